From an optimization exercise on the open Yosys and OpenROAD flow, aimed at small area, a short achievable clock period and few clock cycles per item; shortcuts taken in it are not production practice.
At most, simulation tests tie the RTL to the original design; equivalence was not proved.
Runs are listed by start time; runs that overlapped did not see each other's results, and the first one shown may already differ from the original design.
Not every run is shown, and edits may drop behaviour that the tests do not exercise.
Only the layout flow was run in runs 2 to 4, 6, 8, 14, 16, 23 and 27; the RTL was not checked for function there.

<file path="flow/config.mk">
export PLATFORM = sky130hd
export DESIGN_NAME = part4_mac
export DESIGN_NICKNAME = part4_mac
export VERILOG_FILES = /design/flow/design.v
export SDC_FILE = /design/flow/constraint.sdc
export NUM_CORES = 4
export LEC_CHECK = 0
export CAP_MARGIN = 20
export CORE_MARGIN = 2
export CORE_UTILIZATION = 40
export SLEW_MARGIN = 20
</file>
<file path="flow/constraint.sdc">
create_clock -name core_clock -period 6.0 [get_ports {clk}]
set_input_delay 1.2000 -clock core_clock [delete_from_list [all_inputs] [get_ports {clk}]]
set_output_delay 1.2000 -clock core_clock [all_outputs]
set_load 0.01 [all_outputs]
</file>
<file path="flow/design.v">
module D_FF_13b(d, q, clk, enable_ab, reset);
    input [13:0] d;
    input clk, reset, enable_ab;
    output logic [13:0] q;
    always_ff @(posedge clk) begin
        if (reset == 1)
            q <= 0;
        else if(enable_ab == 1)
            q <= d;
    end
endmodule
module D_FF_PipelineReg_28b(regProdIn, regProdOut, clk, reset);  
    input [27:0] regProdIn;
    input clk, reset;
    output logic [27:0] regProdOut;
    always_ff @(posedge clk) begin
        if (reset == 1)
            regProdOut <= 0;
        else
            regProdOut <= regProdIn;
    end
endmodule 
module D_FF_28b(sum, f, clk, enable_f, reset);
    input clk, enable_f, reset;
    input signed [27:0] sum;
    output logic signed [27:0] f;
    always_ff @(posedge clk) begin
        if(reset == 1)
            f <= 0;
        else if(enable_f == 1)
            f <= sum;
    end
endmodule
module Controller(clk, valid_in, enable_ab, enable_f, valid_out, reset);
    input clk, valid_in, reset;
    output logic enable_ab, enable_f, valid_out;
    logic vin_temp_out1, vin_temp_out2;
    logic f_temp_out1;
    always_comb begin 
        enable_ab = valid_in;
    end
    always_ff @(posedge clk) begin
        f_temp_out1 <= valid_in;
        enable_f <= f_temp_out1;
        vin_temp_out1 <= valid_in;
        vin_temp_out2 <= vin_temp_out1;
        valid_out <= vin_temp_out2; 
        if(reset == 1) begin
            vin_temp_out1 <= 0;
            vin_temp_out2 <= 0;
            valid_out <= 0;
            f_temp_out1 <= 0;
            enable_f <= 0;
        end
    end
endmodule
module part4_mac(clk, reset, a, b, f, valid_in, valid_out);
    input clk, reset, valid_in;
    input signed [13:0] a, b;
    output logic signed [27:0] f;
    output logic valid_out;
    logic enable_ab, enable_f;
    logic signed [27:0] prod, sum;
    logic signed [27:0] pipelinedRegOut;
    logic signed [13:0] q1,q2;
    Controller controller(.clk(clk), .valid_in(valid_in), .enable_ab(enable_ab), .enable_f(enable_f), .valid_out(valid_out), .reset(reset));
    D_FF_13b D1(a,q1,clk,enable_ab, reset);
    D_FF_13b D2(b,q2,clk,enable_ab, reset); 
    logic [27:0] MIN_VALUE, MAX_VALUE;
    assign MAX_VALUE = 28'h7ffffff;
    assign MIN_VALUE = 28'h8000000;   
    always_comb begin
        prod = q1 * q2;
        sum = pipelinedRegOut + f;        
        if(pipelinedRegOut[27] && f[27] && ~sum[27]) begin
            sum = MIN_VALUE;  
        end
        else if(~pipelinedRegOut[27] && ~f[27] && sum[27]) begin
            sum = MAX_VALUE;
        end
    end
    D_FF_PipelineReg_28b pipelineReg(prod, pipelinedRegOut, clk, reset);
    D_FF_28b D_FF_28b(sum, f, clk, enable_f, reset);
endmodule
</file>
<file path="flow/run.sh">
#!/bin/bash
# synth_recipe.tcl (not shown) runs the flow's synth.tcl, then flattens the netlist and writes it again
# the make line also repeats each setting of config.mk as NAME=value (left out here)
make -C /OpenROAD-flow-scripts/flow DESIGN_CONFIG=/design/flow/config.mk WORK_HOME=/design/flow/orfs CLKGATE_MAP_FILE= SYNTH_SCRIPT=/design/flow/synth_recipe.tcl finish
</file>
==> qor.csv, run 1 <==
stage,metric,value,unit
clock_tree,cts bufs inserted,9,
floorplanning,Starting Density,0.405,
clock_tree,Root Driver,clkbuf_16,
timing,FMAX,172,MHz
detailed_routing,vias,9289,
worst_setup_path,top cell family by delay on the critical path,adder cells,
timing,max-slew violations,0,
detailed_routing,router iterations before antenna repair,5,
timing,Min Hold Slack,0.438,ns
placement,buffers added on ports,59,
worst_setup_path,CP Launch Type,register,
detailed_routing,final wirelength,28300,um
clock_tree,Sink Count,87,
synth,syn avg cell area,8.91,um2
timing,fin crit period,5.83,ns
synth,Post-synth top flop,dfxtp_1,
timing,Final Setup Violations,0,
floorplanning,total I/O pin count,60,
worst_setup_path,Worst EP arrival,6.08,ns
synth,synth cell count leaders,"inv_1 (230), fa_1 (196), nand2_1 (118)",
global_routing,Total GRT Usage,0.196,
clock_tree,clock latency on the worst-skew pair,0.37,ns
worst_setup_path,worst r2r src,D2.q[2]$_SDFFE_PP0P_,
timing,Worst-Margin Slew,1.05,ns
worst_setup_path,"Cell Chain, Critical Path",and2_1 -> fa_1 -> inv_1 -> fa_1 -> inv_1 -> fa_1 -> inv_1 -> fa_1 -> inv_1 -> fa_1 -> inv_1 -> fa_1 -> inv_1 -> ha_1 -> or4_1 -> a21oi_2 -> nor3_2 -> nor3_2 -> o31ai_1 -> a31oi_1 -> mux2_2,
worst_setup_path,crit-path max FO,4,
placement,placed wire-length estimate,23100,um
min_path,Hold Crit Class,register to register,
timing,RSZ-0062 raised after global routing,no,
floorplanning,DIE AREA,31300,um2
timing,Final Hold Viols,0,
synth,"EDFF count, synth",0,
synth,leading post-synthesis cells by cell area,"fa_1 (33%), dfxtp_1 (15%), ha_1 (10%)",
run_status,status,"complete, no violations",
detailed_routing,DRT iter0 DRCs,551,
global_routing,GRT Residual Overflow,0,
synth,top-count cell post-synth,inv_1,
detailed_routing,DR DRC count,0,
worst_setup_path,CP max-delay cell,fa_1,
placement,gpl congestion,0.875,
worst_setup_path,CP Capture Type,register,
floorplanning,core area,29600,um2
worst_setup_path,crit path launch,D2.q[2]$_SDFFE_PP0P_,
global_routing,vias in the first global route,9937,
floorplanning,Row Count,63,
floorplanning,die width,177,um
worst_setup_path,largest stage delay on the critical path,0.55,ns
cells_and_area,# diodes,0,
clock_tree,CTS tree,yes,
worst_setup_path,WP buf/inv,6,
detailed_routing,vias per inst,5.11,
worst_setup_path,worst endpoint required time,6.25,ns
synth,synth warn,5,
min_path,cell depth of the worst hold path,1,
detailed_routing,post-route ant nets,0,
timing,period utilization,0.972,
synth,syn nets,1666,
synth,Yosys top cell area share,0.328,
cells_and_area,Area Overhead vs Synth,14.7,%
synth,Gate Count Post-Synth,1343,
synth,post-synth top area cell,fa_1,
min_path,hold_sp,controller.vin_temp_out1$_SDFF_PP0_,
detailed_routing,drt wl/cell,15.6,um
timing,skew final,0.0183,ns
global_routing,largest net degree at the start of global routing,57,
global_routing,first-pass GRT wire length,48900,um
synth,Post-Syn Area,12000,um2
global_routing,initial antenna violation count,0,
clock_tree,Max clock buf depth,2,
synth,"FF+latch count, synth",87,
synth,Synth async-reset ratio,0,
floorplanning,die height,177,um
clock_tree,H-tree depth,3,
worst_setup_path,R2R setup slack,0.17,ns
clock_tree,Hold Buf Count CTS,0,
clock_tree,Worst-path clk slew,0.07,ns
worst_setup_path,worst r2r dst,pipelineReg.regProdOut[20]$_SDFF_PP0_,
worst_setup_path,CP Class,register to register,
timing,relative slew slack,0.297,
cells_and_area,Layout Nets,1747,
synth,Yosys cell types,68,
cells_and_area,Filler cells,2872,
cells_and_area,fraction of layout cells with a size suffix above 1,0.0812,
min_path,Hold EP,controller.enable_f$_SDFF_PP0_,
synth,register area share after synthesis,0.146,
job,max-cap violations,0,
worst_setup_path,R2R cell count,21,
[registers in the layout, indices dropped and copies added, names as in the netlist]
name / flops
controller.valid_out: 1
D2.q: 14
D1.q: 14
controller.vin_temp_out1: 1
pipelineReg.regProdOut: 28
controller.enable_f: 1
D_FF_28b.f: 28
[area by class of cell]
type | count | area, um2 | area share
Timing Repair Buffer | 122 | 1100 | 0.0802
Clock inverter | 6 | 56.3 | 0.00410
Sequential cell | 87 | 1750 | 0.127
Tap cell | 390 | 488 | 0.0356
Multi-Input combinational cell | 973 | 9220 | 0.672
Clock buffer | 10 | 239 | 0.0174
Inverter | 231 | 867 | 0.0632
[layer usage]
metal	GRT usage	vias to the layer above	wire, um
li1	-	4441	-
met1	0.249	4658	12500
met2	0.354	153	14500
met3	0.0193	37	765
met4	0.0510	0	547
met5	0	-	0
[through the flow]
stage,setup WS (ns),setup TNS [ns],instance area (um2),utilization,std cells
after floorplan,0.148,0,12000,-,1343
after global placement,0.0736,0,13300,0.451,1802
after detailed placement,-0.0475,-0.0570,13300,0.451,1802
after CTS,0.0372,0,13600,0.461,1818
after global routing,0.000540,0,13700,0.464,1819
final,0.169,0,13700,0.464,1819
[layout by cell type (no fill, tap or decap), drive strengths merged, types with 57 or more instances in the layout]
master and n:
a21oi 64, and2 106, dfxtp 87, nand2 118, clkdlybuf4s50 57, fa 196, buf 65, nor2 84
ha 96, inv 235
[logic make-up (layout without fill, tap and decap cells)]
family | Yosys count | after routing | share of synthesized area
AND/OR/NAND/NOR | 412 | 412 | 0.174
adder cells (fa/ha/maj) | 292 | 292 | 0.428
buffers and inverters | 283 | 369 | 0.0907
AO/OA/AOI/OAI | 197 | 197 | 0.105
flip-flops | 87 | 87 | 0.146
XOR/XNOR | 41 | 41 | 0.0300
multiplexers | 31 | 31 | 0.0271
[what timing repair did]
item	CTS	global route
gates resized for setup	2	24
endpoints found under the hold margin	0	0
buffers inserted	0	0
pin swaps	0	1
cloned	0	0
setup endpoints to repair	3	9
[worst max-delay path by stage]
stage,cells past startpoint,endpoint
3_3_place_gp,22,pipelineReg.regProdOut[27]$_SDFF_PP0_
3_5_place_dp,22,pipelineReg.regProdOut[27]$_SDFF_PP0_
4_1_cts,21,pipelineReg.regProdOut[20]$_SDFF_PP0_
2_1_floorplan,19,pipelineReg.regProdOut[27]$_SDFF_PP0_
6_report,21,pipelineReg.regProdOut[20]$_SDFF_PP0_
5_1_grt,20,pipelineReg.regProdOut[20]$_SDFF_PP0_
Testbench counts, summed over its fixed seeds: cycles 4,824, items 4,800.
Power of run 1 is not shown: the default activity estimate is doubtful for this run.
==> run 2, diff against run 1 <==
==> flow/design.v (replaced) <==
module part4_mac(clk, reset, a, b, f, valid_in, valid_out);
    input clk, reset, valid_in;
    input signed [13:0] a, b;
    output logic signed [27:0] f;
    output logic valid_out;
  logic [13:0] a_r;
  logic [13:0] b_r;
  logic one1;
  logic two2;
  logic pp0_3;
  logic pp0_4;
  logic pp0_5;
  logic pp0_6;
  logic pp0_7;
  logic pp0_8;
  logic pp0_9;
  logic pp0_10;
  logic pp0_11;
  logic pp0_12;
  logic pp0_13;
  logic pp0_14;
  logic pp0_15;
  logic pp0_16;
  logic pp0_17;
  logic ps0_18;
  logic one19;
  logic two20;
  logic pp1_21;
  logic pp1_22;
  logic pp1_23;
  logic pp1_24;
  logic pp1_25;
  logic pp1_26;
  logic pp1_27;
  logic pp1_28;
  logic pp1_29;
  logic pp1_30;
  logic pp1_31;
  logic pp1_32;
  logic pp1_33;
  logic pp1_34;
  logic pp1_35;
  logic ps1_36;
  logic one37;
  logic two38;
  logic pp2_39;
  logic pp2_40;
  logic pp2_41;
  logic pp2_42;
  logic pp2_43;
  logic pp2_44;
  logic pp2_45;
  logic pp2_46;
  logic pp2_47;
  logic pp2_48;
  logic pp2_49;
  logic pp2_50;
  logic pp2_51;
  logic pp2_52;
  logic pp2_53;
  logic ps2_54;
  logic one55;
  logic two56;
  logic pp3_57;
  logic pp3_58;
  logic pp3_59;
  logic pp3_60;
  logic pp3_61;
  logic pp3_62;
  logic pp3_63;
  logic pp3_64;
  logic pp3_65;
  logic pp3_66;
  logic pp3_67;
  logic pp3_68;
  logic pp3_69;
  logic pp3_70;
  logic pp3_71;
  logic ps3_72;
  logic one73;
  logic two74;
  logic pp4_75;
  logic pp4_76;
  logic pp4_77;
  logic pp4_78;
  logic pp4_79;
  logic pp4_80;
  logic pp4_81;
  logic pp4_82;
  logic pp4_83;
  logic pp4_84;
  logic pp4_85;
  logic pp4_86;
  logic pp4_87;
  logic pp4_88;
  logic pp4_89;
  logic ps4_90;
  logic one91;
  logic two92;
  logic pp5_93;
  logic pp5_94;
  logic pp5_95;
  logic pp5_96;
  logic pp5_97;
  logic pp5_98;
  logic pp5_99;
  logic pp5_100;
  logic pp5_101;
  logic pp5_102;
  logic pp5_103;
  logic pp5_104;
  logic pp5_105;
  logic pp5_106;
  logic pp5_107;
  logic ps5_108;
  logic one109;
  logic two110;
  logic pp6_111;
  logic pp6_112;
  logic pp6_113;
  logic pp6_114;
  logic pp6_115;
  logic pp6_116;
  logic pp6_117;
  logic pp6_118;
  logic pp6_119;
  logic pp6_120;
  logic pp6_121;
  logic pp6_122;
  logic pp6_123;
  logic pp6_124;
  logic pp6_125;
  logic ps6_126;
  logic s127;
  logic c128;
  logic s129;
  logic c130;
  logic s131;
  logic c132;
  logic s133;
  logic c134;
  logic s135;
  logic c136;
  logic s137;
  logic c138;
  logic s139;
  logic c140;
  logic s141;
  logic c142;
  logic s143;
  logic c144;
  logic s145;
  logic c146;
  logic s147;
  logic c148;
  logic s149;
  logic c150;
  logic s151;
  logic c152;
  logic s153;
  logic c154;
  logic s155;
  logic c156;
  logic s157;
  logic c158;
  logic s159;
  logic c160;
  logic s161;
  logic c162;
  logic s163;
  logic c164;
  logic s165;
  logic c166;
  logic s167;
  logic c168;
  logic s169;
  logic c170;
  logic s171;
  logic c172;
  logic s173;
  logic c174;
  logic s175;
  logic c176;
  logic s177;
  logic c178;
  logic s179;
  logic c180;
  logic s181;
  logic c182;
  logic s183;
  logic c184;
  logic s185;
  logic c186;
  logic s187;
  logic c188;
  logic s189;
  logic c190;
  logic s191;
  logic c192;
  logic s193;
  logic c194;
  logic s195;
  logic c196;
  logic s197;
  logic c198;
  logic s199;
  logic c200;
  logic s201;
  logic c202;
  logic s203;
  logic c204;
  logic s205;
  logic c206;
  logic s207;
  logic c208;
  logic s209;
  logic c210;
  logic s211;
  logic c212;
  logic s213;
  logic c214;
  logic s215;
  logic c216;
  logic s217;
  logic c218;
  logic s219;
  logic c220;
  logic s221;
  logic c222;
  logic s223;
  logic c224;
  logic s225;
  logic c226;
  logic s227;
  logic c228;
  logic s229;
  logic c230;
  logic s231;
  logic c232;
  logic s233;
  logic c234;
  logic s235;
  logic c236;
  logic s237;
  logic c238;
  logic s239;
  logic c240;
  logic s241;
  logic c242;
  logic s243;
  logic c244;
  logic s245;
  logic c246;
  logic s247;
  logic c248;
  logic s249;
  logic c250;
  logic s251;
  logic c252;
  logic s253;
  logic c254;
  logic s255;
  logic c256;
  logic s257;
  logic c258;
  logic s259;
  logic c260;
  logic s261;
  logic c262;
  logic s263;
  logic c264;
  logic s265;
  logic c266;
  logic s267;
  logic c268;
  logic s269;
  logic c270;
  logic s271;
  logic c272;
  logic s273;
  logic c274;
  logic s275;
  logic c276;
  logic s277;
  logic c278;
  logic s279;
  logic c280;
  logic s281;
  logic c282;
  logic s283;
  logic c284;
  logic s285;
  logic c286;
  logic s287;
  logic c288;
  logic s289;
  logic c290;
  logic s291;
  logic c292;
  logic s293;
  logic c294;
  logic [27:0] sS, sC, prod;
  logic [27:0] p_r;
  logic r1_c0_0;
  logic r1_c0_1;
  logic r1_c1_0;
  logic r1_c2_0;
  logic r1_c2_1;
  logic r1_c2_2;
  logic r1_c3_0;
  logic r1_c3_1;
  logic r1_c4_0;
  logic r1_c4_1;
  logic r1_c4_2;
  logic r1_c4_3;
  logic r1_c5_0;
  logic r1_c5_1;
  logic r1_c5_2;
  logic r1_c6_0;
  logic r1_c6_1;
  logic r1_c6_2;
  logic r1_c6_3;
  logic r1_c7_0;
  logic r1_c7_1;
  logic r1_c7_2;
  logic r1_c7_3;
  logic r1_c8_0;
  logic r1_c8_1;
  logic r1_c8_2;
  logic r1_c8_3;
  logic r1_c9_0;
  logic r1_c9_1;
  logic r1_c9_2;
  logic r1_c9_3;
  logic r1_c10_0;
  logic r1_c10_1;
  logic r1_c10_2;
  logic r1_c10_3;
  logic r1_c11_0;
  logic r1_c11_1;
  logic r1_c11_2;
  logic r1_c11_3;
  logic r1_c12_0;
  logic r1_c12_1;
  logic r1_c12_2;
  logic r1_c12_3;
  logic r1_c13_0;
  logic r1_c13_1;
  logic r1_c13_2;
  logic r1_c13_3;
  logic r1_c14_0;
  logic r1_c14_1;
  logic r1_c14_2;
  logic r1_c14_3;
  logic r1_c15_0;
  logic r1_c15_1;
  logic r1_c15_2;
  logic r1_c15_3;
  logic r1_c16_0;
  logic r1_c16_1;
  logic r1_c16_2;
  logic r1_c16_3;
  logic r1_c17_0;
  logic r1_c17_1;
  logic r1_c17_2;
  logic r1_c17_3;
  logic r1_c18_0;
  logic r1_c18_1;
  logic r1_c18_2;
  logic r1_c18_3;
  logic r1_c19_0;
  logic r1_c19_1;
  logic r1_c19_2;
  logic r1_c19_3;
  logic r1_c20_0;
  logic r1_c20_1;
  logic r1_c20_2;
  logic r1_c20_3;
  logic r1_c21_0;
  logic r1_c21_1;
  logic r1_c21_2;
  logic r1_c21_3;
  logic r1_c22_0;
  logic r1_c22_1;
  logic r1_c22_2;
  logic r1_c22_3;
  logic r1_c23_0;
  logic r1_c23_1;
  logic r1_c24_0;
  logic r1_c24_1;
  logic r1_c25_0;
  logic r1_c26_0;
  assign one1 = b_r[0] ^ 1'b0;
  assign two2 = (b_r[1] ^ b_r[0]) & ~(b_r[0] ^ 1'b0);
  assign pp0_3 = (one1 & a_r[0]) ^ b_r[1];
  assign pp0_4 = ((one1 & a_r[1]) | (two2 & a_r[0])) ^ b_r[1];
  assign pp0_5 = ((one1 & a_r[2]) | (two2 & a_r[1])) ^ b_r[1];
  assign pp0_6 = ((one1 & a_r[3]) | (two2 & a_r[2])) ^ b_r[1];
  assign pp0_7 = ((one1 & a_r[4]) | (two2 & a_r[3])) ^ b_r[1];
  assign pp0_8 = ((one1 & a_r[5]) | (two2 & a_r[4])) ^ b_r[1];
  assign pp0_9 = ((one1 & a_r[6]) | (two2 & a_r[5])) ^ b_r[1];
  assign pp0_10 = ((one1 & a_r[7]) | (two2 & a_r[6])) ^ b_r[1];
  assign pp0_11 = ((one1 & a_r[8]) | (two2 & a_r[7])) ^ b_r[1];
  assign pp0_12 = ((one1 & a_r[9]) | (two2 & a_r[8])) ^ b_r[1];
  assign pp0_13 = ((one1 & a_r[10]) | (two2 & a_r[9])) ^ b_r[1];
  assign pp0_14 = ((one1 & a_r[11]) | (two2 & a_r[10])) ^ b_r[1];
  assign pp0_15 = ((one1 & a_r[12]) | (two2 & a_r[11])) ^ b_r[1];
  assign pp0_16 = ((one1 & a_r[13]) | (two2 & a_r[12])) ^ b_r[1];
  assign pp0_17 = ((one1 & a_r[13]) | (two2 & a_r[13])) ^ b_r[1];
  assign ps0_18 = ~pp0_17;
  assign one19 = b_r[2] ^ b_r[1];
  assign two20 = (b_r[3] ^ b_r[2]) & ~(b_r[2] ^ b_r[1]);
  assign pp1_21 = (one19 & a_r[0]) ^ b_r[3];
  assign pp1_22 = ((one19 & a_r[1]) | (two20 & a_r[0])) ^ b_r[3];
  assign pp1_23 = ((one19 & a_r[2]) | (two20 & a_r[1])) ^ b_r[3];
  assign pp1_24 = ((one19 & a_r[3]) | (two20 & a_r[2])) ^ b_r[3];
  assign pp1_25 = ((one19 & a_r[4]) | (two20 & a_r[3])) ^ b_r[3];
  assign pp1_26 = ((one19 & a_r[5]) | (two20 & a_r[4])) ^ b_r[3];
  assign pp1_27 = ((one19 & a_r[6]) | (two20 & a_r[5])) ^ b_r[3];
  assign pp1_28 = ((one19 & a_r[7]) | (two20 & a_r[6])) ^ b_r[3];
  assign pp1_29 = ((one19 & a_r[8]) | (two20 & a_r[7])) ^ b_r[3];
  assign pp1_30 = ((one19 & a_r[9]) | (two20 & a_r[8])) ^ b_r[3];
  assign pp1_31 = ((one19 & a_r[10]) | (two20 & a_r[9])) ^ b_r[3];
  assign pp1_32 = ((one19 & a_r[11]) | (two20 & a_r[10])) ^ b_r[3];
  assign pp1_33 = ((one19 & a_r[12]) | (two20 & a_r[11])) ^ b_r[3];
  assign pp1_34 = ((one19 & a_r[13]) | (two20 & a_r[12])) ^ b_r[3];
  assign pp1_35 = ((one19 & a_r[13]) | (two20 & a_r[13])) ^ b_r[3];
  assign ps1_36 = ~pp1_35;
  assign one37 = b_r[4] ^ b_r[3];
  assign two38 = (b_r[5] ^ b_r[4]) & ~(b_r[4] ^ b_r[3]);
  assign pp2_39 = (one37 & a_r[0]) ^ b_r[5];
  assign pp2_40 = ((one37 & a_r[1]) | (two38 & a_r[0])) ^ b_r[5];
  assign pp2_41 = ((one37 & a_r[2]) | (two38 & a_r[1])) ^ b_r[5];
  assign pp2_42 = ((one37 & a_r[3]) | (two38 & a_r[2])) ^ b_r[5];
  assign pp2_43 = ((one37 & a_r[4]) | (two38 & a_r[3])) ^ b_r[5];
  assign pp2_44 = ((one37 & a_r[5]) | (two38 & a_r[4])) ^ b_r[5];
  assign pp2_45 = ((one37 & a_r[6]) | (two38 & a_r[5])) ^ b_r[5];
  assign pp2_46 = ((one37 & a_r[7]) | (two38 & a_r[6])) ^ b_r[5];
  assign pp2_47 = ((one37 & a_r[8]) | (two38 & a_r[7])) ^ b_r[5];
  assign pp2_48 = ((one37 & a_r[9]) | (two38 & a_r[8])) ^ b_r[5];
  assign pp2_49 = ((one37 & a_r[10]) | (two38 & a_r[9])) ^ b_r[5];
  assign pp2_50 = ((one37 & a_r[11]) | (two38 & a_r[10])) ^ b_r[5];
  assign pp2_51 = ((one37 & a_r[12]) | (two38 & a_r[11])) ^ b_r[5];
  assign pp2_52 = ((one37 & a_r[13]) | (two38 & a_r[12])) ^ b_r[5];
  assign pp2_53 = ((one37 & a_r[13]) | (two38 & a_r[13])) ^ b_r[5];
  assign ps2_54 = ~pp2_53;
  assign one55 = b_r[6] ^ b_r[5];
  assign two56 = (b_r[7] ^ b_r[6]) & ~(b_r[6] ^ b_r[5]);
  assign pp3_57 = (one55 & a_r[0]) ^ b_r[7];
  assign pp3_58 = ((one55 & a_r[1]) | (two56 & a_r[0])) ^ b_r[7];
  assign pp3_59 = ((one55 & a_r[2]) | (two56 & a_r[1])) ^ b_r[7];
  assign pp3_60 = ((one55 & a_r[3]) | (two56 & a_r[2])) ^ b_r[7];
  assign pp3_61 = ((one55 & a_r[4]) | (two56 & a_r[3])) ^ b_r[7];
  assign pp3_62 = ((one55 & a_r[5]) | (two56 & a_r[4])) ^ b_r[7];
  assign pp3_63 = ((one55 & a_r[6]) | (two56 & a_r[5])) ^ b_r[7];
  assign pp3_64 = ((one55 & a_r[7]) | (two56 & a_r[6])) ^ b_r[7];
  assign pp3_65 = ((one55 & a_r[8]) | (two56 & a_r[7])) ^ b_r[7];
  assign pp3_66 = ((one55 & a_r[9]) | (two56 & a_r[8])) ^ b_r[7];
  assign pp3_67 = ((one55 & a_r[10]) | (two56 & a_r[9])) ^ b_r[7];
  assign pp3_68 = ((one55 & a_r[11]) | (two56 & a_r[10])) ^ b_r[7];
  assign pp3_69 = ((one55 & a_r[12]) | (two56 & a_r[11])) ^ b_r[7];
  assign pp3_70 = ((one55 & a_r[13]) | (two56 & a_r[12])) ^ b_r[7];
  assign pp3_71 = ((one55 & a_r[13]) | (two56 & a_r[13])) ^ b_r[7];
  assign ps3_72 = ~pp3_71;
  assign one73 = b_r[8] ^ b_r[7];
  assign two74 = (b_r[9] ^ b_r[8]) & ~(b_r[8] ^ b_r[7]);
  assign pp4_75 = (one73 & a_r[0]) ^ b_r[9];
  assign pp4_76 = ((one73 & a_r[1]) | (two74 & a_r[0])) ^ b_r[9];
  assign pp4_77 = ((one73 & a_r[2]) | (two74 & a_r[1])) ^ b_r[9];
  assign pp4_78 = ((one73 & a_r[3]) | (two74 & a_r[2])) ^ b_r[9];
  assign pp4_79 = ((one73 & a_r[4]) | (two74 & a_r[3])) ^ b_r[9];
  assign pp4_80 = ((one73 & a_r[5]) | (two74 & a_r[4])) ^ b_r[9];
  assign pp4_81 = ((one73 & a_r[6]) | (two74 & a_r[5])) ^ b_r[9];
  assign pp4_82 = ((one73 & a_r[7]) | (two74 & a_r[6])) ^ b_r[9];
  assign pp4_83 = ((one73 & a_r[8]) | (two74 & a_r[7])) ^ b_r[9];
  assign pp4_84 = ((one73 & a_r[9]) | (two74 & a_r[8])) ^ b_r[9];
  assign pp4_85 = ((one73 & a_r[10]) | (two74 & a_r[9])) ^ b_r[9];
  assign pp4_86 = ((one73 & a_r[11]) | (two74 & a_r[10])) ^ b_r[9];
  assign pp4_87 = ((one73 & a_r[12]) | (two74 & a_r[11])) ^ b_r[9];
  assign pp4_88 = ((one73 & a_r[13]) | (two74 & a_r[12])) ^ b_r[9];
  assign pp4_89 = ((one73 & a_r[13]) | (two74 & a_r[13])) ^ b_r[9];
  assign ps4_90 = ~pp4_89;
  assign one91 = b_r[10] ^ b_r[9];
  assign two92 = (b_r[11] ^ b_r[10]) & ~(b_r[10] ^ b_r[9]);
  assign pp5_93 = (one91 & a_r[0]) ^ b_r[11];
  assign pp5_94 = ((one91 & a_r[1]) | (two92 & a_r[0])) ^ b_r[11];
  assign pp5_95 = ((one91 & a_r[2]) | (two92 & a_r[1])) ^ b_r[11];
  assign pp5_96 = ((one91 & a_r[3]) | (two92 & a_r[2])) ^ b_r[11];
  assign pp5_97 = ((one91 & a_r[4]) | (two92 & a_r[3])) ^ b_r[11];
  assign pp5_98 = ((one91 & a_r[5]) | (two92 & a_r[4])) ^ b_r[11];
  assign pp5_99 = ((one91 & a_r[6]) | (two92 & a_r[5])) ^ b_r[11];
  assign pp5_100 = ((one91 & a_r[7]) | (two92 & a_r[6])) ^ b_r[11];
  assign pp5_101 = ((one91 & a_r[8]) | (two92 & a_r[7])) ^ b_r[11];
  assign pp5_102 = ((one91 & a_r[9]) | (two92 & a_r[8])) ^ b_r[11];
  assign pp5_103 = ((one91 & a_r[10]) | (two92 & a_r[9])) ^ b_r[11];
  assign pp5_104 = ((one91 & a_r[11]) | (two92 & a_r[10])) ^ b_r[11];
  assign pp5_105 = ((one91 & a_r[12]) | (two92 & a_r[11])) ^ b_r[11];
  assign pp5_106 = ((one91 & a_r[13]) | (two92 & a_r[12])) ^ b_r[11];
  assign pp5_107 = ((one91 & a_r[13]) | (two92 & a_r[13])) ^ b_r[11];
  assign ps5_108 = ~pp5_107;
  assign one109 = b_r[12] ^ b_r[11];
  assign two110 = (b_r[13] ^ b_r[12]) & ~(b_r[12] ^ b_r[11]);
  assign pp6_111 = (one109 & a_r[0]) ^ b_r[13];
  assign pp6_112 = ((one109 & a_r[1]) | (two110 & a_r[0])) ^ b_r[13];
  assign pp6_113 = ((one109 & a_r[2]) | (two110 & a_r[1])) ^ b_r[13];
  assign pp6_114 = ((one109 & a_r[3]) | (two110 & a_r[2])) ^ b_r[13];
  assign pp6_115 = ((one109 & a_r[4]) | (two110 & a_r[3])) ^ b_r[13];
  assign pp6_116 = ((one109 & a_r[5]) | (two110 & a_r[4])) ^ b_r[13];
  assign pp6_117 = ((one109 & a_r[6]) | (two110 & a_r[5])) ^ b_r[13];
  assign pp6_118 = ((one109 & a_r[7]) | (two110 & a_r[6])) ^ b_r[13];
  assign pp6_119 = ((one109 & a_r[8]) | (two110 & a_r[7])) ^ b_r[13];
  assign pp6_120 = ((one109 & a_r[9]) | (two110 & a_r[8])) ^ b_r[13];
  assign pp6_121 = ((one109 & a_r[10]) | (two110 & a_r[9])) ^ b_r[13];
  assign pp6_122 = ((one109 & a_r[11]) | (two110 & a_r[10])) ^ b_r[13];
  assign pp6_123 = ((one109 & a_r[12]) | (two110 & a_r[11])) ^ b_r[13];
  assign pp6_124 = ((one109 & a_r[13]) | (two110 & a_r[12])) ^ b_r[13];
  assign pp6_125 = ((one109 & a_r[13]) | (two110 & a_r[13])) ^ b_r[13];
  assign ps6_126 = ~pp6_125;
  assign s127 = b_r[11] ^ pp5_93;
  assign c128 = b_r[11] & pp5_93;
  assign s129 = pp5_94 ^ pp4_78;
  assign c130 = pp5_94 & pp4_78;
  assign s131 = b_r[13] ^ pp6_111 ^ pp5_95;
  assign c132 = (b_r[13] & pp6_111) | (b_r[13] & pp5_95) | (pp6_111 & pp5_95);
  assign s133 = pp4_79 ^ pp3_63;
  assign c134 = pp4_79 & pp3_63;
  assign s135 = pp6_112 ^ pp5_96 ^ pp4_80;
  assign c136 = (pp6_112 & pp5_96) | (pp6_112 & pp4_80) | (pp5_96 & pp4_80);
  assign s137 = pp3_64 ^ pp2_48;
  assign c138 = pp3_64 & pp2_48;
  assign s139 = 1'b1 ^ pp6_113 ^ pp5_97;
  assign c140 = (1'b1 & pp6_113) | (1'b1 & pp5_97) | (pp6_113 & pp5_97);
  assign s141 = pp4_81 ^ pp3_65 ^ pp2_49;
  assign c142 = (pp4_81 & pp3_65) | (pp4_81 & pp2_49) | (pp3_65 & pp2_49);
  assign s143 = 1'b1 ^ pp6_114 ^ pp5_98;
  assign c144 = (1'b1 & pp6_114) | (1'b1 & pp5_98) | (pp6_114 & pp5_98);
  assign s145 = pp4_82 ^ pp3_66;
  assign c146 = pp4_82 & pp3_66;
  assign s147 = pp6_115 ^ pp5_99 ^ pp4_83;
  assign c148 = (pp6_115 & pp5_99) | (pp6_115 & pp4_83) | (pp5_99 & pp4_83);
  assign s149 = 1'b1 ^ pp6_116;
  assign c150 = 1'b1 & pp6_116;
  assign s151 = b_r[7] ^ pp3_57;
  assign c152 = b_r[7] & pp3_57;
  assign s153 = pp3_58 ^ pp2_42;
  assign c154 = pp3_58 & pp2_42;
  assign s155 = b_r[9] ^ pp4_75 ^ pp3_59;
  assign c156 = (b_r[9] & pp4_75) | (b_r[9] & pp3_59) | (pp4_75 & pp3_59);
  assign s157 = pp2_43 ^ pp1_27;
  assign c158 = pp2_43 & pp1_27;
  assign s159 = pp4_76 ^ pp3_60 ^ pp2_44;
  assign c160 = (pp4_76 & pp3_60) | (pp4_76 & pp2_44) | (pp3_60 & pp2_44);
  assign s161 = pp1_28 ^ pp0_12;
  assign c162 = pp1_28 & pp0_12;
  assign s163 = pp4_77 ^ pp3_61 ^ pp2_45;
  assign c164 = (pp4_77 & pp3_61) | (pp4_77 & pp2_45) | (pp3_61 & pp2_45);
  assign s165 = pp1_29 ^ pp0_13 ^ s127;
  assign c166 = (pp1_29 & pp0_13) | (pp1_29 & s127) | (pp0_13 & s127);
  assign s167 = pp3_62 ^ pp2_46 ^ pp1_30;
  assign c168 = (pp3_62 & pp2_46) | (pp3_62 & pp1_30) | (pp2_46 & pp1_30);
  assign s169 = pp0_14 ^ s129 ^ c128;
  assign c170 = (pp0_14 & s129) | (pp0_14 & c128) | (s129 & c128);
  assign s171 = pp2_47 ^ pp1_31 ^ pp0_15;
  assign c172 = (pp2_47 & pp1_31) | (pp2_47 & pp0_15) | (pp1_31 & pp0_15);
  assign s173 = s133 ^ s131 ^ c130;
  assign c174 = (s133 & s131) | (s133 & c130) | (s131 & c130);
  assign s175 = pp1_32 ^ pp0_16 ^ s137;
  assign c176 = (pp1_32 & pp0_16) | (pp1_32 & s137) | (pp0_16 & s137);
  assign s177 = s135 ^ c134 ^ c132;
  assign c178 = (s135 & c134) | (s135 & c132) | (c134 & c132);
  assign s179 = pp1_33 ^ ps0_18 ^ s141;
  assign c180 = (pp1_33 & ps0_18) | (pp1_33 & s141) | (ps0_18 & s141);
  assign s181 = s139 ^ c138 ^ c136;
  assign c182 = (s139 & c138) | (s139 & c136) | (c138 & c136);
  assign s183 = pp2_50 ^ pp1_34 ^ s145;
  assign c184 = (pp2_50 & pp1_34) | (pp2_50 & s145) | (pp1_34 & s145);
  assign s185 = s143 ^ c142 ^ c140;
  assign c186 = (s143 & c142) | (s143 & c140) | (c142 & c140);
  assign s187 = pp3_67 ^ pp2_51 ^ ps1_36;
  assign c188 = (pp3_67 & pp2_51) | (pp3_67 & ps1_36) | (pp2_51 & ps1_36);
  assign s189 = s147 ^ c146 ^ c144;
  assign c190 = (s147 & c146) | (s147 & c144) | (c146 & c144);
  assign s191 = pp5_100 ^ pp4_84 ^ pp3_68;
  assign c192 = (pp5_100 & pp4_84) | (pp5_100 & pp3_68) | (pp4_84 & pp3_68);
  assign s193 = pp2_52 ^ s149 ^ c148;
  assign c194 = (pp2_52 & s149) | (pp2_52 & c148) | (s149 & c148);
  assign s195 = pp6_117 ^ pp5_101 ^ pp4_85;
  assign c196 = (pp6_117 & pp5_101) | (pp6_117 & pp4_85) | (pp5_101 & pp4_85);
  assign s197 = pp3_69 ^ ps2_54 ^ c150;
  assign c198 = (pp3_69 & ps2_54) | (pp3_69 & c150) | (ps2_54 & c150);
  assign s199 = 1'b1 ^ pp6_118 ^ pp5_102;
  assign c200 = (1'b1 & pp6_118) | (1'b1 & pp5_102) | (pp6_118 & pp5_102);
  assign s201 = pp4_86 ^ pp3_70;
  assign c202 = pp4_86 & pp3_70;
  assign s203 = pp6_119 ^ pp5_103 ^ pp4_87;
  assign c204 = (pp6_119 & pp5_103) | (pp6_119 & pp4_87) | (pp5_103 & pp4_87);
  assign s205 = 1'b1 ^ pp6_120;
  assign c206 = 1'b1 & pp6_120;
  assign s207 = r1_c4_3 ^ r1_c4_2;
  assign c208 = r1_c4_3 & r1_c4_2;
  assign s209 = r1_c5_2 ^ r1_c5_1;
  assign c210 = r1_c5_2 & r1_c5_1;
  assign s211 = r1_c6_3 ^ r1_c6_2 ^ r1_c6_1;
  assign c212 = (r1_c6_3 & r1_c6_2) | (r1_c6_3 & r1_c6_1) | (r1_c6_2 & r1_c6_1);
  assign s213 = r1_c7_3 ^ r1_c7_2 ^ r1_c7_1;
  assign c214 = (r1_c7_3 & r1_c7_2) | (r1_c7_3 & r1_c7_1) | (r1_c7_2 & r1_c7_1);
  assign s215 = r1_c8_3 ^ r1_c8_2 ^ r1_c8_1;
  assign c216 = (r1_c8_3 & r1_c8_2) | (r1_c8_3 & r1_c8_1) | (r1_c8_2 & r1_c8_1);
  assign s217 = r1_c9_3 ^ r1_c9_2 ^ r1_c9_1;
  assign c218 = (r1_c9_3 & r1_c9_2) | (r1_c9_3 & r1_c9_1) | (r1_c9_2 & r1_c9_1);
  assign s219 = r1_c10_3 ^ r1_c10_2 ^ r1_c10_1;
  assign c220 = (r1_c10_3 & r1_c10_2) | (r1_c10_3 & r1_c10_1) | (r1_c10_2 & r1_c10_1);
  assign s221 = r1_c11_3 ^ r1_c11_2 ^ r1_c11_1;
  assign c222 = (r1_c11_3 & r1_c11_2) | (r1_c11_3 & r1_c11_1) | (r1_c11_2 & r1_c11_1);
  assign s223 = r1_c12_3 ^ r1_c12_2 ^ r1_c12_1;
  assign c224 = (r1_c12_3 & r1_c12_2) | (r1_c12_3 & r1_c12_1) | (r1_c12_2 & r1_c12_1);
  assign s225 = r1_c13_3 ^ r1_c13_2 ^ r1_c13_1;
  assign c226 = (r1_c13_3 & r1_c13_2) | (r1_c13_3 & r1_c13_1) | (r1_c13_2 & r1_c13_1);
  assign s227 = r1_c14_3 ^ r1_c14_2 ^ r1_c14_1;
  assign c228 = (r1_c14_3 & r1_c14_2) | (r1_c14_3 & r1_c14_1) | (r1_c14_2 & r1_c14_1);
  assign s229 = r1_c15_3 ^ r1_c15_2 ^ r1_c15_1;
  assign c230 = (r1_c15_3 & r1_c15_2) | (r1_c15_3 & r1_c15_1) | (r1_c15_2 & r1_c15_1);
  assign s231 = r1_c16_3 ^ r1_c16_2 ^ r1_c16_1;
  assign c232 = (r1_c16_3 & r1_c16_2) | (r1_c16_3 & r1_c16_1) | (r1_c16_2 & r1_c16_1);
  assign s233 = r1_c17_3 ^ r1_c17_2 ^ r1_c17_1;
  assign c234 = (r1_c17_3 & r1_c17_2) | (r1_c17_3 & r1_c17_1) | (r1_c17_2 & r1_c17_1);
  assign s235 = r1_c18_3 ^ r1_c18_2 ^ r1_c18_1;
  assign c236 = (r1_c18_3 & r1_c18_2) | (r1_c18_3 & r1_c18_1) | (r1_c18_2 & r1_c18_1);
  assign s237 = r1_c19_3 ^ r1_c19_2 ^ r1_c19_1;
  assign c238 = (r1_c19_3 & r1_c19_2) | (r1_c19_3 & r1_c19_1) | (r1_c19_2 & r1_c19_1);
  assign s239 = r1_c20_3 ^ r1_c20_2 ^ r1_c20_1;
  assign c240 = (r1_c20_3 & r1_c20_2) | (r1_c20_3 & r1_c20_1) | (r1_c20_2 & r1_c20_1);
  assign s241 = r1_c21_3 ^ r1_c21_2 ^ r1_c21_1;
  assign c242 = (r1_c21_3 & r1_c21_2) | (r1_c21_3 & r1_c21_1) | (r1_c21_2 & r1_c21_1);
  assign s243 = r1_c22_3 ^ r1_c22_2 ^ r1_c22_1;
  assign c244 = (r1_c22_3 & r1_c22_2) | (r1_c22_3 & r1_c22_1) | (r1_c22_2 & r1_c22_1);
  assign s245 = 1'b1 ^ r1_c23_1;
  assign c246 = 1'b1 & r1_c23_1;
  assign s247 = r1_c2_2 ^ r1_c2_1;
  assign c248 = r1_c2_2 & r1_c2_1;
  assign s249 = r1_c3_1 ^ r1_c3_0;
  assign c250 = r1_c3_1 & r1_c3_0;
  assign s251 = r1_c4_1 ^ r1_c4_0 ^ s207;
  assign c252 = (r1_c4_1 & r1_c4_0) | (r1_c4_1 & s207) | (r1_c4_0 & s207);
  assign s253 = r1_c5_0 ^ s209 ^ c208;
  assign c254 = (r1_c5_0 & s209) | (r1_c5_0 & c208) | (s209 & c208);
  assign s255 = r1_c6_0 ^ s211 ^ c210;
  assign c256 = (r1_c6_0 & s211) | (r1_c6_0 & c210) | (s211 & c210);
  assign s257 = r1_c7_0 ^ s213 ^ c212;
  assign c258 = (r1_c7_0 & s213) | (r1_c7_0 & c212) | (s213 & c212);
  assign s259 = r1_c8_0 ^ s215 ^ c214;
  assign c260 = (r1_c8_0 & s215) | (r1_c8_0 & c214) | (s215 & c214);
  assign s261 = r1_c9_0 ^ s217 ^ c216;
  assign c262 = (r1_c9_0 & s217) | (r1_c9_0 & c216) | (s217 & c216);
  assign s263 = r1_c10_0 ^ s219 ^ c218;
  assign c264 = (r1_c10_0 & s219) | (r1_c10_0 & c218) | (s219 & c218);
  assign s265 = r1_c11_0 ^ s221 ^ c220;
  assign c266 = (r1_c11_0 & s221) | (r1_c11_0 & c220) | (s221 & c220);
  assign s267 = r1_c12_0 ^ s223 ^ c222;
  assign c268 = (r1_c12_0 & s223) | (r1_c12_0 & c222) | (s223 & c222);
  assign s269 = r1_c13_0 ^ s225 ^ c224;
  assign c270 = (r1_c13_0 & s225) | (r1_c13_0 & c224) | (s225 & c224);
  assign s271 = r1_c14_0 ^ s227 ^ c226;
  assign c272 = (r1_c14_0 & s227) | (r1_c14_0 & c226) | (s227 & c226);
  assign s273 = r1_c15_0 ^ s229 ^ c228;
  assign c274 = (r1_c15_0 & s229) | (r1_c15_0 & c228) | (s229 & c228);
  assign s275 = r1_c16_0 ^ s231 ^ c230;
  assign c276 = (r1_c16_0 & s231) | (r1_c16_0 & c230) | (s231 & c230);
  assign s277 = r1_c17_0 ^ s233 ^ c232;
  assign c278 = (r1_c17_0 & s233) | (r1_c17_0 & c232) | (s233 & c232);
  assign s279 = r1_c18_0 ^ s235 ^ c234;
  assign c280 = (r1_c18_0 & s235) | (r1_c18_0 & c234) | (s235 & c234);
  assign s281 = r1_c19_0 ^ s237 ^ c236;
  assign c282 = (r1_c19_0 & s237) | (r1_c19_0 & c236) | (s237 & c236);
  assign s283 = r1_c20_0 ^ s239 ^ c238;
  assign c284 = (r1_c20_0 & s239) | (r1_c20_0 & c238) | (s239 & c238);
  assign s285 = r1_c21_0 ^ s241 ^ c240;
  assign c286 = (r1_c21_0 & s241) | (r1_c21_0 & c240) | (s241 & c240);
  assign s287 = r1_c22_0 ^ s243 ^ c242;
  assign c288 = (r1_c22_0 & s243) | (r1_c22_0 & c242) | (s243 & c242);
  assign s289 = r1_c23_0 ^ s245 ^ c244;
  assign c290 = (r1_c23_0 & s245) | (r1_c23_0 & c244) | (s245 & c244);
  assign s291 = r1_c24_1 ^ r1_c24_0 ^ c246;
  assign c292 = (r1_c24_1 & r1_c24_0) | (r1_c24_1 & c246) | (r1_c24_0 & c246);
  assign s293 = 1'b1 ^ r1_c25_0;
  assign c294 = 1'b1 & r1_c25_0;
  assign sS = {1'b1, c294, c292, c290, c288, c286, c284, c282, c280, c278, c276, c274, c272, c270, c268, c266, c264, c262, c260, c258, c256, c254, c252, c250, c248, s247, r1_c1_0, r1_c0_0};
  assign sC = {1'b0, r1_c26_0, s293, s291, s289, s287, s285, s283, s281, s279, s277, s275, s273, s271, s269, s267, s265, s263, s261, s259, s257, s255, s253, s251, s249, r1_c2_0, 1'b0, r1_c0_1};
  assign prod = sS + sC;
  logic [2:0] v;
  logic [1:0] rd;    
  logic take;
  assign take = valid_in & ~reset;
  always_ff @(posedge clk) begin
    a_r <= take ? a : 14'd0;
    b_r <= b;
    r1_c0_0 <= pp0_3;
    r1_c0_1 <= b_r[1];
    r1_c1_0 <= pp0_4;
    r1_c2_0 <= pp0_5;
    r1_c2_1 <= pp1_21;
    r1_c2_2 <= b_r[3];
    r1_c3_0 <= pp0_6;
    r1_c3_1 <= pp1_22;
    r1_c4_0 <= pp0_7;
    r1_c4_1 <= pp1_23;
    r1_c4_2 <= pp2_39;
    r1_c4_3 <= b_r[5];
    r1_c5_0 <= pp0_8;
    r1_c5_1 <= pp1_24;
    r1_c5_2 <= pp2_40;
    r1_c6_0 <= s151;
    r1_c6_1 <= pp0_9;
    r1_c6_2 <= pp1_25;
    r1_c6_3 <= pp2_41;
    r1_c7_0 <= c152;
    r1_c7_1 <= s153;
    r1_c7_2 <= pp0_10;
    r1_c7_3 <= pp1_26;
    r1_c8_0 <= c154;
    r1_c8_1 <= s155;
    r1_c8_2 <= s157;
    r1_c8_3 <= pp0_11;
    r1_c9_0 <= c156;
    r1_c9_1 <= c158;
    r1_c9_2 <= s159;
    r1_c9_3 <= s161;
    r1_c10_0 <= c160;
    r1_c10_1 <= c162;
    r1_c10_2 <= s163;
    r1_c10_3 <= s165;
    r1_c11_0 <= c164;
    r1_c11_1 <= c166;
    r1_c11_2 <= s167;
    r1_c11_3 <= s169;
    r1_c12_0 <= c168;
    r1_c12_1 <= c170;
    r1_c12_2 <= s171;
    r1_c12_3 <= s173;
    r1_c13_0 <= c172;
    r1_c13_1 <= c174;
    r1_c13_2 <= s175;
    r1_c13_3 <= s177;
    r1_c14_0 <= c176;
    r1_c14_1 <= c178;
    r1_c14_2 <= s179;
    r1_c14_3 <= s181;
    r1_c15_0 <= c180;
    r1_c15_1 <= c182;
    r1_c15_2 <= s183;
    r1_c15_3 <= s185;
    r1_c16_0 <= c184;
    r1_c16_1 <= c186;
    r1_c16_2 <= s187;
    r1_c16_3 <= s189;
    r1_c17_0 <= c188;
    r1_c17_1 <= c190;
    r1_c17_2 <= s191;
    r1_c17_3 <= s193;
    r1_c18_0 <= c192;
    r1_c18_1 <= c194;
    r1_c18_2 <= s195;
    r1_c18_3 <= s197;
    r1_c19_0 <= c196;
    r1_c19_1 <= c198;
    r1_c19_2 <= s199;
    r1_c19_3 <= s201;
    r1_c20_0 <= c200;
    r1_c20_1 <= c202;
    r1_c20_2 <= s203;
    r1_c20_3 <= ps3_72;
    r1_c21_0 <= c204;
    r1_c21_1 <= s205;
    r1_c21_2 <= pp4_88;
    r1_c21_3 <= pp5_104;
    r1_c22_0 <= c206;
    r1_c22_1 <= ps4_90;
    r1_c22_2 <= pp5_105;
    r1_c22_3 <= pp6_121;
    r1_c23_0 <= pp5_106;
    r1_c23_1 <= pp6_122;
    r1_c24_0 <= ps5_108;
    r1_c24_1 <= pp6_123;
    r1_c25_0 <= pp6_124;
    r1_c26_0 <= ps6_126;
    p_r <= prod;
  end
  always_ff @(posedge clk) begin
    if (reset) begin
      v <= '0;
      valid_out <= 1'b0;
    end else begin
      v <= {v, valid_in};
      valid_out <= v[2];
    end
    rd <= {rd, reset};
  end
  logic [27:0] sum;
  logic ovp, ovn, clr;
  assign sum = f + p_r;
  assign ovp = ~f[27] & ~p_r[27] & sum[27];
  assign ovn = f[27] & p_r[27] & ~sum[27];
  assign clr = reset | (|rd);
  always_ff @(posedge clk) begin
    if (clr)
      f <= 28'd0;
    else if (ovp)
      f <= 28'h7ffffff;
    else if (ovn)
      f <= 28'h8000000;
    else
      f <= sum;
  end
endmodule
--- a/flow/config.mk
+++ b/flow/config.mk
@@ -8,4 +8,5 @@
 export CAP_MARGIN = 20
 export CORE_MARGIN = 2
 export CORE_UTILIZATION = 40
+export SETUP_SLACK_MARGIN = 3.9
 export SLEW_MARGIN = 20
==> qor.csv, run 2 <==
stage,metric,value,unit
run_status,status,"complete, no violations",
detailed_routing,drt wl/cell,16.6,um
detailed_routing,router iterations before antenna repair,5,
floorplanning,core area,30300,um2
placement,Inst Count DP,1875,
floorplanning,Starting Density,0.404,
synth,register area share after synthesis,0.293,
global_routing,GRT Residual Overflow,0,
synth,syn nets,1693,
synth,"EDFF count, synth",0,
detailed_routing,final wirelength,33700,um
synth,post-synth top area cell,dfxtp_1,
worst_setup_path,R2R cell count,13,
synth,synth warn,1,
timing,setup TNS,0,ns
min_path,Hold EP,rd[1]$_DFF_P_,
global_routing,Total GRT Usage,0.205,
worst_setup_path,crit-path max FO,3,
cells_and_area,Area Overhead vs Synth,35.6,%
synth,syn avg cell area,8.02,um2
clock_tree,Hold Buf Count CTS,0,
worst_setup_path,worst endpoint required time,6.32,ns
worst_setup_path,"most used cell, CP",inv_2,
clock_tree,CTS tree,yes,
global_routing,initial antenna violation count,0,
clock_tree,Sink Count,179,
detailed_routing,post-route ant nets,0,
cells_and_area,"most common cell after layout, fill and taps aside",nand2_1,
timing,RSZ-0062 raised after global routing,yes,
timing,FMAX,315,MHz
floorplanning,die height,179,um
floorplanning,DIE AREA,32000,um2
timing,Final Setup Violations,0,
job,max-cap violations,0,
detailed_routing,vias per inst,5.42,
synth,Yosys cell types,65,
synth,Synth async-reset ratio,0,
synth,Post-synth top flop,dfxtp_1,
clock_tree,clock latency on the worst-skew pair,0.44,ns
cells_and_area,most frequent cells in the layout,"nand2_1 (147), inv_1 (126), dfxtp_1 (119)",
clock_tree,Root Driver,clkbuf_16,
synth,Gate Count Post-Synth,1527,
global_routing,first-pass GRT wire length,52200,um
detailed_routing,vias,11000,
clock_tree,H-tree depth,4,
worst_setup_path,worst r2r dst,p_r[20]$_DFF_P_,
worst_setup_path,CP max-delay cell,fa_1,
cells_and_area,leading registers by flop count,"f (28), p_r (28)",
worst_setup_path,CP Launch Type,register,
synth,Yosys top cell area share,0.293,
timing,fin crit period,3.17,ns
timing,period utilization,0.529,
worst_setup_path,R2R setup slack,2.83,ns
timing,Worst-Margin Slew,0.581,ns
worst_setup_path,Worst EP arrival,3.50,ns
global_routing,vias in the first global route,9948,
placement,Place WS,2.60,ns
clock_tree,Worst-path clk slew,0.07,ns
placement,gpl congestion,0.855,
worst_setup_path,CP Class,register to register,
synth,leading post-synthesis cells by cell area,"dfxtp_1 (29%), fa_1 (10%), ha_1 (7.5%)",
worst_setup_path,crit path launch,r1_c6_3$_DFF_P_,
worst_setup_path,"Cell Chain, Critical Path",inv_2 -> fa_2 -> fa_1 -> inv_2 -> ha_4 -> inv_2 -> o32a_1 -> a21bo_2 -> buf_6 -> o211ai_1 -> a21o_1 -> a21oi_2 -> xnor2_1,
timing,max-slew violations,0,
clock_tree,cts bufs inserted,17,
floorplanning,Row Count,64,
cells_and_area,# diodes,0,
floorplanning,total I/O pin count,60,
cells_and_area,Final Non-Filler Cells,2030,
placement,buffers added on ports,59,
floorplanning,die width,179,um
synth,top-count cell post-synth,dfxtp_1,
min_path,Hold Crit Class,register to register,
timing,relative slew slack,0.612,
synth,synth cell count leaders,"dfxtp_1 (179), nand2_1 (156), inv_1 (149)",
synth,Post-Syn Area,12200,um2
clock_tree,Max clock buf depth,2,
timing,skew final,0.0151,ns
cells_and_area,fraction of layout cells with a size suffix above 1,0.296,
worst_setup_path,largest stage delay on the critical path,0.51,ns
worst_setup_path,CP Capture Type,register,
cells_and_area,Layout Nets,1787,
timing,Final Hold Viols,0,
detailed_routing,DR DRC count,0,
min_path,hold_sp,rd[0]$_DFF_P_,
synth,"FF+latch count, synth",179,
detailed_routing,DRT iter0 DRCs,773,
placement,placed wire-length estimate,20600,um
timing,Final Worst Setup Slack,2.83,ns
global_routing,largest net degree at the start of global routing,45,
min_path,cell depth of the worst hold path,0,
worst_setup_path,worst r2r src,r1_c6_3$_DFF_P_,
[run 2: cell count changes after synthesis, moves of 23 or more]
cell,change
fa_1,-134
dfxtp_1,+92
a21oi_1,+83
inv_1,-81
and2_1,-77
o21ai_0,+61
clkbuf_1,+55
o22ai_1,+42
nand2_1,+38
a221oi_1,+36
maj3_1,+29
ha_1,-23
[run 2: kinds of logic (layout without fill, tap and decap cells)]
logic type | count (synthesis) | in the layout | synth area share
muxes | 11 | 11 | 0.00909
xor gates and xnor gates | 55 | 55 | 0.0393
and+or+nand+nor | 389 | 392 | 0.144
AOI/OAI and AO/OA | 455 | 458 | 0.230
DFF | 179 | 179 | 0.293
adders and majority gates | 164 | 164 | 0.200
buffers and inverters | 274 | 375 | 0.0852
[run 2: repair_timing]
item	4_1_cts	5_1_grt
pin swaps	94	93
hold endpoints to repair	0	0
setup buffers	64	43
setup endpoints to repair	140	103
cloned	13	3
gates resized for setup	367	144
[run 2: per-stage QoR]
stage,utilization,instance area (um2),hold WS [ns]
after floorplan,-,12700,0.329
after global placement,0.438,13300,0.353
after detailed placement,0.438,13300,0.358
after CTS,0.512,15500,0.390
after global routing,0.547,16600,0.397
final,0.547,16600,0.390
[run 2: how the worst max path moves through the flow]
stage	endpoint	slack, ns	cells after the start
after CTS	p_r[26]$_DFF_P_	2.85	13
after detailed placement	f[25]$_SDFF_PP0_	2.60	5
after global routing	p_r[22]$_DFF_P_	2.69	12
after floorplan	p_r[26]$_DFF_P_	3.01	13
after global placement	f[16]$_SDFF_PP0_	2.66	5
final	p_r[20]$_DFF_P_	2.83	13
[run 2: per-layer routing]
layer | GRT usage | vias up | share of wire
met5 | 0 | - | 0
met4 | 0.0684 | 0 | 0.019
met3 | 0.0237 | 52 | 0.042
met2 | 0.340 | 287 | 0.48
met1 | 0.279 | 5226 | 0.46
li1 | - | 5428 | -
[run 2: final cells by class]
cell class	instances	area, um2
Clock buffer	17	425
Clock inverter	15	244
Fill cell	2660	13700
Inverter	149	564
Multi-Input combinational cell	1080	9050
Sequential cell	179	3720
Tap cell	396	495
Timing Repair Buffer	194	2110
[run 2: critical path: cells and delay by family, from the launching register on]
kind            cells  cell delay (ns)
fa+ha+maj           3             1.23
compound gates      5             1.09
flops               1             0.32
buf+inv             4             0.31
xor+xnor            1             0.12
Power of run 2 is not shown: the default activity estimate is doubtful for this run.
==> run 3, diff against run 2 <==
--- a/flow/config.mk
+++ b/flow/config.mk
@@ -8,5 +8,4 @@
 export CAP_MARGIN = 20
 export CORE_MARGIN = 2
 export CORE_UTILIZATION = 40
-export SETUP_SLACK_MARGIN = 3.9
 export SLEW_MARGIN = 20
==> qor.csv, run 3 <==
stage,metric,value,unit
run_status,status,"complete, no violations",
timing,RSZ-0062 raised after global routing,no,
timing,Worst-Margin Slew,1.10,ns
timing,skew final,0.0116,ns
clock_tree,setup bufs post-CTS,0,
synth,top-count cell post-synth,dfxtp_1,
placement,buffers added on ports,59,
worst_setup_path,Worst EP arrival,3.89,ns
detailed_routing,vias per inst,5.30,
worst_setup_path,CP Launch Type,register,
worst_setup_path,CP max-delay cell,fa_1,
detailed_routing,router iterations before antenna repair,5,
synth,syn nets,1693,
global_routing,first-pass GRT wire length,47300,um
clock_tree,Resized cells post-CTS,0,
detailed_routing,post-route ant nets,0,
timing,Final Hold Viols,0,
worst_setup_path,CP Class,register to register,
synth,"EDFF count, synth",0,
global_routing,initial antenna violation count,0,
worst_setup_path,top cell family by delay on the critical path,adder cells,
floorplanning,DIE AREA,32000,um2
synth,"FF+latch count, synth",179,
synth,leading post-synthesis cells by cell area,"dfxtp_1 (29%), fa_1 (10%), ha_1 (7.5%)",
clock_tree,CTS tree,yes,
clock_tree,Sink Count,179,
timing,setup TNS,0,ns
cells_and_area,Layout Nets,1667,
clock_tree,Hold Buf Count CTS,0,
clock_tree,clock latency on the worst-skew pair,0.44,ns
detailed_routing,DRT iter0 DRCs,757,
timing,max-slew violations,0,
synth,Post-Syn Area,12200,um2
clock_tree,Max clock buf depth,2,
floorplanning,die width,179,um
cells_and_area,most frequent cells in the layout,"dfxtp_1 (175), nand2_1 (156), inv_1 (149)",
placement,placed wire-length estimate,20400,um
placement,gpl congestion,0.841,
floorplanning,Starting Density,0.404,
worst_setup_path,worst endpoint required time,6.37,ns
job,max-cap violations,0,
synth,register area share after synthesis,0.293,
floorplanning,die height,179,um
detailed_routing,vias,10100,
global_routing,vias in the first global route,9438,
worst_setup_path,crit-path max FO,5,
synth,Post-synth top flop,dfxtp_1,
floorplanning,core area,30300,um2
detailed_routing,final wirelength,27900,um
timing,FMAX,285,MHz
global_routing,Total GRT Usage,0.184,
synth,Synth async-reset ratio,0,
global_routing,GRT Residual Overflow,0,
detailed_routing,DR DRC count,0,
clock_tree,Root Driver,clkbuf_16,
cells_and_area,"most common cell after layout, fill and taps aside",dfxtp_1,
floorplanning,total I/O pin count,60,
timing,period utilization,0.586,
worst_setup_path,WP buf/inv,2,
worst_setup_path,CP Capture Type,register,
synth,Yosys top cell area share,0.293,
worst_setup_path,"Cell Chain, Critical Path",inv_1 -> fa_1 -> fa_1 -> inv_1 -> ha_1 -> a21o_1 -> a21oi_1 -> nor4b_1 -> a21bo_2 -> o2111ai_1 -> and2_1 -> a311oi_1 -> xnor2_1,
global_routing,largest net degree at the start of global routing,58,
detailed_routing,drt wl/cell,14.6,um
clock_tree,Worst-path clk slew,0.08,ns
timing,Final Setup Violations,0,
timing,fin crit period,3.51,ns
clock_tree,H-tree depth,4,
floorplanning,Row Count,64,
min_path,Hold Crit Class,register to register,
synth,synth cell count leaders,"dfxtp_1 (179), nand2_1 (156), inv_1 (149)",
synth,syn avg cell area,8.02,um2
synth,post-synth top area cell,dfxtp_1,
cells_and_area,fraction of layout cells with a size suffix above 1,0.0482,
worst_setup_path,largest stage delay on the critical path,0.51,ns
synth,synth warn,1,
cells_and_area,Area Overhead vs Synth,11.3,%
timing,relative slew slack,0.265,
cells_and_area,leading registers by flop count,"f (28), p_r (28)",
clock_tree,cts bufs inserted,17,
synth,Yosys cell types,65,
cells_and_area,Filler cells,3000,
synth,Gate Count Post-Synth,1527,
cells_and_area,# diodes,0,
run 3: layout make-up:
class,instances,area (um2),share of cell area
Timing Repair Buffer,80,748,0.0549
Clock buffer,18,439,0.0322
Multi-Input combinational cell,1074,7620,0.559
Tap cell,396,495,0.0363
Sequential cell,179,3590,0.263
Inverter,149,559,0.0410
Clock inverter,14,179,0.0131
run 3: worst reg2reg max path: cells and delay by family, from the launching register on:
family / cells / cell delay [ns]
AOI/OAI and AO/OA: 5 / 1.14
DFF: 1 / 0.32
adders and majority gates: 3 / 1.28
xor gates and xnor gates: 1 / 0.15
and+or+nand+nor: 2 / 0.47
buffers and inverters: 2 / 0.10
run 3: per-layer routing:
layer | global-route usage | part of all wire | vias up
met4 | 0.0491 | 0.013 | 0
li1 | - | - | 5162
met1 | 0.262 | 0.50 | 4683
met5 | 0 | 0 | -
met2 | 0.289 | 0.44 | 240
met3 | 0.0291 | 0.043 | 30
run 3: kinds of logic (layout without fill, tap and decap cells):
logic type      Yosys count  count (layout)  share of synthesized area
xor+xnor                 55              55                     0.0393
simple gates            389             389                      0.144
buf+inv                 274             261                     0.0852
fa+ha+maj               164             164                      0.200
mux                      11              11                    0.00909
compound gates          455             455                      0.230
flops                   179             179                      0.293
run 3: final timing paths:
kind / startpoint / endpoint / slack [ns] / cells past startpoint
worst max-delay path: r1_c8_1$_DFF_P_ / p_r[26]$_DFF_P_ / 2.49 / 13
worst min-delay path: rd[0]$_DFF_P_ / rd[1]$_DFF_P_ / 0.37 / 0
worst min register to register: rd[0]$_DFF_P_ / rd[1]$_DFF_P_ / 0.37 / 0
worst max register to register: r1_c8_1$_DFF_P_ / p_r[26]$_DFF_P_ / 2.49 / 13
run 3: through the flow:
step                instance area [um2]  setup WS, ns  hold slack (ns)  std cells  utilization
global placement                  13000          2.56            0.337       1878        0.429
detailed placement                13000          2.53            0.350       1878        0.429
finish                            13600          2.49            0.369       1910        0.449
global route                      13600          2.22            0.387       1910        0.449
floorplan                         12200          2.80            0.329       1527            -
CTS                               13600          2.49            0.371       1910        0.449
Power of run 3 is not shown: the default activity estimate is doubtful for this run.
## Run 4: large edit since run 3, in outline
flow/design.v: 814 -> 1766 lines; modules unchanged: 0
  part4_mac: edited, 814 -> 1766 lines, shown in part
==> module part4_mac, changes in run 4, first 102 of 2339 lines <==
@@ -4,9 +4,9 @@
     output logic signed [27:0] f;
     output logic valid_out;
   logic [13:0] a_r;
-  logic [13:0] b_r;
-  logic one1;
-  logic two2;
+  logic [6:0] neg_r, one_r, two_r;
+  logic pp0_1;
+  logic pp0_2;
   logic pp0_3;
   logic pp0_4;
   logic pp0_5;
@@ -20,11 +20,11 @@
   logic pp0_13;
   logic pp0_14;
   logic pp0_15;
-  logic pp0_16;
-  logic pp0_17;
-  logic ps0_18;
-  logic one19;
-  logic two20;
+  logic pp1_16;
+  logic pp1_17;
+  logic pp1_18;
+  logic pp1_19;
+  logic pp1_20;
   logic pp1_21;
   logic pp1_22;
   logic pp1_23;
@@ -35,14 +35,14 @@
   logic pp1_28;
   logic pp1_29;
   logic pp1_30;
-  logic pp1_31;
-  logic pp1_32;
-  logic pp1_33;
-  logic pp1_34;
-  logic pp1_35;
-  logic ps1_36;
-  logic one37;
-  logic two38;
+  logic pp2_31;
+  logic pp2_32;
+  logic pp2_33;
+  logic pp2_34;
+  logic pp2_35;
+  logic pp2_36;
+  logic pp2_37;
+  logic pp2_38;
   logic pp2_39;
   logic pp2_40;
   logic pp2_41;
@@ -50,257 +50,658 @@
   logic pp2_43;
   logic pp2_44;
   logic pp2_45;
-  logic pp2_46;
-  logic pp2_47;
-  logic pp2_48;
-  logic pp2_49;
-  logic pp2_50;
-  logic pp2_51;
-  logic pp2_52;
-  logic pp2_53;
-  logic ps2_54;
-  logic one55;
-  logic two56;
+  logic pp3_46;
+  logic pp3_47;
+  logic pp3_48;
+  logic pp3_49;
+  logic pp3_50;
+  logic pp3_51;
+  logic pp3_52;
+  logic pp3_53;
+  logic pp3_54;
+  logic pp3_55;
+  logic pp3_56;
   logic pp3_57;
   logic pp3_58;
   logic pp3_59;
   logic pp3_60;
-  logic pp3_61;
-  logic pp3_62;
-  logic pp3_63;
-  logic pp3_64;
-  logic pp3_65;
-  logic pp3_66;
-  logic pp3_67;
-  logic pp3_68;
-  logic pp3_69;
-  logic pp3_70;
-  logic pp3_71;
-  logic ps3_72;
-  logic one73;
-  logic two74;
+  logic pp4_61;
+  logic pp4_62;
+  logic pp4_63;
+  logic pp4_64;
+  logic pp4_65;
--- a/flow/config.mk
+++ b/flow/config.mk
@@ -8,4 +8,5 @@
 export CAP_MARGIN = 20
 export CORE_MARGIN = 2
 export CORE_UTILIZATION = 40
+export SETUP_SLACK_MARGIN = 3.4
 export SLEW_MARGIN = 20
==> qor.csv, run 4 <==
stage,metric,value,unit
floorplanning,die width,169,um
worst_setup_path,R2R cell count,12,
worst_setup_path,worst r2r dst,raw[27]$_DFF_P_,
timing,Worst-Margin Slew,0.977,ns
cells_and_area,Area Overhead vs Synth,22.0,%
synth,synth warn,1,
timing,RSZ-0062 raised after global routing,yes,
synth,Yosys top cell area share,0.449,
clock_tree,CTS tree,yes,
floorplanning,Row Count,60,
synth,top-count cell post-synth,dfxtp_1,
worst_setup_path,worst r2r src,keep$_DFF_P_,
floorplanning,core area,26900,um2
synth,Post-synth top flop,dfxtp_1,
detailed_routing,DR DRC count,0,
synth,"FF+latch count, synth",245,
synth,syn nets,1122,
detailed_routing,Routed met1 length,10600,um
detailed_routing,final wirelength,21400,um
timing,Final Setup Violations,0,
timing,Min Hold Slack,0.323,ns
global_routing,GRT Residual Overflow,0,
timing,period utilization,0.486,
synth,Post-Syn Area,10900,um2
global_routing,initial antenna violation count,0,
job,max-cap violations,0,
placement,gpl congestion,0.819,
floorplanning,die height,169,um
timing,fin crit period,2.91,ns
timing,FMAX,343,MHz
placement,placed wire-length estimate,14400,um
min_path,Hold Crit Class,register to register,
timing,max-slew violations,0,
worst_setup_path,CP Capture Type,register,
detailed_routing,WL met2,9530,um
worst_setup_path,crit path launch,keep$_DFF_P_,
clock_tree,Sink Count,245,
detailed_routing,router iterations before antenna repair,4,
detailed_routing,vias per inst,4.80,
clock_tree,clock latency on the worst-skew pair,0.51,ns
detailed_routing,met3 routed WL,905,um
worst_setup_path,crit-path max FO,7,
detailed_routing,drt wl/cell,15.4,um
floorplanning,total I/O pin count,60,
synth,post-synth top area cell,dfxtp_1,
detailed_routing,vias,6662,
synth,Gate Count Post-Synth,953,
global_routing,largest net degree at the start of global routing,17,
worst_setup_path,Worst EP arrival,3.37,ns
cells_and_area,"most common cell after layout, fill and taps aside",dfxtp_1,
cells_and_area,post-route cell area,13300,um2
worst_setup_path,CP Launch Type,register,
cells_and_area,Layout Nets,1201,
global_routing,Total GRT Usage,0.152,
timing,Final Hold Viols,0,
worst_setup_path,Worst Setup EP,raw[27]$_DFF_P_,
clock_tree,Worst-path clk slew,0.06,ns
placement,cell area after placement,11800,um2
timing,setup TNS,0,ns
cells_and_area,most frequent cells in the layout,"dfxtp_1 (243), xnor2_1 (102), a22oi_1 (91)",
clock_tree,cts bufs inserted,25,
synth,synth cell count leaders,"dfxtp_1 (245), xnor2_1 (103), a22oi_1 (91)",
synth,register area share after synthesis,0.449,
detailed_routing,DRT iter0 DRCs,303,
synth,leading post-synthesis cells by cell area,"dfxtp_1 (45%), fa_1 (13%), xnor2_1 (8.2%)",
floorplanning,DIE AREA,28700,um2
run_status,status,"complete, no violations",
synth,Synth async-reset ratio,0,
timing,relative slew slack,0.348,
global_routing,vias in the first global route,6819,
floorplanning,Starting Density,0.407,
synth,"EDFF count, synth",0,
worst_setup_path,worst endpoint required time,6.45,ns
global_routing,first-pass GRT wire length,35400,um
detailed_routing,DR top layer,met4,
synth,Yosys cell types,50,
cells_and_area,fraction of layout cells with a size suffix above 1,0.148,
worst_setup_path,R2R setup slack,3.09,ns
worst_setup_path,CP Class,register to register,
clock_tree,Root Driver,clkbuf_16,
synth,syn avg cell area,11.5,um2
placement,buffers added on ports,59,
detailed_routing,post-route ant nets,0,
cells_and_area,# diodes,0,
clock_tree,H-tree depth,1,
timing,skew final,0.0111,ns
clock_tree,Max clock buf depth,3,
cells_and_area,leading registers by flop count,"p_r (28), raw (28), a_r (14)",
==> run 4: layout make-up <==
class / instances / area, um2
flip-flops and latches: 245 / 4910
clock inverters: 12 / 221
well taps: 341 / 427
multi-input cells: 613 / 5900
repair buffers: 101 / 1000
fillers: 2407 / 13500
inverters: 46 / 173
clock buffers: 31 / 698
==> run 4: worst min path at each step <==
stage / startpoint / end / slack [ns] / depth (start not counted)
finish: r1_c0_1$_DFF_P_ / r2_c0_1$_DFF_P_ / 0.32 / 0
global route: r1_c0_0$_DFF_P_ / r2_c0_0$_DFF_P_ / 0.33 / 0
CTS: r1_c0_1$_DFF_P_ / r2_c0_1$_DFF_P_ / 0.32 / 0
detailed placement: r1_c0_1$_DFF_P_ / r2_c0_1$_DFF_P_ / 0.32 / 0
global placement: r1_c0_1$_DFF_P_ / r2_c0_1$_DFF_P_ / 0.31 / 0
floorplan: r1_c0_0$_DFF_P_ / r2_c0_0$_DFF_P_ / 0.31 / 0
==> run 4: cell families after synthesis <==
logic type | share of synthesized area
AO/OA/AOI/OAI | 0.136
XOR/XNOR | 0.117
adder cells (fa/ha/maj) | 0.206
multiplexers | 0.00206
flip-flops | 0.449
buffers and inverters | 0.0326
AND/OR/NAND/NOR | 0.0580
==> run 4: per-stage QoR <==
stage               utilization  cells  setup WS [ns]
detailed placement        0.440   1307           2.37
floorplan                     -    953           3.00
global route              0.496   1389           2.94
CTS                       0.487   1376           3.07
finish                    0.496   1389           3.09
global placement          0.440   1307           2.45
==> run 4: per-layer routing <==
metal  GRT usage  up-vias
li1            -     3401
met1       0.214     3095
met2       0.242      134
met3      0.0236       32
met4      0.0438        0
met5           0        -
==> run 4: repair_timing <==
item | CTS | global route
setup endpoints to repair | 52 | 49
endpoints found under the hold margin | 0 | 0
buffers inserted | 24 | 12
gates resized for setup | 124 | 64
hold buffers | 0 | 0
cloned | 2 | 1
pin swaps | 17 | 18
==> run 4: worst max-delay path, stage by stage (launching register included) <==
cell	delay (ns)
dfxtp_4	0.38
buf_12	0.13
buf_16	0.13
a21o_1	0.18
ha_1	0.34
and4_1	0.23
nand4_1	0.11
a21oi_2	0.04
nand3b_4	0.18
o21ba_4	0.23
a221o_1	0.34
or4b_1	0.50
nand3_1	0.09
Power of run 4 is not shown: the default activity estimate is doubtful for this run.
==> run 5: too many edits to list; what changed since run 4 <==
flow/design.v: 1766 -> 1253 lines; modules unchanged: 0
  part4_mac: edited, 1766 -> 1253 lines, shown in part
==> module part4_mac as of run 5, first 105 of 1253 lines <==
module part4_mac(clk, reset, a, b, f, valid_in, valid_out);
    input clk, reset, valid_in;
    input signed [13:0] a, b;
    output logic signed [27:0] f;
    output logic valid_out;
  logic [13:0] a_r;
  logic [6:0] neg_r, one_r, two_r;
  logic pp0_1;
  logic pp0_2;
  logic pp0_3;
  logic pp0_4;
  logic pp0_5;
  logic pp0_6;
  logic pp0_7;
  logic pp0_8;
  logic pp0_9;
  logic pp0_10;
  logic pp0_11;
  logic pp0_12;
  logic pp0_13;
  logic pp0_14;
  logic pp0_15;
  logic pp1_16;
  logic pp1_17;
  logic pp1_18;
  logic pp1_19;
  logic pp1_20;
  logic pp1_21;
  logic pp1_22;
  logic pp1_23;
  logic pp1_24;
  logic pp1_25;
  logic pp1_26;
  logic pp1_27;
  logic pp1_28;
  logic pp1_29;
  logic pp1_30;
  logic pp2_31;
  logic pp2_32;
  logic pp2_33;
  logic pp2_34;
  logic pp2_35;
  logic pp2_36;
  logic pp2_37;
  logic pp2_38;
  logic pp2_39;
  logic pp2_40;
  logic pp2_41;
  logic pp2_42;
  logic pp2_43;
  logic pp2_44;
  logic pp2_45;
  logic pp3_46;
  logic pp3_47;
  logic pp3_48;
  logic pp3_49;
  logic pp3_50;
  logic pp3_51;
  logic pp3_52;
  logic pp3_53;
  logic pp3_54;
  logic pp3_55;
  logic pp3_56;
  logic pp3_57;
  logic pp3_58;
  logic pp3_59;
  logic pp3_60;
  logic pp4_61;
  logic pp4_62;
  logic pp4_63;
  logic pp4_64;
  logic pp4_65;
  logic pp4_66;
  logic pp4_67;
  logic pp4_68;
  logic pp4_69;
  logic pp4_70;
  logic pp4_71;
  logic pp4_72;
  logic pp4_73;
  logic pp4_74;
  logic pp4_75;
  logic pp5_76;
  logic pp5_77;
  logic pp5_78;
  logic pp5_79;
  logic pp5_80;
  logic pp5_81;
  logic pp5_82;
  logic pp5_83;
  logic pp5_84;
  logic pp5_85;
  logic pp5_86;
  logic pp5_87;
  logic pp5_88;
  logic pp5_89;
  logic pp5_90;
  logic pp6_91;
  logic pp6_92;
  logic pp6_93;
  logic pp6_94;
  logic pp6_95;
  logic pp6_96;
  logic pp6_97;
  logic pp6_98;
--- a/flow/config.mk
+++ b/flow/config.mk
@@ -8,5 +8,5 @@
 export CAP_MARGIN = 20
 export CORE_MARGIN = 2
 export CORE_UTILIZATION = 40
-export SETUP_SLACK_MARGIN = 3.4
+export SETUP_SLACK_MARGIN = 2.8
 export SLEW_MARGIN = 20
==> qor.csv, run 5 <==
stage,metric,value,unit
run_status,status,"complete, no violations",
floorplanning,die width,150,um
global_routing,initial antenna violation count,0,
timing,FMAX,300,MHz
cells_and_area,"most common cell after layout, fill and taps aside",inv_1,
placement,placed wire-length estimate,13500,um
cells_and_area,# diodes,0,
detailed_routing,drt wl/cell,16.3,um
detailed_routing,router iterations before antenna repair,5,
cells_and_area,Layout Nets,1105,
global_routing,vias in the first global route,5996,
global_routing,Total GRT Usage,0.185,
placement,Place WS,2.06,ns
synth,syn nets,1042,
cells_and_area,max FFs per register,28,
timing,Worst-Margin Slew,0.875,ns
floorplanning,DIE AREA,22600,um2
cells_and_area,fraction of layout cells with a size suffix above 1,0.151,
timing,RSZ-0062 raised after global routing,yes,
timing,skew final,0.00839,ns
worst_setup_path,Worst EP arrival,3.64,ns
synth,synth warn,1,
synth,syn avg cell area,9.75,um2
clock_tree,Hold Buf Count CTS,0,
synth,top-count cell post-synth,inv_1,
worst_setup_path,CP Class,register to register,
cells_and_area,Area Overhead vs Synth,24.1,%
cells_and_area,post-layout util,0.506,
cells_and_area,Filler cells,1876,
clock_tree,cts bufs inserted,17,
floorplanning,Row Count,53,
synth,Post-Syn Area,8580,um2
synth,Gate Count Post-Synth,880,
cells_and_area,leading registers by flop count,"raw (28), a_r (14)",
detailed_routing,DR DRC count,0,
synth,Synth async-reset ratio,0,
synth,Yosys cell types,45,
worst_setup_path,CP Launch Type,register,
synth,"FF+latch count, synth",126,
detailed_routing,DRT iter0 DRCs,378,
global_routing,largest net degree at the start of global routing,17,
timing,max-slew violations,0,
timing,Final Hold Viols,0,
timing,period utilization,0.556,
global_routing,GRT Residual Overflow,0,
synth,"EDFF count, synth",0,
synth,leading post-synthesis cells by cell area,"dfxtp_1 (29%), fa_1 (21%), xnor2_1 (8.3%)",
timing,setup TNS,0,ns
worst_setup_path,crit-path max FO,5,
min_path,Hold Crit Class,register to register,
detailed_routing,vias,5914,
clock_tree,Worst-path clk slew,0.06,ns
synth,register area share after synthesis,0.294,
floorplanning,Starting Density,0.408,
clock_tree,clock latency on the worst-skew pair,0.42,ns
synth,synth cell count leaders,"inv_1 (186), dfxtp_1 (126), a22oi_1 (91), fa_1 (91), xnor2_1 (81)",
worst_setup_path,worst endpoint required time,6.31,ns
clock_tree,CTS tree,yes,
placement,gpl congestion,0.836,
floorplanning,core area,21000,um2
detailed_routing,post-route ant nets,0,
timing,fin crit period,3.34,ns
detailed_routing,final wirelength,20000,um
timing,Final Worst Setup Slack,2.66,ns
detailed_routing,vias per inst,4.81,
cells_and_area,Top reg by flops,raw,
cells_and_area,most frequent cells in the layout,"inv_1 (183), dfxtp_1 (98), a22oi_1 (89)",
job,max-cap violations,0,
synth,Post-synth top flop,dfxtp_1,
floorplanning,die height,150,um
clock_tree,Root Driver,clkbuf_16,
clock_tree,Max clock buf depth,2,
timing,Final Setup Violations,0,
clock_tree,H-tree depth,4,
clock_tree,Sink Count,126,
timing,relative slew slack,0.416,
synth,post-synth top area cell,dfxtp_1,
worst_setup_path,CP Capture Type,register,
placement,buffers added on ports,59,
synth,Yosys top cell area share,0.294,
floorplanning,total I/O pin count,60,
global_routing,first-pass GRT wire length,32100,um
## run 5: changes by cell type in the layout (fill, tap and decap cells not counted), sizes merged, moves of 21 or more
| cell | change |
|---|---|
| inv | +139 |
| dfxtp | -119 |
| buf | -32 |
| ha | -28 |
| clkdlybuf4s50 | +27 |
| xnor2 | -22 |
| fa | +21 |
## run 5: kinds of logic after synthesis
group | after synthesis | synth area share
buf+inv | 237 | 0.104
compound gates | 174 | 0.146
mux | 2 | 0.00263
xor+xnor | 129 | 0.133
flops | 126 | 0.294
simple gates | 81 | 0.0487
fa+ha+maj | 131 | 0.271
## run 5: final timing paths
check                                    start              end  slack [ns]  cells after the start
worst min register to register  sgn[0]$_DFF_P_   sgn[1]$_DFF_P_        0.34                      0
worst max register to register    keep$_DFF_P_  raw[22]$_DFF_P_        2.66                     13
worst min-delay path            sgn[0]$_DFF_P_   sgn[1]$_DFF_P_        0.34                      0
worst max-delay path              keep$_DFF_P_  raw[22]$_DFF_P_        2.66                     13
## run 5: layout make-up
class | instances | area [um2] | area share
Inverter | 186 | 698 | 0.0656
Timing Repair Buffer | 95 | 956 | 0.0898
Tap cell | 275 | 344 | 0.0323
Clock inverter | 12 | 123 | 0.0115
Clock buffer | 18 | 439 | 0.0413
Sequential cell | 126 | 2610 | 0.245
Multi-Input combinational cell | 517 | 5470 | 0.514
## run 5: through the flow
| step | instances | hold WS [ns] | area, um2 |
|---|---|---|---|
| after detailed placement | 1163 | 0.332 | 9350 |
| after CTS | 1222 | 0.345 | 10400 |
| after floorplan | 880 | 0.310 | 8670 |
| final | 1229 | 0.336 | 10600 |
| after global placement | 1163 | 0.331 | 9350 |
| after global routing | 1229 | 0.349 | 10600 |
## run 5: metal layers
| metal | up-vias | part of all wire | track usage |
|---|---|---|---|
| met5 | - | 0 | 0 |
| met4 | 0 | 0.021 | 0.0670 |
| met3 | 27 | 0.053 | 0.0467 |
| met2 | 151 | 0.45 | 0.277 |
| met1 | 2839 | 0.48 | 0.259 |
| li1 | 2897 | - | - |
## run 5: critical path, stage by stage (launching register included)
cell       delay [ns]
dfxtp_4          0.36
buf_4            0.16
buf_4            0.14
a21o_1           0.20
fa_1             0.51
ha_4             0.32
inv_1            0.04
a2111o_1         0.42
o2bb2ai_4        0.19
buf_4            0.17
a41oi_4          0.15
o31ai_4          0.30
a21oi_1          0.13
xnor2_1          0.13
## run 5: what timing repair did
item | CTS | global route
gates resized for setup | 54 | 51
setup buffers | 29 | 7
setup endpoints to repair | 60 | 30
endpoints found under the hold margin | 0 | 0
pin swaps | 16 | 28
Testbench counts for the RTL of run 5, summed over its fixed seeds: cycles 4,824, items 4,800.
Power of run 5 is not shown: the default activity estimate is doubtful for this run.
--- run 6: outline of the changes from run 5 ---
flow/design.v: 1253 -> 1871 lines; modules unchanged: 0
  part4_mac: edited, 1253 -> 1871 lines, shown in part
==> module part4_mac as of run 6, first 105 of 1871 lines <==
module part4_mac(clk, reset, a, b, f, valid_in, valid_out);
    input clk, reset, valid_in;
    input signed [13:0] a, b;
    output logic signed [27:0] f;
    output logic valid_out;
  logic [13:0] a_r;
  logic [6:0] neg_r, one_r, two_r;
  logic pp0_1;
  logic pp0_2;
  logic pp0_3;
  logic pp0_4;
  logic pp0_5;
  logic pp0_6;
  logic pp0_7;
  logic pp0_8;
  logic pp0_9;
  logic pp0_10;
  logic pp0_11;
  logic pp0_12;
  logic pp0_13;
  logic pp0_14;
  logic pp0_15;
  logic pp1_16;
  logic pp1_17;
  logic pp1_18;
  logic pp1_19;
  logic pp1_20;
  logic pp1_21;
  logic pp1_22;
  logic pp1_23;
  logic pp1_24;
  logic pp1_25;
  logic pp1_26;
  logic pp1_27;
  logic pp1_28;
  logic pp1_29;
  logic pp1_30;
  logic pp2_31;
  logic pp2_32;
  logic pp2_33;
  logic pp2_34;
  logic pp2_35;
  logic pp2_36;
  logic pp2_37;
  logic pp2_38;
  logic pp2_39;
  logic pp2_40;
  logic pp2_41;
  logic pp2_42;
  logic pp2_43;
  logic pp2_44;
  logic pp2_45;
  logic pp3_46;
  logic pp3_47;
  logic pp3_48;
  logic pp3_49;
  logic pp3_50;
  logic pp3_51;
  logic pp3_52;
  logic pp3_53;
  logic pp3_54;
  logic pp3_55;
  logic pp3_56;
  logic pp3_57;
  logic pp3_58;
  logic pp3_59;
  logic pp3_60;
  logic pp4_61;
  logic pp4_62;
  logic pp4_63;
  logic pp4_64;
  logic pp4_65;
  logic pp4_66;
  logic pp4_67;
  logic pp4_68;
  logic pp4_69;
  logic pp4_70;
  logic pp4_71;
  logic pp4_72;
  logic pp4_73;
  logic pp4_74;
  logic pp4_75;
  logic pp5_76;
  logic pp5_77;
  logic pp5_78;
  logic pp5_79;
  logic pp5_80;
  logic pp5_81;
  logic pp5_82;
  logic pp5_83;
  logic pp5_84;
  logic pp5_85;
  logic pp5_86;
  logic pp5_87;
  logic pp5_88;
  logic pp5_89;
  logic pp5_90;
  logic pp6_91;
  logic pp6_92;
  logic pp6_93;
  logic pp6_94;
  logic pp6_95;
  logic pp6_96;
  logic pp6_97;
  logic pp6_98;
--- a/flow/config.mk
+++ b/flow/config.mk
@@ -8,5 +8,4 @@
 export CAP_MARGIN = 20
 export CORE_MARGIN = 2
 export CORE_UTILIZATION = 40
-export SETUP_SLACK_MARGIN = 2.8
 export SLEW_MARGIN = 20
==> qor.csv, run 6 <==
stage,metric,value,unit
run_status,status,"complete, no violations",
cells_and_area,# diodes,0,
clock_tree,clock latency on the worst-skew pair,0.43,ns
synth,"EDFF count, synth",0,
timing,fin crit period,3.30,ns
timing,max-slew violations,0,
synth,Post-Syn Area,10400,um2
global_routing,initial antenna violation count,0,
timing,Final Setup Violations,0,
synth,register area share after synthesis,0.332,
clock_tree,cts bufs inserted,17,
synth,Synth async-reset ratio,0,
detailed_routing,vias,7218,
synth,"FF+latch count, synth",173,
clock_tree,setup bufs post-CTS,0,
detailed_routing,vias per inst,4.99,
global_routing,largest net degree at the start of global routing,51,
timing,skew final,0.0133,ns
floorplanning,core area,25800,um2
detailed_routing,drt wl/cell,14.5,um
cells_and_area,leading registers by flop count,"p_r (28), raw (28), a_r (14)",
detailed_routing,DRT iter0 DRCs,341,
synth,post-synth top area cell,dfxtp_1,
detailed_routing,DR DRC count,0,
placement,cell area after placement,11200,um2
worst_setup_path,CP Launch Type,register,
cells_and_area,Layout Nets,1278,
placement,buffers added on ports,59,
clock_tree,Max clock buf depth,2,
cells_and_area,most frequent cells in the layout,"dfxtp_1 (172), a22oi_1 (92), xnor2_1 (87)",
timing,relative slew slack,0.354,
timing,Final Hold Viols,0,
worst_setup_path,CP Capture Type,register,
clock_tree,Worst-path clk slew,0.06,ns
placement,placed wire-length estimate,15700,um
global_routing,vias in the first global route,7154,
synth,Post-synth top flop,dfxtp_1,
detailed_routing,final wirelength,21100,um
synth,synth cell count leaders,"dfxtp_1 (173), a22oi_1 (92), xnor2_1 (87)",
synth,syn nets,1257,
synth,Yosys top cell area share,0.332,
floorplanning,Row Count,59,
floorplanning,Starting Density,0.404,
cells_and_area,fraction of layout cells with a size suffix above 1,0.0414,
clock_tree,Hold Buf Count CTS,0,
cells_and_area,"most common cell after layout, fill and taps aside",dfxtp_1,
worst_setup_path,Worst EP arrival,3.61,ns
floorplanning,total I/O pin count,60,
job,max-cap violations,0,
timing,period utilization,0.550,
detailed_routing,post-route ant nets,0,
clock_tree,H-tree depth,4,
synth,syn avg cell area,9.68,um2
timing,setup TNS,0,ns
synth,synth warn,1,
worst_setup_path,crit-path max FO,4,
worst_setup_path,CP max-delay cell,fa_1,
global_routing,Total GRT Usage,0.165,
global_routing,first-pass GRT wire length,35600,um
timing,RSZ-0062 raised after global routing,no,
cells_and_area,Filler cells,2503,
min_path,Hold Crit Class,register to register,
floorplanning,DIE AREA,27400,um2
global_routing,GRT Residual Overflow,0,
clock_tree,Resized cells post-CTS,0,
cells_and_area,post-route cell area,11900,um2
worst_setup_path,largest stage delay on the critical path,0.59,ns
synth,Yosys cell types,53,
worst_setup_path,"Cell Chain, Critical Path",fa_1 -> ha_1 -> a21oi_1 -> nor2b_1 -> o31ai_1 -> a211oi_1 -> a31oi_1 -> a211oi_1 -> o31ai_1 -> nand2b_1 -> xor2_1,
detailed_routing,router iterations before antenna repair,5,
worst_setup_path,CP Class,register to register,
synth,Gate Count Post-Synth,1078,
synth,top-count cell post-synth,dfxtp_1,
cells_and_area,Area Overhead vs Synth,13.8,%
synth,leading post-synthesis cells by cell area,"dfxtp_1 (33%), fa_1 (13%), ha_1 (9.4%)",
clock_tree,Root Driver,clkbuf_16,
timing,Min Hold Slack,0.359,ns
timing,FMAX,303,MHz
clock_tree,CTS tree,yes,
floorplanning,die width,165,um
timing,Worst-Margin Slew,0.967,ns
worst_setup_path,worst endpoint required time,6.31,ns
clock_tree,Sink Count,173,
floorplanning,die height,165,um
placement,gpl congestion,0.844,
## run 6: final timing paths
| kind | startpoint | to | slack [ns] | cells after the start |
|---|---|---|---|---|
| setup / recovery | r1_c4_0$_DFF_P_ | p_r[26]$_DFF_P_ | 2.70 | 11 |
| hold / removal | rd[0]$_DFF_P_ | rd[1]$_DFF_P_ | 0.36 | 0 |
| setup reg to reg | r1_c4_0$_DFF_P_ | p_r[26]$_DFF_P_ | 2.70 | 11 |
| hold reg to reg | rd[0]$_DFF_P_ | rd[1]$_DFF_P_ | 0.36 | 0 |
## run 6: critical path: cells and delay by family (launching register included)
kind / cells / cell delay (ns)
AOI/OAI and AO/OA: 6 / 1.68
DFF: 1 / 0.31
xor gates and xnor gates: 1 / 0.15
and+or+nand+nor: 2 / 0.20
adders and majority gates: 2 / 0.85
## run 6: layer usage
layer  vias to the layer above  share of wire  GRT usage
met5                         -              0          0
met4                         0          0.014     0.0525
met3                        20          0.049     0.0385
met2                       161           0.44      0.259
met1                      3369           0.50      0.226
li1                       3668              -          -
## run 6: kinds of logic (layout without fill, tap and decap cells)
kind of cell / Yosys count / count (layout) / synth area share
compound gates: 247 / 247 / 0.154
xor+xnor: 169 / 169 / 0.142
fa+ha+maj: 148 / 148 / 0.228
buf+inv: 147 / 181 / 0.0529
flops: 173 / 173 / 0.332
mux: 3 / 3 / 0.00300
simple gates: 191 / 191 / 0.0882
## run 6: layout make-up
class | count | area (um2) | share of cell area
Inverter | 87 | 327 | 0.0275
Timing Repair Buffer | 62 | 613 | 0.0517
Clock inverter | 10 | 136 | 0.0115
Clock buffer | 22 | 484 | 0.0408
Multi-Input combinational cell | 758 | 6420 | 0.541
Tap cell | 335 | 419 | 0.0353
Sequential cell | 173 | 3460 | 0.292
## run 6: stage by stage
step                cells  setup WS, ns  utilization
floorplan            1078          3.16            -
global placement     1415          2.75        0.435
detailed placement   1415          2.68        0.435
CTS                  1447          2.51        0.459
global route         1447          2.35        0.459
finish               1447          2.70        0.459
Power of run 6 is not shown: the default activity estimate is doubtful for this run.
==> run 7, diff against run 6 <==
==> flow/design.v: back to that of run 5 <==
--- a/flow/config.mk
+++ b/flow/config.mk
@@ -8,4 +8,5 @@
 export CAP_MARGIN = 20
 export CORE_MARGIN = 2
 export CORE_UTILIZATION = 40
+export SETUP_SLACK_MARGIN = 3.1
 export SLEW_MARGIN = 20
==> qor.csv, run 7 <==
stage,metric,value,unit
floorplanning,Starting Density,0.408,
cells_and_area,# diodes,0,
cells_and_area,Filler cells,1852,
placement,placed wire-length estimate,13800,um
detailed_routing,post-route ant nets,0,
placement,gpl congestion,0.846,
global_routing,initial antenna violation count,0,
synth,"EDFF count, synth",0,
synth,leading post-synthesis cells by cell area,"dfxtp_1 (29%), fa_1 (21%), xnor2_1 (8.3%)",
worst_setup_path,top cell family by delay on the critical path,compound AO/OA/AOI/OAI gates,
cells_and_area,leading registers by flop count,"raw (28), a_r (14)",
detailed_routing,drt wl/cell,15.9,um
run_status,status,"complete, no violations",
global_routing,largest net degree at the start of global routing,17,
cells_and_area,max FFs per register,28,
timing,RSZ-0062 raised after global routing,yes,
clock_tree,cts bufs inserted,17,
synth,Post-Syn Area,8580,um2
timing,relative slew slack,0.538,
synth,synth warn,1,
timing,Final Hold Viols,0,
placement,buffers added on ports,59,
worst_setup_path,Worst EP arrival,3.58,ns
synth,Post-synth top flop,dfxtp_1,
synth,synth cell count leaders,"inv_1 (186), dfxtp_1 (126), a22oi_1 (91), fa_1 (91), xnor2_1 (81)",
cells_and_area,"most common cell after layout, fill and taps aside",inv_1,
worst_setup_path,CP Launch Type,register,
floorplanning,Row Count,53,
worst_setup_path,crit-path max FO,14,
timing,max-slew violations,0,
timing,fin crit period,3.28,ns
synth,syn nets,1042,
synth,Gate Count Post-Synth,880,
cells_and_area,most frequent cells in the layout,"inv_1 (181), dfxtp_1 (93), fa_1 (88)",
cells_and_area,Area Overhead vs Synth,26.5,%
timing,FMAX,305,MHz
synth,top-count cell post-synth,inv_1,
worst_setup_path,WP buf/inv,3,
detailed_routing,DRT iter0 DRCs,431,
clock_tree,Root Driver,clkbuf_16,
clock_tree,Sink Count,126,
global_routing,GRT Residual Overflow,0,
worst_setup_path,CP Capture Type,register,
detailed_routing,final wirelength,19900,um
synth,Yosys top cell area share,0.294,
floorplanning,total I/O pin count,60,
timing,Final Setup Violations,0,
timing,period utilization,0.546,
timing,Worst-Margin Slew,0.692,ns
worst_setup_path,CP Class,register to register,
detailed_routing,vias,5985,
cells_and_area,Top reg by flops,raw,
detailed_routing,vias per inst,4.79,
job,max-cap violations,0,
floorplanning,core area,21000,um2
synth,Yosys cell types,45,
clock_tree,CTS tree,yes,
cells_and_area,Layout Nets,1124,
floorplanning,die width,150,um
worst_setup_path,"Cell Chain, Critical Path",buf_12 -> a21o_1 -> inv_1 -> fa_1 -> inv_2 -> ha_4 -> a2111o_1 -> a21oi_4 -> o2bb2ai_4 -> and3b_4 -> o2111a_2 -> o21a_1 -> o31a_1,
floorplanning,die height,150,um
worst_setup_path,CP max-delay cell,fa_1,
floorplanning,DIE AREA,22600,um2
cells_and_area,fraction of layout cells with a size suffix above 1,0.196,
clock_tree,Hold Buf Count CTS,0,
detailed_routing,router iterations before antenna repair,5,
clock_tree,Worst-path clk slew,0.06,ns
clock_tree,H-tree depth,4,
synth,Synth async-reset ratio,0,
clock_tree,clock latency on the worst-skew pair,0.42,ns
global_routing,first-pass GRT wire length,32100,um
global_routing,vias in the first global route,6005,
timing,skew final,0.0106,ns
cells_and_area,post-layout util,0.516,
worst_setup_path,largest stage delay on the critical path,0.50,ns
clock_tree,Max clock buf depth,2,
detailed_routing,DR DRC count,0,
synth,"FF+latch count, synth",126,
timing,setup TNS,0,ns
global_routing,Total GRT Usage,0.184,
synth,register area share after synthesis,0.294,
worst_setup_path,worst endpoint required time,6.30,ns
synth,post-synth top area cell,dfxtp_1,
synth,syn avg cell area,9.75,um2
min_path,Hold Crit Class,register to register,
run 7: cell types whose count changed after synthesis, moves of 38 or more:
cell / before / now
a21oi_1: 53 / 15
dfxtp_1: 173 / 126
ha_1: 78 / 40
inv_1: 86 / 186
nand2_1: 64 / 26
nor2_1: 56 / 15
run 7: final timing paths:
| path | startpoint | cells after the start | endpoint | slack [ns] |
|---|---|---|---|---|
| worst max-delay path | keep$_DFF_P_ | 13 | keep$_DFF_P_ | 2.72 |
| worst min-delay path | sgn[0]$_DFF_P_ | 0 | sgn[1]$_DFF_P_ | 0.34 |
| worst max register to register | keep$_DFF_P_ | 13 | keep$_DFF_P_ | 2.72 |
| worst min register to register | sgn[0]$_DFF_P_ | 0 | sgn[1]$_DFF_P_ | 0.34 |
run 7: layout make-up:
class                      count  area, um2  share of cell area
multi-input combinational    517       5530               0.509
sequential                   126       2630               0.243
timing repair buffer         114       1040              0.0961
inverter                     186        698              0.0644
clock buffer                  23        498              0.0459
tap                          275        344              0.0317
clock inverter                 9        106             0.00980
run 7: cells by family (layout without fill, tap and decap cells):
group,Yosys count,count (layout),synth area share
flops,126,126,0.294
buf+inv,237,332,0.104
mux,2,2,0.00263
simple gates,81,81,0.0487
fa+ha+maj,131,131,0.271
compound gates,174,174,0.146
xor+xnor,129,129,0.133
run 7: timing repair:
action,4_1_cts,5_1_grt
pin swaps,3,15
resized for setup,65,50
gates cloned,0,0
setup endpoints to repair,71,38
setup buffers,40,15
run 7: routing by layer:
layer | wire [um] | vias up | track usage
li1 | - | 2932 | -
met4 | 179 | 0 | 0.0491
met3 | 1040 | 15 | 0.0336
met1 | 9790 | 2875 | 0.275
met5 | 0 | - | 0
met2 | 8890 | 163 | 0.273
run 7: per-stage QoR:
| stage | area, um2 | worst slack (ns) | instances | hold WS, ns |
|---|---|---|---|---|
| 6_report | 10800 | 2.72 | 1250 | 0.342 |
| 5_1_grt | 10800 | 2.62 | 1250 | 0.356 |
| 4_1_cts | 10500 | 2.76 | 1235 | 0.348 |
| 3_5_place_dp | 9440 | 2.14 | 1163 | 0.334 |
| 3_3_place_gp | 9440 | 2.20 | 1163 | 0.326 |
| 2_1_floorplan | 8950 | 2.81 | 880 | 0.310 |
Testbench counts for the RTL of run 7, summed over its fixed seeds: cycles 4,824, items 4,800.
Power of run 7 is not shown: the default activity estimate is doubtful for this run.
==> run 8, diff against run 7 <==
==> flow/design.v: back to that of run 6 <==
--- a/flow/config.mk
+++ b/flow/config.mk
@@ -8,5 +8,5 @@
 export CAP_MARGIN = 20
 export CORE_MARGIN = 2
 export CORE_UTILIZATION = 40
-export SETUP_SLACK_MARGIN = 3.1
+export SETUP_SLACK_MARGIN = 3.3
 export SLEW_MARGIN = 20
==> qor.csv, run 8 <==
stage,metric,value,unit
synth,"FF+latch count, synth",173,
clock_tree,cts bufs inserted,17,
clock_tree,Sink Count,173,
min_path,Hold Crit Class,register to register,
global_routing,GRT Residual Overflow,0,
placement,gpl congestion,0.824,
synth,syn avg cell area,9.68,um2
synth,register area share after synthesis,0.332,
floorplanning,Starting Density,0.404,
clock_tree,Root Driver,clkbuf_16,
timing,period utilization,0.480,
placement,Inst Count DP,1414,
synth,post-synth top area cell,dfxtp_1,
cells_and_area,"most common cell after layout, fill and taps aside",dfxtp_1,
synth,Yosys cell types,53,
clock_tree,Hold Buf Count CTS,0,
global_routing,vias in the first global route,7394,
detailed_routing,vias per inst,5.05,
detailed_routing,router iterations before antenna repair,5,
cells_and_area,leading registers by flop count,"p_r (28), raw (28), a_r (14)",
run_status,status,"complete, no violations",
synth,top-count cell post-synth,dfxtp_1,
synth,"EDFF count, synth",0,
global_routing,first-pass GRT wire length,37800,um
synth,Post-Syn Area,10400,um2
cells_and_area,post-route cell area,12400,um2
timing,Final Hold Viols,0,
synth,synth cell count leaders,"dfxtp_1 (173), a22oi_1 (92), xnor2_1 (87)",
placement,buffers added on ports,59,
timing,Final Setup Violations,0,
cells_and_area,most frequent cells in the layout,"dfxtp_1 (141), a22oi_1 (92), xnor2_1 (86)",
synth,Synth async-reset ratio,0,
global_routing,Total GRT Usage,0.176,
synth,Post-synth top flop,dfxtp_1,
global_routing,initial antenna violation count,0,
clock_tree,Worst-path clk slew,0.06,ns
global_routing,largest net degree at the start of global routing,31,
worst_setup_path,CP Capture Type,register,
placement,placed wire-length estimate,15700,um
timing,Worst-Margin Slew,0.899,ns
synth,syn nets,1257,
synth,Gate Count Post-Synth,1078,
worst_setup_path,Worst EP arrival,3.19,ns
timing,skew final,0.0106,ns
cells_and_area,Layout Nets,1295,
job,max-cap violations,0,
cells_and_area,Area Overhead vs Synth,19.0,%
worst_setup_path,R2R cell count,11,
floorplanning,die width,165,um
clock_tree,Max clock buf depth,2,
floorplanning,total I/O pin count,60,
global_routing,GR peak layer,met2,
detailed_routing,DRT iter0 DRCs,394,
global_routing,met1 usage,0.241,
global_routing,GR Util met2,0.280,
timing,setup TNS,0,ns
timing,max-slew violations,0,
timing,RSZ-0062 raised after global routing,yes,
worst_setup_path,CP Launch Type,register,
clock_tree,H-tree depth,4,
floorplanning,DIE AREA,27400,um2
worst_setup_path,worst endpoint required time,6.31,ns
clock_tree,clock latency on the worst-skew pair,0.42,ns
floorplanning,die height,165,um
timing,FMAX,347,MHz
floorplanning,core area,25800,um2
cells_and_area,Final Non-Filler Cells,1461,
clock_tree,CTS tree,yes,
detailed_routing,post-route ant nets,0,
cells_and_area,# diodes,0,
cells_and_area,fraction of layout cells with a size suffix above 1,0.139,
synth,leading post-synthesis cells by cell area,"dfxtp_1 (33%), fa_1 (13%), ha_1 (9.4%)",
min_path,cell depth of the worst hold path,0,
detailed_routing,DR DRC count,0,
global_routing,GRT met3 Usage,0.0357,
detailed_routing,drt wl/cell,15.5,um
placement,cell area after placement,11300,um2
worst_setup_path,CP Class,register to register,
synth,synth warn,1,
timing,fin crit period,2.88,ns
timing,relative slew slack,0.400,
detailed_routing,vias,7378,
detailed_routing,final wirelength,22700,um
floorplanning,Row Count,59,
synth,Yosys top cell area share,0.332,
worst_setup_path,crit-path max FO,4,
run 8: final cells by class:
class	count	area (um2)
Timing Repair inverter	1	8.76
Clock inverter	8	144
Tap cell	335	419
Sequential cell	173	3530
Multi-Input combinational cell	758	6760
Clock buffer	21	440
Timing Repair Buffer	78	778
Fill cell	2416	13400
Inverter	87	334
run 8: path summary, 6_finish.rpt:
path              startpoint         endpoint  slack, ns
max reg2reg  r1_c4_1$_DFF_P_  p_r[26]$_DFF_P_       3.12
max          r1_c4_1$_DFF_P_  p_r[26]$_DFF_P_       3.12
min reg2reg    rd[0]$_DFF_P_    rd[1]$_DFF_P_       0.37
min            rd[0]$_DFF_P_    rd[1]$_DFF_P_       0.37
run 8: kinds of logic (layout without fill, tap and decap cells):
logic type	after synthesis	count (layout)	synth area share
compound gates	247	247	0.154
xor+xnor	169	169	0.142
fa+ha+maj	148	148	0.228
buf+inv	147	195	0.0529
flops	173	173	0.332
mux	3	3	0.00300
simple gates	191	191	0.0882
run 8: critical path, stage by stage (launching register included):
cell,delay (ns)
dfxtp_1,0.32
fa_2,0.61
ha_4,0.21
a21oi_2,0.15
nor2b_2,0.07
o31ai_4,0.30
a211oi_4,0.13
a31oi_4,0.27
a211oi_2,0.12
o31ai_2,0.29
nand2b_1,0.12
xor2_1,0.17
run 8: through the flow:
step,setup slack [ns],hold WS (ns),utilization
2_1_floorplan,3.28,0.329,-
3_3_place_gp,3.00,0.335,0.436
3_5_place_dp,2.89,0.344,0.436
4_1_cts,3.09,0.354,0.474
5_1_grt,2.99,0.387,0.481
6_report,3.12,0.371,0.481
run 8: timing repair:
item                                    CTS  global route
setup buffers                            13             2
gates cloned                              3             0
endpoints found under the setup margin   65            48
pin swaps                                29            22
resized for setup                       131            46
run 8: metal layers:
layer,wire length [um],vias up,share of wire
met5,0,-,0
met4,314,0,0.014
met3,1080,28,0.047
met2,10400,183,0.46
met1,10900,3472,0.48
li1,-,3695,-
Power of run 8 is not shown: the default activity estimate is doubtful for this run.
==> run 9, diff against run 8 <==
==> flow/design.v: back to that of run 5 <==
==> flow/flow/run.sh (new file) <==
#!/bin/bash
# The standard layout, with the I/O ports buffered by buf_2 cells.
set -uo pipefail
bash standard.sh BUFFER_PORTS_ARGS="-buffer_cell sky130_fd_sc_hd__buf_2" finish > standard.log 2>&1
==> flow/standard.sh (new file) <==
#!/bin/bash
# synth_recipe.tcl (not shown) runs the flow's synth.tcl, then flattens the netlist and writes it again
# the make line also repeats each setting of config.mk as NAME=value (left out here)
make -C /OpenROAD-flow-scripts/flow DESIGN_CONFIG=/design/flow/config.mk WORK_HOME=/design/flow/orfs CLKGATE_MAP_FILE= SYNTH_SCRIPT=/design/flow/synth_recipe.tcl "${@:-finish}"
--- a/flow/config.mk
+++ b/flow/config.mk
@@ -8,5 +8,5 @@
 export CAP_MARGIN = 20
 export CORE_MARGIN = 2
 export CORE_UTILIZATION = 40
-export SETUP_SLACK_MARGIN = 3.3
+export SETUP_SLACK_MARGIN = 3.1
 export SLEW_MARGIN = 20
removed: flow/run.sh
==> qor.csv, run 9 <==
stage,metric,value,unit
worst_setup_path,CP Class,register to register,
synth,post-synth top area cell,dfxtp_1,
global_routing,initial antenna violation count,0,
timing,max-slew violations,0,
worst_setup_path,"Cell Chain, Critical Path",buf_12 -> clkbuf_16 -> a21o_1 -> fa_2 -> ha_4 -> a2111o_1 -> a21oi_4 -> o2bb2ai_4 -> and3b_4 -> o2111a_2 -> o21a_1 -> o31a_1,
cells_and_area,Area Overhead vs Synth,25.3,%
detailed_routing,DR DRC count,0,
run_status,status,"complete, no violations",
cells_and_area,leading registers by flop count,"raw (28), a_r (14)",
detailed_routing,router iterations before antenna repair,5,
global_routing,first-pass GRT wire length,32400,um
placement,Inst Count DP,1163,
detailed_routing,DRT iter0 DRCs,359,
cells_and_area,"most common cell after layout, fill and taps aside",inv_1,
global_routing,vias in the first global route,6059,
synth,Post-Syn Area,8580,um2
worst_setup_path,CP max-delay cell,a2111o_1,
job,max-cap violations,0,
detailed_routing,vias,6132,
synth,top-count cell post-synth,inv_1,
synth,Yosys cell types,45,
synth,Gate Count Post-Synth,880,
clock_tree,Worst-path clk slew,0.06,ns
synth,syn nets,1042,
worst_setup_path,CP Launch Type,register,
detailed_routing,final wirelength,20400,um
timing,FMAX,304,MHz
synth,Synth Area in Adders,0.271,
timing,fin crit period,3.29,ns
timing,RSZ-0062 raised after global routing,yes,
timing,Final Setup Violations,0,
worst_setup_path,WP buf/inv,2,
clock_tree,Root Driver,clkbuf_16,
synth,synth cell count leaders,"inv_1 (186), dfxtp_1 (126), a22oi_1 (91), fa_1 (91), xnor2_1 (81)",
synth,XOR/XNOR Fraction of Synth Area,0.133,
clock_tree,Max clock buf depth,2,
cells_and_area,max FFs per register,28,
cells_and_area,Filler cells,1832,
synth,"FF+latch count, synth",126,
cells_and_area,most frequent cells in the layout,"inv_1 (174), dfxtp_1 (93), fa_1 (83)",
worst_setup_path,crit-path max FO,7,
floorplanning,die width,150,um
floorplanning,Row Count,53,
synth,Yosys top cell area share,0.294,
timing,Worst-Margin Slew,0.922,ns
clock_tree,Hold Buf Count CTS,0,
clock_tree,cts bufs inserted,17,
floorplanning,DIE AREA,22600,um2
synth,"EDFF count, synth",0,
timing,Min Hold Slack,0.336,ns
global_routing,GRT Residual Overflow,0,
cells_and_area,# diodes,0,
timing,setup TNS,0,ns
clock_tree,CTS tree,yes,
synth,Synth async-reset ratio,0,
floorplanning,core area,21000,um2
placement,gpl congestion,0.854,
detailed_routing,post-route ant nets,0,
synth,main combinational cell family by area after synthesis,adder cells,
clock_tree,Sink Count,126,
clock_tree,H-tree depth,4,
placement,buffers added on ports,59,
synth,mux contribution to synthesized area,0.00263,
synth,syn avg cell area,9.75,um2
cells_and_area,Layout Nets,1139,
synth,Compound-Gate Fraction of Synth Area,0.146,
synth,Post-synth top flop,dfxtp_1,
worst_setup_path,worst endpoint required time,6.31,ns
timing,period utilization,0.549,
timing,Final Hold Viols,0,
detailed_routing,vias per inst,4.85,
timing,relative slew slack,0.384,
synth,Post-Synth Simple-Gate Area,0.0487,
min_path,Hold Crit Class,register to register,
global_routing,largest net degree at the start of global routing,17,
cells_and_area,fraction of layout cells with a size suffix above 1,0.282,
worst_setup_path,largest stage delay on the critical path,0.44,ns
synth,synth warn,1,
synth,leading post-synthesis cells by cell area,"dfxtp_1 (29%), fa_1 (21%), xnor2_1 (8.3%)",
floorplanning,Starting Density,0.408,
cells_and_area,post-layout util,0.511,
worst_setup_path,CP Capture Type,register,
timing,skew final,0.0167,ns
cells_and_area,Final Non-Filler Cells,1265,
placement,placed wire-length estimate,13800,um
floorplanning,die height,150,um
cells_and_area,Top reg by flops,raw,
synth,register area share after synthesis,0.294,
worst_setup_path,top cell family by delay on the critical path,compound AO/OA/AOI/OAI gates,
global_routing,Total GRT Usage,0.187,
detailed_routing,drt wl/cell,16.1,um
worst_setup_path,Worst EP arrival,3.60,ns
clock_tree,clock latency on the worst-skew pair,0.43,ns
floorplanning,total I/O pin count,60,
-- run 9: cell count changes after synthesis, sizes merged, moves of 6 or more --
cell	previous run	this run
a21oi	53	16
xnor2	87	81
a21o	16	30
nor3	10	3
inv	87	186
nor2	56	15
dfxtp	173	126
ha	78	40
nand2	64	26
clkbuf	54	43
xor2	82	47
o21ai	54	20
fa	70	91
-- run 9: path summary, 6_finish.rpt --
| path | from | to | slack [ns] | cells past startpoint |
|---|---|---|---|---|
| setup reg to reg | keep$_DFF_P_ | keep$_DFF_P_ | 2.71 | 12 |
| hold reg to reg | sgn[0]$_DFF_P_ | sgn[1]$_DFF_P_ | 0.34 | 0 |
| hold / removal | sgn[0]$_DFF_P_ | sgn[1]$_DFF_P_ | 0.34 | 0 |
| setup / recovery | keep$_DFF_P_ | keep$_DFF_P_ | 2.71 | 12 |
-- run 9: kinds of logic (layout without fill, tap and decap cells) --
| kind of cell | after synthesis | count (layout) |
|---|---|---|
| DFF | 126 | 126 |
| muxes | 2 | 2 |
| xor gates and xnor gates | 129 | 129 |
| and+or+nand+nor | 81 | 81 |
| buffers and inverters | 237 | 347 |
| AOI/OAI and AO/OA | 174 | 174 |
| adders and majority gates | 131 | 131 |
-- run 9: per-layer routing --
layer	GRT usage	vias to the layer above	wire length, um
met5	0	-	0
met4	0.0675	0	310
met3	0.0403	23	1200
met2	0.278	180	9170
met1	0.267	2952	9730
li1	-	2977	-
-- run 9: final cells by class --
cell class | instances | area (um2) | share of cell area
Tap cell | 275 | 344 | 0.0320
Multi-Input combinational cell | 517 | 5590 | 0.520
Clock inverter | 12 | 136 | 0.0127
Clock buffer | 20 | 457 | 0.0425
Sequential cell | 126 | 2630 | 0.245
Inverter | 186 | 698 | 0.0650
Timing Repair Buffer | 129 | 891 | 0.0829
-- run 9: metrics by stage --
stage	cell area, um2	setup WS (ns)
global route	10700	2.63
global placement	9140	2.22
finish	10700	2.71
detailed placement	9140	2.16
floorplan	8950	2.81
CTS	10200	2.76
-- run 9: worst register-to-register path: stages (launching register included) --
cell,delay [ns]
dfxtp_4,0.37
buf_12,0.13
clkbuf_16,0.15
a21o_1,0.22
fa_2,0.40
ha_4,0.23
a2111o_1,0.44
a21oi_4,0.17
o2bb2ai_4,0.11
and3b_4,0.21
o2111a_2,0.28
o21a_1,0.22
o31a_1,0.25
-- run 9: repair_timing --
action | CTS | global route
pin swaps | 3 | 38
hold endpoints to repair | 0 | 0
setup endpoints to repair | 71 | 35
setup buffers | 34 | 35
resized for setup | 63 | 56
gates cloned | 0 | 1
Testbench counts for the RTL of run 9, summed over its fixed seeds: cycles 4,824, items 4,800.
Power of run 9 is not shown: the default activity estimate is doubtful for this run.
==> run 10, diff against run 9 <==
==> flow/flow/run.sh (replaced) <==
#!/bin/bash
# The standard layout, without Yosys's full-adder extraction (the adder
# logic is left to ABC), and with the I/O ports buffered by buf_2 cells.
set -uo pipefail
bash standard.sh ADDER_MAP_FILE= BUFFER_PORTS_ARGS="-buffer_cell sky130_fd_sc_hd__buf_2" finish > standard.log 2>&1
--- a/flow/config.mk
+++ b/flow/config.mk
@@ -8,5 +8,5 @@
 export CAP_MARGIN = 20
 export CORE_MARGIN = 2
 export CORE_UTILIZATION = 40
-export SETUP_SLACK_MARGIN = 3.1
+export SETUP_SLACK_MARGIN = 3.4
 export SLEW_MARGIN = 20
==> qor.csv, run 10 <==
stage,metric,value,unit
placement,gpl congestion,0.864,
timing,skew final,0.0108,ns
timing,Final Hold Viols,0,
synth,Synth async-reset ratio,0,
run_status,status,"complete, no violations",
global_routing,largest net degree at the start of global routing,20,
placement,placed wire-length estimate,18300,um
worst_setup_path,worst r2r src,keep$_DFF_P_,
cells_and_area,# diodes,0,
cells_and_area,Layout Nets,1414,
worst_setup_path,R2R setup slack,2.35,ns
worst_setup_path,CP Launch Type,register,
timing,period utilization,0.608,
synth,Yosys top cell area share,0.242,
floorplanning,die height,165,um
clock_tree,CTS tree,yes,
worst_setup_path,CP Depth,17,
floorplanning,total I/O pin count,60,
synth,syn nets,1305,
cells_and_area,"most common cell after layout, fill and taps aside",xnor2_1,
global_routing,vias in the first global route,8732,
synth,Post-Syn Area,10400,um2
floorplanning,Starting Density,0.403,
detailed_routing,vias per inst,5.47,
worst_setup_path,Worst EP arrival,3.95,ns
detailed_routing,DRT iter0 DRCs,768,
timing,setup TNS,0,ns
detailed_routing,drt wl/cell,16.7,um
floorplanning,core area,25800,um2
synth,syn avg cell area,8.18,um2
detailed_routing,router iterations before antenna repair,5,
timing,FMAX,274,MHz
detailed_routing,DR DRC count,0,
cells_and_area,Top reg by flops,raw,
worst_setup_path,"Cell Chain, Critical Path",buf_8 -> buf_4 -> a21oi_4 -> buf_12 -> nor3_4 -> a21oi_1 -> o211ai_1 -> o2bb2ai_2 -> or2_1 -> o21a_4 -> buf_4 -> buf_6 -> nor3b_4 -> o22a_1 -> a221o_2 -> buf_6 -> xnor2_2,
synth,"EDFF count, synth",0,
cells_and_area,leading registers by flop count,"raw (28), a_r (14)",
synth,synth warn,1,
timing,max-slew violations,0,
worst_setup_path,R2R cell count,17,
synth,"FF+latch count, synth",126,
worst_setup_path,CP Class,register to register,
worst_setup_path,largest stage delay on the critical path,0.43,ns
global_routing,GRT Residual Overflow,0,
synth,Post-synth top flop,dfxtp_1,
placement,buffers added on ports,59,
global_routing,Total GRT Usage,0.203,
detailed_routing,final wirelength,28900,um
floorplanning,DIE AREA,27400,um2
floorplanning,die width,165,um
cells_and_area,fraction of layout cells with a size suffix above 1,0.270,
timing,Worst-Margin Slew,0.676,ns
timing,RSZ-0062 raised after global routing,yes,
timing,fin crit period,3.65,ns
worst_setup_path,top cell family by delay on the critical path,compound AO/OA/AOI/OAI gates,
worst_setup_path,crit-path max FO,7,
synth,register area share after synthesis,0.242,
worst_setup_path,WP buf/inv,6,
timing,relative slew slack,0.549,
min_path,Hold Crit Class,register to register,
worst_setup_path,worst endpoint required time,6.30,ns
synth,Yosys cell types,82,
clock_tree,Root Driver,clkbuf_16,
worst_setup_path,crit path launch,keep$_DFF_P_,
clock_tree,H-tree depth,4,
cells_and_area,most frequent cells in the layout,"xnor2_1 (257), a22oi_1 (94), dfxtp_1 (88)",
cells_and_area,max FFs per register,28,
timing,Final Setup Violations,0,
clock_tree,Max clock buf depth,2,
clock_tree,cts bufs inserted,17,
global_routing,initial antenna violation count,0,
worst_setup_path,Worst Setup EP,raw[18]$_DFF_P_,
clock_tree,clock latency on the worst-skew pair,0.42,ns
cells_and_area,Area Overhead vs Synth,26.7,%
detailed_routing,post-route ant nets,0,
clock_tree,Sink Count,126,
floorplanning,Row Count,59,
synth,post-synth top area cell,dfxtp_1,
job,max-cap violations,0,
synth,top-count cell post-synth,xnor2_1,
worst_setup_path,worst r2r dst,raw[18]$_DFF_P_,
detailed_routing,vias,9476,
worst_setup_path,CP max-delay cell,dfxtp_4,
worst_setup_path,CP Capture Type,register,
synth,synth cell count leaders,"xnor2_1 (267), dfxtp_1 (126), a22oi_1 (96)",
timing,Min Hold Slack,0.398,ns
global_routing,first-pass GRT wire length,44500,um
synth,leading post-synthesis cells by cell area,"dfxtp_1 (24%), xnor2_1 (22%), a22oi_1 (6.9%)",
synth,Gate Count Post-Synth,1274,
clock_tree,Worst-path clk slew,0.06,ns
[run 10: how the worst min path moves through the flow]
stage / startpoint / endpoint / slack [ns] / cells past startpoint
finish: sgn[0]$_DFF_P_ / sgn[1]$_DFF_P_ / 0.40 / 0
global route: sgn[0]$_DFF_P_ / sgn[1]$_DFF_P_ / 0.41 / 0
CTS: sgn[0]$_DFF_P_ / sgn[1]$_DFF_P_ / 0.39 / 0
detailed placement: sgn[0]$_DFF_P_ / sgn[1]$_DFF_P_ / 0.39 / 0
global placement: sgn[0]$_DFF_P_ / sgn[1]$_DFF_P_ / 0.39 / 0
floorplan: sgn[0]$_DFF_P_ / sgn[1]$_DFF_P_ / 0.31 / 0
[run 10: what timing repair did]
action / in CTS / in global routing
hold buffers: 0 / 0
pin swaps: 32 / 55
buffers inserted: 50 / 46
endpoints found under the setup margin: 65 / 62
cloned: 2 / 1
resized for setup: 129 / 101
[run 10: worst register-to-register path, stage by stage, from the launching register on]
cell and delay (ns):
dfxtp_4 0.43, buf_8 0.16, buf_4 0.13, a21oi_4 0.08, buf_12 0.14, nor3_4 0.22, a21oi_1 0.08, o211ai_1 0.41
o2bb2ai_2 0.11, or2_1 0.27, o21a_4 0.24, buf_4 0.15, buf_6 0.11, nor3b_4 0.16, o22a_1 0.19, a221o_2 0.37
buf_6 0.14, xnor2_2 0.13
[run 10: final cells by class]
| type | instances | area (um2) |
|---|---|---|
| fill | 2393 | 12600 |
| multi-input combinational | 1037 | 8150 |
| sequential | 126 | 2610 |
| timing repair buffer | 159 | 1240 |
| clock buffer | 19 | 453 |
| tap | 335 | 419 |
| inverter | 42 | 166 |
| clock inverter | 13 | 165 |
[run 10: kinds of logic after synthesis]
logic type      synth area share
mux                      0.00492
buf+inv                   0.0446
flops                      0.242
fa+ha+maj                 0.0548
compound gates             0.237
xor+xnor                   0.283
simple gates               0.134
[run 10: metrics by stage]
stage	std cells	setup slack (ns)	area [um2]	util
2_1_floorplan	1274	2.71	10500	-
3_3_place_gp	1600	2.09	10900	0.422
3_5_place_dp	1600	1.97	10900	0.422
4_1_cts	1684	2.52	12400	0.481
5_1_grt	1731	2.25	13200	0.511
6_report	1731	2.35	13200	0.511
[run 10: metal layers]
| layer | share of wire | vias to the layer above | wire length [um] | GRT usage |
|---|---|---|---|---|
| met5 | 0 | - | 0 | 0 |
| met4 | 0.016 | 0 | 462 | 0.0717 |
| met3 | 0.054 | 39 | 1560 | 0.0312 |
| met2 | 0.46 | 322 | 13300 | 0.314 |
| met1 | 0.47 | 4436 | 13600 | 0.288 |
| li1 | - | 4679 | - | - |
Power of run 10 is not shown: the default activity estimate is doubtful for this run.
==> run 11, diff against run 10 <==
==> flow/flow/run.sh (replaced) <==
#!/bin/bash
# The standard layout, with one extra step between synthesis and
# floorplan: flow/bubble.py removes the inverters that Yosys's full-adder
# extraction leaves around full adders (a full adder is self-dual, so it can
# work on complemented inputs and give complemented outputs instead).
# Registers and the logic function are unchanged.
set -uo pipefail
R=$PWD/orfs/results/sky130hd/part4_mac/base
bash standard.sh synth > synth.log 2>&1 || exit 1
cp "$R/1_2_yosys.v" 1_2_yosys_standard.v
python3 flow/bubble.py 1_2_yosys_standard.v "$R/1_2_yosys.v" > bubble.log 2>&1 || exit 1
touch "$R/1_2_yosys.v"
bash standard.sh finish > standard.log 2>&1
==> flow/flow/bubble.py (new file) <==
#!/usr/bin/env python3
"""Remove inverters around full-adder cells in a flat Yosys netlist.

A full adder is self-dual: FA(~a, ~b, ~c) = (~sum, ~cout). Yosys's full-adder
extraction often builds adders whose inputs and outputs all go through
inverters. This pass removes every inverter that does not drive a port,
chooses for each full adder whether it works on true or complemented
signals so that as few signals as possible are needed in both polarities,
and puts back one inverter per signal that is still needed inverted.
The logic function of every register input and output port is unchanged.

usage: bubble.py netlist.v [out.v]
"""
import re
import sys
from collections import defaultdict

OUT_PINS = {'X', 'Y', 'Q', 'Q_N', 'SUM', 'COUT', 'HI', 'LO'}
src = open(sys.argv[1]).read()
dst = sys.argv[2] if len(sys.argv) > 2 else sys.argv[1]

m = re.search(r'^\s*module\s+(\S+)\s*\((.*?)\);', src, re.S | re.M)
top = m.group(1)
# port bit names
ports = set()
for d, rng, names in re.findall(r'^\s*(input|output|inout)\s*(\[\d+:\d+\])?\s*([^;]+);', src, re.M):
    for n in names.split(','):
        n = n.strip()
        if rng:
            hi, lo = map(int, rng[1:-1].split(':'))
            for i in range(min(hi, lo), max(hi, lo) + 1):
                ports.add(f'{n}[{i}]')
        else:
            ports.add(n)

inst_re = re.compile(r'^\s*(sky130_fd_sc_hd__\w+)\s+(\S+)\s*\((.*?)\);\s*$', re.S | re.M)
pin_re = re.compile(r'\.(\w+)\((.*?)\)\s*(?:,|$)', re.S)


raw = {}


def norm(net):
    r = net.strip()
    net = r
    if net.startswith('\\'):
        net = net[1:].strip()
    raw.setdefault(net, r + (' ' if r.startswith('\\') else ''))
    return net


def vname(net):
    """net name as written in Verilog"""
    if net in raw:
        return raw[net]
    if re.fullmatch(r'[A-Za-z_][A-Za-z0-9_$]*(\[\d+\])?', net):
        return net
    if re.fullmatch(r'.*\[\d+\]', net):
        b, i = re.fullmatch(r'(.*)(\[\d+\])', net).groups()
        if re.fullmatch(r'[A-Za-z_][A-Za-z0-9_$]*', b):
            return net
        return '\\' + b + ' ' + i
    return '\\' + net + ' '


insts = []
for mm in inst_re.finditer(src):
    typ, name, body = mm.groups()
    pins = [(p, norm(n)) for p, n in pin_re.findall(body)]
    insts.append({'type': typ, 'name': name, 'pins': pins, 'span': mm.span()})

driver = {}
for k, it in enumerate(insts):
    for p, n in it['pins']:
        if p in OUT_PINS:
            driver[n] = (k, p)


def is_inv(it):
    return re.match(r'sky130_fd_sc_hd__(clk)?inv_\d+$', it['type']) is not None


def is_fa(it):
    return re.match(r'sky130_fd_sc_hd__fa_\d+$', it['type']) is not None


def pin(it, p):
    for q, n in it['pins']:
        if q == p:
            return n
    return None


removable = set()
for k, it in enumerate(insts):
    if is_inv(it) and pin(it, 'Y') not in ports and pin(it, 'A') is not None:
        removable.add(k)

memo = {}


def base(net):
    """(base net, polarity) of a net, looking through removable inverters"""
    if net in memo:
        return memo[net]
    d = driver.get(net)
    if d is not None and d[0] in removable:
        b, p = base(pin(insts[d[0]], 'A'))
        r = (b, p ^ 1)
    else:
        r = (net, 0)
    memo[net] = r
    return r


fas = [k for k, it in enumerate(insts) if is_fa(it)]
flippable = set()
for k in fas:
    outs = [pin(insts[k], 'SUM'), pin(insts[k], 'COUT')]
    if not any(o in ports for o in outs if o):
        flippable.add(k)

flip = defaultdict(int)
phys = defaultdict(int)
cnt = defaultdict(lambda: [0, 0])
demands = []          # (inst, pin, base, pol)
by_inst = defaultdict(list)
for k, it in enumerate(insts):
    if k in removable:
        continue
    for p, n in it['pins']:
        if p in OUT_PINS or n == '' or "'" in n:
            continue
        b, pol = base(n)
        demands.append([k, p, b, pol])
        by_inst[k].append(len(demands) - 1)
        cnt[b][pol] += 1


def needs(b):
    return 1 if cnt[b][phys[b] ^ 1] > 0 else 0


before = sum(needs(b) for b in list(cnt))
changed = True
passes = 0
while changed and passes < 50:
    changed = False
    passes += 1
    for k in fas:
        if k not in flippable:
            continue
        it = insts[k]
        outs = [o for o in (pin(it, 'SUM'), pin(it, 'COUT')) if o]
        aff = set(demands[i][2] for i in by_inst[k]) | set(outs)
        old = sum(needs(b) for b in aff)
        for i in by_inst[k]:
            d = demands[i]
            cnt[d[2]][d[3]] -= 1
            d[3] ^= 1
            cnt[d[2]][d[3]] += 1
        for o in outs:
            phys[o] ^= 1
        new = sum(needs(b) for b in aff)
        if new < old:
            flip[k] ^= 1
            changed = True
        else:   # undo
            for i in by_inst[k]:
                d = demands[i]
                cnt[d[2]][d[3]] -= 1
                d[3] ^= 1
                cnt[d[2]][d[3]] += 1
            for o in outs:
                phys[o] ^= 1
after = sum(needs(b) for b in list(cnt))

# rebuild
invnet = {}
newinst = []
newwires = []
conn = {}
for k, p, b, pol in demands:
    if pol == phys[b]:
        conn[(k, p)] = b
    else:
        if b not in invnet:
            j = len(invnet)
            invnet[b] = f'bbl_n{j}'
            newwires.append(f'bbl_n{j}')
            newinst.append(f'  sky130_fd_sc_hd__inv_1 bbl_i{j} (\n    .A({vname(b)}),\n    .Y(bbl_n{j})\n  );\n')
        conn[(k, p)] = invnet[b]

out = []
pos = 0
for k, it in enumerate(insts):
    s, e = it['span']
    out.append(src[pos:s])
    pos = e
    if k in removable:
        continue
    lines = [f'  {it["type"]} {it["name"]} (']
    pl = []
    for p, n in it['pins']:
        n2 = conn.get((k, p), n)
        pl.append(f'    .{p}({vname(n2) if n2 else ""})')
    lines.append(',\n'.join(pl))
    lines.append('  );')
    out.append('\n'.join(lines))
rest = src[pos:]
i = rest.rfind('endmodule')
out.append(rest[:i] + ''.join(newinst) + rest[i:])
text = ''.join(out)
# declare the new wires after the module header
hdr_end = m.end()
decl = ''.join(f'  wire {w};\n' for w in newwires)
text = text[:hdr_end] + '\n' + decl + text[hdr_end:]
open(dst, 'w').write(text)
print(f'bubble: {len(removable)} inverters removed, {len(invnet)} added '
      f'({before} -> {after} by count), {sum(flip.values())} of {len(fas)} full adders flipped',
      file=sys.stderr)
--- a/flow/config.mk
+++ b/flow/config.mk
@@ -8,5 +8,5 @@
 export CAP_MARGIN = 20
 export CORE_MARGIN = 2
 export CORE_UTILIZATION = 40
-export SETUP_SLACK_MARGIN = 3.4
+export SETUP_SLACK_MARGIN = 3.1
 export SLEW_MARGIN = 20
==> qor.csv, run 11 <==
stage,metric,value,unit
min_path,cell depth of the worst hold path,0,
placement,Inst Count DP,1004,
timing,setup TNS,0,ns
timing,skew final,0.0106,ns
cells_and_area,Seq. cell area,2630,um2
worst_setup_path,top cell family by delay on the critical path,compound AO/OA/AOI/OAI gates,
cells_and_area,max FFs per register,28,
detailed_routing,router iterations before antenna repair,5,
synth,syn avg cell area,11.0,um2
worst_setup_path,R2R cell count,12,
worst_setup_path,worst r2r src,ovp$_DFF_P_,
timing,RSZ-0062 raised after global routing,yes,
floorplanning,Row Count,51,
timing,period utilization,0.539,
clock_tree,cts bufs inserted,17,
job,max-cap violations,0,
run_status,status,"complete, no violations",
global_routing,largest net degree at the start of global routing,17,
clock_tree,Sink Count,126,
detailed_routing,post-route ant nets,0,
timing,FMAX,309,MHz
cells_and_area,fraction of layout cells with a size suffix above 1,0.234,
placement,gpl congestion,0.835,
placement,placed wire-length estimate,13500,um
floorplanning,core area,19600,um2
cells_and_area,Multi-input gate area,5520,um2
worst_setup_path,"Cell Chain, Critical Path",buf_12 -> buf_6 -> a21o_1 -> fa_1 -> ha_1 -> a21oi_1 -> o21bai_1 -> a21oi_2 -> o21ai_2 -> o2111a_2 -> o21a_1 -> o31a_1,
cells_and_area,"most common cell after layout, fill and taps aside",dfxtp_1,
clock_tree,Max clock buf depth,2,
clock_tree,Hold Buf Count CTS,0,
global_routing,initial antenna violation count,0,
worst_setup_path,crit path launch,ovp$_DFF_P_,
worst_setup_path,CP Launch Type,register,
clock_tree,clock latency on the worst-skew pair,0.42,ns
clock_tree,CTS tree,yes,
global_routing,Total GRT Usage,0.200,
floorplanning,die height,146,um
synth,synth warn,1,
detailed_routing,final wirelength,20600,um
floorplanning,die width,146,um
detailed_routing,drt wl/cell,18.6,um
worst_setup_path,CP Capture Type,register,
floorplanning,Starting Density,0.409,
floorplanning,total I/O pin count,60,
clock_tree,Worst-path clk slew,0.06,ns
min_path,hold_sp,sgn[0]$_DFF_P_,
worst_setup_path,WP buf/inv,2,
worst_setup_path,worst endpoint required time,6.30,ns
detailed_routing,DRT iter0 DRCs,393,
timing,max-slew violations,0,
timing,relative slew slack,0.437,
cells_and_area,most frequent cells in the layout,"dfxtp_1 (97), fa_1 (85), xnor2_1 (80)",
clock_tree,Root Driver,clkbuf_16,
detailed_routing,vias,5785,
timing,Worst-Margin Slew,0.844,ns
timing,fin crit period,3.23,ns
worst_setup_path,largest stage delay on the critical path,0.44,ns
placement,buffers added on ports,59,
synth,Gate Count Post-Synth,731,
cells_and_area,Layout Nets,994,
synth,Post-Syn Area,8020,um2
worst_setup_path,crit-path max FO,7,
worst_setup_path,CP Class,register to register,
floorplanning,DIE AREA,21200,um2
cells_and_area,Filler cells,1677,
global_routing,GRT Residual Overflow,0,
global_routing,vias in the first global route,6100,
timing,Final Hold Viols,0,
min_path,Hold Crit Class,register to register,
synth,syn nets,893,
cells_and_area,leading registers by flop count,"raw (28), a_r (14)",
cells_and_area,Area Overhead vs Synth,29.6,%
worst_setup_path,Worst EP arrival,3.53,ns
worst_setup_path,CP Depth,12,
worst_setup_path,CP max-delay cell,fa_1,
cells_and_area,# diodes,0,
clock_tree,H-tree depth,4,
global_routing,first-pass GRT wire length,33100,um
cells_and_area,Top reg by flops,raw,
detailed_routing,DR DRC count,0,
timing,Final Setup Violations,0,
detailed_routing,vias per inst,5.22,
cells_and_area,Final Non-Filler Cells,1108,
-- run 11: repair_timing --
item / CTS / global route
gates cloned: 0 / 0
setup buffers: 56 / 18
resized for setup: 124 / 28
pin swaps: 23 / 24
endpoints found under the setup margin: 71 / 37
-- run 11: area by class of cell --
class,instances,area share
timing repair buffer,133,0.116
inverter,37,0.0134
tap,265,0.0319
sequential,126,0.253
multi-input combinational,517,0.531
clock inverter,7,0.00843
clock buffer,23,0.0460
-- run 11: per-layer routing --
metal,track usage,part of all wire,vias to the layer above
met5,0,0,-
met4,0.0755,0.029,0
li1,-,-,2676
met3,0.0470,0.063,40
met2,0.325,0.47,187
met1,0.259,0.44,2882
-- run 11: path summary, 6_finish.rpt --
check	endpoint	slack [ns]
setup / recovery	keep$_DFF_P_	2.77
hold / removal	sgn[1]$_DFF_P_	0.35
setup reg to reg	keep$_DFF_P_	2.77
hold reg to reg	sgn[1]$_DFF_P_	0.35
-- run 11: per-stage QoR --
| stage | hold WS (ns) | cell area [um2] | util | worst slack [ns] |
|---|---|---|---|---|
| 2_1_floorplan | 0.310 | 8260 | - | 2.89 |
| 3_3_place_gp | 0.347 | 8820 | 0.450 | 2.25 |
| 3_5_place_dp | 0.338 | 8820 | 0.450 | 2.19 |
| 4_1_cts | 0.357 | 10100 | 0.517 | 2.78 |
| 5_1_grt | 0.362 | 10400 | 0.530 | 2.64 |
| 6_report | 0.354 | 10400 | 0.530 | 2.77 |
Power of run 11 is not shown: the default activity estimate is doubtful for this run.
==> run 12, diff against run 11 <==
--- a/flow/config.mk
+++ b/flow/config.mk
@@ -7,6 +7,7 @@
 export LEC_CHECK = 0
 export CAP_MARGIN = 20
 export CORE_MARGIN = 2
-export CORE_UTILIZATION = 40
+export CORE_UTILIZATION = 65
+export PLACE_DENSITY = 0.75
 export SETUP_SLACK_MARGIN = 3.1
 export SLEW_MARGIN = 20
==> qor.csv, run 12 <==
stage,metric,value,unit
worst_setup_path,largest stage delay on the critical path,0.49,ns
clock_tree,Sink Count,126,
timing,Worst-Margin Slew,0.913,ns
min_path,Hold EP,sgn[1]$_DFF_P_,
worst_setup_path,top cell family by delay on the critical path,compound AO/OA/AOI/OAI gates,
global_routing,largest net degree at the start of global routing,17,
clock_tree,cts bufs inserted,17,
floorplanning,Starting Density,0.668,
cells_and_area,Filler cells,583,
min_path,Hold Crit Class,register to register,
detailed_routing,router iterations before antenna repair,6,
worst_setup_path,CP Capture Type,register,
clock_tree,Max clock buf depth,2,
floorplanning,DIE AREA,13200,um2
cells_and_area,"most common cell after layout, fill and taps aside",dfxtp_1,
clock_tree,CTS tree,yes,
placement,placed wire-length estimate,13000,um
detailed_routing,vias,6162,
global_routing,GRT Residual Overflow,0,
worst_setup_path,R2R setup slack,2.83,ns
timing,max-slew violations,0,
cells_and_area,max FFs per register,28,
global_routing,vias in the first global route,6150,
detailed_routing,drt wl/cell,22.2,um
global_routing,initial antenna violation count,0,
synth,syn nets,893,
job,max-cap violations,0,
run_status,status,"complete, no violations",
synth,Post-Syn Area,8020,um2
worst_setup_path,CP Launch Type,register,
min_path,cell depth of the worst hold path,0,
worst_setup_path,R2R cell count,11,
floorplanning,die height,115,um
floorplanning,die width,115,um
worst_setup_path,crit path launch,ovp$_DFF_P_,
clock_tree,Root Driver,clkbuf_16,
clock_tree,H-tree depth,4,
floorplanning,total I/O pin count,60,
cells_and_area,most frequent cells in the layout,"dfxtp_1 (97), fa_1 (86), xnor2_1 (81)",
worst_setup_path,"Cell Chain, Critical Path",buf_6 -> a21o_1 -> fa_1 -> ha_4 -> inv_1 -> a2111o_1 -> o2bb2ai_4 -> a41oi_1 -> o21ba_2 -> o21bai_1 -> xor2_1,
floorplanning,Row Count,40,
detailed_routing,DR DRC count,0,
detailed_routing,vias per inst,6.24,
global_routing,first-pass GRT wire length,32800,um
synth,synth warn,1,
timing,RSZ-0062 raised after global routing,yes,
cells_and_area,# diodes,0,
clock_tree,clock latency on the worst-skew pair,0.42,ns
cells_and_area,Top reg by flops,raw,
worst_setup_path,CP Class,register to register,
worst_setup_path,worst endpoint required time,6.34,ns
cells_and_area,Layout Nets,990,
timing,fin crit period,3.17,ns
clock_tree,Hold Buf Count CTS,0,
synth,syn avg cell area,11.0,um2
worst_setup_path,Worst EP arrival,3.51,ns
timing,relative slew slack,0.390,
floorplanning,core area,12000,um2
detailed_routing,post-route ant nets,0,
cells_and_area,leading registers by flop count,"raw (28), a_r (14)",
placement,buffers added on ports,59,
placement,gpl congestion,0.872,
cells_and_area,fraction of layout cells with a size suffix above 1,0.233,
timing,setup TNS,0,ns
worst_setup_path,worst r2r src,ovp$_DFF_P_,
cells_and_area,Area Overhead vs Synth,27.9,%
timing,FMAX,315,MHz
timing,Final Hold Viols,0,
clock_tree,Worst-path clk slew,0.06,ns
timing,Final Setup Violations,0,
worst_setup_path,CP max-delay cell,fa_1,
synth,Gate Count Post-Synth,731,
min_path,hold_sp,sgn[0]$_DFF_P_,
detailed_routing,DRT iter0 DRCs,904,
detailed_routing,final wirelength,21900,um
timing,skew final,0.00781,ns
worst_setup_path,WP buf/inv,2,
global_routing,Total GRT Usage,0.329,
timing,period utilization,0.529,
worst_setup_path,crit-path max FO,8,
worst_setup_path,worst r2r dst,raw[23]$_DFF_P_,
run 12: layout make-up:
type / instances / area [um2] / area share
clock inverter: 11 / 165 / 0.0161
multi-input combinational: 517 / 5570 / 0.543
tap: 147 / 184 / 0.0179
clock buffer: 21 / 450 / 0.0439
inverter: 37 / 139 / 0.0135
timing repair buffer: 129 / 1120 / 0.109
sequential: 126 / 2630 / 0.256
run 12: layer usage:
metal  global-route usage  wire (um)
met2                0.531      10500
met3               0.0548       1850
met5                    0          0
met4                0.105        498
met1                0.458       9080
run 12: repair_timing:
| item | in CTS | in global routing |
|---|---|---|
| resized for setup | 113 | 27 |
| buffers inserted | 45 | 25 |
| pin swaps | 21 | 21 |
| endpoints found under the setup margin | 71 | 33 |
run 12: worst max path at each step:
stage               depth (start not counted)               to  slack, ns
floorplan                                  12     keep$_DFF_P_       2.89
global placement                           10  raw[22]$_DFF_P_       2.35
detailed placement                         10  raw[22]$_DFF_P_       2.25
CTS                                        10     keep$_DFF_P_       2.91
global route                               11     keep$_DFF_P_       2.74
finish                                     11  raw[23]$_DFF_P_       2.83
run 12: through the flow:
step	hold slack (ns)	util	instances	area [um2]	setup slack, ns
6_report	0.345	0.854	988	10300	2.83
2_1_floorplan	0.310	-	731	8260	2.89
4_1_cts	0.337	0.827	963	9940	2.91
3_5_place_dp	0.325	0.722	886	8670	2.25
5_1_grt	0.336	0.854	988	10300	2.74
3_3_place_gp	0.317	0.722	886	8670	2.35
Power of run 12 is not shown: the default activity estimate is doubtful for this run.
==> run 13, diff against run 12 <==
--- a/flow/config.mk
+++ b/flow/config.mk
@@ -7,7 +7,7 @@
 export LEC_CHECK = 0
 export CAP_MARGIN = 20
 export CORE_MARGIN = 2
-export CORE_UTILIZATION = 65
-export PLACE_DENSITY = 0.75
+export CORE_UTILIZATION = 40
+export CTS_BUF_LIST = sky130_fd_sc_hd__clkbuf_4 sky130_fd_sc_hd__clkbuf_8
 export SETUP_SLACK_MARGIN = 3.1
 export SLEW_MARGIN = 20
==> qor.csv, run 13 <==
stage,metric,value,unit
clock_tree,Worst-path clk slew,0.08,ns
clock_tree,H-tree depth,4,
min_path,cell depth of the worst hold path,0,
run_status,status,"complete, no violations",
cells_and_area,Filler cells,1717,
cells_and_area,most frequent cells in the layout,"dfxtp_1 (97), fa_1 (85), xnor2_1 (80)",
detailed_routing,router iterations before antenna repair,5,
timing,setup TNS,0,ns
cells_and_area,max FFs per register,28,
worst_setup_path,worst r2r src,keep$_DFF_P_,
floorplanning,Starting Density,0.409,
cells_and_area,Top reg by flops,raw,
detailed_routing,drt wl/cell,18.0,um
floorplanning,core area,19600,um2
cells_and_area,# diodes,0,
job,max-cap violations,0,
clock_tree,cts bufs inserted,17,
worst_setup_path,CP max-delay cell,fa_1,
cells_and_area,"most common cell after layout, fill and taps aside",dfxtp_1,
worst_setup_path,top cell family by delay on the critical path,compound AO/OA/AOI/OAI gates,
floorplanning,DIE AREA,21200,um2
placement,buffers added on ports,59,
timing,RSZ-0062 raised after global routing,yes,
timing,FMAX,311,MHz
min_path,Hold EP,sgn[1]$_DFF_P_,
synth,Gate Count Post-Synth,731,
worst_setup_path,R2R cell count,11,
clock_tree,Hold Buf Count CTS,0,
global_routing,first-pass GRT wire length,32300,um
timing,Final Setup Violations,0,
worst_setup_path,CP Capture Type,register,
detailed_routing,vias,5754,
placement,gpl congestion,0.835,
worst_setup_path,largest stage delay on the critical path,0.53,ns
worst_setup_path,WP buf/inv,1,
global_routing,largest net degree at the start of global routing,17,
global_routing,initial antenna violation count,0,
detailed_routing,DR DRC count,0,
cells_and_area,Multi-input gate area,5530,um2
min_path,Hold Crit Class,register to register,
floorplanning,total I/O pin count,60,
worst_setup_path,R2R setup slack,2.78,ns
worst_setup_path,Worst EP arrival,3.56,ns
synth,syn nets,893,
worst_setup_path,CP Class,register to register,
worst_setup_path,"Cell Chain, Critical Path",buf_6 -> a21o_1 -> fa_1 -> ha_4 -> a2111o_1 -> a21oi_4 -> o2bb2ai_4 -> and3b_4 -> o2111a_2 -> o21a_1 -> o31a_1,
detailed_routing,final wirelength,20000,um
clock_tree,clock latency on the worst-skew pair,0.46,ns
timing,Final Hold Viols,0,
timing,relative slew slack,0.415,
timing,fin crit period,3.22,ns
floorplanning,Row Count,51,
worst_setup_path,worst endpoint required time,6.34,ns
timing,period utilization,0.537,
worst_setup_path,crit-path max FO,4,
cells_and_area,Layout Nets,997,
cells_and_area,post-layout util,0.521,
detailed_routing,DRT iter0 DRCs,287,
placement,placed wire-length estimate,13500,um
synth,synth warn,1,
cells_and_area,Area Overhead vs Synth,27.4,%
timing,skew final,0.0139,ns
global_routing,Total GRT Usage,0.193,
cells_and_area,leading registers by flop count,"raw (28), a_r (14)",
worst_setup_path,worst r2r dst,keep$_DFF_P_,
global_routing,vias in the first global route,6074,
clock_tree,CTS tree,yes,
cells_and_area,Seq. cell area,2630,um2
cells_and_area,fraction of layout cells with a size suffix above 1,0.238,
floorplanning,die width,146,um
synth,syn avg cell area,11.0,um2
clock_tree,Root Driver,clkbuf_8,
timing,max-slew violations,0,
clock_tree,Max clock buf depth,2,
worst_setup_path,CP Launch Type,register,
detailed_routing,post-route ant nets,0,
min_path,hold_sp,sgn[0]$_DFF_P_,
global_routing,GRT Residual Overflow,0,
detailed_routing,vias per inst,5.18,
synth,Post-Syn Area,8020,um2
clock_tree,Sink Count,126,
floorplanning,die height,146,um
timing,Worst-Margin Slew,0.876,ns
==> run 13: how the worst max path moves through the flow <==
stage	start	depth (start not counted)	endpoint
3_5_place_dp	keep$_DFF_P_	10	raw[22]$_DFF_P_
2_1_floorplan	keep$_DFF_P_	12	keep$_DFF_P_
5_1_grt	ovp$_DFF_P_	11	raw[23]$_DFF_P_
6_report	keep$_DFF_P_	11	keep$_DFF_P_
4_1_cts	keep$_DFF_P_	11	keep$_DFF_P_
3_3_place_gp	keep$_DFF_P_	9	keep$_DFF_P_
==> run 13: final cells by class <==
| type | count | area share |
|---|---|---|
| multi-input cells | 517 | 0.542 |
| flip-flops and latches | 126 | 0.257 |
| repair buffers | 136 | 0.117 |
| well taps | 265 | 0.0325 |
| clock buffers | 23 | 0.0292 |
| inverters | 37 | 0.0136 |
| clock inverters | 7 | 0.00858 |
==> run 13: metrics by stage <==
stage	instances	cell area, um2	worst slack (ns)	hold slack, ns
after floorplan	731	8260	2.89	0.310
after global placement	1004	8820	2.25	0.347
after detailed placement	1004	8820	2.19	0.338
after CTS	1085	9880	2.79	0.363
after global routing	1111	10200	2.73	0.367
final	1111	10200	2.78	0.357
==> run 13: repair_timing <==
| action | CTS | global route |
|---|---|---|
| endpoints found under the hold margin | 0 | 0 |
| setup buffers | 51 | 26 |
| pin swaps | 24 | 21 |
| setup endpoints to repair | 71 | 34 |
| resized for setup | 109 | 30 |
==> run 13: routing by layer <==
layer | routed length, um | vias up | part of all wire | GRT usage
met5 | 0 | - | 0 | 0
met4 | 459 | 0 | 0.023 | 0.0775
met3 | 1270 | 31 | 0.063 | 0.0382
met2 | 9620 | 184 | 0.48 | 0.316
met1 | 8620 | 2862 | 0.43 | 0.253
li1 | - | 2677 | - | -
Power of run 13 is not shown: the default activity estimate is doubtful for this run.
==> run 14, diff against run 13 <==
--- a/flow/design.v
+++ b/flow/design.v
@@ -278,170 +278,170 @@
   logic c271;
   logic s272;
   logic c273;
-  logic s274;
-  logic c275;
-  logic s276;
-  logic c277;
-  logic s278;
-  logic c279;
-  logic s280;
-  logic c281;
-  logic s282;
-  logic c283;
-  logic s284;
-  logic c285;
-  logic s286;
-  logic c287;
-  logic s288;
-  logic c289;
-  logic s290;
-  logic c291;
-  logic s292;
-  logic c293;
-  logic s294;
-  logic c295;
-  logic s296;
-  logic c297;
-  logic s298;
-  logic c299;
-  logic s300;
-  logic c301;
-  logic s302;
-  logic c303;
-  logic s304;
-  logic c305;
-  logic s306;
-  logic c307;
-  logic s308;
-  logic c309;
-  logic s310;
-  logic c311;
-  logic s312;
-  logic c313;
-  logic s314;
-  logic c315;
-  logic s316;
-  logic c317;
-  logic s318;
-  logic c319;
-  logic s320;
-  logic c321;
-  logic s322;
-  logic c323;
-  logic s324;
-  logic c325;
-  logic s326;
-  logic c327;
-  logic s328;
-  logic c329;
-  logic sag330;
-  logic sag331;
-  logic sag332;
-  logic sag333;
-  logic sag334;
-  logic sag335;
-  logic sag336;
-  logic sag337;
-  logic sag338;
-  logic sag339;
-  logic sag340;
-  logic sag341;
-  logic sag342;
-  logic sag343;
-  logic sag344;
-  logic sag345;
-  logic sag346;
-  logic sag347;
-  logic sag348;
-  logic sag349;
-  logic sag350;
-  logic sag351;
-  logic sag352;
-  logic sag353;
-  logic sag354;
-  logic sag355;
-  logic sag356;
-  logic sag357;
-  logic sap358;
-  logic sap359;
-  logic sap360;
-  logic sap361;
-  logic sap362;
-  logic sap363;
-  logic sap364;
-  logic sap365;
-  logic sap366;
-  logic sap367;
-  logic sap368;
-  logic sap369;
-  logic sap370;
-  logic sap371;
-  logic sap372;
-  logic sap373;
-  logic sap374;
-  logic sap375;
-  logic sap376;
-  logic sap377;
-  logic sap378;
-  logic sap379;
-  logic sap380;
-  logic sap381;
-  logic sap382;
-  logic sap383;
-  logic sap384;
-  logic sap385;
-  logic saG386;
-  logic saP387;
-  logic saG388;
-  logic saP389;
-  logic saG390;
-  logic saP391;
-  logic saG392;
-  logic saP393;
-  logic saG394;
-  logic saP395;
-  logic saG396;
-  logic saP397;
-  logic saG398;
-  logic saP399;
-  logic saG400;
-  logic saP401;
-  logic saG402;
-  logic saP403;
-  logic saG404;
-  logic saP405;
-  logic saG406;
-  logic saP407;
-  logic saG408;
-  logic saP409;
-  logic saG410;
-  logic saP411;
-  logic saG412;
-  logic saP413;
-  logic saG414;
-  logic saP415;
-  logic saG416;
-  logic saP417;
-  logic saG418;
-  logic saP419;
-  logic saG420;
-  logic saP421;
-  logic saG422;
-  logic saP423;
-  logic saG424;
-  logic saP425;
-  logic saG426;
-  logic saP427;
-  logic saG428;
-  logic saP429;
-  logic saG430;
-  logic saP431;
-  logic saG432;
-  logic saP433;
-  logic saG434;
-  logic saP435;
-  logic saG436;
-  logic saP437;
+  logic h274;
+  logic g275;
+  logic h276;
+  logic g277;
+  logic h278;
+  logic g279;
+  logic h280;
+  logic g281;
+  logic h282;
+  logic g283;
+  logic h284;
+  logic g285;
+  logic h286;
+  logic g287;
+  logic h288;
+  logic g289;
+  logic h290;
+  logic g291;
+  logic h292;
+  logic g293;
+  logic h294;
+  logic g295;
+  logic h296;
+  logic g297;
+  logic h298;
+  logic g299;
+  logic h300;
+  logic g301;
+  logic h302;
+  logic g303;
+  logic h304;
+  logic g305;
+  logic h306;
+  logic g307;
+  logic h308;
+  logic g309;
+  logic h310;
+  logic g311;
+  logic h312;
+  logic g313;
+  logic h314;
+  logic g315;
+  logic h316;
+  logic g317;
+  logic h318;
+  logic g319;
+  logic h320;
+  logic g321;
+  logic h322;
+  logic g323;
+  logic h324;
+  logic g325;
+  logic x326;
+  logic y327;
+  logic x328;
+  logic y329;
+  logic x330;
+  logic y331;
+  logic x332;
+  logic y333;
+  logic x334;
+  logic y335;
+  logic x336;
+  logic y337;
+  logic x338;
+  logic y339;
+  logic x340;
+  logic y341;
+  logic x342;
+  logic y343;
+  logic x344;
+  logic y345;
+  logic x346;
+  logic y347;
+  logic x348;
+  logic y349;
+  logic x350;
+  logic y351;
+  logic x352;
+  logic y353;
+  logic x354;
+  logic y355;
+  logic x356;
+  logic y357;
+  logic x358;
+  logic y359;
+  logic x360;
+  logic y361;
+  logic x362;
+  logic y363;
+  logic x364;
+  logic y365;
+  logic x366;
+  logic y367;
+  logic x368;
+  logic y369;
+  logic x370;
+  logic y371;
+  logic x372;
+  logic y373;
+  logic x374;
+  logic y375;
+  logic x376;
+  logic y377;
+  logic x378;
+  logic y379;
+  logic x380;
+  logic y381;
+  logic sag382;
+  logic sag383;
+  logic sag384;
+  logic sag385;
+  logic sag386;
+  logic sag387;
+  logic sag388;
+  logic sag389;
+  logic sag390;
+  logic sag391;
+  logic sag392;
+  logic sag393;
+  logic sag394;
+  logic sag395;
+  logic sag396;
+  logic sag397;
+  logic sag398;
+  logic sag399;
+  logic sag400;
+  logic sag401;
+  logic sag402;
+  logic sag403;
+  logic sag404;
+  logic sag405;
+  logic sag406;
+  logic sag407;
+  logic sag408;
+  logic sag409;
+  logic sap410;
+  logic sap411;
+  logic sap412;
+  logic sap413;
+  logic sap414;
+  logic sap415;
+  logic sap416;
+  logic sap417;
+  logic sap418;
+  logic sap419;
+  logic sap420;
+  logic sap421;
+  logic sap422;
+  logic sap423;
+  logic sap424;
+  logic sap425;
+  logic sap426;
+  logic sap427;
+  logic sap428;
+  logic sap429;
+  logic sap430;
+  logic sap431;
+  logic sap432;
+  logic sap433;
+  logic sap434;
+  logic sap435;
+  logic sap436;
+  logic sap437;
   logic saG438;
   logic saP439;
   logic saG440;
@@ -518,33 +518,85 @@
   logic saP511;
   logic saG512;
   logic saP513;
-  logic sas514;
-  logic sas515;
-  logic sas516;
-  logic sas517;
-  logic sas518;
-  logic sas519;
-  logic sas520;
-  logic sas521;
-  logic sas522;
-  logic sas523;
-  logic sas524;
-  logic sas525;
-  logic sas526;
-  logic sas527;
-  logic sas528;
-  logic sas529;
-  logic sas530;
-  logic sas531;
-  logic sas532;
-  logic sas533;
-  logic sas534;
-  logic sas535;
-  logic sas536;
-  logic sas537;
-  logic sas538;
-  logic sas539;
-  logic sas540;
+  logic saG514;
+  logic saP515;
+  logic saG516;
+  logic saP517;
+  logic saG518;
+  logic saP519;
+  logic saG520;
+  logic saP521;
+  logic saG522;
+  logic saP523;
+  logic saG524;
+  logic saP525;
+  logic saG526;
+  logic saP527;
+  logic saG528;
+  logic saP529;
+  logic saG530;
+  logic saP531;
+  logic saG532;
+  logic saP533;
+  logic saG534;
+  logic saP535;
+  logic saG536;
+  logic saP537;
+  logic saG538;
+  logic saP539;
+  logic saG540;
+  logic saP541;
+  logic saG542;
+  logic saP543;
+  logic saG544;
+  logic saP545;
+  logic saG546;
+  logic saP547;
+  logic saG548;
+  logic saP549;
+  logic saG550;
+  logic saP551;
+  logic saG552;
+  logic saP553;
+  logic saG554;
+  logic saP555;
+  logic saG556;
+  logic saP557;
+  logic saG558;
+  logic saP559;
+  logic saG560;
+  logic saP561;
+  logic saG562;
+  logic saP563;
+  logic saG564;
+  logic saP565;
+  logic sas566;
+  logic sas567;
+  logic sas568;
+  logic sas569;
+  logic sas570;
+  logic sas571;
+  logic sas572;
+  logic sas573;
+  logic sas574;
+  logic sas575;
+  logic sas576;
+  logic sas577;
+  logic sas578;
+  logic sas579;
+  logic sas580;
+  logic sas581;
+  logic sas582;
+  logic sas583;
+  logic sas584;
+  logic sas585;
+  logic sas586;
+  logic sas587;
+  logic sas588;
+  logic sas589;
+  logic sas590;
+  logic sas591;
+  logic sas592;
   logic [27:0] accx;
   logic r1_c0_0;
   logic r1_c0_1;
@@ -875,273 +927,325 @@
   assign c271 = (pp6_103 & pp5_90) | (pp6_103 & c225) | (pp5_90 & c225);
   assign s272 = 1'b1 ^ pp6_104;
   assign c273 = 1'b1 & pp6_104;
-  assign s274 = accx[0] ^ r1_c0_0 ^ r1_c0_1;
-  assign c275 = (accx[0] & r1_c0_0) | (accx[0] & r1_c0_1) | (r1_c0_0 & r1_c0_1);
-  assign s276 = accx[1] ^ r1_c1_0;
-  assign c277 = accx[1] & r1_c1_0;
-  assign s278 = accx[2] ^ r1_c2_0 ^ r1_c2_1;
-  assign c279 = (accx[2] & r1_c2_0) | (accx[2] & r1_c2_1) | (r1_c2_0 & r1_c2_1);
-  assign s280 = accx[3] ^ r1_c3_0 ^ r1_c3_1;
-  assign c281 = (accx[3] & r1_c3_0) | (accx[3] & r1_c3_1) | (r1_c3_0 & r1_c3_1);
-  assign s282 = accx[4] ^ r1_c4_0 ^ r1_c4_1;
-  assign c283 = (accx[4] & r1_c4_0) | (accx[4] & r1_c4_1) | (r1_c4_0 & r1_c4_1);
-  assign s284 = accx[5] ^ r1_c5_0 ^ r1_c5_1;
-  assign c285 = (accx[5] & r1_c5_0) | (accx[5] & r1_c5_1) | (r1_c5_0 & r1_c5_1);
-  assign s286 = accx[6] ^ r1_c6_0 ^ r1_c6_1;
-  assign c287 = (accx[6] & r1_c6_0) | (accx[6] & r1_c6_1) | (r1_c6_0 & r1_c6_1);
-  assign s288 = accx[7] ^ r1_c7_0 ^ r1_c7_1;
-  assign c289 = (accx[7] & r1_c7_0) | (accx[7] & r1_c7_1) | (r1_c7_0 & r1_c7_1);
-  assign s290 = accx[8] ^ r1_c8_0 ^ r1_c8_1;
-  assign c291 = (accx[8] & r1_c8_0) | (accx[8] & r1_c8_1) | (r1_c8_0 & r1_c8_1);
-  assign s292 = accx[9] ^ r1_c9_0 ^ r1_c9_1;
-  assign c293 = (accx[9] & r1_c9_0) | (accx[9] & r1_c9_1) | (r1_c9_0 & r1_c9_1);
-  assign s294 = accx[10] ^ r1_c10_0 ^ r1_c10_1;
-  assign c295 = (accx[10] & r1_c10_0) | (accx[10] & r1_c10_1) | (r1_c10_0 & r1_c10_1);
-  assign s296 = accx[11] ^ r1_c11_0 ^ r1_c11_1;
-  assign c297 = (accx[11] & r1_c11_0) | (accx[11] & r1_c11_1) | (r1_c11_0 & r1_c11_1);
-  assign s298 = accx[12] ^ r1_c12_0 ^ r1_c12_1;
-  assign c299 = (accx[12] & r1_c12_0) | (accx[12] & r1_c12_1) | (r1_c12_0 & r1_c12_1);
-  assign s300 = accx[13] ^ r1_c13_0 ^ r1_c13_1;
-  assign c301 = (accx[13] & r1_c13_0) | (accx[13] & r1_c13_1) | (r1_c13_0 & r1_c13_1);
-  assign s302 = accx[14] ^ r1_c14_0 ^ r1_c14_1;
-  assign c303 = (accx[14] & r1_c14_0) | (accx[14] & r1_c14_1) | (r1_c14_0 & r1_c14_1);
-  assign s304 = accx[15] ^ r1_c15_0 ^ r1_c15_1;
-  assign c305 = (accx[15] & r1_c15_0) | (accx[15] & r1_c15_1) | (r1_c15_0 & r1_c15_1);
-  assign s306 = accx[16] ^ r1_c16_0 ^ r1_c16_1;
-  assign c307 = (accx[16] & r1_c16_0) | (accx[16] & r1_c16_1) | (r1_c16_0 & r1_c16_1);
-  assign s308 = accx[17] ^ r1_c17_0 ^ r1_c17_1;
-  assign c309 = (accx[17] & r1_c17_0) | (accx[17] & r1_c17_1) | (r1_c17_0 & r1_c17_1);
-  assign s310 = accx[18] ^ r1_c18_0 ^ r1_c18_1;
-  assign c311 = (accx[18] & r1_c18_0) | (accx[18] & r1_c18_1) | (r1_c18_0 & r1_c18_1);
-  assign s312 = accx[19] ^ r1_c19_0 ^ r1_c19_1;
-  assign c313 = (accx[19] & r1_c19_0) | (accx[19] & r1_c19_1) | (r1_c19_0 & r1_c19_1);
-  assign s314 = accx[20] ^ r1_c20_0 ^ r1_c20_1;
-  assign c315 = (accx[20] & r1_c20_0) | (accx[20] & r1_c20_1) | (r1_c20_0 & r1_c20_1);
-  assign s316 = accx[21] ^ r1_c21_0 ^ r1_c21_1;
-  assign c317 = (accx[21] & r1_c21_0) | (accx[21] & r1_c21_1) | (r1_c21_0 & r1_c21_1);
-  assign s318 = accx[22] ^ r1_c22_0 ^ r1_c22_1;
-  assign c319 = (accx[22] & r1_c22_0) | (accx[22] & r1_c22_1) | (r1_c22_0 & r1_c22_1);
-  assign s320 = accx[23] ^ r1_c23_0 ^ r1_c23_1;
-  assign c321 = (accx[23] & r1_c23_0) | (accx[23] & r1_c23_1) | (r1_c23_0 & r1_c23_1);
-  assign s322 = accx[24] ^ r1_c24_0 ^ r1_c24_1;
-  assign c323 = (accx[24] & r1_c24_0) | (accx[24] & r1_c24_1) | (r1_c24_0 & r1_c24_1);
-  assign s324 = accx[25] ^ r1_c25_0 ^ r1_c25_1;
-  assign c325 = (accx[25] & r1_c25_0) | (accx[25] & r1_c25_1) | (r1_c25_0 & r1_c25_1);
-  assign s326 = accx[26] ^ r1_c26_0 ^ r1_c26_1;
-  assign c327 = (accx[26] & r1_c26_0) | (accx[26] & r1_c26_1) | (r1_c26_0 & r1_c26_1);
-  assign s328 = accx[27] ^ 1'b1;
-  assign c329 = accx[27] & 1'b1;
-  assign sag330 = s274 & 1'b0;
-  assign sag331 = s276 & c275;
-  assign sag332 = s278 & c277;
-  assign sag333 = s280 & c279;
-  assign sag334 = s282 & c281;
-  assign sag335 = s284 & c283;
-  assign sag336 = s286 & c285;
-  assign sag337 = s288 & c287;
-  assign sag338 = s290 & c289;
-  assign sag339 = s292 & c291;
-  assign sag340 = s294 & c293;
-  assign sag341 = s296 & c295;
-  assign sag342 = s298 & c297;
-  assign sag343 = s300 & c299;
-  assign sag344 = s302 & c301;
-  assign sag345 = s304 & c303;
-  assign sag346 = s306 & c305;
-  assign sag347 = s308 & c307;
-  assign sag348 = s310 & c309;
-  assign sag349 = s312 & c311;
-  assign sag350 = s314 & c313;
-  assign sag351 = s316 & c315;
-  assign sag352 = s318 & c317;
-  assign sag353 = s320 & c319;
-  assign sag354 = s322 & c321;
-  assign sag355 = s324 & c323;
-  assign sag356 = s326 & c325;
-  assign sag357 = s328 & c327;
-  assign sap358 = s274 ^ 1'b0;
-  assign sap359 = s276 ^ c275;
-  assign sap360 = s278 ^ c277;
-  assign sap361 = s280 ^ c279;
-  assign sap362 = s282 ^ c281;
-  assign sap363 = s284 ^ c283;
-  assign sap364 = s286 ^ c285;
-  assign sap365 = s288 ^ c287;
-  assign sap366 = s290 ^ c289;
-  assign sap367 = s292 ^ c291;
-  assign sap368 = s294 ^ c293;
-  assign sap369 = s296 ^ c295;
-  assign sap370 = s298 ^ c297;
-  assign sap371 = s300 ^ c299;
-  assign sap372 = s302 ^ c301;
-  assign sap373 = s304 ^ c303;
-  assign sap374 = s306 ^ c305;
-  assign sap375 = s308 ^ c307;
-  assign sap376 = s310 ^ c309;
-  assign sap377 = s312 ^ c311;
-  assign sap378 = s314 ^ c313;
-  assign sap379 = s316 ^ c315;
-  assign sap380 = s318 ^ c317;
-  assign sap381 = s320 ^ c319;
-  assign sap382 = s322 ^ c321;
-  assign sap383 = s324 ^ c323;
-  assign sap384 = s326 ^ c325;
-  assign sap385 = s328 ^ c327;
-  assign saG386 = sag331 | (sap359 & sag330);
-  assign saP387 = sap359 & sap358;
-  assign saG388 = sag333 | (sap361 & sag332);
-  assign saP389 = sap361 & sap360;
-  assign saG390 = sag335 | (sap363 & sag334);
-  assign saP391 = sap363 & sap362;
-  assign saG392 = sag337 | (sap365 & sag336);
-  assign saP393 = sap365 & sap364;
-  assign saG394 = sag339 | (sap367 & sag338);
-  assign saP395 = sap367 & sap366;
-  assign saG396 = sag341 | (sap369 & sag340);
-  assign saP397 = sap369 & sap368;
-  assign saG398 = sag343 | (sap371 & sag342);
-  assign saP399 = sap371 & sap370;
-  assign saG400 = sag345 | (sap373 & sag344);
-  assign saP401 = sap373 & sap372;
-  assign saG402 = sag347 | (sap375 & sag346);
-  assign saP403 = sap375 & sap374;
-  assign saG404 = sag349 | (sap377 & sag348);
-  assign saP405 = sap377 & sap376;
-  assign saG406 = sag351 | (sap379 & sag350);
-  assign saP407 = sap379 & sap378;
-  assign saG408 = sag353 | (sap381 & sag352);
-  assign saP409 = sap381 & sap380;
-  assign saG410 = sag355 | (sap383 & sag354);
-  assign saP411 = sap383 & sap382;
-  assign saG412 = sag357 | (sap385 & sag356);
-  assign saP413 = sap385 & sap384;
-  assign saG414 = sag332 | (sap360 & saG386);
-  assign saP415 = sap360 & saP387;
-  assign saG416 = saG388 | (saP389 & saG386);
-  assign saP417 = saP389 & saP387;
-  assign saG418 = sag336 | (sap364 & saG390);
-  assign saP419 = sap364 & saP391;
-  assign saG420 = saG392 | (saP393 & saG390);
-  assign saP421 = saP393 & saP391;
-  assign saG422 = sag340 | (sap368 & saG394);
-  assign saP423 = sap368 & saP395;
-  assign saG424 = saG396 | (saP397 & saG394);
-  assign saP425 = saP397 & saP395;
-  assign saG426 = sag344 | (sap372 & saG398);
-  assign saP427 = sap372 & saP399;
-  assign saG428 = saG400 | (saP401 & saG398);
-  assign saP429 = saP401 & saP399;
-  assign saG430 = sag348 | (sap376 & saG402);
-  assign saP431 = sap376 & saP403;
-  assign saG432 = saG404 | (saP405 & saG402);
-  assign saP433 = saP405 & saP403;
-  assign saG434 = sag352 | (sap380 & saG406);
-  assign saP435 = sap380 & saP407;
-  assign saG436 = saG408 | (saP409 & saG406);
-  assign saP437 = saP409 & saP407;
-  assign saG438 = sag356 | (sap384 & saG410);
-  assign saP439 = sap384 & saP411;
-  assign saG440 = saG412 | (saP413 & saG410);
-  assign saP441 = saP413 & saP411;
-  assign saG442 = sag334 | (sap362 & saG416);
-  assign saP443 = sap362 & saP417;
-  assign saG444 = saG390 | (saP391 & saG416);
-  assign saP445 = saP391 & saP417;
-  assign saG446 = saG418 | (saP419 & saG416);
-  assign saP447 = saP419 & saP417;
-  assign saG448 = saG420 | (saP421 & saG416);
-  assign saP449 = saP421 & saP417;
-  assign saG450 = sag342 | (sap370 & saG424);
-  assign saP451 = sap370 & saP425;
-  assign saG452 = saG398 | (saP399 & saG424);
-  assign saP453 = saP399 & saP425;
-  assign saG454 = saG426 | (saP427 & saG424);
-  assign saP455 = saP427 & saP425;
-  assign saG456 = saG428 | (saP429 & saG424);
-  assign saP457 = saP429 & saP425;
-  assign saG458 = sag350 | (sap378 & saG432);
-  assign saP459 = sap378 & saP433;
-  assign saG460 = saG406 | (saP407 & saG432);
-  assign saP461 = saP407 & saP433;
-  assign saG462 = saG434 | (saP435 & saG432);
-  assign saP463 = saP435 & saP433;
-  assign saG464 = saG436 | (saP437 & saG432);
-  assign saP465 = saP437 & saP433;
-  assign saG466 = sag338 | (sap366 & saG448);
-  assign saP467 = sap366 & saP449;
-  assign saG468 = saG394 | (saP395 & saG448);
-  assign saP469 = saP395 & saP449;
-  assign saG470 = saG422 | (saP423 & saG448);
-  assign saP471 = saP423 & saP449;
-  assign saG472 = saG424 | (saP425 & saG448);
-  assign saP473 = saP425 & saP449;
-  assign saG474 = saG450 | (saP451 & saG448);
-  assign saP475 = saP451 & saP449;
-  assign saG476 = saG452 | (saP453 & saG448);
-  assign saP477 = saP453 & saP449;
-  assign saG478 = saG454 | (saP455 & saG448);
-  assign saP479 = saP455 & saP449;
-  assign saG480 = saG456 | (saP457 & saG448);
-  assign saP481 = saP457 & saP449;
-  assign saG482 = sag354 | (sap382 & saG464);
-  assign saP483 = sap382 & saP465;
-  assign saG484 = saG410 | (saP411 & saG464);
-  assign saP485 = saP411 & saP465;
-  assign saG486 = saG438 | (saP439 & saG464);
-  assign saP487 = saP439 & saP465;
-  assign saG488 = saG440 | (saP441 & saG464);
-  assign saP489 = saP441 & saP465;
-  assign saG490 = sag346 | (sap374 & saG480);
-  assign saP491 = sap374 & saP481;
-  assign saG492 = saG402 | (saP403 & saG480);
-  assign saP493 = saP403 & saP481;
-  assign saG494 = saG430 | (saP431 & saG480);
-  assign saP495 = saP431 & saP481;
-  assign saG496 = saG432 | (saP433 & saG480);
-  assign saP497 = saP433 & saP481;
-  assign saG498 = saG458 | (saP459 & saG480);
-  assign saP499 = saP459 & saP481;
-  assign saG500 = saG460 | (saP461 & saG480);
-  assign saP501 = saP461 & saP481;
-  assign saG502 = saG462 | (saP463 & saG480);
-  assign saP503 = saP463 & saP481;
-  assign saG504 = saG464 | (saP465 & saG480);
-  assign saP505 = saP465 & saP481;
-  assign saG506 = saG482 | (saP483 & saG480);
-  assign saP507 = saP483 & saP481;
-  assign saG508 = saG484 | (saP485 & saG480);
-  assign saP509 = saP485 & saP481;
-  assign saG510 = saG486 | (saP487 & saG480);
-  assign saP511 = saP487 & saP481;
-  assign saG512 = saG488 | (saP489 & saG480);
-  assign saP513 = saP489 & saP481;
-  assign sas514 = sap359 ^ sag330;
-  assign sas515 = sap360 ^ saG386;
-  assign sas516 = sap361 ^ saG414;
-  assign sas517 = sap362 ^ saG416;
-  assign sas518 = sap363 ^ saG442;
-  assign sas519 = sap364 ^ saG444;
-  assign sas520 = sap365 ^ saG446;
-  assign sas521 = sap366 ^ saG448;
-  assign sas522 = sap367 ^ saG466;
-  assign sas523 = sap368 ^ saG468;
-  assign sas524 = sap369 ^ saG470;
-  assign sas525 = sap370 ^ saG472;
-  assign sas526 = sap371 ^ saG474;
-  assign sas527 = sap372 ^ saG476;
-  assign sas528 = sap373 ^ saG478;
-  assign sas529 = sap374 ^ saG480;
-  assign sas530 = sap375 ^ saG490;
-  assign sas531 = sap376 ^ saG492;
-  assign sas532 = sap377 ^ saG494;
-  assign sas533 = sap378 ^ saG496;
-  assign sas534 = sap379 ^ saG498;
-  assign sas535 = sap380 ^ saG500;
-  assign sas536 = sap381 ^ saG502;
-  assign sas537 = sap382 ^ saG504;
-  assign sas538 = sap383 ^ saG506;
-  assign sas539 = sap384 ^ saG508;
-  assign sas540 = sap385 ^ saG510;
+  assign h274 = pp0_1 ^ neg_r[0];
+  assign g275 = pp0_1 & neg_r[0];
+  assign h276 = s226 ^ pp0_3;
+  assign g277 = s226 & pp0_3;
+  assign h278 = c227 ^ s228;
+  assign g279 = c227 & s228;
+  assign h280 = c229 ^ s230;
+  assign g281 = c229 & s230;
+  assign h282 = c231 ^ s232;
+  assign g283 = c231 & s232;
+  assign h284 = c233 ^ s234;
+  assign g285 = c233 & s234;
+  assign h286 = c235 ^ s236;
+  assign g287 = c235 & s236;
+  assign h288 = c237 ^ s238;
+  assign g289 = c237 & s238;
+  assign h290 = c239 ^ s240;
+  assign g291 = c239 & s240;
+  assign h292 = c241 ^ s242;
+  assign g293 = c241 & s242;
+  assign h294 = c243 ^ s244;
+  assign g295 = c243 & s244;
+  assign h296 = c245 ^ s246;
+  assign g297 = c245 & s246;
+  assign h298 = c247 ^ s248;
+  assign g299 = c247 & s248;
+  assign h300 = c249 ^ s250;
+  assign g301 = c249 & s250;
+  assign h302 = c251 ^ s252;
+  assign g303 = c251 & s252;
+  assign h304 = c253 ^ s254;
+  assign g305 = c253 & s254;
+  assign h306 = c255 ^ s256;
+  assign g307 = c255 & s256;
+  assign h308 = c257 ^ s258;
+  assign g309 = c257 & s258;
+  assign h310 = c259 ^ s260;
+  assign g311 = c259 & s260;
+  assign h312 = c261 ^ s262;
+  assign g313 = c261 & s262;
+  assign h314 = c263 ^ s264;
+  assign g315 = c263 & s264;
+  assign h316 = c265 ^ s266;
+  assign g317 = c265 & s266;
+  assign h318 = c267 ^ s268;
+  assign g319 = c267 & s268;
+  assign h320 = c269 ^ s270;
+  assign g321 = c269 & s270;
+  assign h322 = c271 ^ s272;
+  assign g323 = c271 & s272;
+  assign h324 = c273 ^ pp6_105;
+  assign g325 = c273 & pp6_105;
+  assign x326 = accx[0] ^ r1_c0_0;
+  assign y327 = r1_c0_1 | (accx[0] & r1_c0_0);
+  assign x328 = accx[1] ^ r1_c1_0;
+  assign y329 = accx[1] & r1_c1_0;
+  assign x330 = accx[2] ^ r1_c2_0;
+  assign y331 = r1_c2_1 | (accx[2] & r1_c2_0);
+  assign x332 = accx[3] ^ r1_c3_0;
+  assign y333 = r1_c3_1 | (accx[3] & r1_c3_0);
+  assign x334 = accx[4] ^ r1_c4_0;
+  assign y335 = r1_c4_1 | (accx[4] & r1_c4_0);
+  assign x336 = accx[5] ^ r1_c5_0;
+  assign y337 = r1_c5_1 | (accx[5] & r1_c5_0);
+  assign x338 = accx[6] ^ r1_c6_0;
+  assign y339 = r1_c6_1 | (accx[6] & r1_c6_0);
+  assign x340 = accx[7] ^ r1_c7_0;
+  assign y341 = r1_c7_1 | (accx[7] & r1_c7_0);
+  assign x342 = accx[8] ^ r1_c8_0;
+  assign y343 = r1_c8_1 | (accx[8] & r1_c8_0);
+  assign x344 = accx[9] ^ r1_c9_0;
+  assign y345 = r1_c9_1 | (accx[9] & r1_c9_0);
+  assign x346 = accx[10] ^ r1_c10_0;
+  assign y347 = r1_c10_1 | (accx[10] & r1_c10_0);
+  assign x348 = accx[11] ^ r1_c11_0;
+  assign y349 = r1_c11_1 | (accx[11] & r1_c11_0);
+  assign x350 = accx[12] ^ r1_c12_0;
+  assign y351 = r1_c12_1 | (accx[12] & r1_c12_0);
+  assign x352 = accx[13] ^ r1_c13_0;
+  assign y353 = r1_c13_1 | (accx[13] & r1_c13_0);
+  assign x354 = accx[14] ^ r1_c14_0;
+  assign y355 = r1_c14_1 | (accx[14] & r1_c14_0);
+  assign x356 = accx[15] ^ r1_c15_0;
+  assign y357 = r1_c15_1 | (accx[15] & r1_c15_0);
+  assign x358 = accx[16] ^ r1_c16_0;
+  assign y359 = r1_c16_1 | (accx[16] & r1_c16_0);
+  assign x360 = accx[17] ^ r1_c17_0;
+  assign y361 = r1_c17_1 | (accx[17] & r1_c17_0);
+  assign x362 = accx[18] ^ r1_c18_0;
+  assign y363 = r1_c18_1 | (accx[18] & r1_c18_0);
+  assign x364 = accx[19] ^ r1_c19_0;
+  assign y365 = r1_c19_1 | (accx[19] & r1_c19_0);
+  assign x366 = accx[20] ^ r1_c20_0;
+  assign y367 = r1_c20_1 | (accx[20] & r1_c20_0);
+  assign x368 = accx[21] ^ r1_c21_0;
+  assign y369 = r1_c21_1 | (accx[21] & r1_c21_0);
+  assign x370 = accx[22] ^ r1_c22_0;
+  assign y371 = r1_c22_1 | (accx[22] & r1_c22_0);
+  assign x372 = accx[23] ^ r1_c23_0;
+  assign y373 = r1_c23_1 | (accx[23] & r1_c23_0);
+  assign x374 = accx[24] ^ r1_c24_0;
+  assign y375 = r1_c24_1 | (accx[24] & r1_c24_0);
+  assign x376 = accx[25] ^ r1_c25_0;
+  assign y377 = r1_c25_1 | (accx[25] & r1_c25_0);
+  assign x378 = accx[26] ^ r1_c26_0;
+  assign y379 = r1_c26_1 | (accx[26] & r1_c26_0);
+  assign x380 = accx[27] ^ 1'b1;
+  assign y381 = accx[27] & 1'b1;
+  assign sag382 = x326 & 1'b0;
+  assign sag383 = x328 & y327;
+  assign sag384 = x330 & y329;
+  assign sag385 = x332 & y331;
+  assign sag386 = x334 & y333;
+  assign sag387 = x336 & y335;
+  assign sag388 = x338 & y337;
+  assign sag389 = x340 & y339;
+  assign sag390 = x342 & y341;
+  assign sag391 = x344 & y343;
+  assign sag392 = x346 & y345;
+  assign sag393 = x348 & y347;
+  assign sag394 = x350 & y349;
+  assign sag395 = x352 & y351;
+  assign sag396 = x354 & y353;
+  assign sag397 = x356 & y355;
+  assign sag398 = x358 & y357;
+  assign sag399 = x360 & y359;
+  assign sag400 = x362 & y361;
+  assign sag401 = x364 & y363;
+  assign sag402 = x366 & y365;
+  assign sag403 = x368 & y367;
+  assign sag404 = x370 & y369;
+  assign sag405 = x372 & y371;
+  assign sag406 = x374 & y373;
+  assign sag407 = x376 & y375;
+  assign sag408 = x378 & y377;
+  assign sag409 = x380 & y379;
+  assign sap410 = x326 ^ 1'b0;
+  assign sap411 = x328 ^ y327;
+  assign sap412 = x330 ^ y329;
+  assign sap413 = x332 ^ y331;
+  assign sap414 = x334 ^ y333;
+  assign sap415 = x336 ^ y335;
+  assign sap416 = x338 ^ y337;
+  assign sap417 = x340 ^ y339;
+  assign sap418 = x342 ^ y341;
+  assign sap419 = x344 ^ y343;
+  assign sap420 = x346 ^ y345;
+  assign sap421 = x348 ^ y347;
+  assign sap422 = x350 ^ y349;
+  assign sap423 = x352 ^ y351;
+  assign sap424 = x354 ^ y353;
+  assign sap425 = x356 ^ y355;
+  assign sap426 = x358 ^ y357;
+  assign sap427 = x360 ^ y359;
+  assign sap428 = x362 ^ y361;
+  assign sap429 = x364 ^ y363;
+  assign sap430 = x366 ^ y365;
+  assign sap431 = x368 ^ y367;
+  assign sap432 = x370 ^ y369;
+  assign sap433 = x372 ^ y371;
+  assign sap434 = x374 ^ y373;
+  assign sap435 = x376 ^ y375;
+  assign sap436 = x378 ^ y377;
+  assign sap437 = x380 ^ y379;
+  assign saG438 = sag383 | (sap411 & sag382);
+  assign saP439 = sap411 & sap410;
+  assign saG440 = sag385 | (sap413 & sag384);
+  assign saP441 = sap413 & sap412;
+  assign saG442 = sag387 | (sap415 & sag386);
+  assign saP443 = sap415 & sap414;
+  assign saG444 = sag389 | (sap417 & sag388);
+  assign saP445 = sap417 & sap416;
+  assign saG446 = sag391 | (sap419 & sag390);
+  assign saP447 = sap419 & sap418;
+  assign saG448 = sag393 | (sap421 & sag392);
+  assign saP449 = sap421 & sap420;
+  assign saG450 = sag395 | (sap423 & sag394);
+  assign saP451 = sap423 & sap422;
+  assign saG452 = sag397 | (sap425 & sag396);
+  assign saP453 = sap425 & sap424;
+  assign saG454 = sag399 | (sap427 & sag398);
+  assign saP455 = sap427 & sap426;
+  assign saG456 = sag401 | (sap429 & sag400);
+  assign saP457 = sap429 & sap428;
+  assign saG458 = sag403 | (sap431 & sag402);
+  assign saP459 = sap431 & sap430;
+  assign saG460 = sag405 | (sap433 & sag404);
+  assign saP461 = sap433 & sap432;
+  assign saG462 = sag407 | (sap435 & sag406);
+  assign saP463 = sap435 & sap434;
+  assign saG464 = sag409 | (sap437 & sag408);
+  assign saP465 = sap437 & sap436;
+  assign saG466 = sag384 | (sap412 & saG438);
+  assign saP467 = sap412 & saP439;
+  assign saG468 = saG440 | (saP441 & saG438);
+  assign saP469 = saP441 & saP439;
+  assign saG470 = sag388 | (sap416 & saG442);
+  assign saP471 = sap416 & saP443;
+  assign saG472 = saG444 | (saP445 & saG442);
+  assign saP473 = saP445 & saP443;
+  assign saG474 = sag392 | (sap420 & saG446);
+  assign saP475 = sap420 & saP447;
+  assign saG476 = saG448 | (saP449 & saG446);
+  assign saP477 = saP449 & saP447;
+  assign saG478 = sag396 | (sap424 & saG450);
+  assign saP479 = sap424 & saP451;
+  assign saG480 = saG452 | (saP453 & saG450);
+  assign saP481 = saP453 & saP451;
+  assign saG482 = sag400 | (sap428 & saG454);
+  assign saP483 = sap428 & saP455;
+  assign saG484 = saG456 | (saP457 & saG454);
+  assign saP485 = saP457 & saP455;
+  assign saG486 = sag404 | (sap432 & saG458);
+  assign saP487 = sap432 & saP459;
+  assign saG488 = saG460 | (saP461 & saG458);
+  assign saP489 = saP461 & saP459;
+  assign saG490 = sag408 | (sap436 & saG462);
+  assign saP491 = sap436 & saP463;
+  assign saG492 = saG464 | (saP465 & saG462);
+  assign saP493 = saP465 & saP463;
+  assign saG494 = sag386 | (sap414 & saG468);
+  assign saP495 = sap414 & saP469;
+  assign saG496 = saG442 | (saP443 & saG468);
+  assign saP497 = saP443 & saP469;
+  assign saG498 = saG470 | (saP471 & saG468);
+  assign saP499 = saP471 & saP469;
+  assign saG500 = saG472 | (saP473 & saG468);
+  assign saP501 = saP473 & saP469;
+  assign saG502 = sag394 | (sap422 & saG476);
+  assign saP503 = sap422 & saP477;
+  assign saG504 = saG450 | (saP451 & saG476);
+  assign saP505 = saP451 & saP477;
+  assign saG506 = saG478 | (saP479 & saG476);
+  assign saP507 = saP479 & saP477;
+  assign saG508 = saG480 | (saP481 & saG476);
+  assign saP509 = saP481 & saP477;
+  assign saG510 = sag402 | (sap430 & saG484);
+  assign saP511 = sap430 & saP485;
+  assign saG512 = saG458 | (saP459 & saG484);
+  assign saP513 = saP459 & saP485;
+  assign saG514 = saG486 | (saP487 & saG484);
+  assign saP515 = saP487 & saP485;
+  assign saG516 = saG488 | (saP489 & saG484);
+  assign saP517 = saP489 & saP485;
+  assign saG518 = sag390 | (sap418 & saG500);
+  assign saP519 = sap418 & saP501;
+  assign saG520 = saG446 | (saP447 & saG500);
+  assign saP521 = saP447 & saP501;
+  assign saG522 = saG474 | (saP475 & saG500);
+  assign saP523 = saP475 & saP501;
+  assign saG524 = saG476 | (saP477 & saG500);
+  assign saP525 = saP477 & saP501;
+  assign saG526 = saG502 | (saP503 & saG500);
+  assign saP527 = saP503 & saP501;
+  assign saG528 = saG504 | (saP505 & saG500);
+  assign saP529 = saP505 & saP501;
+  assign saG530 = saG506 | (saP507 & saG500);
+  assign saP531 = saP507 & saP501;
+  assign saG532 = saG508 | (saP509 & saG500);
+  assign saP533 = saP509 & saP501;
+  assign saG534 = sag406 | (sap434 & saG516);
+  assign saP535 = sap434 & saP517;
+  assign saG536 = saG462 | (saP463 & saG516);
+  assign saP537 = saP463 & saP517;
+  assign saG538 = saG490 | (saP491 & saG516);
+  assign saP539 = saP491 & saP517;
+  assign saG540 = saG492 | (saP493 & saG516);
+  assign saP541 = saP493 & saP517;
+  assign saG542 = sag398 | (sap426 & saG532);
+  assign saP543 = sap426 & saP533;
+  assign saG544 = saG454 | (saP455 & saG532);
+  assign saP545 = saP455 & saP533;
+  assign saG546 = saG482 | (saP483 & saG532);
+  assign saP547 = saP483 & saP533;
+  assign saG548 = saG484 | (saP485 & saG532);
+  assign saP549 = saP485 & saP533;
+  assign saG550 = saG510 | (saP511 & saG532);
+  assign saP551 = saP511 & saP533;
+  assign saG552 = saG512 | (saP513 & saG532);
+  assign saP553 = saP513 & saP533;
+  assign saG554 = saG514 | (saP515 & saG532);
+  assign saP555 = saP515 & saP533;
+  assign saG556 = saG516 | (saP517 & saG532);
+  assign saP557 = saP517 & saP533;
+  assign saG558 = saG534 | (saP535 & saG532);
+  assign saP559 = saP535 & saP533;
+  assign saG560 = saG536 | (saP537 & saG532);
+  assign saP561 = saP537 & saP533;
+  assign saG562 = saG538 | (saP539 & saG532);
+  assign saP563 = saP539 & saP533;
+  assign saG564 = saG540 | (saP541 & saG532);
+  assign saP565 = saP541 & saP533;
+  assign sas566 = sap411 ^ sag382;
+  assign sas567 = sap412 ^ saG438;
+  assign sas568 = sap413 ^ saG466;
+  assign sas569 = sap414 ^ saG468;
+  assign sas570 = sap415 ^ saG494;
+  assign sas571 = sap416 ^ saG496;
+  assign sas572 = sap417 ^ saG498;
+  assign sas573 = sap418 ^ saG500;
+  assign sas574 = sap419 ^ saG518;
+  assign sas575 = sap420 ^ saG520;
+  assign sas576 = sap421 ^ saG522;
+  assign sas577 = sap422 ^ saG524;
+  assign sas578 = sap423 ^ saG526;
+  assign sas579 = sap424 ^ saG528;
+  assign sas580 = sap425 ^ saG530;
+  assign sas581 = sap426 ^ saG532;
+  assign sas582 = sap427 ^ saG542;
+  assign sas583 = sap428 ^ saG544;
+  assign sas584 = sap429 ^ saG546;
+  assign sas585 = sap430 ^ saG548;
+  assign sas586 = sap431 ^ saG550;
+  assign sas587 = sap432 ^ saG552;
+  assign sas588 = sap433 ^ saG554;
+  assign sas589 = sap434 ^ saG556;
+  assign sas590 = sap435 ^ saG558;
+  assign sas591 = sap436 ^ saG560;
+  assign sas592 = sap437 ^ saG562;
   logic [1:0] v;       
   logic [0:0] rd;      
   logic take;
@@ -1170,59 +1274,59 @@
     one_r[6] <= b[12] ^ b[11];
     two_r[6] <= (b[13] ^ b[12]) & ~(b[12] ^ b[11]);
     sgn <= {sgn, a[13] ^ b[13]};
-    r1_c0_0 <= pp0_1;
-    r1_c0_1 <= neg_r[0];
+    r1_c0_0 <= h274;
+    r1_c0_1 <= g275;
     r1_c1_0 <= pp0_2;
-    r1_c2_0 <= s226;
-    r1_c2_1 <= pp0_3;
-    r1_c3_0 <= c227;
-    r1_c3_1 <= s228;
-    r1_c4_0 <= c229;
-    r1_c4_1 <= s230;
-    r1_c5_0 <= c231;
-    r1_c5_1 <= s232;
-    r1_c6_0 <= c233;
-    r1_c6_1 <= s234;
-    r1_c7_0 <= c235;
-    r1_c7_1 <= s236;
-    r1_c8_0 <= c237;
-    r1_c8_1 <= s238;
-    r1_c9_0 <= c239;
-    r1_c9_1 <= s240;
-    r1_c10_0 <= c241;
-    r1_c10_1 <= s242;
-    r1_c11_0 <= c243;
-    r1_c11_1 <= s244;
-    r1_c12_0 <= c245;
-    r1_c12_1 <= s246;
-    r1_c13_0 <= c247;
-    r1_c13_1 <= s248;
-    r1_c14_0 <= c249;
-    r1_c14_1 <= s250;
-    r1_c15_0 <= c251;
-    r1_c15_1 <= s252;
-    r1_c16_0 <= c253;
-    r1_c16_1 <= s254;
-    r1_c17_0 <= c255;
-    r1_c17_1 <= s256;
-    r1_c18_0 <= c257;
-    r1_c18_1 <= s258;
-    r1_c19_0 <= c259;
-    r1_c19_1 <= s260;
-    r1_c20_0 <= c261;
-    r1_c20_1 <= s262;
-    r1_c21_0 <= c263;
-    r1_c21_1 <= s264;
-    r1_c22_0 <= c265;
-    r1_c22_1 <= s266;
-    r1_c23_0 <= c267;
-    r1_c23_1 <= s268;
-    r1_c24_0 <= c269;
-    r1_c24_1 <= s270;
-    r1_c25_0 <= c271;
-    r1_c25_1 <= s272;
-    r1_c26_0 <= c273;
-    r1_c26_1 <= pp6_105;
+    r1_c2_0 <= h276;
+    r1_c2_1 <= g277;
+    r1_c3_0 <= h278;
+    r1_c3_1 <= g279;
+    r1_c4_0 <= h280;
+    r1_c4_1 <= g281;
+    r1_c5_0 <= h282;
+    r1_c5_1 <= g283;
+    r1_c6_0 <= h284;
+    r1_c6_1 <= g285;
+    r1_c7_0 <= h286;
+    r1_c7_1 <= g287;
+    r1_c8_0 <= h288;
+    r1_c8_1 <= g289;
+    r1_c9_0 <= h290;
+    r1_c9_1 <= g291;
+    r1_c10_0 <= h292;
+    r1_c10_1 <= g293;
+    r1_c11_0 <= h294;
+    r1_c11_1 <= g295;
+    r1_c12_0 <= h296;
+    r1_c12_1 <= g297;
+    r1_c13_0 <= h298;
+    r1_c13_1 <= g299;
+    r1_c14_0 <= h300;
+    r1_c14_1 <= g301;
+    r1_c15_0 <= h302;
+    r1_c15_1 <= g303;
+    r1_c16_0 <= h304;
+    r1_c16_1 <= g305;
+    r1_c17_0 <= h306;
+    r1_c17_1 <= g307;
+    r1_c18_0 <= h308;
+    r1_c18_1 <= g309;
+    r1_c19_0 <= h310;
+    r1_c19_1 <= g311;
+    r1_c20_0 <= h312;
+    r1_c20_1 <= g313;
+    r1_c21_0 <= h314;
+    r1_c21_1 <= g315;
+    r1_c22_0 <= h316;
+    r1_c22_1 <= g317;
+    r1_c23_0 <= h318;
+    r1_c23_1 <= g319;
+    r1_c24_0 <= h320;
+    r1_c24_1 <= g321;
+    r1_c25_0 <= h322;
+    r1_c25_1 <= g323;
+    r1_c26_0 <= h324;
+    r1_c26_1 <= g325;
   end
   always_ff @(posedge clk) begin
     if (reset) begin
@@ -1240,7 +1344,7 @@
   assign accx[26:0] = {27{ovp}} | (raw[26:0] & {27{keep}});
   assign accx[27] = ovn | (raw[27] & ~ovp & ~zr);
   assign f = accx;
-  assign sum = {sas540, sas539, sas538, sas537, sas536, sas535, sas534, sas533, sas532, sas531, sas530, sas529, sas528, sas527, sas526, sas525, sas524, sas523, sas522, sas521, sas520, sas519, sas518, sas517, sas516, sas515, sas514, sap358};
+  assign sum = {sas592, sas591, sas590, sas589, sas588, sas587, sas586, sas585, sas584, sas583, sas582, sas581, sas580, sas579, sas578, sas577, sas576, sas575, sas574, sas573, sas572, sas571, sas570, sas569, sas568, sas567, sas566, sap410};
   assign ovp_n = ~clr & ~accx[27] & ~sp_r & sum[27];
   assign ovn_n = ~clr & accx[27] & sp_r & ~sum[27];
   always_ff @(posedge clk) begin
--- a/flow/config.mk
+++ b/flow/config.mk
@@ -7,7 +7,8 @@
 export LEC_CHECK = 0
 export CAP_MARGIN = 20
 export CORE_MARGIN = 2
-export CORE_UTILIZATION = 40
+export CORE_UTILIZATION = 65
 export CTS_BUF_LIST = sky130_fd_sc_hd__clkbuf_4 sky130_fd_sc_hd__clkbuf_8
+export PLACE_DENSITY = 0.75
 export SETUP_SLACK_MARGIN = 3.1
 export SLEW_MARGIN = 20
==> qor.csv, run 14 <==
stage,metric,value,unit
cells_and_area,Layout Nets,1151,
worst_setup_path,"Cell Chain, Critical Path",buf_16 -> a21o_1 -> ha_1 -> or2_2 -> ha_4 -> buf_4 -> a21oi_1 -> o21ai_2 -> a22oi_2 -> a31oi_4 -> buf_6 -> o21a_4 -> buf_12 -> nor2_4 -> xnor2_1,
cells_and_area,Top reg by flops,raw,
timing,Final Hold Viols,0,
floorplanning,DIE AREA,14000,um2
cells_and_area,fraction of layout cells with a size suffix above 1,0.363,
detailed_routing,post-route ant nets,0,
min_path,Hold Crit Class,register to register,
floorplanning,total I/O pin count,60,
placement,gpl congestion,0.927,
clock_tree,H-tree depth,4,
worst_setup_path,CP max-delay cell,dfxtp_4,
detailed_routing,DRT iter0 DRCs,1088,
cells_and_area,max FFs per register,28,
global_routing,vias in the first global route,6606,
job,max-cap violations,0,
synth,synth warn,1,
worst_setup_path,crit path launch,ovp$_DFF_P_,
detailed_routing,DR DRC count,0,
synth,syn avg cell area,10.3,um2
global_routing,GRT Residual Overflow,0,
cells_and_area,# diodes,0,
cells_and_area,leading registers by flop count,"raw (28), a_r (14)",
clock_tree,Sink Count,126,
placement,buffers added on ports,59,
clock_tree,CTS tree,yes,
placement,Inst Count DP,1006,
detailed_routing,router iterations before antenna repair,8,
floorplanning,die height,118,um
worst_setup_path,CP Launch Type,register,
floorplanning,Starting Density,0.668,
clock_tree,Worst-path clk slew,0.07,ns
synth,Post-Syn Area,8470,um2
clock_tree,cts bufs inserted,17,
floorplanning,Row Count,41,
worst_setup_path,CP Class,register to register,
cells_and_area,most frequent cells in the layout,"dfxtp_1 (91), buf_4 (86), xor2_1 (60)",
cells_and_area,Final Non-Filler Cells,1149,
worst_setup_path,CP Capture Type,register,
timing,skew final,0.0130,ns
synth,syn nets,1011,
global_routing,Total GRT Usage,0.317,
worst_setup_path,largest stage delay on the critical path,0.41,ns
cells_and_area,"most common cell after layout, fill and taps aside",dfxtp_1,
synth,Gate Count Post-Synth,824,
worst_setup_path,crit-path max FO,7,
global_routing,initial antenna violation count,0,
timing,FMAX,303,MHz
timing,Final Setup Violations,0,
min_path,hold_sp,sgn[0]$_DFF_P_,
timing,Worst-Margin Slew,0.691,ns
timing,RSZ-0062 raised after global routing,yes,
worst_setup_path,worst r2r src,ovp$_DFF_P_,
timing,relative slew slack,0.539,
cells_and_area,Area Overhead vs Synth,35.7,%
detailed_routing,drt wl/cell,24.6,um
placement,cell area after placement,9320,um2
worst_setup_path,Worst EP arrival,3.66,ns
floorplanning,die width,118,um
detailed_routing,final wirelength,28300,um
clock_tree,Root Driver,clkbuf_8,
worst_setup_path,worst endpoint required time,6.36,ns
timing,fin crit period,3.30,ns
detailed_routing,vias per inst,6.39,
placement,placed wire-length estimate,14100,um
run_status,status,"complete, no violations",
cells_and_area,post-route cell area,11500,um2
detailed_routing,vias,7338,
timing,period utilization,0.550,
timing,setup TNS,0,ns
clock_tree,clock latency on the worst-skew pair,0.45,ns
global_routing,largest net degree at the start of global routing,28,
clock_tree,Max clock buf depth,2,
floorplanning,core area,12700,um2
timing,max-slew violations,0,
worst_setup_path,R2R setup slack,2.70,ns
global_routing,first-pass GRT wire length,34300,um
## run 14: worst max-delay path: cells and delay by family, from the launching register on
| family | cells | cell delay, ns |
|---|---|---|
| compound gates | 6 | 1.25 |
| xor+xnor | 1 | 0.13 |
| buf+inv | 4 | 0.61 |
| simple gates | 2 | 0.38 |
| fa+ha+maj | 2 | 0.42 |
| flops | 1 | 0.41 |
## run 14: metal layers
metal / global-route usage / share of wire / vias to the layer above
met4: 0.141 / 0.064 / 0
li1: - / - / 3063
met2: 0.497 / 0.47 / 557
met5: 0 / 0 / -
met3: 0.0707 / 0.097 / 182
met1: 0.420 / 0.37 / 3536
## run 14: worst paths after layout
path,cells past startpoint,to
setup / recovery,15,raw[25]$_DFF_P_
hold / removal,0,sgn[1]$_DFF_P_
setup reg to reg,15,raw[25]$_DFF_P_
hold reg to reg,0,sgn[1]$_DFF_P_
## run 14: metrics by stage
step	hold slack (ns)	utilization	setup slack, ns
2_1_floorplan	0.310	-	2.86
3_3_place_gp	0.316	0.735	2.52
3_5_place_dp	0.318	0.735	2.44
4_1_cts	0.335	0.836	2.81
5_1_grt	0.346	0.907	2.65
6_report	0.331	0.907	2.70
## run 14: layout make-up
cell class                 count  area, um2
multi-input combinational    580       6380
sequential                   126       2630
timing repair buffer         172       1630
fill                         480       1180
clock buffer                  19        262
inverter                      67        251
tap                          172        215
clock inverter                13        116
## run 14: repair_timing
item                                    4_1_cts  5_1_grt
buffers inserted                             52       56
hold buffers                                  0        0
gates resized for setup                     150      102
gates cloned                                  2        1
pin swaps                                    47       60
endpoints found under the setup margin       75       55
Power of run 14 is not shown: the default activity estimate is doubtful for this run.
==> run 15, diff against run 14 <==
==> flow/design.v: back to that of run 5 <==
==> qor.csv, run 15 <==
stage,metric,value,unit
placement,gpl congestion,0.872,
clock_tree,Max clock buf depth,2,
worst_setup_path,"Cell Chain, Critical Path",buf_4 -> a21o_1 -> fa_1 -> ha_4 -> a2111o_1 -> a21oi_4 -> o2bb2ai_4 -> and3b_4 -> o2111a_2 -> o21a_1 -> o31a_1,
synth,synth warn,1,
detailed_routing,DRT iter0 DRCs,690,
timing,max-slew violations,0,
floorplanning,Row Count,40,
cells_and_area,most frequent cells in the layout,"dfxtp_1 (97), fa_1 (85), a22oi_1 (82)",
cells_and_area,max FFs per register,28,
global_routing,vias in the first global route,6107,
detailed_routing,post-route ant nets,0,
placement,buffers added on ports,59,
synth,syn nets,893,
cells_and_area,leading registers by flop count,"raw (28), a_r (14)",
cells_and_area,Layout Nets,985,
floorplanning,die width,115,um
global_routing,first-pass GRT wire length,31700,um
timing,period utilization,0.533,
worst_setup_path,worst endpoint required time,6.33,ns
timing,setup TNS,0,ns
synth,syn avg cell area,11.0,um2
floorplanning,total I/O pin count,60,
detailed_routing,drt wl/cell,20.6,um
placement,placed wire-length estimate,13000,um
cells_and_area,Area Overhead vs Synth,23.7,%
detailed_routing,DR DRC count,0,
worst_setup_path,crit-path max FO,4,
detailed_routing,vias,5871,
floorplanning,DIE AREA,13200,um2
clock_tree,cts bufs inserted,17,
timing,Min Hold Slack,0.348,ns
floorplanning,core area,12000,um2
worst_setup_path,Worst EP arrival,3.53,ns
run_status,status,"complete, no violations",
global_routing,largest net degree at the start of global routing,17,
synth,Post-Syn Area,8020,um2
timing,relative slew slack,0.369,
min_path,Hold Crit Class,register to register,
timing,fin crit period,3.20,ns
worst_setup_path,CP Class,register to register,
clock_tree,CTS tree,yes,
detailed_routing,final wirelength,20300,um
detailed_routing,router iterations before antenna repair,6,
global_routing,Total GRT Usage,0.318,
worst_setup_path,CP Capture Type,register,
worst_setup_path,CP max-delay cell,fa_1,
detailed_routing,DR top layer,met4,
clock_tree,Hold Buf Count CTS,0,
detailed_routing,WL met2,9580,um
clock_tree,H-tree depth,4,
worst_setup_path,largest stage delay on the critical path,0.50,ns
cells_and_area,"most common cell after layout, fill and taps aside",dfxtp_1,
cells_and_area,Final Non-Filler Cells,983,
floorplanning,die height,115,um
timing,skew final,0.0127,ns
cells_and_area,fraction of layout cells with a size suffix above 1,0.212,
global_routing,initial antenna violation count,0,
placement,Inst Count DP,886,
clock_tree,Root Driver,clkbuf_8,
timing,RSZ-0062 raised after global routing,yes,
timing,Final Setup Violations,0,
synth,Gate Count Post-Synth,731,
detailed_routing,met3 routed WL,1530,um
job,max-cap violations,0,
global_routing,GRT Residual Overflow,0,
cells_and_area,Top reg by flops,raw,
cells_and_area,post-layout util,0.825,
timing,FMAX,312,MHz
clock_tree,Worst-path clk slew,0.07,ns
detailed_routing,vias per inst,5.97,
timing,Worst-Margin Slew,0.945,ns
clock_tree,Sink Count,126,
timing,Final Hold Viols,0,
clock_tree,clock latency on the worst-skew pair,0.45,ns
cells_and_area,# diodes,0,
detailed_routing,Routed met1 length,8800,um
worst_setup_path,CP Launch Type,register,
floorplanning,Starting Density,0.668,
## run 15: worst paths after layout
path	start	end	slack [ns]	cells after the start
worst max-delay path	keep$_DFF_P_	keep$_DFF_P_	2.80	11
worst max register to register	keep$_DFF_P_	keep$_DFF_P_	2.80	11
worst min register to register	sgn[0]$_DFF_P_	sgn[1]$_DFF_P_	0.35	0
worst min-delay path	sgn[0]$_DFF_P_	sgn[1]$_DFF_P_	0.35	0
## run 15: layer usage
| metal | up-vias | global-route usage |
|---|---|---|
| li1 | 2654 | - |
| met1 | 2881 | 0.435 |
| met2 | 304 | 0.525 |
| met3 | 32 | 0.0580 |
| met4 | 0 | 0.0900 |
| met5 | - | 0 |
## run 15: final cells by class
type / instances / area, um2
flip-flops and latches: 126 / 2630
fillers: 665 / 2100
well taps: 147 / 184
repair buffers: 124 / 1090
multi-input cells: 517 / 5440
inverters: 37 / 139
clock buffers: 21 / 270
clock inverters: 11 / 165
## run 15: what timing repair did
| item | 4_1_cts | 5_1_grt |
|---|---|---|
| resized for setup | 96 | 24 |
| setup buffers | 49 | 16 |
| setup endpoints to repair | 71 | 33 |
| pin swaps | 24 | 20 |
## run 15: per-stage QoR
step	worst slack (ns)	instance area [um2]
floorplan	2.89	8260
global placement	2.35	8670
detailed placement	2.25	8670
CTS	2.81	9690
global route	2.73	9910
finish	2.80	9910
## run 15: worst max-delay path, delay by kind of cell (launching register included)
family / cells / cell delay, ns
AOI/OAI and AO/OA: 7 / 1.64
and+or+nand+nor: 1 / 0.21
DFF: 1 / 0.36
buffers and inverters: 1 / 0.16
adders and majority gates: 2 / 0.70
Testbench counts for the RTL of run 15, summed over its fixed seeds: cycles 4,824, items 4,800.
Power of run 15 is not shown: the default activity estimate is doubtful for this run.
==> run 16, diff against run 15 <==
--- a/flow/design.v
+++ b/flow/design.v
@@ -390,161 +390,189 @@
   logic sap383;
   logic sap384;
   logic sap385;
-  logic saG386;
-  logic saP387;
-  logic saG388;
-  logic saP389;
-  logic saG390;
-  logic saP391;
-  logic saG392;
-  logic saP393;
-  logic saG394;
-  logic saP395;
-  logic saG396;
-  logic saP397;
-  logic saG398;
-  logic saP399;
-  logic saG400;
-  logic saP401;
-  logic saG402;
-  logic saP403;
-  logic saG404;
-  logic saP405;
-  logic saG406;
-  logic saP407;
-  logic saG408;
-  logic saP409;
-  logic saG410;
-  logic saP411;
-  logic saG412;
-  logic saP413;
+  logic sat386;
+  logic sat387;
+  logic sat388;
+  logic sat389;
+  logic sat390;
+  logic sat391;
+  logic sat392;
+  logic sat393;
+  logic sat394;
+  logic sat395;
+  logic sat396;
+  logic sat397;
+  logic sat398;
+  logic sat399;
+  logic sat400;
+  logic sat401;
+  logic sat402;
+  logic sat403;
+  logic sat404;
+  logic sat405;
+  logic sat406;
+  logic sat407;
+  logic sat408;
+  logic sat409;
+  logic sat410;
+  logic sat411;
+  logic sat412;
+  logic sat413;
   logic saG414;
-  logic saP415;
-  logic saG416;
-  logic saP417;
-  logic saG418;
-  logic saP419;
-  logic saG420;
-  logic saP421;
-  logic saG422;
-  logic saP423;
-  logic saG424;
-  logic saP425;
-  logic saG426;
-  logic saP427;
-  logic saG428;
-  logic saP429;
-  logic saG430;
-  logic saP431;
-  logic saG432;
-  logic saP433;
-  logic saG434;
-  logic saP435;
-  logic saG436;
-  logic saP437;
-  logic saG438;
-  logic saP439;
-  logic saG440;
-  logic saP441;
+  logic saG415;
+  logic saP416;
+  logic saG417;
+  logic saP418;
+  logic saG419;
+  logic saP420;
+  logic saG421;
+  logic saP422;
+  logic saG423;
+  logic saP424;
+  logic saG425;
+  logic saP426;
+  logic saG427;
+  logic saP428;
+  logic saG429;
+  logic saP430;
+  logic saG431;
+  logic saP432;
+  logic saG433;
+  logic saP434;
+  logic saG435;
+  logic saP436;
+  logic saG437;
+  logic saP438;
+  logic saG439;
+  logic saP440;
+  logic saG441;
   logic saG442;
-  logic saP443;
-  logic saG444;
-  logic saP445;
-  logic saG446;
-  logic saP447;
-  logic saG448;
-  logic saP449;
-  logic saG450;
-  logic saP451;
-  logic saG452;
-  logic saP453;
-  logic saG454;
-  logic saP455;
-  logic saG456;
-  logic saP457;
-  logic saG458;
-  logic saP459;
-  logic saG460;
-  logic saP461;
-  logic saG462;
-  logic saP463;
-  logic saG464;
-  logic saP465;
-  logic saG466;
-  logic saP467;
+  logic saG443;
+  logic saP444;
+  logic saG445;
+  logic saP446;
+  logic saG447;
+  logic saP448;
+  logic saG449;
+  logic saP450;
+  logic saG451;
+  logic saP452;
+  logic saG453;
+  logic saP454;
+  logic saG455;
+  logic saP456;
+  logic saG457;
+  logic saP458;
+  logic saG459;
+  logic saP460;
+  logic saG461;
+  logic saP462;
+  logic saG463;
+  logic saP464;
+  logic saG465;
+  logic saP466;
+  logic saG467;
   logic saG468;
-  logic saP469;
+  logic saG469;
   logic saG470;
-  logic saP471;
-  logic saG472;
-  logic saP473;
-  logic saG474;
-  logic saP475;
-  logic saG476;
-  logic saP477;
-  logic saG478;
-  logic saP479;
-  logic saG480;
-  logic saP481;
-  logic saG482;
-  logic saP483;
-  logic saG484;
-  logic saP485;
-  logic saG486;
-  logic saP487;
+  logic saG471;
+  logic saP472;
+  logic saG473;
+  logic saP474;
+  logic saG475;
+  logic saP476;
+  logic saG477;
+  logic saP478;
+  logic saG479;
+  logic saP480;
+  logic saG481;
+  logic saP482;
+  logic saG483;
+  logic saP484;
+  logic saG485;
+  logic saP486;
+  logic saG487;
   logic saG488;
-  logic saP489;
+  logic saG489;
   logic saG490;
-  logic saP491;
+  logic saG491;
   logic saG492;
-  logic saP493;
+  logic saG493;
   logic saG494;
-  logic saP495;
-  logic saG496;
-  logic saP497;
-  logic saG498;
-  logic saP499;
-  logic saG500;
-  logic saP501;
-  logic saG502;
-  logic saP503;
+  logic saG495;
+  logic saP496;
+  logic saG497;
+  logic saP498;
+  logic saG499;
+  logic saP500;
+  logic saG501;
+  logic saP502;
+  logic saG503;
   logic saG504;
-  logic saP505;
+  logic saG505;
   logic saG506;
-  logic saP507;
+  logic saG507;
   logic saG508;
-  logic saP509;
+  logic saG509;
   logic saG510;
-  logic saP511;
+  logic saG511;
   logic saG512;
-  logic saP513;
-  logic sas514;
-  logic sas515;
+  logic saG513;
+  logic saG514;
+  logic sau515;
   logic sas516;
-  logic sas517;
+  logic sau517;
   logic sas518;
-  logic sas519;
+  logic sau519;
   logic sas520;
-  logic sas521;
+  logic sau521;
   logic sas522;
-  logic sas523;
+  logic sau523;
   logic sas524;
-  logic sas525;
+  logic sau525;
   logic sas526;
-  logic sas527;
+  logic sau527;
   logic sas528;
-  logic sas529;
+  logic sau529;
   logic sas530;
-  logic sas531;
+  logic sau531;
   logic sas532;
-  logic sas533;
+  logic sau533;
   logic sas534;
-  logic sas535;
+  logic sau535;
   logic sas536;
-  logic sas537;
+  logic sau537;
   logic sas538;
-  logic sas539;
+  logic sau539;
   logic sas540;
+  logic sau541;
+  logic sas542;
+  logic sau543;
+  logic sas544;
+  logic sau545;
+  logic sas546;
+  logic sau547;
+  logic sas548;
+  logic sau549;
+  logic sas550;
+  logic sau551;
+  logic sas552;
+  logic sau553;
+  logic sas554;
+  logic sau555;
+  logic sas556;
+  logic sau557;
+  logic sas558;
+  logic sau559;
+  logic sas560;
+  logic sau561;
+  logic sas562;
+  logic sau563;
+  logic sas564;
+  logic sau565;
+  logic sas566;
+  logic sau567;
+  logic sas568;
   logic [27:0] accx;
   logic r1_c0_0;
   logic r1_c0_1;
@@ -987,161 +1015,189 @@
   assign sap383 = s324 ^ c323;
   assign sap384 = s326 ^ c325;
   assign sap385 = s328 ^ c327;
-  assign saG386 = sag331 | (sap359 & sag330);
-  assign saP387 = sap359 & sap358;
-  assign saG388 = sag333 | (sap361 & sag332);
-  assign saP389 = sap361 & sap360;
-  assign saG390 = sag335 | (sap363 & sag334);
-  assign saP391 = sap363 & sap362;
-  assign saG392 = sag337 | (sap365 & sag336);
-  assign saP393 = sap365 & sap364;
-  assign saG394 = sag339 | (sap367 & sag338);
-  assign saP395 = sap367 & sap366;
-  assign saG396 = sag341 | (sap369 & sag340);
-  assign saP397 = sap369 & sap368;
-  assign saG398 = sag343 | (sap371 & sag342);
-  assign saP399 = sap371 & sap370;
-  assign saG400 = sag345 | (sap373 & sag344);
-  assign saP401 = sap373 & sap372;
-  assign saG402 = sag347 | (sap375 & sag346);
-  assign saP403 = sap375 & sap374;
-  assign saG404 = sag349 | (sap377 & sag348);
-  assign saP405 = sap377 & sap376;
-  assign saG406 = sag351 | (sap379 & sag350);
-  assign saP407 = sap379 & sap378;
-  assign saG408 = sag353 | (sap381 & sag352);
-  assign saP409 = sap381 & sap380;
-  assign saG410 = sag355 | (sap383 & sag354);
-  assign saP411 = sap383 & sap382;
-  assign saG412 = sag357 | (sap385 & sag356);
-  assign saP413 = sap385 & sap384;
-  assign saG414 = sag332 | (sap360 & saG386);
-  assign saP415 = sap360 & saP387;
-  assign saG416 = saG388 | (saP389 & saG386);
-  assign saP417 = saP389 & saP387;
-  assign saG418 = sag336 | (sap364 & saG390);
-  assign saP419 = sap364 & saP391;
-  assign saG420 = saG392 | (saP393 & saG390);
-  assign saP421 = saP393 & saP391;
-  assign saG422 = sag340 | (sap368 & saG394);
-  assign saP423 = sap368 & saP395;
-  assign saG424 = saG396 | (saP397 & saG394);
-  assign saP425 = saP397 & saP395;
-  assign saG426 = sag344 | (sap372 & saG398);
-  assign saP427 = sap372 & saP399;
-  assign saG428 = saG400 | (saP401 & saG398);
-  assign saP429 = saP401 & saP399;
-  assign saG430 = sag348 | (sap376 & saG402);
-  assign saP431 = sap376 & saP403;
-  assign saG432 = saG404 | (saP405 & saG402);
-  assign saP433 = saP405 & saP403;
-  assign saG434 = sag352 | (sap380 & saG406);
-  assign saP435 = sap380 & saP407;
-  assign saG436 = saG408 | (saP409 & saG406);
-  assign saP437 = saP409 & saP407;
-  assign saG438 = sag356 | (sap384 & saG410);
-  assign saP439 = sap384 & saP411;
-  assign saG440 = saG412 | (saP413 & saG410);
-  assign saP441 = saP413 & saP411;
-  assign saG442 = sag334 | (sap362 & saG416);
-  assign saP443 = sap362 & saP417;
-  assign saG444 = saG390 | (saP391 & saG416);
-  assign saP445 = saP391 & saP417;
-  assign saG446 = saG418 | (saP419 & saG416);
-  assign saP447 = saP419 & saP417;
-  assign saG448 = saG420 | (saP421 & saG416);
-  assign saP449 = saP421 & saP417;
-  assign saG450 = sag342 | (sap370 & saG424);
-  assign saP451 = sap370 & saP425;
-  assign saG452 = saG398 | (saP399 & saG424);
-  assign saP453 = saP399 & saP425;
-  assign saG454 = saG426 | (saP427 & saG424);
-  assign saP455 = saP427 & saP425;
-  assign saG456 = saG428 | (saP429 & saG424);
-  assign saP457 = saP429 & saP425;
-  assign saG458 = sag350 | (sap378 & saG432);
-  assign saP459 = sap378 & saP433;
-  assign saG460 = saG406 | (saP407 & saG432);
-  assign saP461 = saP407 & saP433;
-  assign saG462 = saG434 | (saP435 & saG432);
-  assign saP463 = saP435 & saP433;
-  assign saG464 = saG436 | (saP437 & saG432);
-  assign saP465 = saP437 & saP433;
-  assign saG466 = sag338 | (sap366 & saG448);
-  assign saP467 = sap366 & saP449;
-  assign saG468 = saG394 | (saP395 & saG448);
-  assign saP469 = saP395 & saP449;
-  assign saG470 = saG422 | (saP423 & saG448);
-  assign saP471 = saP423 & saP449;
-  assign saG472 = saG424 | (saP425 & saG448);
-  assign saP473 = saP425 & saP449;
-  assign saG474 = saG450 | (saP451 & saG448);
-  assign saP475 = saP451 & saP449;
-  assign saG476 = saG452 | (saP453 & saG448);
-  assign saP477 = saP453 & saP449;
-  assign saG478 = saG454 | (saP455 & saG448);
-  assign saP479 = saP455 & saP449;
-  assign saG480 = saG456 | (saP457 & saG448);
-  assign saP481 = saP457 & saP449;
-  assign saG482 = sag354 | (sap382 & saG464);
-  assign saP483 = sap382 & saP465;
-  assign saG484 = saG410 | (saP411 & saG464);
-  assign saP485 = saP411 & saP465;
-  assign saG486 = saG438 | (saP439 & saG464);
-  assign saP487 = saP439 & saP465;
-  assign saG488 = saG440 | (saP441 & saG464);
-  assign saP489 = saP441 & saP465;
-  assign saG490 = sag346 | (sap374 & saG480);
-  assign saP491 = sap374 & saP481;
-  assign saG492 = saG402 | (saP403 & saG480);
-  assign saP493 = saP403 & saP481;
-  assign saG494 = saG430 | (saP431 & saG480);
-  assign saP495 = saP431 & saP481;
-  assign saG496 = saG432 | (saP433 & saG480);
-  assign saP497 = saP433 & saP481;
-  assign saG498 = saG458 | (saP459 & saG480);
-  assign saP499 = saP459 & saP481;
-  assign saG500 = saG460 | (saP461 & saG480);
-  assign saP501 = saP461 & saP481;
-  assign saG502 = saG462 | (saP463 & saG480);
-  assign saP503 = saP463 & saP481;
-  assign saG504 = saG464 | (saP465 & saG480);
-  assign saP505 = saP465 & saP481;
-  assign saG506 = saG482 | (saP483 & saG480);
-  assign saP507 = saP483 & saP481;
-  assign saG508 = saG484 | (saP485 & saG480);
-  assign saP509 = saP485 & saP481;
-  assign saG510 = saG486 | (saP487 & saG480);
-  assign saP511 = saP487 & saP481;
-  assign saG512 = saG488 | (saP489 & saG480);
-  assign saP513 = saP489 & saP481;
-  assign sas514 = sap359 ^ sag330;
-  assign sas515 = sap360 ^ saG386;
-  assign sas516 = sap361 ^ saG414;
-  assign sas517 = sap362 ^ saG416;
-  assign sas518 = sap363 ^ saG442;
-  assign sas519 = sap364 ^ saG444;
-  assign sas520 = sap365 ^ saG446;
-  assign sas521 = sap366 ^ saG448;
-  assign sas522 = sap367 ^ saG466;
-  assign sas523 = sap368 ^ saG468;
-  assign sas524 = sap369 ^ saG470;
-  assign sas525 = sap370 ^ saG472;
-  assign sas526 = sap371 ^ saG474;
-  assign sas527 = sap372 ^ saG476;
-  assign sas528 = sap373 ^ saG478;
-  assign sas529 = sap374 ^ saG480;
-  assign sas530 = sap375 ^ saG490;
-  assign sas531 = sap376 ^ saG492;
-  assign sas532 = sap377 ^ saG494;
-  assign sas533 = sap378 ^ saG496;
-  assign sas534 = sap379 ^ saG498;
-  assign sas535 = sap380 ^ saG500;
-  assign sas536 = sap381 ^ saG502;
-  assign sas537 = sap382 ^ saG504;
-  assign sas538 = sap383 ^ saG506;
-  assign sas539 = sap384 ^ saG508;
-  assign sas540 = sap385 ^ saG510;
+  assign sat386 = s274 | 1'b0;
+  assign sat387 = s276 | c275;
+  assign sat388 = s278 | c277;
+  assign sat389 = s280 | c279;
+  assign sat390 = s282 | c281;
+  assign sat391 = s284 | c283;
+  assign sat392 = s286 | c285;
+  assign sat393 = s288 | c287;
+  assign sat394 = s290 | c289;
+  assign sat395 = s292 | c291;
+  assign sat396 = s294 | c293;
+  assign sat397 = s296 | c295;
+  assign sat398 = s298 | c297;
+  assign sat399 = s300 | c299;
+  assign sat400 = s302 | c301;
+  assign sat401 = s304 | c303;
+  assign sat402 = s306 | c305;
+  assign sat403 = s308 | c307;
+  assign sat404 = s310 | c309;
+  assign sat405 = s312 | c311;
+  assign sat406 = s314 | c313;
+  assign sat407 = s316 | c315;
+  assign sat408 = s318 | c317;
+  assign sat409 = s320 | c319;
+  assign sat410 = s322 | c321;
+  assign sat411 = s324 | c323;
+  assign sat412 = s326 | c325;
+  assign sat413 = s328 | c327;
+  assign saG414 = sag331 | (sat386 & sag330);
+  assign saG415 = sag333 | (sat388 & sag332);
+  assign saP416 = sat388 & sat387;
+  assign saG417 = sag335 | (sat390 & sag334);
+  assign saP418 = sat390 & sat389;
+  assign saG419 = sag337 | (sat392 & sag336);
+  assign saP420 = sat392 & sat391;
+  assign saG421 = sag339 | (sat394 & sag338);
+  assign saP422 = sat394 & sat393;
+  assign saG423 = sag341 | (sat396 & sag340);
+  assign saP424 = sat396 & sat395;
+  assign saG425 = sag343 | (sat398 & sag342);
+  assign saP426 = sat398 & sat397;
+  assign saG427 = sag345 | (sat400 & sag344);
+  assign saP428 = sat400 & sat399;
+  assign saG429 = sag347 | (sat402 & sag346);
+  assign saP430 = sat402 & sat401;
+  assign saG431 = sag349 | (sat404 & sag348);
+  assign saP432 = sat404 & sat403;
+  assign saG433 = sag351 | (sat406 & sag350);
+  assign saP434 = sat406 & sat405;
+  assign saG435 = sag353 | (sat408 & sag352);
+  assign saP436 = sat408 & sat407;
+  assign saG437 = sag355 | (sat410 & sag354);
+  assign saP438 = sat410 & sat409;
+  assign saG439 = sag357 | (sat412 & sag356);
+  assign saP440 = sat412 & sat411;
+  assign saG441 = sag332 | (sat387 & saG414);
+  assign saG442 = saG415 | (saP416 & saG414);
+  assign saG443 = sag336 | (sat391 & saG417);
+  assign saP444 = sat391 & saP418;
+  assign saG445 = saG419 | (saP420 & saG417);
+  assign saP446 = saP420 & saP418;
+  assign saG447 = sag340 | (sat395 & saG421);
+  assign saP448 = sat395 & saP422;
+  assign saG449 = saG423 | (saP424 & saG421);
+  assign saP450 = saP424 & saP422;
+  assign saG451 = sag344 | (sat399 & saG425);
+  assign saP452 = sat399 & saP426;
+  assign saG453 = saG427 | (saP428 & saG425);
+  assign saP454 = saP428 & saP426;
+  assign saG455 = sag348 | (sat403 & saG429);
+  assign saP456 = sat403 & saP430;
+  assign saG457 = saG431 | (saP432 & saG429);
+  assign saP458 = saP432 & saP430;
+  assign saG459 = sag352 | (sat407 & saG433);
+  assign saP460 = sat407 & saP434;
+  assign saG461 = saG435 | (saP436 & saG433);
+  assign saP462 = saP436 & saP434;
+  assign saG463 = sag356 | (sat411 & saG437);
+  assign saP464 = sat411 & saP438;
+  assign saG465 = saG439 | (saP440 & saG437);
+  assign saP466 = saP440 & saP438;
+  assign saG467 = sag334 | (sat389 & saG442);
+  assign saG468 = saG417 | (saP418 & saG442);
+  assign saG469 = saG443 | (saP444 & saG442);
+  assign saG470 = saG445 | (saP446 & saG442);
+  assign saG471 = sag342 | (sat397 & saG449);
+  assign saP472 = sat397 & saP450;
+  assign saG473 = saG425 | (saP426 & saG449);
+  assign saP474 = saP426 & saP450;
+  assign saG475 = saG451 | (saP452 & saG449);
+  assign saP476 = saP452 & saP450;
+  assign saG477 = saG453 | (saP454 & saG449);
+  assign saP478 = saP454 & saP450;
+  assign saG479 = sag350 | (sat405 & saG457);
+  assign saP480 = sat405 & saP458;
+  assign saG481 = saG433 | (saP434 & saG457);
+  assign saP482 = saP434 & saP458;
+  assign saG483 = saG459 | (saP460 & saG457);
+  assign saP484 = saP460 & saP458;
+  assign saG485 = saG461 | (saP462 & saG457);
+  assign saP486 = saP462 & saP458;
+  assign saG487 = sag338 | (sat393 & saG470);
+  assign saG488 = saG421 | (saP422 & saG470);
+  assign saG489 = saG447 | (saP448 & saG470);
+  assign saG490 = saG449 | (saP450 & saG470);
+  assign saG491 = saG471 | (saP472 & saG470);
+  assign saG492 = saG473 | (saP474 & saG470);
+  assign saG493 = saG475 | (saP476 & saG470);
+  assign saG494 = saG477 | (saP478 & saG470);
+  assign saG495 = sag354 | (sat409 & saG485);
+  assign saP496 = sat409 & saP486;
+  assign saG497 = saG437 | (saP438 & saG485);
+  assign saP498 = saP438 & saP486;
+  assign saG499 = saG463 | (saP464 & saG485);
+  assign saP500 = saP464 & saP486;
+  assign saG501 = saG465 | (saP466 & saG485);
+  assign saP502 = saP466 & saP486;
+  assign saG503 = sag346 | (sat401 & saG494);
+  assign saG504 = saG429 | (saP430 & saG494);
+  assign saG505 = saG455 | (saP456 & saG494);
+  assign saG506 = saG457 | (saP458 & saG494);
+  assign saG507 = saG479 | (saP480 & saG494);
+  assign saG508 = saG481 | (saP482 & saG494);
+  assign saG509 = saG483 | (saP484 & saG494);
+  assign saG510 = saG485 | (saP486 & saG494);
+  assign saG511 = saG495 | (saP496 & saG494);
+  assign saG512 = saG497 | (saP498 & saG494);
+  assign saG513 = saG499 | (saP500 & saG494);
+  assign saG514 = saG501 | (saP502 & saG494);
+  assign sau515 = sap359 ^ sat386;
+  assign sas516 = sag330 ? sau515 : sap359;
+  assign sau517 = sap360 ^ sat387;
+  assign sas518 = saG414 ? sau517 : sap360;
+  assign sau519 = sap361 ^ sat388;
+  assign sas520 = saG441 ? sau519 : sap361;
+  assign sau521 = sap362 ^ sat389;
+  assign sas522 = saG442 ? sau521 : sap362;
+  assign sau523 = sap363 ^ sat390;
+  assign sas524 = saG467 ? sau523 : sap363;
+  assign sau525 = sap364 ^ sat391;
+  assign sas526 = saG468 ? sau525 : sap364;
+  assign sau527 = sap365 ^ sat392;
+  assign sas528 = saG469 ? sau527 : sap365;
+  assign sau529 = sap366 ^ sat393;
+  assign sas530 = saG470 ? sau529 : sap366;
+  assign sau531 = sap367 ^ sat394;
+  assign sas532 = saG487 ? sau531 : sap367;
+  assign sau533 = sap368 ^ sat395;
+  assign sas534 = saG488 ? sau533 : sap368;
+  assign sau535 = sap369 ^ sat396;
+  assign sas536 = saG489 ? sau535 : sap369;
+  assign sau537 = sap370 ^ sat397;
+  assign sas538 = saG490 ? sau537 : sap370;
+  assign sau539 = sap371 ^ sat398;
+  assign sas540 = saG491 ? sau539 : sap371;
+  assign sau541 = sap372 ^ sat399;
+  assign sas542 = saG492 ? sau541 : sap372;
+  assign sau543 = sap373 ^ sat400;
+  assign sas544 = saG493 ? sau543 : sap373;
+  assign sau545 = sap374 ^ sat401;
+  assign sas546 = saG494 ? sau545 : sap374;
+  assign sau547 = sap375 ^ sat402;
+  assign sas548 = saG503 ? sau547 : sap375;
+  assign sau549 = sap376 ^ sat403;
+  assign sas550 = saG504 ? sau549 : sap376;
+  assign sau551 = sap377 ^ sat404;
+  assign sas552 = saG505 ? sau551 : sap377;
+  assign sau553 = sap378 ^ sat405;
+  assign sas554 = saG506 ? sau553 : sap378;
+  assign sau555 = sap379 ^ sat406;
+  assign sas556 = saG507 ? sau555 : sap379;
+  assign sau557 = sap380 ^ sat407;
+  assign sas558 = saG508 ? sau557 : sap380;
+  assign sau559 = sap381 ^ sat408;
+  assign sas560 = saG509 ? sau559 : sap381;
+  assign sau561 = sap382 ^ sat409;
+  assign sas562 = saG510 ? sau561 : sap382;
+  assign sau563 = sap383 ^ sat410;
+  assign sas564 = saG511 ? sau563 : sap383;
+  assign sau565 = sap384 ^ sat411;
+  assign sas566 = saG512 ? sau565 : sap384;
+  assign sau567 = sap385 ^ sat412;
+  assign sas568 = saG513 ? sau567 : sap385;
   logic [1:0] v;       
   logic [0:0] rd;      
   logic take;
@@ -1240,7 +1296,7 @@
   assign accx[26:0] = {27{ovp}} | (raw[26:0] & {27{keep}});
   assign accx[27] = ovn | (raw[27] & ~ovp & ~zr);
   assign f = accx;
-  assign sum = {sas540, sas539, sas538, sas537, sas536, sas535, sas534, sas533, sas532, sas531, sas530, sas529, sas528, sas527, sas526, sas525, sas524, sas523, sas522, sas521, sas520, sas519, sas518, sas517, sas516, sas515, sas514, sap358};
+  assign sum = {sas568, sas566, sas564, sas562, sas560, sas558, sas556, sas554, sas552, sas550, sas548, sas546, sas544, sas542, sas540, sas538, sas536, sas534, sas532, sas530, sas528, sas526, sas524, sas522, sas520, sas518, sas516, sap358};
   assign ovp_n = ~clr & ~accx[27] & ~sp_r & sum[27];
   assign ovn_n = ~clr & accx[27] & sp_r & ~sum[27];
   always_ff @(posedge clk) begin
==> qor.csv, run 16 <==
stage,metric,value,unit
timing,setup TNS,0,ns
placement,gpl congestion,0.902,
detailed_routing,vias,6738,
timing,Final Hold Viols,0,
cells_and_area,Filler cells,772,
detailed_routing,drt wl/cell,20.7,um
worst_setup_path,"most used cell, CP",buf_4,
detailed_routing,DR top layer,met4,
worst_setup_path,CP Class,register to register,
placement,cell area after placement,9490,um2
timing,RSZ-0062 raised after global routing,yes,
detailed_routing,router iterations before antenna repair,6,
cells_and_area,# diodes,0,
floorplanning,Starting Density,0.663,
worst_setup_path,crit-path max FO,7,
clock_tree,Sink Count,126,
floorplanning,die height,120,um
job,max-cap violations,0,
worst_setup_path,"Cell Chain, Critical Path",buf_12 -> a21o_1 -> fa_1 -> inv_2 -> ha_4 -> nor4_4 -> o31ai_4 -> a211oi_4 -> buf_4 -> a31oi_4 -> buf_4 -> nor2_4 -> o21bai_1 -> xnor2_1,
worst_setup_path,Worst EP arrival,3.69,ns
cells_and_area,most frequent cells in the layout,"dfxtp_1 (96), fa_1 (84), a22oi_1 (80), inv_1 (80), xnor2_1 (78)",
timing,relative slew slack,0.440,
synth,Post-Syn Area,8780,um2
detailed_routing,DR DRC count,0,
worst_setup_path,top cell family by delay on the critical path,compound AO/OA/AOI/OAI gates,
detailed_routing,DRT iter0 DRCs,771,
detailed_routing,vias per inst,5.95,
cells_and_area,post-layout util,0.821,
clock_tree,H-tree depth,4,
timing,max-slew violations,0,
synth,synth warn,1,
global_routing,Total GRT Usage,0.322,
floorplanning,die width,120,um
worst_setup_path,worst endpoint required time,6.33,ns
cells_and_area,"most common cell after layout, fill and taps aside",dfxtp_1,
global_routing,GRT Residual Overflow,0,
worst_setup_path,largest stage delay on the critical path,0.57,ns
timing,Worst-Margin Slew,0.839,ns
floorplanning,total I/O pin count,60,
placement,placed wire-length estimate,14800,um
clock_tree,CTS tree,yes,
cells_and_area,fraction of layout cells with a size suffix above 1,0.217,
worst_setup_path,CP Capture Type,register,
worst_setup_path,WP buf/inv,4,
global_routing,largest net degree at the start of global routing,17,
cells_and_area,Top reg by flops,raw,
global_routing,first-pass GRT wire length,35700,um
clock_tree,Worst-path clk slew,0.08,ns
clock_tree,cts bufs inserted,17,
timing,skew final,0.0131,ns
run_status,status,"complete, no violations",
synth,syn nets,1036,
placement,Inst Count DP,1032,
detailed_routing,met3 routed WL,1960,um
cells_and_area,leading registers by flop count,"raw (28), a_r (14)",
detailed_routing,post-route ant nets,0,
worst_setup_path,CP Launch Type,register,
timing,Final Setup Violations,0,
timing,FMAX,298,MHz
synth,Gate Count Post-Synth,847,
cells_and_area,Layout Nets,1132,
clock_tree,Hold Buf Count CTS,0,
cells_and_area,post-route cell area,10900,um2
min_path,Hold Crit Class,register to register,
floorplanning,core area,13200,um2
synth,syn avg cell area,10.4,um2
cells_and_area,max FFs per register,28,
clock_tree,Max clock buf depth,2,
timing,fin crit period,3.36,ns
floorplanning,DIE AREA,14500,um2
clock_tree,clock latency on the worst-skew pair,0.46,ns
detailed_routing,WL met2,11100,um
timing,period utilization,0.560,
worst_setup_path,CP max-delay cell,fa_1,
floorplanning,Row Count,42,
cells_and_area,Area Overhead vs Synth,23.9,%
clock_tree,Root Driver,clkbuf_8,
global_routing,initial antenna violation count,1,
cells_and_area,Final Non-Filler Cells,1132,
detailed_routing,final wirelength,23400,um
global_routing,vias in the first global route,6851,
detailed_routing,Routed met1 length,9660,um
placement,buffers added on ports,59,
-- run 16: final cells by class --
type | count | area (um2) | share of cell area
clock buffers | 19 | 255 | 0.0235
multi-input cells | 585 | 6130 | 0.564
flip-flops and latches | 126 | 2630 | 0.242
repair buffers | 127 | 1180 | 0.108
inverters | 86 | 323 | 0.0297
well taps | 176 | 220 | 0.0202
clock inverters | 13 | 140 | 0.0129
-- run 16: final timing paths --
check	start	endpoint	slack [ns]	cells after the start
max	ovp$_DFF_P_	raw[17]$_DFF_P_	2.64	14
min	sgn[0]$_DFF_P_	sgn[1]$_DFF_P_	0.33	0
max reg2reg	ovp$_DFF_P_	raw[17]$_DFF_P_	2.64	14
min reg2reg	sgn[0]$_DFF_P_	sgn[1]$_DFF_P_	0.33	0
-- run 16: what timing repair did --
| action | 4_1_cts | 5_1_grt |
|---|---|---|
| pin swaps | 24 | 29 |
| gates resized for setup | 114 | 46 |
| setup endpoints to repair | 68 | 34 |
| cloned | 2 | 0 |
| buffers inserted | 40 | 26 |
-- run 16: per-layer routing --
metal	vias to the layer above	GRT usage
met1	3303	0.424
met3	69	0.0849
met2	369	0.518
met5	-	0
li1	2997	-
met4	0	0.110
-- run 16: per-stage QoR --
stage | hold slack (ns) | setup slack [ns]
3_3_place_gp | 0.314 | 2.53
2_1_floorplan | 0.310 | 3.07
4_1_cts | 0.332 | 2.91
6_report | 0.330 | 2.64
5_1_grt | 0.338 | 2.57
3_5_place_dp | 0.314 | 2.42
Power of run 16 is not shown: the default activity estimate is doubtful for this run.
==> run 17, diff against run 16 <==
==> flow/design.v: back to that of run 5 <==
--- a/flow/config.mk
+++ b/flow/config.mk
@@ -12,3 +12,4 @@
 export PLACE_DENSITY = 0.75
 export SETUP_SLACK_MARGIN = 3.1
 export SLEW_MARGIN = 20
+export TNS_END_PERCENT = 10
==> qor.csv, run 17 <==
stage,metric,value,unit
run_status,status,"complete, no violations",
floorplanning,core area,12000,um2
timing,setup TNS,0,ns
min_path,Hold Crit Class,register to register,
global_routing,GR Util met2,0.496,
cells_and_area,max FFs per register,28,
worst_setup_path,Worst EP arrival,3.55,ns
clock_tree,CTS tree,yes,
global_routing,initial antenna violation count,0,
clock_tree,clock latency on the worst-skew pair,0.45,ns
worst_setup_path,CP Launch Type,register,
detailed_routing,post-route ant nets,0,
floorplanning,die height,115,um
detailed_routing,DR DRC count,0,
clock_tree,Sink Count,126,
timing,skew final,0.0131,ns
placement,placed wire-length estimate,13100,um
cells_and_area,"most common cell after layout, fill and taps aside",dfxtp_1,
global_routing,largest net degree at the start of global routing,17,
clock_tree,Root Driver,clkbuf_8,
global_routing,Total GRT Usage,0.317,
timing,fin crit period,3.21,ns
clock_tree,Worst-path clk slew,0.07,ns
timing,period utilization,0.536,
worst_setup_path,crit-path max FO,7,
detailed_routing,final wirelength,19600,um
worst_setup_path,CP Capture Type,register,
global_routing,vias in the first global route,6012,
clock_tree,Hold Buf Count CTS,0,
synth,syn nets,893,
floorplanning,Starting Density,0.668,
floorplanning,Row Count,40,
detailed_routing,DRT iter0 DRCs,743,
worst_setup_path,CP Class,register to register,
placement,gpl congestion,0.921,
detailed_routing,vias per inst,6.07,
clock_tree,cts bufs inserted,17,
timing,Worst-Margin Slew,0.938,ns
global_routing,first-pass GRT wire length,31900,um
cells_and_area,Top reg by flops,raw,
cells_and_area,Area Overhead vs Synth,20.0,%
clock_tree,H-tree depth,4,
job,max-cap violations,0,
global_routing,met1 usage,0.447,
synth,synth warn,1,
placement,buffers added on ports,59,
timing,relative slew slack,0.374,
detailed_routing,drt wl/cell,20.6,um
cells_and_area,# diodes,0,
timing,max-slew violations,0,
synth,syn avg cell area,11.0,um2
worst_setup_path,worst endpoint required time,6.34,ns
floorplanning,die width,115,um
global_routing,GRT met3 Usage,0.0801,
timing,FMAX,311,MHz
detailed_routing,vias,5770,
timing,RSZ-0062 raised after global routing,yes,
global_routing,GR peak layer,met2,
cells_and_area,fraction of layout cells with a size suffix above 1,0.165,
floorplanning,total I/O pin count,60,
synth,Gate Count Post-Synth,731,
cells_and_area,leading registers by flop count,"raw (28), a_r (14)",
timing,Final Setup Violations,0,
detailed_routing,router iterations before antenna repair,5,
cells_and_area,Layout Nets,954,
clock_tree,Max clock buf depth,2,
timing,Final Hold Viols,0,
cells_and_area,most frequent cells in the layout,"dfxtp_1 (98), a22oi_1 (88), fa_1 (86)",
global_routing,GRT Residual Overflow,0,
synth,Post-Syn Area,8020,um2
floorplanning,DIE AREA,13200,um2
[run 17: layout make-up]
class | count | area [um2]
Multi-Input combinational cell | 517 | 5360
Timing Repair Buffer | 93 | 897
Sequential cell | 126 | 2620
Clock buffer | 19 | 255
Fill cell | 766 | 2390
Clock inverter | 12 | 169
Inverter | 37 | 139
Tap cell | 147 | 184
[run 17: metrics by stage]
stage	util	setup WS, ns	std cells	hold slack, ns	area, um2
6_report	0.801	2.79	951	0.330	9620
5_1_grt	0.801	2.70	951	0.336	9620
4_1_cts	0.782	2.82	939	0.329	9390
3_5_place_dp	0.719	2.16	886	0.312	8630
3_3_place_gp	0.719	2.34	886	0.310	8630
2_1_floorplan	-	2.89	731	0.310	8110
[run 17: per-layer routing]
layer  wire length (um)  vias to the layer above
li1                   -                     2591
met1               8600                     2887
met2               9140                      261
met3               1500                       31
met4                329                        0
met5                  0                        -
[run 17: path summary, 6_finish.rpt]
path,cells after the start,endpoint,start,slack [ns]
max,11,keep$_DFF_P_,keep$_DFF_P_,2.79
min,0,sgn[1]$_DFF_P_,sgn[0]$_DFF_P_,0.33
max reg2reg,11,keep$_DFF_P_,keep$_DFF_P_,2.79
min reg2reg,0,sgn[1]$_DFF_P_,sgn[0]$_DFF_P_,0.33
[run 17: timing repair]
action,CTS,global route
endpoints found under the setup margin,71,61
setup buffers,22,12
resized for setup,46,40
pin swaps,9,4
[run 17: critical path, cell delays in order, from the launching register on]
cell and delay (ns):
dfxtp_4 0.40, buf_4 0.15, a21o_1 0.20, fa_1 0.49
ha_1 0.34, a211o_1 0.32, a21oi_4 0.18, o2bb2ai_4 0.10
and3b_4 0.20, o2111a_2 0.28, o21a_1 0.20, o31a_1 0.23
Testbench counts for the RTL of run 17, summed over its fixed seeds: cycles 4,824, items 4,800.
Power of run 17 is not shown: the default activity estimate is doubtful for this run.
==> run 18, diff against run 17 <==
--- a/flow/config.mk
+++ b/flow/config.mk
@@ -10,6 +10,6 @@
 export CORE_UTILIZATION = 65
 export CTS_BUF_LIST = sky130_fd_sc_hd__clkbuf_4 sky130_fd_sc_hd__clkbuf_8
 export PLACE_DENSITY = 0.75
-export SETUP_SLACK_MARGIN = 3.1
+export SETUP_SLACK_MARGIN = 3.3
 export SLEW_MARGIN = 20
 export TNS_END_PERCENT = 10
==> qor.csv, run 18 <==
stage,metric,value,unit
floorplanning,Row Count,40,
worst_setup_path,"Cell Chain, Critical Path",buf_6 -> a21o_1 -> fa_1 -> ha_1 -> a2111o_1 -> a21oi_4 -> o2bb2ai_4 -> and3b_4 -> o2111a_2 -> buf_4 -> nor2_2 -> xnor3_1,
synth,Gate Count Post-Synth,731,
global_routing,Total GRT Usage,0.315,
cells_and_area,Area Overhead vs Synth,22.4,%
global_routing,largest net degree at the start of global routing,17,
detailed_routing,vias,5877,
cells_and_area,fraction of layout cells with a size suffix above 1,0.203,
timing,setup TNS,0,ns
cells_and_area,most frequent cells in the layout,"dfxtp_1 (97), fa_1 (85), a22oi_1 (83)",
floorplanning,core area,12000,um2
clock_tree,Hold Buf Count CTS,0,
clock_tree,Worst-path clk slew,0.08,ns
placement,gpl congestion,0.892,
timing,period utilization,0.540,
floorplanning,Starting Density,0.668,
global_routing,first-pass GRT wire length,31500,um
global_routing,vias in the first global route,5986,
job,max-cap violations,0,
synth,synth warn,1,
worst_setup_path,worst endpoint required time,6.34,ns
timing,FMAX,309,MHz
worst_setup_path,crit-path max FO,7,
worst_setup_path,largest stage delay on the critical path,0.48,ns
clock_tree,cts bufs inserted,17,
placement,placed wire-length estimate,13200,um
min_path,hold_sp,sgn[0]$_DFF_P_,
timing,Worst-Margin Slew,0.894,ns
worst_setup_path,CP max-delay cell,fa_1,
clock_tree,Max clock buf depth,2,
worst_setup_path,crit path launch,keep$_DFF_P_,
worst_setup_path,Worst EP arrival,3.58,ns
clock_tree,clock latency on the worst-skew pair,0.46,ns
synth,syn avg cell area,11.0,um2
cells_and_area,Top reg by flops,raw,
min_path,Hold Crit Class,register to register,
worst_setup_path,top cell family by delay on the critical path,compound AO/OA/AOI/OAI gates,
timing,max-slew violations,0,
timing,Final Hold Viols,0,
detailed_routing,DRT iter0 DRCs,667,
worst_setup_path,CP Launch Type,register,
cells_and_area,# diodes,0,
worst_setup_path,WP buf/inv,2,
floorplanning,die width,115,um
floorplanning,die height,115,um
timing,Final Setup Violations,0,
timing,RSZ-0062 raised after global routing,yes,
floorplanning,total I/O pin count,60,
placement,buffers added on ports,59,
detailed_routing,vias per inst,6.01,
worst_setup_path,worst r2r src,keep$_DFF_P_,
floorplanning,DIE AREA,13200,um2
synth,Post-Syn Area,8020,um2
detailed_routing,drt wl/cell,20.7,um
worst_setup_path,CP Class,register to register,
global_routing,GRT Residual Overflow,0,
clock_tree,H-tree depth,4,
cells_and_area,max FFs per register,28,
worst_setup_path,R2R setup slack,2.76,ns
cells_and_area,"most common cell after layout, fill and taps aside",dfxtp_1,
cells_and_area,Layout Nets,980,
run_status,status,"complete, no violations",
detailed_routing,post-route ant nets,0,
clock_tree,CTS tree,yes,
detailed_routing,DR DRC count,0,
clock_tree,Root Driver,clkbuf_8,
synth,syn nets,893,
worst_setup_path,CP Capture Type,register,
timing,skew final,0.0113,ns
cells_and_area,post-layout util,0.817,
timing,fin crit period,3.24,ns
global_routing,initial antenna violation count,0,
detailed_routing,router iterations before antenna repair,5,
cells_and_area,leading registers by flop count,"raw (28), a_r (14)",
timing,relative slew slack,0.403,
clock_tree,Sink Count,126,
detailed_routing,final wirelength,20300,um
[run 18: cell count changes in the layout (fill, tap and decap cells not counted), sizes merged]
cell,previous run,this run
buf,34,61
dlygate4sd2,1,0
bufinv,4,1
inv,37,42
clkbuf,19,18
[run 18: final timing paths]
check | cells past startpoint | endpoint
max | 12 | raw[27]$_DFF_P_
min | 0 | sgn[1]$_DFF_P_
max reg2reg | 12 | raw[27]$_DFF_P_
min reg2reg | 0 | sgn[1]$_DFF_P_
[run 18: final cells by class]
class / count / area (um2)
fillers: 729 / 2190
clock buffers: 18 / 248
flip-flops and latches: 126 / 2630
inverters: 37 / 139
clock inverters: 14 / 133
well taps: 147 / 184
multi-input cells: 517 / 5430
repair buffers: 119 / 1060
[run 18: worst reg2reg max path: cells and delay by family (launching register included)]
kind                     cells  cell delay, ns
AO/OA/AOI/OAI                5            1.20
XOR/XNOR                     1            0.22
adder cells (fa/ha/maj)      2            0.70
buffers and inverters        2            0.30
flip-flops                   1            0.40
AND/OR/NAND/NOR              2            0.30
[run 18: through the flow]
| step | hold slack (ns) | worst slack [ns] | std cells | instance area [um2] |
|---|---|---|---|---|
| 6_report | 0.359 | 2.76 | 978 | 9820 |
| 3_5_place_dp | 0.343 | 2.23 | 886 | 8630 |
| 5_1_grt | 0.370 | 2.68 | 978 | 9820 |
| 3_3_place_gp | 0.312 | 2.35 | 886 | 8630 |
| 4_1_cts | 0.365 | 2.79 | 940 | 9350 |
| 2_1_floorplan | 0.310 | 2.89 | 731 | 8110 |
[run 18: metal layers]
layer / vias up / wire (um) / track usage
li1: 2653 / - / -
met1: 2908 / 8940 / 0.438
met2: 279 / 9430 / 0.495
met3: 37 / 1540 / 0.0838
met4: 0 / 342 / 0.0803
met5: - / 0 / 0
[run 18: what timing repair did]
item	CTS	global route
hold endpoints to repair	0	0
setup endpoints to repair	78	74
resized for setup	56	51
buffers inserted	22	38
pin swaps	16	17
Power of run 18 is not shown: the default activity estimate is doubtful for this run.
==> run 19, diff against run 18 <==
--- a/flow/design.v
+++ b/flow/design.v
@@ -518,33 +518,123 @@
   logic saP511;
   logic saG512;
   logic saP513;
-  logic sas514;
-  logic sas515;
-  logic sas516;
-  logic sas517;
-  logic sas518;
-  logic sas519;
-  logic sas520;
-  logic sas521;
-  logic sas522;
-  logic sas523;
-  logic sas524;
-  logic sas525;
-  logic sas526;
-  logic sas527;
-  logic sas528;
-  logic sas529;
-  logic sas530;
-  logic sas531;
-  logic sas532;
-  logic sas533;
-  logic sas534;
-  logic sas535;
-  logic sas536;
-  logic sas537;
-  logic sas538;
-  logic sas539;
-  logic sas540;
+  logic saG514;
+  logic saP515;
+  logic saG516;
+  logic saP517;
+  logic saG518;
+  logic saP519;
+  logic saG520;
+  logic saP521;
+  logic saG522;
+  logic saP523;
+  logic saG524;
+  logic saP525;
+  logic saG526;
+  logic saP527;
+  logic saG528;
+  logic saP529;
+  logic saG530;
+  logic saP531;
+  logic saG532;
+  logic saP533;
+  logic saG534;
+  logic saP535;
+  logic saG536;
+  logic saP537;
+  logic saG538;
+  logic saP539;
+  logic saG540;
+  logic saP541;
+  logic saG542;
+  logic saP543;
+  logic saG544;
+  logic saP545;
+  logic saG546;
+  logic saP547;
+  logic saG548;
+  logic saP549;
+  logic saG550;
+  logic saP551;
+  logic saG552;
+  logic saP553;
+  logic saG554;
+  logic saP555;
+  logic saG556;
+  logic saP557;
+  logic saG558;
+  logic saP559;
+  logic saG560;
+  logic saP561;
+  logic saG562;
+  logic saP563;
+  logic saG564;
+  logic saP565;
+  logic saG566;
+  logic saP567;
+  logic saG568;
+  logic saP569;
+  logic saG570;
+  logic saP571;
+  logic saG572;
+  logic saP573;
+  logic saG574;
+  logic saP575;
+  logic saG576;
+  logic saP577;
+  logic saG578;
+  logic saP579;
+  logic saG580;
+  logic saP581;
+  logic saG582;
+  logic saP583;
+  logic saG584;
+  logic saP585;
+  logic saG586;
+  logic saP587;
+  logic saG588;
+  logic saP589;
+  logic saG590;
+  logic saP591;
+  logic saG592;
+  logic saP593;
+  logic saG594;
+  logic saP595;
+  logic saG596;
+  logic saP597;
+  logic saG598;
+  logic saP599;
+  logic saG600;
+  logic saP601;
+  logic saG602;
+  logic saP603;
+  logic sas604;
+  logic sas605;
+  logic sas606;
+  logic sas607;
+  logic sas608;
+  logic sas609;
+  logic sas610;
+  logic sas611;
+  logic sas612;
+  logic sas613;
+  logic sas614;
+  logic sas615;
+  logic sas616;
+  logic sas617;
+  logic sas618;
+  logic sas619;
+  logic sas620;
+  logic sas621;
+  logic sas622;
+  logic sas623;
+  logic sas624;
+  logic sas625;
+  logic sas626;
+  logic sas627;
+  logic sas628;
+  logic sas629;
+  logic sas630;
   logic [27:0] accx;
   logic r1_c0_0;
   logic r1_c0_1;
@@ -989,159 +1079,249 @@
   assign sap385 = s328 ^ c327;
   assign saG386 = sag331 | (sap359 & sag330);
   assign saP387 = sap359 & sap358;
-  assign saG388 = sag333 | (sap361 & sag332);
-  assign saP389 = sap361 & sap360;
-  assign saG390 = sag335 | (sap363 & sag334);
-  assign saP391 = sap363 & sap362;
-  assign saG392 = sag337 | (sap365 & sag336);
-  assign saP393 = sap365 & sap364;
-  assign saG394 = sag339 | (sap367 & sag338);
-  assign saP395 = sap367 & sap366;
-  assign saG396 = sag341 | (sap369 & sag340);
-  assign saP397 = sap369 & sap368;
-  assign saG398 = sag343 | (sap371 & sag342);
-  assign saP399 = sap371 & sap370;
-  assign saG400 = sag345 | (sap373 & sag344);
-  assign saP401 = sap373 & sap372;
-  assign saG402 = sag347 | (sap375 & sag346);
-  assign saP403 = sap375 & sap374;
-  assign saG404 = sag349 | (sap377 & sag348);
-  assign saP405 = sap377 & sap376;
-  assign saG406 = sag351 | (sap379 & sag350);
-  assign saP407 = sap379 & sap378;
-  assign saG408 = sag353 | (sap381 & sag352);
-  assign saP409 = sap381 & sap380;
-  assign saG410 = sag355 | (sap383 & sag354);
-  assign saP411 = sap383 & sap382;
-  assign saG412 = sag357 | (sap385 & sag356);
-  assign saP413 = sap385 & sap384;
-  assign saG414 = sag332 | (sap360 & saG386);
-  assign saP415 = sap360 & saP387;
-  assign saG416 = saG388 | (saP389 & saG386);
-  assign saP417 = saP389 & saP387;
-  assign saG418 = sag336 | (sap364 & saG390);
-  assign saP419 = sap364 & saP391;
-  assign saG420 = saG392 | (saP393 & saG390);
-  assign saP421 = saP393 & saP391;
-  assign saG422 = sag340 | (sap368 & saG394);
-  assign saP423 = sap368 & saP395;
-  assign saG424 = saG396 | (saP397 & saG394);
-  assign saP425 = saP397 & saP395;
-  assign saG426 = sag344 | (sap372 & saG398);
-  assign saP427 = sap372 & saP399;
-  assign saG428 = saG400 | (saP401 & saG398);
-  assign saP429 = saP401 & saP399;
-  assign saG430 = sag348 | (sap376 & saG402);
-  assign saP431 = sap376 & saP403;
-  assign saG432 = saG404 | (saP405 & saG402);
-  assign saP433 = saP405 & saP403;
-  assign saG434 = sag352 | (sap380 & saG406);
-  assign saP435 = sap380 & saP407;
-  assign saG436 = saG408 | (saP409 & saG406);
-  assign saP437 = saP409 & saP407;
-  assign saG438 = sag356 | (sap384 & saG410);
-  assign saP439 = sap384 & saP411;
-  assign saG440 = saG412 | (saP413 & saG410);
-  assign saP441 = saP413 & saP411;
-  assign saG442 = sag334 | (sap362 & saG416);
-  assign saP443 = sap362 & saP417;
-  assign saG444 = saG390 | (saP391 & saG416);
-  assign saP445 = saP391 & saP417;
-  assign saG446 = saG418 | (saP419 & saG416);
-  assign saP447 = saP419 & saP417;
-  assign saG448 = saG420 | (saP421 & saG416);
-  assign saP449 = saP421 & saP417;
-  assign saG450 = sag342 | (sap370 & saG424);
-  assign saP451 = sap370 & saP425;
-  assign saG452 = saG398 | (saP399 & saG424);
-  assign saP453 = saP399 & saP425;
-  assign saG454 = saG426 | (saP427 & saG424);
-  assign saP455 = saP427 & saP425;
-  assign saG456 = saG428 | (saP429 & saG424);
-  assign saP457 = saP429 & saP425;
-  assign saG458 = sag350 | (sap378 & saG432);
-  assign saP459 = sap378 & saP433;
-  assign saG460 = saG406 | (saP407 & saG432);
-  assign saP461 = saP407 & saP433;
-  assign saG462 = saG434 | (saP435 & saG432);
-  assign saP463 = saP435 & saP433;
-  assign saG464 = saG436 | (saP437 & saG432);
-  assign saP465 = saP437 & saP433;
-  assign saG466 = sag338 | (sap366 & saG448);
-  assign saP467 = sap366 & saP449;
-  assign saG468 = saG394 | (saP395 & saG448);
-  assign saP469 = saP395 & saP449;
-  assign saG470 = saG422 | (saP423 & saG448);
-  assign saP471 = saP423 & saP449;
-  assign saG472 = saG424 | (saP425 & saG448);
-  assign saP473 = saP425 & saP449;
-  assign saG474 = saG450 | (saP451 & saG448);
-  assign saP475 = saP451 & saP449;
-  assign saG476 = saG452 | (saP453 & saG448);
-  assign saP477 = saP453 & saP449;
-  assign saG478 = saG454 | (saP455 & saG448);
-  assign saP479 = saP455 & saP449;
-  assign saG480 = saG456 | (saP457 & saG448);
-  assign saP481 = saP457 & saP449;
-  assign saG482 = sag354 | (sap382 & saG464);
-  assign saP483 = sap382 & saP465;
-  assign saG484 = saG410 | (saP411 & saG464);
-  assign saP485 = saP411 & saP465;
-  assign saG486 = saG438 | (saP439 & saG464);
-  assign saP487 = saP439 & saP465;
-  assign saG488 = saG440 | (saP441 & saG464);
-  assign saP489 = saP441 & saP465;
-  assign saG490 = sag346 | (sap374 & saG480);
-  assign saP491 = sap374 & saP481;
-  assign saG492 = saG402 | (saP403 & saG480);
-  assign saP493 = saP403 & saP481;
-  assign saG494 = saG430 | (saP431 & saG480);
-  assign saP495 = saP431 & saP481;
-  assign saG496 = saG432 | (saP433 & saG480);
-  assign saP497 = saP433 & saP481;
-  assign saG498 = saG458 | (saP459 & saG480);
-  assign saP499 = saP459 & saP481;
-  assign saG500 = saG460 | (saP461 & saG480);
-  assign saP501 = saP461 & saP481;
-  assign saG502 = saG462 | (saP463 & saG480);
-  assign saP503 = saP463 & saP481;
-  assign saG504 = saG464 | (saP465 & saG480);
-  assign saP505 = saP465 & saP481;
-  assign saG506 = saG482 | (saP483 & saG480);
-  assign saP507 = saP483 & saP481;
-  assign saG508 = saG484 | (saP485 & saG480);
-  assign saP509 = saP485 & saP481;
-  assign saG510 = saG486 | (saP487 & saG480);
-  assign saP511 = saP487 & saP481;
-  assign saG512 = saG488 | (saP489 & saG480);
-  assign saP513 = saP489 & saP481;
-  assign sas514 = sap359 ^ sag330;
-  assign sas515 = sap360 ^ saG386;
-  assign sas516 = sap361 ^ saG414;
-  assign sas517 = sap362 ^ saG416;
-  assign sas518 = sap363 ^ saG442;
-  assign sas519 = sap364 ^ saG444;
-  assign sas520 = sap365 ^ saG446;
-  assign sas521 = sap366 ^ saG448;
-  assign sas522 = sap367 ^ saG466;
-  assign sas523 = sap368 ^ saG468;
-  assign sas524 = sap369 ^ saG470;
-  assign sas525 = sap370 ^ saG472;
-  assign sas526 = sap371 ^ saG474;
-  assign sas527 = sap372 ^ saG476;
-  assign sas528 = sap373 ^ saG478;
-  assign sas529 = sap374 ^ saG480;
-  assign sas530 = sap375 ^ saG490;
-  assign sas531 = sap376 ^ saG492;
-  assign sas532 = sap377 ^ saG494;
-  assign sas533 = sap378 ^ saG496;
-  assign sas534 = sap379 ^ saG498;
-  assign sas535 = sap380 ^ saG500;
-  assign sas536 = sap381 ^ saG502;
-  assign sas537 = sap382 ^ saG504;
-  assign sas538 = sap383 ^ saG506;
-  assign sas539 = sap384 ^ saG508;
-  assign sas540 = sap385 ^ saG510;
+  assign saG388 = sag332 | (sap360 & sag331);
+  assign saP389 = sap360 & sap359;
+  assign saG390 = sag333 | (sap361 & sag332);
+  assign saP391 = sap361 & sap360;
+  assign saG392 = sag334 | (sap362 & sag333);
+  assign saP393 = sap362 & sap361;
+  assign saG394 = sag335 | (sap363 & sag334);
+  assign saP395 = sap363 & sap362;
+  assign saG396 = sag336 | (sap364 & sag335);
+  assign saP397 = sap364 & sap363;
+  assign saG398 = sag337 | (sap365 & sag336);
+  assign saP399 = sap365 & sap364;
+  assign saG400 = sag338 | (sap366 & sag337);
+  assign saP401 = sap366 & sap365;
+  assign saG402 = sag339 | (sap367 & sag338);
+  assign saP403 = sap367 & sap366;
+  assign saG404 = sag340 | (sap368 & sag339);
+  assign saP405 = sap368 & sap367;
+  assign saG406 = sag341 | (sap369 & sag340);
+  assign saP407 = sap369 & sap368;
+  assign saG408 = sag342 | (sap370 & sag341);
+  assign saP409 = sap370 & sap369;
+  assign saG410 = sag343 | (sap371 & sag342);
+  assign saP411 = sap371 & sap370;
+  assign saG412 = sag344 | (sap372 & sag343);
+  assign saP413 = sap372 & sap371;
+  assign saG414 = sag345 | (sap373 & sag344);
+  assign saP415 = sap373 & sap372;
+  assign saG416 = sag346 | (sap374 & sag345);
+  assign saP417 = sap374 & sap373;
+  assign saG418 = sag347 | (sap375 & sag346);
+  assign saP419 = sap375 & sap374;
+  assign saG420 = sag348 | (sap376 & sag347);
+  assign saP421 = sap376 & sap375;
+  assign saG422 = sag349 | (sap377 & sag348);
+  assign saP423 = sap377 & sap376;
+  assign saG424 = sag350 | (sap378 & sag349);
+  assign saP425 = sap378 & sap377;
+  assign saG426 = sag351 | (sap379 & sag350);
+  assign saP427 = sap379 & sap378;
+  assign saG428 = sag352 | (sap380 & sag351);
+  assign saP429 = sap380 & sap379;
+  assign saG430 = sag353 | (sap381 & sag352);
+  assign saP431 = sap381 & sap380;
+  assign saG432 = sag354 | (sap382 & sag353);
+  assign saP433 = sap382 & sap381;
+  assign saG434 = sag355 | (sap383 & sag354);
+  assign saP435 = sap383 & sap382;
+  assign saG436 = sag356 | (sap384 & sag355);
+  assign saP437 = sap384 & sap383;
+  assign saG438 = sag357 | (sap385 & sag356);
+  assign saP439 = sap385 & sap384;
+  assign saG440 = saG388 | (saP389 & sag330);
+  assign saP441 = saP389 & sap358;
+  assign saG442 = saG390 | (saP391 & saG386);
+  assign saP443 = saP391 & saP387;
+  assign saG444 = saG392 | (saP393 & saG388);
+  assign saP445 = saP393 & saP389;
+  assign saG446 = saG394 | (saP395 & saG390);
+  assign saP447 = saP395 & saP391;
+  assign saG448 = saG396 | (saP397 & saG392);
+  assign saP449 = saP397 & saP393;
+  assign saG450 = saG398 | (saP399 & saG394);
+  assign saP451 = saP399 & saP395;
+  assign saG452 = saG400 | (saP401 & saG396);
+  assign saP453 = saP401 & saP397;
+  assign saG454 = saG402 | (saP403 & saG398);
+  assign saP455 = saP403 & saP399;
+  assign saG456 = saG404 | (saP405 & saG400);
+  assign saP457 = saP405 & saP401;
+  assign saG458 = saG406 | (saP407 & saG402);
+  assign saP459 = saP407 & saP403;
+  assign saG460 = saG408 | (saP409 & saG404);
+  assign saP461 = saP409 & saP405;
+  assign saG462 = saG410 | (saP411 & saG406);
+  assign saP463 = saP411 & saP407;
+  assign saG464 = saG412 | (saP413 & saG408);
+  assign saP465 = saP413 & saP409;
+  assign saG466 = saG414 | (saP415 & saG410);
+  assign saP467 = saP415 & saP411;
+  assign saG468 = saG416 | (saP417 & saG412);
+  assign saP469 = saP417 & saP413;
+  assign saG470 = saG418 | (saP419 & saG414);
+  assign saP471 = saP419 & saP415;
+  assign saG472 = saG420 | (saP421 & saG416);
+  assign saP473 = saP421 & saP417;
+  assign saG474 = saG422 | (saP423 & saG418);
+  assign saP475 = saP423 & saP419;
+  assign saG476 = saG424 | (saP425 & saG420);
+  assign saP477 = saP425 & saP421;
+  assign saG478 = saG426 | (saP427 & saG422);
+  assign saP479 = saP427 & saP423;
+  assign saG480 = saG428 | (saP429 & saG424);
+  assign saP481 = saP429 & saP425;
+  assign saG482 = saG430 | (saP431 & saG426);
+  assign saP483 = saP431 & saP427;
+  assign saG484 = saG432 | (saP433 & saG428);
+  assign saP485 = saP433 & saP429;
+  assign saG486 = saG434 | (saP435 & saG430);
+  assign saP487 = saP435 & saP431;
+  assign saG488 = saG436 | (saP437 & saG432);
+  assign saP489 = saP437 & saP433;
+  assign saG490 = saG438 | (saP439 & saG434);
+  assign saP491 = saP439 & saP435;
+  assign saG492 = saG444 | (saP445 & sag330);
+  assign saP493 = saP445 & sap358;
+  assign saG494 = saG446 | (saP447 & saG386);
+  assign saP495 = saP447 & saP387;
+  assign saG496 = saG448 | (saP449 & saG440);
+  assign saP497 = saP449 & saP441;
+  assign saG498 = saG450 | (saP451 & saG442);
+  assign saP499 = saP451 & saP443;
+  assign saG500 = saG452 | (saP453 & saG444);
+  assign saP501 = saP453 & saP445;
+  assign saG502 = saG454 | (saP455 & saG446);
+  assign saP503 = saP455 & saP447;
+  assign saG504 = saG456 | (saP457 & saG448);
+  assign saP505 = saP457 & saP449;
+  assign saG506 = saG458 | (saP459 & saG450);
+  assign saP507 = saP459 & saP451;
+  assign saG508 = saG460 | (saP461 & saG452);
+  assign saP509 = saP461 & saP453;
+  assign saG510 = saG462 | (saP463 & saG454);
+  assign saP511 = saP463 & saP455;
+  assign saG512 = saG464 | (saP465 & saG456);
+  assign saP513 = saP465 & saP457;
+  assign saG514 = saG466 | (saP467 & saG458);
+  assign saP515 = saP467 & saP459;
+  assign saG516 = saG468 | (saP469 & saG460);
+  assign saP517 = saP469 & saP461;
+  assign saG518 = saG470 | (saP471 & saG462);
+  assign saP519 = saP471 & saP463;
+  assign saG520 = saG472 | (saP473 & saG464);
+  assign saP521 = saP473 & saP465;
+  assign saG522 = saG474 | (saP475 & saG466);
+  assign saP523 = saP475 & saP467;
+  assign saG524 = saG476 | (saP477 & saG468);
+  assign saP525 = saP477 & saP469;
+  assign saG526 = saG478 | (saP479 & saG470);
+  assign saP527 = saP479 & saP471;
+  assign saG528 = saG480 | (saP481 & saG472);
+  assign saP529 = saP481 & saP473;
+  assign saG530 = saG482 | (saP483 & saG474);
+  assign saP531 = saP483 & saP475;
+  assign saG532 = saG484 | (saP485 & saG476);
+  assign saP533 = saP485 & saP477;
+  assign saG534 = saG486 | (saP487 & saG478);
+  assign saP535 = saP487 & saP479;
+  assign saG536 = saG488 | (saP489 & saG480);
+  assign saP537 = saP489 & saP481;
+  assign saG538 = saG490 | (saP491 & saG482);
+  assign saP539 = saP491 & saP483;
+  assign saG540 = saG500 | (saP501 & sag330);
+  assign saP541 = saP501 & sap358;
+  assign saG542 = saG502 | (saP503 & saG386);
+  assign saP543 = saP503 & saP387;
+  assign saG544 = saG504 | (saP505 & saG440);
+  assign saP545 = saP505 & saP441;
+  assign saG546 = saG506 | (saP507 & saG442);
+  assign saP547 = saP507 & saP443;
+  assign saG548 = saG508 | (saP509 & saG492);
+  assign saP549 = saP509 & saP493;
+  assign saG550 = saG510 | (saP511 & saG494);
+  assign saP551 = saP511 & saP495;
+  assign saG552 = saG512 | (saP513 & saG496);
+  assign saP553 = saP513 & saP497;
+  assign saG554 = saG514 | (saP515 & saG498);
+  assign saP555 = saP515 & saP499;
+  assign saG556 = saG516 | (saP517 & saG500);
+  assign saP557 = saP517 & saP501;
+  assign saG558 = saG518 | (saP519 & saG502);
+  assign saP559 = saP519 & saP503;
+  assign saG560 = saG520 | (saP521 & saG504);
+  assign saP561 = saP521 & saP505;
+  assign saG562 = saG522 | (saP523 & saG506);
+  assign saP563 = saP523 & saP507;
+  assign saG564 = saG524 | (saP525 & saG508);
+  assign saP565 = saP525 & saP509;
+  assign saG566 = saG526 | (saP527 & saG510);
+  assign saP567 = saP527 & saP511;
+  assign saG568 = saG528 | (saP529 & saG512);
+  assign saP569 = saP529 & saP513;
+  assign saG570 = saG530 | (saP531 & saG514);
+  assign saP571 = saP531 & saP515;
+  assign saG572 = saG532 | (saP533 & saG516);
+  assign saP573 = saP533 & saP517;
+  assign saG574 = saG534 | (saP535 & saG518);
+  assign saP575 = saP535 & saP519;
+  assign saG576 = saG536 | (saP537 & saG520);
+  assign saP577 = saP537 & saP521;
+  assign saG578 = saG538 | (saP539 & saG522);
+  assign saP579 = saP539 & saP523;
+  assign saG580 = saG556 | (saP557 & sag330);
+  assign saP581 = saP557 & sap358;
+  assign saG582 = saG558 | (saP559 & saG386);
+  assign saP583 = saP559 & saP387;
+  assign saG584 = saG560 | (saP561 & saG440);
+  assign saP585 = saP561 & saP441;
+  assign saG586 = saG562 | (saP563 & saG442);
+  assign saP587 = saP563 & saP443;
+  assign saG588 = saG564 | (saP565 & saG492);
+  assign saP589 = saP565 & saP493;
+  assign saG590 = saG566 | (saP567 & saG494);
+  assign saP591 = saP567 & saP495;
+  assign saG592 = saG568 | (saP569 & saG496);
+  assign saP593 = saP569 & saP497;
+  assign saG594 = saG570 | (saP571 & saG498);
+  assign saP595 = saP571 & saP499;
+  assign saG596 = saG572 | (saP573 & saG540);
+  assign saP597 = saP573 & saP541;
+  assign saG598 = saG574 | (saP575 & saG542);
+  assign saP599 = saP575 & saP543;
+  assign saG600 = saG576 | (saP577 & saG544);
+  assign saP601 = saP577 & saP545;
+  assign saG602 = saG578 | (saP579 & saG546);
+  assign saP603 = saP579 & saP547;
+  assign sas604 = sap359 ^ sag330;
+  assign sas605 = sap360 ^ saG386;
+  assign sas606 = sap361 ^ saG440;
+  assign sas607 = sap362 ^ saG442;
+  assign sas608 = sap363 ^ saG492;
+  assign sas609 = sap364 ^ saG494;
+  assign sas610 = sap365 ^ saG496;
+  assign sas611 = sap366 ^ saG498;
+  assign sas612 = sap367 ^ saG540;
+  assign sas613 = sap368 ^ saG542;
+  assign sas614 = sap369 ^ saG544;
+  assign sas615 = sap370 ^ saG546;
+  assign sas616 = sap371 ^ saG548;
+  assign sas617 = sap372 ^ saG550;
+  assign sas618 = sap373 ^ saG552;
+  assign sas619 = sap374 ^ saG554;
+  assign sas620 = sap375 ^ saG580;
+  assign sas621 = sap376 ^ saG582;
+  assign sas622 = sap377 ^ saG584;
+  assign sas623 = sap378 ^ saG586;
+  assign sas624 = sap379 ^ saG588;
+  assign sas625 = sap380 ^ saG590;
+  assign sas626 = sap381 ^ saG592;
+  assign sas627 = sap382 ^ saG594;
+  assign sas628 = sap383 ^ saG596;
+  assign sas629 = sap384 ^ saG598;
+  assign sas630 = sap385 ^ saG600;
   logic [1:0] v;       
   logic [0:0] rd;      
   logic take;
@@ -1240,7 +1420,7 @@
   assign accx[26:0] = {27{ovp}} | (raw[26:0] & {27{keep}});
   assign accx[27] = ovn | (raw[27] & ~ovp & ~zr);
   assign f = accx;
-  assign sum = {sas540, sas539, sas538, sas537, sas536, sas535, sas534, sas533, sas532, sas531, sas530, sas529, sas528, sas527, sas526, sas525, sas524, sas523, sas522, sas521, sas520, sas519, sas518, sas517, sas516, sas515, sas514, sap358};
+  assign sum = {sas630, sas629, sas628, sas627, sas626, sas625, sas624, sas623, sas622, sas621, sas620, sas619, sas618, sas617, sas616, sas615, sas614, sas613, sas612, sas611, sas610, sas609, sas608, sas607, sas606, sas605, sas604, sap358};
   assign ovp_n = ~clr & ~accx[27] & ~sp_r & sum[27];
   assign ovn_n = ~clr & accx[27] & sp_r & ~sum[27];
   always_ff @(posedge clk) begin
--- a/flow/config.mk
+++ b/flow/config.mk
@@ -10,6 +10,6 @@
 export CORE_UTILIZATION = 65
 export CTS_BUF_LIST = sky130_fd_sc_hd__clkbuf_4 sky130_fd_sc_hd__clkbuf_8
 export PLACE_DENSITY = 0.75
-export SETUP_SLACK_MARGIN = 3.3
+export SETUP_SLACK_MARGIN = 3.1
 export SLEW_MARGIN = 20
 export TNS_END_PERCENT = 10
==> qor.csv, run 19 <==
stage,metric,value,unit
cells_and_area,post-route cell area,9690,um2
timing,Worst-Margin Slew,0.911,ns
min_path,hold_sp,sgn[0]$_DFF_P_,
cells_and_area,max FFs per register,28,
detailed_routing,vias,6001,
min_path,Hold EP,sgn[1]$_DFF_P_,
detailed_routing,DRT iter0 DRCs,645,
timing,setup TNS,0,ns
job,max-cap violations,0,
synth,syn avg cell area,10.4,um2
worst_setup_path,R2R setup slack,2.84,ns
cells_and_area,# diodes,0,
worst_setup_path,CP Launch Type,register,
detailed_routing,post-route ant nets,0,
cells_and_area,Filler cells,841,
clock_tree,CTS tree,yes,
detailed_routing,final wirelength,19500,um
worst_setup_path,crit-path max FO,10,
clock_tree,Hold Buf Count CTS,0,
worst_setup_path,CP Class,register to register,
global_routing,first-pass GRT wire length,31300,um
floorplanning,DIE AREA,13700,um2
timing,skew final,0.0107,ns
placement,gpl congestion,0.956,
cells_and_area,leading registers by flop count,"raw (28), a_r (14)",
timing,relative slew slack,0.392,
synth,syn nets,960,
floorplanning,die width,117,um
global_routing,GR Util met2,0.495,
worst_setup_path,R2R cell count,11,
global_routing,GRT Residual Overflow,0,
detailed_routing,router iterations before antenna repair,7,
cells_and_area,Multi-input gate area,5610,um2
global_routing,initial antenna violation count,0,
clock_tree,Worst-path clk slew,0.08,ns
synth,Post-Syn Area,8300,um2
timing,FMAX,317,MHz
synth,synth warn,1,
placement,Place WS,2.43,ns
min_path,cell depth of the worst hold path,0,
clock_tree,Root Driver,clkbuf_8,
global_routing,Total GRT Usage,0.306,
floorplanning,total I/O pin count,60,
min_path,Hold Crit Class,register to register,
clock_tree,Sink Count,126,
floorplanning,core area,12600,um2
global_routing,met1 usage,0.418,
cells_and_area,Layout Nets,994,
worst_setup_path,worst endpoint required time,6.33,ns
detailed_routing,drt wl/cell,19.1,um
timing,max-slew violations,0,
cells_and_area,most frequent cells in the layout,"dfxtp_1 (98), a22oi_1 (89), fa_1 (86)",
timing,fin crit period,3.16,ns
worst_setup_path,worst r2r src,keep$_DFF_P_,
global_routing,GRT met3 Usage,0.0767,
global_routing,largest net degree at the start of global routing,18,
global_routing,vias in the first global route,5990,
cells_and_area,Seq. cell area,2560,um2
cells_and_area,fraction of layout cells with a size suffix above 1,0.127,
clock_tree,H-tree depth,4,
placement,placed wire-length estimate,14200,um
cells_and_area,Top reg by flops,raw,
clock_tree,clock latency on the worst-skew pair,0.45,ns
placement,cell area after placement,9000,um2
clock_tree,cts bufs inserted,17,
cells_and_area,Area Overhead vs Synth,16.7,%
timing,Final Worst Setup Slack,2.84,ns
timing,period utilization,0.526,
floorplanning,Row Count,41,
timing,RSZ-0062 raised after global routing,yes,
clock_tree,Max clock buf depth,2,
global_routing,GR peak layer,met2,
worst_setup_path,CP Capture Type,register,
cells_and_area,"most common cell after layout, fill and taps aside",dfxtp_1,
timing,Final Hold Viols,0,
floorplanning,die height,117,um
run_status,status,"complete, no violations",
timing,Final Setup Violations,0,
worst_setup_path,Worst EP arrival,3.49,ns
synth,Gate Count Post-Synth,801,
floorplanning,Starting Density,0.661,
detailed_routing,DR DRC count,0,
worst_setup_path,worst r2r dst,raw[24]$_DFF_P_,
detailed_routing,vias per inst,5.88,
placement,buffers added on ports,59,
==> run 19: through the flow <==
step,hold slack (ns),cells,utilization
2_1_floorplan,0.310,801,-
3_3_place_gp,0.351,981,0.716
3_5_place_dp,0.339,981,0.716
4_1_cts,0.357,1017,0.764
5_1_grt,0.361,1020,0.771
6_report,0.360,1020,0.771
==> run 19: what timing repair did <==
action	CTS	global route
gates cloned	1	0
pin swaps	11	2
endpoints found under the setup margin	62	62
setup buffers	3	3
gates resized for setup	49	12
hold endpoints to repair	0	0
==> run 19: area by class of cell <==
| cell class | instances | share of cell area |
|---|---|---|
| inverters | 38 | 0.0147 |
| multi-input cells | 584 | 0.579 |
| well taps | 172 | 0.0222 |
| clock buffers | 20 | 0.0271 |
| flip-flops and latches | 126 | 0.265 |
| clock inverters | 12 | 0.0190 |
| repair buffers | 68 | 0.0736 |
==> run 19: worst max-delay path, stage by stage (launching register included) <==
cell	delay [ns]
dfxtp_4	0.37
buf_12	0.14
a21o_1	0.19
fa_1	0.42
ha_1	0.41
nand2_1	0.09
o211a_1	0.25
or3b_1	0.40
a311o_1	0.33
a21oi_2	0.22
a221oi_2	0.09
xnor2_1	0.13
==> run 19: worst max path at each step <==
| stage | startpoint | endpoint | slack (ns) | cells past startpoint |
|---|---|---|---|---|
| 3_3_place_gp | ovp$_DFF_P_ | keep$_DFF_P_ | 2.44 | 11 |
| 3_5_place_dp | ovp$_DFF_P_ | keep$_DFF_P_ | 2.43 | 11 |
| 2_1_floorplan | keep$_DFF_P_ | raw[24]$_DFF_P_ | 2.94 | 12 |
| 5_1_grt | keep$_DFF_P_ | raw[21]$_DFF_P_ | 2.74 | 11 |
| 4_1_cts | keep$_DFF_P_ | raw[24]$_DFF_P_ | 2.86 | 11 |
| 6_report | keep$_DFF_P_ | raw[24]$_DFF_P_ | 2.84 | 11 |
==> run 19: layer usage <==
layer / wire length [um] / vias up
met3: 1370 / 42
met2: 9170 / 279
met5: 0 / -
met4: 297 / 0
li1: - / 2790
met1: 8660 / 2890
Testbench counts for the RTL of run 19, summed over its fixed seeds: cycles 4,824, items 4,800.
Power of run 19 is not shown: the default activity estimate is doubtful for this run.
==> run 20, diff against run 19 <==
==> flow/design.v: back to that of run 5 <==
--- a/flow/config.mk
+++ b/flow/config.mk
@@ -10,6 +10,6 @@
 export CORE_UTILIZATION = 65
 export CTS_BUF_LIST = sky130_fd_sc_hd__clkbuf_4 sky130_fd_sc_hd__clkbuf_8
 export PLACE_DENSITY = 0.75
-export SETUP_SLACK_MARGIN = 3.1
+export SETUP_SLACK_MARGIN = 2.9
 export SLEW_MARGIN = 20
 export TNS_END_PERCENT = 10
==> qor.csv, run 20 <==
stage,metric,value,unit
clock_tree,Max clock buf depth,2,
clock_tree,H-tree depth,4,
min_path,Hold Crit Class,register to register,
timing,RSZ-0062 raised after global routing,yes,
floorplanning,DIE AREA,13200,um2
floorplanning,die height,115,um
timing,skew final,0.00882,ns
global_routing,vias in the first global route,5848,
detailed_routing,DRT iter0 DRCs,565,
timing,max-slew violations,0,
clock_tree,Hold Buf Count CTS,0,
job,max-cap violations,0,
detailed_routing,drt wl/cell,20.1,um
timing,period utilization,0.539,
global_routing,GRT Residual Overflow,0,
detailed_routing,post-route ant nets,0,
floorplanning,Starting Density,0.668,
timing,relative slew slack,0.369,
floorplanning,total I/O pin count,60,
clock_tree,clock latency on the worst-skew pair,0.45,ns
worst_setup_path,worst endpoint required time,6.34,ns
clock_tree,Worst-path clk slew,0.07,ns
cells_and_area,fraction of layout cells with a size suffix above 1,0.132,
cells_and_area,most frequent cells in the layout,"dfxtp_1 (98), a22oi_1 (91), fa_1 (88)",
worst_setup_path,CP Launch Type,register,
global_routing,first-pass GRT wire length,30200,um
cells_and_area,# diodes,0,
worst_setup_path,crit-path max FO,8,
cells_and_area,leading registers by flop count,"raw (28), a_r (14)",
floorplanning,die width,115,um
detailed_routing,router iterations before antenna repair,6,
global_routing,largest net degree at the start of global routing,17,
cells_and_area,Top reg by flops,raw,
worst_setup_path,Worst EP arrival,3.58,ns
cells_and_area,Area Overhead vs Synth,16.9,%
cells_and_area,Multi-input gate area,5330,um2
timing,Final Hold Viols,0,
floorplanning,core area,12000,um2
detailed_routing,DR DRC count,0,
placement,buffers added on ports,59,
synth,syn avg cell area,11.0,um2
worst_setup_path,CP Capture Type,register,
synth,syn nets,893,
synth,Post-Syn Area,8020,um2
timing,setup TNS,0,ns
floorplanning,Row Count,40,
cells_and_area,max FFs per register,28,
clock_tree,Root Driver,clkbuf_8,
clock_tree,cts bufs inserted,17,
placement,gpl congestion,0.902,
placement,placed wire-length estimate,13000,um
cells_and_area,Layout Nets,935,
cells_and_area,Seq. cell area,2580,um2
clock_tree,CTS tree,yes,
detailed_routing,vias,5637,
timing,Worst-Margin Slew,0.945,ns
cells_and_area,Filler cells,810,
detailed_routing,vias per inst,6.05,
worst_setup_path,CP Class,register to register,
timing,fin crit period,3.24,ns
run_status,status,"complete, no violations",
global_routing,Total GRT Usage,0.301,
clock_tree,Sink Count,126,
synth,Gate Count Post-Synth,731,
synth,synth warn,1,
timing,FMAX,309,MHz
timing,Final Setup Violations,0,
detailed_routing,final wirelength,18700,um
global_routing,initial antenna violation count,0,
cells_and_area,"most common cell after layout, fill and taps aside",dfxtp_1,
==> run 20: per-stage QoR <==
stage               hold WS [ns]  instances  setup slack (ns)  cell area (um2)   util
CTS                        0.334        930              2.81             9290  0.773
global route               0.333        932              2.70             9370  0.780
global placement           0.310        886              2.36             8630  0.719
detailed placement         0.312        886              2.15             8630  0.719
floorplan                  0.310        731              2.88             8110      -
finish                     0.331        932              2.76             9370  0.780
==> run 20: per-layer routing <==
metal / GRT usage / vias to the layer above / wire (um)
met3: 0.0717 / 26 / 1490
met1: 0.427 / 2764 / 8330
li1: - / 2560 / -
met2: 0.465 / 287 / 8600
met4: 0.0876 / 0 / 277
met5: 0 / - / 0
==> run 20: timing repair <==
action / in CTS / in global routing
pin swaps: 6 / 6
gates cloned: 0 / 0
endpoints found under the setup margin: 66 / 22
gates resized for setup: 40 / 17
setup buffers: 13 / 2
==> run 20: final cells by class <==
type / count / share of cell area
Clock inverter: 10 / 0.0148
Clock buffer: 21 / 0.0295
Sequential cell: 126 / 0.275
Multi-Input combinational cell: 517 / 0.568
Tap cell: 147 / 0.0196
Timing Repair Buffer: 74 / 0.0776
Inverter: 37 / 0.0148
==> run 20: path summary, 6_finish.rpt <==
check / slack [ns] / from / cells past startpoint / endpoint
setup / recovery: 2.76 / ovp$_DFF_P_ / 11 / keep$_DFF_P_
hold / removal: 0.33 / sgn[0]$_DFF_P_ / 0 / sgn[1]$_DFF_P_
setup reg to reg: 2.76 / ovp$_DFF_P_ / 11 / keep$_DFF_P_
hold reg to reg: 0.33 / sgn[0]$_DFF_P_ / 0 / sgn[1]$_DFF_P_
==> run 20: worst max-delay path: stages, from the launching register on <==
cell and delay, ns:
dfxtp_4 0.40, buf_4 0.15, a21o_1 0.18, fa_2 0.57
ha_4 0.21, a211o_1 0.34, a21oi_4 0.22, o2bb2ai_4 0.12
and3b_4 0.20, o2111a_2 0.29, o21a_4 0.22, o31a_1 0.23
Testbench counts for the RTL of run 20, summed over its fixed seeds: cycles 4,824, items 4,800.
Power of run 20 is not shown: the default activity estimate is doubtful for this run.
==> run 21, diff against run 20 <==
==> flow/design.v: back to that of run 19 <==
--- a/flow/config.mk
+++ b/flow/config.mk
@@ -7,9 +7,9 @@
 export LEC_CHECK = 0
 export CAP_MARGIN = 20
 export CORE_MARGIN = 2
-export CORE_UTILIZATION = 65
+export CORE_UTILIZATION = 75
 export CTS_BUF_LIST = sky130_fd_sc_hd__clkbuf_4 sky130_fd_sc_hd__clkbuf_8
-export PLACE_DENSITY = 0.75
-export SETUP_SLACK_MARGIN = 2.9
+export PLACE_DENSITY = 0.85
+export SETUP_SLACK_MARGIN = 3.1
 export SLEW_MARGIN = 20
 export TNS_END_PERCENT = 10
==> qor.csv, run 21 <==
stage,metric,value,unit
worst_setup_path,CP Class,register to register,
detailed_routing,DR top layer,met4,
timing,period utilization,0.578,
worst_setup_path,CP Launch Type,register,
cells_and_area,most frequent cells in the layout,"dfxtp_1 (98), a22oi_1 (89), fa_1 (86)",
timing,Final Setup Violations,0,
detailed_routing,final wirelength,26000,um
run_status,status,"complete, no violations",
floorplanning,die height,109,um
worst_setup_path,CP Capture Type,register,
cells_and_area,fraction of layout cells with a size suffix above 1,0.129,
global_routing,GRT Residual Overflow,0,
detailed_routing,DR DRC count,0,
timing,fin crit period,3.47,ns
clock_tree,Sink Count,126,
min_path,cell depth of the worst hold path,0,
global_routing,first-pass GRT wire length,36400,um
cells_and_area,# diodes,0,
timing,skew final,0.0107,ns
detailed_routing,DRT iter0 DRCs,1112,
clock_tree,CTS tree,yes,
synth,synth warn,1,
detailed_routing,vias,7034,
clock_tree,Max clock buf depth,2,
worst_setup_path,crit-path max FO,7,
job,max-cap violations,0,
placement,placed wire-length estimate,14600,um
clock_tree,H-tree depth,4,
cells_and_area,"most common cell after layout, fill and taps aside",dfxtp_1,
placement,gpl congestion,0.936,
floorplanning,Starting Density,0.766,
min_path,Hold Crit Class,register to register,
placement,Inst Count DP,949,
cells_and_area,Final Non-Filler Cells,994,
floorplanning,total I/O pin count,60,
cells_and_area,Filler cells,449,
placement,cell area after placement,8960,um2
timing,RSZ-0062 raised after global routing,yes,
worst_setup_path,Worst EP arrival,3.84,ns
synth,Gate Count Post-Synth,801,
timing,setup TNS,0,ns
timing,Worst-Margin Slew,0.899,ns
detailed_routing,met3 routed WL,3300,um
clock_tree,clock latency on the worst-skew pair,0.47,ns
clock_tree,Worst-path clk slew,0.08,ns
cells_and_area,Layout Nets,1000,
clock_tree,Hold Buf Count CTS,0,
synth,syn nets,960,
detailed_routing,post-route ant nets,0,
worst_setup_path,worst endpoint required time,6.38,ns
floorplanning,Row Count,38,
cells_and_area,Top reg by flops,raw,
timing,relative slew slack,0.400,
cells_and_area,max FFs per register,28,
clock_tree,Root Driver,clkbuf_8,
floorplanning,die width,109,um
placement,buffers added on ports,59,
timing,FMAX,289,MHz
worst_setup_path,R2R cell count,12,
timing,Final Hold Viols,0,
detailed_routing,WL met2,11700,um
global_routing,largest net degree at the start of global routing,28,
global_routing,initial antenna violation count,0,
cells_and_area,post-route cell area,9680,um2
timing,max-slew violations,0,
floorplanning,core area,10800,um2
detailed_routing,router iterations before antenna repair,10,
clock_tree,cts bufs inserted,17,
floorplanning,DIE AREA,11900,um2
cells_and_area,leading registers by flop count,"raw (28), a_r (14)",
synth,Post-Syn Area,8300,um2
detailed_routing,drt wl/cell,26.2,um
detailed_routing,vias per inst,7.08,
cells_and_area,Area Overhead vs Synth,16.6,%
detailed_routing,Routed met1 length,8860,um
global_routing,vias in the first global route,6791,
synth,syn avg cell area,10.4,um2
global_routing,Total GRT Usage,0.412,
[run 21: critical path: stages (launching register included)]
cell and delay [ns]:
dfxtp_4 0.38, clkbuf_16 0.17, a21o_1 0.21, fa_1 0.52, ha_2 0.44, nand4_1 0.19, nor3_2 0.37, nand2_1 0.11
o211ai_1 0.32, nor3_2 0.10, xor2_1 0.18, buf_4 0.16, xnor2_1 0.21
[run 21: layout make-up]
cell class	count	area, um2	share of cell area
Timing Repair Buffer	74	763	0.0789
Inverter	38	143	0.0147
Sequential cell	126	2560	0.265
Tap cell	140	175	0.0181
Clock buffer	18	241	0.0250
Multi-Input combinational cell	584	5620	0.581
Clock inverter	14	169	0.0175
[run 21: final timing paths]
| kind | end | slack (ns) | from |
|---|---|---|---|
| max reg2reg | raw[27]$_DFF_P_ | 2.53 | keep$_DFF_P_ |
| min reg2reg | sgn[1]$_DFF_P_ | 0.35 | sgn[0]$_DFF_P_ |
| min | sgn[1]$_DFF_P_ | 0.35 | sgn[0]$_DFF_P_ |
| max | raw[27]$_DFF_P_ | 2.53 | keep$_DFF_P_ |
[run 21: per-stage QoR]
stage | utilization | hold WS (ns) | setup slack [ns]
after detailed placement | 0.827 | 0.324 | 2.43
final | 0.893 | 0.345 | 2.53
after floorplan | - | 0.310 | 2.94
after global placement | 0.827 | 0.312 | 2.65
after global routing | 0.893 | 0.363 | 2.54
after CTS | 0.877 | 0.346 | 2.82
[run 21: metal layers]
metal	track usage	vias to the layer above
met1	0.509	3261
met3	0.112	252
met4	0.202	0
met2	0.671	712
li1	-	2809
met5	0	-
[run 21: timing repair]
action,in CTS,in global routing
buffers inserted,5,6
gates resized for setup,41,16
pin swaps,10,5
endpoints found under the setup margin,66,66
gates cloned,0,2
Testbench counts for the RTL of run 21, summed over its fixed seeds: cycles 4,824, items 4,800.
Power of run 21 is not shown: the default activity estimate is doubtful for this run.
==> run 22, diff against run 21 <==
--- a/flow/config.mk
+++ b/flow/config.mk
@@ -7,9 +7,9 @@
 export LEC_CHECK = 0
 export CAP_MARGIN = 20
 export CORE_MARGIN = 2
-export CORE_UTILIZATION = 75
+export CORE_UTILIZATION = 65
 export CTS_BUF_LIST = sky130_fd_sc_hd__clkbuf_4 sky130_fd_sc_hd__clkbuf_8
-export PLACE_DENSITY = 0.85
-export SETUP_SLACK_MARGIN = 3.1
+export PLACE_DENSITY = 0.75
+export SETUP_SLACK_MARGIN = 2.9
 export SLEW_MARGIN = 20
 export TNS_END_PERCENT = 10
==> qor.csv, run 22 <==
stage,metric,value,unit
run_status,status,"complete, no violations",
worst_setup_path,crit-path max FO,5,
timing,period utilization,0.545,
floorplanning,Row Count,41,
timing,Worst-Margin Slew,0.900,ns
worst_setup_path,CP max-delay cell,fa_1,
clock_tree,cts bufs inserted,17,
detailed_routing,final wirelength,19500,um
worst_setup_path,worst r2r src,keep$_DFF_P_,
worst_setup_path,CP Class,register to register,
worst_setup_path,Worst EP arrival,3.62,ns
min_path,Hold Crit Class,register to register,
worst_setup_path,"Cell Chain, Critical Path",buf_12 -> a21o_1 -> fa_1 -> ha_4 -> and2_4 -> a221o_1 -> o211ai_1 -> buf_4 -> o211ai_1 -> nor3_2 -> xor2_1 -> buf_4 -> nor3_1,
floorplanning,DIE AREA,13700,um2
floorplanning,core area,12600,um2
global_routing,first-pass GRT wire length,30500,um
clock_tree,CTS tree,yes,
cells_and_area,max FFs per register,28,
synth,syn avg cell area,10.4,um2
timing,skew final,0.00938,ns
timing,max-slew violations,0,
detailed_routing,DR DRC count,0,
cells_and_area,Area Overhead vs Synth,16.8,%
clock_tree,Root Driver,clkbuf_8,
cells_and_area,"most common cell after layout, fill and taps aside",dfxtp_1,
floorplanning,Starting Density,0.661,
min_path,hold_sp,sgn[0]$_DFF_P_,
cells_and_area,most frequent cells in the layout,"dfxtp_1 (98), a22oi_1 (89), fa_1 (86)",
timing,fin crit period,3.27,ns
worst_setup_path,worst r2r dst,ovn$_DFF_P_,
worst_setup_path,R2R cell count,13,
floorplanning,total I/O pin count,60,
global_routing,Total GRT Usage,0.295,
min_path,cell depth of the worst hold path,0,
detailed_routing,drt wl/cell,19.1,um
synth,Post-Syn Area,8300,um2
clock_tree,H-tree depth,4,
worst_setup_path,R2R setup slack,2.73,ns
floorplanning,die height,117,um
placement,placed wire-length estimate,13800,um
synth,synth warn,1,
cells_and_area,# diodes,0,
timing,setup TNS,0,ns
worst_setup_path,CP Capture Type,register,
cells_and_area,Layout Nets,996,
synth,syn nets,960,
global_routing,vias in the first global route,6049,
worst_setup_path,CP Launch Type,register,
timing,FMAX,306,MHz
timing,Final Setup Violations,0,
job,max-cap violations,0,
worst_setup_path,worst endpoint required time,6.35,ns
clock_tree,Max clock buf depth,2,
cells_and_area,fraction of layout cells with a size suffix above 1,0.118,
worst_setup_path,largest stage delay on the critical path,0.57,ns
placement,gpl congestion,0.969,
detailed_routing,vias per inst,6.01,
cells_and_area,leading registers by flop count,"raw (28), a_r (14)",
floorplanning,die width,117,um
clock_tree,Sink Count,126,
timing,Final Hold Viols,0,
placement,buffers added on ports,59,
timing,RSZ-0062 raised after global routing,yes,
global_routing,initial antenna violation count,0,
synth,Gate Count Post-Synth,801,
detailed_routing,DRT iter0 DRCs,634,
global_routing,GRT Residual Overflow,0,
detailed_routing,router iterations before antenna repair,6,
cells_and_area,post-layout util,0.772,
clock_tree,clock latency on the worst-skew pair,0.44,ns
min_path,Hold EP,sgn[1]$_DFF_P_,
cells_and_area,Top reg by flops,raw,
timing,relative slew slack,0.399,
detailed_routing,vias,6139,
detailed_routing,post-route ant nets,0,
clock_tree,Worst-path clk slew,0.07,ns
global_routing,largest net degree at the start of global routing,22,
## run 22: worst max-delay path by stage
stage	start	to	slack, ns	depth (start not counted)
2_1_floorplan	neg_r[5]$_DFF_P_	r1_c13_1$_DFF_P_	2.88	8
3_3_place_gp	keep$_DFF_P_	raw[23]$_DFF_P_	2.44	10
3_5_place_dp	keep$_DFF_P_	raw[27]$_DFF_P_	2.33	10
4_1_cts	keep$_DFF_P_	raw[24]$_DFF_P_	2.80	11
5_1_grt	keep$_DFF_P_	ovn$_DFF_P_	2.60	14
6_report	keep$_DFF_P_	ovn$_DFF_P_	2.73	13
## run 22: layout make-up
cell class,count,area (um2)
Clock buffer,20,263
Clock inverter,11,190
Fill cell,843,2870
Inverter,38,143
Multi-Input combinational cell,584,5580
Sequential cell,126,2590
Tap cell,172,215
Timing Repair Buffer,70,716
## run 22: repair_timing
item / in CTS / in global routing
pin swaps: 3 / 16
gates cloned: 0 / 1
buffers inserted: 4 / 4
gates resized for setup: 36 / 30
endpoints found under the setup margin: 59 / 30
hold buffers: 0 / 0
## run 22: critical path, delay by kind of cell, from the launching register on
family	cells	cell delay, ns
AO/OA/AOI/OAI	4	0.84
adder cells (fa/ha/maj)	2	0.79
AND/OR/NAND/NOR	3	0.59
buffers and inverters	3	0.48
flip-flops	1	0.38
XOR/XNOR	1	0.10
## run 22: layer usage
layer,vias to the layer above,share of wire,track usage
met3,36,0.090,0.0649
met2,346,0.46,0.459
met5,-,0,0
li1,2801,-,-
met1,2956,0.43,0.406
met4,0,0.021,0.115
## run 22: metrics by stage
| step | instances | hold WS, ns | setup slack [ns] | cell area [um2] |
|---|---|---|---|---|
| final | 1021 | 0.352 | 2.73 | 9700 |
| after global routing | 1021 | 0.363 | 2.60 | 9700 |
| after CTS | 1016 | 0.340 | 2.80 | 9510 |
| after detailed placement | 981 | 0.318 | 2.33 | 8950 |
| after global placement | 981 | 0.317 | 2.44 | 8950 |
| after floorplan | 801 | 0.310 | 2.88 | 8350 |
Power of run 22 is not shown: the default activity estimate is doubtful for this run.
--- run 23: outline of the changes from run 22 ---
flow/design.v: 1433 -> 2231 lines; modules unchanged: 0
  part4_mac: edited, 1433 -> 2231 lines, shown in part
==> module part4_mac as of run 23, first 105 of 2231 lines <==
module part4_mac(clk, reset, a, b, f, valid_in, valid_out);
    input clk, reset, valid_in;
    input signed [13:0] a, b;
    output logic signed [27:0] f;
    output logic valid_out;
  logic [13:0] a_r;
  logic [6:0] neg_r, one_r, two_r;
  logic pp0_1;
  logic pp0_2;
  logic pp0_3;
  logic pp0_4;
  logic pp0_5;
  logic pp0_6;
  logic pp0_7;
  logic pp0_8;
  logic pp0_9;
  logic pp0_10;
  logic pp0_11;
  logic pp0_12;
  logic pp0_13;
  logic pp0_14;
  logic pp0_15;
  logic pp1_16;
  logic pp1_17;
  logic pp1_18;
  logic pp1_19;
  logic pp1_20;
  logic pp1_21;
  logic pp1_22;
  logic pp1_23;
  logic pp1_24;
  logic pp1_25;
  logic pp1_26;
  logic pp1_27;
  logic pp1_28;
  logic pp1_29;
  logic pp1_30;
  logic pp2_31;
  logic pp2_32;
  logic pp2_33;
  logic pp2_34;
  logic pp2_35;
  logic pp2_36;
  logic pp2_37;
  logic pp2_38;
  logic pp2_39;
  logic pp2_40;
  logic pp2_41;
  logic pp2_42;
  logic pp2_43;
  logic pp2_44;
  logic pp2_45;
  logic pp3_46;
  logic pp3_47;
  logic pp3_48;
  logic pp3_49;
  logic pp3_50;
  logic pp3_51;
  logic pp3_52;
  logic pp3_53;
  logic pp3_54;
  logic pp3_55;
  logic pp3_56;
  logic pp3_57;
  logic pp3_58;
  logic pp3_59;
  logic pp3_60;
  logic pp4_61;
  logic pp4_62;
  logic pp4_63;
  logic pp4_64;
  logic pp4_65;
  logic pp4_66;
  logic pp4_67;
  logic pp4_68;
  logic pp4_69;
  logic pp4_70;
  logic pp4_71;
  logic pp4_72;
  logic pp4_73;
  logic pp4_74;
  logic pp4_75;
  logic pp5_76;
  logic pp5_77;
  logic pp5_78;
  logic pp5_79;
  logic pp5_80;
  logic pp5_81;
  logic pp5_82;
  logic pp5_83;
  logic pp5_84;
  logic pp5_85;
  logic pp5_86;
  logic pp5_87;
  logic pp5_88;
  logic pp5_89;
  logic pp5_90;
  logic pp6_91;
  logic pp6_92;
  logic pp6_93;
  logic pp6_94;
  logic pp6_95;
  logic pp6_96;
  logic pp6_97;
  logic pp6_98;
--- a/flow/config.mk
+++ b/flow/config.mk
@@ -10,6 +10,6 @@
 export CORE_UTILIZATION = 65
 export CTS_BUF_LIST = sky130_fd_sc_hd__clkbuf_4 sky130_fd_sc_hd__clkbuf_8
 export PLACE_DENSITY = 0.75
-export SETUP_SLACK_MARGIN = 2.9
+export SETUP_SLACK_MARGIN = 3.1
 export SLEW_MARGIN = 20
 export TNS_END_PERCENT = 10
==> qor.csv, run 23 <==
stage,metric,value,unit
run_status,status,"complete, no violations",
detailed_routing,DRT iter0 DRCs,518,
clock_tree,Max clock buf depth,2,
detailed_routing,router iterations before antenna repair,5,
global_routing,GRT Residual Overflow,0,
synth,Gate Count Post-Synth,1177,
placement,cell area after placement,11600,um2
cells_and_area,Area Overhead vs Synth,11.7,%
timing,relative slew slack,0.359,
placement,Inst Count DP,1395,
timing,fin crit period,3.02,ns
placement,placed wire-length estimate,16800,um
detailed_routing,post-route ant nets,0,
timing,FMAX,331,MHz
clock_tree,Sink Count,173,
worst_setup_path,CP Class,register to primary output,
detailed_routing,DR DRC count,0,
worst_setup_path,top cell family by delay on the critical path,buffers and inverters,
synth,syn avg cell area,9.34,um2
global_routing,vias in the first global route,8234,
worst_setup_path,crit-path max FO,4,
floorplanning,die width,134,um
worst_setup_path,CP max-delay cell,clkdlybuf4s50_1,
timing,Final Setup Violations,0,
worst_setup_path,CP Launch Type,register,
clock_tree,CTS tree,yes,
timing,Final Hold Viols,0,
global_routing,first-pass GRT wire length,39700,um
timing,period utilization,0.503,
cells_and_area,"most common cell after layout, fill and taps aside",dfxtp_1,
synth,synth warn,1,
min_path,hold_sp,rd[0]$_DFF_P_,
worst_setup_path,"Cell Chain, Critical Path",clkinvlp_4 -> buf_4 -> a21oi_1 -> nor2_1 -> clkdlybuf4s50_1,
cells_and_area,fraction of layout cells with a size suffix above 1,0.0704,
synth,Post-Syn Area,11000,um2
floorplanning,Row Count,47,
worst_setup_path,worst r2r src,r1_c2_1$_DFF_P_,
clock_tree,Root Driver,clkbuf_8,
job,max-cap violations,0,
detailed_routing,vias per inst,5.86,
placement,buffers added on ports,59,
clock_tree,clock latency on the worst-skew pair,0.48,ns
floorplanning,Starting Density,0.663,
floorplanning,core area,16600,um2
detailed_routing,drt wl/cell,16.6,um
floorplanning,DIE AREA,18000,um2
timing,setup TNS,0,ns
cells_and_area,# diodes,0,
clock_tree,Worst-path clk slew,0.10,ns
cells_and_area,Layout Nets,1377,
cells_and_area,most frequent cells in the layout,"dfxtp_1 (169), xnor2_1 (100), a22oi_1 (91)",
timing,max-slew violations,0,
worst_setup_path,Worst EP arrival,1.82,ns
worst_setup_path,largest stage delay on the critical path,0.49,ns
placement,gpl congestion,0.951,
clock_tree,H-tree depth,4,
worst_setup_path,crit path launch,ovn$_DFF_P_,
worst_setup_path,WP buf/inv,3,
timing,skew final,0.0159,ns
global_routing,largest net degree at the start of global routing,52,
timing,Min Hold Slack,0.359,ns
cells_and_area,leading registers by flop count,"p_r (28), raw (28), a_r (14)",
worst_setup_path,CP Capture Type,primary output,
min_path,Hold Crit Class,register to register,
global_routing,initial antenna violation count,0,
clock_tree,Hold Buf Count CTS,0,
cells_and_area,post-route cell area,12300,um2
clock_tree,cts bufs inserted,17,
floorplanning,total I/O pin count,60,
detailed_routing,vias,8441,
global_routing,Total GRT Usage,0.274,
cells_and_area,Final Non-Filler Cells,1441,
floorplanning,die height,134,um
worst_setup_path,worst endpoint required time,4.80,ns
synth,syn nets,1346,
detailed_routing,final wirelength,23900,um
timing,Worst-Margin Slew,0.960,ns
timing,RSZ-0062 raised after global routing,yes,
-- run 23: layout make-up --
cell class	instances	area, um2
Tap cell	220	275
Fill cell	1266	4310
Timing Repair Buffer	74	732
Multi-Input combinational cell	876	7150
Timing Repair inverter	1	7.51
Inverter	65	248
Clock inverter	14	143
Sequential cell	173	3470
Clock buffer	18	248
-- run 23: worst register-to-register path: cells and delay by family, from the launching register on --
| kind | cells | cell delay, ns |
|---|---|---|
| AND/OR/NAND/NOR | 1 | 0.13 |
| XOR/XNOR | 1 | 0.15 |
| AO/OA/AOI/OAI | 7 | 1.67 |
| adder cells (fa/ha/maj) | 2 | 0.61 |
| flip-flops | 1 | 0.32 |
-- run 23: repair_timing --
action | CTS | global route
pin swaps | 0 | 12
buffers inserted | 6 | 6
resized for setup | 14 | 19
gates cloned | 1 | 1
endpoints found under the setup margin | 33 | 46
-- run 23: final timing paths --
check	endpoint	slack, ns	depth (start not counted)
max	f[24]	2.98	5
min	rd[1]$_DFF_P_	0.36	0
max reg2reg	p_r[23]$_DFF_P_	3.05	11
min reg2reg	rd[1]$_DFF_P_	0.36	0
-- run 23: metrics by stage --
step / setup WS [ns] / util
after floorplan: 3.16 / -
after global placement: 2.96 / 0.702
after detailed placement: 2.89 / 0.702
after CTS: 2.91 / 0.729
after global routing: 2.85 / 0.740
final: 2.98 / 0.740
-- run 23: metal layers --
metal / GRT usage / up-vias / wire, um
met5: 0 / - / 0
met1: 0.359 / 3987 / 10700
met4: 0.103 / 0 / 552
met3: 0.0461 / 49 / 1320
li1: - / 4134 / -
met2: 0.460 / 271 / 11400
Power of run 23 is not shown: the default activity estimate is doubtful for this run.
==> run 24, diff against run 23 <==
==> flow/design.v: back to that of run 19 <==
==> flow/flow/run.sh (replaced) <==
#!/bin/bash
# The standard layout, with two changes:
#  - one extra step between synthesis and floorplan: flow/bubble.py removes
#    the inverters that Yosys's full-adder extraction leaves around full
#    adders (a full adder is self-dual, so it can work on complemented inputs
#    and give complemented outputs instead). Registers and the logic
#    function are unchanged.
#  - the I/O ports are buffered with buf_2 cells instead of the default
#    delay-buffer cells.
set -uo pipefail
R=$PWD/orfs/results/sky130hd/part4_mac/base
P='BUFFER_PORTS_ARGS=-buffer_cell sky130_fd_sc_hd__buf_2'
bash standard.sh "$P" synth > synth.log 2>&1 || exit 1
cp "$R/1_2_yosys.v" 1_2_yosys_standard.v
python3 flow/bubble.py 1_2_yosys_standard.v "$R/1_2_yosys.v" > bubble.log 2>&1 || exit 1
touch "$R/1_2_yosys.v"
bash standard.sh "$P" finish > standard.log 2>&1
==> qor.csv, run 24 <==
stage,metric,value,unit
run_status,status,"complete, no violations",
clock_tree,Max clock buf depth,2,
timing,Final Setup Violations,0,
global_routing,GRT Residual Overflow,0,
clock_tree,cts bufs inserted,17,
detailed_routing,final wirelength,19800,um
worst_setup_path,largest stage delay on the critical path,0.44,ns
worst_setup_path,"most used cell, CP",nor3_2,
synth,Gate Count Post-Synth,801,
detailed_routing,router iterations before antenna repair,5,
worst_setup_path,top cell family by delay on the critical path,adder cells,
timing,Final Hold Viols,0,
synth,Post-Syn Area,8300,um2
cells_and_area,"most common cell after layout, fill and taps aside",dfxtp_1,
clock_tree,H-tree depth,4,
cells_and_area,Top reg by flops,raw,
cells_and_area,leading registers by flop count,"raw (28), a_r (14)",
global_routing,initial antenna violation count,0,
job,max-cap violations,0,
detailed_routing,DRT iter0 DRCs,722,
worst_setup_path,"Cell Chain, Critical Path",clkbuf_16 -> a21o_1 -> fa_1 -> ha_1 -> nand4_1 -> nor3_2 -> nand2_1 -> o211ai_1 -> nor3_2 -> xor2_2 -> o21ba_2,
placement,buffers added on ports,59,
timing,FMAX,313,MHz
detailed_routing,post-route ant nets,0,
floorplanning,core area,12600,um2
timing,RSZ-0062 raised after global routing,yes,
placement,placed wire-length estimate,13900,um
worst_setup_path,crit-path max FO,7,
clock_tree,CTS tree,yes,
floorplanning,total I/O pin count,60,
synth,syn nets,960,
timing,max-slew violations,0,
detailed_routing,DR DRC count,0,
floorplanning,Starting Density,0.661,
min_path,Hold Crit Class,register to register,
cells_and_area,Area Overhead vs Synth,11.8,%
timing,fin crit period,3.19,ns
worst_setup_path,worst endpoint required time,6.34,ns
worst_setup_path,CP max-delay cell,fa_1,
cells_and_area,# diodes,0,
floorplanning,DIE AREA,13700,um2
clock_tree,Sink Count,126,
timing,skew final,0.00897,ns
floorplanning,die height,117,um
clock_tree,clock latency on the worst-skew pair,0.44,ns
timing,Worst-Margin Slew,0.911,ns
worst_setup_path,Worst EP arrival,3.53,ns
cells_and_area,max FFs per register,28,
timing,period utilization,0.532,
cells_and_area,most frequent cells in the layout,"dfxtp_1 (98), a22oi_1 (89), fa_1 (86)",
timing,setup TNS,0,ns
worst_setup_path,WP buf/inv,1,
worst_setup_path,CP Class,register to register,
global_routing,largest net degree at the start of global routing,17,
global_routing,first-pass GRT wire length,31200,um
placement,gpl congestion,0.886,
detailed_routing,vias per inst,5.92,
clock_tree,Worst-path clk slew,0.07,ns
clock_tree,Hold Buf Count CTS,0,
synth,syn avg cell area,10.4,um2
clock_tree,Root Driver,clkbuf_8,
cells_and_area,Layout Nets,998,
floorplanning,die width,117,um
cells_and_area,fraction of layout cells with a size suffix above 1,0.185,
detailed_routing,vias,6052,
synth,synth warn,1,
detailed_routing,drt wl/cell,19.4,um
timing,relative slew slack,0.392,
floorplanning,Row Count,41,
worst_setup_path,CP Capture Type,register,
worst_setup_path,CP Launch Type,register,
global_routing,Total GRT Usage,0.303,
global_routing,vias in the first global route,5991,
run 24: metrics by stage:
stage               cells  setup WS [ns]  hold slack [ns]  utilization  area, um2
global placement      979           2.29            0.359        0.692       8690
CTS                  1020           2.87            0.374        0.734       9230
finish               1022           2.81            0.380        0.738       9280
global route         1022           2.72            0.387        0.738       9280
detailed placement    979           2.16            0.357        0.692       8690
floorplan             801           2.94            0.310            -       8490
run 24: layer usage:
metal | share of wire | up-vias | track usage
li1 | - | 2800 | -
met1 | 0.44 | 2902 | 0.426
met2 | 0.46 | 315 | 0.475
met3 | 0.078 | 35 | 0.0633
met4 | 0.018 | 0 | 0.0933
met5 | 0 | - | 0
run 24: final cells by class:
type                    instances  area (um2)
repair buffers                 72         447
clock inverters                11        96.3
flip-flops and latches        126        2560
clock buffers                  19         255
fillers                       910        3290
multi-input cells             584        5560
well taps                     172         215
inverters                      38         143
run 24: worst paths after layout:
check	startpoint	to	slack (ns)	cells past startpoint
worst max-delay path	keep$_DFF_P_	keep$_DFF_P_	2.81	11
worst min-delay path	sgn[0]$_DFF_P_	sgn[1]$_DFF_P_	0.38	0
worst max register to register	keep$_DFF_P_	keep$_DFF_P_	2.81	11
worst min register to register	sgn[0]$_DFF_P_	sgn[1]$_DFF_P_	0.38	0
run 24: repair_timing:
action	CTS	global route
pin swaps	13	0
endpoints found under the setup margin	68	32
setup buffers	11	1
cloned	0	1
gates resized for setup	35	5
Testbench counts for the RTL of run 24, summed over its fixed seeds: cycles 4,824, items 4,800.
Power of run 24 is not shown: the default activity estimate is doubtful for this run.
==> run 25, diff against run 24 <==
--- a/flow/config.mk
+++ b/flow/config.mk
@@ -7,9 +7,9 @@
 export LEC_CHECK = 0
 export CAP_MARGIN = 20
 export CORE_MARGIN = 2
-export CORE_UTILIZATION = 65
+export CORE_UTILIZATION = 55
 export CTS_BUF_LIST = sky130_fd_sc_hd__clkbuf_4 sky130_fd_sc_hd__clkbuf_8
-export PLACE_DENSITY = 0.75
+export PLACE_DENSITY = 0.7
 export SETUP_SLACK_MARGIN = 3.1
 export SLEW_MARGIN = 20
 export TNS_END_PERCENT = 10
==> qor.csv, run 25 <==
stage,metric,value,unit
run_status,status,"complete, no violations",
cells_and_area,Final Non-Filler Cells,1033,
detailed_routing,DR DRC count,0,
timing,setup TNS,0,ns
floorplanning,total I/O pin count,60,
placement,cell area after placement,8720,um2
cells_and_area,most frequent cells in the layout,"dfxtp_1 (98), a22oi_1 (89), fa_1 (86)",
timing,Final Hold Viols,0,
detailed_routing,vias per inst,5.85,
placement,buffers added on ports,59,
worst_setup_path,WP buf/inv,2,
global_routing,GR Util met2,0.378,
clock_tree,CTS tree,yes,
clock_tree,Hold Buf Count CTS,0,
global_routing,first-pass GRT wire length,30900,um
global_routing,initial antenna violation count,0,
detailed_routing,final wirelength,19100,um
placement,Inst Count DP,993,
floorplanning,Starting Density,0.567,
worst_setup_path,CP Class,register to register,
worst_setup_path,CP Launch Type,register,
floorplanning,core area,14600,um2
cells_and_area,leading registers by flop count,"raw (28), a_r (14)",
job,max-cap violations,0,
floorplanning,DIE AREA,16100,um2
clock_tree,Root Driver,clkbuf_8,
cells_and_area,"most common cell after layout, fill and taps aside",dfxtp_1,
timing,skew final,0.0112,ns
global_routing,met1 usage,0.346,
worst_setup_path,largest stage delay on the critical path,0.45,ns
worst_setup_path,CP Capture Type,register,
timing,relative slew slack,0.411,
floorplanning,die height,127,um
worst_setup_path,worst r2r dst,keep$_DFF_P_,
cells_and_area,max FFs per register,28,
clock_tree,Worst-path clk slew,0.08,ns
worst_setup_path,Worst EP arrival,3.57,ns
detailed_routing,vias,6043,
global_routing,GRT met3 Usage,0.0527,
worst_setup_path,CP Depth,12,
cells_and_area,Top reg by flops,raw,
synth,synth warn,1,
placement,placed wire-length estimate,13700,um
synth,syn nets,960,
worst_setup_path,worst endpoint required time,6.34,ns
cells_and_area,post-route cell area,9370,um2
timing,FMAX,309,MHz
synth,syn avg cell area,10.4,um2
worst_setup_path,"Cell Chain, Critical Path",clkbuf_16 -> a21o_1 -> fa_1 -> ha_2 -> nand4_1 -> nor3_2 -> nand2_1 -> o211ai_1 -> nor3_1 -> xor2_1 -> buf_4 -> o21ba_2,
clock_tree,cts bufs inserted,17,
global_routing,Total GRT Usage,0.244,
floorplanning,die width,127,um
clock_tree,Max clock buf depth,2,
placement,gpl congestion,0.956,
worst_setup_path,crit path launch,keep$_DFF_P_,
timing,Worst-Margin Slew,0.882,ns
global_routing,vias in the first global route,6080,
cells_and_area,fraction of layout cells with a size suffix above 1,0.188,
detailed_routing,post-route ant nets,0,
timing,max-slew violations,0,
timing,Final Setup Violations,0,
cells_and_area,Area Overhead vs Synth,12.9,%
worst_setup_path,worst r2r src,keep$_DFF_P_,
timing,period utilization,0.539,
global_routing,largest net degree at the start of global routing,28,
worst_setup_path,R2R cell count,12,
worst_setup_path,CP max-delay cell,fa_1,
global_routing,GR peak layer,met2,
timing,RSZ-0062 raised after global routing,yes,
synth,Post-Syn Area,8300,um2
worst_setup_path,crit-path max FO,7,
clock_tree,clock latency on the worst-skew pair,0.44,ns
cells_and_area,# diodes,0,
global_routing,GRT Residual Overflow,0,
clock_tree,H-tree depth,4,
min_path,Hold Crit Class,register to register,
floorplanning,Row Count,44,
cells_and_area,Layout Nets,995,
detailed_routing,drt wl/cell,18.5,um
detailed_routing,DRT iter0 DRCs,769,
worst_setup_path,Worst Setup EP,keep$_DFF_P_,
detailed_routing,router iterations before antenna repair,5,
worst_setup_path,R2R setup slack,2.77,ns
worst_setup_path,top cell family by delay on the critical path,adder cells,
synth,Gate Count Post-Synth,801,
clock_tree,Sink Count,126,
timing,fin crit period,3.23,ns
==> run 25: cell types whose count changed in the layout (fill, tap and decap cells not counted), sizes merged <==
| cell | previous run | this run |
|---|---|---|
| clkbuf | 20 | 23 |
| clkinv | 5 | 8 |
| clkinvlp | 5 | 0 |
| buf | 71 | 67 |
| bufinv | 1 | 3 |
==> run 25: how the worst min path moves through the flow <==
| stage | start | end | slack (ns) | cells past startpoint |
|---|---|---|---|---|
| 2_1_floorplan | sgn[0]$_DFF_P_ | sgn[1]$_DFF_P_ | 0.31 | 0 |
| 3_3_place_gp | sgn[0]$_DFF_P_ | sgn[1]$_DFF_P_ | 0.32 | 0 |
| 3_5_place_dp | sgn[0]$_DFF_P_ | sgn[1]$_DFF_P_ | 0.31 | 0 |
| 4_1_cts | sgn[0]$_DFF_P_ | sgn[1]$_DFF_P_ | 0.33 | 0 |
| 5_1_grt | sgn[0]$_DFF_P_ | sgn[1]$_DFF_P_ | 0.32 | 0 |
| 6_report | sgn[0]$_DFF_P_ | sgn[1]$_DFF_P_ | 0.33 | 0 |
==> run 25: per-stage QoR <==
step,hold slack [ns],setup slack [ns],util
after floorplan,0.310,2.94,-
after global placement,0.316,2.58,0.596
after detailed placement,0.315,2.54,0.596
after CTS,0.329,2.85,0.631
after global routing,0.324,2.71,0.640
final,0.327,2.77,0.640
==> run 25: area by class of cell <==
type	count	area (um2)
Clock buffer	21	270
Clock inverter	11	141
Fill cell	1195	5270
Inverter	38	143
Multi-Input combinational cell	584	5600
Sequential cell	126	2560
Tap cell	184	230
Timing Repair Buffer	69	430
==> run 25: routing by layer <==
layer	up-vias	wire, um
li1	2789	-
met1	2927	8850
met2	292	8680
met3	35	1260
met4	0	338
met5	-	0
==> run 25: what timing repair did <==
item	CTS	global route
endpoints found under the hold margin	0	0
setup buffers	2	4
resized for setup	40	12
setup endpoints to repair	38	36
gates cloned	0	2
pin swaps	8	4
Power of run 25 is not shown: the default activity estimate is doubtful for this run.
==> run 26, diff against run 25 <==
--- a/flow/config.mk
+++ b/flow/config.mk
@@ -7,9 +7,11 @@
 export LEC_CHECK = 0
 export CAP_MARGIN = 20
 export CORE_MARGIN = 2
-export CORE_UTILIZATION = 55
+export CORE_UTILIZATION = 65
 export CTS_BUF_LIST = sky130_fd_sc_hd__clkbuf_4 sky130_fd_sc_hd__clkbuf_8
-export PLACE_DENSITY = 0.7
+export CTS_CLUSTER_DIAMETER = 150
+export CTS_CLUSTER_SIZE = 40
+export PLACE_DENSITY = 0.75
 export SETUP_SLACK_MARGIN = 3.1
 export SLEW_MARGIN = 20
 export TNS_END_PERCENT = 10
==> qor.csv, run 26 <==
stage,metric,value,unit
clock_tree,cts bufs inserted,17,
cells_and_area,Top reg by flops,raw,
worst_setup_path,Worst EP arrival,3.53,ns
floorplanning,die height,117,um
cells_and_area,Layout Nets,998,
cells_and_area,"most common cell after layout, fill and taps aside",dfxtp_1,
timing,skew final,0.00897,ns
synth,Gate Count Post-Synth,801,
synth,syn avg cell area,10.4,um2
cells_and_area,most frequent cells in the layout,"dfxtp_1 (98), a22oi_1 (89), fa_1 (86)",
detailed_routing,vias,6052,
run_status,status,"complete, no violations",
detailed_routing,vias per inst,5.92,
clock_tree,CTS tree,yes,
timing,setup TNS,0,ns
cells_and_area,fraction of layout cells with a size suffix above 1,0.185,
floorplanning,Starting Density,0.661,
placement,gpl congestion,0.886,
synth,synth warn,1,
timing,RSZ-0062 raised after global routing,yes,
cells_and_area,# diodes,0,
clock_tree,H-tree depth,4,
cells_and_area,leading registers by flop count,"raw (28), a_r (14)",
placement,placed wire-length estimate,13900,um
detailed_routing,DRT iter0 DRCs,722,
timing,relative slew slack,0.392,
detailed_routing,router iterations before antenna repair,5,
floorplanning,Row Count,41,
detailed_routing,post-route ant nets,0,
job,max-cap violations,0,
timing,FMAX,313,MHz
worst_setup_path,CP Class,register to register,
cells_and_area,Multi-input gate area,5560,um2
timing,max-slew violations,0,
cells_and_area,Seq. cell area,2560,um2
clock_tree,Worst-path clk slew,0.07,ns
floorplanning,die width,117,um
clock_tree,Root Driver,clkbuf_8,
floorplanning,total I/O pin count,60,
global_routing,vias in the first global route,5991,
timing,Worst-Margin Slew,0.911,ns
clock_tree,Sink Count,126,
worst_setup_path,crit-path max FO,7,
synth,syn nets,960,
synth,Post-Syn Area,8300,um2
worst_setup_path,worst endpoint required time,6.34,ns
global_routing,first-pass GRT wire length,31200,um
clock_tree,clock latency on the worst-skew pair,0.44,ns
min_path,Hold Crit Class,register to register,
global_routing,initial antenna violation count,0,
timing,fin crit period,3.19,ns
global_routing,largest net degree at the start of global routing,17,
cells_and_area,Area Overhead vs Synth,11.8,%
timing,Final Setup Violations,0,
cells_and_area,Filler cells,910,
cells_and_area,max FFs per register,28,
floorplanning,core area,12600,um2
global_routing,GRT Residual Overflow,0,
floorplanning,DIE AREA,13700,um2
timing,Final Hold Viols,0,
global_routing,Total GRT Usage,0.303,
detailed_routing,drt wl/cell,19.4,um
detailed_routing,DR DRC count,0,
worst_setup_path,CP Launch Type,register,
clock_tree,Hold Buf Count CTS,0,
timing,period utilization,0.532,
clock_tree,Max clock buf depth,2,
placement,buffers added on ports,59,
worst_setup_path,CP Capture Type,register,
detailed_routing,final wirelength,19800,um
==> run 26: worst max-delay path: stages, from the launching register on <==
cell and delay (ns):
dfxtp_4 0.38, clkbuf_16 0.17, a21o_1 0.20, fa_1 0.44, ha_1 0.44, nand4_1 0.23
nor3_2 0.30, nand2_1 0.09, o211ai_1 0.30, nor3_2 0.11, xor2_2 0.19, o21ba_2 0.24
==> run 26: area by class of cell <==
cell class	instances	area share
repair buffers	72	0.0481
multi-input cells	584	0.599
clock buffers	19	0.0275
flip-flops and latches	126	0.276
inverters	38	0.0154
well taps	172	0.0232
clock inverters	11	0.0104
==> run 26: final timing paths <==
check        slack (ns)             end  cells after the start            from
max                2.81    keep$_DFF_P_                     11    keep$_DFF_P_
min                0.38  sgn[1]$_DFF_P_                      0  sgn[0]$_DFF_P_
max reg2reg        2.81    keep$_DFF_P_                     11    keep$_DFF_P_
min reg2reg        0.38  sgn[1]$_DFF_P_                      0  sgn[0]$_DFF_P_
==> run 26: routing by layer <==
metal / GRT usage / part of all wire
met1: 0.426 / 0.44
met2: 0.475 / 0.46
met3: 0.0633 / 0.078
met4: 0.0933 / 0.018
met5: 0 / 0
==> run 26: per-stage QoR <==
step | worst slack (ns) | std cells | util | area [um2] | hold WS, ns
2_1_floorplan | 2.94 | 801 | - | 8490 | 0.310
3_3_place_gp | 2.29 | 979 | 0.692 | 8690 | 0.359
3_5_place_dp | 2.16 | 979 | 0.692 | 8690 | 0.357
4_1_cts | 2.87 | 1020 | 0.734 | 9230 | 0.374
5_1_grt | 2.72 | 1022 | 0.738 | 9280 | 0.387
6_report | 2.81 | 1022 | 0.738 | 9280 | 0.380
==> run 26: repair_timing <==
action	4_1_cts	5_1_grt
gates cloned	0	1
gates resized for setup	35	5
buffers inserted	11	1
endpoints found under the setup margin	68	32
pin swaps	13	0
Power of run 26 is not shown: the default activity estimate is doubtful for this run.
==> run 27, diff against run 26 <==
--- a/flow/design.v
+++ b/flow/design.v
@@ -334,307 +334,7 @@
   logic c327;
   logic s328;
   logic c329;
-  logic sag330;
-  logic sag331;
-  logic sag332;
-  logic sag333;
-  logic sag334;
-  logic sag335;
-  logic sag336;
-  logic sag337;
-  logic sag338;
-  logic sag339;
-  logic sag340;
-  logic sag341;
-  logic sag342;
-  logic sag343;
-  logic sag344;
-  logic sag345;
-  logic sag346;
-  logic sag347;
-  logic sag348;
-  logic sag349;
-  logic sag350;
-  logic sag351;
-  logic sag352;
-  logic sag353;
-  logic sag354;
-  logic sag355;
-  logic sag356;
-  logic sag357;
-  logic sap358;
-  logic sap359;
-  logic sap360;
-  logic sap361;
-  logic sap362;
-  logic sap363;
-  logic sap364;
-  logic sap365;
-  logic sap366;
-  logic sap367;
-  logic sap368;
-  logic sap369;
-  logic sap370;
-  logic sap371;
-  logic sap372;
-  logic sap373;
-  logic sap374;
-  logic sap375;
-  logic sap376;
-  logic sap377;
-  logic sap378;
-  logic sap379;
-  logic sap380;
-  logic sap381;
-  logic sap382;
-  logic sap383;
-  logic sap384;
-  logic sap385;
-  logic saG386;
-  logic saP387;
-  logic saG388;
-  logic saP389;
-  logic saG390;
-  logic saP391;
-  logic saG392;
-  logic saP393;
-  logic saG394;
-  logic saP395;
-  logic saG396;
-  logic saP397;
-  logic saG398;
-  logic saP399;
-  logic saG400;
-  logic saP401;
-  logic saG402;
-  logic saP403;
-  logic saG404;
-  logic saP405;
-  logic saG406;
-  logic saP407;
-  logic saG408;
-  logic saP409;
-  logic saG410;
-  logic saP411;
-  logic saG412;
-  logic saP413;
-  logic saG414;
-  logic saP415;
-  logic saG416;
-  logic saP417;
-  logic saG418;
-  logic saP419;
-  logic saG420;
-  logic saP421;
-  logic saG422;
-  logic saP423;
-  logic saG424;
-  logic saP425;
-  logic saG426;
-  logic saP427;
-  logic saG428;
-  logic saP429;
-  logic saG430;
-  logic saP431;
-  logic saG432;
-  logic saP433;
-  logic saG434;
-  logic saP435;
-  logic saG436;
-  logic saP437;
-  logic saG438;
-  logic saP439;
-  logic saG440;
-  logic saP441;
-  logic saG442;
-  logic saP443;
-  logic saG444;
-  logic saP445;
-  logic saG446;
-  logic saP447;
-  logic saG448;
-  logic saP449;
-  logic saG450;
-  logic saP451;
-  logic saG452;
-  logic saP453;
-  logic saG454;
-  logic saP455;
-  logic saG456;
-  logic saP457;
-  logic saG458;
-  logic saP459;
-  logic saG460;
-  logic saP461;
-  logic saG462;
-  logic saP463;
-  logic saG464;
-  logic saP465;
-  logic saG466;
-  logic saP467;
-  logic saG468;
-  logic saP469;
-  logic saG470;
-  logic saP471;
-  logic saG472;
-  logic saP473;
-  logic saG474;
-  logic saP475;
-  logic saG476;
-  logic saP477;
-  logic saG478;
-  logic saP479;
-  logic saG480;
-  logic saP481;
-  logic saG482;
-  logic saP483;
-  logic saG484;
-  logic saP485;
-  logic saG486;
-  logic saP487;
-  logic saG488;
-  logic saP489;
-  logic saG490;
-  logic saP491;
-  logic saG492;
-  logic saP493;
-  logic saG494;
-  logic saP495;
-  logic saG496;
-  logic saP497;
-  logic saG498;
-  logic saP499;
-  logic saG500;
-  logic saP501;
-  logic saG502;
-  logic saP503;
-  logic saG504;
-  logic saP505;
-  logic saG506;
-  logic saP507;
-  logic saG508;
-  logic saP509;
-  logic saG510;
-  logic saP511;
-  logic saG512;
-  logic saP513;
-  logic saG514;
-  logic saP515;
-  logic saG516;
-  logic saP517;
-  logic saG518;
-  logic saP519;
-  logic saG520;
-  logic saP521;
-  logic saG522;
-  logic saP523;
-  logic saG524;
-  logic saP525;
-  logic saG526;
-  logic saP527;
-  logic saG528;
-  logic saP529;
-  logic saG530;
-  logic saP531;
-  logic saG532;
-  logic saP533;
-  logic saG534;
-  logic saP535;
-  logic saG536;
-  logic saP537;
-  logic saG538;
-  logic saP539;
-  logic saG540;
-  logic saP541;
-  logic saG542;
-  logic saP543;
-  logic saG544;
-  logic saP545;
-  logic saG546;
-  logic saP547;
-  logic saG548;
-  logic saP549;
-  logic saG550;
-  logic saP551;
-  logic saG552;
-  logic saP553;
-  logic saG554;
-  logic saP555;
-  logic saG556;
-  logic saP557;
-  logic saG558;
-  logic saP559;
-  logic saG560;
-  logic saP561;
-  logic saG562;
-  logic saP563;
-  logic saG564;
-  logic saP565;
-  logic saG566;
-  logic saP567;
-  logic saG568;
-  logic saP569;
-  logic saG570;
-  logic saP571;
-  logic saG572;
-  logic saP573;
-  logic saG574;
-  logic saP575;
-  logic saG576;
-  logic saP577;
-  logic saG578;
-  logic saP579;
-  logic saG580;
-  logic saP581;
-  logic saG582;
-  logic saP583;
-  logic saG584;
-  logic saP585;
-  logic saG586;
-  logic saP587;
-  logic saG588;
-  logic saP589;
-  logic saG590;
-  logic saP591;
-  logic saG592;
-  logic saP593;
-  logic saG594;
-  logic saP595;
-  logic saG596;
-  logic saP597;
-  logic saG598;
-  logic saP599;
-  logic saG600;
-  logic saP601;
-  logic saG602;
-  logic saP603;
-  logic sas604;
-  logic sas605;
-  logic sas606;
-  logic sas607;
-  logic sas608;
-  logic sas609;
-  logic sas610;
-  logic sas611;
-  logic sas612;
-  logic sas613;
-  logic sas614;
-  logic sas615;
-  logic sas616;
-  logic sas617;
-  logic sas618;
-  logic sas619;
-  logic sas620;
-  logic sas621;
-  logic sas622;
-  logic sas623;
-  logic sas624;
-  logic sas625;
-  logic sas626;
-  logic sas627;
-  logic sas628;
-  logic sas629;
-  logic sas630;
+  logic [27:0] sa;
   logic [27:0] accx;
   logic r1_c0_0;
   logic r1_c0_1;
@@ -1021,307 +721,7 @@
   assign c327 = (accx[26] & r1_c26_0) | (accx[26] & r1_c26_1) | (r1_c26_0 & r1_c26_1);
   assign s328 = accx[27] ^ 1'b1;
   assign c329 = accx[27] & 1'b1;
-  assign sag330 = s274 & 1'b0;
-  assign sag331 = s276 & c275;
-  assign sag332 = s278 & c277;
-  assign sag333 = s280 & c279;
-  assign sag334 = s282 & c281;
-  assign sag335 = s284 & c283;
-  assign sag336 = s286 & c285;
-  assign sag337 = s288 & c287;
-  assign sag338 = s290 & c289;
-  assign sag339 = s292 & c291;
-  assign sag340 = s294 & c293;
-  assign sag341 = s296 & c295;
-  assign sag342 = s298 & c297;
-  assign sag343 = s300 & c299;
-  assign sag344 = s302 & c301;
-  assign sag345 = s304 & c303;
-  assign sag346 = s306 & c305;
-  assign sag347 = s308 & c307;
-  assign sag348 = s310 & c309;
-  assign sag349 = s312 & c311;
-  assign sag350 = s314 & c313;
-  assign sag351 = s316 & c315;
-  assign sag352 = s318 & c317;
-  assign sag353 = s320 & c319;
-  assign sag354 = s322 & c321;
-  assign sag355 = s324 & c323;
-  assign sag356 = s326 & c325;
-  assign sag357 = s328 & c327;
-  assign sap358 = s274 ^ 1'b0;
-  assign sap359 = s276 ^ c275;
-  assign sap360 = s278 ^ c277;
-  assign sap361 = s280 ^ c279;
-  assign sap362 = s282 ^ c281;
-  assign sap363 = s284 ^ c283;
-  assign sap364 = s286 ^ c285;
-  assign sap365 = s288 ^ c287;
-  assign sap366 = s290 ^ c289;
-  assign sap367 = s292 ^ c291;
-  assign sap368 = s294 ^ c293;
-  assign sap369 = s296 ^ c295;
-  assign sap370 = s298 ^ c297;
-  assign sap371 = s300 ^ c299;
-  assign sap372 = s302 ^ c301;
-  assign sap373 = s304 ^ c303;
-  assign sap374 = s306 ^ c305;
-  assign sap375 = s308 ^ c307;
-  assign sap376 = s310 ^ c309;
-  assign sap377 = s312 ^ c311;
-  assign sap378 = s314 ^ c313;
-  assign sap379 = s316 ^ c315;
-  assign sap380 = s318 ^ c317;
-  assign sap381 = s320 ^ c319;
-  assign sap382 = s322 ^ c321;
-  assign sap383 = s324 ^ c323;
-  assign sap384 = s326 ^ c325;
-  assign sap385 = s328 ^ c327;
-  assign saG386 = sag331 | (sap359 & sag330);
-  assign saP387 = sap359 & sap358;
-  assign saG388 = sag332 | (sap360 & sag331);
-  assign saP389 = sap360 & sap359;
-  assign saG390 = sag333 | (sap361 & sag332);
-  assign saP391 = sap361 & sap360;
-  assign saG392 = sag334 | (sap362 & sag333);
-  assign saP393 = sap362 & sap361;
-  assign saG394 = sag335 | (sap363 & sag334);
-  assign saP395 = sap363 & sap362;
-  assign saG396 = sag336 | (sap364 & sag335);
-  assign saP397 = sap364 & sap363;
-  assign saG398 = sag337 | (sap365 & sag336);
-  assign saP399 = sap365 & sap364;
-  assign saG400 = sag338 | (sap366 & sag337);
-  assign saP401 = sap366 & sap365;
-  assign saG402 = sag339 | (sap367 & sag338);
-  assign saP403 = sap367 & sap366;
-  assign saG404 = sag340 | (sap368 & sag339);
-  assign saP405 = sap368 & sap367;
-  assign saG406 = sag341 | (sap369 & sag340);
-  assign saP407 = sap369 & sap368;
-  assign saG408 = sag342 | (sap370 & sag341);
-  assign saP409 = sap370 & sap369;
-  assign saG410 = sag343 | (sap371 & sag342);
-  assign saP411 = sap371 & sap370;
-  assign saG412 = sag344 | (sap372 & sag343);
-  assign saP413 = sap372 & sap371;
-  assign saG414 = sag345 | (sap373 & sag344);
-  assign saP415 = sap373 & sap372;
-  assign saG416 = sag346 | (sap374 & sag345);
-  assign saP417 = sap374 & sap373;
-  assign saG418 = sag347 | (sap375 & sag346);
-  assign saP419 = sap375 & sap374;
-  assign saG420 = sag348 | (sap376 & sag347);
-  assign saP421 = sap376 & sap375;
-  assign saG422 = sag349 | (sap377 & sag348);
-  assign saP423 = sap377 & sap376;
-  assign saG424 = sag350 | (sap378 & sag349);
-  assign saP425 = sap378 & sap377;
-  assign saG426 = sag351 | (sap379 & sag350);
-  assign saP427 = sap379 & sap378;
-  assign saG428 = sag352 | (sap380 & sag351);
-  assign saP429 = sap380 & sap379;
-  assign saG430 = sag353 | (sap381 & sag352);
-  assign saP431 = sap381 & sap380;
-  assign saG432 = sag354 | (sap382 & sag353);
-  assign saP433 = sap382 & sap381;
-  assign saG434 = sag355 | (sap383 & sag354);
-  assign saP435 = sap383 & sap382;
-  assign saG436 = sag356 | (sap384 & sag355);
-  assign saP437 = sap384 & sap383;
-  assign saG438 = sag357 | (sap385 & sag356);
-  assign saP439 = sap385 & sap384;
-  assign saG440 = saG388 | (saP389 & sag330);
-  assign saP441 = saP389 & sap358;
-  assign saG442 = saG390 | (saP391 & saG386);
-  assign saP443 = saP391 & saP387;
-  assign saG444 = saG392 | (saP393 & saG388);
-  assign saP445 = saP393 & saP389;
-  assign saG446 = saG394 | (saP395 & saG390);
-  assign saP447 = saP395 & saP391;
-  assign saG448 = saG396 | (saP397 & saG392);
-  assign saP449 = saP397 & saP393;
-  assign saG450 = saG398 | (saP399 & saG394);
-  assign saP451 = saP399 & saP395;
-  assign saG452 = saG400 | (saP401 & saG396);
-  assign saP453 = saP401 & saP397;
-  assign saG454 = saG402 | (saP403 & saG398);
-  assign saP455 = saP403 & saP399;
-  assign saG456 = saG404 | (saP405 & saG400);
-  assign saP457 = saP405 & saP401;
-  assign saG458 = saG406 | (saP407 & saG402);
-  assign saP459 = saP407 & saP403;
-  assign saG460 = saG408 | (saP409 & saG404);
-  assign saP461 = saP409 & saP405;
-  assign saG462 = saG410 | (saP411 & saG406);
-  assign saP463 = saP411 & saP407;
-  assign saG464 = saG412 | (saP413 & saG408);
-  assign saP465 = saP413 & saP409;
-  assign saG466 = saG414 | (saP415 & saG410);
-  assign saP467 = saP415 & saP411;
-  assign saG468 = saG416 | (saP417 & saG412);
-  assign saP469 = saP417 & saP413;
-  assign saG470 = saG418 | (saP419 & saG414);
-  assign saP471 = saP419 & saP415;
-  assign saG472 = saG420 | (saP421 & saG416);
-  assign saP473 = saP421 & saP417;
-  assign saG474 = saG422 | (saP423 & saG418);
-  assign saP475 = saP423 & saP419;
-  assign saG476 = saG424 | (saP425 & saG420);
-  assign saP477 = saP425 & saP421;
-  assign saG478 = saG426 | (saP427 & saG422);
-  assign saP479 = saP427 & saP423;
-  assign saG480 = saG428 | (saP429 & saG424);
-  assign saP481 = saP429 & saP425;
-  assign saG482 = saG430 | (saP431 & saG426);
-  assign saP483 = saP431 & saP427;
-  assign saG484 = saG432 | (saP433 & saG428);
-  assign saP485 = saP433 & saP429;
-  assign saG486 = saG434 | (saP435 & saG430);
-  assign saP487 = saP435 & saP431;
-  assign saG488 = saG436 | (saP437 & saG432);
-  assign saP489 = saP437 & saP433;
-  assign saG490 = saG438 | (saP439 & saG434);
-  assign saP491 = saP439 & saP435;
-  assign saG492 = saG444 | (saP445 & sag330);
-  assign saP493 = saP445 & sap358;
-  assign saG494 = saG446 | (saP447 & saG386);
-  assign saP495 = saP447 & saP387;
-  assign saG496 = saG448 | (saP449 & saG440);
-  assign saP497 = saP449 & saP441;
-  assign saG498 = saG450 | (saP451 & saG442);
-  assign saP499 = saP451 & saP443;
-  assign saG500 = saG452 | (saP453 & saG444);
-  assign saP501 = saP453 & saP445;
-  assign saG502 = saG454 | (saP455 & saG446);
-  assign saP503 = saP455 & saP447;
-  assign saG504 = saG456 | (saP457 & saG448);
-  assign saP505 = saP457 & saP449;
-  assign saG506 = saG458 | (saP459 & saG450);
-  assign saP507 = saP459 & saP451;
-  assign saG508 = saG460 | (saP461 & saG452);
-  assign saP509 = saP461 & saP453;
-  assign saG510 = saG462 | (saP463 & saG454);
-  assign saP511 = saP463 & saP455;
-  assign saG512 = saG464 | (saP465 & saG456);
-  assign saP513 = saP465 & saP457;
-  assign saG514 = saG466 | (saP467 & saG458);
-  assign saP515 = saP467 & saP459;
-  assign saG516 = saG468 | (saP469 & saG460);
-  assign saP517 = saP469 & saP461;
-  assign saG518 = saG470 | (saP471 & saG462);
-  assign saP519 = saP471 & saP463;
-  assign saG520 = saG472 | (saP473 & saG464);
-  assign saP521 = saP473 & saP465;
-  assign saG522 = saG474 | (saP475 & saG466);
-  assign saP523 = saP475 & saP467;
-  assign saG524 = saG476 | (saP477 & saG468);
-  assign saP525 = saP477 & saP469;
-  assign saG526 = saG478 | (saP479 & saG470);
-  assign saP527 = saP479 & saP471;
-  assign saG528 = saG480 | (saP481 & saG472);
-  assign saP529 = saP481 & saP473;
-  assign saG530 = saG482 | (saP483 & saG474);
-  assign saP531 = saP483 & saP475;
-  assign saG532 = saG484 | (saP485 & saG476);
-  assign saP533 = saP485 & saP477;
-  assign saG534 = saG486 | (saP487 & saG478);
-  assign saP535 = saP487 & saP479;
-  assign saG536 = saG488 | (saP489 & saG480);
-  assign saP537 = saP489 & saP481;
-  assign saG538 = saG490 | (saP491 & saG482);
-  assign saP539 = saP491 & saP483;
-  assign saG540 = saG500 | (saP501 & sag330);
-  assign saP541 = saP501 & sap358;
-  assign saG542 = saG502 | (saP503 & saG386);
-  assign saP543 = saP503 & saP387;
-  assign saG544 = saG504 | (saP505 & saG440);
-  assign saP545 = saP505 & saP441;
-  assign saG546 = saG506 | (saP507 & saG442);
-  assign saP547 = saP507 & saP443;
-  assign saG548 = saG508 | (saP509 & saG492);
-  assign saP549 = saP509 & saP493;
-  assign saG550 = saG510 | (saP511 & saG494);
-  assign saP551 = saP511 & saP495;
-  assign saG552 = saG512 | (saP513 & saG496);
-  assign saP553 = saP513 & saP497;
-  assign saG554 = saG514 | (saP515 & saG498);
-  assign saP555 = saP515 & saP499;
-  assign saG556 = saG516 | (saP517 & saG500);
-  assign saP557 = saP517 & saP501;
-  assign saG558 = saG518 | (saP519 & saG502);
-  assign saP559 = saP519 & saP503;
-  assign saG560 = saG520 | (saP521 & saG504);
-  assign saP561 = saP521 & saP505;
-  assign saG562 = saG522 | (saP523 & saG506);
-  assign saP563 = saP523 & saP507;
-  assign saG564 = saG524 | (saP525 & saG508);
-  assign saP565 = saP525 & saP509;
-  assign saG566 = saG526 | (saP527 & saG510);
-  assign saP567 = saP527 & saP511;
-  assign saG568 = saG528 | (saP529 & saG512);
-  assign saP569 = saP529 & saP513;
-  assign saG570 = saG530 | (saP531 & saG514);
-  assign saP571 = saP531 & saP515;
-  assign saG572 = saG532 | (saP533 & saG516);
-  assign saP573 = saP533 & saP517;
-  assign saG574 = saG534 | (saP535 & saG518);
-  assign saP575 = saP535 & saP519;
-  assign saG576 = saG536 | (saP537 & saG520);
-  assign saP577 = saP537 & saP521;
-  assign saG578 = saG538 | (saP539 & saG522);
-  assign saP579 = saP539 & saP523;
-  assign saG580 = saG556 | (saP557 & sag330);
-  assign saP581 = saP557 & sap358;
-  assign saG582 = saG558 | (saP559 & saG386);
-  assign saP583 = saP559 & saP387;
-  assign saG584 = saG560 | (saP561 & saG440);
-  assign saP585 = saP561 & saP441;
-  assign saG586 = saG562 | (saP563 & saG442);
-  assign saP587 = saP563 & saP443;
-  assign saG588 = saG564 | (saP565 & saG492);
-  assign saP589 = saP565 & saP493;
-  assign saG590 = saG566 | (saP567 & saG494);
-  assign saP591 = saP567 & saP495;
-  assign saG592 = saG568 | (saP569 & saG496);
-  assign saP593 = saP569 & saP497;
-  assign saG594 = saG570 | (saP571 & saG498);
-  assign saP595 = saP571 & saP499;
-  assign saG596 = saG572 | (saP573 & saG540);
-  assign saP597 = saP573 & saP541;
-  assign saG598 = saG574 | (saP575 & saG542);
-  assign saP599 = saP575 & saP543;
-  assign saG600 = saG576 | (saP577 & saG544);
-  assign saP601 = saP577 & saP545;
-  assign saG602 = saG578 | (saP579 & saG546);
-  assign saP603 = saP579 & saP547;
-  assign sas604 = sap359 ^ sag330;
-  assign sas605 = sap360 ^ saG386;
-  assign sas606 = sap361 ^ saG440;
-  assign sas607 = sap362 ^ saG442;
-  assign sas608 = sap363 ^ saG492;
-  assign sas609 = sap364 ^ saG494;
-  assign sas610 = sap365 ^ saG496;
-  assign sas611 = sap366 ^ saG498;
-  assign sas612 = sap367 ^ saG540;
-  assign sas613 = sap368 ^ saG542;
-  assign sas614 = sap369 ^ saG544;
-  assign sas615 = sap370 ^ saG546;
-  assign sas616 = sap371 ^ saG548;
-  assign sas617 = sap372 ^ saG550;
-  assign sas618 = sap373 ^ saG552;
-  assign sas619 = sap374 ^ saG554;
-  assign sas620 = sap375 ^ saG580;
-  assign sas621 = sap376 ^ saG582;
-  assign sas622 = sap377 ^ saG584;
-  assign sas623 = sap378 ^ saG586;
-  assign sas624 = sap379 ^ saG588;
-  assign sas625 = sap380 ^ saG590;
-  assign sas626 = sap381 ^ saG592;
-  assign sas627 = sap382 ^ saG594;
-  assign sas628 = sap383 ^ saG596;
-  assign sas629 = sap384 ^ saG598;
-  assign sas630 = sap385 ^ saG600;
+  assign sa = {s328, s326, s324, s322, s320, s318, s316, s314, s312, s310, s308, s306, s304, s302, s300, s298, s296, s294, s292, s290, s288, s286, s284, s282, s280, s278, s276, s274} + {c327, c325, c323, c321, c319, c317, c315, c313, c311, c309, c307, c305, c303, c301, c299, c297, c295, c293, c291, c289, c287, c285, c283, c281, c279, c277, c275, 1'b0};
   logic [1:0] v;       
   logic [0:0] rd;      
   logic take;
@@ -1420,7 +820,7 @@
   assign accx[26:0] = {27{ovp}} | (raw[26:0] & {27{keep}});
   assign accx[27] = ovn | (raw[27] & ~ovp & ~zr);
   assign f = accx;
-  assign sum = {sas630, sas629, sas628, sas627, sas626, sas625, sas624, sas623, sas622, sas621, sas620, sas619, sas618, sas617, sas616, sas615, sas614, sas613, sas612, sas611, sas610, sas609, sas608, sas607, sas606, sas605, sas604, sap358};
+  assign sum = {sa[27], sa[26], sa[25], sa[24], sa[23], sa[22], sa[21], sa[20], sa[19], sa[18], sa[17], sa[16], sa[15], sa[14], sa[13], sa[12], sa[11], sa[10], sa[9], sa[8], sa[7], sa[6], sa[5], sa[4], sa[3], sa[2], sa[1], sa[0]};
   assign ovp_n = ~clr & ~accx[27] & ~sp_r & sum[27];
   assign ovn_n = ~clr & accx[27] & sp_r & ~sum[27];
   always_ff @(posedge clk) begin
--- a/flow/config.mk
+++ b/flow/config.mk
@@ -9,8 +9,6 @@
 export CORE_MARGIN = 2
 export CORE_UTILIZATION = 65
 export CTS_BUF_LIST = sky130_fd_sc_hd__clkbuf_4 sky130_fd_sc_hd__clkbuf_8
-export CTS_CLUSTER_DIAMETER = 150
-export CTS_CLUSTER_SIZE = 40
 export PLACE_DENSITY = 0.75
 export SETUP_SLACK_MARGIN = 3.1
 export SLEW_MARGIN = 20
==> qor.csv, run 27 <==
stage,metric,value,unit
run_status,status,"complete, no violations",
timing,Worst-Margin Slew,0.898,ns
global_routing,first-pass GRT wire length,34400,um
clock_tree,cts bufs inserted,17,
floorplanning,die width,118,um
floorplanning,Row Count,41,
detailed_routing,vias,6422,
cells_and_area,Filler cells,857,
placement,Inst Count DP,985,
worst_setup_path,R2R setup slack,2.92,ns
timing,Final Worst Setup Slack,2.92,ns
timing,max-slew violations,0,
global_routing,largest net degree at the start of global routing,17,
detailed_routing,DRT iter0 DRCs,837,
placement,gpl congestion,0.925,
global_routing,Total GRT Usage,0.312,
synth,synth warn,1,
cells_and_area,most frequent cells in the layout,"dfxtp_1 (98), a22oi_1 (89), xnor2_1 (85), fa_1 (85), buf_2 (59)",
cells_and_area,Final Non-Filler Cells,1049,
worst_setup_path,CP Capture Type,register,
cells_and_area,post-route cell area,9820,um2
detailed_routing,DR DRC count,0,
global_routing,vias in the first global route,6647,
job,max-cap violations,0,
timing,FMAX,324,MHz
timing,RSZ-0062 raised after global routing,yes,
cells_and_area,fraction of layout cells with a size suffix above 1,0.245,
timing,relative slew slack,0.400,
synth,syn avg cell area,10.5,um2
clock_tree,Worst-path clk slew,0.08,ns
placement,Place WS,2.36,ns
cells_and_area,leading registers by flop count,"raw (28), a_r (14)",
synth,syn nets,969,
cells_and_area,Top reg by flops,raw,
detailed_routing,drt wl/cell,20.3,um
cells_and_area,"most common cell after layout, fill and taps aside",dfxtp_1,
cells_and_area,max FFs per register,28,
worst_setup_path,worst endpoint required time,6.33,ns
timing,fin crit period,3.08,ns
clock_tree,Root Driver,clkbuf_8,
worst_setup_path,worst r2r src,a_r[4]$_SDFF_PN0_,
placement,placed wire-length estimate,14200,um
worst_setup_path,Worst EP arrival,3.42,ns
floorplanning,Starting Density,0.669,
worst_setup_path,"Cell Chain, Critical Path",a22oi_1 -> xor2_1 -> fa_1 -> fa_1 -> fa_1 -> inv_1 -> fa_1,
worst_setup_path,"most used cell, CP",fa_1,
worst_setup_path,R2R cell count,7,
worst_setup_path,CP Launch Type,register,
worst_setup_path,worst r2r dst,r1_c16_1$_DFF_P_,
min_path,Hold Crit Class,register to register,
timing,setup TNS,0,ns
floorplanning,DIE AREA,14000,um2
worst_setup_path,Worst Setup EP,r1_c16_1$_DFF_P_,
worst_setup_path,crit-path max FO,14,
worst_setup_path,crit path launch,a_r[4]$_SDFF_PN0_,
clock_tree,Max clock buf depth,2,
global_routing,GRT Residual Overflow,0,
detailed_routing,vias per inst,6.12,
detailed_routing,router iterations before antenna repair,5,
floorplanning,die height,118,um
synth,Gate Count Post-Synth,810,
cells_and_area,Area Overhead vs Synth,15.9,%
cells_and_area,Layout Nets,1023,
cells_and_area,# diodes,0,
clock_tree,H-tree depth,4,
timing,period utilization,0.514,
worst_setup_path,CP Class,register to register,
placement,cell area after placement,8770,um2
worst_setup_path,largest stage delay on the critical path,0.58,ns
timing,Final Hold Viols,0,
detailed_routing,final wirelength,21300,um
placement,buffers added on ports,59,
global_routing,initial antenna violation count,0,
min_path,cell depth of the worst hold path,0,
clock_tree,clock latency on the worst-skew pair,0.46,ns
synth,Post-Syn Area,8480,um2
detailed_routing,post-route ant nets,0,
floorplanning,core area,12700,um2
clock_tree,CTS tree,yes,
clock_tree,Sink Count,126,
timing,skew final,0.00986,ns
floorplanning,total I/O pin count,60,
timing,Final Setup Violations,0,
worst_setup_path,CP max-delay cell,fa_1,
==> run 27: cell count changes in the layout (fill, tap and decap cells not counted), moves of 8 or more <==
cell / delta
buf_4: +17
dfxtp_2: -16
dfxtp_4: +16
ha_1: -11
a21oi_1: -8
ha_2: +8
==> run 27: cell type report <==
cell class	count	area, um2	share of cell area
Tap cell	172	215	0.0219
Clock buffer	21	283	0.0288
Sequential cell	126	2600	0.265
Inverter	36	135	0.0138
Timing Repair Buffer	91	602	0.0613
Clock inverter	11	133	0.0135
Multi-Input combinational cell	592	5850	0.596
==> run 27: worst min-delay path by stage <==
stage	from	end	slack, ns
after floorplan	sgn[0]$_DFF_P_	sgn[1]$_DFF_P_	0.31
after global placement	sgn[0]$_DFF_P_	sgn[1]$_DFF_P_	0.36
after detailed placement	sgn[0]$_DFF_P_	sgn[1]$_DFF_P_	0.35
after CTS	sgn[0]$_DFF_P_	sgn[1]$_DFF_P_	0.36
after global routing	sgn[0]$_DFF_P_	sgn[1]$_DFF_P_	0.39
final	sgn[0]$_DFF_P_	sgn[1]$_DFF_P_	0.36
==> run 27: timing repair <==
item                                    4_1_cts  5_1_grt
pin swaps                                    12       27
gates resized for setup                      46       58
setup buffers                                19       12
endpoints found under the setup margin       69       36
gates cloned                                  0        1
hold buffers                                  0        0
endpoints found under the hold margin         0        0
==> run 27: worst max-delay path: cells and delay by family, from the launching register on <==
kind / cells / cell delay [ns]
buf+inv: 1 / 0.06
flops: 1 / 0.52
compound gates: 1 / 0.13
xor+xnor: 1 / 0.20
fa+ha+maj: 4 / 2.05
==> run 27: per-layer routing <==
layer  vias to the layer above  global-route usage  wire (um)
met5                         -                   0          0
met4                         0               0.117        639
met3                        70              0.0690       1910
met2                       360               0.481       9830
met1                      3112               0.433       8950
li1                       2880                   -          -
==> run 27: through the flow <==
step	hold slack [ns]	utilization
floorplan	0.310	-
global placement	0.362	0.692
detailed placement	0.347	0.692
CTS	0.359	0.746
global route	0.388	0.775
finish	0.364	0.775
Power of run 27 is not shown: the default activity estimate is doubtful for this run.
==> run 28, diff against run 27 <==
==> flow/design.v: back to that of run 19 <==
--- a/flow/config.mk
+++ b/flow/config.mk
@@ -9,7 +9,8 @@
 export CORE_MARGIN = 2
 export CORE_UTILIZATION = 65
 export CTS_BUF_LIST = sky130_fd_sc_hd__clkbuf_4 sky130_fd_sc_hd__clkbuf_8
+export GPL_ROUTABILITY_DRIVEN = 0
 export PLACE_DENSITY = 0.75
-export SETUP_SLACK_MARGIN = 3.1
+export SETUP_SLACK_MARGIN = 3.0
 export SLEW_MARGIN = 20
 export TNS_END_PERCENT = 10
==> qor.csv, run 28 <==
stage,metric,value,unit
run_status,status,"complete, no violations",
cells_and_area,Top reg by flops,raw,
cells_and_area,most frequent cells in the layout,"dfxtp_1 (98), a22oi_1 (90), fa_1 (85)",
clock_tree,Worst-path clk slew,0.08,ns
detailed_routing,DR DRC count,0,
detailed_routing,drt wl/cell,19.8,um
floorplanning,Row Count,41,
timing,skew final,0.0108,ns
worst_setup_path,"Cell Chain, Critical Path",buf_4 -> buf_6 -> a21o_1 -> fa_1 -> ha_2 -> nand2_1 -> nor3_2 -> nand2_1 -> o211ai_1 -> nor3_2 -> xor2_1 -> buf_4 -> nor4_1,
cells_and_area,# diodes,0,
detailed_routing,DR top layer,met4,
cells_and_area,fraction of layout cells with a size suffix above 1,0.203,
timing,fin crit period,3.17,ns
placement,cell area after placement,8680,um2
detailed_routing,DRT iter0 DRCs,784,
min_path,Hold EP,sgn[1]$_DFF_P_,
global_routing,Total GRT Usage,0.312,
worst_setup_path,CP max-delay cell,fa_1,
worst_setup_path,Worst EP arrival,3.53,ns
synth,synth warn,1,
timing,Final Worst Setup Slack,2.83,ns
timing,FMAX,316,MHz
detailed_routing,vias per inst,6.01,
synth,Post-Syn Area,8300,um2
min_path,cell depth of the worst hold path,0,
worst_setup_path,crit-path max FO,13,
clock_tree,Max clock buf depth,2,
cells_and_area,max FFs per register,28,
timing,setup TNS,0,ns
worst_setup_path,worst r2r dst,ovp$_DFF_P_,
timing,relative slew slack,0.407,
worst_setup_path,top cell family by delay on the critical path,adder cells,
synth,syn avg cell area,10.4,um2
detailed_routing,WL met2,9400,um
clock_tree,H-tree depth,4,
detailed_routing,final wirelength,20200,um
worst_setup_path,WP buf/inv,3,
clock_tree,clock latency on the worst-skew pair,0.46,ns
timing,Final Hold Viols,0,
floorplanning,Starting Density,0.661,
floorplanning,core area,12600,um2
clock_tree,cts bufs inserted,17,
cells_and_area,post-route cell area,9470,um2
cells_and_area,Area Overhead vs Synth,14.1,%
placement,buffers added on ports,59,
placement,placed wire-length estimate,13800,um
clock_tree,Hold Buf Count CTS,0,
detailed_routing,met3 routed WL,1740,um
global_routing,vias in the first global route,6250,
worst_setup_path,worst r2r src,keep$_DFF_P_,
global_routing,initial antenna violation count,0,
worst_setup_path,largest stage delay on the critical path,0.44,ns
worst_setup_path,CP Class,register to register,
detailed_routing,router iterations before antenna repair,8,
worst_setup_path,R2R setup slack,2.83,ns
global_routing,first-pass GRT wire length,32200,um
synth,Gate Count Post-Synth,801,
global_routing,largest net degree at the start of global routing,17,
cells_and_area,post-layout util,0.754,
timing,max-slew violations,0,
worst_setup_path,R2R cell count,13,
worst_setup_path,CP Capture Type,register,
clock_tree,Root Driver,clkbuf_8,
floorplanning,die height,117,um
cells_and_area,"most common cell after layout, fill and taps aside",dfxtp_1,
detailed_routing,Routed met1 length,8660,um
worst_setup_path,CP Launch Type,register,
job,max-cap violations,0,
cells_and_area,Filler cells,855,
placement,Place WS,2.30,ns
detailed_routing,post-route ant nets,0,
timing,period utilization,0.528,
cells_and_area,leading registers by flop count,"raw (28), a_r (14)",
timing,RSZ-0062 raised after global routing,yes,
floorplanning,DIE AREA,13700,um2
synth,syn nets,960,
min_path,hold_sp,sgn[0]$_DFF_P_,
clock_tree,CTS tree,yes,
floorplanning,total I/O pin count,60,
min_path,Hold Crit Class,register to register,
detailed_routing,vias,6159,
global_routing,GRT Residual Overflow,0,
cells_and_area,Layout Nets,999,
timing,Final Setup Violations,0,
floorplanning,die width,117,um
clock_tree,Sink Count,126,
worst_setup_path,worst endpoint required time,6.36,ns
timing,Worst-Margin Slew,0.888,ns
run 28: changes by cell type in the layout (fill, tap and decap cells not counted), sizes merged, moves of 3 or more:
| cell | before | now |
|---|---|---|
| o21a | 5 | 0 |
| bufinv | 2 | 5 |
| clkbuf | 22 | 18 |
| xor2 | 47 | 51 |
| a21o | 36 | 31 |
| buf | 90 | 73 |
| nor2b | 8 | 12 |
| nand3 | 9 | 6 |
run 28: worst max-delay path by stage:
stage | startpoint | end | slack, ns | depth (start not counted)
after global routing | keep$_DFF_P_ | ovp$_DFF_P_ | 2.70 | 13
final | keep$_DFF_P_ | ovp$_DFF_P_ | 2.83 | 13
after CTS | keep$_DFF_P_ | ovp$_DFF_P_ | 2.91 | 13
after detailed placement | keep$_DFF_P_ | raw[27]$_DFF_P_ | 2.30 | 10
after floorplan | keep$_DFF_P_ | raw[24]$_DFF_P_ | 2.94 | 12
after global placement | keep$_DFF_P_ | raw[27]$_DFF_P_ | 2.40 | 10
run 28: per-stage QoR:
step | hold WS (ns) | std cells
after floorplan | 0.310 | 801
after global placement | 0.315 | 979
after detailed placement | 0.315 | 979
after CTS | 0.331 | 1020
after global routing | 0.351 | 1024
final | 0.332 | 1024
run 28: cell type report:
| cell class | count | area, um2 | share of cell area |
|---|---|---|---|
| well taps | 172 | 215 | 0.0227 |
| multi-input cells | 584 | 5640 | 0.595 |
| flip-flops and latches | 126 | 2590 | 0.273 |
| clock inverters | 13 | 213 | 0.0225 |
| repair buffers | 73 | 433 | 0.0457 |
| inverters | 38 | 143 | 0.0151 |
| clock buffers | 18 | 248 | 0.0261 |
run 28: per-layer routing:
metal / up-vias / GRT usage
met5: - / 0
met4: 0 / 0.0980
met3: 49 / 0.0855
met2: 330 / 0.485
met1: 2975 / 0.431
li1: 2805 / -
run 28: what timing repair did:
action,in CTS,in global routing
resized for setup,59,11
buffers inserted,10,4
pin swaps,15,5
endpoints found under the setup margin,68,23
run 28: worst register-to-register path: stages, from the launching register on:
cell	delay (ns)
dfxtp_4	0.36
buf_4	0.13
buf_6	0.14
a21o_1	0.20
fa_1	0.44
ha_2	0.41
nand2_1	0.15
nor3_2	0.28
nand2_1	0.09
o211ai_1	0.29
nor3_2	0.08
xor2_1	0.15
buf_4	0.15
nor4_1	0.20
Testbench counts for the RTL of run 28, summed over its fixed seeds: cycles 4,824, items 4,800.
Power of run 28 is not shown: the default activity estimate is doubtful for this run.
==> run 29, diff against run 28 <==
--- a/flow/config.mk
+++ b/flow/config.mk
@@ -11,6 +11,6 @@
 export CTS_BUF_LIST = sky130_fd_sc_hd__clkbuf_4 sky130_fd_sc_hd__clkbuf_8
 export GPL_ROUTABILITY_DRIVEN = 0
 export PLACE_DENSITY = 0.75
-export SETUP_SLACK_MARGIN = 3.0
+export SETUP_SLACK_MARGIN = 3.2
 export SLEW_MARGIN = 20
 export TNS_END_PERCENT = 10
==> qor.csv, run 29 <==
stage,metric,value,unit
run_status,status,"complete, no violations",
worst_setup_path,R2R cell count,14,
global_routing,vias in the first global route,6108,
detailed_routing,post-route ant nets,0,
timing,period utilization,0.546,
synth,syn avg cell area,10.4,um2
worst_setup_path,top cell family by delay on the critical path,adder cells,
worst_setup_path,crit-path max FO,10,
cells_and_area,fraction of layout cells with a size suffix above 1,0.195,
timing,FMAX,305,MHz
timing,max-slew violations,0,
min_path,cell depth of the worst hold path,0,
floorplanning,Row Count,41,
clock_tree,Worst-path clk slew,0.07,ns
timing,Final Setup Violations,0,
global_routing,Total GRT Usage,0.299,
clock_tree,clock latency on the worst-skew pair,0.45,ns
floorplanning,core area,12600,um2
floorplanning,Starting Density,0.661,
detailed_routing,DRT iter0 DRCs,733,
timing,setup TNS,0,ns
detailed_routing,final wirelength,19800,um
synth,Post-Syn Area,8300,um2
timing,relative slew slack,0.416,
worst_setup_path,"Cell Chain, Critical Path",buf_6 -> a21o_1 -> fa_2 -> ha_2 -> fa_2 -> a21oi_4 -> nor3b_4 -> o211ai_1 -> buf_4 -> o211ai_1 -> nor3_2 -> xor2_1 -> buf_4 -> xnor2_1,
worst_setup_path,CP Capture Type,register,
cells_and_area,most frequent cells in the layout,"dfxtp_1 (99), a22oi_1 (88), fa_1 (85)",
worst_setup_path,CP Launch Type,register,
cells_and_area,Top reg by flops,raw,
worst_setup_path,largest stage delay on the critical path,0.41,ns
placement,placed wire-length estimate,13800,um
worst_setup_path,R2R setup slack,2.72,ns
clock_tree,CTS tree,yes,
floorplanning,die width,117,um
clock_tree,Sink Count,126,
global_routing,first-pass GRT wire length,30700,um
floorplanning,die height,117,um
floorplanning,DIE AREA,13700,um2
timing,skew final,0.00983,ns
timing,Worst-Margin Slew,0.874,ns
worst_setup_path,crit path launch,ovp$_DFF_P_,
cells_and_area,Seq. cell area,2560,um2
timing,RSZ-0062 raised after global routing,yes,
cells_and_area,max FFs per register,28,
clock_tree,Max clock buf depth,2,
timing,fin crit period,3.28,ns
clock_tree,cts bufs inserted,17,
detailed_routing,vias per inst,6.11,
synth,synth warn,1,
cells_and_area,post-layout util,0.745,
worst_setup_path,worst r2r src,ovp$_DFF_P_,
min_path,Hold EP,sgn[1]$_DFF_P_,
cells_and_area,"most common cell after layout, fill and taps aside",dfxtp_1,
worst_setup_path,CP max-delay cell,fa_2,
placement,buffers added on ports,59,
min_path,Hold Crit Class,register to register,
detailed_routing,DR DRC count,0,
job,max-cap violations,0,
synth,Gate Count Post-Synth,801,
detailed_routing,drt wl/cell,19.3,um
worst_setup_path,Worst EP arrival,3.64,ns
cells_and_area,Area Overhead vs Synth,12.8,%
timing,Final Hold Viols,0,
clock_tree,Root Driver,clkbuf_8,
cells_and_area,Filler cells,872,
global_routing,GRT Residual Overflow,0,
detailed_routing,router iterations before antenna repair,6,
detailed_routing,vias,6241,
clock_tree,H-tree depth,4,
cells_and_area,# diodes,0,
global_routing,largest net degree at the start of global routing,22,
global_routing,initial antenna violation count,0,
cells_and_area,Multi-input gate area,5630,um2
worst_setup_path,worst endpoint required time,6.36,ns
worst_setup_path,CP Class,register to register,
min_path,hold_sp,sgn[0]$_DFF_P_,
cells_and_area,leading registers by flop count,"raw (28), a_r (14)",
worst_setup_path,worst r2r dst,raw[27]$_DFF_P_,
floorplanning,total I/O pin count,60,
clock_tree,Hold Buf Count CTS,0,
cells_and_area,Layout Nets,999,
worst_setup_path,WP buf/inv,3,
synth,syn nets,960,
[run 29: changes by cell type in the layout (fill, tap and decap cells not counted), moves of 3 or more]
cell	previous run	this run
dfxtp_4	12	2
ha_2	8	4
dfxtp_2	16	25
ha_4	10	6
ha_1	22	30
a21oi_2	5	2
clkbuf_4	0	3
bufinv_16	5	2
[run 29: layer usage]
| layer | vias up | GRT usage | wire [um] |
|---|---|---|---|
| li1 | 2798 | - | - |
| met1 | 3002 | 0.413 | 8200 |
| met2 | 387 | 0.460 | 9270 |
| met3 | 54 | 0.0747 | 1880 |
| met4 | 0 | 0.111 | 409 |
| met5 | - | 0 | 0 |
[run 29: stage by stage]
stage	area, um2	worst slack [ns]	std cells	hold slack [ns]
floorplan	8520	2.94	801	0.310
global placement	8720	2.49	982	0.313
detailed placement	8720	2.42	982	0.322
CTS	9260	2.87	1016	0.341
global route	9370	2.67	1022	0.349
finish	9370	2.72	1022	0.337
[run 29: final cells by class]
| cell class | count | area share |
|---|---|---|
| repair buffers | 73 | 0.0476 |
| multi-input cells | 584 | 0.601 |
| clock inverters | 7 | 0.00962 |
| inverters | 38 | 0.0152 |
| clock buffers | 22 | 0.0303 |
| flip-flops and latches | 126 | 0.273 |
| well taps | 172 | 0.0230 |
[run 29: worst max path at each step]
stage,endpoint,slack [ns],cells after the start
after floorplan,raw[24]$_DFF_P_,2.94,12
after global placement,raw[23]$_DFF_P_,2.49,10
after detailed placement,keep$_DFF_P_,2.42,11
after CTS,keep$_DFF_P_,2.87,12
after global routing,raw[27]$_DFF_P_,2.67,13
final,raw[27]$_DFF_P_,2.72,14
[run 29: what timing repair did]
| item | in CTS | in global routing |
|---|---|---|
| buffers inserted | 4 | 6 |
| gates resized for setup | 42 | 14 |
| pin swaps | 9 | 12 |
| gates cloned | 1 | 0 |
| setup endpoints to repair | 71 | 38 |
Power of run 29 is not shown: the default activity estimate is doubtful for this run.
==> run 30, diff against run 29 <==
--- a/flow/config.mk
+++ b/flow/config.mk
@@ -10,7 +10,7 @@
 export CORE_UTILIZATION = 65
 export CTS_BUF_LIST = sky130_fd_sc_hd__clkbuf_4 sky130_fd_sc_hd__clkbuf_8
 export GPL_ROUTABILITY_DRIVEN = 0
-export PLACE_DENSITY = 0.75
-export SETUP_SLACK_MARGIN = 3.2
+export PLACE_DENSITY = 0.85
+export SETUP_SLACK_MARGIN = 3.1
 export SLEW_MARGIN = 20
 export TNS_END_PERCENT = 10
==> qor.csv, run 30 <==
stage,metric,value,unit
cells_and_area,# diodes,0,
floorplanning,Row Count,41,
cells_and_area,Layout Nets,1001,
timing,RSZ-0062 raised after global routing,yes,
min_path,cell depth of the worst hold path,0,
worst_setup_path,worst endpoint required time,6.32,ns
synth,syn avg cell area,10.4,um2
cells_and_area,max FFs per register,28,
min_path,Hold Crit Class,register to register,
detailed_routing,vias,6638,
timing,Worst-Margin Slew,0.929,ns
global_routing,first-pass GRT wire length,34400,um
worst_setup_path,CP Class,register to register,
detailed_routing,vias per inst,6.46,
worst_setup_path,R2R setup slack,2.61,ns
worst_setup_path,CP Capture Type,register,
synth,synth warn,1,
worst_setup_path,worst r2r dst,keep$_DFF_P_,
timing,Final Setup Violations,0,
clock_tree,clock latency on the worst-skew pair,0.44,ns
cells_and_area,Top reg by flops,raw,
cells_and_area,Filler cells,758,
timing,max-slew violations,0,
clock_tree,cts bufs inserted,17,
run_status,status,"complete, no violations",
timing,setup TNS,0,ns
timing,period utilization,0.565,
cells_and_area,leading registers by flop count,"raw (28), a_r (14)",
clock_tree,Max clock buf depth,2,
global_routing,GRT Residual Overflow,0,
timing,skew final,0.0170,ns
cells_and_area,fraction of layout cells with a size suffix above 1,0.209,
floorplanning,core area,12600,um2
detailed_routing,drt wl/cell,21.4,um
cells_and_area,most frequent cells in the layout,"dfxtp_1 (98), a22oi_1 (89), fa_1 (85)",
worst_setup_path,crit-path max FO,10,
clock_tree,H-tree depth,4,
worst_setup_path,CP Launch Type,register,
clock_tree,Root Driver,clkbuf_8,
synth,Gate Count Post-Synth,801,
clock_tree,Sink Count,126,
worst_setup_path,R2R cell count,12,
floorplanning,die height,117,um
global_routing,largest net degree at the start of global routing,22,
floorplanning,DIE AREA,13700,um2
cells_and_area,"most common cell after layout, fill and taps aside",dfxtp_1,
global_routing,vias in the first global route,6613,
timing,FMAX,295,MHz
detailed_routing,DR DRC count,0,
worst_setup_path,worst r2r src,ovp$_DFF_P_,
synth,syn nets,960,
placement,buffers added on ports,59,
placement,placed wire-length estimate,13800,um
detailed_routing,post-route ant nets,0,
clock_tree,CTS tree,yes,
timing,fin crit period,3.39,ns
detailed_routing,final wirelength,22000,um
job,max-cap violations,0,
clock_tree,Worst-path clk slew,0.09,ns
worst_setup_path,Worst EP arrival,3.71,ns
global_routing,initial antenna violation count,0,
synth,Post-Syn Area,8300,um2
clock_tree,Hold Buf Count CTS,0,
detailed_routing,DRT iter0 DRCs,1099,
floorplanning,total I/O pin count,60,
min_path,hold_sp,sgn[0]$_DFF_P_,
floorplanning,Starting Density,0.661,
cells_and_area,Area Overhead vs Synth,14.7,%
min_path,Hold EP,sgn[1]$_DFF_P_,
floorplanning,die width,117,um
detailed_routing,router iterations before antenna repair,6,
timing,relative slew slack,0.380,
global_routing,Total GRT Usage,0.330,
timing,Final Hold Viols,0,
[run 30: worst max-delay path, cell delays in order, from the launching register on]
cell       delay, ns
dfxtp_4         0.40
clkbuf_16       0.18
a21o_1          0.19
fa_1            0.45
ha_1            0.44
nand2_1         0.17
nor3_2          0.32
nand2_1         0.09
o211ai_1        0.39
nor3_2          0.10
xor2_1          0.16
buf_4           0.17
o21ba_2         0.19
[run 30: what timing repair did]
item,4_1_cts,5_1_grt
gates resized for setup,50,13
pin swaps,13,2
endpoints found under the setup margin,67,34
gates cloned,0,2
buffers inserted,12,1
[run 30: worst max-delay path by stage]
stage	slack (ns)	cells after the start	endpoint	from
floorplan	2.94	12	raw[24]$_DFF_P_	keep$_DFF_P_
global placement	2.36	10	raw[27]$_DFF_P_	keep$_DFF_P_
detailed placement	2.26	10	raw[27]$_DFF_P_	keep$_DFF_P_
CTS	2.86	7	r1_c13_1$_DFF_P_	a_r[1]$_SDFF_PN0_
global route	2.59	13	ovp$_DFF_P_	ovp$_DFF_P_
finish	2.61	12	keep$_DFF_P_	ovp$_DFF_P_
[run 30: metal layers]
metal | vias to the layer above | GRT usage | wire length (um)
li1 | 2809 | - | -
met1 | 3183 | 0.440 | 8610
met4 | 0 | 0.139 | 824
met5 | - | 0 | 0
met3 | 104 | 0.0659 | 2220
met2 | 542 | 0.532 | 10300
[run 30: area by class of cell]
type,count,area [um2],share of cell area
inverter,38,143,0.0150
tap,172,215,0.0226
timing repair buffer,75,479,0.0503
clock inverter,12,206,0.0217
sequential,126,2560,0.269
clock buffer,20,269,0.0282
multi-input combinational,584,5650,0.593
[run 30: metrics by stage]
| step | hold slack, ns | util | cells | setup WS (ns) | instance area [um2] |
|---|---|---|---|---|---|
| detailed placement | 0.328 | 0.692 | 980 | 2.26 | 8700 |
| global route | 0.355 | 0.758 | 1027 | 2.59 | 9530 |
| global placement | 0.317 | 0.692 | 980 | 2.36 | 8700 |
| floorplan | 0.310 | - | 801 | 2.94 | 8490 |
| CTS | 0.345 | 0.750 | 1024 | 2.86 | 9430 |
| finish | 0.344 | 0.758 | 1027 | 2.61 | 9530 |
Power of run 30 is not shown: the default activity estimate is doubtful for this run.
==> run 31, diff against run 30 <==
--- a/flow/config.mk
+++ b/flow/config.mk
@@ -7,10 +7,10 @@
 export LEC_CHECK = 0
 export CAP_MARGIN = 20
 export CORE_MARGIN = 2
-export CORE_UTILIZATION = 65
+export CORE_UTILIZATION = 70
 export CTS_BUF_LIST = sky130_fd_sc_hd__clkbuf_4 sky130_fd_sc_hd__clkbuf_8
 export GPL_ROUTABILITY_DRIVEN = 0
-export PLACE_DENSITY = 0.85
+export PLACE_DENSITY = 0.75
 export SETUP_SLACK_MARGIN = 3.1
 export SLEW_MARGIN = 20
 export TNS_END_PERCENT = 10
==> qor.csv, run 31 <==
stage,metric,value,unit
global_routing,GRT Residual Overflow,0,
placement,Inst Count DP,952,
cells_and_area,fraction of layout cells with a size suffix above 1,0.205,
detailed_routing,DR DRC count,0,
timing,RSZ-0062 raised after global routing,yes,
clock_tree,Sink Count,126,
floorplanning,DIE AREA,12700,um2
floorplanning,die height,113,um
worst_setup_path,CP Capture Type,register,
detailed_routing,vias,6241,
min_path,Hold EP,sgn[1]$_DFF_P_,
detailed_routing,final wirelength,19400,um
floorplanning,core area,11500,um2
detailed_routing,post-route ant nets,0,
placement,cell area after placement,8670,um2
worst_setup_path,worst r2r dst,keep$_DFF_P_,
synth,synth warn,1,
timing,FMAX,310,MHz
cells_and_area,post-route cell area,9400,um2
timing,period utilization,0.538,
detailed_routing,vias per inst,6.20,
detailed_routing,drt wl/cell,19.3,um
timing,Final Hold Viols,0,
global_routing,largest net degree at the start of global routing,28,
clock_tree,Max clock buf depth,2,
worst_setup_path,R2R cell count,12,
run_status,status,"complete, no violations",
detailed_routing,DRT iter0 DRCs,586,
detailed_routing,router iterations before antenna repair,19,
timing,skew final,0.0132,ns
timing,Worst-Margin Slew,0.873,ns
cells_and_area,Area Overhead vs Synth,13.2,%
worst_setup_path,CP Launch Type,register,
cells_and_area,# diodes,0,
cells_and_area,"most common cell after layout, fill and taps aside",dfxtp_1,
worst_setup_path,crit path launch,keep$_DFF_P_,
clock_tree,cts bufs inserted,17,
worst_setup_path,R2R setup slack,2.77,ns
worst_setup_path,CP Class,register to register,
cells_and_area,Final Non-Filler Cells,1007,
cells_and_area,Layout Nets,1011,
worst_setup_path,worst r2r src,keep$_DFF_P_,
clock_tree,CTS tree,yes,
placement,buffers added on ports,59,
min_path,Hold Crit Class,register to register,
global_routing,first-pass GRT wire length,31100,um
floorplanning,die width,113,um
job,max-cap violations,0,
global_routing,initial antenna violation count,0,
synth,syn nets,960,
min_path,cell depth of the worst hold path,0,
timing,fin crit period,3.23,ns
floorplanning,Starting Density,0.721,
timing,setup TNS,0,ns
clock_tree,Root Driver,clkbuf_8,
global_routing,vias in the first global route,6169,
cells_and_area,most frequent cells in the layout,"dfxtp_1 (95), a22oi_1 (85), fa_1 (85)",
cells_and_area,leading registers by flop count,"raw (28), a_r (14)",
worst_setup_path,Worst EP arrival,3.56,ns
timing,Final Setup Violations,0,
floorplanning,Row Count,39,
clock_tree,Hold Buf Count CTS,0,
synth,syn avg cell area,10.4,um2
min_path,hold_sp,sgn[0]$_DFF_P_,
worst_setup_path,worst endpoint required time,6.33,ns
clock_tree,H-tree depth,4,
global_routing,Total GRT Usage,0.314,
placement,placed wire-length estimate,13600,um
timing,relative slew slack,0.417,
synth,Gate Count Post-Synth,801,
worst_setup_path,crit-path max FO,14,
floorplanning,total I/O pin count,60,
timing,max-slew violations,0,
clock_tree,Worst-path clk slew,0.07,ns
cells_and_area,Top reg by flops,raw,
cells_and_area,max FFs per register,28,
clock_tree,clock latency on the worst-skew pair,0.44,ns
synth,Post-Syn Area,8300,um2
run 31: cell count changes in the layout (fill, tap and decap cells not counted), moves of 5 or more:
cell and delta:
ha_2 -5, ha_1 +8, dfxtp_2 -22, buf_4 +12
bufinv_16 -5, dfxtp_4 +25
run 31: repair_timing:
action | CTS | global route
pin swaps | 8 | 1
buffers inserted | 3 | 20
resized for setup | 36 | 38
endpoints found under the setup margin | 37 | 34
cloned | 0 | 1
run 31: routing by layer:
metal | wire length, um | GRT usage
met2 | 8900 | 0.487
met1 | 8030 | 0.440
met5 | 0 | 0
met4 | 559 | 0.107
met3 | 1920 | 0.0755
run 31: layout make-up:
cell class | instances | area, um2
repair buffers | 85 | 533
inverters | 38 | 143
clock buffers | 25 | 319
fillers | 703 | 2120
clock inverters | 6 | 35.0
multi-input cells | 584 | 5560
well taps | 143 | 179
flip-flops and latches | 126 | 2630
run 31: worst max-delay path: stages, from the launching register on:
cell      delay (ns)
dfxtp_2         0.35
buf_12          0.15
a21o_1          0.19
fa_1            0.56
ha_4            0.22
and2_1          0.14
a221o_1         0.35
o211ai_1        0.32
o211ai_1        0.17
nor3_1          0.19
xor2_1          0.11
buf_4           0.16
o21ba_2         0.19
run 31: worst max-delay path by stage:
stage	end	slack (ns)	depth (start not counted)
6_report	keep$_DFF_P_	2.77	12
4_1_cts	ovp$_DFF_P_	2.84	12
5_1_grt	raw[20]$_DFF_P_	2.67	11
2_1_floorplan	raw[24]$_DFF_P_	2.94	12
3_5_place_dp	raw[27]$_DFF_P_	2.55	11
3_3_place_gp	raw[27]$_DFF_P_	2.64	11
run 31: metrics by stage:
step / hold WS, ns / utilization / worst slack, ns
final: 0.336 / 0.816 / 2.77
after global routing: 0.356 / 0.816 / 2.67
after CTS: 0.339 / 0.792 / 2.84
after detailed placement: 0.315 / 0.753 / 2.55
after global placement: 0.311 / 0.753 / 2.64
after floorplan: 0.310 / - / 2.94
Power of run 31 is not shown: the default activity estimate is doubtful for this run.
==> run 32, diff against run 31 <==
--- a/flow/config.mk
+++ b/flow/config.mk
@@ -7,7 +7,7 @@
 export LEC_CHECK = 0
 export CAP_MARGIN = 20
 export CORE_MARGIN = 2
-export CORE_UTILIZATION = 70
+export CORE_UTILIZATION = 65
 export CTS_BUF_LIST = sky130_fd_sc_hd__clkbuf_4 sky130_fd_sc_hd__clkbuf_8
 export GPL_ROUTABILITY_DRIVEN = 0
 export PLACE_DENSITY = 0.75
==> qor.csv, run 32 <==
stage,metric,value,unit
detailed_routing,DR DRC count,0,
floorplanning,Starting Density,0.661,
floorplanning,core area,12600,um2
cells_and_area,Area Overhead vs Synth,12.5,%
worst_setup_path,Worst EP arrival,3.58,ns
timing,Worst-Margin Slew,0.899,ns
detailed_routing,met3 routed WL,1420,um
clock_tree,Max clock buf depth,2,
synth,Post-Syn Area,8300,um2
cells_and_area,# diodes,0,
placement,placed wire-length estimate,13800,um
clock_tree,clock latency on the worst-skew pair,0.45,ns
worst_setup_path,CP Class,register to register,
timing,skew final,0.0124,ns
cells_and_area,Filler cells,889,
worst_setup_path,worst r2r src,ovp$_DFF_P_,
timing,Final Setup Violations,0,
timing,Final Hold Viols,0,
clock_tree,H-tree depth,4,
floorplanning,die width,117,um
cells_and_area,"most common cell after layout, fill and taps aside",dfxtp_1,
detailed_routing,DR top layer,met4,
cells_and_area,most frequent cells in the layout,"dfxtp_1 (98), a22oi_1 (89), fa_1 (87)",
clock_tree,Worst-path clk slew,0.07,ns
worst_setup_path,worst endpoint required time,6.39,ns
run_status,status,"complete, no violations",
global_routing,initial antenna violation count,0,
detailed_routing,vias per inst,5.98,
floorplanning,die height,117,um
global_routing,Total GRT Usage,0.306,
detailed_routing,vias,6120,
worst_setup_path,CP Launch Type,register,
global_routing,largest net degree at the start of global routing,17,
detailed_routing,final wirelength,19700,um
detailed_routing,router iterations before antenna repair,5,
worst_setup_path,crit path launch,ovp$_DFF_P_,
synth,syn avg cell area,10.4,um2
timing,period utilization,0.532,
worst_setup_path,R2R cell count,12,
timing,max-slew violations,0,
timing,FMAX,313,MHz
global_routing,first-pass GRT wire length,31500,um
worst_setup_path,Worst Setup EP,keep$_DFF_P_,
detailed_routing,Routed met1 length,8590,um
detailed_routing,drt wl/cell,19.3,um
timing,relative slew slack,0.400,
synth,synth warn,1,
timing,RSZ-0062 raised after global routing,yes,
cells_and_area,fraction of layout cells with a size suffix above 1,0.187,
worst_setup_path,worst r2r dst,keep$_DFF_P_,
synth,syn nets,960,
min_path,Hold Crit Class,register to register,
cells_and_area,max FFs per register,28,
detailed_routing,DRT iter0 DRCs,763,
cells_and_area,leading registers by flop count,"raw (28), a_r (14)",
placement,buffers added on ports,59,
floorplanning,DIE AREA,13700,um2
clock_tree,CTS tree,yes,
worst_setup_path,CP Capture Type,register,
clock_tree,Root Driver,clkbuf_8,
floorplanning,total I/O pin count,60,
detailed_routing,post-route ant nets,0,
cells_and_area,Layout Nets,998,
timing,fin crit period,3.19,ns
detailed_routing,WL met2,9240,um
synth,Gate Count Post-Synth,801,
timing,setup TNS,0,ns
clock_tree,Sink Count,126,
clock_tree,cts bufs inserted,17,
floorplanning,Row Count,41,
job,max-cap violations,0,
cells_and_area,Top reg by flops,raw,
worst_setup_path,crit-path max FO,14,
global_routing,GRT Residual Overflow,0,
worst_setup_path,R2R setup slack,2.81,ns
global_routing,vias in the first global route,6126,
## run 32: critical path, cell delays in order (launching register included)
cell	delay (ns)
dfxtp_4	0.38
buf_8	0.16
a21o_1	0.18
fa_1	0.37
ha_2	0.21
fa_2	0.41
a21oi_2	0.18
nor3b_2	0.08
o211ai_1	0.31
o211ai_1	0.19
nor3_2	0.22
xor2_2	0.27
o21ba_2	0.16
## run 32: layout make-up
| cell class | count | area, um2 | share of cell area |
|---|---|---|---|
| multi-input cells | 584 | 5550 | 0.595 |
| inverters | 38 | 143 | 0.0153 |
| clock inverters | 12 | 160 | 0.0171 |
| clock buffers | 20 | 275 | 0.0295 |
| flip-flops and latches | 126 | 2560 | 0.274 |
| well taps | 172 | 215 | 0.0230 |
| repair buffers | 72 | 429 | 0.0460 |
## run 32: what timing repair did
action                                 in CTS  in global routing
pin swaps                                  11                  0
hold buffers                                0                  0
setup endpoints to repair                  68                 32
endpoints found under the hold margin       0                  0
resized for setup                          37                  2
setup buffers                              13                  0
## run 32: worst min path at each step
stage / from / end / slack (ns) / cells after the start
finish: sgn[0]$_DFF_P_ / sgn[1]$_DFF_P_ / 0.38 / 0
global route: sgn[0]$_DFF_P_ / sgn[1]$_DFF_P_ / 0.38 / 0
CTS: sgn[0]$_DFF_P_ / sgn[1]$_DFF_P_ / 0.37 / 0
detailed placement: sgn[0]$_DFF_P_ / sgn[1]$_DFF_P_ / 0.36 / 0
global placement: sgn[0]$_DFF_P_ / sgn[1]$_DFF_P_ / 0.36 / 0
floorplan: sgn[0]$_DFF_P_ / sgn[1]$_DFF_P_ / 0.31 / 0
## run 32: per-stage QoR
step                instances  setup slack [ns]  area [um2]  hold slack [ns]  utilization
global route             1024              2.72        9340            0.381        0.743
CTS                      1024              2.87        9330            0.370        0.742
detailed placement        979              2.18        8690            0.357        0.692
global placement          979              2.28        8690            0.358        0.692
floorplan                 801              2.94        8490            0.310            -
finish                   1024              2.81        9340            0.376        0.743
## run 32: routing by layer
metal	up-vias	global-route usage
li1	2809	-
met1	2942	0.415
met2	318	0.487
met3	51	0.0721
met4	0	0.101
met5	-	0
Power of run 32 is not shown: the default activity estimate is doubtful for this run.
==> run 33, diff against run 32 <==
==> flow/design.v: back to that of run 5 <==
==> qor.csv, run 33 <==
stage,metric,value,unit
worst_setup_path,largest stage delay on the critical path,0.58,ns
worst_setup_path,CP Class,register to register,
min_path,Hold Crit Class,register to register,
detailed_routing,DRT iter0 DRCs,657,
detailed_routing,drt wl/cell,19.9,um
timing,Final Setup Violations,0,
detailed_routing,DR DRC count,0,
timing,RSZ-0062 raised after global routing,yes,
floorplanning,total I/O pin count,60,
timing,Final Worst Setup Slack,2.80,ns
cells_and_area,leading registers by flop count,"raw (28), a_r (14)",
run_status,status,"complete, no violations",
clock_tree,Root Driver,clkbuf_8,
clock_tree,Max clock buf depth,2,
job,max-cap violations,0,
timing,Worst-Margin Slew,0.949,ns
cells_and_area,fraction of layout cells with a size suffix above 1,0.234,
detailed_routing,post-route ant nets,0,
clock_tree,Hold Buf Count CTS,0,
clock_tree,CTS tree,yes,
worst_setup_path,crit-path max FO,8,
floorplanning,core area,12000,um2
placement,Place WS,2.18,ns
placement,placed wire-length estimate,12700,um
synth,Gate Count Post-Synth,731,
clock_tree,clock latency on the worst-skew pair,0.46,ns
global_routing,initial antenna violation count,0,
clock_tree,cts bufs inserted,17,
detailed_routing,final wirelength,18800,um
cells_and_area,Filler cells,792,
floorplanning,DIE AREA,13200,um2
timing,max-slew violations,0,
cells_and_area,Top reg by flops,raw,
cells_and_area,"most common cell after layout, fill and taps aside",dfxtp_1,
worst_setup_path,CP Launch Type,register,
floorplanning,Starting Density,0.668,
global_routing,GRT Residual Overflow,0,
cells_and_area,Layout Nets,944,
timing,setup TNS,0,ns
timing,skew final,0.0122,ns
detailed_routing,vias per inst,6.04,
floorplanning,die width,115,um
worst_setup_path,Worst EP arrival,3.54,ns
worst_setup_path,CP Capture Type,register,
detailed_routing,router iterations before antenna repair,7,
placement,Inst Count DP,886,
synth,synth warn,1,
clock_tree,Worst-path clk slew,0.08,ns
global_routing,largest net degree at the start of global routing,17,
worst_setup_path,worst endpoint required time,6.34,ns
timing,FMAX,313,MHz
cells_and_area,max FFs per register,28,
cells_and_area,Area Overhead vs Synth,16.6,%
global_routing,Total GRT Usage,0.301,
cells_and_area,Final Non-Filler Cells,942,
clock_tree,H-tree depth,4,
cells_and_area,most frequent cells in the layout,"dfxtp_1 (98), a22oi_1 (89), fa_1 (87)",
floorplanning,Row Count,40,
floorplanning,die height,115,um
cells_and_area,# diodes,0,
global_routing,vias in the first global route,5779,
timing,Final Hold Viols,0,
global_routing,first-pass GRT wire length,30100,um
timing,period utilization,0.533,
clock_tree,Sink Count,126,
worst_setup_path,CP max-delay cell,fa_2,
cells_and_area,post-layout util,0.778,
placement,buffers added on ports,59,
synth,syn nets,893,
timing,fin crit period,3.20,ns
worst_setup_path,"Cell Chain, Critical Path",buf_12 -> a21o_1 -> fa_2 -> ha_4 -> a211o_1 -> a21oi_2 -> o2bb2ai_4 -> and3b_4 -> o2111a_2 -> o21a_1 -> o31a_1,
synth,Post-Syn Area,8020,um2
detailed_routing,vias,5690,
synth,syn avg cell area,11.0,um2
timing,relative slew slack,0.367,
[run 33: changes by cell type in the layout (fill, tap and decap cells not counted), sizes merged, moves of 4 or more]
cell / delta
o21bai: -4
nor2: -5
nor2b: -5
nand3: -4
a21oi: -18
buf: +10
xor2: -4
nand2: -9
o21ai: -9
[run 33: worst paths after layout]
kind	startpoint	end	slack, ns	cells after the start
worst max-delay path	ovp$_DFF_P_	keep$_DFF_P_	2.80	11
worst min-delay path	sgn[0]$_DFF_P_	sgn[1]$_DFF_P_	0.36	0
worst max register to register	ovp$_DFF_P_	keep$_DFF_P_	2.80	11
worst min register to register	sgn[0]$_DFF_P_	sgn[1]$_DFF_P_	0.36	0
[run 33: worst max-delay path, delay by kind of cell (launching register included)]
kind	cells	cell delay [ns]
flip-flops	1	0.40
AND/OR/NAND/NOR	1	0.20
buffers and inverters	1	0.15
AO/OA/AOI/OAI	7	1.53
adder cells (fa/ha/maj)	2	0.79
[run 33: metal layers]
metal  global-route usage  share of wire  vias to the layer above  wire [um]
met5                    0              0                        -          0
met4               0.0795          0.015                        0        273
li1                     -              -                     2577          -
met3               0.0770          0.083                       38       1560
met2                0.464           0.47                      308       8720
met1                0.429           0.44                     2767       8190
[run 33: stage by stage]
step           hold WS, ns  area (um2)
2_1_floorplan        0.310        8110
3_3_place_gp         0.312        8340
3_5_place_dp         0.329        8340
4_1_cts              0.348        9190
5_1_grt              0.357        9350
6_report             0.360        9350
[run 33: layout make-up]
class,instances,area (um2),area share
clock buffer,18,248,0.0265
clock inverter,14,215,0.0230
inverter,37,139,0.0149
multi-input combinational,517,5380,0.575
sequential,126,2620,0.280
tap,147,184,0.0197
timing repair buffer,83,563,0.0602
[run 33: repair_timing]
item / in CTS / in global routing
setup endpoints to repair: 71 / 35
setup buffers: 19 / 4
cloned: 1 / 0
resized for setup: 48 / 41
pin swaps: 17 / 8
Testbench counts for the RTL of run 33, summed over its fixed seeds: cycles 4,824, items 4,800.
Power of run 33 is not shown: the default activity estimate is doubtful for this run.
==> run 34, diff against run 33 <==
==> flow/design.v: back to that of run 19 <==
--- a/flow/config.mk
+++ b/flow/config.mk
@@ -13,4 +13,4 @@
 export PLACE_DENSITY = 0.75
 export SETUP_SLACK_MARGIN = 3.1
 export SLEW_MARGIN = 20
-export TNS_END_PERCENT = 10
+export TNS_END_PERCENT = 3
==> qor.csv, run 34 <==
stage,metric,value,unit
worst_setup_path,worst r2r src,keep$_DFF_P_,
cells_and_area,fraction of layout cells with a size suffix above 1,0.195,
timing,setup TNS,0,ns
worst_setup_path,Worst EP arrival,3.56,ns
cells_and_area,Layout Nets,995,
global_routing,initial antenna violation count,0,
placement,placed wire-length estimate,13800,um
global_routing,GRT Residual Overflow,0,
clock_tree,Sink Count,126,
synth,synth warn,1,
clock_tree,clock latency on the worst-skew pair,0.46,ns
cells_and_area,Top reg by flops,raw,
global_routing,vias in the first global route,6233,
floorplanning,Starting Density,0.661,
timing,max-slew violations,0,
min_path,Hold Crit Class,register to register,
timing,skew final,0.0116,ns
clock_tree,Hold Buf Count CTS,0,
run_status,status,"complete, no violations",
synth,syn avg cell area,10.4,um2
clock_tree,CTS tree,yes,
worst_setup_path,R2R cell count,13,
placement,buffers added on ports,59,
worst_setup_path,CP Class,register to register,
timing,Worst-Margin Slew,0.882,ns
cells_and_area,"most common cell after layout, fill and taps aside",dfxtp_1,
timing,FMAX,313,MHz
floorplanning,core area,12600,um2
worst_setup_path,worst endpoint required time,6.37,ns
clock_tree,H-tree depth,4,
detailed_routing,DRT iter0 DRCs,710,
detailed_routing,DR DRC count,0,
timing,Final Setup Violations,0,
cells_and_area,# diodes,0,
detailed_routing,vias,6113,
global_routing,GR Util met2,0.482,
clock_tree,Max clock buf depth,2,
global_routing,GR peak layer,met2,
min_path,hold_sp,sgn[0]$_DFF_P_,
timing,period utilization,0.532,
floorplanning,Row Count,41,
detailed_routing,vias per inst,5.99,
worst_setup_path,worst r2r dst,raw[27]$_DFF_P_,
floorplanning,DIE AREA,13700,um2
detailed_routing,router iterations before antenna repair,5,
timing,relative slew slack,0.411,
detailed_routing,drt wl/cell,19.7,um
worst_setup_path,crit-path max FO,13,
worst_setup_path,R2R setup slack,2.81,ns
cells_and_area,leading registers by flop count,"raw (28), a_r (14)",
cells_and_area,Area Overhead vs Synth,13.5,%
worst_setup_path,CP Capture Type,register,
clock_tree,cts bufs inserted,17,
global_routing,GRT met3 Usage,0.0824,
floorplanning,total I/O pin count,60,
floorplanning,die width,117,um
detailed_routing,final wirelength,20100,um
global_routing,met1 usage,0.432,
synth,Post-Syn Area,8300,um2
cells_and_area,most frequent cells in the layout,"dfxtp_1 (98), a22oi_1 (90), fa_1 (86)",
global_routing,first-pass GRT wire length,32100,um
min_path,Hold EP,sgn[1]$_DFF_P_,
worst_setup_path,CP Launch Type,register,
cells_and_area,max FFs per register,28,
timing,fin crit period,3.19,ns
global_routing,Total GRT Usage,0.312,
clock_tree,Root Driver,clkbuf_8,
job,max-cap violations,0,
synth,syn nets,960,
detailed_routing,post-route ant nets,0,
timing,RSZ-0062 raised after global routing,yes,
global_routing,largest net degree at the start of global routing,17,
clock_tree,Worst-path clk slew,0.08,ns
synth,Gate Count Post-Synth,801,
timing,Final Hold Viols,0,
floorplanning,die height,117,um
min_path,cell depth of the worst hold path,0,
==> run 34: through the flow <==
step,setup slack [ns],hold WS [ns],utilization,area [um2],cells
3_3_place_gp,2.40,0.315,0.691,8680,979
5_1_grt,2.65,0.351,0.750,9430,1020
2_1_floorplan,2.94,0.310,-,8440,801
6_report,2.81,0.329,0.750,9430,1020
3_5_place_dp,2.30,0.315,0.691,8680,979
4_1_cts,2.91,0.331,0.746,9380,1019
==> run 34: worst max-delay path by stage <==
stage,startpoint,to,depth (start not counted)
4_1_cts,ovp$_DFF_P_,raw[24]$_DFF_P_,11
2_1_floorplan,keep$_DFF_P_,raw[24]$_DFF_P_,12
3_5_place_dp,keep$_DFF_P_,raw[27]$_DFF_P_,10
3_3_place_gp,keep$_DFF_P_,raw[27]$_DFF_P_,10
5_1_grt,keep$_DFF_P_,ovp$_DFF_P_,13
6_report,keep$_DFF_P_,raw[27]$_DFF_P_,13
==> run 34: layout make-up <==
cell class	count	area, um2
clock buffer	18	248
timing repair buffer	69	403
inverter	38	143
sequential	126	2590
clock inverter	13	213
tap	172	215
fill	862	3140
multi-input combinational	584	5620
==> run 34: what timing repair did <==
action                     in CTS  in global routing
pin swaps                      11                  6
setup endpoints to repair      68                 29
setup buffers                   9                  1
gates resized for setup        57                  9
==> run 34: critical path, stage by stage (launching register included) <==
cell and delay [ns]:
dfxtp_4 0.36, buf_4 0.13, buf_6 0.14, a21o_1 0.19, fa_1 0.49, ha_2 0.31, a21oi_1 0.21, o21ai_0 0.16
a32oi_1 0.31, a21oi_1 0.14, nor3_2 0.20, xor2_1 0.17, buf_4 0.15, xnor2_1 0.14
==> run 34: layer usage <==
| layer | vias up | share of wire |
|---|---|---|
| met4 | 0 | 0.025 |
| met1 | 2941 | 0.44 |
| met5 | - | 0 |
| li1 | 2796 | - |
| met2 | 322 | 0.46 |
| met3 | 54 | 0.077 |
Testbench counts for the RTL of run 34, summed over its fixed seeds: cycles 4,824, items 4,800.
Power of run 34 is not shown: the default activity estimate is doubtful for this run.
==> run 35, diff against run 34 <==
--- a/flow/config.mk
+++ b/flow/config.mk
@@ -7,10 +7,10 @@
 export LEC_CHECK = 0
 export CAP_MARGIN = 20
 export CORE_MARGIN = 2
-export CORE_UTILIZATION = 65
+export CORE_UTILIZATION = 60
 export CTS_BUF_LIST = sky130_fd_sc_hd__clkbuf_4 sky130_fd_sc_hd__clkbuf_8
 export GPL_ROUTABILITY_DRIVEN = 0
 export PLACE_DENSITY = 0.75
 export SETUP_SLACK_MARGIN = 3.1
 export SLEW_MARGIN = 20
-export TNS_END_PERCENT = 3
+export TNS_END_PERCENT = 10
==> qor.csv, run 35 <==
stage,metric,value,unit
synth,synth warn,1,
timing,relative slew slack,0.407,
synth,Post-Syn Area,8300,um2
cells_and_area,"most common cell after layout, fill and taps aside",dfxtp_1,
detailed_routing,router iterations before antenna repair,8,
cells_and_area,max FFs per register,28,
worst_setup_path,CP Capture Type,register,
worst_setup_path,CP max-delay cell,fa_1,
clock_tree,cts bufs inserted,17,
clock_tree,Sink Count,126,
worst_setup_path,crit-path max FO,7,
timing,Final Hold Viols,0,
floorplanning,DIE AREA,14800,um2
worst_setup_path,largest stage delay on the critical path,0.55,ns
cells_and_area,Top reg by flops,raw,
timing,period utilization,0.540,
synth,syn avg cell area,10.4,um2
detailed_routing,vias,6225,
global_routing,Total GRT Usage,0.282,
timing,fin crit period,3.24,ns
worst_setup_path,"most used cell, CP",o211ai_1,
floorplanning,die width,122,um
timing,Final Setup Violations,0,
clock_tree,Root Driver,clkbuf_8,
min_path,Hold Crit Class,register to register,
detailed_routing,vias per inst,6.02,
worst_setup_path,CP Launch Type,register,
global_routing,GRT Residual Overflow,0,
detailed_routing,final wirelength,20000,um
clock_tree,H-tree depth,4,
clock_tree,CTS tree,yes,
timing,setup TNS,0,ns
timing,skew final,0.0113,ns
synth,syn nets,960,
detailed_routing,post-route ant nets,0,
cells_and_area,most frequent cells in the layout,"dfxtp_1 (98), a22oi_1 (89), fa_1 (86)",
floorplanning,Starting Density,0.620,
worst_setup_path,CP Class,register to register,
global_routing,vias in the first global route,6213,
synth,Gate Count Post-Synth,801,
placement,placed wire-length estimate,13900,um
detailed_routing,drt wl/cell,19.3,um
cells_and_area,fraction of layout cells with a size suffix above 1,0.214,
detailed_routing,DR DRC count,0,
global_routing,initial antenna violation count,0,
run_status,status,"complete, no violations",
clock_tree,clock latency on the worst-skew pair,0.46,ns
job,max-cap violations,0,
worst_setup_path,crit path launch,ovp$_DFF_P_,
placement,buffers added on ports,59,
worst_setup_path,worst endpoint required time,6.34,ns
clock_tree,Worst-path clk slew,0.08,ns
floorplanning,core area,13400,um2
floorplanning,Row Count,42,
detailed_routing,DRT iter0 DRCs,803,
global_routing,first-pass GRT wire length,32000,um
timing,FMAX,309,MHz
cells_and_area,Layout Nets,1004,
global_routing,largest net degree at the start of global routing,17,
timing,RSZ-0062 raised after global routing,yes,
worst_setup_path,R2R setup slack,2.76,ns
worst_setup_path,WP buf/inv,1,
timing,Worst-Margin Slew,0.888,ns
cells_and_area,# diodes,0,
worst_setup_path,"Cell Chain, Critical Path",buf_8 -> a21o_1 -> fa_1 -> ha_4 -> and2_4 -> a221o_1 -> o211ai_1 -> o211ai_1 -> nor3_2 -> xor2_2 -> xnor2_1,
cells_and_area,Area Overhead vs Synth,15.1,%
floorplanning,die height,122,um
clock_tree,Hold Buf Count CTS,0,
timing,max-slew violations,0,
worst_setup_path,worst r2r src,ovp$_DFF_P_,
worst_setup_path,Worst EP arrival,3.58,ns
cells_and_area,leading registers by flop count,"raw (28), a_r (14)",
clock_tree,Max clock buf depth,2,
min_path,hold_sp,sgn[0]$_DFF_P_,
floorplanning,total I/O pin count,60,
worst_setup_path,top cell family by delay on the critical path,compound AO/OA/AOI/OAI gates,
## run 35: changes by cell type in the layout (fill, tap and decap cells not counted), moves of 2 or more
| cell | change |
|---|---|
| buf_4 | +8 |
| bufinv_16 | -3 |
| clkinv_4 | +4 |
| dfxtp_2 | +11 |
| dfxtp_4 | -11 |
| ha_1 | -4 |
| ha_2 | -2 |
| ha_4 | +6 |
| nor3_2 | -2 |
| nor3_4 | +2 |
## run 35: repair_timing
item | in CTS | in global routing
endpoints found under the setup margin | 53 | 34
buffers inserted | 11 | 4
pin swaps | 16 | 10
gates resized for setup | 52 | 21
gates cloned | 2 | 0
## run 35: worst paths after layout
kind                                         to  depth (start not counted)
worst max register to register  raw[27]$_DFF_P_                         11
worst min-delay path             sgn[1]$_DFF_P_                          0
worst max-delay path            raw[27]$_DFF_P_                         11
worst min register to register   sgn[1]$_DFF_P_                          0
## run 35: layer usage
| metal | part of all wire | up-vias | GRT usage |
|---|---|---|---|
| met5 | 0 | - | 0 |
| met3 | 0.085 | 67 | 0.0707 |
| met4 | 0.032 | 0 | 0.110 |
| met2 | 0.46 | 352 | 0.445 |
| li1 | - | 2811 | - |
| met1 | 0.42 | 2995 | 0.375 |
## run 35: layout make-up
cell class | instances | area, um2
fillers | 988 | 3840
repair buffers | 78 | 507
multi-input cells | 584 | 5720
inverters | 38 | 143
flip-flops and latches | 126 | 2560
clock inverters | 14 | 159
clock buffers | 18 | 248
well taps | 176 | 220
## run 35: per-stage QoR
step	area, um2	utilization	instances	setup slack, ns	hold WS, ns
floorplan	8490	-	801	2.94	0.310
global placement	8710	0.650	985	2.51	0.319
detailed placement	8710	0.650	985	2.39	0.321
CTS	9450	0.705	1030	2.85	0.340
global route	9560	0.713	1034	2.69	0.347
finish	9560	0.713	1034	2.76	0.347
## run 35: worst reg2reg max path, cell delays in order, from the launching register on
cell,delay [ns]
dfxtp_4,0.38
buf_8,0.14
a21o_1,0.18
fa_1,0.55
ha_4,0.23
and2_4,0.14
a221o_1,0.33
o211ai_1,0.34
o211ai_1,0.21
nor3_2,0.22
xor2_2,0.27
xnor2_1,0.13
Power of run 35 is not shown: the default activity estimate is doubtful for this run.
==> run 36, diff against run 35 <==
--- a/flow/config.mk
+++ b/flow/config.mk
@@ -7,10 +7,10 @@
 export LEC_CHECK = 0
 export CAP_MARGIN = 20
 export CORE_MARGIN = 2
-export CORE_UTILIZATION = 60
+export CORE_UTILIZATION = 65
 export CTS_BUF_LIST = sky130_fd_sc_hd__clkbuf_4 sky130_fd_sc_hd__clkbuf_8
 export GPL_ROUTABILITY_DRIVEN = 0
-export PLACE_DENSITY = 0.75
+export PLACE_DENSITY = 0.7
 export SETUP_SLACK_MARGIN = 3.1
 export SLEW_MARGIN = 20
 export TNS_END_PERCENT = 10
==> qor.csv, run 36 <==
stage,metric,value,unit
run_status,status,"complete, no violations",
global_routing,Total GRT Usage,0.302,
min_path,Hold Crit Class,register to register,
job,max-cap violations,0,
worst_setup_path,largest stage delay on the critical path,0.53,ns
cells_and_area,most frequent cells in the layout,"dfxtp_1 (99), a22oi_1 (89), fa_1 (86)",
timing,Min Hold Slack,0.334,ns
placement,Place WS,2.26,ns
floorplanning,die height,117,um
cells_and_area,Seq. cell area,2570,um2
detailed_routing,vias per inst,6.03,
clock_tree,H-tree depth,4,
clock_tree,clock latency on the worst-skew pair,0.43,ns
worst_setup_path,WP buf/inv,1,
timing,Final Hold Viols,0,
worst_setup_path,worst r2r src,keep$_DFF_P_,
worst_setup_path,R2R cell count,11,
clock_tree,Root Driver,clkbuf_8,
clock_tree,Max clock buf depth,2,
cells_and_area,"most common cell after layout, fill and taps aside",dfxtp_1,
placement,placed wire-length estimate,13900,um
global_routing,first-pass GRT wire length,31300,um
cells_and_area,Layout Nets,994,
timing,max-slew violations,0,
global_routing,initial antenna violation count,0,
synth,Gate Count Post-Synth,801,
timing,period utilization,0.535,
floorplanning,DIE AREA,13700,um2
cells_and_area,fraction of layout cells with a size suffix above 1,0.182,
floorplanning,die width,117,um
worst_setup_path,"most used cell, CP",o211ai_1,
timing,FMAX,311,MHz
detailed_routing,post-route ant nets,0,
detailed_routing,router iterations before antenna repair,7,
cells_and_area,# diodes,0,
synth,synth warn,1,
timing,Final Worst Setup Slack,2.79,ns
detailed_routing,vias,6150,
timing,relative slew slack,0.400,
floorplanning,total I/O pin count,60,
min_path,cell depth of the worst hold path,0,
worst_setup_path,Worst EP arrival,3.59,ns
synth,syn nets,960,
clock_tree,Worst-path clk slew,0.07,ns
worst_setup_path,worst endpoint required time,6.38,ns
placement,buffers added on ports,59,
detailed_routing,DRT iter0 DRCs,927,
timing,Worst-Margin Slew,0.899,ns
cells_and_area,Area Overhead vs Synth,12.3,%
timing,skew final,0.00684,ns
worst_setup_path,CP Capture Type,register,
global_routing,largest net degree at the start of global routing,29,
worst_setup_path,CP Class,register to register,
floorplanning,Starting Density,0.661,
detailed_routing,drt wl/cell,19.0,um
detailed_routing,DR DRC count,0,
global_routing,vias in the first global route,6184,
cells_and_area,post-layout util,0.742,
global_routing,GRT Residual Overflow,0,
synth,Post-Syn Area,8300,um2
worst_setup_path,top cell family by delay on the critical path,compound AO/OA/AOI/OAI gates,
worst_setup_path,R2R setup slack,2.79,ns
cells_and_area,Top reg by flops,raw,
synth,syn avg cell area,10.4,um2
cells_and_area,leading registers by flop count,"raw (28), a_r (14)",
worst_setup_path,"Cell Chain, Critical Path",buf_12 -> a21o_1 -> fa_1 -> ha_4 -> and2_1 -> a221o_1 -> o211ai_1 -> o211ai_1 -> nor3_2 -> xor2_2 -> o21ba_2,
clock_tree,Sink Count,126,
timing,RSZ-0062 raised after global routing,yes,
detailed_routing,final wirelength,19400,um
timing,Final Setup Violations,0,
worst_setup_path,CP Launch Type,register,
cells_and_area,Filler cells,913,
cells_and_area,Multi-input gate area,5570,um2
worst_setup_path,crit-path max FO,14,
worst_setup_path,CP max-delay cell,fa_1,
worst_setup_path,worst r2r dst,keep$_DFF_P_,
clock_tree,CTS tree,yes,
min_path,Hold EP,sgn[1]$_DFF_P_,
timing,fin crit period,3.21,ns
timing,setup TNS,0,ns
floorplanning,core area,12600,um2
floorplanning,Row Count,41,
clock_tree,cts bufs inserted,17,
cells_and_area,max FFs per register,28,
min_path,hold_sp,sgn[0]$_DFF_P_,
-- run 36: through the flow --
step                std cells  cell area [um2]
detailed placement        980             8700
CTS                      1018             9290
global placement          980             8700
floorplan                 801             8490
global route             1020             9320
finish                   1020             9320
-- run 36: timing repair --
item / 4_1_cts / 5_1_grt
pin swaps: 15 / 4
resized for setup: 44 / 3
buffers inserted: 6 / 2
hold buffers: 0 / 0
endpoints found under the setup margin: 67 / 34
-- run 36: final cells by class --
type	count	share of cell area
sequential	126	0.276
inverter	38	0.0153
multi-input combinational	584	0.597
tap	172	0.0231
clock inverter	11	0.0165
clock buffer	21	0.0303
timing repair buffer	68	0.0415
-- run 36: layer usage --
metal | GRT usage | vias up | share of wire
li1 | - | 2790 | -
met1 | 0.427 | 2961 | 0.44
met2 | 0.461 | 343 | 0.46
met3 | 0.0680 | 56 | 0.080
met4 | 0.111 | 0 | 0.020
met5 | 0 | - | 0
-- run 36: worst reg2reg max path: stages (launching register included) --
cell	delay, ns
dfxtp_4	0.36
buf_12	0.15
a21o_1	0.19
fa_1	0.53
ha_4	0.22
and2_1	0.15
a221o_1	0.35
o211ai_1	0.37
o211ai_1	0.20
nor3_2	0.20
xor2_2	0.26
o21ba_2	0.17
-- run 36: worst max path at each step --
stage / from / endpoint / slack (ns) / cells past startpoint
3_3_place_gp: keep$_DFF_P_ / raw[27]$_DFF_P_ / 2.34 / 10
3_5_place_dp: keep$_DFF_P_ / keep$_DFF_P_ / 2.26 / 10
6_report: keep$_DFF_P_ / keep$_DFF_P_ / 2.79 / 11
5_1_grt: keep$_DFF_P_ / raw[21]$_DFF_P_ / 2.71 / 12
2_1_floorplan: keep$_DFF_P_ / raw[24]$_DFF_P_ / 2.94 / 12
4_1_cts: a_r[0]$_SDFF_PN0_ / r1_c13_1$_DFF_P_ / 2.90 / 7
Power of run 36 is not shown: the default activity estimate is doubtful for this run.
==> run 37, diff against run 36 <==
==> flow/config.mk (replaced) <==
export PLATFORM = sky130hd
export DESIGN_NAME = part4_mac
export DESIGN_NICKNAME = part4_mac
export VERILOG_FILES = /design/flow/design.v
export SDC_FILE = /design/flow/constraint.sdc
export NUM_CORES = 4
export LEC_CHECK = 0
export CAP_MARGIN = 10
export CORE_MARGIN = 2
export CORE_UTILIZATION = 65
export CTS_BUF_LIST = sky130_fd_sc_hd__clkbuf_4 sky130_fd_sc_hd__clkbuf_8
export GPL_ROUTABILITY_DRIVEN = 0
export PLACE_DENSITY = 0.75
export SETUP_SLACK_MARGIN = 3.1
export SLEW_MARGIN = 10
export TNS_END_PERCENT = 10
==> qor.csv, run 37 <==
stage,metric,value,unit
run_status,status,"complete, no violations",
clock_tree,Hold Buf Count CTS,0,
min_path,hold_sp,sgn[0]$_DFF_P_,
synth,syn nets,960,
cells_and_area,Top reg by flops,raw,
clock_tree,Worst-path clk slew,0.07,ns
clock_tree,clock latency on the worst-skew pair,0.45,ns
cells_and_area,Seq. cell area,2560,um2
clock_tree,CTS tree,yes,
floorplanning,core area,12600,um2
timing,fin crit period,3.19,ns
clock_tree,Root Driver,clkbuf_8,
detailed_routing,final wirelength,19700,um
detailed_routing,post-route ant nets,0,
worst_setup_path,CP Capture Type,register,
timing,FMAX,313,MHz
cells_and_area,max FFs per register,28,
cells_and_area,Filler cells,889,
global_routing,initial antenna violation count,0,
clock_tree,Sink Count,126,
clock_tree,cts bufs inserted,17,
worst_setup_path,worst r2r src,ovp$_DFF_P_,
timing,skew final,0.0124,ns
timing,Final Setup Violations,0,
global_routing,first-pass GRT wire length,31500,um
clock_tree,Max clock buf depth,2,
cells_and_area,most frequent cells in the layout,"dfxtp_1 (98), a22oi_1 (89), fa_1 (87)",
job,max-cap violations,0,
timing,Final Hold Viols,0,
cells_and_area,Multi-input gate area,5550,um2
synth,Gate Count Post-Synth,801,
floorplanning,die width,117,um
cells_and_area,leading registers by flop count,"raw (28), a_r (14)",
timing,setup TNS,0,ns
placement,buffers added on ports,59,
worst_setup_path,crit path launch,ovp$_DFF_P_,
detailed_routing,vias per inst,5.98,
floorplanning,total I/O pin count,60,
worst_setup_path,CP Launch Type,register,
clock_tree,H-tree depth,4,
cells_and_area,# diodes,0,
global_routing,GRT Residual Overflow,0,
timing,Worst-Margin Slew,0.899,ns
detailed_routing,drt wl/cell,19.3,um
floorplanning,DIE AREA,13700,um2
global_routing,vias in the first global route,6126,
min_path,cell depth of the worst hold path,0,
worst_setup_path,worst endpoint required time,6.39,ns
timing,RSZ-0062 raised after global routing,yes,
detailed_routing,DRT iter0 DRCs,763,
global_routing,Total GRT Usage,0.306,
worst_setup_path,R2R cell count,12,
timing,Min Hold Slack,0.376,ns
timing,relative slew slack,0.400,
cells_and_area,fraction of layout cells with a size suffix above 1,0.187,
cells_and_area,"most common cell after layout, fill and taps aside",dfxtp_1,
floorplanning,Starting Density,0.661,
synth,syn avg cell area,10.4,um2
synth,synth warn,1,
cells_and_area,Area Overhead vs Synth,12.5,%
floorplanning,Row Count,41,
synth,Post-Syn Area,8300,um2
worst_setup_path,crit-path max FO,14,
detailed_routing,vias,6120,
detailed_routing,router iterations before antenna repair,5,
cells_and_area,Layout Nets,998,
timing,period utilization,0.532,
detailed_routing,DR DRC count,0,
worst_setup_path,Worst EP arrival,3.58,ns
placement,placed wire-length estimate,13800,um
timing,max-slew violations,0,
min_path,Hold Crit Class,register to register,
global_routing,largest net degree at the start of global routing,17,
worst_setup_path,CP Class,register to register,
floorplanning,die height,117,um
==> run 37: path summary, 6_finish.rpt <==
path	end	slack (ns)
worst max-delay path	keep$_DFF_P_	2.81
worst min register to register	sgn[1]$_DFF_P_	0.38
worst max register to register	keep$_DFF_P_	2.81
worst min-delay path	sgn[1]$_DFF_P_	0.38
==> run 37: layout make-up <==
cell class              count  area share
inverters                  38      0.0153
clock inverters            12      0.0171
well taps                 172      0.0230
flip-flops and latches    126       0.274
multi-input cells         584       0.595
clock buffers              20      0.0295
repair buffers             72      0.0460
==> run 37: metrics by stage <==
stage                     setup WS (ns)  instances   util  instance area (um2)
after detailed placement           2.18        979  0.692                 8690
after CTS                          2.87       1024  0.742                 9330
final                              2.81       1024  0.743                 9340
after global placement             2.28        979  0.692                 8690
after floorplan                    2.94        801      -                 8490
after global routing               2.72       1024  0.743                 9340
==> run 37: what timing repair did <==
action	CTS	global route
gates cloned	0	0
setup buffers	13	0
setup endpoints to repair	68	32
resized for setup	37	2
pin swaps	11	0
==> run 37: routing by layer <==
layer  GRT usage  wire length, um  part of all wire  vias up
met2       0.487             9240              0.47      318
met4       0.101              461             0.023        0
met1       0.415             8590              0.44     2942
li1            -                -                 -     2809
met5           0                0                 0        -
met3      0.0721             1420             0.072       51
==> run 37: worst max-delay path: stages (launching register included) <==
cell,delay (ns)
dfxtp_4,0.38
buf_8,0.16
a21o_1,0.18
fa_1,0.37
ha_2,0.21
fa_2,0.41
a21oi_2,0.18
nor3b_2,0.08
o211ai_1,0.31
o211ai_1,0.19
nor3_2,0.22
xor2_2,0.27
o21ba_2,0.16
Power of run 37 is not shown: the default activity estimate is doubtful for this run.
==> run 38, diff against run 37 <==
--- a/flow/config.mk
+++ b/flow/config.mk
@@ -5,12 +5,12 @@
 export SDC_FILE = /design/flow/constraint.sdc
 export NUM_CORES = 4
 export LEC_CHECK = 0
-export CAP_MARGIN = 10
+export CAP_MARGIN = 0
 export CORE_MARGIN = 2
 export CORE_UTILIZATION = 65
 export CTS_BUF_LIST = sky130_fd_sc_hd__clkbuf_4 sky130_fd_sc_hd__clkbuf_8
 export GPL_ROUTABILITY_DRIVEN = 0
 export PLACE_DENSITY = 0.75
 export SETUP_SLACK_MARGIN = 3.1
-export SLEW_MARGIN = 10
+export SLEW_MARGIN = 0
 export TNS_END_PERCENT = 10
==> qor.csv, run 38 <==
stage,metric,value,unit
cells_and_area,Filler cells,889,
timing,setup TNS,0,ns
worst_setup_path,"most used cell, CP",o211ai_1,
floorplanning,total I/O pin count,60,
timing,relative slew slack,0.400,
placement,placed wire-length estimate,13800,um
clock_tree,Root Driver,clkbuf_8,
clock_tree,H-tree depth,4,
global_routing,vias in the first global route,6126,
worst_setup_path,CP Capture Type,register,
cells_and_area,# diodes,0,
detailed_routing,DRT iter0 DRCs,763,
min_path,hold_sp,sgn[0]$_DFF_P_,
detailed_routing,final wirelength,19700,um
clock_tree,cts bufs inserted,17,
worst_setup_path,CP Launch Type,register,
detailed_routing,drt wl/cell,19.3,um
placement,buffers added on ports,59,
worst_setup_path,crit path launch,ovp$_DFF_P_,
synth,Post-Syn Area,8300,um2
cells_and_area,Layout Nets,998,
cells_and_area,Area Overhead vs Synth,12.5,%
global_routing,GRT Residual Overflow,0,
floorplanning,DIE AREA,13700,um2
worst_setup_path,top cell family by delay on the critical path,compound AO/OA/AOI/OAI gates,
cells_and_area,most frequent cells in the layout,"dfxtp_1 (98), a22oi_1 (89), fa_1 (87)",
worst_setup_path,CP max-delay cell,fa_2,
global_routing,Total GRT Usage,0.306,
global_routing,first-pass GRT wire length,31500,um
worst_setup_path,worst r2r src,ovp$_DFF_P_,
clock_tree,Sink Count,126,
synth,synth warn,1,
cells_and_area,Seq. cell area,2560,um2
cells_and_area,leading registers by flop count,"raw (28), a_r (14)",
detailed_routing,vias,6120,
synth,Gate Count Post-Synth,801,
timing,Min Hold Slack,0.376,ns
worst_setup_path,R2R cell count,12,
cells_and_area,"most common cell after layout, fill and taps aside",dfxtp_1,
worst_setup_path,CP Class,register to register,
floorplanning,core area,12600,um2
timing,RSZ-0062 raised after global routing,yes,
floorplanning,die width,117,um
worst_setup_path,crit-path max FO,14,
timing,FMAX,313,MHz
cells_and_area,Top reg by flops,raw,
min_path,Hold Crit Class,register to register,
worst_setup_path,CP Depth,12,
clock_tree,Hold Buf Count CTS,0,
detailed_routing,vias per inst,5.98,
job,max-cap violations,0,
timing,Worst-Margin Slew,0.899,ns
timing,Final Setup Violations,0,
worst_setup_path,"Cell Chain, Critical Path",buf_8 -> a21o_1 -> fa_1 -> ha_2 -> fa_2 -> a21oi_2 -> nor3b_2 -> o211ai_1 -> o211ai_1 -> nor3_2 -> xor2_2 -> o21ba_2,
timing,Final Hold Viols,0,
global_routing,largest net degree at the start of global routing,17,
timing,skew final,0.0124,ns
clock_tree,Worst-path clk slew,0.07,ns
global_routing,initial antenna violation count,0,
detailed_routing,DR DRC count,0,
detailed_routing,post-route ant nets,0,
cells_and_area,fraction of layout cells with a size suffix above 1,0.187,
floorplanning,die height,117,um
worst_setup_path,WP buf/inv,1,
detailed_routing,router iterations before antenna repair,5,
min_path,cell depth of the worst hold path,0,
timing,fin crit period,3.19,ns
timing,period utilization,0.532,
worst_setup_path,worst endpoint required time,6.39,ns
cells_and_area,max FFs per register,28,
worst_setup_path,largest stage delay on the critical path,0.41,ns
timing,max-slew violations,0,
cells_and_area,Multi-input gate area,5550,um2
clock_tree,CTS tree,yes,
floorplanning,Row Count,41,
floorplanning,Starting Density,0.661,
worst_setup_path,Worst EP arrival,3.58,ns
synth,syn nets,960,
synth,syn avg cell area,10.4,um2
run_status,status,"complete, no violations",
clock_tree,Max clock buf depth,2,
clock_tree,clock latency on the worst-skew pair,0.45,ns
==> run 38: final timing paths <==
path | to | slack (ns)
setup / recovery | keep$_DFF_P_ | 2.81
hold / removal | sgn[1]$_DFF_P_ | 0.38
setup reg to reg | keep$_DFF_P_ | 2.81
hold reg to reg | sgn[1]$_DFF_P_ | 0.38
==> run 38: cell type report <==
class                      instances  area share
clock buffer                      20      0.0295
timing repair buffer              72      0.0460
tap                              172      0.0230
multi-input combinational        584       0.595
clock inverter                    12      0.0171
inverter                          38      0.0153
sequential                       126       0.274
==> run 38: per-layer routing <==
layer  up-vias  wire (um)  share of wire  global-route usage
met5         -          0              0                   0
met4         0        461          0.023               0.101
met3        51       1420          0.072              0.0721
met2       318       9240           0.47               0.487
met1      2942       8590           0.44               0.415
li1       2809          -              -                   -
==> run 38: per-stage QoR <==
stage          instance area, um2  utilization  cells  worst slack (ns)
5_1_grt                      9340        0.743   1024              2.72
3_3_place_gp                 8690        0.692    979              2.28
3_5_place_dp                 8690        0.692    979              2.18
2_1_floorplan                8490            -    801              2.94
6_report                     9340        0.743   1024              2.81
4_1_cts                      9330        0.742   1024              2.87
==> run 38: repair_timing <==
action                                 in CTS  in global routing
gates cloned                                0                  0
resized for setup                          37                  2
endpoints found under the hold margin       0                  0
setup buffers                              13                  0
setup endpoints to repair                  68                 32
pin swaps                                  11                  0
Power of run 38 is not shown: the default activity estimate is doubtful for this run.

[afterwards: timing with drivers on the ports]
In the flow no input, the clock included, has a driving cell. The finished layouts below were timed again as built, in two steps.
Step 1 (the two cells are an assumption about what drives the block):
set clk [get_ports {clk}]
set_driving_cell -lib_cell sky130_fd_sc_hd__clkbuf_16 $clk
set_driving_cell -lib_cell sky130_fd_sc_hd__buf_2 [delete_from_list [all_inputs] $clk]
Step 2 times the ports against the registers' clock, not the clock port: input delays grow and output delays shrink by t, the midpoint of the rising clock arrivals with the driver on.
Three values: ideal, step 1, step 2; two values: the first two.
| run | t, ns | setup slack, ns | latest minus earliest clock arrival (ns) | cell pins on the clock port's net |
|---|---|---|---|---|
| run 1 | 0.405 | 0.169 / 0.169 / 0.169 | 0.019 / 0.019 | 1 |
| run 2 | 0.477 | 2.825 / 2.825 / 2.825 | 0.015 / 0.015 | 1 |
| run 3 | 0.482 | 2.485 / 2.485 / 2.485 | 0.012 / 0.012 | 1 |
| run 4 | 0.557 | 3.086 / 3.086 / 3.086 | 0.013 / 0.012 | 1 |
| run 5 | 0.460 | 2.664 / 2.664 / 2.664 | 0.009 / 0.009 | 1 |
| run 6 | 0.465 | 2.699 / 2.699 / 2.699 | 0.014 / 0.014 | 1 |
| run 7 | 0.453 | 2.722 / 2.722 / 2.722 | 0.011 / 0.010 | 1 |
| run 8 | 0.468 | 3.117 / 3.117 / 3.117 | 0.010 / 0.010 | 1 |
| run 9 | 0.469 | 2.709 / 2.709 / 2.709 | 0.017 / 0.017 | 1 |
| run 10 | 0.465 | 2.350 / 2.350 / 2.350 | 0.011 / 0.012 | 1 |
| run 11 | 0.459 | 2.768 / 2.768 / 2.768 | 0.010 / 0.011 | 1 |
| run 12 | 0.453 | 2.828 / 2.828 / 2.828 | 0.010 / 0.010 | 1 |
| run 13 | 0.487 | 2.780 / 2.780 / 2.780 | 0.014 / 0.015 | 1 |
| run 14 | 0.479 | 2.700 / 2.700 / 2.700 | 0.013 / 0.013 | 1 |
| run 15 | 0.475 | 2.800 / 2.800 / 2.800 | 0.013 / 0.013 | 1 |
| run 16 | 0.491 | 2.642 / 2.642 / 2.642 | 0.015 / 0.014 | 1 |
| run 17 | 0.482 | 2.787 / 2.787 / 2.787 | 0.013 / 0.013 | 1 |
| run 18 | 0.488 | 2.762 / 2.762 / 2.762 | 0.011 / 0.012 | 1 |
| run 19 | 0.483 | 2.843 / 2.843 / 2.843 | 0.010 / 0.011 | 1 |
| run 20 | 0.482 | 2.764 / 2.764 / 2.764 | 0.010 / 0.009 | 1 |
| run 21 | 0.506 | 2.535 / 2.535 / 2.535 | 0.011 / 0.011 | 1 |
| run 22 | 0.470 | 2.729 / 2.729 / 2.729 | 0.010 / 0.009 | 1 |
| run 23 | 0.508 | 2.981 / 2.942 / 2.897 | 0.016 / 0.016 | 1 |
| run 24 | 0.476 | 2.808 / 2.808 / 2.808 | 0.010 / 0.010 | 1 |
| run 25 | 0.473 | 2.767 / 2.767 / 2.767 | 0.011 / 0.011 | 1 |
| run 26 | 0.476 | 2.808 / 2.808 / 2.808 | 0.010 / 0.010 | 1 |
| run 27 | 0.489 | 2.916 / 2.916 / 2.916 | 0.010 / 0.010 | 1 |
| run 28 | 0.489 | 2.832 / 2.832 / 2.832 | 0.011 / 0.011 | 1 |
| run 29 | 0.482 | 2.722 / 2.722 / 2.722 | 0.010 / 0.010 | 1 |
| run 30 | 0.471 | 2.611 / 2.611 / 2.611 | 0.017 / 0.017 | 1 |
| run 31 | 0.472 | 2.769 / 2.769 / 2.769 | 0.013 / 0.013 | 1 |
| run 32 | 0.479 | 2.806 / 2.806 / 2.806 | 0.015 / 0.015 | 1 |
| run 33 | 0.488 | 2.801 / 2.801 / 2.801 | 0.016 / 0.016 | 1 |
| run 34 | 0.490 | 2.806 / 2.806 / 2.806 | 0.013 / 0.012 | 1 |
| run 35 | 0.492 | 2.763 / 2.763 / 2.763 | 0.011 / 0.011 | 1 |
| run 36 | 0.468 | 2.789 / 2.789 / 2.789 | 0.012 / 0.011 | 1 |
| run 37 | 0.479 | 2.806 / 2.806 / 2.806 | 0.015 / 0.015 | 1 |
| run 38 | 0.479 | 2.806 / 2.806 / 2.806 | 0.015 / 0.015 | 1 |
After both steps every run listed still meets setup and hold. For run 23, which loses most, drivers alone change the setup slack by -0.039 ns; drivers and shift together by -0.084 ns.
